From an optimization exercise on the open Yosys and OpenROAD flow, aimed at small area, a short achievable clock period and few clock cycles; shortcuts taken in it are not production practice.
RTL that was checked went through simulation tests only; none was proved equivalent to the original.
The runs stand in the order in which they began. Some may have run side by side, so a run need not build on the results above it, and the first need not be the original design.
Not every run is shown, and edits may drop behaviour that the tests do not exercise.
For runs 2 to 5, 7 to 11, 13 to 16, 18 and 21, only the layout was checked, not whether the RTL still works.
No activity file was given, so power comes from the tool's default toggle rates.

File: flow/design.v
module inst_decoder(
    input wire [(32-1):0] instruction_code,
    input en,
    output wire [4:0] rd, rs1, rs2,
    output wire [19:0] imm_1231,
    output reg invalid_instruction,
    output [47:0] inst_flags
);
 	reg inst_beq;
    reg inst_bge;
    reg inst_bgeu;
    reg inst_blt;
    reg inst_bltu;
    reg inst_bne;
	reg inst_jalr;
	reg inst_jal;
	reg inst_auipc;
    reg inst_addi;
    reg inst_andi;
	reg inst_ori;
    reg inst_slli;
    reg inst_slti;
    reg inst_sltiu;
    reg inst_srai;
    reg inst_srli;
    reg inst_xori;
	reg inst_add;
    reg inst_and;
	reg inst_or;
    reg inst_sll;
    reg inst_slt;
    reg inst_sltu;
    reg inst_sra;
    reg inst_srl;
    reg inst_sub;
	reg inst_xor;
	reg inst_lui;
	reg inst_lb;
    reg inst_lbu;
    reg inst_lh;
    reg inst_lhu;
    reg inst_lw;
    reg inst_sb;
    reg inst_sh;
    reg inst_sw;
    reg inst_csrrc;
    reg inst_csrrci;
    reg inst_csrrs;
    reg inst_csrrsi;
    reg inst_csrrw;
    reg inst_csrrwi;
    reg inst_ebreak;
    reg inst_ecall;
	reg inst_mret;
	reg inst_sret;
	reg inst_wfi;
    wire [4:0] opcode;
    wire [2:0] funct3;
    assign opcode = instruction_code[6:2];
    assign funct3 = instruction_code[14:12];
    assign imm_1231 = en ? instruction_code[31:12] : 20'b0;
    assign rd = en ? instruction_code[11:7] : 5'b0;
    assign rs1 = en ? instruction_code[19:15] : 5'b0;
    assign rs2 = en ? instruction_code[24:20] : 5'b0;
    assign inst_flags = {inst_wfi,inst_sret,inst_mret,inst_ecall,inst_ebreak,inst_csrrwi,inst_csrrw,inst_csrrsi,inst_csrrs,inst_csrrci,inst_csrrc,inst_sw,inst_sh,inst_sb,inst_lw,inst_lhu,inst_lh,inst_lbu,inst_lb,inst_lui,inst_xor,inst_sub,inst_srl,inst_sra,inst_sltu,inst_slt,inst_sll,inst_or,inst_and,inst_add,inst_xori,inst_srli,inst_srai,inst_sltiu,inst_slti,inst_slli,inst_ori,inst_andi,inst_addi,inst_auipc,inst_jal,inst_jalr,inst_bne,inst_bltu,inst_blt,inst_bgeu,inst_bge,inst_beq};
    task get_jmp_op;
        case (funct3)
            3'b000: inst_beq = 1'b1;  
            3'b001: inst_bne = 1'b1;  
            3'b100: inst_blt = 1'b1;  
            3'b101: inst_bge = 1'b1;  
            3'b110: inst_bltu = 1'b1;  
            3'b111: inst_bgeu = 1'b1;  
            default: begin
                invalid_instruction = 1'd1;
            end
        endcase
    endtask
    task get_alu_op;
        case (funct3)
            3'b000: begin 
                inst_add = instruction_code[30] ? 1'b0 : 1'b1;   
                inst_sub = instruction_code[30] ? 1'b1 : 1'b0;
            end
            3'b001: inst_sll = 1'b1;   
            3'b010: inst_slt = 1'b1;   
            3'b011: inst_sltu = 1'b1;   
            3'b100: inst_xor = 1'b1;   
            3'b101: begin
                inst_srl = instruction_code[30] ? 1'b0 : 1'b1;  
                inst_sra = instruction_code[30] ? 1'b1 : 1'b0;
            end
            3'b110: inst_or = 1'b1;   
            3'b111: inst_and = 1'b1;   
            default: begin
                invalid_instruction = 1'd1;
            end
        endcase
    endtask
    task get_alu1_op;
        case (funct3)
            3'b000: inst_addi = 1'b1;   
            3'b001: inst_slli = 1'b1;   
            3'b010: inst_slti = 1'b1;   
            3'b011: inst_sltiu = 1'b1;   
            3'b100: inst_xori = 1'b1;   
            3'b101: begin 
                inst_srli = instruction_code[30] ? 1'b0 : 1'b1;  
                inst_srai = instruction_code[30] ? 1'b1 : 1'b0;
            end
            3'b110: inst_ori = 1'b1;  
            3'b111: inst_andi = 1'b1;  
            default: begin
                invalid_instruction = 1'd1;
            end
        endcase
    endtask
    task get_mem_load_op;
        case (funct3)
            3'b000: inst_lb = 1'b1;  
            3'b001: inst_lh = 1'b1;  
            3'b010: inst_lw = 1'b1;  
            3'b100: inst_lbu = 1'b1;  
            3'b101: inst_lhu = 1'b1;  
            default: begin
                invalid_instruction = (instruction_code == 32'd0) ? 1'd0 : 1'd1;
            end
        endcase
    endtask
    task get_mem_store_op;
        case (funct3)
            3'b000: inst_sb = 1'b1;  
            3'b001: inst_sh = 1'b1;  
            3'b010: inst_sw = 1'b1;  
            default: begin
                invalid_instruction = 1'd1;
            end
        endcase
    endtask
    task get_csr_op;
        case (funct3)
            3'b001: inst_csrrw = 1'b1;  
            3'b010: inst_csrrs = 1'b1;  
            3'b011: inst_csrrc = 1'b1;  
            3'b101: inst_csrrwi = 1'b1;  
            3'b110: inst_csrrsi = 1'b1;  
            3'b111: inst_csrrci = 1'b1;  
            default: begin
                invalid_instruction = 1'd1;
            end
        endcase
    endtask
    task get_mechine_op;
        case (instruction_code)
            32'h10200073: inst_sret = 1'b1;  
            32'h10500073: inst_wfi = 1'b1;  
            32'h30200073: inst_mret = 1'b1;  
            32'h100073: inst_ebreak = 1'b1;  
            32'h73: inst_ecall = 1'b1;  
            default: begin
                invalid_instruction = 1'd1;
            end
        endcase
    endtask
    always @(*) begin
        if (en) begin
    invalid_instruction = 1'b0; 
    inst_beq = 1'b0; 
    inst_bge = 1'b0; 
    inst_bgeu = 1'b0; 
    inst_blt = 1'b0; 
    inst_bltu = 1'b0; 
    inst_bne = 1'b0; 
    inst_addi = 1'b0; 
    inst_andi = 1'b0; 
    inst_csrrc = 1'b0; 
    inst_csrrci = 1'b0; 
    inst_csrrs = 1'b0; 
    inst_csrrsi = 1'b0; 
    inst_csrrw = 1'b0; 
    inst_csrrwi = 1'b0; 
    inst_ebreak = 1'b0; 
    inst_ecall = 1'b0; 
    inst_jalr = 1'b0; 
    inst_lb = 1'b0; 
    inst_lbu = 1'b0; 
    inst_lh = 1'b0; 
    inst_lhu = 1'b0; 
    inst_lw = 1'b0; 
    inst_ori = 1'b0; 
    inst_slli = 1'b0; 
    inst_slti = 1'b0; 
    inst_sltiu = 1'b0; 
    inst_srai = 1'b0; 
    inst_srli = 1'b0; 
    inst_xori = 1'b0; 
    inst_jal = 1'b0; 
    inst_add = 1'b0; 
    inst_and = 1'b0; 
    inst_mret = 1'b0; 
    inst_or = 1'b0; 
    inst_sll = 1'b0; 
    inst_slt = 1'b0; 
    inst_sltu = 1'b0; 
    inst_sra = 1'b0; 
    inst_sret = 1'b0; 
    inst_srl = 1'b0; 
    inst_sub = 1'b0; 
    inst_wfi = 1'b0; 
    inst_xor = 1'b0; 
    inst_sb = 1'b0; 
    inst_sh = 1'b0; 
    inst_sw = 1'b0; 
    inst_auipc = 1'b0; 
    inst_lui = 1'b0;;
            if(instruction_code[1:0] != 2'b11) begin
                invalid_instruction = (instruction_code == 32'd0) ? 1'd0 : 1'd1;
            end
            else begin
                case (opcode)
                    5'b11000: begin
                        get_jmp_op();
                    end
                    5'b11001: begin
                        if (funct3 == 3'b000) begin  
                            inst_jalr = 1'b1;
                        end
                    end
                    5'b11011: begin  
                        inst_jal = 1'b1;
                    end
                    5'b00101: begin
                        inst_auipc = 1'b1;  
                    end
                    5'b00100: begin
                        get_alu1_op();
                    end
                    5'b01100: begin
                        get_alu_op();
                    end
                    5'b01101: begin
                        inst_lui = 1'b1;  
                    end
                    5'b00000: begin
                        get_mem_load_op();
                    end
                    5'b01000: begin
                        get_mem_store_op();
                    end
                    5'b11100: begin
                        if (funct3 == 3'b000) begin
                            get_mechine_op();
                        end
                        else begin
                            get_csr_op();
                        end
                    end
                    default: begin
                        invalid_instruction = (instruction_code == 32'd0) ? 1'd0 : 1'd1;
                    end
                endcase
            end
        end
        else begin
    invalid_instruction = 1'b0; 
    inst_beq = 1'b0; 
    inst_bge = 1'b0; 
    inst_bgeu = 1'b0; 
    inst_blt = 1'b0; 
    inst_bltu = 1'b0; 
    inst_bne = 1'b0; 
    inst_addi = 1'b0; 
    inst_andi = 1'b0; 
    inst_csrrc = 1'b0; 
    inst_csrrci = 1'b0; 
    inst_csrrs = 1'b0; 
    inst_csrrsi = 1'b0; 
    inst_csrrw = 1'b0; 
    inst_csrrwi = 1'b0; 
    inst_ebreak = 1'b0; 
    inst_ecall = 1'b0; 
    inst_jalr = 1'b0; 
    inst_lb = 1'b0; 
    inst_lbu = 1'b0; 
    inst_lh = 1'b0; 
    inst_lhu = 1'b0; 
    inst_lw = 1'b0; 
    inst_ori = 1'b0; 
    inst_slli = 1'b0; 
    inst_slti = 1'b0; 
    inst_sltiu = 1'b0; 
    inst_srai = 1'b0; 
    inst_srli = 1'b0; 
    inst_xori = 1'b0; 
    inst_jal = 1'b0; 
    inst_add = 1'b0; 
    inst_and = 1'b0; 
    inst_mret = 1'b0; 
    inst_or = 1'b0; 
    inst_sll = 1'b0; 
    inst_slt = 1'b0; 
    inst_sltu = 1'b0; 
    inst_sra = 1'b0; 
    inst_sret = 1'b0; 
    inst_srl = 1'b0; 
    inst_sub = 1'b0; 
    inst_wfi = 1'b0; 
    inst_xor = 1'b0; 
    inst_sb = 1'b0; 
    inst_sh = 1'b0; 
    inst_sw = 1'b0; 
    inst_auipc = 1'b0; 
    inst_lui = 1'b0;;
        end
    end
endmodule
module ex_alu(
    input rst_n,
    input [4:0] rd, 
    input [(32-1):0] rs1_data, rs2_data,
    input [19:0] imm_1231,
    input [47:0] inst_flags,
    output reg [4:0] rd_out,
    output reg out_en,
    output reg [(32-1):0] rd_data
);
wire inst_addi;
wire inst_andi;
wire inst_ori;
wire inst_slli;
wire inst_slti;
wire inst_sltiu;
wire inst_srai;
wire inst_srli;
wire inst_xori;
wire inst_add;
wire inst_and;
wire inst_or;
wire inst_sll;
wire inst_slt;
wire inst_sltu;
wire inst_sra;
wire inst_srl;
wire inst_sub;
wire inst_xor;
wire inst_lui;
wire [11:0] imm_2031;
assign imm_2031 = imm_1231[19:8];
assign inst_addi = inst_flags[9];
assign inst_andi = inst_flags[10];
assign inst_ori = inst_flags[11];
assign inst_slli = inst_flags[12];
assign inst_slti = inst_flags[13];
assign inst_sltiu = inst_flags[14];
assign inst_srai = inst_flags[15];
assign inst_srli = inst_flags[16];
assign inst_xori = inst_flags[17];
assign inst_add = inst_flags[18];
assign inst_and = inst_flags[19];
assign inst_or = inst_flags[20];
assign inst_sll = inst_flags[21];
assign inst_slt = inst_flags[22];
assign inst_sltu = inst_flags[23];
assign inst_sra = inst_flags[24];
assign inst_srl = inst_flags[25];
assign inst_sub = inst_flags[26];
assign inst_xor = inst_flags[27];
assign inst_lui = inst_flags[28];
always @(*) begin
    if (rst_n) begin
        rd_out = rd;
        if (inst_addi) begin
            rd_data = rs1_data + {{20{imm_2031[11]}}, imm_2031};
            out_en = 1'b1;
        end
        else if (inst_add) begin
            rd_data = rs1_data + rs2_data;
            out_en = 1'b1;
        end
        else if (inst_sub) begin
            rd_data = rs1_data - rs2_data;
            out_en = 1'b1;
        end
        else if (inst_andi) begin
            rd_data = rs1_data & {{20{imm_2031[11]}}, imm_2031};
            out_en = 1'b1;
        end
        else if (inst_and) begin
            rd_data = rs1_data & rs2_data;
            out_en = 1'b1;
        end
        else if (inst_ori) begin
            rd_data = rs1_data | {{20{imm_2031[11]}}, imm_2031};
            out_en = 1'b1;
        end
        else if (inst_or) begin
            rd_data = rs1_data | rs2_data;
            out_en = 1'b1;
        end
        else if (inst_xor) begin
            rd_data = rs1_data ^ rs2_data;
            out_en = 1'b1;
        end
        else if (inst_xori) begin
            rd_data = rs1_data ^ {{20{imm_2031[11]}}, imm_2031};
            out_en = 1'b1;
        end
        else if (inst_slli) begin
            rd_data = rs1_data << {imm_2031[4:0]};
            out_en = 1'b1;
        end
        else if (inst_sll) begin
            rd_data = rs1_data << {rs2_data[4:0]};
            out_en = 1'b1;
        end
        else if (inst_slti) begin
            rd_data = ($signed(rs1_data) < $signed({{20{imm_2031[11]}}, imm_2031})) ? 32'd1 : 32'b0;
            out_en = 1'b1;
        end
        else if (inst_sltiu) begin
            rd_data = (rs1_data < {{20{imm_2031[11]}}, imm_2031}) ? 32'd1 : 32'b0;
            out_en = 1'b1;
        end
        else if (inst_srai) begin
            rd_data = $signed(rs1_data) >>> imm_2031[4:0];
            out_en = 1'b1;
        end
        else if (inst_sra)  begin
            rd_data = $signed(rs1_data) >>> rs2_data[4:0];
            out_en = 1'b1;
        end
        else if (inst_srli) begin
            rd_data = rs1_data >> imm_2031[4:0];
            out_en = 1'b1;
        end
        else if (inst_srl) begin
            rd_data = rs1_data >> rs2_data[4:0];
            out_en = 1'b1;
        end
        else if (inst_slt) begin
            rd_data = ($signed(rs1_data) < $signed(rs2_data)) ? 32'd1 : 32'b0;
            out_en = 1'b1;
        end
        else if (inst_sltu) begin
            rd_data = (rs1_data < rs2_data) ? 32'd1 : 32'b0;
            out_en = 1'b1;
        end
        else if (inst_lui) begin
            rd_data = {imm_1231, 12'b0};
            out_en = 1'b1;
        end
        else begin
            out_en = 1'b0;
            rd_out = 0;
            rd_data = 0;
        end
    end
    else begin
        out_en = 0;
        rd_out = 0;
        rd_data = 0;
    end
end
endmodule
module ex_branch(
    input rst_n,
    input [(32-1):0] pc_cur,pc_next,
    input [4:0] rd,
    input [(32-1):0] rs1_data, rs2_data,
    input [19:0] imm_1231,
    input [47:0] inst_flags,
    input branch_hazard,  
    output reg [(32-1):0] pc_next_out,
    output reg jmp_en,
    output reg [4:0] rd_out,
    output reg [(32-1):0] rd_data_out,
    output reg b_n_jmp,  
    output reg rd_out_en
);
    wire [6:0] imm_2531;
    wire inst_beq;
    wire inst_bge;
    wire inst_bgeu;
    wire inst_blt;
    wire inst_bltu;
    wire inst_bne;
	wire inst_jalr;
	wire inst_jal;
	wire inst_auipc;
    assign imm_2531 = imm_1231[19:13];
    assign inst_beq = inst_flags[0];
    assign inst_bge = inst_flags[1];
    assign inst_bgeu = inst_flags[2];
    assign inst_blt = inst_flags[3];
    assign inst_bltu = inst_flags[4];
    assign inst_bne = inst_flags[5];
	assign inst_jalr = inst_flags[6];
	assign inst_jal = inst_flags[7];
	assign inst_auipc = inst_flags[8];
    wire [(32-1):0] b_target;
    assign b_target = pc_cur + {{20{imm_2531[6]}}, rd[0], imm_2531[5:0], rd[4:1], 1'b0};
    always @(*) begin
        pc_next_out = 0;
        jmp_en = 1'b0;
        rd_out_en = 1'b0;
        b_n_jmp = 1'b0;
        rd_out = 5'b0;
        rd_data_out = 0;
        if (rst_n) begin
            if (inst_beq) begin
                pc_next_out = b_target;
                jmp_en = (rs1_data == rs2_data) ? 1'b1 : 1'b0;
                b_n_jmp = branch_hazard ? 1'b0 : (~jmp_en);
            end
            else if (inst_bge) begin
                pc_next_out = b_target;
                jmp_en = ($signed(rs1_data) >= $signed(rs2_data)) ? 1'b1 : 1'b0;
                b_n_jmp = branch_hazard ? 1'b0 : ~jmp_en;
            end
            else if (inst_bgeu) begin
                pc_next_out = b_target;
                jmp_en = (rs1_data >= rs2_data) ? 1'b1 : 1'b0;
                b_n_jmp = branch_hazard ? 1'b0 : ~jmp_en;
            end
            else if (inst_blt) begin
                pc_next_out = b_target;
                jmp_en = ($signed(rs1_data) < $signed(rs2_data)) ? 1'b1 : 1'b0;
                b_n_jmp = branch_hazard ? 1'b0 : ~jmp_en;
            end
            else if (inst_bltu) begin
                pc_next_out = b_target;
                jmp_en = (rs1_data < rs2_data) ? 1'b1 : 1'b0;
                b_n_jmp = branch_hazard ? 1'b0 : ~jmp_en;
            end
            else if (inst_bne) begin
                pc_next_out = b_target;
                jmp_en = (rs1_data != rs2_data) ? 1'b1 : 1'b0;
                b_n_jmp = branch_hazard ? 1'b0 : ~jmp_en;
            end
            else if (inst_jalr) begin
                pc_next_out = (rs1_data + {{20{imm_1231[19]}}, imm_1231[19:8]});
                pc_next_out[0] = 1'b0;
                jmp_en = 1'b1;
                rd_out = rd;
                rd_data_out = pc_next;
                rd_out_en = 1'b1;
            end
            else if (inst_jal) begin
                pc_next_out = (pc_cur + {{12{imm_1231[19]}}, imm_1231[7:0], imm_1231[8], imm_1231[18:9], 1'b0});
                jmp_en = 1'b1;
                rd_out = rd;
                rd_data_out = pc_next;
                rd_out_en = 1'b1;
            end
            else if (inst_auipc) begin
                rd_data_out = pc_cur + ({{12{imm_1231[19]}}, imm_1231[19:0]} << 12);
                rd_out_en = 1'b1;
                rd_out = rd;
            end
        end
    end
endmodule
module ex_mem(
    input clk, rst_n,
    input valid,
    input [4:0] rd,
    input [(32-1):0] rs1_data, rs2_data,
    input [11:0] imm_2031,
    input [(32-1):0] mem_data_in,
    input mem_ready,
    input [47:0] inst_flags,
    output wire [4:0] rd_out,
    output wire rd_en,
    output reg [(32-1):0] rd_data,
    output reg [1:0] byte_size,  
    output reg [(32-1):0] mem_data,
    output reg [(32-1):0] mem_addr,
    output wire busy_flag,
    output wire mem_req,
    output reg mem_write_en
);
    reg state;
    reg load_signed;
    wire inst_lb;
    wire inst_lbu;
    wire inst_lh;
    wire inst_lhu;
    wire inst_lw;
    wire inst_sb;
    wire inst_sh;
    wire inst_sw;
    wire is_load, is_store;
    assign inst_lb = inst_flags[29];
    assign inst_lbu = inst_flags[30];
    assign inst_lh = inst_flags[31];
    assign inst_lhu = inst_flags[32];
    assign inst_lw = inst_flags[33];
    assign inst_sb = inst_flags[34];
    assign inst_sh = inst_flags[35];
    assign inst_sw = inst_flags[36];
    assign is_load = valid & (inst_lb | inst_lbu | inst_lh | inst_lhu | inst_lw);
    assign is_store = valid & (inst_sb | inst_sh | inst_sw);
    assign mem_req = (state == 1'b1);
    assign busy_flag = (is_load | is_store) & ~(mem_req & mem_ready);
    assign rd_en = is_load & mem_req & mem_ready;
    assign rd_out = rd_en ? rd : 5'd0;
    always @(*) begin
        case (byte_size)
            2'd1: rd_data = load_signed ? {{24{mem_data_in[7]}}, mem_data_in[7:0]} : {24'd0, mem_data_in[7:0]};
            2'd2: rd_data = load_signed ? {{16{mem_data_in[15]}}, mem_data_in[15:0]} : {16'd0, mem_data_in[15:0]};
            default: rd_data = mem_data_in;
        endcase
        if (!rd_en) begin
            rd_data = 32'd0;
        end
    end
    always @(posedge clk or negedge rst_n) begin
        if (!rst_n) begin
            state <= 1'b0;
            byte_size <= 2'd0;
            mem_data <= 32'd0;
            mem_addr <= 32'd0;
            mem_write_en <= 1'b0;
            load_signed <= 1'b0;
        end
        else begin
            case (state)
                1'b0: begin
                    if (is_load) begin
                        state <= 1'b1;
                        mem_addr <= rs1_data + {{20{imm_2031[11]}},imm_2031};
                        byte_size <= (inst_lb | inst_lbu) ? 2'd1 : (inst_lh | inst_lhu) ? 2'd2 : 2'd0;
                        load_signed <= inst_lb | inst_lh;
                        mem_write_en <= 1'b0;
                    end
                    else if (is_store) begin
                        state <= 1'b1;
                        mem_addr <= rs1_data + {{20{imm_2031[11]}},imm_2031[11:5],rd};
                        mem_data <= inst_sb ? {24'd0, rs2_data[7:0]} : inst_sh ? {16'd0, rs2_data[15:0]} : rs2_data;
                        byte_size <= inst_sb ? 2'd1 : inst_sh ? 2'd2 : 2'd0;
                        mem_write_en <= 1'b1;
                    end
                end
                1'b1: begin
                    if (mem_ready) begin
                        state <= 1'b0;
                        mem_write_en <= 1'b0;
                    end
                end
            endcase
        end
    end
endmodule
 module registers(
    input wire clk,
    input wire rst_n,
    input wire [4:0] rs1_addr,
    input wire [4:0] rs2_addr,
    input wire [4:0] rd_addr,
    input wire [(32-1):0] rd_data,
    input wire rd_en,
    output wire [(32-1):0] rs1_out,
    output wire [(32-1):0] rs2_out
    );
    reg [(32-1):0] reg_file[(32-1):0];
    integer i;
    wire [(32-1):0] x1_out;
    wire [(32-1):0] x2_out;
    assign rs1_out = (rs1_addr == 5'd0) ? 32'd0 : reg_file[rs1_addr];
    assign rs2_out = (rs2_addr == 5'd0) ? 32'd0 : reg_file[rs2_addr];
    assign x1_out = reg_file[1];
    assign x2_out = reg_file[2];
    always @(posedge clk or negedge rst_n) begin
        if (!rst_n) begin
            for (i = 0; i < 32; i = i + 1) begin
                reg_file[i] <= 32'h00000000;
            end
        end
        else begin 
            if (rd_en & (rd_addr != 5'd0)) begin
                reg_file[rd_addr] <= rd_data;
            end
        end
    end
endmodule
 module inst_fetch(
    input clk,
    input rst_n,
    input [(32-1):0] jmp_pc,
    input jmp_en,
    input next_en,
    input [(32-1):0]inst_data,
    input inst_mem_ready,
    output wire inst_mem_read_en,
    output reg [(32-1):0] cur_inst_addr,
    output wire [(32-1):0] next_inst_addr,
    output wire [(32-1):0] inst_code,
    output wire inst_ready
 );
    assign next_inst_addr = cur_inst_addr + 4;
    assign inst_mem_read_en = next_en;
    assign inst_ready = inst_mem_read_en & inst_mem_ready & ~jmp_en;
    assign inst_code = inst_data;
    always @(posedge clk or negedge rst_n) begin
        if (!rst_n) begin
            cur_inst_addr <= 32'h0000_0000;
        end
        else begin
            if (jmp_en) begin
                cur_inst_addr <= jmp_pc;
            end
            else if (inst_ready) begin
                cur_inst_addr <= next_inst_addr;
            end
        end
    end
 endmodule
module cpu_pipeline(
    input wire clk,
    input wire rst_n,
    output wire ibus_req,
    output wire [(32-1):0] ibus_addr,
    input wire [(32-1):0] ibus_rdata,
    input wire ibus_ready,
    output wire dbus_req,
    output wire dbus_we,
    output wire [(32-1):0] dbus_addr,
    output wire [(32-1):0] dbus_wdata,
    output wire [1:0] dbus_size,
    input wire [(32-1):0] dbus_rdata,
    input wire dbus_ready
);
    wire [(32-1):0] inst_code;
    wire inst_ready;
    wire [(32-1):0] cur_inst_addr;
    wire [(32-1):0] next_inst_addr;
    wire fetch_en;
    reg jmp_en;
    reg [(32-1):0] jmp_pc;
    wire [(32-1):0] branch_pc_next_out;
    wire branch_jmp_en;
    wire [4:0] branch_rd_out;
    wire [(32-1):0] branch_rd_data_out;
    wire branch_rd_out_en;
    wire [47:0] inst_decode_out;
    wire inst_mem_busy;
    reg if_id_valid;
    reg [(32-1):0] if_id_pc_cur;
    reg [(32-1):0] if_id_inst_code;
    reg id_ex_valid;
    reg [47:0] id_ex_inst_flags;
    reg [4:0] id_ex_rd;
    reg [(32-1):0] id_ex_rs1_data;
    reg [(32-1):0] id_ex_rs2_data;
    reg [19:0] id_ex_imm_1231;
    reg [(32-1):0] id_ex_pc_cur;
    inst_fetch inst_fetch(
        .clk(clk),
        .rst_n(rst_n),
        .jmp_pc(jmp_pc),
        .jmp_en(jmp_en),
        .next_en(fetch_en),
        .inst_data(ibus_rdata),
        .inst_mem_ready(ibus_ready),
        .inst_mem_read_en(ibus_req),
        .cur_inst_addr(cur_inst_addr),
        .next_inst_addr(next_inst_addr),
        .inst_code(inst_code),
        .inst_ready(inst_ready)
    );
    assign ibus_addr = cur_inst_addr;
    wire [4:0] rd, rs1, rs2;
    wire [19:0] imm_1231;
    wire invalid_instruction;
    inst_decoder inst_decoder(
        .instruction_code(if_id_valid ? if_id_inst_code : 32'd0),
        .en(1'd1),
        .rd(rd),
        .rs1(rs1),
        .rs2(rs2),
        .imm_1231(imm_1231),
        .invalid_instruction(invalid_instruction),
        .inst_flags(inst_decode_out)
    );
    wire [4:0] alu_rd_out;
    wire alu_rd_out_en;
    wire [(32-1):0] alu_rd_data;
    ex_alu alu(
        .rst_n(rst_n),
        .rd(id_ex_rd),
        .rs1_data(id_ex_rs1_data),
        .rs2_data(id_ex_rs2_data),
        .imm_1231(id_ex_imm_1231),
        .inst_flags(id_ex_inst_flags),
        .rd_out(alu_rd_out),
        .out_en(alu_rd_out_en),
        .rd_data(alu_rd_data)
    );
    ex_branch ex_branch(
        .rst_n(rst_n),
        .pc_cur(id_ex_pc_cur),
        .pc_next(id_ex_pc_cur + 32'd4),
        .rd(id_ex_rd),
        .rs1_data(id_ex_rs1_data),
        .rs2_data(id_ex_rs2_data),
        .imm_1231(id_ex_imm_1231),
        .inst_flags(id_ex_inst_flags),
        .branch_hazard(1'b1),
        .rd_out(branch_rd_out),
        .rd_out_en(branch_rd_out_en),
        .rd_data_out(branch_rd_data_out),
        .b_n_jmp(),
        .pc_next_out(branch_pc_next_out),
        .jmp_en(branch_jmp_en)
    );
    wire [4:0] mem_rd_out;
    wire mem_rd_en;
    wire [(32-1):0] mem_rd_data;
    ex_mem ex_mem(
        .clk(clk),
        .rst_n(rst_n),
        .valid(id_ex_valid),
        .rd(id_ex_rd),
        .rs1_data(id_ex_rs1_data),
        .rs2_data(id_ex_rs2_data),
        .imm_2031(id_ex_imm_1231[19:8]),
        .inst_flags(id_ex_inst_flags),
        .mem_data_in(dbus_rdata),
        .mem_ready(dbus_ready),
        .busy_flag(inst_mem_busy),
        .rd_out(mem_rd_out),
        .rd_en(mem_rd_en),
        .rd_data(mem_rd_data),
        .byte_size(dbus_size),
        .mem_data(dbus_wdata),
        .mem_addr(dbus_addr),
        .mem_req(dbus_req),
        .mem_write_en(dbus_we)
    );
    wire [(32-1):0] rs1_out;
    wire [(32-1):0] rs2_out;
    reg ex_stop;
    reg fowrard_wb_rd_en;
    reg [4:0] fowrard_wb_rd;
    reg [(32-1):0] fowrard_wb_rd_data;
    reg rs1_forward, rs2_forward;
    wire pipe_flush;
    registers registers(
        .clk(clk),
        .rst_n(rst_n),
        .rd_addr(fowrard_wb_rd),
        .rs1_addr(rs1),
        .rs2_addr(rs2),
        .rd_data(fowrard_wb_rd_data),
        .rd_en(fowrard_wb_rd_en),
        .rs1_out(rs1_out),
        .rs2_out(rs2_out)
    );
    always @(*) begin
        ex_stop = inst_mem_busy;
    end
    always @(*) begin
        fowrard_wb_rd_en = 1'b0;
        fowrard_wb_rd = 0;
        fowrard_wb_rd_data = 0;
        if (mem_rd_en) begin
            fowrard_wb_rd_en = 1'b1;
            fowrard_wb_rd = mem_rd_out;
            fowrard_wb_rd_data = mem_rd_data;
        end
        else if (branch_rd_out_en && id_ex_valid) begin
            fowrard_wb_rd = branch_rd_out;
            fowrard_wb_rd_data = branch_rd_data_out;
            fowrard_wb_rd_en = 1'b1;
        end
        else if (alu_rd_out_en && id_ex_valid) begin
            fowrard_wb_rd = alu_rd_out;
            fowrard_wb_rd_data = alu_rd_data;
            fowrard_wb_rd_en = 1'b1;
        end
        rs1_forward = (rs1 != 5'd0 && rs1 == fowrard_wb_rd && fowrard_wb_rd_en);
        rs2_forward = (rs2 != 5'd0 && rs2 == fowrard_wb_rd && fowrard_wb_rd_en);
    end
    always @(*) begin
        jmp_en = branch_jmp_en & id_ex_valid;
        jmp_pc = branch_pc_next_out;
    end
    assign pipe_flush = jmp_en;
    assign fetch_en = ~ex_stop;
    always @(posedge clk or negedge rst_n) begin
        if (!rst_n) begin
            if_id_valid <= 1'b0;
            if_id_pc_cur <= 32'd0;
            if_id_inst_code <= 32'd0;
        end
        else if (!ex_stop) begin
            if_id_valid <= ~pipe_flush & inst_ready;
            if_id_pc_cur <= cur_inst_addr;
            if_id_inst_code <= inst_code;
        end
    end
    always @(posedge clk or negedge rst_n) begin
        if (!rst_n) begin
            id_ex_valid <= 1'b0;
            id_ex_pc_cur <= 32'd0;
            id_ex_inst_flags <= 48'd0;
            id_ex_rd <= 5'd0;
            id_ex_rs1_data <= 32'd0;
            id_ex_rs2_data <= 32'd0;
            id_ex_imm_1231 <= 20'd0;
        end
        else if (!ex_stop) begin
            if (pipe_flush) begin
                id_ex_valid <= 1'b0;
                id_ex_inst_flags <= 48'd0;
            end
            else begin
                id_ex_valid <= if_id_valid;
                id_ex_inst_flags <= inst_decode_out;
            end
            id_ex_pc_cur <= if_id_pc_cur;
            id_ex_rd <= rd;
            id_ex_imm_1231 <= imm_1231;
            id_ex_rs1_data <= rs1_forward ? fowrard_wb_rd_data : rs1_out;
            id_ex_rs2_data <= rs2_forward ? fowrard_wb_rd_data : rs2_out;
        end
    end
endmodule
File: flow/run.sh
#!/bin/bash
# synth_recipe.tcl (not shown) runs the flow's synth.tcl, then flattens the netlist and writes it again
# the make line also repeats each setting of config.mk as NAME=value (left out here)
make -C /OpenROAD-flow-scripts/flow DESIGN_CONFIG=/design/flow/config.mk WORK_HOME=/design/flow/orfs CLKGATE_MAP_FILE= SYNTH_SCRIPT=/design/flow/synth_recipe.tcl finish
File: flow/config.mk
export PLATFORM = sky130hd
export DESIGN_NAME = cpu_pipeline
export DESIGN_NICKNAME = cpu_pipeline
export VERILOG_FILES = /design/flow/design.v
export SDC_FILE = /design/flow/constraint.sdc
export NUM_CORES = 8
export LEC_CHECK = 0
export CAP_MARGIN = 30
export CORE_MARGIN = 2
export CORE_UTILIZATION = 40
export SLEW_MARGIN = 20
File: flow/constraint.sdc
create_clock -name core_clock -period 8.0 [get_ports {clk}]
set_input_delay 1.6000 -clock core_clock [delete_from_list [all_inputs] [get_ports {clk}]]
set_output_delay 1.6000 -clock core_clock [all_outputs]
set_load 0.01 [all_outputs]
==> flow_summary_export.csv, run 1 <==
group,metric,value,unit
critical_path,startpoint,"id_ex_rs2_data[1]",
placement,post-place-ws,2.15,ns
clocking,postCtsSetupRepairBufs,0,
clocking,cts_tree,"built",
critical_path,slowest_delay,1.10,ns
synth,synth.most_common_cell,"nand2_1",
clocking,hold_buffers,0,
critical_path,worstPathCellList,"clkinv_1, buf_4, fa_1, a221oi_1, o21ai_0, a2111oi_1, buf_4, o41ai_4, a21oi_2, buf_4, o221ai_1",
synth,seq_area_frac_synth,0.383,
floorplan,core,214000,sq um
synth,yosys-top-cells-count,"nand2_1, dfrtp_1, o21ai_0, clkbuf_1, a22oi_1",
placement,dp_hpwl,343000,um
critical_path,required,8.50,ns
final_layout,drive_above_1_share,0.109,
floorplan,rows,170,
synth,ys_ff_latch,1317,
grt,antenna_found_initial,49,
clocking,clk_pin_slew_worst_paths,0.06,ns
critical_path,cp_num_buf_inv,4,
synth,synth_cell_types,111,
placement,dp_cells,12600,
power_and_ir_drop,p_leak,39.5,nW
critical_path,end_kind,"register",
power_and_ir_drop,peakVddDrop,0.258,mV
critical_path,critPathKind,"reg2reg",
clocking,cts_buffer_depth,3,
synth,synth.area.top_cells,"dfrtp_1, nand2_1, o21ai_0",
placement,io_buffers,168,
synth,synth_edf_count,0,
timing,worst_pin_slew,1.23,ns
timing,rsz0062_at_grt,"false",
outcome,status,"no timing/DRC/antenna violations",
final_layout,fillerInstances,20800,
synth,synth_cells,10100,
timing,finalCritPeriodShare,0.739,
drt,dr.pass1.iters,13,
timing,max_freq,169,MHz
drt,wirelength,522000,um
drt,vias,93900,
clocking,clk_latency,0.88,ns
timing,slew_violations,0,
critical_path,cp_max_fo,42,
synth,postSynth.asyncResetShare,1.00,
critical_path,crit_path_top_delay_cell,"a2111oi_1",
final_layout,fin_cells,12900,
timing,finalHoldViolCount,0,
power_and_ir_drop,p_switching,6.06,mW
clocking,cts.sinks,1317,
placement,place_congestion,1.11,
power_and_ir_drop,pwr-share-comb,0.200,
placement,placed_area,91100,sq um
drt,initialDrtViolationCount,17500,
synth,synth_ff_type,"dfrtp_1",
critical_path,crit_path_frequent_cell,"buf_4",
drt,wl_per_cell,40.4,um
clocking,ctsHtreeMaxLevel,4,
clocking,post_cts_resized,0,
grt,grt_max_degree,188,
grt,grt.overflow.total,0,
drt,drc,0,
synth,syn_avg_cell_area,8.48,sq um
synth,ys_warn_count,8,
power_and_ir_drop,pwr-share-seq,0.391,
grt,grt_pass1_wl,711000,um
drt,vias_per_cell,7.28,
timing,worst_slack,2.09,ns
worst_hold_path,hp-class,"reg2reg",
floorplan,start_util,0.401,
critical_path,arrival,6.42,ns
critical_path,worst-r2r-cell-count,11,
power_and_ir_drop,powerDensity,192,nW/um^2
final_layout,area_growth,12.6,%
floorplan,die_w,468,um
power_and_ir_drop,pwr-share-clk,0.409,
synth,netlist.top_cell.by_area,"dfrtp_1",
clocking,cts_buffers,150,
timing,fin_setup_tns,0,ns
critical_path,crit_cells,11,
timing,setup_viol,0,
final_layout,final_cell_area,96800,sq um
final_layout,final_util,0.452,
flow_run,maxCapViolCount,0,
grt,gr-usage-all-layers,0.463,
final_layout,largest_reg_flops,992,
power_and_ir_drop,p_sw_frac,0.327,
clocking,clockRootBuffer,"clkbuf_16",
power_and_ir_drop,p_total,18.6,mW
critical_path,crit_end,"id_ex_rs2_data[2]",
critical_path,r2r_start,"id_ex_rs2_data[1]",
synth,synth_area,86000,sq um
timing,fin_crit,5.91,ns
drt,antenna_left,0,
critical_path,r2r_slack,2.09,ns
timing,slew_headroom,0.177,
floorplan,die_y,468,um
synth,synth.top_cell.area_share,0.383,
final_layout,top_regs,"registers.reg_file (992), id_ex_inst_flags (37)",
grt,grt_pass1_vias,86600,
final_layout,regMostFlops,"registers.reg_file",
critical_path,startpoint_type,"register",
timing,hold_slack,0.469,ns
timing,finClkSkew,0.0692,ns
critical_path,reg2reg_to,"id_ex_rs2_data[2]",
critical_path,cp_top_family,"compound AO/OA/AOI/OAI gates",
floorplan,ios,169,
floorplan,die_area,219000,sq um
power_and_ir_drop,p_int,12.5,mW
final_layout,num-nets-final,10200,
[power by group through the flow]
stage / clock, mW / combinational, mW / sequential, mW
floorplan: 0 / 1.90 / 7.28
global placement: 0 / 3.50 / 7.36
detailed placement: 0 / 3.53 / 7.37
CTS: 7.61 / 3.54 / 7.25
global route: 7.89 / 3.86 / 7.27
finish: 7.59 / 3.71 / 7.25
[cell type report]
cell class	instances	area (sq um)	share of cell area
Multi-Input combinational cell	7700	49200	0.508
Antenna cell	35	87.6	0.000905
Timing Repair Buffer	546	4910	0.0508
Sequential cell	1317	33000	0.341
Clock buffer	210	4300	0.0444
Clock inverter	68	1080	0.0112
Tap cell	2838	3550	0.0367
Inverter	183	694	0.00717
[cells by family after synthesis]
| group | count (synthesis) | share of synthesized area |
|---|---|---|
| fa+ha+maj | 264 | 0.0390 |
| simple gates | 3291 | 0.167 |
| mux | 299 | 0.0561 |
| xor+xnor | 194 | 0.0198 |
| flops | 1317 | 0.383 |
| buf+inv | 1120 | 0.0541 |
| compound gates | 3652 | 0.281 |
[worst min path at each step]
stage	start	end	cells past startpoint
floorplan	if_id_pc_cur[10]	if_id_pc_cur[10]	2
global route	if_id_pc_cur[11]	if_id_pc_cur[11]	2
CTS	if_id_pc_cur[9]	if_id_pc_cur[9]	2
global placement	if_id_pc_cur[28]	if_id_pc_cur[28]	2
detailed placement	if_id_pc_cur[26]	if_id_pc_cur[26]	2
finish	if_id_pc_cur[24]	if_id_pc_cur[24]	2
[routing by layer]
metal / track usage / share of wire
met4: 0.370 / 0.10
met1: 0.567 / 0.36
met5: 0.00856 / 0.00096
met2: 0.645 / 0.40
met3: 0.179 / 0.14
[placed cells by master (no fill, tap or decap), types with 95 or more instances in the layout]
| cell | count |
|---|---|
| a21oi_1 | 453 |
| a221oi_1 | 172 |
| a22o_1 | 133 |
| a22oi_1 | 619 |
| a31oi_1 | 95 |
| buf_4 | 344 |
| clkbuf_16 | 151 |
| clkdlybuf4s50_1 | 167 |
| dfrtp_1 | 1295 |
| ha_1 | 257 |
| inv_1 | 168 |
| mux2i_1 | 101 |
| mux4_2 | 132 |
| nand2_1 | 1870 |
| nand3_1 | 200 |
| nand4_1 | 179 |
| nor2_1 | 458 |
| nor3_1 | 111 |
| o21ai_0 | 1133 |
| o21ai_1 | 140 |
| xnor2_1 | 128 |
[tightest hold or removal path, stage by stage (launching register included)]
cell and delay [ns]:
dfrtp_1 0.34, nand2_1 0.05, nand2_1 0.05
Testbench counts, summed over its fixed seeds: cycles 117,740.
==> run 2, diff against run 1 <==
==> flow/design.v (replaced) <==
module ex_alu(
    input wire [(32-1):0] a,
    input wire [(32-1):0] b,
    input wire [2:0] funct3,
    input wire sub,           
    input wire arith,         
    output wire [(32-1):0] result,
    output wire lt_s,         
    output wire lt_u,         
    output wire eq
);
    wire [32:0] sum = {1'b0, a} + {1'b0, b} + {32'd0, sub};
    assign lt_u = ~sum[32];
    assign lt_s = (a[31] ^ b[31]) ? sum[31] : a[31];
    wire [31:0] x = a ^ b;
    assign eq = &x;           
    wire left = (funct3 == 3'b001);
    reg [31:0] a_rev;
    integer i;
    always @(*) begin
        for (i = 0; i < 32; i = i + 1) a_rev[i] = a[31 - i];
    end
    wire [31:0] sh_in = left ? a_rev : a;
    wire [32:0] sh_ext = {arith & ~left & a[31], sh_in};
    wire [32:0] sh_out = $signed(sh_ext) >>> b[4:0];
    reg [31:0] sh_rev;
    always @(*) begin
        for (i = 0; i < 32; i = i + 1) sh_rev[i] = sh_out[31 - i];
    end
    reg [31:0] r;
    always @(*) begin
        case (funct3)
            3'b000: r = sum[31:0];
            3'b001: r = sh_rev;
            3'b010: r = {31'd0, lt_s};
            3'b011: r = {31'd0, lt_u};
            3'b100: r = x;
            3'b101: r = sh_out[31:0];
            3'b110: r = a | b;
            default: r = a & b;
        endcase
    end
    assign result = r;
endmodule
module registers(
    input wire clk,
    input wire [4:0] rs1_addr,
    input wire [4:0] rs2_addr,
    input wire [4:0] rd_addr,
    input wire [(32-1):0] rd_data,
    input wire rd_en,
    output wire [(32-1):0] rs1_out,
    output wire [(32-1):0] rs2_out
);
    reg [(32-1):0] reg_file[1:31];
    assign rs1_out = (rs1_addr == 5'd0) ? 32'd0 : reg_file[rs1_addr];
    assign rs2_out = (rs2_addr == 5'd0) ? 32'd0 : reg_file[rs2_addr];
    always @(posedge clk) begin
        if (rd_en && rd_addr != 5'd0)
            reg_file[rd_addr] <= rd_data;
    end
endmodule
module cpu_pipeline(
    input wire clk,
    input wire rst_n,
    output wire ibus_req,
    output wire [(32-1):0] ibus_addr,
    input wire [(32-1):0] ibus_rdata,
    input wire ibus_ready,
    output wire dbus_req,
    output wire dbus_we,
    output wire [(32-1):0] dbus_addr,
    output wire [(32-1):0] dbus_wdata,
    output wire [1:0] dbus_size,
    input wire [(32-1):0] dbus_rdata,
    input wire dbus_ready
);
    reg ex_valid;
    reg [31:0] ex_rs1, ex_b, ex_imm;
    reg ex_sub;         
    reg [4:0] ex_rd;
    reg [2:0] ex_f3;
    reg ex_f7;           
    reg ex_wr;           
    reg ex_lui, ex_auipc, ex_jal, ex_jalr, ex_br, ex_ld, ex_st, ex_opimm, ex_op;
    reg [31:2] fetch_q;
    reg fetch_inc;
    wire [31:2] seq_pc = fetch_q + {29'd0, fetch_inc};
    wire redirect;
    wire [31:0] agu;
    wire [31:0] wb_data;
    wire ex_mem = ex_ld | ex_st;
    wire stall = ex_valid & ex_mem & ~dbus_ready;
    wire accept = ibus_ready & ~stall;
    wire [31:2] fetch_pc = redirect ? agu[31:2] : seq_pc;
    assign ibus_addr = {fetch_pc, 2'b00};
    assign ibus_req = ~stall;
    always @(posedge clk or negedge rst_n) begin
        if (!rst_n) begin
            fetch_q <= 30'd0;
            fetch_inc <= 1'b0;
        end
        else begin
            fetch_q <= fetch_pc;
            fetch_inc <= accept;
        end
    end
    wire [31:0] inst = ibus_rdata;
    wire [6:0] opc = inst[6:0];
    wire d_lui   = (opc == 7'b0110111);
    wire d_auipc = (opc == 7'b0010111);
    wire d_jal   = (opc == 7'b1101111);
    wire d_jalr  = (opc == 7'b1100111);
    wire d_br    = (opc == 7'b1100011);
    wire d_ld    = (opc == 7'b0000011);
    wire d_st    = (opc == 7'b0100011);
    wire d_opimm = (opc == 7'b0010011);
    wire d_op    = (opc == 7'b0110011);
    wire d_wr = (d_lui | d_auipc | d_jal | d_jalr | d_ld | d_opimm | d_op) & (inst[11:7] != 5'd0);
    wire [31:0] imm_i = {{20{inst[31]}}, inst[31:20]};
    wire [31:0] imm_s = {{20{inst[31]}}, inst[31:25], inst[11:7]};
    wire [31:0] imm_b = {{19{inst[31]}}, inst[31], inst[7], inst[30:25], inst[11:8], 1'b0};
    wire [31:0] imm_j = {{11{inst[31]}}, inst[31], inst[19:12], inst[20], inst[30:21], 1'b0};
    wire [31:0] imm_u = {inst[31:12], 12'd0};
    wire [31:0] imm_raw = d_st ? imm_s :
                          d_br ? imm_b :
                          d_jal ? imm_j :
                          (d_lui | d_auipc) ? imm_u : imm_i;
    wire d_sub = d_br | ((d_op | d_opimm) & (inst[14:13] == 2'b01)) |
                 (d_op & inst[30] & (inst[14:12] == 3'b000));
    wire [4:0] rs1 = inst[19:15];
    wire [4:0] rs2 = inst[24:20];
    wire [31:0] rf_rs1, rf_rs2;
    wire wb_en = ex_valid & ex_wr;
    registers registers(
        .clk(clk),
        .rs1_addr(rs1),
        .rs2_addr(rs2),
        .rd_addr(ex_rd),
        .rd_data(wb_data),
        .rd_en(wb_en & ~stall),
        .rs1_out(rf_rs1),
        .rs2_out(rf_rs2)
    );
    wire fwd1 = wb_en & (ex_rd == rs1);
    wire fwd2 = wb_en & (ex_rd == rs2);
    always @(posedge clk or negedge rst_n) begin
        if (!rst_n)
            ex_valid <= 1'b0;
        else if (!stall)
            ex_valid <= ibus_ready;
    end
    always @(posedge clk) begin
        if (!stall) begin
            ex_rs1 <= fwd1 ? wb_data : rf_rs1;
            ex_b <= {32{d_sub}} ^ (d_opimm ? imm_i : (fwd2 ? wb_data : rf_rs2));
            ex_sub <= d_sub;
            ex_imm <= imm_raw;
            ex_rd <= inst[11:7];
            ex_f3 <= inst[14:12];
            ex_f7 <= inst[30];
            ex_wr <= d_wr;
            ex_lui <= d_lui;
            ex_auipc <= d_auipc;
            ex_jal <= d_jal;
            ex_jalr <= d_jalr;
            ex_br <= d_br;
            ex_ld <= d_ld;
            ex_st <= d_st;
            ex_opimm <= d_opimm;
            ex_op <= d_op;
        end
    end
    wire [31:0] alu_out;
    wire lt_s, lt_u, eq;
    ex_alu alu(
        .a(ex_rs1),
        .b(ex_b),
        .funct3(ex_br ? 3'b000 : ex_f3),
        .sub(ex_sub),
        .arith(ex_f7),
        .result(alu_out),
        .lt_s(lt_s),
        .lt_u(lt_u),
        .eq(eq)
    );
    wire br_cond = (ex_f3[2] ? (ex_f3[1] ? lt_u : lt_s) : eq) ^ ex_f3[0];
    assign redirect = ex_valid & (ex_jal | ex_jalr | (ex_br & br_cond));
    wire base_pc = ex_br | ex_jal | ex_auipc;
    wire base_rs1 = ex_ld | ex_st | ex_jalr;
    wire [31:0] base = ({32{base_pc}} & {fetch_q, 2'b00}) | ({32{base_rs1}} & ex_rs1);
    assign agu = base + ex_imm;
    wire [31:0] ld_data;
    assign ld_data[7:0] = dbus_rdata[7:0];
    assign ld_data[15:8] = (ex_f3 == 3'b000) ? {8{dbus_rdata[7]}} : dbus_rdata[15:8];
    assign ld_data[31:16] = (ex_f3 == 3'b000) ? {16{dbus_rdata[7]}} :
                            (ex_f3 == 3'b001) ? {16{dbus_rdata[15]}} : dbus_rdata[31:16];
    assign wb_data = ex_ld ? ld_data :
                     (ex_jal | ex_jalr) ? {seq_pc, 2'b00} :
                     (ex_lui | ex_auipc) ? agu : alu_out;
    assign dbus_req = ex_valid & ex_mem;
    assign dbus_we = ex_st;
    assign dbus_addr = agu;
    assign dbus_wdata = ex_b;
    assign dbus_size = {~ex_f3[1] & ex_f3[0], ~ex_f3[1] & ~ex_f3[0]};
endmodule
==> flow_summary_export.csv, run 2 <==
group,metric,value,unit
outcome,status,"no timing/DRC/antenna violations",
clocking,clockRootBuffer,"clkbuf_16",
timing,fin_crit,7.61,ns
power_and_ir_drop,peakVddDrop,0.178,mV
critical_path,required,6.40,ns
drt,drc,0,
synth,seq_area_frac_synth,0.543,
clocking,clk_pin_slew_worst_paths,0.07,ns
placement,dp_hpwl,162000,um
floorplan,core,156000,sq um
timing,worst_pin_slew,1.28,ns
drt,vias,44400,
timing,fin_setup_tns,0,ns
critical_path,r2r_slack,1.57,ns
clocking,postCtsSetupRepairBufs,0,
floorplan,die_y,400,um
final_layout,final_cell_mix,"edfxtp_1, mux4_2, nor2_1, a21oi_1, mux2i_1",
critical_path,arrival,6.01,ns
worst_hold_path,holdPathStages,2,
timing,slew_headroom,0.147,
critical_path,critPathKind,"reg2out",
critical_path,worst-r2r-cell-count,12,
clocking,cts.sinks,1138,
flow_run,maxCapViolCount,0,
placement,place_congestion,1.03,
timing,finClkSkew,0.0600,ns
worst_hold_path,hp-class,"reg2reg",
power_and_ir_drop,p_leak,24.3,nW
power_and_ir_drop,powerDensity,239,nW/um^2
final_layout,final_util,0.457,
drt,initialDrtViolationCount,6383,
grt,antenna_found_initial,11,
critical_path,reg2reg_to,"registers.reg_file[18][12]",
clocking,cts_buffer_depth,3,
drt,wl_per_cell,37.3,um
floorplan,die_w,400,um
timing,max_freq,131,MHz
floorplan,die_area,160000,sq um
synth,synth_edf_count,1106,
drt,vias_per_cell,6.66,
synth,synth_cell_types,90,
drt,wirelength,248000,um
timing,rsz0062_at_grt,"false",
clocking,hold_buffers,0,
synth,syn_avg_cell_area,14.3,sq um
floorplan,ios,169,
synth,netlist.top_cell.by_area,"edfxtp_1",
clocking,clk_latency,0.77,ns
critical_path,r2r_start,"ex_br",
floorplan,rows,145,
grt,grt_max_degree,96,
synth,postSynth.asyncResetShare,0.0281,
final_layout,area_growth,13.7,%
synth,ys_warn_count,3,
clocking,cts_buffers,115,
clocking,ctsHtreeMaxLevel,3,
synth,yosys-top-cells-count,"edfxtp_1, mux4_2, nor2_1, a21oi_1, mux2i_1",
timing,setup_viol,0,
grt,gr-usage-all-layers,0.307,
timing,finalCritPeriodShare,0.951,
synth,synth.top_cell.area_share,0.530,
synth,ys_ff_latch,1138,
worst_hold_path,min_to,"fetch_q[27]",
clocking,post_cts_resized,0,
grt,grt_pass1_wl,341000,um
critical_path,startpoint_type,"register",
synth,synth_area,62600,sq um
critical_path,cp_max_fo,17,
worst_hold_path,min-delay-start,"fetch_q[27]",
final_layout,num-nets-final,4663,
timing,slew_violations,0,
synth,synth_cells,4384,
final_layout,largest_reg_flops,992,
synth,synth_ff_type,"edfxtp_1",
final_layout,multiInputGateArea,27200,sq um
final_layout,regMostFlops,"registers.reg_file",
critical_path,end_kind,"output port",
synth,synth.area.top_cells,"edfxtp_1, mux4_2, mux2i_1",
synth,synth.most_common_cell,"edfxtp_1",
floorplan,start_util,0.402,
power_and_ir_drop,p_total,17.0,mW
final_layout,drive_above_1_share,0.210,
placement,io_buffers,166,
grt,grt_pass1_vias,42500,
drt,antenna_left,0,
final_layout,final_common_cell,"edfxtp_1",
final_layout,seqCellArea,34000,sq um
timing,finalHoldViolCount,0,
final_layout,fillerInstances,13600,
clocking,cts_tree,"built",
drt,dr.pass1.iters,6,
grt,grt.overflow.total,0,
## run 2: cell types whose count changed after synthesis, sizes merged, moves of 187 or more
cell,before,now
edfxtp,0,1106
nand2,1905,211
mux4,138,515
nor2,508,321
a22oi,619,56
dfrtp,1317,32
o21ai,1310,179
clkbuf,751,236
## run 2: cell families after synthesis
group / synth area share
AO/OA/AOI/OAI: 0.103
multiplexers: 0.231
other: 0.0000599
buffers and inverters: 0.0285
AND/OR/NAND/NOR: 0.0571
flip-flops: 0.543
adder cells (fa/ha/maj): 0.0203
XOR/XNOR: 0.0161
## run 2: critical path, stage by stage (launching register included)
cell and delay [ns]:
edfxtp_1 0.63, or3_1 0.72, buf_4 0.32, a22o_1 0.27
ha_1 0.37, nand2_1 0.14, o21ai_0 0.25, o21ai_0 0.16
a21oi_1 0.61, a31oi_1 0.22, nor2b_1 0.20, o21a_1 0.20
xnor2_1 0.27, nor2_1 0.08, a21oi_1 0.20, clkdlybuf4s50_1 0.57
## run 2: how the worst max path moves through the flow
stage,slack [ns],depth (start not counted),start,endpoint
CTS,0.45,15,ex_br,ibus_addr[31]
floorplan,1.81,19,ex_b[3],ibus_addr[17]
finish,0.39,15,ex_br,ibus_addr[24]
global route,0.15,15,ex_br,ibus_addr[31]
global placement,1.32,15,ex_br,ibus_addr[31]
detailed placement,1.28,15,ex_br,ibus_addr[31]
## run 2: final cells by class
type | instances | share of cell area
diodes | 4 | 0.000141
clock buffers | 137 | 0.0425
clock inverters | 80 | 0.0110
inverters | 126 | 0.00668
multi-input cells | 2787 | 0.383
flip-flops and latches | 1138 | 0.478
well taps | 2058 | 0.0362
repair buffers | 327 | 0.0432
## run 2: layer usage
layer  routed length (um)  track usage  vias to the layer above
met5                   72            0                        -
met4                14500        0.156                       12
met3                26400       0.0656                      565
met2               112000        0.472                     2894
met1                95700        0.412                    22900
li1                     -            -                    18000
## run 2: per-stage QoR
step / setup slack [ns] / cells / hold WS, ns / instance area (sq um)
5_1_grt: 0.150 / 6653 / 0.803 / 71200
2_1_floorplan: 1.81 / 4385 / 0.647 / 62600
4_1_cts: 0.453 / 6650 / 0.790 / 71200
3_5_place_dp: 1.28 / 6433 / 0.765 / 67300
6_report: 0.389 / 6657 / 0.778 / 71200
3_3_place_gp: 1.32 / 6422 / 0.752 / 67100
## run 2: power breakdown
| group | switching (mW) | internal (mW) | total (mW) | leakage [nW] |
|---|---|---|---|---|
| registers | 0.326 | 7.13 | 7.46 | 10.6 |
| clock network | 2.42 | 3.12 | 5.54 | 1.87 |
| logic | 2.65 | 1.38 | 4.03 | 11.8 |
==> run 3, diff against run 2 <==
==> flow/design.v (replaced) <==
module ex_alu(
    input wire [(32-1):0] a,
    input wire [(32-1):0] b,
    input wire [2:0] funct3,
    input wire sub,           
    input wire arith,         
    output wire [(32-1):0] result,
    output wire lt_s,         
    output wire lt_u          
);
    wire [32:0] sum = {1'b0, a} + {1'b0, b} + {32'd0, sub};
    assign lt_u = ~sum[32];
    assign lt_s = (a[31] ^ b[31]) ? sum[31] : a[31];
    wire [31:0] x = a ^ b;
    wire left = (funct3 == 3'b001);
    reg [31:0] a_rev;
    integer i;
    always @(*) begin
        for (i = 0; i < 32; i = i + 1) a_rev[i] = a[31 - i];
    end
    wire [31:0] sh_in = left ? a_rev : a;
    wire [32:0] sh_ext = {arith & ~left & a[31], sh_in};
    wire [32:0] sh_out = $signed(sh_ext) >>> b[4:0];
    reg [31:0] sh_rev;
    always @(*) begin
        for (i = 0; i < 32; i = i + 1) sh_rev[i] = sh_out[31 - i];
    end
    reg [31:0] r;
    always @(*) begin
        case (funct3)
            3'b000: r = sum[31:0];
            3'b001: r = sh_rev;
            3'b010: r = {31'd0, lt_s};
            3'b011: r = {31'd0, lt_u};
            3'b100: r = x;
            3'b101: r = sh_out[31:0];
            3'b110: r = a | b;
            default: r = a & b;
        endcase
    end
    assign result = r;
endmodule
module ex_branch(
    input wire [(32-1):0] a,
    input wire [(32-1):0] b,
    input wire [2:0] funct3,
    output wire taken
);
    wire eq = (a == b);
    wire lt_u = (a < b);
    wire lt_s = (a[31] ^ b[31]) ? a[31] : lt_u;
    assign taken = (funct3[2] ? (funct3[1] ? lt_u : lt_s) : eq) ^ funct3[0];
endmodule
module rf_aoi222(input wire a1, a2, b1, b2, c1, c2, output wire y);
    assign y = ~((a1 & a2) | (b1 & b2) | (c1 & c2));
endmodule
module rf_nand2(input wire a, b, output wire y);
    assign y = ~(a & b);
endmodule
module rf_or11n(input wire [10:0] a, output wire y);
    assign y = ~&a;
endmodule
module rf_wmux(input wire s, sn, a, b, output wire y);
    assign y = (s & a) | (sn & b);
endmodule
module rf_read(input wire [31:1] sel, input wire [32*31-1:0] q, output wire [31:0] y);
    genvar b, g;
    generate for (b = 0; b < 32; b = b + 1) begin : bit_
        wire [10:0] t;
        for (g = 0; g < 10; g = g + 1) begin : grp
            rf_aoi222 u(.a1(sel[3*g+1]), .a2(q[32*(3*g+0) + b]),
                        .b1(sel[3*g+2]), .b2(q[32*(3*g+1) + b]),
                        .c1(sel[3*g+3]), .c2(q[32*(3*g+2) + b]),
                        .y(t[g]));
        end
        rf_nand2 u31(.a(sel[31]), .b(q[32*30 + b]), .y(t[10]));
        rf_or11n o(.a(t), .y(y[b]));
    end endgenerate
endmodule
module registers(
    input wire clk,
    input wire [4:0] rs1_addr,
    input wire [4:0] rs2_addr,
    input wire [4:0] rd_addr,
    input wire [(32-1):0] rd_data,
    input wire rd_en,
    output wire [(32-1):0] rs1_out,
    output wire [(32-1):0] rs2_out
);
    reg [32*31-1:0] q;      
    wire [32*31-1:0] d;
    wire [31:1] sel1, sel2, we;
    genvar i, b;
    generate for (i = 1; i < 32; i = i + 1) begin : reg_
        assign sel1[i] = (rs1_addr == i);
        assign sel2[i] = (rs2_addr == i);
        assign we[i] = rd_en & (rd_addr == i);
        for (b = 0; b < 32; b = b + 1) begin : bit_
            rf_wmux m(.s(we[i]), .sn(~we[i]), .a(rd_data[b]), .b(q[32*(i-1) + b]), .y(d[32*(i-1) + b]));
        end
    end endgenerate
    always @(posedge clk)
        q <= d;
    rf_read p1(.sel(sel1), .q(q), .y(rs1_out));
    rf_read p2(.sel(sel2), .q(q), .y(rs2_out));
endmodule
module cpu_pipeline(
    input wire clk,
    input wire rst_n,
    output wire ibus_req,
    output wire [(32-1):0] ibus_addr,
    input wire [(32-1):0] ibus_rdata,
    input wire ibus_ready,
    output wire dbus_req,
    output wire dbus_we,
    output wire [(32-1):0] dbus_addr,
    output wire [(32-1):0] dbus_wdata,
    output wire [1:0] dbus_size,
    input wire [(32-1):0] dbus_rdata,
    input wire dbus_ready
);
    reg ex_valid;
    reg ex_redirect;     
    reg [31:0] ex_rs1;
    reg [31:0] ex_b;     
    reg ex_sub;
    reg [31:0] ex_addr;  
    reg [4:0] ex_rd;
    reg [2:0] ex_f3;
    reg ex_f7;           
    reg ex_wr;           
    reg ex_link;         
    reg ex_upper;        
    reg ex_ld, ex_st;
    reg [31:2] fetch_q;
    reg fetch_inc;
    wire [31:2] seq_pc = fetch_q + {29'd0, fetch_inc};
    wire [31:0] wb_data;
    wire ex_mem = ex_ld | ex_st;
    wire replay = ex_valid & ex_mem & ~dbus_ready;
    wire accept = ibus_ready & ~replay;
    wire [31:2] fetch_pc = ex_redirect ? ex_addr[31:2] : seq_pc;
    assign ibus_addr = {fetch_pc, 2'b00};
    assign ibus_req = ~replay;
    always @(posedge clk or negedge rst_n) begin
        if (!rst_n) begin
            fetch_q <= 30'd0;
            fetch_inc <= 1'b0;
        end
        else begin
            if (!replay)
                fetch_q <= fetch_pc;
            fetch_inc <= accept;
        end
    end
    wire [31:0] inst = ibus_rdata;
    wire [6:0] opc = inst[6:0];
    wire d_lui   = (opc == 7'b0110111);
    wire d_auipc = (opc == 7'b0010111);
    wire d_jal   = (opc == 7'b1101111);
    wire d_jalr  = (opc == 7'b1100111);
    wire d_br    = (opc == 7'b1100011);
    wire d_ld    = (opc == 7'b0000011);
    wire d_st    = (opc == 7'b0100011);
    wire d_opimm = (opc == 7'b0010011);
    wire d_op    = (opc == 7'b0110011);
    wire d_wr = (d_lui | d_auipc | d_jal | d_jalr | d_ld | d_opimm | d_op) & (inst[11:7] != 5'd0);
    wire d_sub = ((d_op | d_opimm) & (inst[14:13] == 2'b01)) |
                 (d_op & inst[30] & (inst[14:12] == 3'b000));
    wire [31:0] imm_i = {{20{inst[31]}}, inst[31:20]};
    wire [31:0] imm_s = {{20{inst[31]}}, inst[31:25], inst[11:7]};
    wire [31:0] imm_b = {{19{inst[31]}}, inst[31], inst[7], inst[30:25], inst[11:8], 1'b0};
    wire [31:0] imm_j = {{11{inst[31]}}, inst[31], inst[19:12], inst[20], inst[30:21], 1'b0};
    wire [31:0] imm_u = {inst[31:12], 12'd0};
    wire [31:0] imm = d_st ? imm_s :
                      d_br ? imm_b :
                      d_jal ? imm_j :
                      (d_lui | d_auipc) ? imm_u : imm_i;
    wire [4:0] rs1 = inst[19:15];
    wire [4:0] rs2 = inst[24:20];
    wire [31:0] rf_rs1, rf_rs2;
    wire wb_en = ex_valid & ex_wr;
    registers registers(
        .clk(clk),
        .rs1_addr(rs1),
        .rs2_addr(rs2),
        .rd_addr(ex_rd),
        .rd_data(wb_data),
        .rd_en(wb_en & ~replay),
        .rs1_out(rf_rs1),
        .rs2_out(rf_rs2)
    );
    wire fwd1 = wb_en & (ex_rd == rs1);
    wire fwd2 = wb_en & (ex_rd == rs2);
    wire [31:0] rs1v = fwd1 ? wb_data : rf_rs1;
    wire [31:0] rs2v = fwd2 ? wb_data : rf_rs2;
    wire base_pc = d_br | d_jal | d_auipc;
    wire base_rs1 = d_ld | d_st | d_jalr;
    wire [31:0] base = ({32{base_pc}} & {fetch_pc, 2'b00}) | ({32{base_rs1}} & rs1v);
    wire [31:0] addr = base + imm;
    wire br_taken;
    ex_branch ex_branch(
        .a(rs1v),
        .b(rs2v),
        .funct3(inst[14:12]),
        .taken(br_taken)
    );
    always @(posedge clk or negedge rst_n) begin
        if (!rst_n) begin
            ex_valid <= 1'b0;
            ex_redirect <= 1'b0;
        end
        else begin
            ex_valid <= accept;
            ex_redirect <= accept & (d_jal | d_jalr | (d_br & br_taken));
        end
    end
    always @(posedge clk) begin
        ex_rs1 <= rs1v;
        ex_b <= {32{d_sub}} ^ (d_opimm ? imm_i : rs2v);
        ex_sub <= d_sub;
        ex_addr <= addr;
        ex_rd <= inst[11:7];
        ex_f3 <= inst[14:12];
        ex_f7 <= inst[30];
        ex_wr <= d_wr;
        ex_link <= d_jal | d_jalr;
        ex_upper <= d_lui | d_auipc;
        ex_ld <= d_ld;
        ex_st <= d_st;
    end
    wire [31:0] alu_out;
    ex_alu alu(
        .a(ex_rs1),
        .b(ex_b),
        .funct3(ex_f3),
        .sub(ex_sub),
        .arith(ex_f7),
        .result(alu_out),
        .lt_s(),
        .lt_u()
    );
    wire [31:0] ld_data;
    assign ld_data[7:0] = dbus_rdata[7:0];
    assign ld_data[15:8] = (ex_f3 == 3'b000) ? {8{dbus_rdata[7]}} : dbus_rdata[15:8];
    assign ld_data[31:16] = (ex_f3 == 3'b000) ? {16{dbus_rdata[7]}} :
                            (ex_f3 == 3'b001) ? {16{dbus_rdata[15]}} : dbus_rdata[31:16];
    assign wb_data = ex_ld ? ld_data :
                     ex_link ? {seq_pc, 2'b00} :
                     ex_upper ? ex_addr : alu_out;
    assign dbus_req = ex_valid & ex_mem;
    assign dbus_we = ex_st;
    assign dbus_addr = ex_addr;
    assign dbus_wdata = ex_b;
    assign dbus_size = {~ex_f3[1] & ex_f3[0], ~ex_f3[1] & ~ex_f3[0]};
endmodule
--- a/flow/config.mk
+++ b/flow/config.mk
@@ -5,7 +5,12 @@
 export SDC_FILE = /design/flow/constraint.sdc
 export NUM_CORES = 8
 export LEC_CHECK = 0
+export ABC_CLOCK_PERIOD_IN_PS = 4000
 export CAP_MARGIN = 30
 export CORE_MARGIN = 2
 export CORE_UTILIZATION = 40
+export SETUP_SLACK_MARGIN = 3.5
 export SLEW_MARGIN = 20
+export SYNTH_HIERARCHICAL = 1
+export SYNTH_MINIMUM_KEEP_SIZE = 0
+export TNS_END_PERCENT = 20
==> flow_summary_export.csv, run 3 <==
group,metric,value,unit
drt,drc,0,
critical_path,end_kind,"register",
synth,synth_cells,5270,
final_layout,largest_reg_flops,992,
clocking,clk_latency,0.81,ns
timing,setup_viol,0,
final_layout,final_common_cell,"dfxtp_1",
drt,vias_per_cell,7.42,
critical_path,startpoint_type,"primary input",
timing,fin_setup_tns,0,ns
drt,vias,57500,
clocking,cts.sinks,1135,
timing,worst_pin_slew,1.10,ns
critical_path,startpoint,"ibus_rdata[18]",
floorplan,die_area,139000,sq um
synth,ys_warn_count,9,
floorplan,core,135000,sq um
timing,rsz0062_at_grt,"true",
timing,finalCritPeriodShare,0.805,
clocking,cts_buffers,119,
critical_path,cp_max_fo,24,
clocking,ctsHtreeMaxLevel,3,
final_layout,fillerInstances,12100,
timing,fin_crit,6.44,ns
placement,place_congestion,1.04,
floorplan,die_w,372,um
grt,grt_pass1_vias,52600,
drt,wl_per_cell,37.4,um
timing,finClkSkew,0.106,ns
flow_run,maxCapViolCount,0,
timing,slew_headroom,0.262,
final_layout,final_util,0.510,
grt,grt-busiest-layer,"met2",
clocking,cts_buffer_depth,3,
grt,grt.overflow.total,0,
timing,max_freq,155,MHz
placement,io_buffers,166,
floorplan,die_y,372,um
final_layout,drive_above_1_share,0.203,
worst_hold_path,hp-class,"reg2reg",
outcome,status,"no timing/DRC/antenna violations",
critical_path,arrival,7.11,ns
floorplan,start_util,0.402,
power_and_ir_drop,p_leak,26.1,nW
final_layout,final_cell_mix,"dfxtp_1, a22o_1, a222oi_1, buf_4, nand2_1",
drt,dr.pass1.iters,14,
grt,grtUsageMet3,0.119,
final_layout,area_growth,26.9,%
final_layout,regMostFlops,"registers.q",
clocking,clk_pin_slew_worst_paths,0.06,ns
synth,synth_area,54200,sq um
grt,grt_pass1_wl,401000,um
critical_path,critPathKind,"in2reg",
timing,finalHoldViolCount,0,
clocking,clockRootBuffer,"clkbuf_16",
clocking,cts_tree,"built",
critical_path,required,8.67,ns
grt,antenna_found_initial,23,
timing,slew_violations,0,
critical_path,reg2reg_to,"ex_addr[24]",
critical_path,crit_end,"ex_addr[21]",
grt,gr-usage-all-layers,0.398,
drt,initialDrtViolationCount,14000,
critical_path,r2r_start,"ex_rs1[1]",
critical_path,r2r_slack,1.61,ns
power_and_ir_drop,peakVddDrop,0.179,mV
floorplan,ios,169,
drt,wirelength,290000,um
grt,met1_usage,0.493,
grt,grt_max_degree,42,
grt,use_met2,0.586,
power_and_ir_drop,powerDensity,196,nW/um^2
final_layout,num-nets-final,6068,
critical_path,worst-r2r-cell-count,31,
synth,syn_avg_cell_area,10.3,sq um
drt,antenna_left,0,
placement,dp_hpwl,193000,um
floorplan,rows,135,
[run 3: layout make-up]
| class | count | area [sq um] | share of cell area |
|---|---|---|---|
| inverters | 152 | 591 | 0.00858 |
| clock inverters | 57 | 693 | 0.0101 |
| repair inverters | 1 | 8.76 | 0.000127 |
| multi-input cells | 3846 | 32500 | 0.473 |
| repair buffers | 611 | 6320 | 0.0919 |
| diodes | 8 | 20.0 | 0.000291 |
| flip-flops and latches | 1135 | 23000 | 0.334 |
| clock buffers | 164 | 3410 | 0.0495 |
| well taps | 1781 | 2230 | 0.0324 |
[run 3: report_power, final]
group	total, mW	internal (mW)	switching (mW)
clock network	5.83	3.32	2.51
registers	5.95	5.79	0.160
logic	1.71	0.660	1.05
total	13.5	9.76	3.72
[run 3: worst min path at each step]
stage	from	end	slack, ns	depth (start not counted)
finish	registers.q[37]	registers.q[37]	0.50	1
global route	registers.q[921]	registers.q[921]	0.51	1
CTS	registers.q[972]	registers.q[972]	0.50	1
detailed placement	registers.q[890]	registers.q[890]	0.48	1
global placement	registers.q[414]	registers.q[414]	0.47	1
floorplan	fetch_q[21]	fetch_q[21]	0.45	2
[run 3: critical path, cell delays in order]
cell and delay [ns]:
clkdlybuf4s15_1 0.47, or3b_4 0.31, buf_4 0.15, nor2_4 0.15
buf_4 0.24, a222oi_1 0.41, nand4_1 0.45, or3_1 0.58
mux2_2 0.35, nand2_1 0.09, o21ai_0 0.09, ha_2 0.47
o21ai_1 0.18, nor2_4 0.19, nand3_4 0.11, buf_4 0.17
buf_6 0.11, buf_6 0.10, buf_6 0.10, a21oi_4 0.18
o21ai_2 0.10, a21oi_2 0.22, mux2i_1 0.20, nand2_1 0.06
[run 3: what timing repair did]
action                     in CTS  in global routing
pin swaps                     102                 69
gates resized for setup       344                152
cloned                          8                  5
hold buffers                    0                  0
hold endpoints to repair        0                  0
buffers inserted              116                 48
setup endpoints to repair     945                610
[run 3: per-layer routing]
| metal | part of all wire | routed length (um) |
|---|---|---|
| met2 | 0.42 | 121000 |
| met1 | 0.36 | 105000 |
| met3 | 0.13 | 37400 |
| met5 | 0.00047 | 135 |
| met4 | 0.091 | 26400 |
[run 3: per-stage QoR]
step | hold slack, ns | power (mW) | std cells | setup slack, ns | cell area (sq um)
after floorplan | 0.453 | 6.72 | 5271 | 2.16 | 54700
after CTS | 0.496 | 13.3 | 7683 | 1.64 | 67500
final | 0.496 | 13.5 | 7755 | 1.56 | 68800
after global routing | 0.509 | 13.8 | 7748 | 1.45 | 68800
after global placement | 0.473 | 7.47 | 7311 | 0.578 | 60400
after detailed placement | 0.477 | 7.49 | 7338 | 0.593 | 61000
==> run 4, diff against run 3 <==
--- a/flow/design.v
+++ b/flow/design.v
@@ -1,17 +1,61 @@
+module add_xor32(input wire [31:0] a, input wire [31:0] b, output wire [31:0] y);
+    assign y = a ^ b;
+endmodule
+module add_and32(input wire [31:0] a, input wire [31:0] b, output wire [31:0] y);
+    assign y = a & b;
+endmodule
+module add_carry32(
+    input wire [31:0] g,
+    input wire [31:0] p,
+    input wire cin,
+    output wire [32:0] c
+);
+    wire [32:0] gl [0:6];
+    wire [32:0] pl [0:6];
+    assign gl[0] = {g, cin};
+    assign pl[0] = {p, 1'b0};
+    genvar l, i;
+    generate for (l = 0; l < 6; l = l + 1) begin : lv
+        for (i = 0; i < 33; i = i + 1) begin : pos
+            if (i >= (1 << l)) begin : m
+                assign gl[l+1][i] = gl[l][i] | (pl[l][i] & gl[l][i - (1 << l)]);
+                assign pl[l+1][i] = pl[l][i] & pl[l][i - (1 << l)];
+            end else begin : t
+                assign gl[l+1][i] = gl[l][i];
+                assign pl[l+1][i] = pl[l][i];
+            end
+        end
+    end endgenerate
+    assign c = gl[6];
+endmodule
+module add32(
+    input wire [31:0] a,
+    input wire [31:0] b,
+    input wire cin,
+    output wire [31:0] sum,
+    output wire cout
+);
+    wire [31:0] p, g;
+    wire [32:0] c;
+    add_xor32 px(.a(a), .b(b), .y(p));
+    add_and32 gx(.a(a), .b(b), .y(g));
+    add_carry32 cy(.g(g), .p(p), .cin(cin), .c(c));
+    add_xor32 sx(.a(p), .b(c[31:0]), .y(sum));
+    assign cout = c[32];
+endmodule
 module ex_alu(
     input wire [(32-1):0] a,
     input wire [(32-1):0] b,
     input wire [2:0] funct3,
     input wire sub,           
     input wire arith,         
-    output wire [(32-1):0] result,
-    output wire lt_s,         
-    output wire lt_u          
+    output wire [(32-1):0] result
 );
-    wire [32:0] sum = {1'b0, a} + {1'b0, b} + {32'd0, sub};
-    assign lt_u = ~sum[32];
-    assign lt_s = (a[31] ^ b[31]) ? sum[31] : a[31];
-    wire [31:0] x = a ^ b;
+    wire [31:0] sum;
+    wire cout;
+    add32 add(.a(a), .b(b), .cin(sub), .sum(sum), .cout(cout));
+    wire lt_u = ~cout;
+    wire lt_s = (a[31] ^ b[31]) ? sum[31] : a[31];
     wire left = (funct3 == 3'b001);
     reg [31:0] a_rev;
     integer i;
@@ -28,11 +72,11 @@
     reg [31:0] r;
     always @(*) begin
         case (funct3)
-            3'b000: r = sum[31:0];
+            3'b000: r = sum;
             3'b001: r = sh_rev;
             3'b010: r = {31'd0, lt_s};
             3'b011: r = {31'd0, lt_u};
-            3'b100: r = x;
+            3'b100: r = a ^ b;
             3'b101: r = sh_out[31:0];
             3'b110: r = a | b;
             default: r = a & b;
@@ -40,15 +84,60 @@
     end
     assign result = r;
 endmodule
+module br_eqv(input wire [31:0] a, input wire [31:0] b, output wire [31:0] y);
+    assign y = ~(a ^ b);
+endmodule
+module br_tree(
+    input wire [31:0] a,
+    input wire [31:0] b,
+    input wire [31:0] eq,      
+    output wire eq_all,
+    output wire lt_u,
+    output wire lt_s
+);
+    wire [31:0] lt = ~a & b;   
+    wire [30:0] l0 = lt[30:0], e0 = eq[30:0];
+    wire [15:0] l1, e1;
+    wire [7:0] l2, e2;
+    wire [3:0] l3, e3;
+    wire [1:0] l4, e4;
+    genvar i;
+    generate
+        for (i = 0; i < 15; i = i + 1) begin : s1
+            assign l1[i] = l0[2*i+1] | (e0[2*i+1] & l0[2*i]);
+            assign e1[i] = e0[2*i+1] & e0[2*i];
+        end
+        assign l1[15] = l0[30];
+        assign e1[15] = e0[30];
+        for (i = 0; i < 8; i = i + 1) begin : s2
+            assign l2[i] = l1[2*i+1] | (e1[2*i+1] & l1[2*i]);
+            assign e2[i] = e1[2*i+1] & e1[2*i];
+        end
+        for (i = 0; i < 4; i = i + 1) begin : s3
+            assign l3[i] = l2[2*i+1] | (e2[2*i+1] & l2[2*i]);
+            assign e3[i] = e2[2*i+1] & e2[2*i];
+        end
+        for (i = 0; i < 2; i = i + 1) begin : s4
+            assign l4[i] = l3[2*i+1] | (e3[2*i+1] & l3[2*i]);
+            assign e4[i] = e3[2*i+1] & e3[2*i];
+        end
+    endgenerate
+    wire l5 = l4[1] | (e4[1] & l4[0]);
+    wire e5 = e4[1] & e4[0];
+    assign eq_all = eq[31] & e5;
+    assign lt_u = lt[31] | (eq[31] & l5);
+    assign lt_s = (a[31] & ~b[31]) | (eq[31] & l5);
+endmodule
 module ex_branch(
     input wire [(32-1):0] a,
     input wire [(32-1):0] b,
     input wire [2:0] funct3,
     output wire taken
 );
-    wire eq = (a == b);
-    wire lt_u = (a < b);
-    wire lt_s = (a[31] ^ b[31]) ? a[31] : lt_u;
+    wire [31:0] eqv;
+    wire eq, lt_u, lt_s;
+    br_eqv ev(.a(a), .b(b), .y(eqv));
+    br_tree t(.a(a), .b(b), .eq(eqv), .eq_all(eq), .lt_u(lt_u), .lt_s(lt_s));
     assign taken = (funct3[2] ? (funct3[1] ? lt_u : lt_s) : eq) ^ funct3[0];
 endmodule
 module rf_aoi222(input wire a1, a2, b1, b2, c1, c2, output wire y);
@@ -120,26 +209,25 @@
     input wire dbus_ready
 );
     reg ex_valid;
-    reg ex_redirect;     
     reg [31:0] ex_rs1;
     reg [31:0] ex_b;     
     reg ex_sub;
-    reg [31:0] ex_addr;  
+    reg [31:0] ex_imm;
     reg [4:0] ex_rd;
     reg [2:0] ex_f3;
     reg ex_f7;           
     reg ex_wr;           
-    reg ex_link;         
-    reg ex_upper;        
-    reg ex_ld, ex_st;
+    reg ex_lui, ex_auipc, ex_jal, ex_jalr, ex_br, ex_ld, ex_st;
     reg [31:2] fetch_q;
     reg fetch_inc;
     wire [31:2] seq_pc = fetch_q + {29'd0, fetch_inc};
     wire [31:0] wb_data;
+    wire redirect;
+    wire [31:0] target;
     wire ex_mem = ex_ld | ex_st;
     wire replay = ex_valid & ex_mem & ~dbus_ready;
     wire accept = ibus_ready & ~replay;
-    wire [31:2] fetch_pc = ex_redirect ? ex_addr[31:2] : seq_pc;
+    wire [31:2] fetch_pc = redirect ? target[31:2] : seq_pc;
     assign ibus_addr = {fetch_pc, 2'b00};
     assign ibus_req = ~replay;
     always @(posedge clk or negedge rst_n) begin
@@ -194,38 +282,26 @@
     wire fwd2 = wb_en & (ex_rd == rs2);
     wire [31:0] rs1v = fwd1 ? wb_data : rf_rs1;
     wire [31:0] rs2v = fwd2 ? wb_data : rf_rs2;
-    wire base_pc = d_br | d_jal | d_auipc;
-    wire base_rs1 = d_ld | d_st | d_jalr;
-    wire [31:0] base = ({32{base_pc}} & {fetch_pc, 2'b00}) | ({32{base_rs1}} & rs1v);
-    wire [31:0] addr = base + imm;
-    wire br_taken;
-    ex_branch ex_branch(
-        .a(rs1v),
-        .b(rs2v),
-        .funct3(inst[14:12]),
-        .taken(br_taken)
-    );
     always @(posedge clk or negedge rst_n) begin
-        if (!rst_n) begin
+        if (!rst_n)
             ex_valid <= 1'b0;
-            ex_redirect <= 1'b0;
-        end
-        else begin
+        else
             ex_valid <= accept;
-            ex_redirect <= accept & (d_jal | d_jalr | (d_br & br_taken));
-        end
     end
     always @(posedge clk) begin
         ex_rs1 <= rs1v;
         ex_b <= {32{d_sub}} ^ (d_opimm ? imm_i : rs2v);
         ex_sub <= d_sub;
-        ex_addr <= addr;
+        ex_imm <= imm;
         ex_rd <= inst[11:7];
         ex_f3 <= inst[14:12];
         ex_f7 <= inst[30];
         ex_wr <= d_wr;
-        ex_link <= d_jal | d_jalr;
-        ex_upper <= d_lui | d_auipc;
+        ex_lui <= d_lui;
+        ex_auipc <= d_auipc;
+        ex_jal <= d_jal;
+        ex_jalr <= d_jalr;
+        ex_br <= d_br;
         ex_ld <= d_ld;
         ex_st <= d_st;
     end
@@ -236,21 +312,33 @@
         .funct3(ex_f3),
         .sub(ex_sub),
         .arith(ex_f7),
-        .result(alu_out),
-        .lt_s(),
-        .lt_u()
+        .result(alu_out)
+    );
+    wire [31:0] pc_rel;
+    add32 pc_add(.a({fetch_q, 2'b00}), .b(ex_imm), .cin(1'b0), .sum(pc_rel), .cout());
+    wire [31:0] rs_rel;
+    add32 rs_add(.a(ex_rs1), .b(ex_imm), .cin(1'b0), .sum(rs_rel), .cout());
+    wire br_taken;
+    ex_branch ex_branch(
+        .a(ex_rs1),
+        .b(ex_b),
+        .funct3(ex_f3),
+        .taken(br_taken)
     );
+    assign redirect = ex_valid & (ex_jal | ex_jalr | (ex_br & br_taken));
+    assign target = ex_jalr ? rs_rel : pc_rel;
     wire [31:0] ld_data;
     assign ld_data[7:0] = dbus_rdata[7:0];
     assign ld_data[15:8] = (ex_f3 == 3'b000) ? {8{dbus_rdata[7]}} : dbus_rdata[15:8];
     assign ld_data[31:16] = (ex_f3 == 3'b000) ? {16{dbus_rdata[7]}} :
                             (ex_f3 == 3'b001) ? {16{dbus_rdata[15]}} : dbus_rdata[31:16];
     assign wb_data = ex_ld ? ld_data :
-                     ex_link ? {seq_pc, 2'b00} :
-                     ex_upper ? ex_addr : alu_out;
+                     (ex_jal | ex_jalr) ? {seq_pc, 2'b00} :
+                     ex_lui ? ex_imm :
+                     ex_auipc ? pc_rel : alu_out;
     assign dbus_req = ex_valid & ex_mem;
     assign dbus_we = ex_st;
-    assign dbus_addr = ex_addr;
+    assign dbus_addr = rs_rel;
     assign dbus_wdata = ex_b;
     assign dbus_size = {~ex_f3[1] & ex_f3[0], ~ex_f3[1] & ~ex_f3[0]};
 endmodule
==> flow/config.mk (replaced) <==
export PLATFORM = sky130hd
export DESIGN_NAME = cpu_pipeline
export DESIGN_NICKNAME = cpu_pipeline
export VERILOG_FILES = /design/flow/design.v
export SDC_FILE = /design/flow/constraint.sdc
export NUM_CORES = 8
export LEC_CHECK = 0
export CAP_MARGIN = 30
export CORE_MARGIN = 2
export CORE_UTILIZATION = 40
export SLEW_MARGIN = 20
export SYNTH_HIERARCHICAL = 1
export SYNTH_MINIMUM_KEEP_SIZE = 0
==> flow_summary_export.csv, run 4 <==
group,metric,value,unit
final_layout,regMostFlops,"registers.q",
placement,dp_hpwl,197000,um
grt,antenna_found_initial,15,
clocking,clk_pin_slew_worst_paths,0.06,ns
floorplan,ios,169,
timing,rsz0062_at_grt,"false",
synth,syn_avg_cell_area,10.2,sq um
clocking,post_cts_resized,0,
critical_path,r2r_slack,1.44,ns
timing,slew_headroom,0.229,
timing,fin_setup_tns,0,ns
clocking,cts_buffers,131,
grt,gr-usage-all-layers,0.404,
timing,finalHoldViolCount,0,
floorplan,die_area,145000,sq um
timing,max_freq,146,MHz
critical_path,required,6.40,ns
drt,initialDrtViolationCount,13500,
final_layout,drive_above_1_share,0.123,
drt,antenna_left,0,
timing,fin_crit,6.86,ns
drt,wirelength,307000,um
placement,post-place-ws,1.75,ns
final_layout,fin_cells,7943,
floorplan,core,141000,sq um
critical_path,reg2reg_to,"registers.q[153]",
critical_path,r2r_start,"ex_b[4]",
drt,drc,0,
drt,dr.pass1.iters,14,
critical_path,startpoint_type,"register",
power_and_ir_drop,peakVddDrop,0.163,mV
final_layout,largest_reg_flops,992,
grt,grt_pass1_vias,55000,
grt,grt_max_degree,55,
placement,io_buffers,166,
flow_run,maxCapViolCount,0,
final_layout,final_cell_mix,"dfxtp_1, a22o_1, a222oi_1, nand2_1, buf_4",
final_layout,area_growth,18.5,%
timing,worst_pin_slew,1.16,ns
timing,finClkSkew,0.0451,ns
final_layout,final_common_cell,"dfxtp_1",
clocking,cts_tree,"built",
power_and_ir_drop,powerDensity,224,nW/um^2
clocking,hold_buffers,0,
timing,finalCritPeriodShare,0.858,
synth,synth_cells,5552,
timing,worst_slack,1.14,ns
clocking,clockRootBuffer,"clkbuf_16",
grt,grt.overflow.total,0,
critical_path,critPathKind,"reg2out",
power_and_ir_drop,p_leak,25.7,nW
worst_hold_path,holdPathStages,1,
drt,wl_per_cell,38.6,um
floorplan,die_y,380,um
final_layout,final_util,0.476,
clocking,clk_latency,0.78,ns
final_layout,num-nets-final,6075,
synth,ys_warn_count,10,
clocking,cts_buffer_depth,3,
grt,grt_pass1_wl,427000,um
worst_hold_path,min-delay-start,"registers.q[521]",
clocking,cts.sinks,1137,
critical_path,cp_max_fo,34,
floorplan,die_w,380,um
final_layout,fillerInstances,13200,
clocking,postCtsSetupRepairBufs,0,
synth,synth_area,56600,sq um
placement,dp_cells,7695,
clocking,ctsHtreeMaxLevel,4,
critical_path,worst-r2r-cell-count,14,
drt,vias_per_cell,7.44,
timing,setup_viol,0,
critical_path,arrival,5.26,ns
worst_hold_path,hp-class,"reg2reg",
timing,slew_violations,0,
floorplan,rows,138,
drt,vias,59100,
outcome,status,"no timing/DRC/antenna violations",
floorplan,start_util,0.401,
critical_path,end_kind,"output port",
worst_hold_path,min_to,"registers.q[521]",
placement,place_congestion,1.05,
## run 4: through the flow
| stage | cell area, sq um | power [mW] | hold slack, ns |
|---|---|---|---|
| finish | 67100 | 15.1 | 0.495 |
| global route | 67100 | 15.4 | 0.506 |
| CTS | 67000 | 14.9 | 0.497 |
| detailed placement | 62600 | 8.78 | 0.475 |
| global placement | 62400 | 8.78 | 0.473 |
| floorplan | 56600 | 7.60 | 0.460 |
## run 4: cell type report
class                           count  area, sq um  share of cell area
Timing Repair Buffer              401         3570              0.0532
Tap cell                         1890         2360              0.0352
Clock buffer                      189         3850              0.0574
Antenna cell                        7         17.5            0.000261
Inverter                          111          417             0.00621
Sequential cell                  1137        22900               0.342
Clock inverter                     49          609             0.00908
Multi-Input combinational cell   4159        33300               0.497
## run 4: worst max path at each step
stage               start       endpoint  cells after the start
3_3_place_gp   ex_rs1[21]  ibus_addr[20]                     14
6_report       ex_rs1[21]  ibus_addr[26]                     15
5_1_grt        ex_rs1[25]  ibus_addr[23]                     15
2_1_floorplan     ex_b[1]        ex_b[9]                     15
3_5_place_dp   ex_rs1[21]  ibus_addr[20]                     14
4_1_cts        ex_rs1[21]  ibus_addr[26]                     14
## run 4: critical path, cell delays in order, from the launching register on
cell and delay, ns:
dfxtp_1 1.01, xnor2_1 0.22, and3_2 0.23, nand4_2 0.12
nor2_2 0.19, o211ai_1 0.15, a41oi_1 0.22, mux2i_1 0.10
a21oi_1 0.27, xor2_1 0.11, a211oi_1 0.29, nand2b_2 0.37
buf_12 0.24, a211oi_1 0.08, a31oi_1 0.26, clkdlybuf4s50_1 0.58
## run 4: report_power, final
| part | switching [mW] | total (mW) | internal [mW] |
|---|---|---|---|
| combinational | 1.68 | 2.60 | 0.920 |
| clock | 2.65 | 6.27 | 3.62 |
| sequential | 0.351 | 6.18 | 5.83 |
| total | 4.68 | 15.1 | 10.4 |
## run 4: routing by layer
layer,wire (um),up-vias,track usage
li1,-,24200,-
met1,111000,28800,0.499
met2,131000,5013,0.611
met3,37600,1030,0.103
met4,26400,8,0.286
met5,48,-,0
==> run 5, diff against run 4 <==
--- a/flow/config.mk
+++ b/flow/config.mk
@@ -8,6 +8,7 @@
 export CAP_MARGIN = 30
 export CORE_MARGIN = 2
 export CORE_UTILIZATION = 40
+export SETUP_SLACK_MARGIN = 3.0
 export SLEW_MARGIN = 20
 export SYNTH_HIERARCHICAL = 1
 export SYNTH_MINIMUM_KEEP_SIZE = 0
==> flow_summary_export.csv, run 5 <==
group,metric,value,unit
drt,dr.pass1.iters,14,
drt,initialDrtViolationCount,14100,
power_and_ir_drop,peakVddDrop,0.197,mV
clocking,hold_buffers,0,
grt,grt_pass1_wl,419000,um
worst_hold_path,hp-class,"reg2reg",
critical_path,worst-r2r-cell-count,21,
outcome,status,"no timing/DRC/antenna violations",
timing,setup_viol,0,
clocking,cts_buffers,119,
timing,fin_setup_tns,0,ns
power_and_ir_drop,powerDensity,214,nW/um^2
critical_path,end_kind,"output port",
timing,slew_violations,0,
critical_path,critPathKind,"reg2out",
floorplan,die_w,380,um
placement,io_buffers,166,
power_and_ir_drop,p_leak,26.7,nW
clocking,cts_buffer_depth,3,
timing,worst_pin_slew,1.05,ns
synth,synth_area,56600,sq um
floorplan,ios,169,
final_layout,largest_reg_flops,992,
timing,finalCritPeriodShare,0.729,
clocking,ctsHtreeMaxLevel,3,
grt,gr-usage-all-layers,0.393,
flow_run,maxCapViolCount,0,
synth,ys_warn_count,10,
floorplan,die_area,145000,sq um
drt,vias_per_cell,7.45,
drt,drc,0,
clocking,clk_pin_slew_worst_paths,0.07,ns
critical_path,startpoint_type,"register",
final_layout,final_common_cell,"dfxtp_1",
placement,place_congestion,1.10,
critical_path,startpoint,"ex_rs1[18]",
timing,rsz0062_at_grt,"true",
timing,finalHoldViolCount,0,
final_layout,final_cell_area,69800,sq um
floorplan,core,141000,sq um
placement,dp_hpwl,193000,um
final_layout,regMostFlops,"registers.q",
placement,placed_area,62800,sq um
critical_path,r2r_start,"ex_rs1[2]",
floorplan,start_util,0.401,
worst_hold_path,holdPathStages,1,
timing,slew_headroom,0.291,
grt,grt_max_degree,55,
grt,grt.overflow.total,0,
critical_path,reg2reg_to,"ex_rs1[22]",
final_layout,area_growth,23.4,%
synth,synth_cells,5552,
final_layout,drive_above_1_share,0.186,
grt,grt_pass1_vias,55400,
drt,wirelength,301000,um
critical_path,cp_max_fo,13,
drt,wl_per_cell,37.4,um
timing,fin_crit,5.84,ns
timing,finClkSkew,0.0486,ns
clocking,clk_latency,0.79,ns
power_and_ir_drop,p_total,15.0,mW
critical_path,r2r_slack,2.66,ns
worst_hold_path,min_to,"registers.q[149]",
drt,antenna_left,0,
worst_hold_path,min-delay-start,"registers.q[149]",
timing,max_freq,171,MHz
critical_path,arrival,4.24,ns
clocking,clockRootBuffer,"clkbuf_16",
critical_path,required,6.40,ns
floorplan,die_y,380,um
drt,vias,59900,
final_layout,final_cell_mix,"dfxtp_1, a22o_1, a222oi_1, buf_4, nand2_1",
synth,syn_avg_cell_area,10.2,sq um
clocking,cts_tree,"built",
grt,antenna_found_initial,16,
floorplan,rows,138,
clocking,cts.sinks,1137,
final_layout,num-nets-final,6176,
-- run 5: repair_timing --
item | in CTS | in global routing
gates resized for setup | 447 | 192
endpoints found under the setup margin | 910 | 830
gates cloned | 6 | 0
setup buffers | 82 | 37
pin swaps | 48 | 34
-- run 5: how the worst max path moves through the flow --
stage | slack (ns) | to
6_report | 2.16 | ibus_addr[4]
2_1_floorplan | 3.09 | ex_b[15]
3_5_place_dp | 1.76 | ibus_addr[28]
4_1_cts | 2.29 | ibus_addr[26]
3_3_place_gp | 1.73 | ibus_addr[28]
5_1_grt | 2.08 | ibus_addr[31]
-- run 5: critical path: stages (launching register included) --
cell and delay, ns:
dfxtp_1 0.33, buf_6 0.21, xnor2_1 0.13, and3b_1 0.20, o21ai_1 0.18, a31oi_2 0.12
a31oi_2 0.22, a41oi_1 0.15, mux2i_1 0.28, a21oi_4 0.18, xor2_2 0.25, a211oi_2 0.23
buf_4 0.16, nor2b_4 0.04, buf_4 0.16, buf_16 0.18, a21oi_2 0.18, clkdlybuf4s15_1 0.26
-- run 5: metal layers --
| layer | vias up | part of all wire | track usage |
|---|---|---|---|
| met5 | - | 0.00086 | 0.00926 |
| met4 | 18 | 0.095 | 0.310 |
| met3 | 1190 | 0.13 | 0.121 |
| met2 | 5244 | 0.41 | 0.575 |
| met1 | 29100 | 0.35 | 0.478 |
| li1 | 24400 | - | - |
-- run 5: stage by stage --
stage	setup WS, ns	hold WS [ns]	utilization	instances
2_1_floorplan	3.09	0.460	-	5561
3_3_place_gp	1.73	0.472	0.442	7660
3_5_place_dp	1.76	0.476	0.445	7681
4_1_cts	2.29	0.496	0.488	7992
5_1_grt	2.08	0.510	0.495	8035
6_report	2.16	0.492	0.495	8039
-- run 5: power by group --
group	switching (mW)	total, mW	leakage (nW)	internal (mW)
registers	0.337	6.16	9.34	5.83
logic	1.79	2.79	15.3	0.999
clock network	2.54	6.02	2.09	3.48
total	4.67	15.0	26.7	10.3
-- run 5: cell type report --
| cell class | instances | area (sq um) |
|---|---|---|
| clock buffers | 174 | 3570 |
| diodes | 5 | 12.5 |
| flip-flops and latches | 1137 | 23100 |
| repair buffers | 511 | 4910 |
| multi-input cells | 4162 | 34900 |
| well taps | 1890 | 2360 |
| fillers | 12800 | 71200 |
| inverters | 111 | 428 |
| clock inverters | 49 | 641 |
==> run 6, diff against run 5 <==
--- a/flow/design.v
+++ b/flow/design.v
@@ -33,9 +33,10 @@
     input wire [31:0] b,
     input wire cin,
     output wire [31:0] sum,
-    output wire cout
+    output wire cout,
+    output wire [31:0] p,     
+    output wire [31:0] g      
 );
-    wire [31:0] p, g;
     wire [32:0] c;
     add_xor32 px(.a(a), .b(b), .y(p));
     add_and32 gx(.a(a), .b(b), .y(g));
@@ -51,9 +52,9 @@
     input wire arith,         
     output wire [(32-1):0] result
 );
-    wire [31:0] sum;
+    wire [31:0] sum, x, n;
     wire cout;
-    add32 add(.a(a), .b(b), .cin(sub), .sum(sum), .cout(cout));
+    add32 add(.a(a), .b(b), .cin(sub), .sum(sum), .cout(cout), .p(x), .g(n));
     wire lt_u = ~cout;
     wire lt_s = (a[31] ^ b[31]) ? sum[31] : a[31];
     wire left = (funct3 == 3'b001);
@@ -76,10 +77,10 @@
             3'b001: r = sh_rev;
             3'b010: r = {31'd0, lt_s};
             3'b011: r = {31'd0, lt_u};
-            3'b100: r = a ^ b;
+            3'b100: r = x;
             3'b101: r = sh_out[31:0];
-            3'b110: r = a | b;
-            default: r = a & b;
+            3'b110: r = x | n;
+            default: r = n;
         endcase
     end
     assign result = r;
@@ -219,8 +220,7 @@
     reg ex_wr;           
     reg ex_lui, ex_auipc, ex_jal, ex_jalr, ex_br, ex_ld, ex_st;
     reg [31:2] fetch_q;
-    reg fetch_inc;
-    wire [31:2] seq_pc = fetch_q + {29'd0, fetch_inc};
+    wire [31:2] seq_pc = fetch_q + {29'd0, ex_valid};
     wire [31:0] wb_data;
     wire redirect;
     wire [31:0] target;
@@ -231,15 +231,10 @@
     assign ibus_addr = {fetch_pc, 2'b00};
     assign ibus_req = ~replay;
     always @(posedge clk or negedge rst_n) begin
-        if (!rst_n) begin
+        if (!rst_n)
             fetch_q <= 30'd0;
-            fetch_inc <= 1'b0;
-        end
-        else begin
-            if (!replay)
-                fetch_q <= fetch_pc;
-            fetch_inc <= accept;
-        end
+        else if (!replay)
+            fetch_q <= fetch_pc;
     end
     wire [31:0] inst = ibus_rdata;
     wire [6:0] opc = inst[6:0];
@@ -315,9 +310,9 @@
         .result(alu_out)
     );
     wire [31:0] pc_rel;
-    add32 pc_add(.a({fetch_q, 2'b00}), .b(ex_imm), .cin(1'b0), .sum(pc_rel), .cout());
+    add32 pc_add(.a({fetch_q, 2'b00}), .b(ex_imm), .cin(1'b0), .sum(pc_rel), .cout(), .p(), .g());
     wire [31:0] rs_rel;
-    add32 rs_add(.a(ex_rs1), .b(ex_imm), .cin(1'b0), .sum(rs_rel), .cout());
+    add32 rs_add(.a(ex_rs1), .b(ex_imm), .cin(1'b0), .sum(rs_rel), .cout(), .p(), .g());
     wire br_taken;
     ex_branch ex_branch(
         .a(ex_rs1),
==> flow_summary_export.csv, run 6 <==
group,metric,value,unit
outcome,status,"no timing/DRC/antenna violations",
drt,wl_per_cell,37.6,um
final_layout,area_growth,25.6,%
critical_path,end_kind,"output port",
final_layout,final_cell_area,69900,sq um
timing,slew_headroom,0.185,
timing,setup_viol,0,
final_layout,fin_cells,7908,
drt,vias_per_cell,7.59,
worst_hold_path,hp-class,"reg2reg",
timing,slew_violations,0,
timing,max_freq,180,MHz
clocking,hold_buffers,0,
power_and_ir_drop,p_total,15.0,mW
power_and_ir_drop,peakVddDrop,0.204,mV
power_and_ir_drop,p_leak,26.2,nW
floorplan,die_y,377,um
placement,post-place-ws,1.97,ns
grt,grt_pass1_wl,412000,um
floorplan,start_util,0.404,
floorplan,rows,136,
timing,finClkSkew,0.0847,ns
placement,place_congestion,1.10,
clocking,cts_buffer_depth,3,
floorplan,die_w,377,um
grt,grt_max_degree,55,
floorplan,die_area,142000,sq um
final_layout,final_util,0.507,
timing,fin_crit,5.57,ns
synth,synth_area,55700,sq um
placement,io_buffers,166,
critical_path,arrival,3.97,ns
final_layout,num-nets-final,6070,
clocking,cts_buffers,119,
timing,finalCritPeriodShare,0.696,
clocking,cts_tree,"built",
drt,initialDrtViolationCount,13400,
placement,dp_cells,7488,
final_layout,largest_reg_flops,992,
placement,placed_area,61800,sq um
final_layout,final_common_cell,"dfxtp_1",
timing,hold_slack,0.497,ns
clocking,clk_pin_slew_worst_paths,0.07,ns
critical_path,startpoint_type,"register",
timing,finalHoldViolCount,0,
critical_path,required,6.40,ns
placement,dp_hpwl,189000,um
drt,vias,60000,
critical_path,cp_max_fo,5,
floorplan,core,138000,sq um
synth,syn_avg_cell_area,10.2,sq um
clocking,clockRootBuffer,"clkbuf_16",
clocking,clk_latency,0.82,ns
timing,worst_slack,2.43,ns
final_layout,final_cell_mix,"dfxtp_1, a22o_1, a222oi_1, buf_4, nand2_1",
timing,worst_pin_slew,1.21,ns
clocking,cts.sinks,1137,
floorplan,ios,169,
grt,grt_pass1_vias,55200,
timing,fin_setup_tns,0,ns
drt,drc,0,
final_layout,drive_above_1_share,0.208,
final_layout,regMostFlops,"registers.q",
synth,ys_warn_count,10,
clocking,ctsHtreeMaxLevel,3,
grt,grt.overflow.total,0,
flow_run,maxCapViolCount,0,
power_and_ir_drop,powerDensity,214,nW/um^2
grt,antenna_found_initial,15,
synth,synth_cells,5462,
grt,gr-usage-all-layers,0.395,
timing,rsz0062_at_grt,"true",
drt,wirelength,298000,um
drt,antenna_left,0,
critical_path,critPathKind,"reg2out",
drt,dr.pass1.iters,14,
run 6: where the power goes:
part	switching [mW]	total, mW	internal [mW]
sequential	0.339	6.14	5.80
combinational	1.82	2.99	1.17
clock	2.57	5.87	3.30
run 6: final cells by class:
cell class,count,area (sq um)
Fill cell,12300,67900
Multi-Input combinational cell,4110,34500
Sequential cell,1137,23200
Timing Repair Buffer,565,5680
Clock buffer,176,3480
Tap cell,1794,2240
Clock inverter,48,623
Inverter,67,256
Antenna cell,11,27.5
run 6: what timing repair did:
action / in CTS / in global routing
setup endpoints to repair: 815 / 862
cloned: 5 / 3
resized for setup: 488 / 240
pin swaps: 63 / 35
buffers inserted: 127 / 47
run 6: critical path: stages, from the launching register on:
cell and delay (ns):
dfxtp_4 0.47, xor2_4 0.22, and3_4 0.22, a31o_4 0.18, o211ai_1 0.10, buf_4 0.17, a21oi_4 0.23, o21ai_4 0.10
buf_6 0.14, o41ai_4 0.40, xor2_2 0.19, mux2_2 0.31, mux2_4 0.28, buf_6 0.13
run 6: worst paths after layout:
check / depth (start not counted) / start / slack [ns] / endpoint
min: 1 / registers.q[630] / 0.50 / registers.q[630]
max: 13 / ex_imm[3] / 2.43 / ibus_addr[31]
max in group asynchronous: 2 / rst_n / 6.38 / fetch_q[6]
min reg2reg: 1 / registers.q[630] / 0.50 / registers.q[630]
max reg2reg: 35 / ex_b[27] / 2.52 / fetch_q[11]
min in group asynchronous: 2 / rst_n / 1.25 / fetch_q[10]
run 6: metal layers:
layer / global-route usage / vias up / wire length [um]
li1: - / 24200 / -
met1: 0.469 / 29100 / 102000
met2: 0.581 / 5369 / 123000
met3: 0.119 / 1364 / 39800
met4: 0.343 / 10 / 32500
met5: 0.00480 / - / 92
Testbench counts for the RTL of run 6, summed over its fixed seeds: cycles 77,558.
==> run 7, diff against run 6 <==
--- a/flow/design.v
+++ b/flow/design.v
@@ -47,17 +47,21 @@
 module ex_alu(
     input wire [(32-1):0] a,
     input wire [(32-1):0] b,
-    input wire [2:0] funct3,
     input wire sub,           
     input wire arith,         
-    output wire [(32-1):0] result
+    input wire left,          
+    output wire [(32-1):0] sum,
+    output wire [(32-1):0] x,      
+    output wire [(32-1):0] n,      
+    output wire [(32-1):0] shl,
+    output wire [(32-1):0] shr,
+    output wire lt_s,         
+    output wire lt_u          
 );
-    wire [31:0] sum, x, n;
     wire cout;
     add32 add(.a(a), .b(b), .cin(sub), .sum(sum), .cout(cout), .p(x), .g(n));
-    wire lt_u = ~cout;
-    wire lt_s = (a[31] ^ b[31]) ? sum[31] : a[31];
-    wire left = (funct3 == 3'b001);
+    assign lt_u = ~cout;
+    assign lt_s = (a[31] ^ b[31]) ? sum[31] : a[31];
     reg [31:0] a_rev;
     integer i;
     always @(*) begin
@@ -70,20 +74,8 @@
     always @(*) begin
         for (i = 0; i < 32; i = i + 1) sh_rev[i] = sh_out[31 - i];
     end
-    reg [31:0] r;
-    always @(*) begin
-        case (funct3)
-            3'b000: r = sum;
-            3'b001: r = sh_rev;
-            3'b010: r = {31'd0, lt_s};
-            3'b011: r = {31'd0, lt_u};
-            3'b100: r = x;
-            3'b101: r = sh_out[31:0];
-            3'b110: r = x | n;
-            default: r = n;
-        endcase
-    end
-    assign result = r;
+    assign shl = sh_rev;
+    assign shr = sh_out[31:0];
 endmodule
 module br_eqv(input wire [31:0] a, input wire [31:0] b, output wire [31:0] y);
     assign y = ~(a ^ b);
@@ -132,14 +124,13 @@
 module ex_branch(
     input wire [(32-1):0] a,
     input wire [(32-1):0] b,
-    input wire [2:0] funct3,
-    output wire taken
+    output wire eq,
+    output wire lt_u,
+    output wire lt_s
 );
     wire [31:0] eqv;
-    wire eq, lt_u, lt_s;
     br_eqv ev(.a(a), .b(b), .y(eqv));
     br_tree t(.a(a), .b(b), .eq(eqv), .eq_all(eq), .lt_u(lt_u), .lt_s(lt_s));
-    assign taken = (funct3[2] ? (funct3[1] ? lt_u : lt_s) : eq) ^ funct3[0];
 endmodule
 module rf_aoi222(input wire a1, a2, b1, b2, c1, c2, output wire y);
     assign y = ~((a1 & a2) | (b1 & b2) | (c1 & c2));
@@ -218,7 +209,7 @@
     reg [2:0] ex_f3;
     reg ex_f7;           
     reg ex_wr;           
-    reg ex_lui, ex_auipc, ex_jal, ex_jalr, ex_br, ex_ld, ex_st;
+    reg ex_lui, ex_auipc, ex_jal, ex_jalr, ex_br, ex_ld, ex_st, ex_opimm, ex_op;
     reg [31:2] fetch_q;
     wire [31:2] seq_pc = fetch_q + {29'd0, ex_valid};
     wire [31:0] wb_data;
@@ -299,38 +290,73 @@
         ex_br <= d_br;
         ex_ld <= d_ld;
         ex_st <= d_st;
+        ex_opimm <= d_opimm;
+        ex_op <= d_op;
     end
-    wire [31:0] alu_out;
+    wire [31:0] sum, x, n, shl, shr;
+    wire alu_lts, alu_ltu;
     ex_alu alu(
         .a(ex_rs1),
         .b(ex_b),
-        .funct3(ex_f3),
         .sub(ex_sub),
         .arith(ex_f7),
-        .result(alu_out)
+        .left(ex_f3 == 3'b001),
+        .sum(sum),
+        .x(x),
+        .n(n),
+        .shl(shl),
+        .shr(shr),
+        .lt_s(alu_lts),
+        .lt_u(alu_ltu)
     );
     wire [31:0] pc_rel;
     add32 pc_add(.a({fetch_q, 2'b00}), .b(ex_imm), .cin(1'b0), .sum(pc_rel), .cout(), .p(), .g());
     wire [31:0] rs_rel;
     add32 rs_add(.a(ex_rs1), .b(ex_imm), .cin(1'b0), .sum(rs_rel), .cout(), .p(), .g());
-    wire br_taken;
+    wire eq, lt_u, lt_s;
     ex_branch ex_branch(
         .a(ex_rs1),
         .b(ex_b),
-        .funct3(ex_f3),
-        .taken(br_taken)
+        .eq(eq),
+        .lt_u(lt_u),
+        .lt_s(lt_s)
     );
-    assign redirect = ex_valid & (ex_jal | ex_jalr | (ex_br & br_taken));
+    wire exb = ex_valid & ex_br;
+    wire c_beq  = exb & (ex_f3 == 3'b000);
+    wire c_bne  = exb & (ex_f3 == 3'b001);
+    wire c_blt  = exb & (ex_f3 == 3'b100);
+    wire c_bge  = exb & (ex_f3 == 3'b101);
+    wire c_bltu = exb & (ex_f3 == 3'b110);
+    wire c_bgeu = exb & (ex_f3 == 3'b111);
+    assign redirect = (ex_valid & (ex_jal | ex_jalr)) |
+                      (c_beq & eq) | (c_bne & ~eq) |
+                      (c_blt & lt_s) | (c_bge & ~lt_s) |
+                      (c_bltu & lt_u) | (c_bgeu & ~lt_u);
     assign target = ex_jalr ? rs_rel : pc_rel;
     wire [31:0] ld_data;
     assign ld_data[7:0] = dbus_rdata[7:0];
     assign ld_data[15:8] = (ex_f3 == 3'b000) ? {8{dbus_rdata[7]}} : dbus_rdata[15:8];
     assign ld_data[31:16] = (ex_f3 == 3'b000) ? {16{dbus_rdata[7]}} :
                             (ex_f3 == 3'b001) ? {16{dbus_rdata[15]}} : dbus_rdata[31:16];
-    assign wb_data = ex_ld ? ld_data :
-                     (ex_jal | ex_jalr) ? {seq_pc, 2'b00} :
-                     ex_lui ? ex_imm :
-                     ex_auipc ? pc_rel : alu_out;
+    wire ex_alu_op = ex_opimm | ex_op;
+    wire s_sum  = ex_alu_op & (ex_f3 == 3'b000);
+    wire s_sll  = ex_alu_op & (ex_f3 == 3'b001);
+    wire s_slt  = ex_alu_op & (ex_f3 == 3'b010);
+    wire s_sltu = ex_alu_op & (ex_f3 == 3'b011);
+    wire s_sr   = ex_alu_op & (ex_f3 == 3'b101);
+    wire s_x    = ex_alu_op & ((ex_f3 == 3'b100) | (ex_f3 == 3'b110));   
+    wire s_n    = ex_alu_op & ((ex_f3 == 3'b110) | (ex_f3 == 3'b111));   
+    wire s_link = ex_jal | ex_jalr;
+    assign wb_data = ({32{s_sum}} & sum) |
+                     ({32{s_sll}} & shl) |
+                     ({32{s_sr}} & shr) |
+                     ({32{s_x}} & x) |
+                     ({32{s_n}} & n) |
+                     {31'd0, (s_slt & alu_lts) | (s_sltu & alu_ltu)} |
+                     ({32{ex_ld}} & ld_data) |
+                     ({32{s_link}} & {seq_pc, 2'b00}) |
+                     ({32{ex_lui}} & ex_imm) |
+                     ({32{ex_auipc}} & pc_rel);
     assign dbus_req = ex_valid & ex_mem;
     assign dbus_we = ex_st;
     assign dbus_addr = rs_rel;
==> flow_summary_export.csv, run 7 <==
group,metric,value,unit
grt,grt.overflow.total,0,
critical_path,slowest_delay,0.43,ns
floorplan,ios,169,
drt,drc,0,
flow_run,maxCapViolCount,0,
clocking,hold_buffers,0,
critical_path,worst-r2r-cell-count,15,
critical_path,startpoint_type,"register",
timing,max_freq,181,MHz
timing,finalHoldViolCount,0,
critical_path,worstPathCellList,"buf_8, xnor2_1, and4_1, nand3_1, o221ai_2, o21ai_2, a41oi_1, mux2i_1, xnor2_1, a221oi_4, nor2_4, buf_12, buf_16, mux2_4, buf_6",
timing,slew_violations,0,
drt,wirelength,299000,um
final_layout,multiInputGateArea,33700,sq um
drt,antenna_left,0,
drt,vias_per_cell,7.47,
final_layout,num-nets-final,5880,
floorplan,core,139000,sq um
clocking,clockRootBuffer,"clkbuf_16",
final_layout,area_growth,22.9,%
grt,grt_pass1_wl,411000,um
final_layout,fillerInstances,12700,
worst_hold_path,holdPathStages,1,
final_layout,regMostFlops,"registers.q",
critical_path,crit_path_frequent_cell,"xnor2_1",
floorplan,die_y,378,um
critical_path,r2r_start,"ex_f3[1]",
clocking,clk_pin_slew_worst_paths,0.07,ns
power_and_ir_drop,powerDensity,213,nW/um^2
timing,worst_pin_slew,1.20,ns
timing,fin_setup_tns,0,ns
placement,place_congestion,1.01,
floorplan,die_w,378,um
critical_path,critPathKind,"reg2out",
clocking,cts_buffer_depth,3,
synth,ys_warn_count,10,
grt,grt_pass1_vias,52500,
drt,dr.pass1.iters,13,
final_layout,largest_reg_flops,992,
drt,wl_per_cell,38.3,um
worst_hold_path,hp-class,"reg2reg",
final_layout,drive_above_1_share,0.186,
placement,dp_hpwl,196000,um
grt,gr-usage-all-layers,0.398,
timing,finalCritPeriodShare,0.691,
timing,setup_viol,0,
clocking,cts.sinks,1139,
final_layout,final_cell_mix,"dfxtp_1, a22o_1, a222oi_1, nand2_1, buf_4",
timing,slew_headroom,0.201,
clocking,clk_latency,0.79,ns
floorplan,die_area,143000,sq um
final_layout,final_cell_area,68600,sq um
critical_path,required,6.40,ns
critical_path,crit_path_top_delay_cell,"a221oi_4",
synth,synth_cells,5350,
clocking,cts_buffers,118,
critical_path,cp_max_fo,16,
drt,vias,58400,
critical_path,arrival,3.93,ns
critical_path,end_kind,"output port",
power_and_ir_drop,p_leak,26.0,nW
clocking,ctsHtreeMaxLevel,3,
timing,finClkSkew,0.0680,ns
outcome,status,"no timing/DRC/antenna violations",
power_and_ir_drop,peakVddDrop,0.194,mV
critical_path,reg2reg_to,"ex_rs1[21]",
floorplan,start_util,0.402,
power_and_ir_drop,p_total,14.6,mW
synth,syn_avg_cell_area,10.4,sq um
floorplan,rows,137,
grt,antenna_found_initial,47,
worst_hold_path,min-delay-start,"registers.q[147]",
final_layout,seqCellArea,23100,sq um
synth,synth_area,55800,sq um
clocking,cts_tree,"built",
final_layout,final_common_cell,"dfxtp_1",
grt,grt_max_degree,61,
timing,fin_crit,5.53,ns
drt,initialDrtViolationCount,13800,
worst_hold_path,min_to,"registers.q[147]",
placement,placed_area,61600,sq um
timing,rsz0062_at_grt,"true",
placement,io_buffers,166,
critical_path,r2r_slack,2.91,ns
[run 7: how the worst max path moves through the flow]
stage | cells past startpoint | startpoint | slack, ns | end
2_1_floorplan | 8 | dbus_ready | 3.09 | registers.q[623]
5_1_grt | 14 | ex_rs1[2] | 2.40 | ibus_addr[2]
3_3_place_gp | 13 | ex_rs1[18] | 1.81 | ibus_addr[19]
3_5_place_dp | 13 | ex_rs1[18] | 1.86 | ibus_addr[19]
4_1_cts | 14 | ex_rs1[2] | 2.54 | ibus_addr[2]
6_report | 15 | ex_rs1[12] | 2.47 | ibus_addr[2]
[run 7: stage by stage]
stage	worst slack (ns)	hold WS, ns	util	instances
5_1_grt	2.40	0.506	0.493	7789
3_3_place_gp	1.81	0.472	0.439	7408
6_report	2.47	0.495	0.494	7807
3_5_place_dp	1.86	0.475	0.443	7433
4_1_cts	2.54	0.497	0.488	7754
2_1_floorplan	3.09	0.460	-	5359
[run 7: report_power, final]
part           leakage (nW)  internal (mW)  switching (mW)
Sequential             9.36           5.79           0.283
Clock                  2.04           3.44            2.50
Combinational          14.6          0.999            1.60
[run 7: timing repair]
item	4_1_cts	5_1_grt
cloned	4	1
setup endpoints to repair	665	391
setup buffers	99	19
pin swaps	46	26
gates resized for setup	433	92
[run 7: final cells by class]
type,instances,share of cell area
multi-input combinational,3971,0.491
sequential,1139,0.336
timing repair buffer,500,0.0726
clock buffer,162,0.0492
tap,1876,0.0342
clock inverter,56,0.0112
inverter,80,0.00438
antenna,23,0.000839
[run 7: metal layers]
| metal | GRT usage | vias to the layer above | wire length [um] |
|---|---|---|---|
| met4 | 0.245 | 36 | 22400 |
| met2 | 0.580 | 4947 | 124000 |
| met5 | 0.00961 | - | 378 |
| met3 | 0.139 | 1021 | 42100 |
| li1 | - | 23700 | - |
| met1 | 0.499 | 28600 | 110000 |
[run 7: critical path: cells and delay by family (launching register included)]
| family | cells | cell delay, ns |
|---|---|---|
| AO/OA/AOI/OAI | 4 | 0.89 |
| XOR/XNOR | 2 | 0.33 |
| buffers and inverters | 4 | 0.65 |
| flip-flops | 1 | 0.36 |
| multiplexers | 2 | 0.44 |
| AND/OR/NAND/NOR | 3 | 0.45 |
==> run 8, diff against run 7 <==
--- a/flow/design.v
+++ b/flow/design.v
@@ -44,6 +44,74 @@
     add_xor32 sx(.a(p), .b(c[31:0]), .y(sum));
     assign cout = c[32];
 endmodule
+module add_carry32_bk(
+    input wire [31:0] g,
+    input wire [31:0] p,
+    input wire cin,
+    output wire [32:0] c
+);
+    wire [32:0] g0 = {g, cin};
+    wire [32:0] p0 = {p, 1'b0};
+    reg [32:0] gg, pp;
+    integer span, i;
+    always @(*) begin
+        gg = g0;
+        pp = p0;
+        for (span = 1; span < 33; span = span * 2)
+            for (i = 2 * span - 1; i < 33; i = i + 2 * span) begin
+                gg[i] = gg[i] | (pp[i] & gg[i - span]);
+                pp[i] = pp[i] & pp[i - span];
+            end
+        for (span = 16; span >= 1; span = span / 2)
+            for (i = 3 * span - 1; i < 33; i = i + 2 * span) begin
+                gg[i] = gg[i] | (pp[i] & gg[i - span]);
+                pp[i] = pp[i] & pp[i - span];
+            end
+    end
+    assign c = gg;
+endmodule
+module add32_bk(
+    input wire [31:0] a,
+    input wire [31:0] b,
+    input wire cin,
+    output wire [31:0] sum
+);
+    wire [31:0] p, g;
+    wire [32:0] c;
+    add_xor32 px(.a(a), .b(b), .y(p));
+    add_and32 gx(.a(a), .b(b), .y(g));
+    add_carry32_bk cy(.g(g), .p(p), .cin(cin), .c(c));
+    add_xor32 sx(.a(p), .b(c[31:0]), .y(sum));
+endmodule
+module sh_mux2i(input wire s, input wire a1, input wire a0, output wire y);
+    assign y = ~(s ? a1 : a0);
+endmodule
+module sh_right32(
+    input wire [31:0] a,
+    input wire left,
+    input wire fill,         
+    input wire [4:0] amt,
+    output wire [31:0] y
+);
+    wire [31:0] st [0:5];
+    genvar i, k;
+    generate
+        for (i = 0; i < 32; i = i + 1) begin : in_
+            sh_mux2i m(.s(left), .a1(a[31 - i]), .a0(a[i]), .y(st[0][i]));
+        end
+        for (k = 0; k < 5; k = k + 1) begin : stage
+            wire f = (k % 2 == 0) ? ~fill : fill;
+            for (i = 0; i < 32; i = i + 1) begin : b_
+                if (i + (1 << k) < 32) begin : m
+                    sh_mux2i m(.s(amt[k]), .a1(st[k][i + (1 << k)]), .a0(st[k][i]), .y(st[k+1][i]));
+                end else begin : e
+                    sh_mux2i m(.s(amt[k]), .a1(f), .a0(st[k][i]), .y(st[k+1][i]));
+                end
+            end
+        end
+    endgenerate
+    assign y = st[5];
+endmodule
 module ex_alu(
     input wire [(32-1):0] a,
     input wire [(32-1):0] b,
@@ -62,20 +130,15 @@
     add32 add(.a(a), .b(b), .cin(sub), .sum(sum), .cout(cout), .p(x), .g(n));
     assign lt_u = ~cout;
     assign lt_s = (a[31] ^ b[31]) ? sum[31] : a[31];
-    reg [31:0] a_rev;
-    integer i;
-    always @(*) begin
-        for (i = 0; i < 32; i = i + 1) a_rev[i] = a[31 - i];
-    end
-    wire [31:0] sh_in = left ? a_rev : a;
-    wire [32:0] sh_ext = {arith & ~left & a[31], sh_in};
-    wire [32:0] sh_out = $signed(sh_ext) >>> b[4:0];
+    wire [31:0] sh_out;
+    sh_right32 sh(.a(a), .left(left), .fill(arith & ~left & a[31]), .amt(b[4:0]), .y(sh_out));
     reg [31:0] sh_rev;
+    integer i;
     always @(*) begin
         for (i = 0; i < 32; i = i + 1) sh_rev[i] = sh_out[31 - i];
     end
     assign shl = sh_rev;
-    assign shr = sh_out[31:0];
+    assign shr = sh_out;
 endmodule
 module br_eqv(input wire [31:0] a, input wire [31:0] b, output wire [31:0] y);
     assign y = ~(a ^ b);
@@ -185,6 +248,22 @@
     rf_read p1(.sel(sel1), .q(q), .y(rs1_out));
     rf_read p2(.sel(sel2), .q(q), .y(rs2_out));
 endmodule
+module inst_fetch #(parameter W = 8) (
+    input wire jalr,           
+    input wire jal,            
+    input wire c_beq, c_bne, c_blt, c_bge, c_bltu, c_bgeu,   
+    input wire eq, lt_s, lt_u,
+    input wire [W-1:0] rs_target,
+    input wire [W-1:0] pc_target,
+    input wire [W-1:0] seq,
+    output wire [W-1:0] pc
+);
+    wire taken = jal |
+                 (eq ? c_beq : c_bne) |
+                 (lt_s ? c_blt : c_bge) |
+                 (lt_u ? c_bltu : c_bgeu);
+    assign pc = jalr ? rs_target : (taken ? pc_target : seq);
+endmodule
 module cpu_pipeline(
     input wire clk,
     input wire rst_n,
@@ -213,12 +292,10 @@
     reg [31:2] fetch_q;
     wire [31:2] seq_pc = fetch_q + {29'd0, ex_valid};
     wire [31:0] wb_data;
-    wire redirect;
-    wire [31:0] target;
+    wire [31:2] fetch_pc;
     wire ex_mem = ex_ld | ex_st;
     wire replay = ex_valid & ex_mem & ~dbus_ready;
     wire accept = ibus_ready & ~replay;
-    wire [31:2] fetch_pc = redirect ? target[31:2] : seq_pc;
     assign ibus_addr = {fetch_pc, 2'b00};
     assign ibus_req = ~replay;
     always @(posedge clk or negedge rst_n) begin
@@ -310,7 +387,7 @@
         .lt_u(alu_ltu)
     );
     wire [31:0] pc_rel;
-    add32 pc_add(.a({fetch_q, 2'b00}), .b(ex_imm), .cin(1'b0), .sum(pc_rel), .cout(), .p(), .g());
+    add32_bk pc_add(.a({fetch_q, 2'b00}), .b(ex_imm), .cin(1'b0), .sum(pc_rel));
     wire [31:0] rs_rel;
     add32 rs_add(.a(ex_rs1), .b(ex_imm), .cin(1'b0), .sum(rs_rel), .cout(), .p(), .g());
     wire eq, lt_u, lt_s;
@@ -328,11 +405,23 @@
     wire c_bge  = exb & (ex_f3 == 3'b101);
     wire c_bltu = exb & (ex_f3 == 3'b110);
     wire c_bgeu = exb & (ex_f3 == 3'b111);
-    assign redirect = (ex_valid & (ex_jal | ex_jalr)) |
-                      (c_beq & eq) | (c_bne & ~eq) |
-                      (c_blt & lt_s) | (c_bge & ~lt_s) |
-                      (c_bltu & lt_u) | (c_bgeu & ~lt_u);
-    assign target = ex_jalr ? rs_rel : pc_rel;
+    wire j_jal = ex_valid & ex_jal;
+    wire j_jalr = ex_valid & ex_jalr;
+    genvar gs;
+    generate for (gs = 0; gs < 4; gs = gs + 1) begin : fsel
+        localparam integer LO = 2 + 8 * gs;
+        localparam integer W = (gs == 3) ? 6 : 8;
+        inst_fetch #(.W(W)) f(
+            .jalr(j_jalr), .jal(j_jal),
+            .c_beq(c_beq), .c_bne(c_bne), .c_blt(c_blt), .c_bge(c_bge),
+            .c_bltu(c_bltu), .c_bgeu(c_bgeu),
+            .eq(eq), .lt_s(lt_s), .lt_u(lt_u),
+            .rs_target(rs_rel[LO+W-1:LO]),
+            .pc_target(pc_rel[LO+W-1:LO]),
+            .seq(seq_pc[LO+W-1:LO]),
+            .pc(fetch_pc[LO+W-1:LO])
+        );
+    end endgenerate
     wire [31:0] ld_data;
     assign ld_data[7:0] = dbus_rdata[7:0];
     assign ld_data[15:8] = (ex_f3 == 3'b000) ? {8{dbus_rdata[7]}} : dbus_rdata[15:8];
==> flow_summary_export.csv, run 8 <==
group,metric,value,unit
drt,vias_per_cell,7.62,
clocking,ctsHtreeMaxLevel,3,
worst_hold_path,min_to,"registers.q[133]",
final_layout,drive_above_1_share,0.199,
final_layout,area_growth,25.7,%
clocking,clockRootBuffer,"clkbuf_16",
grt,grt_pass1_wl,409000,um
placement,place_congestion,1.06,
timing,fin_crit,5.42,ns
critical_path,arrival,3.82,ns
drt,vias,59500,
critical_path,worstPathCellList,"buf_12, xor2_4, and3_4, a31o_4, buf_6, o21ai_4, a31oi_4, a221o_1, a221o_1, xor2_2, nor2b_1, a21oi_1, buf_2",
clocking,clk_pin_slew_worst_paths,0.06,ns
critical_path,critPathKind,"reg2out",
grt,grt_pass1_vias,55300,
clocking,cts_buffers,119,
placement,dp_hpwl,186000,um
critical_path,crit_path_frequent_cell,"a221o_1",
synth,syn_avg_cell_area,10.4,sq um
drt,antenna_left,0,
clocking,cts_tree,"built",
power_and_ir_drop,peakVddDrop,0.208,mV
critical_path,end_kind,"output port",
critical_path,r2r_start,"ex_b[2]",
critical_path,crit_path_top_delay_cell,"dfxtp_4",
placement,placed_area,61300,sq um
critical_path,cp_num_buf_inv,3,
synth,synth_area,55400,sq um
final_layout,final_util,0.506,
drt,dr.pass1.iters,17,
clocking,cts.sinks,1139,
timing,slew_violations,0,
grt,antenna_found_initial,31,
clocking,clk_latency,0.85,ns
timing,finalCritPeriodShare,0.677,
grt,gr-usage-all-layers,0.395,
final_layout,fillerInstances,12300,
floorplan,start_util,0.403,
clocking,cts_buffer_depth,3,
critical_path,crit_cells,13,
drt,initialDrtViolationCount,13500,
floorplan,die_w,376,um
timing,rsz0062_at_grt,"true",
floorplan,core,137000,sq um
drt,drc,0,
critical_path,cp_top_family,"compound AO/OA/AOI/OAI gates",
final_layout,num-nets-final,5958,
timing,finalHoldViolCount,0,
floorplan,die_area,141000,sq um
power_and_ir_drop,powerDensity,218,nW/um^2
drt,wl_per_cell,37.9,um
grt,grt_max_degree,61,
synth,synth_cells,5317,
clocking,hold_buffers,0,
timing,max_freq,185,MHz
critical_path,startpoint_type,"register",
final_layout,largest_reg_flops,992,
timing,slew_headroom,0.233,
outcome,status,"no timing/DRC/antenna violations",
final_layout,regMostFlops,"registers.q",
timing,worst_pin_slew,1.15,ns
final_layout,final_common_cell,"dfxtp_1",
worst_hold_path,holdPathStages,1,
power_and_ir_drop,p_leak,26.6,nW
critical_path,r2r_slack,2.68,ns
grt,grt.overflow.total,0,
critical_path,worst-r2r-cell-count,30,
power_and_ir_drop,p_total,15.1,mW
drt,wirelength,296000,um
floorplan,ios,169,
critical_path,slowest_delay,0.41,ns
final_layout,final_cell_mix,"dfxtp_1, a22o_1, a222oi_1, buf_4, nand2_1",
floorplan,die_y,376,um
critical_path,cp_max_fo,3,
synth,ys_warn_count,12,
critical_path,required,6.40,ns
timing,worst_slack,2.58,ns
timing,finClkSkew,0.117,ns
placement,io_buffers,166,
worst_hold_path,min-delay-start,"registers.q[133]",
placement,post-place-ws,2.16,ns
final_layout,final_cell_area,69600,sq um
timing,setup_viol,0,
worst_hold_path,hp-class,"reg2reg",
final_layout,seqCellArea,23200,sq um
floorplan,rows,136,
flow_run,maxCapViolCount,0,
critical_path,reg2reg_to,"fetch_q[6]",
final_layout,multiInputGateArea,34200,sq um
timing,fin_setup_tns,0,ns
## run 8: cell types whose count changed in the layout (fill, tap and decap cells not counted), sizes merged, moves of 19 or more
cell	before	now
mux2	99	79
mux2i	108	226
mux4	45	0
nor2b	29	81
buf	370	437
o21ai	115	72
nand2	269	227
a21oi	72	96
a41oi	2	32
o31ai	33	14
o41ai	3	35
inv	84	59
## run 8: routing by layer
| metal | GRT usage | up-vias | routed length (um) |
|---|---|---|---|
| met5 | 0.00103 | - | 214 |
| met3 | 0.142 | 1515 | 42300 |
| met1 | 0.471 | 28700 | 103000 |
| met4 | 0.310 | 34 | 28000 |
| met2 | 0.574 | 5420 | 122000 |
| li1 | - | 23800 | - |
## run 8: final cells by class
type,instances,area share
Multi-Input combinational cell,4006,0.492
Sequential cell,1139,0.333
Timing Repair Buffer,565,0.0755
Clock buffer,172,0.0503
Tap cell,1794,0.0322
Clock inverter,50,0.0137
Inverter,56,0.00316
Antenna cell,18,0.000647
Timing Repair inverter,1,0.0000719
## run 8: worst max-delay path by stage
| stage | startpoint | end | slack [ns] |
|---|---|---|---|
| 4_1_cts | ex_rs1[1] | ibus_addr[31] | 2.69 |
| 3_3_place_gp | ex_rs1[3] | ibus_addr[31] | 2.20 |
| 2_1_floorplan | ex_f3[2] | ex_rs1[22] | 2.93 |
| 3_5_place_dp | ex_rs1[3] | ibus_addr[31] | 2.16 |
| 6_report | ex_rs1[1] | ibus_addr[19] | 2.58 |
| 5_1_grt | ex_rs1[1] | ibus_addr[19] | 2.54 |
## run 8: repair_timing
item	CTS	global route
cloned	5	1
buffers inserted	121	55
pin swaps	99	61
setup endpoints to repair	311	313
gates resized for setup	456	193
## run 8: where the power goes
group          switching, mW  internal [mW]  total, mW
clock                   2.59           3.73       6.32
combinational           1.57           1.16       2.73
sequential             0.306           5.80       6.10
## run 8: metrics by stage
stage          hold slack [ns]  cells
4_1_cts                  0.496   7723
3_5_place_dp             0.476   7375
6_report                 0.495   7801
5_1_grt                  0.510   7786
2_1_floorplan            0.460   5326
3_3_place_gp             0.472   7353
==> run 9, diff against run 8 <==
--- a/flow/config.mk
+++ b/flow/config.mk
@@ -8,7 +8,7 @@
 export CAP_MARGIN = 30
 export CORE_MARGIN = 2
 export CORE_UTILIZATION = 40
-export SETUP_SLACK_MARGIN = 3.0
+export SETUP_SLACK_MARGIN = 3.6
 export SLEW_MARGIN = 20
 export SYNTH_HIERARCHICAL = 1
 export SYNTH_MINIMUM_KEEP_SIZE = 0
==> flow_summary_export.csv, run 9 <==
group,metric,value,unit
grt,antenna_found_initial,25,
synth,synth_cells,5317,
power_and_ir_drop,p_leak,26.8,nW
critical_path,required,6.40,ns
grt,grt_pass1_wl,413000,um
placement,io_buffers,166,
timing,max_freq,180,MHz
critical_path,startpoint_type,"register",
clocking,cts_buffer_depth,3,
drt,drc,0,
final_layout,final_cell_mix,"dfxtp_1, a22o_1, a222oi_1, buf_4, nand2_1",
synth,syn_avg_cell_area,10.4,sq um
timing,rsz0062_at_grt,"true",
clocking,clockRootBuffer,"clkbuf_16",
drt,wirelength,304000,um
placement,placed_area,61200,sq um
floorplan,rows,136,
clocking,clk_pin_slew_worst_paths,0.06,ns
floorplan,ios,169,
final_layout,drive_above_1_share,0.210,
final_layout,regMostFlops,"registers.q",
floorplan,die_w,376,um
floorplan,start_util,0.403,
drt,dr.pass1.iters,14,
timing,setup_viol,0,
clocking,hold_buffers,0,
clocking,clk_latency,0.83,ns
flow_run,maxCapViolCount,0,
floorplan,core,137000,sq um
grt,grt.overflow.total,0,
timing,finalCritPeriodShare,0.693,
placement,dp_hpwl,186000,um
final_layout,final_common_cell,"dfxtp_1",
drt,vias,59400,
critical_path,cp_max_fo,6,
timing,finClkSkew,0.0957,ns
clocking,ctsHtreeMaxLevel,3,
timing,slew_headroom,0.187,
grt,grt_max_degree,61,
placement,place_congestion,1.03,
timing,worst_pin_slew,1.22,ns
synth,ys_warn_count,12,
drt,vias_per_cell,7.59,
timing,slew_violations,0,
timing,fin_setup_tns,0,ns
drt,antenna_left,0,
final_layout,final_cell_area,70100,sq um
critical_path,end_kind,"output port",
critical_path,critPathKind,"reg2out",
synth,synth_area,55400,sq um
final_layout,area_growth,26.5,%
grt,grt_pass1_vias,54200,
floorplan,die_y,376,um
critical_path,arrival,3.94,ns
clocking,cts_buffers,121,
timing,fin_crit,5.54,ns
timing,finalHoldViolCount,0,
worst_hold_path,hp-class,"reg2reg",
power_and_ir_drop,peakVddDrop,0.214,mV
floorplan,die_area,141000,sq um
clocking,cts.sinks,1139,
power_and_ir_drop,powerDensity,211,nW/um^2
drt,wl_per_cell,38.8,um
drt,initialDrtViolationCount,13600,
clocking,cts_tree,"built",
grt,gr-usage-all-layers,0.401,
final_layout,largest_reg_flops,992,
final_layout,num-nets-final,5991,
outcome,status,"no timing/DRC/antenna violations",
-- run 9: through the flow --
| step | utilization | hold WS, ns | power, mW | std cells | worst slack, ns |
|---|---|---|---|---|---|
| after floorplan | - | 0.460 | 7.36 | 5326 | 3.54 |
| after global placement | 0.442 | 0.472 | 8.24 | 7331 | 1.97 |
| after detailed placement | 0.445 | 0.477 | 8.25 | 7352 | 1.99 |
| after CTS | 0.497 | 0.497 | 14.5 | 7724 | 2.61 |
| after global routing | 0.509 | 0.506 | 15.1 | 7818 | 2.30 |
| final | 0.510 | 0.498 | 14.8 | 7828 | 2.46 |
-- run 9: worst max-delay path, stage by stage (launching register included) --
cell and delay (ns):
dfxtp_4 0.42, xnor2_2 0.13, and4_4 0.27, nand4_4 0.14, nor2_4 0.16, o211ai_1 0.10
buf_4 0.17, a41oi_4 0.33, buf_6 0.15, buf_6 0.10, buf_4 0.11, mux2i_4 0.32
buf_4 0.17, a41oi_1 0.17, a21oi_2 0.22, clkbuf_2 0.15
-- run 9: final timing paths --
check                                  from  depth (start not counted)  slack (ns)               end
max                              ex_rs1[27]                         15        2.46     ibus_addr[25]
min                        registers.q[255]                          1        0.50  registers.q[255]
max reg2reg                      ex_rs1[27]                         31        2.49       fetch_q[13]
min reg2reg                registers.q[255]                          1        0.50  registers.q[255]
max in group asynchronous             rst_n                          1        6.49       fetch_q[16]
min in group asynchronous             rst_n                          1        0.90        fetch_q[6]
-- run 9: what timing repair did --
| item | 4_1_cts | 5_1_grt |
|---|---|---|
| buffers inserted | 142 | 79 |
| gates resized for setup | 555 | 235 |
| setup endpoints to repair | 792 | 425 |
| gates cloned | 4 | 8 |
| pin swaps | 120 | 61 |
-- run 9: cell type report --
cell class | instances | area [sq um]
antenna | 10 | 25.0
clock buffer | 181 | 3590
clock inverter | 45 | 666
fill | 12200 | 67400
inverter | 56 | 221
multi-input combinational | 4010 | 34600
sequential | 1139 | 23100
tap | 1794 | 2240
timing repair buffer | 592 | 5640
timing repair inverter | 1 | 5.00
-- run 9: per-layer routing --
metal / vias up / share of wire / GRT usage
li1: 23900 / - / -
met2: 5396 / 0.42 / 0.596
met3: 1282 / 0.14 / 0.117
met5: - / 0.00046 / 0.00137
met4: 20 / 0.089 / 0.286
met1: 28800 / 0.36 / 0.495
-- run 9: power by group --
part	total (mW)	leakage, nW	switching [mW]	internal, mW
logic	2.64	15.4	1.54	1.09
registers	6.09	9.37	0.288	5.80
clock network	6.07	2.08	2.60	3.46
==> run 10, diff against run 9 <==
--- a/flow/design.v
+++ b/flow/design.v
@@ -1,32 +1,29 @@
-module add_xor32(input wire [31:0] a, input wire [31:0] b, output wire [31:0] y);
+module cg_inv(input wire a, output wire y);
+    assign y = ~a;
+endmodule
+module cg_xor2(input wire a, input wire b, output wire y);
     assign y = a ^ b;
 endmodule
-module add_and32(input wire [31:0] a, input wire [31:0] b, output wire [31:0] y);
+module cg_xnor2(input wire a, input wire b, output wire y);
+    assign y = ~(a ^ b);
+endmodule
+module cg_and2(input wire a, input wire b, output wire y);
     assign y = a & b;
 endmodule
-module add_carry32(
-    input wire [31:0] g,
-    input wire [31:0] p,
-    input wire cin,
-    output wire [32:0] c
-);
-    wire [32:0] gl [0:6];
-    wire [32:0] pl [0:6];
-    assign gl[0] = {g, cin};
-    assign pl[0] = {p, 1'b0};
-    genvar l, i;
-    generate for (l = 0; l < 6; l = l + 1) begin : lv
-        for (i = 0; i < 33; i = i + 1) begin : pos
-            if (i >= (1 << l)) begin : m
-                assign gl[l+1][i] = gl[l][i] | (pl[l][i] & gl[l][i - (1 << l)]);
-                assign pl[l+1][i] = pl[l][i] & pl[l][i - (1 << l)];
-            end else begin : t
-                assign gl[l+1][i] = gl[l][i];
-                assign pl[l+1][i] = pl[l][i];
-            end
-        end
-    end endgenerate
-    assign c = gl[6];
+module cg_nand2(input wire a, input wire b, output wire y);
+    assign y = ~(a & b);
+endmodule
+module cg_nor2(input wire a, input wire b, output wire y);
+    assign y = ~(a | b);
+endmodule
+module cg_nor2b(input wire a, input wire bn, output wire y);   
+    assign y = ~(a | ~bn);
+endmodule
+module cg_a21oi(input wire a1, input wire a2, input wire b1, output wire y);
+    assign y = ~((a1 & a2) | b1);
+endmodule
+module cg_o21ai(input wire a1, input wire a2, input wire b1, output wire y);
+    assign y = ~((a1 | a2) & b1);
 endmodule
 module add32(
     input wire [31:0] a,
@@ -37,51 +34,595 @@
     output wire [31:0] p,     
     output wire [31:0] g      
 );
-    wire [32:0] c;
-    add_xor32 px(.a(a), .b(b), .y(p));
-    add_and32 gx(.a(a), .b(b), .y(g));
-    add_carry32 cy(.g(g), .p(p), .cin(cin), .c(c));
-    add_xor32 sx(.a(p), .b(c[31:0]), .y(sum));
-    assign cout = c[32];
-endmodule
-module add_carry32_bk(
-    input wire [31:0] g,
-    input wire [31:0] p,
-    input wire cin,
-    output wire [32:0] c
-);
-    wire [32:0] g0 = {g, cin};
-    wire [32:0] p0 = {p, 1'b0};
-    reg [32:0] gg, pp;
-    integer span, i;
-    always @(*) begin
-        gg = g0;
-        pp = p0;
-        for (span = 1; span < 33; span = span * 2)
-            for (i = 2 * span - 1; i < 33; i = i + 2 * span) begin
-                gg[i] = gg[i] | (pp[i] & gg[i - span]);
-                pp[i] = pp[i] & pp[i - span];
-            end
-        for (span = 16; span >= 1; span = span / 2)
-            for (i = 3 * span - 1; i < 33; i = i + 2 * span) begin
-                gg[i] = gg[i] | (pp[i] & gg[i - span]);
-                pp[i] = pp[i] & pp[i - span];
-            end
-    end
-    assign c = gg;
-endmodule
-module add32_bk(
-    input wire [31:0] a,
-    input wire [31:0] b,
-    input wire cin,
-    output wire [31:0] sum
-);
-    wire [31:0] p, g;
-    wire [32:0] c;
-    add_xor32 px(.a(a), .b(b), .y(p));
-    add_and32 gx(.a(a), .b(b), .y(g));
-    add_carry32_bk cy(.g(g), .p(p), .cin(cin), .c(c));
-    add_xor32 sx(.a(p), .b(c[31:0]), .y(sum));
+    cg_xor2 px0(.a(a[0]), .b(b[0]), .y(p[0]));
+    cg_and2 gx0(.a(a[0]), .b(b[0]), .y(g[0]));
+    cg_xor2 px1(.a(a[1]), .b(b[1]), .y(p[1]));
+    cg_and2 gx1(.a(a[1]), .b(b[1]), .y(g[1]));
+    cg_xor2 px2(.a(a[2]), .b(b[2]), .y(p[2]));
+    cg_and2 gx2(.a(a[2]), .b(b[2]), .y(g[2]));
+    cg_xor2 px3(.a(a[3]), .b(b[3]), .y(p[3]));
+    cg_and2 gx3(.a(a[3]), .b(b[3]), .y(g[3]));
+    cg_xor2 px4(.a(a[4]), .b(b[4]), .y(p[4]));
+    cg_and2 gx4(.a(a[4]), .b(b[4]), .y(g[4]));
+    cg_xor2 px5(.a(a[5]), .b(b[5]), .y(p[5]));
+    cg_and2 gx5(.a(a[5]), .b(b[5]), .y(g[5]));
+    cg_xor2 px6(.a(a[6]), .b(b[6]), .y(p[6]));
+    cg_and2 gx6(.a(a[6]), .b(b[6]), .y(g[6]));
+    cg_xor2 px7(.a(a[7]), .b(b[7]), .y(p[7]));
+    cg_and2 gx7(.a(a[7]), .b(b[7]), .y(g[7]));
+    cg_xor2 px8(.a(a[8]), .b(b[8]), .y(p[8]));
+    cg_and2 gx8(.a(a[8]), .b(b[8]), .y(g[8]));
+    cg_xor2 px9(.a(a[9]), .b(b[9]), .y(p[9]));
+    cg_and2 gx9(.a(a[9]), .b(b[9]), .y(g[9]));
+    cg_xor2 px10(.a(a[10]), .b(b[10]), .y(p[10]));
+    cg_and2 gx10(.a(a[10]), .b(b[10]), .y(g[10]));
+    cg_xor2 px11(.a(a[11]), .b(b[11]), .y(p[11]));
+    cg_and2 gx11(.a(a[11]), .b(b[11]), .y(g[11]));
+    cg_xor2 px12(.a(a[12]), .b(b[12]), .y(p[12]));
+    cg_and2 gx12(.a(a[12]), .b(b[12]), .y(g[12]));
+    cg_xor2 px13(.a(a[13]), .b(b[13]), .y(p[13]));
+    cg_and2 gx13(.a(a[13]), .b(b[13]), .y(g[13]));
+    cg_xor2 px14(.a(a[14]), .b(b[14]), .y(p[14]));
+    cg_and2 gx14(.a(a[14]), .b(b[14]), .y(g[14]));
+    cg_xor2 px15(.a(a[15]), .b(b[15]), .y(p[15]));
+    cg_and2 gx15(.a(a[15]), .b(b[15]), .y(g[15]));
+    cg_xor2 px16(.a(a[16]), .b(b[16]), .y(p[16]));
+    cg_and2 gx16(.a(a[16]), .b(b[16]), .y(g[16]));
+    cg_xor2 px17(.a(a[17]), .b(b[17]), .y(p[17]));
+    cg_and2 gx17(.a(a[17]), .b(b[17]), .y(g[17]));
+    cg_xor2 px18(.a(a[18]), .b(b[18]), .y(p[18]));
+    cg_and2 gx18(.a(a[18]), .b(b[18]), .y(g[18]));
+    cg_xor2 px19(.a(a[19]), .b(b[19]), .y(p[19]));
+    cg_and2 gx19(.a(a[19]), .b(b[19]), .y(g[19]));
+    cg_xor2 px20(.a(a[20]), .b(b[20]), .y(p[20]));
+    cg_and2 gx20(.a(a[20]), .b(b[20]), .y(g[20]));
+    cg_xor2 px21(.a(a[21]), .b(b[21]), .y(p[21]));
+    cg_and2 gx21(.a(a[21]), .b(b[21]), .y(g[21]));
+    cg_xor2 px22(.a(a[22]), .b(b[22]), .y(p[22]));
+    cg_and2 gx22(.a(a[22]), .b(b[22]), .y(g[22]));
+    cg_xor2 px23(.a(a[23]), .b(b[23]), .y(p[23]));
+    cg_and2 gx23(.a(a[23]), .b(b[23]), .y(g[23]));
+    cg_xor2 px24(.a(a[24]), .b(b[24]), .y(p[24]));
+    cg_and2 gx24(.a(a[24]), .b(b[24]), .y(g[24]));
+    cg_xor2 px25(.a(a[25]), .b(b[25]), .y(p[25]));
+    cg_and2 gx25(.a(a[25]), .b(b[25]), .y(g[25]));
+    cg_xor2 px26(.a(a[26]), .b(b[26]), .y(p[26]));
+    cg_and2 gx26(.a(a[26]), .b(b[26]), .y(g[26]));
+    cg_xor2 px27(.a(a[27]), .b(b[27]), .y(p[27]));
+    cg_and2 gx27(.a(a[27]), .b(b[27]), .y(g[27]));
+    cg_xor2 px28(.a(a[28]), .b(b[28]), .y(p[28]));
+    cg_and2 gx28(.a(a[28]), .b(b[28]), .y(g[28]));
+    cg_xor2 px29(.a(a[29]), .b(b[29]), .y(p[29]));
+    cg_and2 gx29(.a(a[29]), .b(b[29]), .y(g[29]));
+    cg_xor2 px30(.a(a[30]), .b(b[30]), .y(p[30]));
+    cg_and2 gx30(.a(a[30]), .b(b[30]), .y(g[30]));
+    cg_xor2 px31(.a(a[31]), .b(b[31]), .y(p[31]));
+    cg_and2 gx31(.a(a[31]), .b(b[31]), .y(g[31]));
+    wire n1;
+    cg_a21oi u1(.a1(p[0]), .a2(cin), .b1(g[0]), .y(n1));
+    wire n2;
+    cg_a21oi u2(.a1(p[1]), .a2(g[0]), .b1(g[1]), .y(n2));
+    wire n3;
+    cg_nand2 u3(.a(p[1]), .b(p[0]), .y(n3));
+    wire n4;
+    cg_a21oi u4(.a1(p[2]), .a2(g[1]), .b1(g[2]), .y(n4));
+    wire n5;
+    cg_nand2 u5(.a(p[2]), .b(p[1]), .y(n5));
+    wire n6;
+    cg_a21oi u6(.a1(p[3]), .a2(g[2]), .b1(g[3]), .y(n6));
+    wire n7;
+    cg_nand2 u7(.a(p[3]), .b(p[2]), .y(n7));
+    wire n8;
+    cg_a21oi u8(.a1(p[4]), .a2(g[3]), .b1(g[4]), .y(n8));
+    wire n9;
+    cg_nand2 u9(.a(p[4]), .b(p[3]), .y(n9));
+    wire n10;
+    cg_a21oi u10(.a1(p[5]), .a2(g[4]), .b1(g[5]), .y(n10));
+    wire n11;
+    cg_nand2 u11(.a(p[5]), .b(p[4]), .y(n11));
+    wire n12;
+    cg_a21oi u12(.a1(p[6]), .a2(g[5]), .b1(g[6]), .y(n12));
+    wire n13;
+    cg_nand2 u13(.a(p[6]), .b(p[5]), .y(n13));
+    wire n14;
+    cg_a21oi u14(.a1(p[7]), .a2(g[6]), .b1(g[7]), .y(n14));
+    wire n15;
+    cg_nand2 u15(.a(p[7]), .b(p[6]), .y(n15));
+    wire n16;
+    cg_a21oi u16(.a1(p[8]), .a2(g[7]), .b1(g[8]), .y(n16));
+    wire n17;
+    cg_nand2 u17(.a(p[8]), .b(p[7]), .y(n17));
+    wire n18;
+    cg_a21oi u18(.a1(p[9]), .a2(g[8]), .b1(g[9]), .y(n18));
+    wire n19;
+    cg_nand2 u19(.a(p[9]), .b(p[8]), .y(n19));
+    wire n20;
+    cg_a21oi u20(.a1(p[10]), .a2(g[9]), .b1(g[10]), .y(n20));
+    wire n21;
+    cg_nand2 u21(.a(p[10]), .b(p[9]), .y(n21));
+    wire n22;
+    cg_a21oi u22(.a1(p[11]), .a2(g[10]), .b1(g[11]), .y(n22));
+    wire n23;
+    cg_nand2 u23(.a(p[11]), .b(p[10]), .y(n23));
+    wire n24;
+    cg_a21oi u24(.a1(p[12]), .a2(g[11]), .b1(g[12]), .y(n24));
+    wire n25;
+    cg_nand2 u25(.a(p[12]), .b(p[11]), .y(n25));
+    wire n26;
+    cg_a21oi u26(.a1(p[13]), .a2(g[12]), .b1(g[13]), .y(n26));
+    wire n27;
+    cg_nand2 u27(.a(p[13]), .b(p[12]), .y(n27));
+    wire n28;
+    cg_a21oi u28(.a1(p[14]), .a2(g[13]), .b1(g[14]), .y(n28));
+    wire n29;
+    cg_nand2 u29(.a(p[14]), .b(p[13]), .y(n29));
+    wire n30;
+    cg_a21oi u30(.a1(p[15]), .a2(g[14]), .b1(g[15]), .y(n30));
+    wire n31;
+    cg_nand2 u31(.a(p[15]), .b(p[14]), .y(n31));
+    wire n32;
+    cg_a21oi u32(.a1(p[16]), .a2(g[15]), .b1(g[16]), .y(n32));
+    wire n33;
+    cg_nand2 u33(.a(p[16]), .b(p[15]), .y(n33));
+    wire n34;
+    cg_a21oi u34(.a1(p[17]), .a2(g[16]), .b1(g[17]), .y(n34));
+    wire n35;
+    cg_nand2 u35(.a(p[17]), .b(p[16]), .y(n35));
+    wire n36;
+    cg_a21oi u36(.a1(p[18]), .a2(g[17]), .b1(g[18]), .y(n36));
+    wire n37;
+    cg_nand2 u37(.a(p[18]), .b(p[17]), .y(n37));
+    wire n38;
+    cg_a21oi u38(.a1(p[19]), .a2(g[18]), .b1(g[19]), .y(n38));
+    wire n39;
+    cg_nand2 u39(.a(p[19]), .b(p[18]), .y(n39));
+    wire n40;
+    cg_a21oi u40(.a1(p[20]), .a2(g[19]), .b1(g[20]), .y(n40));
+    wire n41;
+    cg_nand2 u41(.a(p[20]), .b(p[19]), .y(n41));
+    wire n42;
+    cg_a21oi u42(.a1(p[21]), .a2(g[20]), .b1(g[21]), .y(n42));
+    wire n43;
+    cg_nand2 u43(.a(p[21]), .b(p[20]), .y(n43));
+    wire n44;
+    cg_a21oi u44(.a1(p[22]), .a2(g[21]), .b1(g[22]), .y(n44));
+    wire n45;
+    cg_nand2 u45(.a(p[22]), .b(p[21]), .y(n45));
+    wire n46;
+    cg_a21oi u46(.a1(p[23]), .a2(g[22]), .b1(g[23]), .y(n46));
+    wire n47;
+    cg_nand2 u47(.a(p[23]), .b(p[22]), .y(n47));
+    wire n48;
+    cg_a21oi u48(.a1(p[24]), .a2(g[23]), .b1(g[24]), .y(n48));
+    wire n49;
+    cg_nand2 u49(.a(p[24]), .b(p[23]), .y(n49));
+    wire n50;
+    cg_a21oi u50(.a1(p[25]), .a2(g[24]), .b1(g[25]), .y(n50));
+    wire n51;
+    cg_nand2 u51(.a(p[25]), .b(p[24]), .y(n51));
+    wire n52;
+    cg_a21oi u52(.a1(p[26]), .a2(g[25]), .b1(g[26]), .y(n52));
+    wire n53;
+    cg_nand2 u53(.a(p[26]), .b(p[25]), .y(n53));
+    wire n54;
+    cg_a21oi u54(.a1(p[27]), .a2(g[26]), .b1(g[27]), .y(n54));
+    wire n55;
+    cg_nand2 u55(.a(p[27]), .b(p[26]), .y(n55));
+    wire n56;
+    cg_a21oi u56(.a1(p[28]), .a2(g[27]), .b1(g[28]), .y(n56));
+    wire n57;
+    cg_nand2 u57(.a(p[28]), .b(p[27]), .y(n57));
+    wire n58;
+    cg_a21oi u58(.a1(p[29]), .a2(g[28]), .b1(g[29]), .y(n58));
+    wire n59;
+    cg_nand2 u59(.a(p[29]), .b(p[28]), .y(n59));
+    wire n60;
+    cg_a21oi u60(.a1(p[30]), .a2(g[29]), .b1(g[30]), .y(n60));
+    wire n61;
+    cg_nand2 u61(.a(p[30]), .b(p[29]), .y(n61));
+    wire n62;
+    cg_a21oi u62(.a1(p[31]), .a2(g[30]), .b1(g[31]), .y(n62));
+    wire n63;
+    cg_nand2 u63(.a(p[31]), .b(p[30]), .y(n63));
+    wire n64;
+    cg_inv u64(.a(cin), .y(n64));
+    wire n65;
+    cg_o21ai u65(.a1(n3), .a2(n64), .b1(n2), .y(n65));
+    wire n66;
+    cg_o21ai u66(.a1(n5), .a2(n1), .b1(n4), .y(n66));
+    wire n67;
+    cg_o21ai u67(.a1(n7), .a2(n2), .b1(n6), .y(n67));
+    wire n68;
+    cg_nor2 u68(.a(n7), .b(n3), .y(n68));
+    wire n69;
+    cg_o21ai u69(.a1(n9), .a2(n4), .b1(n8), .y(n69));
+    wire n70;
+    cg_nor2 u70(.a(n9), .b(n5), .y(n70));
+    wire n71;
+    cg_o21ai u71(.a1(n11), .a2(n6), .b1(n10), .y(n71));
+    wire n72;
+    cg_nor2 u72(.a(n11), .b(n7), .y(n72));
+    wire n73;
+    cg_o21ai u73(.a1(n13), .a2(n8), .b1(n12), .y(n73));
+    wire n74;
+    cg_nor2 u74(.a(n13), .b(n9), .y(n74));
+    wire n75;
+    cg_o21ai u75(.a1(n15), .a2(n10), .b1(n14), .y(n75));
+    wire n76;
+    cg_nor2 u76(.a(n15), .b(n11), .y(n76));
+    wire n77;
+    cg_o21ai u77(.a1(n17), .a2(n12), .b1(n16), .y(n77));
+    wire n78;
+    cg_nor2 u78(.a(n17), .b(n13), .y(n78));
+    wire n79;
+    cg_o21ai u79(.a1(n19), .a2(n14), .b1(n18), .y(n79));
+    wire n80;
+    cg_nor2 u80(.a(n19), .b(n15), .y(n80));
+    wire n81;
+    cg_o21ai u81(.a1(n21), .a2(n16), .b1(n20), .y(n81));
+    wire n82;
+    cg_nor2 u82(.a(n21), .b(n17), .y(n82));
+    wire n83;
+    cg_o21ai u83(.a1(n23), .a2(n18), .b1(n22), .y(n83));
+    wire n84;
+    cg_nor2 u84(.a(n23), .b(n19), .y(n84));
+    wire n85;
+    cg_o21ai u85(.a1(n25), .a2(n20), .b1(n24), .y(n85));
+    wire n86;
+    cg_nor2 u86(.a(n25), .b(n21), .y(n86));
+    wire n87;
+    cg_o21ai u87(.a1(n27), .a2(n22), .b1(n26), .y(n87));
+    wire n88;
+    cg_nor2 u88(.a(n27), .b(n23), .y(n88));
+    wire n89;
+    cg_o21ai u89(.a1(n29), .a2(n24), .b1(n28), .y(n89));
+    wire n90;
+    cg_nor2 u90(.a(n29), .b(n25), .y(n90));
+    wire n91;
+    cg_o21ai u91(.a1(n31), .a2(n26), .b1(n30), .y(n91));
+    wire n92;
+    cg_nor2 u92(.a(n31), .b(n27), .y(n92));
+    wire n93;
+    cg_o21ai u93(.a1(n33), .a2(n28), .b1(n32), .y(n93));
+    wire n94;
+    cg_nor2 u94(.a(n33), .b(n29), .y(n94));
+    wire n95;
+    cg_o21ai u95(.a1(n35), .a2(n30), .b1(n34), .y(n95));
+    wire n96;
+    cg_nor2 u96(.a(n35), .b(n31), .y(n96));
+    wire n97;
+    cg_o21ai u97(.a1(n37), .a2(n32), .b1(n36), .y(n97));
+    wire n98;
+    cg_nor2 u98(.a(n37), .b(n33), .y(n98));
+    wire n99;
+    cg_o21ai u99(.a1(n39), .a2(n34), .b1(n38), .y(n99));
+    wire n100;
+    cg_nor2 u100(.a(n39), .b(n35), .y(n100));
+    wire n101;
+    cg_o21ai u101(.a1(n41), .a2(n36), .b1(n40), .y(n101));
+    wire n102;
+    cg_nor2 u102(.a(n41), .b(n37), .y(n102));
+    wire n103;
+    cg_o21ai u103(.a1(n43), .a2(n38), .b1(n42), .y(n103));
+    wire n104;
+    cg_nor2 u104(.a(n43), .b(n39), .y(n104));
+    wire n105;
+    cg_o21ai u105(.a1(n45), .a2(n40), .b1(n44), .y(n105));
+    wire n106;
+    cg_nor2 u106(.a(n45), .b(n41), .y(n106));
+    wire n107;
+    cg_o21ai u107(.a1(n47), .a2(n42), .b1(n46), .y(n107));
+    wire n108;
+    cg_nor2 u108(.a(n47), .b(n43), .y(n108));
+    wire n109;
+    cg_o21ai u109(.a1(n49), .a2(n44), .b1(n48), .y(n109));
+    wire n110;
+    cg_nor2 u110(.a(n49), .b(n45), .y(n110));
+    wire n111;
+    cg_o21ai u111(.a1(n51), .a2(n46), .b1(n50), .y(n111));
+    wire n112;
+    cg_nor2 u112(.a(n51), .b(n47), .y(n112));
+    wire n113;
+    cg_o21ai u113(.a1(n53), .a2(n48), .b1(n52), .y(n113));
+    wire n114;
+    cg_nor2 u114(.a(n53), .b(n49), .y(n114));
+    wire n115;
+    cg_o21ai u115(.a1(n55), .a2(n50), .b1(n54), .y(n115));
+    wire n116;
+    cg_nor2 u116(.a(n55), .b(n51), .y(n116));
+    wire n117;
+    cg_o21ai u117(.a1(n57), .a2(n52), .b1(n56), .y(n117));
+    wire n118;
+    cg_nor2 u118(.a(n57), .b(n53), .y(n118));
+    wire n119;
+    cg_o21ai u119(.a1(n59), .a2(n54), .b1(n58), .y(n119));
+    wire n120;
+    cg_nor2 u120(.a(n59), .b(n55), .y(n120));
+    wire n121;
+    cg_o21ai u121(.a1(n61), .a2(n56), .b1(n60), .y(n121));
+    wire n122;
+    cg_nor2 u122(.a(n61), .b(n57), .y(n122));
+    wire n123;
+    cg_o21ai u123(.a1(n63), .a2(n58), .b1(n62), .y(n123));
+    wire n124;
+    cg_nor2 u124(.a(n63), .b(n59), .y(n124));
+    wire n125;
+    cg_a21oi u125(.a1(n68), .a2(cin), .b1(n67), .y(n125));
+    wire n126;
+    cg_inv u126(.a(n1), .y(n126));
+    wire n127;
+    cg_a21oi u127(.a1(n70), .a2(n126), .b1(n69), .y(n127));
+    wire n128;
+    cg_a21oi u128(.a1(n72), .a2(n65), .b1(n71), .y(n128));
+    wire n129;
+    cg_a21oi u129(.a1(n74), .a2(n66), .b1(n73), .y(n129));
+    wire n130;
+    cg_a21oi u130(.a1(n76), .a2(n67), .b1(n75), .y(n130));
+    wire n131;
+    cg_nand2 u131(.a(n76), .b(n68), .y(n131));
+    wire n132;
+    cg_a21oi u132(.a1(n78), .a2(n69), .b1(n77), .y(n132));
+    wire n133;
+    cg_nand2 u133(.a(n78), .b(n70), .y(n133));
+    wire n134;
+    cg_a21oi u134(.a1(n80), .a2(n71), .b1(n79), .y(n134));
+    wire n135;
+    cg_nand2 u135(.a(n80), .b(n72), .y(n135));
+    wire n136;
+    cg_a21oi u136(.a1(n82), .a2(n73), .b1(n81), .y(n136));
+    wire n137;
+    cg_nand2 u137(.a(n82), .b(n74), .y(n137));
+    wire n138;
+    cg_a21oi u138(.a1(n84), .a2(n75), .b1(n83), .y(n138));
+    wire n139;
+    cg_nand2 u139(.a(n84), .b(n76), .y(n139));
+    wire n140;
+    cg_a21oi u140(.a1(n86), .a2(n77), .b1(n85), .y(n140));
+    wire n141;
+    cg_nand2 u141(.a(n86), .b(n78), .y(n141));
+    wire n142;
+    cg_a21oi u142(.a1(n88), .a2(n79), .b1(n87), .y(n142));
+    wire n143;
+    cg_nand2 u143(.a(n88), .b(n80), .y(n143));
+    wire n144;
+    cg_a21oi u144(.a1(n90), .a2(n81), .b1(n89), .y(n144));
+    wire n145;
+    cg_nand2 u145(.a(n90), .b(n82), .y(n145));
+    wire n146;
+    cg_a21oi u146(.a1(n92), .a2(n83), .b1(n91), .y(n146));
+    wire n147;
+    cg_nand2 u147(.a(n92), .b(n84), .y(n147));
+    wire n148;
+    cg_a21oi u148(.a1(n94), .a2(n85), .b1(n93), .y(n148));
+    wire n149;
+    cg_nand2 u149(.a(n94), .b(n86), .y(n149));
+    wire n150;
+    cg_a21oi u150(.a1(n96), .a2(n87), .b1(n95), .y(n150));
+    wire n151;
+    cg_nand2 u151(.a(n96), .b(n88), .y(n151));
+    wire n152;
+    cg_a21oi u152(.a1(n98), .a2(n89), .b1(n97), .y(n152));
+    wire n153;
+    cg_nand2 u153(.a(n98), .b(n90), .y(n153));
+    wire n154;
+    cg_a21oi u154(.a1(n100), .a2(n91), .b1(n99), .y(n154));
+    wire n155;
+    cg_nand2 u155(.a(n100), .b(n92), .y(n155));
+    wire n156;
+    cg_a21oi u156(.a1(n102), .a2(n93), .b1(n101), .y(n156));
+    wire n157;
+    cg_nand2 u157(.a(n102), .b(n94), .y(n157));
+    wire n158;
+    cg_a21oi u158(.a1(n104), .a2(n95), .b1(n103), .y(n158));
+    wire n159;
+    cg_nand2 u159(.a(n104), .b(n96), .y(n159));
+    wire n160;
+    cg_a21oi u160(.a1(n106), .a2(n97), .b1(n105), .y(n160));
+    wire n161;
+    cg_nand2 u161(.a(n106), .b(n98), .y(n161));
+    wire n162;
+    cg_a21oi u162(.a1(n108), .a2(n99), .b1(n107), .y(n162));
+    wire n163;
+    cg_nand2 u163(.a(n108), .b(n100), .y(n163));
+    wire n164;
+    cg_a21oi u164(.a1(n110), .a2(n101), .b1(n109), .y(n164));
+    wire n165;
+    cg_nand2 u165(.a(n110), .b(n102), .y(n165));
+    wire n166;
+    cg_a21oi u166(.a1(n112), .a2(n103), .b1(n111), .y(n166));
+    wire n167;
+    cg_nand2 u167(.a(n112), .b(n104), .y(n167));
+    wire n168;
+    cg_a21oi u168(.a1(n114), .a2(n105), .b1(n113), .y(n168));
+    wire n169;
+    cg_nand2 u169(.a(n114), .b(n106), .y(n169));
+    wire n170;
+    cg_a21oi u170(.a1(n116), .a2(n107), .b1(n115), .y(n170));
+    wire n171;
+    cg_nand2 u171(.a(n116), .b(n108), .y(n171));
+    wire n172;
+    cg_a21oi u172(.a1(n118), .a2(n109), .b1(n117), .y(n172));
+    wire n173;
+    cg_nand2 u173(.a(n118), .b(n110), .y(n173));
+    wire n174;
+    cg_a21oi u174(.a1(n120), .a2(n111), .b1(n119), .y(n174));
+    wire n175;
+    cg_nand2 u175(.a(n120), .b(n112), .y(n175));
+    wire n176;
+    cg_a21oi u176(.a1(n122), .a2(n113), .b1(n121), .y(n176));
+    wire n177;
+    cg_nand2 u177(.a(n122), .b(n114), .y(n177));
+    wire n178;
+    cg_a21oi u178(.a1(n124), .a2(n115), .b1(n123), .y(n178));
+    wire n179;
+    cg_nand2 u179(.a(n124), .b(n116), .y(n179));
+    wire n180;
+    cg_o21ai u180(.a1(n131), .a2(n64), .b1(n130), .y(n180));
+    wire n181;
+    cg_o21ai u181(.a1(n133), .a2(n1), .b1(n132), .y(n181));
+    wire n182;
+    cg_inv u182(.a(n65), .y(n182));
+    wire n183;
+    cg_o21ai u183(.a1(n135), .a2(n182), .b1(n134), .y(n183));
+    wire n184;
+    cg_inv u184(.a(n66), .y(n184));
+    wire n185;
+    cg_o21ai u185(.a1(n137), .a2(n184), .b1(n136), .y(n185));
+    wire n186;
+    cg_o21ai u186(.a1(n139), .a2(n125), .b1(n138), .y(n186));
+    wire n187;
+    cg_o21ai u187(.a1(n141), .a2(n127), .b1(n140), .y(n187));
+    wire n188;
+    cg_o21ai u188(.a1(n143), .a2(n128), .b1(n142), .y(n188));
+    wire n189;
+    cg_o21ai u189(.a1(n145), .a2(n129), .b1(n144), .y(n189));
+    wire n190;
+    cg_o21ai u190(.a1(n147), .a2(n130), .b1(n146), .y(n190));
+    wire n191;
+    cg_nor2 u191(.a(n147), .b(n131), .y(n191));
+    wire n192;
+    cg_o21ai u192(.a1(n149), .a2(n132), .b1(n148), .y(n192));
+    wire n193;
+    cg_nor2 u193(.a(n149), .b(n133), .y(n193));
+    wire n194;
+    cg_o21ai u194(.a1(n151), .a2(n134), .b1(n150), .y(n194));
+    wire n195;
+    cg_nor2 u195(.a(n151), .b(n135), .y(n195));
+    wire n196;
+    cg_o21ai u196(.a1(n153), .a2(n136), .b1(n152), .y(n196));
+    wire n197;
+    cg_nor2 u197(.a(n153), .b(n137), .y(n197));
+    wire n198;
+    cg_o21ai u198(.a1(n155), .a2(n138), .b1(n154), .y(n198));
+    wire n199;
+    cg_nor2 u199(.a(n155), .b(n139), .y(n199));
+    wire n200;
+    cg_o21ai u200(.a1(n157), .a2(n140), .b1(n156), .y(n200));
+    wire n201;
+    cg_nor2 u201(.a(n157), .b(n141), .y(n201));
+    wire n202;
+    cg_o21ai u202(.a1(n159), .a2(n142), .b1(n158), .y(n202));
+    wire n203;
+    cg_nor2 u203(.a(n159), .b(n143), .y(n203));
+    wire n204;
+    cg_o21ai u204(.a1(n161), .a2(n144), .b1(n160), .y(n204));
+    wire n205;
+    cg_nor2 u205(.a(n161), .b(n145), .y(n205));
+    wire n206;
+    cg_o21ai u206(.a1(n163), .a2(n146), .b1(n162), .y(n206));
+    wire n207;
+    cg_nor2 u207(.a(n163), .b(n147), .y(n207));
+    wire n208;
+    cg_o21ai u208(.a1(n165), .a2(n148), .b1(n164), .y(n208));
+    wire n209;
+    cg_nor2 u209(.a(n165), .b(n149), .y(n209));
+    wire n210;
+    cg_o21ai u210(.a1(n167), .a2(n150), .b1(n166), .y(n210));
+    wire n211;
+    cg_nor2 u211(.a(n167), .b(n151), .y(n211));
+    wire n212;
+    cg_o21ai u212(.a1(n169), .a2(n152), .b1(n168), .y(n212));
+    wire n213;
+    cg_nor2 u213(.a(n169), .b(n153), .y(n213));
+    wire n214;
+    cg_o21ai u214(.a1(n171), .a2(n154), .b1(n170), .y(n214));
+    wire n215;
+    cg_nor2 u215(.a(n171), .b(n155), .y(n215));
+    wire n216;
+    cg_o21ai u216(.a1(n173), .a2(n156), .b1(n172), .y(n216));
+    wire n217;
+    cg_nor2 u217(.a(n173), .b(n157), .y(n217));
+    wire n218;
+    cg_o21ai u218(.a1(n175), .a2(n158), .b1(n174), .y(n218));
+    wire n219;
+    cg_nor2 u219(.a(n175), .b(n159), .y(n219));
+    wire n220;
+    cg_o21ai u220(.a1(n177), .a2(n160), .b1(n176), .y(n220));
+    wire n221;
+    cg_nor2 u221(.a(n177), .b(n161), .y(n221));
+    wire n222;
+    cg_o21ai u222(.a1(n179), .a2(n162), .b1(n178), .y(n222));
+    wire n223;
+    cg_nor2 u223(.a(n179), .b(n163), .y(n223));
+    wire n224;
+    cg_a21oi u224(.a1(n191), .a2(cin), .b1(n190), .y(n224));
+    wire n225;
+    cg_a21oi u225(.a1(n193), .a2(n126), .b1(n192), .y(n225));
+    wire n226;
+    cg_a21oi u226(.a1(n195), .a2(n65), .b1(n194), .y(n226));
+    wire n227;
+    cg_a21oi u227(.a1(n197), .a2(n66), .b1(n196), .y(n227));
+    wire n228;
+    cg_inv u228(.a(n125), .y(n228));
+    wire n229;
+    cg_a21oi u229(.a1(n199), .a2(n228), .b1(n198), .y(n229));
+    wire n230;
+    cg_inv u230(.a(n127), .y(n230));
+    wire n231;
+    cg_a21oi u231(.a1(n201), .a2(n230), .b1(n200), .y(n231));
+    wire n232;
+    cg_inv u232(.a(n128), .y(n232));
+    wire n233;
+    cg_a21oi u233(.a1(n203), .a2(n232), .b1(n202), .y(n233));
+    wire n234;
+    cg_inv u234(.a(n129), .y(n234));
+    wire n235;
+    cg_a21oi u235(.a1(n205), .a2(n234), .b1(n204), .y(n235));
+    wire n236;
+    cg_a21oi u236(.a1(n207), .a2(n180), .b1(n206), .y(n236));
+    wire n237;
+    cg_a21oi u237(.a1(n209), .a2(n181), .b1(n208), .y(n237));
+    wire n238;
+    cg_a21oi u238(.a1(n211), .a2(n183), .b1(n210), .y(n238));
+    wire n239;
+    cg_a21oi u239(.a1(n213), .a2(n185), .b1(n212), .y(n239));
+    wire n240;
+    cg_a21oi u240(.a1(n215), .a2(n186), .b1(n214), .y(n240));
+    wire n241;
+    cg_a21oi u241(.a1(n217), .a2(n187), .b1(n216), .y(n241));
+    wire n242;
+    cg_a21oi u242(.a1(n219), .a2(n188), .b1(n218), .y(n242));
+    wire n243;
+    cg_a21oi u243(.a1(n221), .a2(n189), .b1(n220), .y(n243));
+    wire n244;
+    cg_a21oi u244(.a1(n223), .a2(n190), .b1(n222), .y(n244));
+    wire n245;
+    cg_nand2 u245(.a(n223), .b(n191), .y(n245));
+    wire n246;
+    cg_o21ai u246(.a1(n245), .a2(n64), .b1(n244), .y(n246));
+    cg_xor2 sx0(.a(p[0]), .b(cin), .y(sum[0]));
+    cg_xnor2 sx1(.a(p[1]), .b(n1), .y(sum[1]));
+    cg_xor2 sx2(.a(p[2]), .b(n65), .y(sum[2]));
+    cg_xor2 sx3(.a(p[3]), .b(n66), .y(sum[3]));
+    cg_xnor2 sx4(.a(p[4]), .b(n125), .y(sum[4]));
+    cg_xnor2 sx5(.a(p[5]), .b(n127), .y(sum[5]));
+    cg_xnor2 sx6(.a(p[6]), .b(n128), .y(sum[6]));
+    cg_xnor2 sx7(.a(p[7]), .b(n129), .y(sum[7]));
+    cg_xor2 sx8(.a(p[8]), .b(n180), .y(sum[8]));
+    cg_xor2 sx9(.a(p[9]), .b(n181), .y(sum[9]));
+    cg_xor2 sx10(.a(p[10]), .b(n183), .y(sum[10]));
+    cg_xor2 sx11(.a(p[11]), .b(n185), .y(sum[11]));
+    cg_xor2 sx12(.a(p[12]), .b(n186), .y(sum[12]));
+    cg_xor2 sx13(.a(p[13]), .b(n187), .y(sum[13]));
+    cg_xor2 sx14(.a(p[14]), .b(n188), .y(sum[14]));
+    cg_xor2 sx15(.a(p[15]), .b(n189), .y(sum[15]));
+    cg_xnor2 sx16(.a(p[16]), .b(n224), .y(sum[16]));
+    cg_xnor2 sx17(.a(p[17]), .b(n225), .y(sum[17]));
+    cg_xnor2 sx18(.a(p[18]), .b(n226), .y(sum[18]));
+    cg_xnor2 sx19(.a(p[19]), .b(n227), .y(sum[19]));
+    cg_xnor2 sx20(.a(p[20]), .b(n229), .y(sum[20]));
+    cg_xnor2 sx21(.a(p[21]), .b(n231), .y(sum[21]));
+    cg_xnor2 sx22(.a(p[22]), .b(n233), .y(sum[22]));
+    cg_xnor2 sx23(.a(p[23]), .b(n235), .y(sum[23]));
+    cg_xnor2 sx24(.a(p[24]), .b(n236), .y(sum[24]));
+    cg_xnor2 sx25(.a(p[25]), .b(n237), .y(sum[25]));
+    cg_xnor2 sx26(.a(p[26]), .b(n238), .y(sum[26]));
+    cg_xnor2 sx27(.a(p[27]), .b(n239), .y(sum[27]));
+    cg_xnor2 sx28(.a(p[28]), .b(n240), .y(sum[28]));
+    cg_xnor2 sx29(.a(p[29]), .b(n241), .y(sum[29]));
+    cg_xnor2 sx30(.a(p[30]), .b(n242), .y(sum[30]));
+    cg_xnor2 sx31(.a(p[31]), .b(n243), .y(sum[31]));
+    assign cout = n246;
 endmodule
 module sh_mux2i(input wire s, input wire a1, input wire a0, output wire y);
     assign y = ~(s ? a1 : a0);
@@ -140,49 +681,271 @@
     assign shl = sh_rev;
     assign shr = sh_out;
 endmodule
-module br_eqv(input wire [31:0] a, input wire [31:0] b, output wire [31:0] y);
-    assign y = ~(a ^ b);
-endmodule
 module br_tree(
     input wire [31:0] a,
     input wire [31:0] b,
-    input wire [31:0] eq,      
     output wire eq_all,
     output wire lt_u,
     output wire lt_s
 );
-    wire [31:0] lt = ~a & b;   
-    wire [30:0] l0 = lt[30:0], e0 = eq[30:0];
-    wire [15:0] l1, e1;
-    wire [7:0] l2, e2;
-    wire [3:0] l3, e3;
-    wire [1:0] l4, e4;
-    genvar i;
-    generate
-        for (i = 0; i < 15; i = i + 1) begin : s1
-            assign l1[i] = l0[2*i+1] | (e0[2*i+1] & l0[2*i]);
-            assign e1[i] = e0[2*i+1] & e0[2*i];
-        end
-        assign l1[15] = l0[30];
-        assign e1[15] = e0[30];
-        for (i = 0; i < 8; i = i + 1) begin : s2
-            assign l2[i] = l1[2*i+1] | (e1[2*i+1] & l1[2*i]);
-            assign e2[i] = e1[2*i+1] & e1[2*i];
-        end
-        for (i = 0; i < 4; i = i + 1) begin : s3
-            assign l3[i] = l2[2*i+1] | (e2[2*i+1] & l2[2*i]);
-            assign e3[i] = e2[2*i+1] & e2[2*i];
-        end
-        for (i = 0; i < 2; i = i + 1) begin : s4
-            assign l4[i] = l3[2*i+1] | (e3[2*i+1] & l3[2*i]);
-            assign e4[i] = e3[2*i+1] & e3[2*i];
-        end
-    endgenerate
-    wire l5 = l4[1] | (e4[1] & l4[0]);
-    wire e5 = e4[1] & e4[0];
-    assign eq_all = eq[31] & e5;
-    assign lt_u = lt[31] | (eq[31] & l5);
-    assign lt_s = (a[31] & ~b[31]) | (eq[31] & l5);
+    wire n1;
+    cg_xnor2 u1(.a(a[0]), .b(b[0]), .y(n1));
+    wire n2;
+    cg_nor2b u2(.a(a[0]), .bn(b[0]), .y(n2));
+    wire n3;
+    cg_xnor2 u3(.a(a[1]), .b(b[1]), .y(n3));
+    wire n4;
+    cg_nor2b u4(.a(a[1]), .bn(b[1]), .y(n4));
+    wire n5;
+    cg_xnor2 u5(.a(a[2]), .b(b[2]), .y(n5));
+    wire n6;
+    cg_nor2b u6(.a(a[2]), .bn(b[2]), .y(n6));
+    wire n7;
+    cg_xnor2 u7(.a(a[3]), .b(b[3]), .y(n7));
+    wire n8;
+    cg_nor2b u8(.a(a[3]), .bn(b[3]), .y(n8));
+    wire n9;
+    cg_xnor2 u9(.a(a[4]), .b(b[4]), .y(n9));
+    wire n10;
+    cg_nor2b u10(.a(a[4]), .bn(b[4]), .y(n10));
+    wire n11;
+    cg_xnor2 u11(.a(a[5]), .b(b[5]), .y(n11));
+    wire n12;
+    cg_nor2b u12(.a(a[5]), .bn(b[5]), .y(n12));
+    wire n13;
+    cg_xnor2 u13(.a(a[6]), .b(b[6]), .y(n13));
+    wire n14;
+    cg_nor2b u14(.a(a[6]), .bn(b[6]), .y(n14));
+    wire n15;
+    cg_xnor2 u15(.a(a[7]), .b(b[7]), .y(n15));
+    wire n16;
+    cg_nor2b u16(.a(a[7]), .bn(b[7]), .y(n16));
+    wire n17;
+    cg_xnor2 u17(.a(a[8]), .b(b[8]), .y(n17));
+    wire n18;
+    cg_nor2b u18(.a(a[8]), .bn(b[8]), .y(n18));
+    wire n19;
+    cg_xnor2 u19(.a(a[9]), .b(b[9]), .y(n19));
+    wire n20;
+    cg_nor2b u20(.a(a[9]), .bn(b[9]), .y(n20));
+    wire n21;
+    cg_xnor2 u21(.a(a[10]), .b(b[10]), .y(n21));
+    wire n22;
+    cg_nor2b u22(.a(a[10]), .bn(b[10]), .y(n22));
+    wire n23;
+    cg_xnor2 u23(.a(a[11]), .b(b[11]), .y(n23));
+    wire n24;
+    cg_nor2b u24(.a(a[11]), .bn(b[11]), .y(n24));
+    wire n25;
+    cg_xnor2 u25(.a(a[12]), .b(b[12]), .y(n25));
+    wire n26;
+    cg_nor2b u26(.a(a[12]), .bn(b[12]), .y(n26));
+    wire n27;
+    cg_xnor2 u27(.a(a[13]), .b(b[13]), .y(n27));
+    wire n28;
+    cg_nor2b u28(.a(a[13]), .bn(b[13]), .y(n28));
+    wire n29;
+    cg_xnor2 u29(.a(a[14]), .b(b[14]), .y(n29));
+    wire n30;
+    cg_nor2b u30(.a(a[14]), .bn(b[14]), .y(n30));
+    wire n31;
+    cg_xnor2 u31(.a(a[15]), .b(b[15]), .y(n31));
+    wire n32;
+    cg_nor2b u32(.a(a[15]), .bn(b[15]), .y(n32));
+    wire n33;
+    cg_xnor2 u33(.a(a[16]), .b(b[16]), .y(n33));
+    wire n34;
+    cg_nor2b u34(.a(a[16]), .bn(b[16]), .y(n34));
+    wire n35;
+    cg_xnor2 u35(.a(a[17]), .b(b[17]), .y(n35));
+    wire n36;
+    cg_nor2b u36(.a(a[17]), .bn(b[17]), .y(n36));
+    wire n37;
+    cg_xnor2 u37(.a(a[18]), .b(b[18]), .y(n37));
+    wire n38;
+    cg_nor2b u38(.a(a[18]), .bn(b[18]), .y(n38));
+    wire n39;
+    cg_xnor2 u39(.a(a[19]), .b(b[19]), .y(n39));
+    wire n40;
+    cg_nor2b u40(.a(a[19]), .bn(b[19]), .y(n40));
+    wire n41;
+    cg_xnor2 u41(.a(a[20]), .b(b[20]), .y(n41));
+    wire n42;
+    cg_nor2b u42(.a(a[20]), .bn(b[20]), .y(n42));
+    wire n43;
+    cg_xnor2 u43(.a(a[21]), .b(b[21]), .y(n43));
+    wire n44;
+    cg_nor2b u44(.a(a[21]), .bn(b[21]), .y(n44));
+    wire n45;
+    cg_xnor2 u45(.a(a[22]), .b(b[22]), .y(n45));
+    wire n46;
+    cg_nor2b u46(.a(a[22]), .bn(b[22]), .y(n46));
+    wire n47;
+    cg_xnor2 u47(.a(a[23]), .b(b[23]), .y(n47));
+    wire n48;
+    cg_nor2b u48(.a(a[23]), .bn(b[23]), .y(n48));
+    wire n49;
+    cg_xnor2 u49(.a(a[24]), .b(b[24]), .y(n49));
+    wire n50;
+    cg_nor2b u50(.a(a[24]), .bn(b[24]), .y(n50));
+    wire n51;
+    cg_xnor2 u51(.a(a[25]), .b(b[25]), .y(n51));
+    wire n52;
+    cg_nor2b u52(.a(a[25]), .bn(b[25]), .y(n52));
+    wire n53;
+    cg_xnor2 u53(.a(a[26]), .b(b[26]), .y(n53));
+    wire n54;
+    cg_nor2b u54(.a(a[26]), .bn(b[26]), .y(n54));
+    wire n55;
+    cg_xnor2 u55(.a(a[27]), .b(b[27]), .y(n55));
+    wire n56;
+    cg_nor2b u56(.a(a[27]), .bn(b[27]), .y(n56));
+    wire n57;
+    cg_xnor2 u57(.a(a[28]), .b(b[28]), .y(n57));
+    wire n58;
+    cg_nor2b u58(.a(a[28]), .bn(b[28]), .y(n58));
+    wire n59;
+    cg_xnor2 u59(.a(a[29]), .b(b[29]), .y(n59));
+    wire n60;
+    cg_nor2b u60(.a(a[29]), .bn(b[29]), .y(n60));
+    wire n61;
+    cg_xnor2 u61(.a(a[30]), .b(b[30]), .y(n61));
+    wire n62;
+    cg_nor2b u62(.a(a[30]), .bn(b[30]), .y(n62));
+    wire n63;
+    cg_a21oi u63(.a1(n3), .a2(n2), .b1(n4), .y(n63));
+    wire n64;
+    cg_nand2 u64(.a(n3), .b(n1), .y(n64));
+    wire n65;
+    cg_a21oi u65(.a1(n7), .a2(n6), .b1(n8), .y(n65));
+    wire n66;
+    cg_nand2 u66(.a(n7), .b(n5), .y(n66));
+    wire n67;
+    cg_a21oi u67(.a1(n11), .a2(n10), .b1(n12), .y(n67));
+    wire n68;
+    cg_nand2 u68(.a(n11), .b(n9), .y(n68));
+    wire n69;
+    cg_a21oi u69(.a1(n15), .a2(n14), .b1(n16), .y(n69));
+    wire n70;
+    cg_nand2 u70(.a(n15), .b(n13), .y(n70));
+    wire n71;
+    cg_a21oi u71(.a1(n19), .a2(n18), .b1(n20), .y(n71));
+    wire n72;
+    cg_nand2 u72(.a(n19), .b(n17), .y(n72));
+    wire n73;
+    cg_a21oi u73(.a1(n23), .a2(n22), .b1(n24), .y(n73));
+    wire n74;
+    cg_nand2 u74(.a(n23), .b(n21), .y(n74));
+    wire n75;
+    cg_a21oi u75(.a1(n27), .a2(n26), .b1(n28), .y(n75));
+    wire n76;
+    cg_nand2 u76(.a(n27), .b(n25), .y(n76));
+    wire n77;
+    cg_a21oi u77(.a1(n31), .a2(n30), .b1(n32), .y(n77));
+    wire n78;
+    cg_nand2 u78(.a(n31), .b(n29), .y(n78));
+    wire n79;
+    cg_a21oi u79(.a1(n35), .a2(n34), .b1(n36), .y(n79));
+    wire n80;
+    cg_nand2 u80(.a(n35), .b(n33), .y(n80));
+    wire n81;
+    cg_a21oi u81(.a1(n39), .a2(n38), .b1(n40), .y(n81));
+    wire n82;
+    cg_nand2 u82(.a(n39), .b(n37), .y(n82));
+    wire n83;
+    cg_a21oi u83(.a1(n43), .a2(n42), .b1(n44), .y(n83));
+    wire n84;
+    cg_nand2 u84(.a(n43), .b(n41), .y(n84));
+    wire n85;
+    cg_a21oi u85(.a1(n47), .a2(n46), .b1(n48), .y(n85));
+    wire n86;
+    cg_nand2 u86(.a(n47), .b(n45), .y(n86));
+    wire n87;
+    cg_a21oi u87(.a1(n51), .a2(n50), .b1(n52), .y(n87));
+    wire n88;
+    cg_nand2 u88(.a(n51), .b(n49), .y(n88));
+    wire n89;
+    cg_a21oi u89(.a1(n55), .a2(n54), .b1(n56), .y(n89));
+    wire n90;
+    cg_nand2 u90(.a(n55), .b(n53), .y(n90));
+    wire n91;
+    cg_a21oi u91(.a1(n59), .a2(n58), .b1(n60), .y(n91));
+    wire n92;
+    cg_nand2 u92(.a(n59), .b(n57), .y(n92));
+    wire n93;
+    cg_inv u93(.a(n62), .y(n93));
+    wire n94;
+    cg_inv u94(.a(n61), .y(n94));
+    wire n95;
+    cg_o21ai u95(.a1(n66), .a2(n63), .b1(n65), .y(n95));
+    wire n96;
+    cg_nor2 u96(.a(n66), .b(n64), .y(n96));
+    wire n97;
+    cg_o21ai u97(.a1(n70), .a2(n67), .b1(n69), .y(n97));
+    wire n98;
+    cg_nor2 u98(.a(n70), .b(n68), .y(n98));
+    wire n99;
+    cg_o21ai u99(.a1(n74), .a2(n71), .b1(n73), .y(n99));
+    wire n100;
+    cg_nor2 u100(.a(n74), .b(n72), .y(n100));
+    wire n101;
+    cg_o21ai u101(.a1(n78), .a2(n75), .b1(n77), .y(n101));
+    wire n102;
+    cg_nor2 u102(.a(n78), .b(n76), .y(n102));
+    wire n103;
+    cg_o21ai u103(.a1(n82), .a2(n79), .b1(n81), .y(n103));
+    wire n104;
+    cg_nor2 u104(.a(n82), .b(n80), .y(n104));
+    wire n105;
+    cg_o21ai u105(.a1(n86), .a2(n83), .b1(n85), .y(n105));
+    wire n106;
+    cg_nor2 u106(.a(n86), .b(n84), .y(n106));
+    wire n107;
+    cg_o21ai u107(.a1(n90), .a2(n87), .b1(n89), .y(n107));
+    wire n108;
+    cg_nor2 u108(.a(n90), .b(n88), .y(n108));
+    wire n109;
+    cg_o21ai u109(.a1(n94), .a2(n91), .b1(n93), .y(n109));
+    wire n110;
+    cg_nor2 u110(.a(n94), .b(n92), .y(n110));
+    wire n111;
+    cg_a21oi u111(.a1(n98), .a2(n95), .b1(n97), .y(n111));
+    wire n112;
+    cg_nand2 u112(.a(n98), .b(n96), .y(n112));
+    wire n113;
+    cg_a21oi u113(.a1(n102), .a2(n99), .b1(n101), .y(n113));
+    wire n114;
+    cg_nand2 u114(.a(n102), .b(n100), .y(n114));
+    wire n115;
+    cg_a21oi u115(.a1(n106), .a2(n103), .b1(n105), .y(n115));
+    wire n116;
+    cg_nand2 u116(.a(n106), .b(n104), .y(n116));
+    wire n117;
+    cg_a21oi u117(.a1(n110), .a2(n107), .b1(n109), .y(n117));
+    wire n118;
+    cg_nand2 u118(.a(n110), .b(n108), .y(n118));
+    wire n119;
+    cg_o21ai u119(.a1(n114), .a2(n111), .b1(n113), .y(n119));
+    wire n120;
+    cg_nor2 u120(.a(n114), .b(n112), .y(n120));
+    wire n121;
+    cg_o21ai u121(.a1(n118), .a2(n115), .b1(n117), .y(n121));
+    wire n122;
+    cg_nor2 u122(.a(n118), .b(n116), .y(n122));
+    wire n123;
+    cg_a21oi u123(.a1(n122), .a2(n119), .b1(n121), .y(n123));
+    wire n124;
+    cg_nand2 u124(.a(n122), .b(n120), .y(n124));
+    wire n125;
+    cg_inv u125(.a(n123), .y(n125));
+    wire n126;
+    cg_inv u126(.a(n124), .y(n126));
+    wire l_low = n125;    
+    wire e_low = n126;    
+    wire e31 = ~(a[31] ^ b[31]);
+    assign eq_all = e31 & e_low;
+    assign lt_u = (~a[31] & b[31]) | (e31 & l_low);
+    assign lt_s = (a[31] & ~b[31]) | (e31 & l_low);
 endmodule
 module ex_branch(
     input wire [(32-1):0] a,
@@ -191,9 +954,7 @@
     output wire lt_u,
     output wire lt_s
 );
-    wire [31:0] eqv;
-    br_eqv ev(.a(a), .b(b), .y(eqv));
-    br_tree t(.a(a), .b(b), .eq(eqv), .eq_all(eq), .lt_u(lt_u), .lt_s(lt_s));
+    br_tree t(.a(a), .b(b), .eq_all(eq), .lt_u(lt_u), .lt_s(lt_s));
 endmodule
 module rf_aoi222(input wire a1, a2, b1, b2, c1, c2, output wire y);
     assign y = ~((a1 & a2) | (b1 & b2) | (c1 & c2));
@@ -249,20 +1010,18 @@
     rf_read p2(.sel(sel2), .q(q), .y(rs2_out));
 endmodule
 module inst_fetch #(parameter W = 8) (
-    input wire jalr,           
-    input wire jal,            
+    input wire jump,           
     input wire c_beq, c_bne, c_blt, c_bge, c_bltu, c_bgeu,   
     input wire eq, lt_s, lt_u,
-    input wire [W-1:0] rs_target,
-    input wire [W-1:0] pc_target,
+    input wire [W-1:0] target,
     input wire [W-1:0] seq,
     output wire [W-1:0] pc
 );
-    wire taken = jal |
+    wire taken = jump |
                  (eq ? c_beq : c_bne) |
                  (lt_s ? c_blt : c_bge) |
                  (lt_u ? c_bltu : c_bgeu);
-    assign pc = jalr ? rs_target : (taken ? pc_target : seq);
+    assign pc = taken ? target : seq;
 endmodule
 module cpu_pipeline(
     input wire clk,
@@ -386,10 +1145,11 @@
         .lt_s(alu_lts),
         .lt_u(alu_ltu)
     );
-    wire [31:0] pc_rel;
-    add32_bk pc_add(.a({fetch_q, 2'b00}), .b(ex_imm), .cin(1'b0), .sum(pc_rel));
-    wire [31:0] rs_rel;
-    add32 rs_add(.a(ex_rs1), .b(ex_imm), .cin(1'b0), .sum(rs_rel), .cout(), .p(), .g());
+    wire base_pc = ex_br | ex_jal | ex_auipc;
+    wire base_rs = ex_ld | ex_st | ex_jalr;
+    wire [31:0] base = ({32{base_pc}} & {fetch_q, 2'b00}) | ({32{base_rs}} & ex_rs1);
+    wire [31:0] agu;
+    add32 agu_add(.a(base), .b(ex_imm), .cin(1'b0), .sum(agu), .cout(), .p(), .g());
     wire eq, lt_u, lt_s;
     ex_branch ex_branch(
         .a(ex_rs1),
@@ -405,19 +1165,17 @@
     wire c_bge  = exb & (ex_f3 == 3'b101);
     wire c_bltu = exb & (ex_f3 == 3'b110);
     wire c_bgeu = exb & (ex_f3 == 3'b111);
-    wire j_jal = ex_valid & ex_jal;
-    wire j_jalr = ex_valid & ex_jalr;
+    wire jump = ex_valid & (ex_jal | ex_jalr);
     genvar gs;
     generate for (gs = 0; gs < 4; gs = gs + 1) begin : fsel
         localparam integer LO = 2 + 8 * gs;
         localparam integer W = (gs == 3) ? 6 : 8;
         inst_fetch #(.W(W)) f(
-            .jalr(j_jalr), .jal(j_jal),
+            .jump(jump),
             .c_beq(c_beq), .c_bne(c_bne), .c_blt(c_blt), .c_bge(c_bge),
             .c_bltu(c_bltu), .c_bgeu(c_bgeu),
             .eq(eq), .lt_s(lt_s), .lt_u(lt_u),
-            .rs_target(rs_rel[LO+W-1:LO]),
-            .pc_target(pc_rel[LO+W-1:LO]),
+            .target(agu[LO+W-1:LO]),
             .seq(seq_pc[LO+W-1:LO]),
             .pc(fetch_pc[LO+W-1:LO])
         );
@@ -445,10 +1203,10 @@
                      ({32{ex_ld}} & ld_data) |
                      ({32{s_link}} & {seq_pc, 2'b00}) |
                      ({32{ex_lui}} & ex_imm) |
-                     ({32{ex_auipc}} & pc_rel);
+                     ({32{ex_auipc}} & agu);
     assign dbus_req = ex_valid & ex_mem;
     assign dbus_we = ex_st;
-    assign dbus_addr = rs_rel;
+    assign dbus_addr = agu;
     assign dbus_wdata = ex_b;
     assign dbus_size = {~ex_f3[1] & ex_f3[0], ~ex_f3[1] & ~ex_f3[0]};
 endmodule
--- a/flow/config.mk
+++ b/flow/config.mk
@@ -8,7 +8,7 @@
 export CAP_MARGIN = 30
 export CORE_MARGIN = 2
 export CORE_UTILIZATION = 40
-export SETUP_SLACK_MARGIN = 3.6
+export SETUP_SLACK_MARGIN = 3.0
 export SLEW_MARGIN = 20
 export SYNTH_HIERARCHICAL = 1
 export SYNTH_MINIMUM_KEEP_SIZE = 0
==> flow_summary_export.csv, run 10 <==
group,metric,value,unit
critical_path,critPathKind,"reg2out",
clocking,cts_tree,"built",
clocking,cts_buffer_depth,3,
floorplan,rows,135,
timing,rsz0062_at_grt,"true",
placement,io_buffers,166,
critical_path,r2r_slack,2.82,ns
clocking,clockRootBuffer,"clkbuf_16",
worst_hold_path,min_to,"registers.q[977]",
worst_hold_path,min-delay-start,"registers.q[977]",
grt,grt_pass1_wl,414000,um
timing,fin_crit,5.54,ns
grt,grt.overflow.total,0,
synth,synth_cells,5212,
timing,finalHoldViolCount,0,
final_layout,largest_reg_flops,992,
final_layout,regMostFlops,"registers.q",
placement,dp_hpwl,195000,um
final_layout,final_common_cell,"dfxtp_1",
grt,antenna_found_initial,31,
final_layout,final_cell_area,69400,sq um
drt,drc,0,
timing,hold_slack,0.496,ns
drt,dr.pass1.iters,13,
critical_path,worst-r2r-cell-count,21,
clocking,clk_latency,0.82,ns
outcome,status,"no timing/DRC/antenna violations",
worst_hold_path,holdPathStages,1,
critical_path,slowest_delay,0.50,ns
timing,max_freq,180,MHz
final_layout,fillerInstances,12000,
timing,finClkSkew,0.0627,ns
grt,grt_max_degree,47,
critical_path,arrival,3.94,ns
clocking,cts.sinks,1139,
floorplan,ios,169,
grt,gr-usage-all-layers,0.406,
synth,synth_area,54600,sq um
synth,ys_warn_count,10,
grt,grt_pass1_vias,52800,
final_layout,final_cell_mix,"dfxtp_1, a22o_1, a222oi_1, buf_4, nand2_1",
drt,vias_per_cell,7.56,
placement,placed_area,60600,sq um
clocking,hold_buffers,0,
critical_path,end_kind,"output port",
synth,syn_avg_cell_area,10.5,sq um
critical_path,cp_max_fo,5,
timing,fin_setup_tns,0,ns
critical_path,cp_top_family,"compound AO/OA/AOI/OAI gates",
floorplan,start_util,0.403,
drt,initialDrtViolationCount,13800,
placement,place_congestion,1.08,
final_layout,drive_above_1_share,0.242,
timing,slew_violations,0,
critical_path,crit_path_frequent_cell,"buf_6",
critical_path,crit_path_top_delay_cell,"or3_4",
worst_hold_path,hp-class,"reg2reg",
floorplan,die_area,140000,sq um
timing,finalCritPeriodShare,0.693,
clocking,cts_buffers,118,
critical_path,required,6.40,ns
critical_path,startpoint_type,"register",
drt,wirelength,301000,um
floorplan,die_y,374,um
timing,slew_headroom,0.165,
flow_run,maxCapViolCount,0,
drt,vias,58000,
final_layout,num-nets-final,5851,
critical_path,reg2reg_to,"ex_rs1[22]",
drt,wl_per_cell,39.2,um
drt,antenna_left,0,
timing,setup_viol,0,
power_and_ir_drop,powerDensity,195,nW/um^2
clocking,clk_pin_slew_worst_paths,0.07,ns
critical_path,worstPathCellList,"or3_4, buf_6, a22o_4, xor2_4, buf_6, a21oi_4, o21ai_4, a21oi_2, o21ai_2, buf_4, xor2_2, buf_4, mux2_4, buf_6",
floorplan,die_w,374,um
floorplan,core,135000,sq um
timing,worst_pin_slew,1.24,ns
clocking,ctsHtreeMaxLevel,3,
critical_path,r2r_start,"ex_st",
power_and_ir_drop,p_leak,25.7,nW
final_layout,area_growth,27.1,%
power_and_ir_drop,peakVddDrop,0.204,mV
critical_path,cp_num_buf_inv,5,
==> run 10: final cells by class <==
type                       instances  area [sq um]  area share
multi-input combinational       3895         34000       0.489
sequential                      1139         23100       0.333
timing repair buffer             571          5580      0.0804
clock buffer                     167          3310      0.0477
tap                             1781          2230      0.0321
clock inverter                    56           947      0.0136
inverter                          54           205     0.00296
antenna                           14          35.0    0.000505
==> run 10: worst max-delay path by stage <==
stage / start / end / slack, ns / cells past startpoint
final: ex_st / ibus_addr[8] / 2.46 / 14
after global routing: ex_st / ibus_addr[8] / 2.40 / 14
after CTS: ex_st / ibus_addr[27] / 2.43 / 14
after detailed placement: ex_ld / ibus_addr[21] / 1.98 / 12
after global placement: ex_ld / ibus_addr[31] / 1.54 / 11
after floorplan: ex_b[2] / ibus_addr[23] / 3.02 / 13
==> run 10: through the flow <==
step,std cells,utilization,setup WS (ns),power [mW]
floorplan,5218,-,3.02,6.66
global placement,7210,0.443,1.54,7.30
finish,7677,0.512,2.46,13.5
global route,7664,0.512,2.40,13.8
detailed placement,7234,0.447,1.98,7.30
CTS,7579,0.499,2.43,13.3
==> run 10: repair_timing <==
item                                    4_1_cts  5_1_grt
resized for setup                           570      299
buffers inserted                            113       75
gates cloned                                  9        5
pin swaps                                    64       99
endpoints found under the setup margin      684      282
==> run 10: layer usage <==
metal	vias up	track usage	share of wire
li1	23300	-	-
met1	28400	0.504	0.36
met2	5172	0.597	0.41
met3	1175	0.129	0.14
met4	28	0.277	0.089
met5	-	0	0.00059
==> run 10: power by group <==
group          internal (mW)  switching, mW  leakage (nW)  total [mW]
clock                   3.50           2.56          2.05        6.06
sequential              5.77          0.227          9.40        6.00
combinational          0.604          0.882          14.3        1.49
total                   9.87           3.67          25.7        13.5
==> run 11, diff against run 10 <==
--- a/flow/design.v
+++ b/flow/design.v
@@ -624,337 +624,354 @@
     cg_xnor2 sx31(.a(p[31]), .b(n243), .y(sum[31]));
     assign cout = n246;
 endmodule
-module sh_mux2i(input wire s, input wire a1, input wire a0, output wire y);
-    assign y = ~(s ? a1 : a0);
-endmodule
-module sh_right32(
-    input wire [31:0] a,
-    input wire left,
-    input wire fill,         
-    input wire [4:0] amt,
-    output wire [31:0] y
-);
-    wire [31:0] st [0:5];
-    genvar i, k;
-    generate
-        for (i = 0; i < 32; i = i + 1) begin : in_
-            sh_mux2i m(.s(left), .a1(a[31 - i]), .a0(a[i]), .y(st[0][i]));
-        end
-        for (k = 0; k < 5; k = k + 1) begin : stage
-            wire f = (k % 2 == 0) ? ~fill : fill;
-            for (i = 0; i < 32; i = i + 1) begin : b_
-                if (i + (1 << k) < 32) begin : m
-                    sh_mux2i m(.s(amt[k]), .a1(st[k][i + (1 << k)]), .a0(st[k][i]), .y(st[k+1][i]));
-                end else begin : e
-                    sh_mux2i m(.s(amt[k]), .a1(f), .a0(st[k][i]), .y(st[k+1][i]));
-                end
-            end
-        end
-    endgenerate
-    assign y = st[5];
-endmodule
-module ex_alu(
-    input wire [(32-1):0] a,
-    input wire [(32-1):0] b,
-    input wire sub,           
-    input wire arith,         
-    input wire left,          
-    output wire [(32-1):0] sum,
-    output wire [(32-1):0] x,      
-    output wire [(32-1):0] n,      
-    output wire [(32-1):0] shl,
-    output wire [(32-1):0] shr,
-    output wire lt_s,         
-    output wire lt_u          
-);
-    wire cout;
-    add32 add(.a(a), .b(b), .cin(sub), .sum(sum), .cout(cout), .p(x), .g(n));
-    assign lt_u = ~cout;
-    assign lt_s = (a[31] ^ b[31]) ? sum[31] : a[31];
-    wire [31:0] sh_out;
-    sh_right32 sh(.a(a), .left(left), .fill(arith & ~left & a[31]), .amt(b[4:0]), .y(sh_out));
-    reg [31:0] sh_rev;
-    integer i;
-    always @(*) begin
-        for (i = 0; i < 32; i = i + 1) sh_rev[i] = sh_out[31 - i];
-    end
-    assign shl = sh_rev;
-    assign shr = sh_out;
-endmodule
-module br_tree(
-    input wire [31:0] a,
-    input wire [31:0] b,
-    output wire eq_all,
-    output wire lt_u,
-    output wire lt_s
+module add16(
+    input wire [15:0] a,
+    input wire [15:0] b,
+    input wire cin,
+    output wire [15:0] sum,
+    output wire cout,
+    output wire [15:0] p,     
+    output wire [15:0] g      
 );
+    cg_xor2 px0(.a(a[0]), .b(b[0]), .y(p[0]));
+    cg_and2 gx0(.a(a[0]), .b(b[0]), .y(g[0]));
+    cg_xor2 px1(.a(a[1]), .b(b[1]), .y(p[1]));
+    cg_and2 gx1(.a(a[1]), .b(b[1]), .y(g[1]));
+    cg_xor2 px2(.a(a[2]), .b(b[2]), .y(p[2]));
+    cg_and2 gx2(.a(a[2]), .b(b[2]), .y(g[2]));
+    cg_xor2 px3(.a(a[3]), .b(b[3]), .y(p[3]));
+    cg_and2 gx3(.a(a[3]), .b(b[3]), .y(g[3]));
+    cg_xor2 px4(.a(a[4]), .b(b[4]), .y(p[4]));
+    cg_and2 gx4(.a(a[4]), .b(b[4]), .y(g[4]));
+    cg_xor2 px5(.a(a[5]), .b(b[5]), .y(p[5]));
+    cg_and2 gx5(.a(a[5]), .b(b[5]), .y(g[5]));
+    cg_xor2 px6(.a(a[6]), .b(b[6]), .y(p[6]));
+    cg_and2 gx6(.a(a[6]), .b(b[6]), .y(g[6]));
+    cg_xor2 px7(.a(a[7]), .b(b[7]), .y(p[7]));
+    cg_and2 gx7(.a(a[7]), .b(b[7]), .y(g[7]));
+    cg_xor2 px8(.a(a[8]), .b(b[8]), .y(p[8]));
+    cg_and2 gx8(.a(a[8]), .b(b[8]), .y(g[8]));
+    cg_xor2 px9(.a(a[9]), .b(b[9]), .y(p[9]));
+    cg_and2 gx9(.a(a[9]), .b(b[9]), .y(g[9]));
+    cg_xor2 px10(.a(a[10]), .b(b[10]), .y(p[10]));
+    cg_and2 gx10(.a(a[10]), .b(b[10]), .y(g[10]));
+    cg_xor2 px11(.a(a[11]), .b(b[11]), .y(p[11]));
+    cg_and2 gx11(.a(a[11]), .b(b[11]), .y(g[11]));
+    cg_xor2 px12(.a(a[12]), .b(b[12]), .y(p[12]));
+    cg_and2 gx12(.a(a[12]), .b(b[12]), .y(g[12]));
+    cg_xor2 px13(.a(a[13]), .b(b[13]), .y(p[13]));
+    cg_and2 gx13(.a(a[13]), .b(b[13]), .y(g[13]));
+    cg_xor2 px14(.a(a[14]), .b(b[14]), .y(p[14]));
+    cg_and2 gx14(.a(a[14]), .b(b[14]), .y(g[14]));
+    cg_xor2 px15(.a(a[15]), .b(b[15]), .y(p[15]));
+    cg_and2 gx15(.a(a[15]), .b(b[15]), .y(g[15]));
     wire n1;
-    cg_xnor2 u1(.a(a[0]), .b(b[0]), .y(n1));
+    cg_a21oi u1(.a1(p[0]), .a2(cin), .b1(g[0]), .y(n1));
     wire n2;
-    cg_nor2b u2(.a(a[0]), .bn(b[0]), .y(n2));
+    cg_a21oi u2(.a1(p[1]), .a2(g[0]), .b1(g[1]), .y(n2));
     wire n3;
-    cg_xnor2 u3(.a(a[1]), .b(b[1]), .y(n3));
+    cg_nand2 u3(.a(p[1]), .b(p[0]), .y(n3));
     wire n4;
-    cg_nor2b u4(.a(a[1]), .bn(b[1]), .y(n4));
+    cg_a21oi u4(.a1(p[2]), .a2(g[1]), .b1(g[2]), .y(n4));
     wire n5;
-    cg_xnor2 u5(.a(a[2]), .b(b[2]), .y(n5));
+    cg_nand2 u5(.a(p[2]), .b(p[1]), .y(n5));
     wire n6;
-    cg_nor2b u6(.a(a[2]), .bn(b[2]), .y(n6));
+    cg_a21oi u6(.a1(p[3]), .a2(g[2]), .b1(g[3]), .y(n6));
     wire n7;
-    cg_xnor2 u7(.a(a[3]), .b(b[3]), .y(n7));
+    cg_nand2 u7(.a(p[3]), .b(p[2]), .y(n7));
     wire n8;
-    cg_nor2b u8(.a(a[3]), .bn(b[3]), .y(n8));
+    cg_a21oi u8(.a1(p[4]), .a2(g[3]), .b1(g[4]), .y(n8));
     wire n9;
-    cg_xnor2 u9(.a(a[4]), .b(b[4]), .y(n9));
+    cg_nand2 u9(.a(p[4]), .b(p[3]), .y(n9));
     wire n10;
-    cg_nor2b u10(.a(a[4]), .bn(b[4]), .y(n10));
+    cg_a21oi u10(.a1(p[5]), .a2(g[4]), .b1(g[5]), .y(n10));
     wire n11;
-    cg_xnor2 u11(.a(a[5]), .b(b[5]), .y(n11));
+    cg_nand2 u11(.a(p[5]), .b(p[4]), .y(n11));
     wire n12;
-    cg_nor2b u12(.a(a[5]), .bn(b[5]), .y(n12));
+    cg_a21oi u12(.a1(p[6]), .a2(g[5]), .b1(g[6]), .y(n12));
     wire n13;
-    cg_xnor2 u13(.a(a[6]), .b(b[6]), .y(n13));
+    cg_nand2 u13(.a(p[6]), .b(p[5]), .y(n13));
     wire n14;
-    cg_nor2b u14(.a(a[6]), .bn(b[6]), .y(n14));
+    cg_a21oi u14(.a1(p[7]), .a2(g[6]), .b1(g[7]), .y(n14));
     wire n15;
-    cg_xnor2 u15(.a(a[7]), .b(b[7]), .y(n15));
+    cg_nand2 u15(.a(p[7]), .b(p[6]), .y(n15));
     wire n16;
-    cg_nor2b u16(.a(a[7]), .bn(b[7]), .y(n16));
+    cg_a21oi u16(.a1(p[8]), .a2(g[7]), .b1(g[8]), .y(n16));
     wire n17;
-    cg_xnor2 u17(.a(a[8]), .b(b[8]), .y(n17));
+    cg_nand2 u17(.a(p[8]), .b(p[7]), .y(n17));
     wire n18;
-    cg_nor2b u18(.a(a[8]), .bn(b[8]), .y(n18));
+    cg_a21oi u18(.a1(p[9]), .a2(g[8]), .b1(g[9]), .y(n18));
     wire n19;
-    cg_xnor2 u19(.a(a[9]), .b(b[9]), .y(n19));
+    cg_nand2 u19(.a(p[9]), .b(p[8]), .y(n19));
     wire n20;
-    cg_nor2b u20(.a(a[9]), .bn(b[9]), .y(n20));
+    cg_a21oi u20(.a1(p[10]), .a2(g[9]), .b1(g[10]), .y(n20));
     wire n21;
-    cg_xnor2 u21(.a(a[10]), .b(b[10]), .y(n21));
+    cg_nand2 u21(.a(p[10]), .b(p[9]), .y(n21));
     wire n22;
-    cg_nor2b u22(.a(a[10]), .bn(b[10]), .y(n22));
+    cg_a21oi u22(.a1(p[11]), .a2(g[10]), .b1(g[11]), .y(n22));
     wire n23;
-    cg_xnor2 u23(.a(a[11]), .b(b[11]), .y(n23));
+    cg_nand2 u23(.a(p[11]), .b(p[10]), .y(n23));
     wire n24;
-    cg_nor2b u24(.a(a[11]), .bn(b[11]), .y(n24));
+    cg_a21oi u24(.a1(p[12]), .a2(g[11]), .b1(g[12]), .y(n24));
     wire n25;
-    cg_xnor2 u25(.a(a[12]), .b(b[12]), .y(n25));
+    cg_nand2 u25(.a(p[12]), .b(p[11]), .y(n25));
     wire n26;
-    cg_nor2b u26(.a(a[12]), .bn(b[12]), .y(n26));
+    cg_a21oi u26(.a1(p[13]), .a2(g[12]), .b1(g[13]), .y(n26));
     wire n27;
-    cg_xnor2 u27(.a(a[13]), .b(b[13]), .y(n27));
+    cg_nand2 u27(.a(p[13]), .b(p[12]), .y(n27));
     wire n28;
-    cg_nor2b u28(.a(a[13]), .bn(b[13]), .y(n28));
+    cg_a21oi u28(.a1(p[14]), .a2(g[13]), .b1(g[14]), .y(n28));
     wire n29;
-    cg_xnor2 u29(.a(a[14]), .b(b[14]), .y(n29));
+    cg_nand2 u29(.a(p[14]), .b(p[13]), .y(n29));
     wire n30;
-    cg_nor2b u30(.a(a[14]), .bn(b[14]), .y(n30));
+    cg_a21oi u30(.a1(p[15]), .a2(g[14]), .b1(g[15]), .y(n30));
     wire n31;
-    cg_xnor2 u31(.a(a[15]), .b(b[15]), .y(n31));
+    cg_nand2 u31(.a(p[15]), .b(p[14]), .y(n31));
     wire n32;
-    cg_nor2b u32(.a(a[15]), .bn(b[15]), .y(n32));
+    cg_inv u32(.a(cin), .y(n32));
     wire n33;
-    cg_xnor2 u33(.a(a[16]), .b(b[16]), .y(n33));
+    cg_o21ai u33(.a1(n3), .a2(n32), .b1(n2), .y(n33));
     wire n34;
-    cg_nor2b u34(.a(a[16]), .bn(b[16]), .y(n34));
+    cg_o21ai u34(.a1(n5), .a2(n1), .b1(n4), .y(n34));
     wire n35;
-    cg_xnor2 u35(.a(a[17]), .b(b[17]), .y(n35));
+    cg_o21ai u35(.a1(n7), .a2(n2), .b1(n6), .y(n35));
     wire n36;
-    cg_nor2b u36(.a(a[17]), .bn(b[17]), .y(n36));
+    cg_nor2 u36(.a(n7), .b(n3), .y(n36));
     wire n37;
-    cg_xnor2 u37(.a(a[18]), .b(b[18]), .y(n37));
+    cg_o21ai u37(.a1(n9), .a2(n4), .b1(n8), .y(n37));
     wire n38;
-    cg_nor2b u38(.a(a[18]), .bn(b[18]), .y(n38));
+    cg_nor2 u38(.a(n9), .b(n5), .y(n38));
     wire n39;
-    cg_xnor2 u39(.a(a[19]), .b(b[19]), .y(n39));
+    cg_o21ai u39(.a1(n11), .a2(n6), .b1(n10), .y(n39));
     wire n40;
-    cg_nor2b u40(.a(a[19]), .bn(b[19]), .y(n40));
+    cg_nor2 u40(.a(n11), .b(n7), .y(n40));
     wire n41;
-    cg_xnor2 u41(.a(a[20]), .b(b[20]), .y(n41));
+    cg_o21ai u41(.a1(n13), .a2(n8), .b1(n12), .y(n41));
     wire n42;
-    cg_nor2b u42(.a(a[20]), .bn(b[20]), .y(n42));
+    cg_nor2 u42(.a(n13), .b(n9), .y(n42));
     wire n43;
-    cg_xnor2 u43(.a(a[21]), .b(b[21]), .y(n43));
+    cg_o21ai u43(.a1(n15), .a2(n10), .b1(n14), .y(n43));
     wire n44;
-    cg_nor2b u44(.a(a[21]), .bn(b[21]), .y(n44));
+    cg_nor2 u44(.a(n15), .b(n11), .y(n44));
     wire n45;
-    cg_xnor2 u45(.a(a[22]), .b(b[22]), .y(n45));
+    cg_o21ai u45(.a1(n17), .a2(n12), .b1(n16), .y(n45));
     wire n46;
-    cg_nor2b u46(.a(a[22]), .bn(b[22]), .y(n46));
+    cg_nor2 u46(.a(n17), .b(n13), .y(n46));
     wire n47;
-    cg_xnor2 u47(.a(a[23]), .b(b[23]), .y(n47));
+    cg_o21ai u47(.a1(n19), .a2(n14), .b1(n18), .y(n47));
     wire n48;
-    cg_nor2b u48(.a(a[23]), .bn(b[23]), .y(n48));
+    cg_nor2 u48(.a(n19), .b(n15), .y(n48));
     wire n49;
-    cg_xnor2 u49(.a(a[24]), .b(b[24]), .y(n49));
+    cg_o21ai u49(.a1(n21), .a2(n16), .b1(n20), .y(n49));
     wire n50;
-    cg_nor2b u50(.a(a[24]), .bn(b[24]), .y(n50));
+    cg_nor2 u50(.a(n21), .b(n17), .y(n50));
     wire n51;
-    cg_xnor2 u51(.a(a[25]), .b(b[25]), .y(n51));
+    cg_o21ai u51(.a1(n23), .a2(n18), .b1(n22), .y(n51));
     wire n52;
-    cg_nor2b u52(.a(a[25]), .bn(b[25]), .y(n52));
+    cg_nor2 u52(.a(n23), .b(n19), .y(n52));
     wire n53;
-    cg_xnor2 u53(.a(a[26]), .b(b[26]), .y(n53));
+    cg_o21ai u53(.a1(n25), .a2(n20), .b1(n24), .y(n53));
     wire n54;
-    cg_nor2b u54(.a(a[26]), .bn(b[26]), .y(n54));
+    cg_nor2 u54(.a(n25), .b(n21), .y(n54));
     wire n55;
-    cg_xnor2 u55(.a(a[27]), .b(b[27]), .y(n55));
+    cg_o21ai u55(.a1(n27), .a2(n22), .b1(n26), .y(n55));
     wire n56;
-    cg_nor2b u56(.a(a[27]), .bn(b[27]), .y(n56));
+    cg_nor2 u56(.a(n27), .b(n23), .y(n56));
     wire n57;
-    cg_xnor2 u57(.a(a[28]), .b(b[28]), .y(n57));
+    cg_o21ai u57(.a1(n29), .a2(n24), .b1(n28), .y(n57));
     wire n58;
-    cg_nor2b u58(.a(a[28]), .bn(b[28]), .y(n58));
+    cg_nor2 u58(.a(n29), .b(n25), .y(n58));
     wire n59;
-    cg_xnor2 u59(.a(a[29]), .b(b[29]), .y(n59));
+    cg_o21ai u59(.a1(n31), .a2(n26), .b1(n30), .y(n59));
     wire n60;
-    cg_nor2b u60(.a(a[29]), .bn(b[29]), .y(n60));
+    cg_nor2 u60(.a(n31), .b(n27), .y(n60));
     wire n61;
-    cg_xnor2 u61(.a(a[30]), .b(b[30]), .y(n61));
+    cg_a21oi u61(.a1(n36), .a2(cin), .b1(n35), .y(n61));
     wire n62;
-    cg_nor2b u62(.a(a[30]), .bn(b[30]), .y(n62));
+    cg_inv u62(.a(n1), .y(n62));
     wire n63;
-    cg_a21oi u63(.a1(n3), .a2(n2), .b1(n4), .y(n63));
+    cg_a21oi u63(.a1(n38), .a2(n62), .b1(n37), .y(n63));
     wire n64;
-    cg_nand2 u64(.a(n3), .b(n1), .y(n64));
+    cg_a21oi u64(.a1(n40), .a2(n33), .b1(n39), .y(n64));
     wire n65;
-    cg_a21oi u65(.a1(n7), .a2(n6), .b1(n8), .y(n65));
+    cg_a21oi u65(.a1(n42), .a2(n34), .b1(n41), .y(n65));
     wire n66;
-    cg_nand2 u66(.a(n7), .b(n5), .y(n66));
+    cg_a21oi u66(.a1(n44), .a2(n35), .b1(n43), .y(n66));
     wire n67;
-    cg_a21oi u67(.a1(n11), .a2(n10), .b1(n12), .y(n67));
+    cg_nand2 u67(.a(n44), .b(n36), .y(n67));
     wire n68;
-    cg_nand2 u68(.a(n11), .b(n9), .y(n68));
+    cg_a21oi u68(.a1(n46), .a2(n37), .b1(n45), .y(n68));
     wire n69;
-    cg_a21oi u69(.a1(n15), .a2(n14), .b1(n16), .y(n69));
+    cg_nand2 u69(.a(n46), .b(n38), .y(n69));
     wire n70;
-    cg_nand2 u70(.a(n15), .b(n13), .y(n70));
+    cg_a21oi u70(.a1(n48), .a2(n39), .b1(n47), .y(n70));
     wire n71;
-    cg_a21oi u71(.a1(n19), .a2(n18), .b1(n20), .y(n71));
+    cg_nand2 u71(.a(n48), .b(n40), .y(n71));
     wire n72;
-    cg_nand2 u72(.a(n19), .b(n17), .y(n72));
+    cg_a21oi u72(.a1(n50), .a2(n41), .b1(n49), .y(n72));
     wire n73;
-    cg_a21oi u73(.a1(n23), .a2(n22), .b1(n24), .y(n73));
+    cg_nand2 u73(.a(n50), .b(n42), .y(n73));
     wire n74;
-    cg_nand2 u74(.a(n23), .b(n21), .y(n74));
+    cg_a21oi u74(.a1(n52), .a2(n43), .b1(n51), .y(n74));
     wire n75;
-    cg_a21oi u75(.a1(n27), .a2(n26), .b1(n28), .y(n75));
+    cg_nand2 u75(.a(n52), .b(n44), .y(n75));
     wire n76;
-    cg_nand2 u76(.a(n27), .b(n25), .y(n76));
+    cg_a21oi u76(.a1(n54), .a2(n45), .b1(n53), .y(n76));
     wire n77;
-    cg_a21oi u77(.a1(n31), .a2(n30), .b1(n32), .y(n77));
+    cg_nand2 u77(.a(n54), .b(n46), .y(n77));
     wire n78;
-    cg_nand2 u78(.a(n31), .b(n29), .y(n78));
+    cg_a21oi u78(.a1(n56), .a2(n47), .b1(n55), .y(n78));
     wire n79;
-    cg_a21oi u79(.a1(n35), .a2(n34), .b1(n36), .y(n79));
+    cg_nand2 u79(.a(n56), .b(n48), .y(n79));
     wire n80;
-    cg_nand2 u80(.a(n35), .b(n33), .y(n80));
+    cg_a21oi u80(.a1(n58), .a2(n49), .b1(n57), .y(n80));
     wire n81;
-    cg_a21oi u81(.a1(n39), .a2(n38), .b1(n40), .y(n81));
+    cg_nand2 u81(.a(n58), .b(n50), .y(n81));
     wire n82;
-    cg_nand2 u82(.a(n39), .b(n37), .y(n82));
+    cg_a21oi u82(.a1(n60), .a2(n51), .b1(n59), .y(n82));
     wire n83;
-    cg_a21oi u83(.a1(n43), .a2(n42), .b1(n44), .y(n83));
+    cg_nand2 u83(.a(n60), .b(n52), .y(n83));
     wire n84;
-    cg_nand2 u84(.a(n43), .b(n41), .y(n84));
+    cg_o21ai u84(.a1(n67), .a2(n32), .b1(n66), .y(n84));
     wire n85;
-    cg_a21oi u85(.a1(n47), .a2(n46), .b1(n48), .y(n85));
+    cg_o21ai u85(.a1(n69), .a2(n1), .b1(n68), .y(n85));
     wire n86;
-    cg_nand2 u86(.a(n47), .b(n45), .y(n86));
+    cg_inv u86(.a(n33), .y(n86));
     wire n87;
-    cg_a21oi u87(.a1(n51), .a2(n50), .b1(n52), .y(n87));
+    cg_o21ai u87(.a1(n71), .a2(n86), .b1(n70), .y(n87));
     wire n88;
-    cg_nand2 u88(.a(n51), .b(n49), .y(n88));
+    cg_inv u88(.a(n34), .y(n88));
     wire n89;
-    cg_a21oi u89(.a1(n55), .a2(n54), .b1(n56), .y(n89));
+    cg_o21ai u89(.a1(n73), .a2(n88), .b1(n72), .y(n89));
     wire n90;
-    cg_nand2 u90(.a(n55), .b(n53), .y(n90));
+    cg_o21ai u90(.a1(n75), .a2(n61), .b1(n74), .y(n90));
     wire n91;
-    cg_a21oi u91(.a1(n59), .a2(n58), .b1(n60), .y(n91));
+    cg_o21ai u91(.a1(n77), .a2(n63), .b1(n76), .y(n91));
     wire n92;
-    cg_nand2 u92(.a(n59), .b(n57), .y(n92));
+    cg_o21ai u92(.a1(n79), .a2(n64), .b1(n78), .y(n92));
     wire n93;
-    cg_inv u93(.a(n62), .y(n93));
+    cg_o21ai u93(.a1(n81), .a2(n65), .b1(n80), .y(n93));
     wire n94;
-    cg_inv u94(.a(n61), .y(n94));
+    cg_o21ai u94(.a1(n83), .a2(n66), .b1(n82), .y(n94));
     wire n95;
-    cg_o21ai u95(.a1(n66), .a2(n63), .b1(n65), .y(n95));
+    cg_nor2 u95(.a(n83), .b(n67), .y(n95));
     wire n96;
-    cg_nor2 u96(.a(n66), .b(n64), .y(n96));
-    wire n97;
-    cg_o21ai u97(.a1(n70), .a2(n67), .b1(n69), .y(n97));
-    wire n98;
-    cg_nor2 u98(.a(n70), .b(n68), .y(n98));
-    wire n99;
-    cg_o21ai u99(.a1(n74), .a2(n71), .b1(n73), .y(n99));
-    wire n100;
-    cg_nor2 u100(.a(n74), .b(n72), .y(n100));
-    wire n101;
-    cg_o21ai u101(.a1(n78), .a2(n75), .b1(n77), .y(n101));
-    wire n102;
-    cg_nor2 u102(.a(n78), .b(n76), .y(n102));
-    wire n103;
-    cg_o21ai u103(.a1(n82), .a2(n79), .b1(n81), .y(n103));
-    wire n104;
-    cg_nor2 u104(.a(n82), .b(n80), .y(n104));
-    wire n105;
-    cg_o21ai u105(.a1(n86), .a2(n83), .b1(n85), .y(n105));
-    wire n106;
-    cg_nor2 u106(.a(n86), .b(n84), .y(n106));
-    wire n107;
-    cg_o21ai u107(.a1(n90), .a2(n87), .b1(n89), .y(n107));
-    wire n108;
-    cg_nor2 u108(.a(n90), .b(n88), .y(n108));
-    wire n109;
-    cg_o21ai u109(.a1(n94), .a2(n91), .b1(n93), .y(n109));
-    wire n110;
-    cg_nor2 u110(.a(n94), .b(n92), .y(n110));
-    wire n111;
-    cg_a21oi u111(.a1(n98), .a2(n95), .b1(n97), .y(n111));
-    wire n112;
-    cg_nand2 u112(.a(n98), .b(n96), .y(n112));
-    wire n113;
-    cg_a21oi u113(.a1(n102), .a2(n99), .b1(n101), .y(n113));
-    wire n114;
-    cg_nand2 u114(.a(n102), .b(n100), .y(n114));
-    wire n115;
-    cg_a21oi u115(.a1(n106), .a2(n103), .b1(n105), .y(n115));
-    wire n116;
-    cg_nand2 u116(.a(n106), .b(n104), .y(n116));
-    wire n117;
-    cg_a21oi u117(.a1(n110), .a2(n107), .b1(n109), .y(n117));
-    wire n118;
-    cg_nand2 u118(.a(n110), .b(n108), .y(n118));
-    wire n119;
-    cg_o21ai u119(.a1(n114), .a2(n111), .b1(n113), .y(n119));
-    wire n120;
-    cg_nor2 u120(.a(n114), .b(n112), .y(n120));
-    wire n121;
-    cg_o21ai u121(.a1(n118), .a2(n115), .b1(n117), .y(n121));
-    wire n122;
-    cg_nor2 u122(.a(n118), .b(n116), .y(n122));
-    wire n123;
-    cg_a21oi u123(.a1(n122), .a2(n119), .b1(n121), .y(n123));
-    wire n124;
-    cg_nand2 u124(.a(n122), .b(n120), .y(n124));
-    wire n125;
-    cg_inv u125(.a(n123), .y(n125));
-    wire n126;
-    cg_inv u126(.a(n124), .y(n126));
-    wire l_low = n125;    
-    wire e_low = n126;    
-    wire e31 = ~(a[31] ^ b[31]);
-    assign eq_all = e31 & e_low;
-    assign lt_u = (~a[31] & b[31]) | (e31 & l_low);
-    assign lt_s = (a[31] & ~b[31]) | (e31 & l_low);
+    cg_a21oi u96(.a1(n95), .a2(cin), .b1(n94), .y(n96));
+    cg_xor2 sx0(.a(p[0]), .b(cin), .y(sum[0]));
+    cg_xnor2 sx1(.a(p[1]), .b(n1), .y(sum[1]));
+    cg_xor2 sx2(.a(p[2]), .b(n33), .y(sum[2]));
+    cg_xor2 sx3(.a(p[3]), .b(n34), .y(sum[3]));
+    cg_xnor2 sx4(.a(p[4]), .b(n61), .y(sum[4]));
+    cg_xnor2 sx5(.a(p[5]), .b(n63), .y(sum[5]));
+    cg_xnor2 sx6(.a(p[6]), .b(n64), .y(sum[6]));
+    cg_xnor2 sx7(.a(p[7]), .b(n65), .y(sum[7]));
+    cg_xor2 sx8(.a(p[8]), .b(n84), .y(sum[8]));
+    cg_xor2 sx9(.a(p[9]), .b(n85), .y(sum[9]));
+    cg_xor2 sx10(.a(p[10]), .b(n87), .y(sum[10]));
+    cg_xor2 sx11(.a(p[11]), .b(n89), .y(sum[11]));
+    cg_xor2 sx12(.a(p[12]), .b(n90), .y(sum[12]));
+    cg_xor2 sx13(.a(p[13]), .b(n91), .y(sum[13]));
+    cg_xor2 sx14(.a(p[14]), .b(n92), .y(sum[14]));
+    cg_xor2 sx15(.a(p[15]), .b(n93), .y(sum[15]));
+    cg_inv co(.a(n96), .y(cout));
 endmodule
-module ex_branch(
+module sh_mux2i(input wire s, input wire a1, input wire a0, output wire y);
+    assign y = ~(s ? a1 : a0);
+endmodule
+module sh_right32(
+    input wire [31:0] a,
+    input wire left,
+    input wire fill,         
+    input wire [4:0] amt,
+    output wire [31:0] y
+);
+    wire [31:0] st [0:5];
+    genvar i, k;
+    generate
+        for (i = 0; i < 32; i = i + 1) begin : in_
+            sh_mux2i m(.s(left), .a1(a[31 - i]), .a0(a[i]), .y(st[0][i]));
+        end
+        for (k = 0; k < 5; k = k + 1) begin : stage
+            wire f = (k % 2 == 0) ? ~fill : fill;
+            for (i = 0; i < 32; i = i + 1) begin : b_
+                if (i + (1 << k) < 32) begin : m
+                    sh_mux2i m(.s(amt[k]), .a1(st[k][i + (1 << k)]), .a0(st[k][i]), .y(st[k+1][i]));
+                end else begin : e
+                    sh_mux2i m(.s(amt[k]), .a1(f), .a0(st[k][i]), .y(st[k+1][i]));
+                end
+            end
+        end
+    endgenerate
+    assign y = st[5];
+endmodule
+module ex_alu(
+    input wire [(32-1):0] a,
+    input wire [(32-1):0] b,
+    input wire sub,           
+    input wire arith,         
+    input wire left,          
+    output wire [(32-1):0] sum,
+    output wire [(32-1):0] x,      
+    output wire [(32-1):0] n,      
+    output wire [(32-1):0] shl,
+    output wire [(32-1):0] shr,
+    output wire lt_s,         
+    output wire lt_u          
+);
+    wire cout;
+    add32 add(.a(a), .b(b), .cin(sub), .sum(sum), .cout(cout), .p(x), .g(n));
+    assign lt_u = ~cout;
+    assign lt_s = (a[31] ^ b[31]) ? sum[31] : a[31];
+    wire [31:0] sh_out;
+    sh_right32 sh(.a(a), .left(left), .fill(arith & ~left & a[31]), .amt(b[4:0]), .y(sh_out));
+    reg [31:0] sh_rev;
+    integer i;
+    always @(*) begin
+        for (i = 0; i < 32; i = i + 1) sh_rev[i] = sh_out[31 - i];
+    end
+    assign shl = sh_rev;
+    assign shr = sh_out;
+endmodule
+module br_group(input wire [3:0] a, input wire [3:0] b, output wire lt, output wire eq);
+    assign eq = (a == b);
+    assign lt = (a < b);
+endmodule
+module br_pre(
     input wire [(32-1):0] a,
     input wire [(32-1):0] b,
-    output wire eq,
+    output wire [7:0] lt,      
+    output wire [7:0] eq,      
+    output wire lt7s           
+);
+    genvar k;
+    generate for (k = 0; k < 8; k = k + 1) begin : g
+        br_group u(.a(a[4*k+3:4*k]), .b(b[4*k+3:4*k]), .lt(lt[k]), .eq(eq[k]));
+    end endgenerate
+    br_group us(.a({~a[31], a[30:28]}), .b({~b[31], b[30:28]}), .lt(lt7s), .eq());
+endmodule
+module br_merge(
+    input wire [7:0] lt,
+    input wire [7:0] eq,
+    input wire lt7s,
+    output wire eq_all,
     output wire lt_u,
     output wire lt_s
 );
-    br_tree t(.a(a), .b(b), .eq_all(eq), .lt_u(lt_u), .lt_s(lt_s));
+    wire l10 = lt[1] | (eq[1] & lt[0]);
+    wire e10 = eq[1] & eq[0];
+    wire l32 = lt[3] | (eq[3] & lt[2]);
+    wire e32 = eq[3] & eq[2];
+    wire l54 = lt[5] | (eq[5] & lt[4]);
+    wire e54 = eq[5] & eq[4];
+    wire l30 = l32 | (e32 & l10);
+    wire e30 = e32 & e10;
+    wire l64 = lt[6] | (eq[6] & l54);
+    wire e64 = eq[6] & e54;
+    wire l60 = l64 | (e64 & l30);
+    wire e60 = e64 & e30;
+    assign eq_all = eq[7] & e60;
+    assign lt_u = lt[7] | (eq[7] & l60);
+    assign lt_s = lt7s | (eq[7] & l60);
 endmodule
 module rf_aoi222(input wire a1, a2, b1, b2, c1, c2, output wire y);
     assign y = ~((a1 & a2) | (b1 & b2) | (c1 & c2));
@@ -1042,12 +1059,18 @@
     reg [31:0] ex_rs1;
     reg [31:0] ex_b;     
     reg ex_sub;
-    reg [31:0] ex_imm;
+    reg [31:16] ex_imm;   
     reg [4:0] ex_rd;
     reg [2:0] ex_f3;
     reg ex_f7;           
     reg ex_wr;           
     reg ex_lui, ex_auipc, ex_jal, ex_jalr, ex_br, ex_ld, ex_st, ex_opimm, ex_op;
+    reg [7:0] ex_clt, ex_ceq;   
+    reg ex_clt7s;
+    reg [15:0] ex_agu_lo;   
+    reg ex_agu_c16;
+    reg ex_base_pc;      
+    reg ex_base_rs;      
     reg [31:2] fetch_q;
     wire [31:2] seq_pc = fetch_q + {29'd0, ex_valid};
     wire [31:0] wb_data;
@@ -1104,6 +1127,15 @@
     wire fwd2 = wb_en & (ex_rd == rs2);
     wire [31:0] rs1v = fwd1 ? wb_data : rf_rs1;
     wire [31:0] rs2v = fwd2 ? wb_data : rf_rs2;
+    wire d_base_pc = d_br | d_jal | d_auipc;
+    wire d_base_rs = d_ld | d_st | d_jalr;
+    wire [15:0] base_lo = ({16{d_base_pc}} & {fetch_pc[15:2], 2'b00}) | ({16{d_base_rs}} & rs1v[15:0]);
+    wire [15:0] agu_lo;
+    wire agu_c16;
+    add16 agu_lo_add(.a(base_lo), .b(imm[15:0]), .cin(1'b0), .sum(agu_lo), .cout(agu_c16), .p(), .g());
+    wire [7:0] d_clt, d_ceq;
+    wire d_clt7s;
+    br_pre br_pre(.a(rs1v), .b(rs2v), .lt(d_clt), .eq(d_ceq), .lt7s(d_clt7s));
     always @(posedge clk or negedge rst_n) begin
         if (!rst_n)
             ex_valid <= 1'b0;
@@ -1114,7 +1146,7 @@
         ex_rs1 <= rs1v;
         ex_b <= {32{d_sub}} ^ (d_opimm ? imm_i : rs2v);
         ex_sub <= d_sub;
-        ex_imm <= imm;
+        ex_imm <= imm[31:16];
         ex_rd <= inst[11:7];
         ex_f3 <= inst[14:12];
         ex_f7 <= inst[30];
@@ -1128,6 +1160,13 @@
         ex_st <= d_st;
         ex_opimm <= d_opimm;
         ex_op <= d_op;
+        ex_clt <= d_clt;
+        ex_ceq <= d_ceq;
+        ex_clt7s <= d_clt7s;
+        ex_base_pc <= d_base_pc;
+        ex_base_rs <= d_base_rs;
+        ex_agu_lo <= agu_lo;
+        ex_agu_c16 <= agu_c16;
     end
     wire [31:0] sum, x, n, shl, shr;
     wire alu_lts, alu_ltu;
@@ -1145,16 +1184,16 @@
         .lt_s(alu_lts),
         .lt_u(alu_ltu)
     );
-    wire base_pc = ex_br | ex_jal | ex_auipc;
-    wire base_rs = ex_ld | ex_st | ex_jalr;
-    wire [31:0] base = ({32{base_pc}} & {fetch_q, 2'b00}) | ({32{base_rs}} & ex_rs1);
-    wire [31:0] agu;
-    add32 agu_add(.a(base), .b(ex_imm), .cin(1'b0), .sum(agu), .cout(), .p(), .g());
+    wire [31:16] base_hi = ({16{ex_base_pc}} & fetch_q[31:16]) | ({16{ex_base_rs}} & ex_rs1[31:16]);
+    wire [31:16] agu_hi;
+    add16 agu_add(.a(base_hi), .b(ex_imm[31:16]), .cin(ex_agu_c16), .sum(agu_hi), .cout(), .p(), .g());
+    wire [31:0] agu = {agu_hi, ex_agu_lo};
     wire eq, lt_u, lt_s;
-    ex_branch ex_branch(
-        .a(ex_rs1),
-        .b(ex_b),
-        .eq(eq),
+    br_merge br_merge(
+        .lt(ex_clt),
+        .eq(ex_ceq),
+        .lt7s(ex_clt7s),
+        .eq_all(eq),
         .lt_u(lt_u),
         .lt_s(lt_s)
     );
@@ -1202,8 +1241,7 @@
                      {31'd0, (s_slt & alu_lts) | (s_sltu & alu_ltu)} |
                      ({32{ex_ld}} & ld_data) |
                      ({32{s_link}} & {seq_pc, 2'b00}) |
-                     ({32{ex_lui}} & ex_imm) |
-                     ({32{ex_auipc}} & agu);
+                     ({32{ex_lui | ex_auipc}} & agu);
     assign dbus_req = ex_valid & ex_mem;
     assign dbus_we = ex_st;
     assign dbus_addr = agu;
==> flow/flow/run.sh (new file) <==
#!/bin/bash
# Layout flow: the standard flow (standard.sh), with every input and
# output port buffered by buf_4 cells instead of the buffer cell that
# buffer_ports picks by default. Its full output goes to standard.log.
set -e
export BUFFER_PORTS_ARGS="-buffer_cell sky130_fd_sc_hd__buf_4"
bash standard.sh > standard.log 2>&1
==> flow/standard.sh (new file) <==
#!/bin/bash
# synth_recipe.tcl (not shown) runs the flow's synth.tcl, then flattens the netlist and writes it again
# the make line also repeats each setting of config.mk as NAME=value (left out here)
make -C /OpenROAD-flow-scripts/flow DESIGN_CONFIG=/design/flow/config.mk WORK_HOME=/design/flow/orfs CLKGATE_MAP_FILE= SYNTH_SCRIPT=/design/flow/synth_recipe.tcl "${@:-finish}"
removed: flow/run.sh
==> flow_summary_export.csv, run 11 <==
group,metric,value,unit
timing,max_freq,185,MHz
clocking,ctsHtreeMaxLevel,3,
power_and_ir_drop,p_int,9.95,mW
timing,finClkSkew,0.0536,ns
power_and_ir_drop,p_switching,3.56,mW
clocking,hold_buffers,0,
timing,fin_crit,5.41,ns
floorplan,die_y,373,um
clocking,cts_tree,"built",
clocking,clk_pin_slew_worst_paths,0.07,ns
synth,synth_area,54400,sq um
timing,worst_slack,2.59,ns
drt,dr.pass1.iters,17,
timing,worst_pin_slew,1.79,ns
drt,initialDrtViolationCount,12800,
drt,wirelength,289000,um
floorplan,die_w,373,um
drt,vias_per_cell,7.39,
critical_path,startpoint_type,"primary input",
clocking,cts.sinks,1159,
floorplan,rows,135,
synth,synth_cells,5165,
grt,grt_max_degree,51,
final_layout,largest_reg_flops,992,
synth,ys_warn_count,10,
clocking,clk_latency,0.80,ns
critical_path,end_kind,"register",
critical_path,arrival,6.13,ns
final_layout,regMostFlops,"registers.q",
worst_hold_path,min_to,"registers.q[987]",
flow_run,maxCapViolCount,1,
timing,finalHoldViolCount,0,
grt,grt_pass1_wl,399000,um
power_and_ir_drop,p_sw_frac,0.264,
clocking,clockRootBuffer,"clkbuf_16",
critical_path,required,8.72,ns
drt,wl_per_cell,38.4,um
placement,post-place-ws,1.67,ns
power_and_ir_drop,powerDensity,203,nW/um^2
final_layout,top_regs,"registers.q (992), ex_b (32), ex_rs1 (32)",
worst_hold_path,holdPathStages,1,
critical_path,reg2reg_to,"ex_agu_lo[12]",
timing,fin_setup_tns,0,ns
power_and_ir_drop,p_leak,24.8,nW
grt,grt_pass1_vias,51100,
floorplan,ios,169,
power_and_ir_drop,pwr-share-clk,0.457,
timing,rsz0062_at_grt,"true",
timing,slew_headroom,-0.227,
drt,antenna_left,0,
final_layout,final_cell_mix,"dfxtp_1, a22o_1, a222oi_1, buf_4, nand2_1",
placement,place_congestion,1.06,
final_layout,num-nets-final,5701,
floorplan,die_area,139000,sq um
grt,grt.overflow.total,0,
timing,finalCritPeriodShare,0.676,
final_layout,drive_above_1_share,0.217,
grt,antenna_found_initial,40,
power_and_ir_drop,pwr-share-comb,0.094,
power_and_ir_drop,pwr-share-seq,0.449,
drt,vias,55500,
critical_path,critPathKind,"in2reg",
worst_hold_path,min-delay-start,"registers.q[987]",
floorplan,core,135000,sq um
outcome,so_faults,"max-capacitance violations, max-slew violations",
outcome,status,"failed layout checks",
clocking,cts_buffer_depth,3,
critical_path,r2r_slack,2.67,ns
worst_hold_path,hp-class,"reg2reg",
timing,slew_violations,4,
critical_path,worst-r2r-cell-count,23,
placement,dp_hpwl,195000,um
final_layout,final_common_cell,"dfxtp_1",
timing,setup_viol,0,
synth,syn_avg_cell_area,10.5,sq um
critical_path,r2r_start,"ex_f3[1]",
final_layout,area_growth,22.3,%
placement,io_buffers,166,
floorplan,start_util,0.402,
clocking,cts_buffers,120,
grt,gr-usage-all-layers,0.392,
drt,drc,0,
power_and_ir_drop,peakVddDrop,0.189,mV
critical_path,cp_max_fo,32,
placement,placed_area,60000,sq um
final_layout,final_cell_area,66500,sq um
[run 11: stage by stage]
stage / cells / hold WS (ns) / total power [mW] / util
3_5_place_dp: 7176 / 0.476 / 7.28 / 0.443
4_1_cts: 7428 / 0.497 / 13.4 / 0.483
2_1_floorplan: 5171 / 0.460 / 6.70 / -
3_3_place_gp: 7147 / 0.473 / 7.28 / 0.438
5_1_grt: 7492 / 0.507 / 13.8 / 0.491
6_report: 7510 / 0.496 / 13.5 / 0.492
[run 11: cell type report]
cell class / instances / area, sq um
antenna: 31 / 77.6
clock buffer: 166 / 3530
clock inverter: 59 / 827
fill: 12400 / 68800
inverter: 97 / 368
multi-input combinational: 3787 / 32100
sequential: 1159 / 23400
tap: 1781 / 2230
timing repair buffer: 429 / 3960
timing repair inverter: 1 / 5.00
[run 11: timing repair]
| item | 4_1_cts | 5_1_grt |
|---|---|---|
| gates resized for setup | 164 | 135 |
| setup endpoints to repair | 332 | 56 |
| gates cloned | 3 | 4 |
| endpoints found under the hold margin | 0 | 0 |
| setup buffers | 24 | 43 |
| pin swaps | 22 | 40 |
[run 11: layer usage]
| metal | global-route usage | routed length (um) | vias up |
|---|---|---|---|
| met1 | 0.472 | 102000 | 27200 |
| met5 | 0 | 101 | - |
| met4 | 0.298 | 27200 | 16 |
| met2 | 0.603 | 124000 | 4507 |
| met3 | 0.0984 | 34700 | 1021 |
| li1 | - | - | 22700 |
[run 11: power by group through the flow]
stage / Clock, mW / Sequential [mW] / Combinational (mW)
after floorplan: 0 / 6.12 / 0.582
after global placement: 0 / 6.18 / 1.10
after global routing: 6.43 / 6.07 / 1.30
after detailed placement: 0 / 6.18 / 1.10
final: 6.18 / 6.07 / 1.27
after CTS: 6.19 / 6.06 / 1.17
[run 11: worst max path at each step]
stage,start,end,slack [ns],cells past startpoint
4_1_cts,ex_f3[1],ex_agu_lo[8],2.87,21
6_report,ibus_rdata[17],ex_agu_lo[14],2.59,15
3_3_place_gp,ibus_rdata[16],ex_agu_lo[11],1.64,15
2_1_floorplan,ex_f3[2],ex_agu_lo[14],2.44,21
5_1_grt,ex_f3[1],ex_agu_lo[14],2.65,22
3_5_place_dp,ibus_rdata[16],ex_agu_lo[14],1.67,15
[run 11: critical path, cell delays in order]
cell,delay [ns]
buf_4,0.17
or3b_4,0.34
nor2_4,0.04
buf_4,0.29
a222oi_1,0.51
nand4_1,0.76
or3_4,0.66
mux2_2,0.39
a22o_1,0.31
xor2_2,0.28
nand2_1,0.14
nor2_1,0.19
nand2_1,0.08
o21ai_1,0.15
xor2_1,0.16
==> run 12, diff against run 11 <==
--- a/flow/design.v
+++ b/flow/design.v
@@ -624,354 +624,337 @@
     cg_xnor2 sx31(.a(p[31]), .b(n243), .y(sum[31]));
     assign cout = n246;
 endmodule
-module add16(
-    input wire [15:0] a,
-    input wire [15:0] b,
-    input wire cin,
-    output wire [15:0] sum,
-    output wire cout,
-    output wire [15:0] p,     
-    output wire [15:0] g      
+module sh_mux2i(input wire s, input wire a1, input wire a0, output wire y);
+    assign y = ~(s ? a1 : a0);
+endmodule
+module sh_right32(
+    input wire [31:0] a,
+    input wire left,
+    input wire fill,         
+    input wire [4:0] amt,
+    output wire [31:0] y
+);
+    wire [31:0] st [0:5];
+    genvar i, k;
+    generate
+        for (i = 0; i < 32; i = i + 1) begin : in_
+            sh_mux2i m(.s(left), .a1(a[31 - i]), .a0(a[i]), .y(st[0][i]));
+        end
+        for (k = 0; k < 5; k = k + 1) begin : stage
+            wire f = (k % 2 == 0) ? ~fill : fill;
+            for (i = 0; i < 32; i = i + 1) begin : b_
+                if (i + (1 << k) < 32) begin : m
+                    sh_mux2i m(.s(amt[k]), .a1(st[k][i + (1 << k)]), .a0(st[k][i]), .y(st[k+1][i]));
+                end else begin : e
+                    sh_mux2i m(.s(amt[k]), .a1(f), .a0(st[k][i]), .y(st[k+1][i]));
+                end
+            end
+        end
+    endgenerate
+    assign y = st[5];
+endmodule
+module ex_alu(
+    input wire [(32-1):0] a,
+    input wire [(32-1):0] b,
+    input wire sub,           
+    input wire arith,         
+    input wire left,          
+    output wire [(32-1):0] sum,
+    output wire [(32-1):0] x,      
+    output wire [(32-1):0] n,      
+    output wire [(32-1):0] shl,
+    output wire [(32-1):0] shr,
+    output wire lt_s,         
+    output wire lt_u          
+);
+    wire cout;
+    add32 add(.a(a), .b(b), .cin(sub), .sum(sum), .cout(cout), .p(x), .g(n));
+    assign lt_u = ~cout;
+    assign lt_s = (a[31] ^ b[31]) ? sum[31] : a[31];
+    wire [31:0] sh_out;
+    sh_right32 sh(.a(a), .left(left), .fill(arith & ~left & a[31]), .amt(b[4:0]), .y(sh_out));
+    reg [31:0] sh_rev;
+    integer i;
+    always @(*) begin
+        for (i = 0; i < 32; i = i + 1) sh_rev[i] = sh_out[31 - i];
+    end
+    assign shl = sh_rev;
+    assign shr = sh_out;
+endmodule
+module br_tree(
+    input wire [31:0] a,
+    input wire [31:0] b,
+    output wire eq_all,
+    output wire lt_u,
+    output wire lt_s
 );
-    cg_xor2 px0(.a(a[0]), .b(b[0]), .y(p[0]));
-    cg_and2 gx0(.a(a[0]), .b(b[0]), .y(g[0]));
-    cg_xor2 px1(.a(a[1]), .b(b[1]), .y(p[1]));
-    cg_and2 gx1(.a(a[1]), .b(b[1]), .y(g[1]));
-    cg_xor2 px2(.a(a[2]), .b(b[2]), .y(p[2]));
-    cg_and2 gx2(.a(a[2]), .b(b[2]), .y(g[2]));
-    cg_xor2 px3(.a(a[3]), .b(b[3]), .y(p[3]));
-    cg_and2 gx3(.a(a[3]), .b(b[3]), .y(g[3]));
-    cg_xor2 px4(.a(a[4]), .b(b[4]), .y(p[4]));
-    cg_and2 gx4(.a(a[4]), .b(b[4]), .y(g[4]));
-    cg_xor2 px5(.a(a[5]), .b(b[5]), .y(p[5]));
-    cg_and2 gx5(.a(a[5]), .b(b[5]), .y(g[5]));
-    cg_xor2 px6(.a(a[6]), .b(b[6]), .y(p[6]));
-    cg_and2 gx6(.a(a[6]), .b(b[6]), .y(g[6]));
-    cg_xor2 px7(.a(a[7]), .b(b[7]), .y(p[7]));
-    cg_and2 gx7(.a(a[7]), .b(b[7]), .y(g[7]));
-    cg_xor2 px8(.a(a[8]), .b(b[8]), .y(p[8]));
-    cg_and2 gx8(.a(a[8]), .b(b[8]), .y(g[8]));
-    cg_xor2 px9(.a(a[9]), .b(b[9]), .y(p[9]));
-    cg_and2 gx9(.a(a[9]), .b(b[9]), .y(g[9]));
-    cg_xor2 px10(.a(a[10]), .b(b[10]), .y(p[10]));
-    cg_and2 gx10(.a(a[10]), .b(b[10]), .y(g[10]));
-    cg_xor2 px11(.a(a[11]), .b(b[11]), .y(p[11]));
-    cg_and2 gx11(.a(a[11]), .b(b[11]), .y(g[11]));
-    cg_xor2 px12(.a(a[12]), .b(b[12]), .y(p[12]));
-    cg_and2 gx12(.a(a[12]), .b(b[12]), .y(g[12]));
-    cg_xor2 px13(.a(a[13]), .b(b[13]), .y(p[13]));
-    cg_and2 gx13(.a(a[13]), .b(b[13]), .y(g[13]));
-    cg_xor2 px14(.a(a[14]), .b(b[14]), .y(p[14]));
-    cg_and2 gx14(.a(a[14]), .b(b[14]), .y(g[14]));
-    cg_xor2 px15(.a(a[15]), .b(b[15]), .y(p[15]));
-    cg_and2 gx15(.a(a[15]), .b(b[15]), .y(g[15]));
     wire n1;
-    cg_a21oi u1(.a1(p[0]), .a2(cin), .b1(g[0]), .y(n1));
+    cg_xnor2 u1(.a(a[0]), .b(b[0]), .y(n1));
     wire n2;
-    cg_a21oi u2(.a1(p[1]), .a2(g[0]), .b1(g[1]), .y(n2));
+    cg_nor2b u2(.a(a[0]), .bn(b[0]), .y(n2));
     wire n3;
-    cg_nand2 u3(.a(p[1]), .b(p[0]), .y(n3));
+    cg_xnor2 u3(.a(a[1]), .b(b[1]), .y(n3));
     wire n4;
-    cg_a21oi u4(.a1(p[2]), .a2(g[1]), .b1(g[2]), .y(n4));
+    cg_nor2b u4(.a(a[1]), .bn(b[1]), .y(n4));
     wire n5;
-    cg_nand2 u5(.a(p[2]), .b(p[1]), .y(n5));
+    cg_xnor2 u5(.a(a[2]), .b(b[2]), .y(n5));
     wire n6;
-    cg_a21oi u6(.a1(p[3]), .a2(g[2]), .b1(g[3]), .y(n6));
+    cg_nor2b u6(.a(a[2]), .bn(b[2]), .y(n6));
     wire n7;
-    cg_nand2 u7(.a(p[3]), .b(p[2]), .y(n7));
+    cg_xnor2 u7(.a(a[3]), .b(b[3]), .y(n7));
     wire n8;
-    cg_a21oi u8(.a1(p[4]), .a2(g[3]), .b1(g[4]), .y(n8));
+    cg_nor2b u8(.a(a[3]), .bn(b[3]), .y(n8));
     wire n9;
-    cg_nand2 u9(.a(p[4]), .b(p[3]), .y(n9));
+    cg_xnor2 u9(.a(a[4]), .b(b[4]), .y(n9));
     wire n10;
-    cg_a21oi u10(.a1(p[5]), .a2(g[4]), .b1(g[5]), .y(n10));
+    cg_nor2b u10(.a(a[4]), .bn(b[4]), .y(n10));
     wire n11;
-    cg_nand2 u11(.a(p[5]), .b(p[4]), .y(n11));
+    cg_xnor2 u11(.a(a[5]), .b(b[5]), .y(n11));
     wire n12;
-    cg_a21oi u12(.a1(p[6]), .a2(g[5]), .b1(g[6]), .y(n12));
+    cg_nor2b u12(.a(a[5]), .bn(b[5]), .y(n12));
     wire n13;
-    cg_nand2 u13(.a(p[6]), .b(p[5]), .y(n13));
+    cg_xnor2 u13(.a(a[6]), .b(b[6]), .y(n13));
     wire n14;
-    cg_a21oi u14(.a1(p[7]), .a2(g[6]), .b1(g[7]), .y(n14));
+    cg_nor2b u14(.a(a[6]), .bn(b[6]), .y(n14));
     wire n15;
-    cg_nand2 u15(.a(p[7]), .b(p[6]), .y(n15));
+    cg_xnor2 u15(.a(a[7]), .b(b[7]), .y(n15));
     wire n16;
-    cg_a21oi u16(.a1(p[8]), .a2(g[7]), .b1(g[8]), .y(n16));
+    cg_nor2b u16(.a(a[7]), .bn(b[7]), .y(n16));
     wire n17;
-    cg_nand2 u17(.a(p[8]), .b(p[7]), .y(n17));
+    cg_xnor2 u17(.a(a[8]), .b(b[8]), .y(n17));
     wire n18;
-    cg_a21oi u18(.a1(p[9]), .a2(g[8]), .b1(g[9]), .y(n18));
+    cg_nor2b u18(.a(a[8]), .bn(b[8]), .y(n18));
     wire n19;
-    cg_nand2 u19(.a(p[9]), .b(p[8]), .y(n19));
+    cg_xnor2 u19(.a(a[9]), .b(b[9]), .y(n19));
     wire n20;
-    cg_a21oi u20(.a1(p[10]), .a2(g[9]), .b1(g[10]), .y(n20));
+    cg_nor2b u20(.a(a[9]), .bn(b[9]), .y(n20));
     wire n21;
-    cg_nand2 u21(.a(p[10]), .b(p[9]), .y(n21));
+    cg_xnor2 u21(.a(a[10]), .b(b[10]), .y(n21));
     wire n22;
-    cg_a21oi u22(.a1(p[11]), .a2(g[10]), .b1(g[11]), .y(n22));
+    cg_nor2b u22(.a(a[10]), .bn(b[10]), .y(n22));
     wire n23;
-    cg_nand2 u23(.a(p[11]), .b(p[10]), .y(n23));
+    cg_xnor2 u23(.a(a[11]), .b(b[11]), .y(n23));
     wire n24;
-    cg_a21oi u24(.a1(p[12]), .a2(g[11]), .b1(g[12]), .y(n24));
+    cg_nor2b u24(.a(a[11]), .bn(b[11]), .y(n24));
     wire n25;
-    cg_nand2 u25(.a(p[12]), .b(p[11]), .y(n25));
+    cg_xnor2 u25(.a(a[12]), .b(b[12]), .y(n25));
     wire n26;
-    cg_a21oi u26(.a1(p[13]), .a2(g[12]), .b1(g[13]), .y(n26));
+    cg_nor2b u26(.a(a[12]), .bn(b[12]), .y(n26));
     wire n27;
-    cg_nand2 u27(.a(p[13]), .b(p[12]), .y(n27));
+    cg_xnor2 u27(.a(a[13]), .b(b[13]), .y(n27));
     wire n28;
-    cg_a21oi u28(.a1(p[14]), .a2(g[13]), .b1(g[14]), .y(n28));
+    cg_nor2b u28(.a(a[13]), .bn(b[13]), .y(n28));
     wire n29;
-    cg_nand2 u29(.a(p[14]), .b(p[13]), .y(n29));
+    cg_xnor2 u29(.a(a[14]), .b(b[14]), .y(n29));
     wire n30;
-    cg_a21oi u30(.a1(p[15]), .a2(g[14]), .b1(g[15]), .y(n30));
+    cg_nor2b u30(.a(a[14]), .bn(b[14]), .y(n30));
     wire n31;
-    cg_nand2 u31(.a(p[15]), .b(p[14]), .y(n31));
+    cg_xnor2 u31(.a(a[15]), .b(b[15]), .y(n31));
     wire n32;
-    cg_inv u32(.a(cin), .y(n32));
+    cg_nor2b u32(.a(a[15]), .bn(b[15]), .y(n32));
     wire n33;
-    cg_o21ai u33(.a1(n3), .a2(n32), .b1(n2), .y(n33));
+    cg_xnor2 u33(.a(a[16]), .b(b[16]), .y(n33));
     wire n34;
-    cg_o21ai u34(.a1(n5), .a2(n1), .b1(n4), .y(n34));
+    cg_nor2b u34(.a(a[16]), .bn(b[16]), .y(n34));
     wire n35;
-    cg_o21ai u35(.a1(n7), .a2(n2), .b1(n6), .y(n35));
+    cg_xnor2 u35(.a(a[17]), .b(b[17]), .y(n35));
     wire n36;
-    cg_nor2 u36(.a(n7), .b(n3), .y(n36));
+    cg_nor2b u36(.a(a[17]), .bn(b[17]), .y(n36));
     wire n37;
-    cg_o21ai u37(.a1(n9), .a2(n4), .b1(n8), .y(n37));
+    cg_xnor2 u37(.a(a[18]), .b(b[18]), .y(n37));
     wire n38;
-    cg_nor2 u38(.a(n9), .b(n5), .y(n38));
+    cg_nor2b u38(.a(a[18]), .bn(b[18]), .y(n38));
     wire n39;
-    cg_o21ai u39(.a1(n11), .a2(n6), .b1(n10), .y(n39));
+    cg_xnor2 u39(.a(a[19]), .b(b[19]), .y(n39));
     wire n40;
-    cg_nor2 u40(.a(n11), .b(n7), .y(n40));
+    cg_nor2b u40(.a(a[19]), .bn(b[19]), .y(n40));
     wire n41;
-    cg_o21ai u41(.a1(n13), .a2(n8), .b1(n12), .y(n41));
+    cg_xnor2 u41(.a(a[20]), .b(b[20]), .y(n41));
     wire n42;
-    cg_nor2 u42(.a(n13), .b(n9), .y(n42));
+    cg_nor2b u42(.a(a[20]), .bn(b[20]), .y(n42));
     wire n43;
-    cg_o21ai u43(.a1(n15), .a2(n10), .b1(n14), .y(n43));
+    cg_xnor2 u43(.a(a[21]), .b(b[21]), .y(n43));
     wire n44;
-    cg_nor2 u44(.a(n15), .b(n11), .y(n44));
+    cg_nor2b u44(.a(a[21]), .bn(b[21]), .y(n44));
     wire n45;
-    cg_o21ai u45(.a1(n17), .a2(n12), .b1(n16), .y(n45));
+    cg_xnor2 u45(.a(a[22]), .b(b[22]), .y(n45));
     wire n46;
-    cg_nor2 u46(.a(n17), .b(n13), .y(n46));
+    cg_nor2b u46(.a(a[22]), .bn(b[22]), .y(n46));
     wire n47;
-    cg_o21ai u47(.a1(n19), .a2(n14), .b1(n18), .y(n47));
+    cg_xnor2 u47(.a(a[23]), .b(b[23]), .y(n47));
     wire n48;
-    cg_nor2 u48(.a(n19), .b(n15), .y(n48));
+    cg_nor2b u48(.a(a[23]), .bn(b[23]), .y(n48));
     wire n49;
-    cg_o21ai u49(.a1(n21), .a2(n16), .b1(n20), .y(n49));
+    cg_xnor2 u49(.a(a[24]), .b(b[24]), .y(n49));
     wire n50;
-    cg_nor2 u50(.a(n21), .b(n17), .y(n50));
+    cg_nor2b u50(.a(a[24]), .bn(b[24]), .y(n50));
     wire n51;
-    cg_o21ai u51(.a1(n23), .a2(n18), .b1(n22), .y(n51));
+    cg_xnor2 u51(.a(a[25]), .b(b[25]), .y(n51));
     wire n52;
-    cg_nor2 u52(.a(n23), .b(n19), .y(n52));
+    cg_nor2b u52(.a(a[25]), .bn(b[25]), .y(n52));
     wire n53;
-    cg_o21ai u53(.a1(n25), .a2(n20), .b1(n24), .y(n53));
+    cg_xnor2 u53(.a(a[26]), .b(b[26]), .y(n53));
     wire n54;
-    cg_nor2 u54(.a(n25), .b(n21), .y(n54));
+    cg_nor2b u54(.a(a[26]), .bn(b[26]), .y(n54));
     wire n55;
-    cg_o21ai u55(.a1(n27), .a2(n22), .b1(n26), .y(n55));
+    cg_xnor2 u55(.a(a[27]), .b(b[27]), .y(n55));
     wire n56;
-    cg_nor2 u56(.a(n27), .b(n23), .y(n56));
+    cg_nor2b u56(.a(a[27]), .bn(b[27]), .y(n56));
     wire n57;
-    cg_o21ai u57(.a1(n29), .a2(n24), .b1(n28), .y(n57));
+    cg_xnor2 u57(.a(a[28]), .b(b[28]), .y(n57));
     wire n58;
-    cg_nor2 u58(.a(n29), .b(n25), .y(n58));
+    cg_nor2b u58(.a(a[28]), .bn(b[28]), .y(n58));
     wire n59;
-    cg_o21ai u59(.a1(n31), .a2(n26), .b1(n30), .y(n59));
+    cg_xnor2 u59(.a(a[29]), .b(b[29]), .y(n59));
     wire n60;
-    cg_nor2 u60(.a(n31), .b(n27), .y(n60));
+    cg_nor2b u60(.a(a[29]), .bn(b[29]), .y(n60));
     wire n61;
-    cg_a21oi u61(.a1(n36), .a2(cin), .b1(n35), .y(n61));
+    cg_xnor2 u61(.a(a[30]), .b(b[30]), .y(n61));
     wire n62;
-    cg_inv u62(.a(n1), .y(n62));
+    cg_nor2b u62(.a(a[30]), .bn(b[30]), .y(n62));
     wire n63;
-    cg_a21oi u63(.a1(n38), .a2(n62), .b1(n37), .y(n63));
+    cg_a21oi u63(.a1(n3), .a2(n2), .b1(n4), .y(n63));
     wire n64;
-    cg_a21oi u64(.a1(n40), .a2(n33), .b1(n39), .y(n64));
+    cg_nand2 u64(.a(n3), .b(n1), .y(n64));
     wire n65;
-    cg_a21oi u65(.a1(n42), .a2(n34), .b1(n41), .y(n65));
+    cg_a21oi u65(.a1(n7), .a2(n6), .b1(n8), .y(n65));
     wire n66;
-    cg_a21oi u66(.a1(n44), .a2(n35), .b1(n43), .y(n66));
+    cg_nand2 u66(.a(n7), .b(n5), .y(n66));
     wire n67;
-    cg_nand2 u67(.a(n44), .b(n36), .y(n67));
+    cg_a21oi u67(.a1(n11), .a2(n10), .b1(n12), .y(n67));
     wire n68;
-    cg_a21oi u68(.a1(n46), .a2(n37), .b1(n45), .y(n68));
+    cg_nand2 u68(.a(n11), .b(n9), .y(n68));
     wire n69;
-    cg_nand2 u69(.a(n46), .b(n38), .y(n69));
+    cg_a21oi u69(.a1(n15), .a2(n14), .b1(n16), .y(n69));
     wire n70;
-    cg_a21oi u70(.a1(n48), .a2(n39), .b1(n47), .y(n70));
+    cg_nand2 u70(.a(n15), .b(n13), .y(n70));
     wire n71;
-    cg_nand2 u71(.a(n48), .b(n40), .y(n71));
+    cg_a21oi u71(.a1(n19), .a2(n18), .b1(n20), .y(n71));
     wire n72;
-    cg_a21oi u72(.a1(n50), .a2(n41), .b1(n49), .y(n72));
+    cg_nand2 u72(.a(n19), .b(n17), .y(n72));
     wire n73;
-    cg_nand2 u73(.a(n50), .b(n42), .y(n73));
+    cg_a21oi u73(.a1(n23), .a2(n22), .b1(n24), .y(n73));
     wire n74;
-    cg_a21oi u74(.a1(n52), .a2(n43), .b1(n51), .y(n74));
+    cg_nand2 u74(.a(n23), .b(n21), .y(n74));
     wire n75;
-    cg_nand2 u75(.a(n52), .b(n44), .y(n75));
+    cg_a21oi u75(.a1(n27), .a2(n26), .b1(n28), .y(n75));
     wire n76;
-    cg_a21oi u76(.a1(n54), .a2(n45), .b1(n53), .y(n76));
+    cg_nand2 u76(.a(n27), .b(n25), .y(n76));
     wire n77;
-    cg_nand2 u77(.a(n54), .b(n46), .y(n77));
+    cg_a21oi u77(.a1(n31), .a2(n30), .b1(n32), .y(n77));
     wire n78;
-    cg_a21oi u78(.a1(n56), .a2(n47), .b1(n55), .y(n78));
+    cg_nand2 u78(.a(n31), .b(n29), .y(n78));
     wire n79;
-    cg_nand2 u79(.a(n56), .b(n48), .y(n79));
+    cg_a21oi u79(.a1(n35), .a2(n34), .b1(n36), .y(n79));
     wire n80;
-    cg_a21oi u80(.a1(n58), .a2(n49), .b1(n57), .y(n80));
+    cg_nand2 u80(.a(n35), .b(n33), .y(n80));
     wire n81;
-    cg_nand2 u81(.a(n58), .b(n50), .y(n81));
+    cg_a21oi u81(.a1(n39), .a2(n38), .b1(n40), .y(n81));
     wire n82;
-    cg_a21oi u82(.a1(n60), .a2(n51), .b1(n59), .y(n82));
+    cg_nand2 u82(.a(n39), .b(n37), .y(n82));
     wire n83;
-    cg_nand2 u83(.a(n60), .b(n52), .y(n83));
+    cg_a21oi u83(.a1(n43), .a2(n42), .b1(n44), .y(n83));
     wire n84;
-    cg_o21ai u84(.a1(n67), .a2(n32), .b1(n66), .y(n84));
+    cg_nand2 u84(.a(n43), .b(n41), .y(n84));
     wire n85;
-    cg_o21ai u85(.a1(n69), .a2(n1), .b1(n68), .y(n85));
+    cg_a21oi u85(.a1(n47), .a2(n46), .b1(n48), .y(n85));
     wire n86;
-    cg_inv u86(.a(n33), .y(n86));
+    cg_nand2 u86(.a(n47), .b(n45), .y(n86));
     wire n87;
-    cg_o21ai u87(.a1(n71), .a2(n86), .b1(n70), .y(n87));
+    cg_a21oi u87(.a1(n51), .a2(n50), .b1(n52), .y(n87));
     wire n88;
-    cg_inv u88(.a(n34), .y(n88));
+    cg_nand2 u88(.a(n51), .b(n49), .y(n88));
     wire n89;
-    cg_o21ai u89(.a1(n73), .a2(n88), .b1(n72), .y(n89));
+    cg_a21oi u89(.a1(n55), .a2(n54), .b1(n56), .y(n89));
     wire n90;
-    cg_o21ai u90(.a1(n75), .a2(n61), .b1(n74), .y(n90));
+    cg_nand2 u90(.a(n55), .b(n53), .y(n90));
     wire n91;
-    cg_o21ai u91(.a1(n77), .a2(n63), .b1(n76), .y(n91));
+    cg_a21oi u91(.a1(n59), .a2(n58), .b1(n60), .y(n91));
     wire n92;
-    cg_o21ai u92(.a1(n79), .a2(n64), .b1(n78), .y(n92));
+    cg_nand2 u92(.a(n59), .b(n57), .y(n92));
     wire n93;
-    cg_o21ai u93(.a1(n81), .a2(n65), .b1(n80), .y(n93));
+    cg_inv u93(.a(n62), .y(n93));
     wire n94;
-    cg_o21ai u94(.a1(n83), .a2(n66), .b1(n82), .y(n94));
+    cg_inv u94(.a(n61), .y(n94));
     wire n95;
-    cg_nor2 u95(.a(n83), .b(n67), .y(n95));
+    cg_o21ai u95(.a1(n66), .a2(n63), .b1(n65), .y(n95));
     wire n96;
-    cg_a21oi u96(.a1(n95), .a2(cin), .b1(n94), .y(n96));
-    cg_xor2 sx0(.a(p[0]), .b(cin), .y(sum[0]));
-    cg_xnor2 sx1(.a(p[1]), .b(n1), .y(sum[1]));
-    cg_xor2 sx2(.a(p[2]), .b(n33), .y(sum[2]));
-    cg_xor2 sx3(.a(p[3]), .b(n34), .y(sum[3]));
-    cg_xnor2 sx4(.a(p[4]), .b(n61), .y(sum[4]));
-    cg_xnor2 sx5(.a(p[5]), .b(n63), .y(sum[5]));
-    cg_xnor2 sx6(.a(p[6]), .b(n64), .y(sum[6]));
-    cg_xnor2 sx7(.a(p[7]), .b(n65), .y(sum[7]));
-    cg_xor2 sx8(.a(p[8]), .b(n84), .y(sum[8]));
-    cg_xor2 sx9(.a(p[9]), .b(n85), .y(sum[9]));
-    cg_xor2 sx10(.a(p[10]), .b(n87), .y(sum[10]));
-    cg_xor2 sx11(.a(p[11]), .b(n89), .y(sum[11]));
-    cg_xor2 sx12(.a(p[12]), .b(n90), .y(sum[12]));
-    cg_xor2 sx13(.a(p[13]), .b(n91), .y(sum[13]));
-    cg_xor2 sx14(.a(p[14]), .b(n92), .y(sum[14]));
-    cg_xor2 sx15(.a(p[15]), .b(n93), .y(sum[15]));
-    cg_inv co(.a(n96), .y(cout));
+    cg_nor2 u96(.a(n66), .b(n64), .y(n96));
+    wire n97;
+    cg_o21ai u97(.a1(n70), .a2(n67), .b1(n69), .y(n97));
+    wire n98;
+    cg_nor2 u98(.a(n70), .b(n68), .y(n98));
+    wire n99;
+    cg_o21ai u99(.a1(n74), .a2(n71), .b1(n73), .y(n99));
+    wire n100;
+    cg_nor2 u100(.a(n74), .b(n72), .y(n100));
+    wire n101;
+    cg_o21ai u101(.a1(n78), .a2(n75), .b1(n77), .y(n101));
+    wire n102;
+    cg_nor2 u102(.a(n78), .b(n76), .y(n102));
+    wire n103;
+    cg_o21ai u103(.a1(n82), .a2(n79), .b1(n81), .y(n103));
+    wire n104;
+    cg_nor2 u104(.a(n82), .b(n80), .y(n104));
+    wire n105;
+    cg_o21ai u105(.a1(n86), .a2(n83), .b1(n85), .y(n105));
+    wire n106;
+    cg_nor2 u106(.a(n86), .b(n84), .y(n106));
+    wire n107;
+    cg_o21ai u107(.a1(n90), .a2(n87), .b1(n89), .y(n107));
+    wire n108;
+    cg_nor2 u108(.a(n90), .b(n88), .y(n108));
+    wire n109;
+    cg_o21ai u109(.a1(n94), .a2(n91), .b1(n93), .y(n109));
+    wire n110;
+    cg_nor2 u110(.a(n94), .b(n92), .y(n110));
+    wire n111;
+    cg_a21oi u111(.a1(n98), .a2(n95), .b1(n97), .y(n111));
+    wire n112;
+    cg_nand2 u112(.a(n98), .b(n96), .y(n112));
+    wire n113;
+    cg_a21oi u113(.a1(n102), .a2(n99), .b1(n101), .y(n113));
+    wire n114;
+    cg_nand2 u114(.a(n102), .b(n100), .y(n114));
+    wire n115;
+    cg_a21oi u115(.a1(n106), .a2(n103), .b1(n105), .y(n115));
+    wire n116;
+    cg_nand2 u116(.a(n106), .b(n104), .y(n116));
+    wire n117;
+    cg_a21oi u117(.a1(n110), .a2(n107), .b1(n109), .y(n117));
+    wire n118;
+    cg_nand2 u118(.a(n110), .b(n108), .y(n118));
+    wire n119;
+    cg_o21ai u119(.a1(n114), .a2(n111), .b1(n113), .y(n119));
+    wire n120;
+    cg_nor2 u120(.a(n114), .b(n112), .y(n120));
+    wire n121;
+    cg_o21ai u121(.a1(n118), .a2(n115), .b1(n117), .y(n121));
+    wire n122;
+    cg_nor2 u122(.a(n118), .b(n116), .y(n122));
+    wire n123;
+    cg_a21oi u123(.a1(n122), .a2(n119), .b1(n121), .y(n123));
+    wire n124;
+    cg_nand2 u124(.a(n122), .b(n120), .y(n124));
+    wire n125;
+    cg_inv u125(.a(n123), .y(n125));
+    wire n126;
+    cg_inv u126(.a(n124), .y(n126));
+    wire l_low = n125;    
+    wire e_low = n126;    
+    wire e31 = ~(a[31] ^ b[31]);
+    assign eq_all = e31 & e_low;
+    assign lt_u = (~a[31] & b[31]) | (e31 & l_low);
+    assign lt_s = (a[31] & ~b[31]) | (e31 & l_low);
 endmodule
-module sh_mux2i(input wire s, input wire a1, input wire a0, output wire y);
-    assign y = ~(s ? a1 : a0);
-endmodule
-module sh_right32(
-    input wire [31:0] a,
-    input wire left,
-    input wire fill,         
-    input wire [4:0] amt,
-    output wire [31:0] y
-);
-    wire [31:0] st [0:5];
-    genvar i, k;
-    generate
-        for (i = 0; i < 32; i = i + 1) begin : in_
-            sh_mux2i m(.s(left), .a1(a[31 - i]), .a0(a[i]), .y(st[0][i]));
-        end
-        for (k = 0; k < 5; k = k + 1) begin : stage
-            wire f = (k % 2 == 0) ? ~fill : fill;
-            for (i = 0; i < 32; i = i + 1) begin : b_
-                if (i + (1 << k) < 32) begin : m
-                    sh_mux2i m(.s(amt[k]), .a1(st[k][i + (1 << k)]), .a0(st[k][i]), .y(st[k+1][i]));
-                end else begin : e
-                    sh_mux2i m(.s(amt[k]), .a1(f), .a0(st[k][i]), .y(st[k+1][i]));
-                end
-            end
-        end
-    endgenerate
-    assign y = st[5];
-endmodule
-module ex_alu(
-    input wire [(32-1):0] a,
-    input wire [(32-1):0] b,
-    input wire sub,           
-    input wire arith,         
-    input wire left,          
-    output wire [(32-1):0] sum,
-    output wire [(32-1):0] x,      
-    output wire [(32-1):0] n,      
-    output wire [(32-1):0] shl,
-    output wire [(32-1):0] shr,
-    output wire lt_s,         
-    output wire lt_u          
-);
-    wire cout;
-    add32 add(.a(a), .b(b), .cin(sub), .sum(sum), .cout(cout), .p(x), .g(n));
-    assign lt_u = ~cout;
-    assign lt_s = (a[31] ^ b[31]) ? sum[31] : a[31];
-    wire [31:0] sh_out;
-    sh_right32 sh(.a(a), .left(left), .fill(arith & ~left & a[31]), .amt(b[4:0]), .y(sh_out));
-    reg [31:0] sh_rev;
-    integer i;
-    always @(*) begin
-        for (i = 0; i < 32; i = i + 1) sh_rev[i] = sh_out[31 - i];
-    end
-    assign shl = sh_rev;
-    assign shr = sh_out;
-endmodule
-module br_group(input wire [3:0] a, input wire [3:0] b, output wire lt, output wire eq);
-    assign eq = (a == b);
-    assign lt = (a < b);
-endmodule
-module br_pre(
+module ex_branch(
     input wire [(32-1):0] a,
     input wire [(32-1):0] b,
-    output wire [7:0] lt,      
-    output wire [7:0] eq,      
-    output wire lt7s           
-);
-    genvar k;
-    generate for (k = 0; k < 8; k = k + 1) begin : g
-        br_group u(.a(a[4*k+3:4*k]), .b(b[4*k+3:4*k]), .lt(lt[k]), .eq(eq[k]));
-    end endgenerate
-    br_group us(.a({~a[31], a[30:28]}), .b({~b[31], b[30:28]}), .lt(lt7s), .eq());
-endmodule
-module br_merge(
-    input wire [7:0] lt,
-    input wire [7:0] eq,
-    input wire lt7s,
-    output wire eq_all,
+    output wire eq,
     output wire lt_u,
     output wire lt_s
 );
-    wire l10 = lt[1] | (eq[1] & lt[0]);
-    wire e10 = eq[1] & eq[0];
-    wire l32 = lt[3] | (eq[3] & lt[2]);
-    wire e32 = eq[3] & eq[2];
-    wire l54 = lt[5] | (eq[5] & lt[4]);
-    wire e54 = eq[5] & eq[4];
-    wire l30 = l32 | (e32 & l10);
-    wire e30 = e32 & e10;
-    wire l64 = lt[6] | (eq[6] & l54);
-    wire e64 = eq[6] & e54;
-    wire l60 = l64 | (e64 & l30);
-    wire e60 = e64 & e30;
-    assign eq_all = eq[7] & e60;
-    assign lt_u = lt[7] | (eq[7] & l60);
-    assign lt_s = lt7s | (eq[7] & l60);
+    br_tree t(.a(a), .b(b), .eq_all(eq), .lt_u(lt_u), .lt_s(lt_s));
 endmodule
 module rf_aoi222(input wire a1, a2, b1, b2, c1, c2, output wire y);
     assign y = ~((a1 & a2) | (b1 & b2) | (c1 & c2));
@@ -1059,16 +1042,12 @@
     reg [31:0] ex_rs1;
     reg [31:0] ex_b;     
     reg ex_sub;
-    reg [31:16] ex_imm;   
+    reg [31:0] ex_imm;
     reg [4:0] ex_rd;
     reg [2:0] ex_f3;
     reg ex_f7;           
     reg ex_wr;           
     reg ex_lui, ex_auipc, ex_jal, ex_jalr, ex_br, ex_ld, ex_st, ex_opimm, ex_op;
-    reg [7:0] ex_clt, ex_ceq;   
-    reg ex_clt7s;
-    reg [15:0] ex_agu_lo;   
-    reg ex_agu_c16;
     reg ex_base_pc;      
     reg ex_base_rs;      
     reg [31:2] fetch_q;
@@ -1127,15 +1106,6 @@
     wire fwd2 = wb_en & (ex_rd == rs2);
     wire [31:0] rs1v = fwd1 ? wb_data : rf_rs1;
     wire [31:0] rs2v = fwd2 ? wb_data : rf_rs2;
-    wire d_base_pc = d_br | d_jal | d_auipc;
-    wire d_base_rs = d_ld | d_st | d_jalr;
-    wire [15:0] base_lo = ({16{d_base_pc}} & {fetch_pc[15:2], 2'b00}) | ({16{d_base_rs}} & rs1v[15:0]);
-    wire [15:0] agu_lo;
-    wire agu_c16;
-    add16 agu_lo_add(.a(base_lo), .b(imm[15:0]), .cin(1'b0), .sum(agu_lo), .cout(agu_c16), .p(), .g());
-    wire [7:0] d_clt, d_ceq;
-    wire d_clt7s;
-    br_pre br_pre(.a(rs1v), .b(rs2v), .lt(d_clt), .eq(d_ceq), .lt7s(d_clt7s));
     always @(posedge clk or negedge rst_n) begin
         if (!rst_n)
             ex_valid <= 1'b0;
@@ -1146,7 +1116,7 @@
         ex_rs1 <= rs1v;
         ex_b <= {32{d_sub}} ^ (d_opimm ? imm_i : rs2v);
         ex_sub <= d_sub;
-        ex_imm <= imm[31:16];
+        ex_imm <= imm;
         ex_rd <= inst[11:7];
         ex_f3 <= inst[14:12];
         ex_f7 <= inst[30];
@@ -1160,13 +1130,8 @@
         ex_st <= d_st;
         ex_opimm <= d_opimm;
         ex_op <= d_op;
-        ex_clt <= d_clt;
-        ex_ceq <= d_ceq;
-        ex_clt7s <= d_clt7s;
-        ex_base_pc <= d_base_pc;
-        ex_base_rs <= d_base_rs;
-        ex_agu_lo <= agu_lo;
-        ex_agu_c16 <= agu_c16;
+        ex_base_pc <= d_br | d_jal | d_auipc;
+        ex_base_rs <= d_ld | d_st | d_jalr;
     end
     wire [31:0] sum, x, n, shl, shr;
     wire alu_lts, alu_ltu;
@@ -1184,16 +1149,14 @@
         .lt_s(alu_lts),
         .lt_u(alu_ltu)
     );
-    wire [31:16] base_hi = ({16{ex_base_pc}} & fetch_q[31:16]) | ({16{ex_base_rs}} & ex_rs1[31:16]);
-    wire [31:16] agu_hi;
-    add16 agu_add(.a(base_hi), .b(ex_imm[31:16]), .cin(ex_agu_c16), .sum(agu_hi), .cout(), .p(), .g());
-    wire [31:0] agu = {agu_hi, ex_agu_lo};
+    wire [31:0] base = ({32{ex_base_pc}} & {fetch_q, 2'b00}) | ({32{ex_base_rs}} & ex_rs1);
+    wire [31:0] agu;
+    add32 agu_add(.a(base), .b(ex_imm), .cin(1'b0), .sum(agu), .cout(), .p(), .g());
     wire eq, lt_u, lt_s;
-    br_merge br_merge(
-        .lt(ex_clt),
-        .eq(ex_ceq),
-        .lt7s(ex_clt7s),
-        .eq_all(eq),
+    ex_branch ex_branch(
+        .a(ex_rs1),
+        .b(ex_b),
+        .eq(eq),
         .lt_u(lt_u),
         .lt_s(lt_s)
     );
@@ -1241,7 +1204,8 @@
                      {31'd0, (s_slt & alu_lts) | (s_sltu & alu_ltu)} |
                      ({32{ex_ld}} & ld_data) |
                      ({32{s_link}} & {seq_pc, 2'b00}) |
-                     ({32{ex_lui | ex_auipc}} & agu);
+                     ({32{ex_lui}} & ex_imm) |
+                     ({32{ex_auipc}} & agu);
     assign dbus_req = ex_valid & ex_mem;
     assign dbus_we = ex_st;
     assign dbus_addr = agu;
==> flow_summary_export.csv, run 12 <==
group,metric,value,unit
critical_path,slowest_delay,0.59,ns
critical_path,end_kind,"output port",
grt,grt.overflow.total,0,
clocking,cts_buffers,121,
critical_path,critPathKind,"reg2out",
clocking,ctsHtreeMaxLevel,3,
drt,wl_met1,105000,um
drt,top_layer,"met5",
critical_path,worstPathCellList,"xnor2_2, a21oi_2, o21ai_1, a21oi_2, o21ai_1, a21oi_2, inv_2, a21o_4, a222oi_1, and3_4, mux2_4, buf_6",
timing,fin_setup_tns,0,ns
final_layout,largest_reg_flops,992,
placement,dp_hpwl,190000,um
floorplan,rows,135,
final_layout,area_growth,22.0,%
final_layout,fillerInstances,12400,
drt,vias_per_cell,7.47,
flow_run,maxCapViolCount,0,
synth,synth_area,54800,sq um
drt,wl_met2,126000,um
grt,antenna_found_initial,26,
floorplan,die_y,374,um
floorplan,core,136000,sq um
placement,place_congestion,1.07,
final_layout,fin_cells,7582,
drt,routed-wl-met3,39200,um
critical_path,arrival,3.69,ns
final_layout,final_util,0.493,
drt,vias,56700,
floorplan,die_area,140000,sq um
timing,finalCritPeriodShare,0.662,
clocking,cts.sinks,1141,
critical_path,r2r_slack,2.93,ns
drt,drc,0,
power_and_ir_drop,powerDensity,200,nW/um^2
clocking,hold_buffers,0,
timing,setup_viol,0,
critical_path,cp_max_fo,8,
critical_path,worst-r2r-cell-count,16,
outcome,status,"no timing/DRC/antenna violations",
floorplan,die_w,374,um
worst_hold_path,holdPathStages,1,
placement,io_buffers,166,
drt,wirelength,298000,um
placement,dp_cells,7263,
power_and_ir_drop,peakVddDrop,0.199,mV
grt,gr-usage-all-layers,0.403,
floorplan,start_util,0.404,
critical_path,crit_cells,12,
critical_path,crit_path_frequent_cell,"a21oi_2",
critical_path,required,6.40,ns
timing,slew_violations,0,
clocking,cts_buffer_depth,3,
timing,max_freq,189,MHz
critical_path,cp_top_family,"compound AO/OA/AOI/OAI gates",
grt,grt_pass1_vias,52400,
drt,wl_per_cell,39.3,um
synth,ys_warn_count,10,
final_layout,num-nets-final,5754,
timing,finalHoldViolCount,0,
timing,slew_headroom,0.248,
clocking,clockRootBuffer,"clkbuf_16",
final_layout,final_common_cell,"dfxtp_1",
timing,finClkSkew,0.0835,ns
grt,grt_pass1_wl,409000,um
clocking,clk_latency,0.81,ns
power_and_ir_drop,p_leak,24.8,nW
final_layout,final_cell_mix,"dfxtp_1, a22o_1, a222oi_1, buf_4, nand2_1",
synth,synth_cells,5238,
clocking,cts_tree,"built",
worst_hold_path,hp-class,"reg2reg",
final_layout,drive_above_1_share,0.216,
floorplan,ios,169,
drt,antenna_left,0,
timing,fin_crit,5.29,ns
critical_path,cp_num_buf_inv,2,
final_layout,regMostFlops,"registers.q",
clocking,clk_pin_slew_worst_paths,0.06,ns
drt,dr.pass1.iters,12,
timing,worst_slack,2.71,ns
placement,post-place-ws,2.21,ns
grt,grt_max_degree,52,
synth,syn_avg_cell_area,10.5,sq um
critical_path,crit_path_top_delay_cell,"dfxtp_1",
critical_path,startpoint_type,"register",
drt,initialDrtViolationCount,12500,
timing,worst_pin_slew,1.13,ns
timing,rsz0062_at_grt,"true",
run 12: report_power, final:
group	switching (mW)	internal [mW]
registers	0.207	5.78
clock network	2.54	3.45
logic	0.835	0.555
total	3.59	9.78
run 12: stage by stage:
| step | instance area, sq um | hold WS [ns] | power [mW] |
|---|---|---|---|
| 2_1_floorplan | 54800 | 0.460 | 6.65 |
| 3_3_place_gp | 59600 | 0.472 | 7.25 |
| 3_5_place_dp | 60200 | 0.477 | 7.26 |
| 4_1_cts | 66200 | 0.496 | 13.3 |
| 5_1_grt | 66800 | 0.507 | 13.7 |
| 6_report | 66800 | 0.498 | 13.4 |
run 12: final timing paths:
path                             startpoint          endpoint
setup / recovery                   ex_b[19]     ibus_addr[16]
hold / removal             registers.q[540]  registers.q[540]
setup reg to reg                  ex_rs1[7]           ex_b[0]
hold reg to reg            registers.q[540]  registers.q[540]
max in group asynchronous             rst_n          ex_valid
min in group asynchronous             rst_n       fetch_q[11]
run 12: what timing repair did:
action / 4_1_cts / 5_1_grt
cloned: 5 / 1
pin swaps: 23 / 17
setup endpoints to repair: 817 / 280
resized for setup: 272 / 64
buffers inserted: 37 / 29
run 12: layer usage:
metal / vias to the layer above / global-route usage
met2: 4802 / 0.596
met1: 27800 / 0.491
met4: 20 / 0.305
li1: 23100 / -
met5: - / 0
met3: 1009 / 0.122
run 12: cell type report:
cell class / count / area (sq um) / area share
multi-input combinational: 3912 / 32800 / 0.490
sequential: 1141 / 23100 / 0.346
timing repair buffer: 448 / 4230 / 0.0633
clock buffer: 186 / 3580 / 0.0536
tap: 1781 / 2230 / 0.0333
clock inverter: 40 / 631 / 0.00944
inverter: 57 / 218 / 0.00326
antenna: 16 / 40.0 / 0.000599
timing repair inverter: 1 / 5.00 / 0.0000749
Testbench counts for the RTL of run 12, summed over its fixed seeds: cycles 77,558.
==> run 13, diff against run 12 <==
==> flow/design.v: back to that of run 11 <==
--- a/flow/config.mk
+++ b/flow/config.mk
@@ -8,7 +8,7 @@
 export CAP_MARGIN = 30
 export CORE_MARGIN = 2
 export CORE_UTILIZATION = 40
-export SETUP_SLACK_MARGIN = 3.0
+export SETUP_SLACK_MARGIN = 3.6
 export SLEW_MARGIN = 20
 export SYNTH_HIERARCHICAL = 1
 export SYNTH_MINIMUM_KEEP_SIZE = 0
==> flow_summary_export.csv, run 13 <==
group,metric,value,unit
placement,io_buffers,166,
drt,vias_per_cell,7.49,
critical_path,end_kind,"register",
floorplan,die_w,373,um
timing,rsz0062_at_grt,"true",
power_and_ir_drop,peakVddDrop,0.154,mV
final_layout,top_regs,"registers.q (992), ex_b (32), ex_rs1 (32)",
clocking,cts_tree,"built",
worst_hold_path,hp-class,"reg2reg",
outcome,status,"no timing/DRC/antenna violations",
clocking,cts.sinks,1159,
critical_path,reg2reg_to,"ex_agu_lo[9]",
timing,worst_pin_slew,1.32,ns
floorplan,ios,169,
grt,grt_pass1_wl,419000,um
power_and_ir_drop,powerDensity,192,nW/um^2
drt,antenna_left,0,
worst_hold_path,min-delay-start,"registers.q[319]",
flow_run,maxCapViolCount,0,
floorplan,die_area,139000,sq um
worst_hold_path,min_to,"registers.q[319]",
synth,synth_cells,5165,
drt,drc,0,
critical_path,worst-r2r-cell-count,24,
drt,wirelength,313000,um
timing,fin_crit,5.06,ns
synth,synth_area,54400,sq um
timing,max_freq,198,MHz
clocking,clk_latency,0.81,ns
power_and_ir_drop,p_leak,27.3,nW
final_layout,final_common_cell,"dfxtp_1",
timing,slew_violations,0,
clocking,cts_buffer_depth,3,
synth,syn_avg_cell_area,10.5,sq um
placement,post-place-ws,1.77,ns
critical_path,cp_max_fo,6,
clocking,cts_buffers,131,
drt,initialDrtViolationCount,14200,
final_layout,regMostFlops,"registers.q",
final_layout,drive_above_1_share,0.285,
placement,place_congestion,1.03,
drt,wl_per_cell,40.1,um
drt,vias,58400,
final_layout,fin_cells,7796,
grt,grt_pass1_vias,53800,
clocking,hold_buffers,0,
floorplan,rows,135,
drt,dr.pass1.iters,17,
final_layout,largest_reg_flops,992,
floorplan,start_util,0.402,
critical_path,arrival,5.74,ns
worst_hold_path,holdPathStages,1,
synth,ys_warn_count,10,
grt,grt.overflow.total,0,
grt,antenna_found_initial,37,
critical_path,r2r_start,"ex_f3[1]",
timing,fin_setup_tns,0,ns
final_layout,num-nets-final,5998,
timing,finalCritPeriodShare,0.632,
timing,worst_slack,2.94,ns
critical_path,critPathKind,"in2reg",
timing,hold_slack,0.494,ns
clocking,ctsHtreeMaxLevel,4,
final_layout,final_cell_mix,"dfxtp_1, a22o_1, a222oi_1, buf_4, nand2_1",
floorplan,die_y,373,um
critical_path,startpoint_type,"primary input",
floorplan,core,135000,sq um
grt,gr-usage-all-layers,0.415,
final_layout,area_growth,32.2,%
placement,dp_hpwl,194000,um
timing,slew_headroom,0.102,
critical_path,r2r_slack,3.10,ns
grt,grt_max_degree,51,
critical_path,required,8.68,ns
clocking,clockRootBuffer,"clkbuf_16",
timing,setup_viol,0,
timing,finClkSkew,0.0315,ns
timing,finalHoldViolCount,0,
clocking,clk_pin_slew_worst_paths,0.06,ns
final_layout,final_util,0.532,
placement,dp_cells,7175,
==> run 13: cell count changes in the layout (fill, tap and decap cells not counted), sizes merged, moves of 13 or more <==
cell,previous run,this run
buf,442,686
inv,58,107
xnor2,115,67
nor2b,47,10
ha,4,38
o21ai,170,138
xor2,100,129
mux2i,238,213
dfxtp,1110,1128
nor2,252,235
mux2,93,109
a22oi,4,18
clkbuf,188,201
==> run 13: worst max path at each step <==
stage	startpoint	end	slack, ns	depth (start not counted)
after detailed placement	ibus_rdata[16]	ex_agu_c16	1.77	17
after floorplan	ex_f3[2]	ex_agu_lo[14]	2.44	21
after global routing	ex_f3[1]	ex_agu_lo[10]	3.00	24
after CTS	ex_ceq[5]	ibus_addr[8]	3.15	8
after global placement	ibus_rdata[16]	ex_agu_lo[14]	1.80	16
final	ibus_rdata[15]	ex_agu_lo[10]	2.94	20
==> run 13: repair_timing <==
item,in CTS,in global routing
endpoints found under the setup margin,748,117
gates resized for setup,579,205
setup buffers,221,104
gates cloned,22,13
pin swaps,182,112
==> run 13: worst max-delay path, stage by stage <==
cell and delay [ns]:
buf_12 0.13, or3b_4 0.29, buf_12 0.11, nor2_4 0.06, buf_12 0.13, buf_12 0.13, buf_12 0.13, buf_12 0.13
a222oi_1 0.39, nand4_1 0.48, or3_1 0.48, mux2_4 0.31, a22o_1 0.28, and2_2 0.26, a21oi_4 0.19, o21ai_4 0.09
buf_4 0.14, a21oi_2 0.15, o21ai_2 0.08, xor2_1 0.15
==> run 13: layout make-up <==
type	instances	area, sq um
multi-input cells	3798	34100
well taps	1781	2230
clock buffers	193	3790
diodes	24	60.1
repair inverters	1	5.00
repair buffers	704	7330
inverters	97	373
fillers	11700	63400
clock inverters	39	524
flip-flops and latches	1159	23500
==> run 13: metal layers <==
layer  GRT usage  vias to the layer above  routed length [um]
met4       0.329                       28               32700
met2       0.597                     5188              125000
met5           0                        -                 178
met3       0.167                     1358               46000
met1       0.489                    28500              108000
li1            -                    23300                   -
==> run 13: where the power goes <==
part | internal [mW] | switching [mW]
logic | 0.670 | 0.912
clock network | 3.51 | 2.65
registers | 5.89 | 0.183
total | 10.1 | 3.75
==> run 13: stage by stage <==
| stage | cell area [sq um] | total power [mW] |
|---|---|---|
| 3_3_place_gp | 59600 | 7.27 |
| 6_report | 71900 | 13.8 |
| 2_1_floorplan | 55000 | 6.71 |
| 5_1_grt | 71900 | 14.1 |
| 4_1_cts | 69700 | 13.6 |
| 3_5_place_dp | 60300 | 7.28 |
==> run 14, diff against run 13 <==
--- a/flow/design.v
+++ b/flow/design.v
@@ -979,16 +979,17 @@
 module rf_nand2(input wire a, b, output wire y);
     assign y = ~(a & b);
 endmodule
-module rf_or11n(input wire [10:0] a, output wire y);
+module rf_or12n(input wire [11:0] a, output wire y);
     assign y = ~&a;
 endmodule
 module rf_wmux(input wire s, sn, a, b, output wire y);
     assign y = (s & a) | (sn & b);
 endmodule
-module rf_read(input wire [31:1] sel, input wire [32*31-1:0] q, output wire [31:0] y);
+module rf_read(input wire [31:1] sel, input wire [32*31-1:0] q,
+               input wire byp, input wire [31:0] wd, output wire [31:0] y);
     genvar b, g;
     generate for (b = 0; b < 32; b = b + 1) begin : bit_
-        wire [10:0] t;
+        wire [11:0] t;
         for (g = 0; g < 10; g = g + 1) begin : grp
             rf_aoi222 u(.a1(sel[3*g+1]), .a2(q[32*(3*g+0) + b]),
                         .b1(sel[3*g+2]), .b2(q[32*(3*g+1) + b]),
@@ -996,7 +997,8 @@
                         .y(t[g]));
         end
         rf_nand2 u31(.a(sel[31]), .b(q[32*30 + b]), .y(t[10]));
-        rf_or11n o(.a(t), .y(y[b]));
+        rf_nand2 ub(.a(byp), .b(wd[b]), .y(t[11]));
+        rf_or12n o(.a(t), .y(y[b]));
     end endgenerate
 endmodule
 module registers(
@@ -1006,16 +1008,19 @@
     input wire [4:0] rd_addr,
     input wire [(32-1):0] rd_data,
     input wire rd_en,
+    input wire byp_en,       
     output wire [(32-1):0] rs1_out,
     output wire [(32-1):0] rs2_out
 );
     reg [32*31-1:0] q;      
     wire [32*31-1:0] d;
     wire [31:1] sel1, sel2, we;
+    wire byp1 = byp_en & (rd_addr == rs1_addr);
+    wire byp2 = byp_en & (rd_addr == rs2_addr);
     genvar i, b;
     generate for (i = 1; i < 32; i = i + 1) begin : reg_
-        assign sel1[i] = (rs1_addr == i);
-        assign sel2[i] = (rs2_addr == i);
+        assign sel1[i] = (rs1_addr == i) & ~byp1;
+        assign sel2[i] = (rs2_addr == i) & ~byp2;
         assign we[i] = rd_en & (rd_addr == i);
         for (b = 0; b < 32; b = b + 1) begin : bit_
             rf_wmux m(.s(we[i]), .sn(~we[i]), .a(rd_data[b]), .b(q[32*(i-1) + b]), .y(d[32*(i-1) + b]));
@@ -1023,8 +1028,8 @@
     end endgenerate
     always @(posedge clk)
         q <= d;
-    rf_read p1(.sel(sel1), .q(q), .y(rs1_out));
-    rf_read p2(.sel(sel2), .q(q), .y(rs2_out));
+    rf_read p1(.sel(sel1), .q(q), .byp(byp1), .wd(rd_data), .y(rs1_out));
+    rf_read p2(.sel(sel2), .q(q), .byp(byp2), .wd(rd_data), .y(rs2_out));
 endmodule
 module inst_fetch #(parameter W = 8) (
     input wire jump,           
@@ -1120,13 +1125,12 @@
         .rd_addr(ex_rd),
         .rd_data(wb_data),
         .rd_en(wb_en & ~replay),
+        .byp_en(wb_en),
         .rs1_out(rf_rs1),
         .rs2_out(rf_rs2)
     );
-    wire fwd1 = wb_en & (ex_rd == rs1);
-    wire fwd2 = wb_en & (ex_rd == rs2);
-    wire [31:0] rs1v = fwd1 ? wb_data : rf_rs1;
-    wire [31:0] rs2v = fwd2 ? wb_data : rf_rs2;
+    wire [31:0] rs1v = rf_rs1;
+    wire [31:0] rs2v = rf_rs2;
     wire d_base_pc = d_br | d_jal | d_auipc;
     wire d_base_rs = d_ld | d_st | d_jalr;
     wire [15:0] base_lo = ({16{d_base_pc}} & {fetch_pc[15:2], 2'b00}) | ({16{d_base_rs}} & rs1v[15:0]);
--- a/flow/config.mk
+++ b/flow/config.mk
@@ -8,7 +8,7 @@
 export CAP_MARGIN = 30
 export CORE_MARGIN = 2
 export CORE_UTILIZATION = 40
-export SETUP_SLACK_MARGIN = 3.6
+export SETUP_SLACK_MARGIN = 3.0
 export SLEW_MARGIN = 20
 export SYNTH_HIERARCHICAL = 1
 export SYNTH_MINIMUM_KEEP_SIZE = 0
==> flow_summary_export.csv, run 14 <==
group,metric,value,unit
power_and_ir_drop,p_int,9.88,mW
timing,max_freq,183,MHz
critical_path,required,8.65,ns
grt,gr-usage-all-layers,0.409,
synth,synth_area,53800,sq um
floorplan,ios,169,
synth,synth_cells,5069,
timing,finalCritPeriodShare,0.683,
power_and_ir_drop,pwr-share-comb,0.085,
critical_path,r2r_slack,2.54,ns
drt,antenna_left,0,
floorplan,start_util,0.403,
final_layout,drive_above_1_share,0.243,
synth,ys_warn_count,10,
grt,grtUsageMet3,0.155,
final_layout,largest_reg_flops,992,
placement,dp_hpwl,191000,um
power_and_ir_drop,pwr-share-seq,0.449,
drt,wirelength,298000,um
floorplan,core,133000,sq um
power_and_ir_drop,pwr-share-clk,0.466,
power_and_ir_drop,p_total,13.3,mW
final_layout,final_cell_mix,"dfxtp_1, a22o_1, a222oi_1, buf_4, nand2_1",
drt,vias,56000,
power_and_ir_drop,powerDensity,196,nW/um^2
drt,drc,0,
floorplan,die_w,371,um
power_and_ir_drop,p_leak,24.5,nW
floorplan,die_y,371,um
grt,grt.overflow.total,0,
critical_path,end_kind,"register",
grt,grt_pass1_wl,404000,um
clocking,clk_latency,0.79,ns
flow_run,maxCapViolCount,0,
timing,setup_viol,0,
grt,grt_max_degree,36,
critical_path,startpoint_type,"register",
grt,grt-busiest-layer,"met2",
timing,fin_setup_tns,0,ns
grt,use_met2,0.605,
final_layout,num-nets-final,5699,
placement,place_congestion,1.09,
drt,vias_per_cell,7.50,
timing,worst_pin_slew,1.22,ns
critical_path,critPathKind,"reg2reg",
critical_path,arrival,6.11,ns
critical_path,cp_max_fo,8,
critical_path,r2r_start,"ex_f3[1]",
grt,met1_usage,0.479,
clocking,clockRootBuffer,"clkbuf_16",
final_layout,top_regs,"registers.q (992), ex_b (32), ex_rs1 (32)",
clocking,cts_tree,"built",
timing,rsz0062_at_grt,"true",
worst_hold_path,holdPathStages,1,
timing,fin_crit,5.46,ns
final_layout,area_growth,26.6,%
worst_hold_path,min_to,"registers.q[290]",
final_layout,regMostFlops,"registers.q",
clocking,ctsHtreeMaxLevel,4,
drt,wl_per_cell,39.9,um
placement,io_buffers,166,
timing,finalHoldViolCount,0,
timing,slew_violations,0,
floorplan,rows,134,
critical_path,worst-r2r-cell-count,24,
timing,slew_headroom,0.185,
timing,finClkSkew,0.0311,ns
worst_hold_path,min-delay-start,"registers.q[290]",
grt,grt_pass1_vias,51500,
worst_hold_path,hp-class,"reg2reg",
synth,syn_avg_cell_area,10.6,sq um
final_layout,final_common_cell,"dfxtp_1",
clocking,clk_pin_slew_worst_paths,0.06,ns
power_and_ir_drop,peakVddDrop,0.192,mV
floorplan,die_area,138000,sq um
clocking,cts_buffer_depth,3,
critical_path,reg2reg_to,"ex_agu_lo[8]",
drt,dr.pass1.iters,15,
power_and_ir_drop,p_switching,3.44,mW
clocking,cts.sinks,1159,
clocking,hold_buffers,0,
outcome,status,"no timing/DRC/antenna violations",
grt,antenna_found_initial,19,
drt,initialDrtViolationCount,13800,
clocking,cts_buffers,130,
power_and_ir_drop,p_sw_frac,0.258,
[run 14: what timing repair did]
item	CTS	global route
setup endpoints to repair	365	83
buffers inserted	79	57
resized for setup	273	220
pin swaps	71	75
cloned	8	5
[run 14: layer usage]
metal | vias up | share of wire
met5 | - | 0.00056
met3 | 1187 | 0.14
met4 | 20 | 0.097
met1 | 27300 | 0.34
met2 | 4924 | 0.42
li1 | 22600 | -
[run 14: final cells by class]
| cell class | count | area, sq um |
|---|---|---|
| repair buffers | 518 | 4880 |
| well taps | 1768 | 2210 |
| inverters | 98 | 374 |
| multi-input cells | 3685 | 32800 |
| clock buffers | 195 | 3880 |
| repair inverters | 1 | 5.00 |
| fillers | 11900 | 65300 |
| flip-flops and latches | 1159 | 23500 |
| diodes | 10 | 25.0 |
| clock inverters | 35 | 464 |
[run 14: critical path, cell delays in order (launching register included)]
cell and delay, ns:
dfxtp_4 0.34, nand2b_4 0.13, buf_6 0.13, nor2_4 0.19, buf_12 0.14, buf_12 0.14
mux2i_4 0.26, mux2i_2 0.13, mux2i_1 0.20, mux2i_1 0.12, mux2i_1 0.33, mux2i_1 0.17
a222oi_1 0.68, nand3_4 0.17, buf_12 0.20, nand2_2 0.05, nand4_1 0.24, or3_4 0.45
a22o_4 0.30, and2_4 0.18, a21oi_4 0.22, o21ai_4 0.11, a21oi_4 0.17, o21ai_2 0.08
xor2_1 0.15
[run 14: worst max path at each step]
stage | start | end | slack, ns | cells after the start
2_1_floorplan | ex_f3[0] | ex_agu_lo[10] | 2.49 | 24
3_3_place_gp | ibus_rdata[18] | ex_agu_lo[14] | 1.55 | 15
3_5_place_dp | ibus_rdata[18] | ex_agu_lo[15] | 1.55 | 16
4_1_cts | ex_f3[1] | ex_agu_lo[15] | 2.76 | 25
5_1_grt | ex_f3[1] | ex_agu_lo[8] | 2.42 | 25
6_report | ex_f3[1] | ex_agu_lo[8] | 2.54 | 24
[run 14: power groups by stage]
stage / Combinational [mW] / Sequential (mW) / Clock [mW]
floorplan: 0.456 / 6.04 / 0
global placement: 0.882 / 6.10 / 0
detailed placement: 0.888 / 6.10 / 0
CTS: 0.977 / 5.98 / 6.19
global route: 1.15 / 5.99 / 6.43
finish: 1.13 / 5.99 / 6.20
[run 14: per-stage QoR]
step                      utilization  instances  area, sq um  hold slack, ns  setup WS [ns]
after detailed placement        0.448       7072        59700           0.475           1.55
after global placement          0.445       7055        59300           0.473           1.55
after floorplan                     -       5075        54400           0.460           2.49
final                           0.510       7469        68100           0.496           2.54
after global routing            0.510       7460        68100           0.507           2.42
after CTS                       0.498       7389        66400           0.495           2.76
==> run 15, diff against run 14 <==
--- a/flow/design.v
+++ b/flow/design.v
@@ -624,257 +624,6 @@
     cg_xnor2 sx31(.a(p[31]), .b(n243), .y(sum[31]));
     assign cout = n246;
 endmodule
-module add16(
-    input wire [15:0] a,
-    input wire [15:0] b,
-    input wire cin,
-    output wire [15:0] sum,
-    output wire cout,
-    output wire [15:0] p,     
-    output wire [15:0] g      
-);
-    cg_xor2 px0(.a(a[0]), .b(b[0]), .y(p[0]));
-    cg_and2 gx0(.a(a[0]), .b(b[0]), .y(g[0]));
-    cg_xor2 px1(.a(a[1]), .b(b[1]), .y(p[1]));
-    cg_and2 gx1(.a(a[1]), .b(b[1]), .y(g[1]));
-    cg_xor2 px2(.a(a[2]), .b(b[2]), .y(p[2]));
-    cg_and2 gx2(.a(a[2]), .b(b[2]), .y(g[2]));
-    cg_xor2 px3(.a(a[3]), .b(b[3]), .y(p[3]));
-    cg_and2 gx3(.a(a[3]), .b(b[3]), .y(g[3]));
-    cg_xor2 px4(.a(a[4]), .b(b[4]), .y(p[4]));
-    cg_and2 gx4(.a(a[4]), .b(b[4]), .y(g[4]));
-    cg_xor2 px5(.a(a[5]), .b(b[5]), .y(p[5]));
-    cg_and2 gx5(.a(a[5]), .b(b[5]), .y(g[5]));
-    cg_xor2 px6(.a(a[6]), .b(b[6]), .y(p[6]));
-    cg_and2 gx6(.a(a[6]), .b(b[6]), .y(g[6]));
-    cg_xor2 px7(.a(a[7]), .b(b[7]), .y(p[7]));
-    cg_and2 gx7(.a(a[7]), .b(b[7]), .y(g[7]));
-    cg_xor2 px8(.a(a[8]), .b(b[8]), .y(p[8]));
-    cg_and2 gx8(.a(a[8]), .b(b[8]), .y(g[8]));
-    cg_xor2 px9(.a(a[9]), .b(b[9]), .y(p[9]));
-    cg_and2 gx9(.a(a[9]), .b(b[9]), .y(g[9]));
-    cg_xor2 px10(.a(a[10]), .b(b[10]), .y(p[10]));
-    cg_and2 gx10(.a(a[10]), .b(b[10]), .y(g[10]));
-    cg_xor2 px11(.a(a[11]), .b(b[11]), .y(p[11]));
-    cg_and2 gx11(.a(a[11]), .b(b[11]), .y(g[11]));
-    cg_xor2 px12(.a(a[12]), .b(b[12]), .y(p[12]));
-    cg_and2 gx12(.a(a[12]), .b(b[12]), .y(g[12]));
-    cg_xor2 px13(.a(a[13]), .b(b[13]), .y(p[13]));
-    cg_and2 gx13(.a(a[13]), .b(b[13]), .y(g[13]));
-    cg_xor2 px14(.a(a[14]), .b(b[14]), .y(p[14]));
-    cg_and2 gx14(.a(a[14]), .b(b[14]), .y(g[14]));
-    cg_xor2 px15(.a(a[15]), .b(b[15]), .y(p[15]));
-    cg_and2 gx15(.a(a[15]), .b(b[15]), .y(g[15]));
-    wire n1;
-    cg_a21oi u1(.a1(p[0]), .a2(cin), .b1(g[0]), .y(n1));
-    wire n2;
-    cg_a21oi u2(.a1(p[1]), .a2(g[0]), .b1(g[1]), .y(n2));
-    wire n3;
-    cg_nand2 u3(.a(p[1]), .b(p[0]), .y(n3));
-    wire n4;
-    cg_a21oi u4(.a1(p[2]), .a2(g[1]), .b1(g[2]), .y(n4));
-    wire n5;
-    cg_nand2 u5(.a(p[2]), .b(p[1]), .y(n5));
-    wire n6;
-    cg_a21oi u6(.a1(p[3]), .a2(g[2]), .b1(g[3]), .y(n6));
-    wire n7;
-    cg_nand2 u7(.a(p[3]), .b(p[2]), .y(n7));
-    wire n8;
-    cg_a21oi u8(.a1(p[4]), .a2(g[3]), .b1(g[4]), .y(n8));
-    wire n9;
-    cg_nand2 u9(.a(p[4]), .b(p[3]), .y(n9));
-    wire n10;
-    cg_a21oi u10(.a1(p[5]), .a2(g[4]), .b1(g[5]), .y(n10));
-    wire n11;
-    cg_nand2 u11(.a(p[5]), .b(p[4]), .y(n11));
-    wire n12;
-    cg_a21oi u12(.a1(p[6]), .a2(g[5]), .b1(g[6]), .y(n12));
-    wire n13;
-    cg_nand2 u13(.a(p[6]), .b(p[5]), .y(n13));
-    wire n14;
-    cg_a21oi u14(.a1(p[7]), .a2(g[6]), .b1(g[7]), .y(n14));
-    wire n15;
-    cg_nand2 u15(.a(p[7]), .b(p[6]), .y(n15));
-    wire n16;
-    cg_a21oi u16(.a1(p[8]), .a2(g[7]), .b1(g[8]), .y(n16));
-    wire n17;
-    cg_nand2 u17(.a(p[8]), .b(p[7]), .y(n17));
-    wire n18;
-    cg_a21oi u18(.a1(p[9]), .a2(g[8]), .b1(g[9]), .y(n18));
-    wire n19;
-    cg_nand2 u19(.a(p[9]), .b(p[8]), .y(n19));
-    wire n20;
-    cg_a21oi u20(.a1(p[10]), .a2(g[9]), .b1(g[10]), .y(n20));
-    wire n21;
-    cg_nand2 u21(.a(p[10]), .b(p[9]), .y(n21));
-    wire n22;
-    cg_a21oi u22(.a1(p[11]), .a2(g[10]), .b1(g[11]), .y(n22));
-    wire n23;
-    cg_nand2 u23(.a(p[11]), .b(p[10]), .y(n23));
-    wire n24;
-    cg_a21oi u24(.a1(p[12]), .a2(g[11]), .b1(g[12]), .y(n24));
-    wire n25;
-    cg_nand2 u25(.a(p[12]), .b(p[11]), .y(n25));
-    wire n26;
-    cg_a21oi u26(.a1(p[13]), .a2(g[12]), .b1(g[13]), .y(n26));
-    wire n27;
-    cg_nand2 u27(.a(p[13]), .b(p[12]), .y(n27));
-    wire n28;
-    cg_a21oi u28(.a1(p[14]), .a2(g[13]), .b1(g[14]), .y(n28));
-    wire n29;
-    cg_nand2 u29(.a(p[14]), .b(p[13]), .y(n29));
-    wire n30;
-    cg_a21oi u30(.a1(p[15]), .a2(g[14]), .b1(g[15]), .y(n30));
-    wire n31;
-    cg_nand2 u31(.a(p[15]), .b(p[14]), .y(n31));
-    wire n32;
-    cg_inv u32(.a(cin), .y(n32));
-    wire n33;
-    cg_o21ai u33(.a1(n3), .a2(n32), .b1(n2), .y(n33));
-    wire n34;
-    cg_o21ai u34(.a1(n5), .a2(n1), .b1(n4), .y(n34));
-    wire n35;
-    cg_o21ai u35(.a1(n7), .a2(n2), .b1(n6), .y(n35));
-    wire n36;
-    cg_nor2 u36(.a(n7), .b(n3), .y(n36));
-    wire n37;
-    cg_o21ai u37(.a1(n9), .a2(n4), .b1(n8), .y(n37));
-    wire n38;
-    cg_nor2 u38(.a(n9), .b(n5), .y(n38));
-    wire n39;
-    cg_o21ai u39(.a1(n11), .a2(n6), .b1(n10), .y(n39));
-    wire n40;
-    cg_nor2 u40(.a(n11), .b(n7), .y(n40));
-    wire n41;
-    cg_o21ai u41(.a1(n13), .a2(n8), .b1(n12), .y(n41));
-    wire n42;
-    cg_nor2 u42(.a(n13), .b(n9), .y(n42));
-    wire n43;
-    cg_o21ai u43(.a1(n15), .a2(n10), .b1(n14), .y(n43));
-    wire n44;
-    cg_nor2 u44(.a(n15), .b(n11), .y(n44));
-    wire n45;
-    cg_o21ai u45(.a1(n17), .a2(n12), .b1(n16), .y(n45));
-    wire n46;
-    cg_nor2 u46(.a(n17), .b(n13), .y(n46));
-    wire n47;
-    cg_o21ai u47(.a1(n19), .a2(n14), .b1(n18), .y(n47));
-    wire n48;
-    cg_nor2 u48(.a(n19), .b(n15), .y(n48));
-    wire n49;
-    cg_o21ai u49(.a1(n21), .a2(n16), .b1(n20), .y(n49));
-    wire n50;
-    cg_nor2 u50(.a(n21), .b(n17), .y(n50));
-    wire n51;
-    cg_o21ai u51(.a1(n23), .a2(n18), .b1(n22), .y(n51));
-    wire n52;
-    cg_nor2 u52(.a(n23), .b(n19), .y(n52));
-    wire n53;
-    cg_o21ai u53(.a1(n25), .a2(n20), .b1(n24), .y(n53));
-    wire n54;
-    cg_nor2 u54(.a(n25), .b(n21), .y(n54));
-    wire n55;
-    cg_o21ai u55(.a1(n27), .a2(n22), .b1(n26), .y(n55));
-    wire n56;
-    cg_nor2 u56(.a(n27), .b(n23), .y(n56));
-    wire n57;
-    cg_o21ai u57(.a1(n29), .a2(n24), .b1(n28), .y(n57));
-    wire n58;
-    cg_nor2 u58(.a(n29), .b(n25), .y(n58));
-    wire n59;
-    cg_o21ai u59(.a1(n31), .a2(n26), .b1(n30), .y(n59));
-    wire n60;
-    cg_nor2 u60(.a(n31), .b(n27), .y(n60));
-    wire n61;
-    cg_a21oi u61(.a1(n36), .a2(cin), .b1(n35), .y(n61));
-    wire n62;
-    cg_inv u62(.a(n1), .y(n62));
-    wire n63;
-    cg_a21oi u63(.a1(n38), .a2(n62), .b1(n37), .y(n63));
-    wire n64;
-    cg_a21oi u64(.a1(n40), .a2(n33), .b1(n39), .y(n64));
-    wire n65;
-    cg_a21oi u65(.a1(n42), .a2(n34), .b1(n41), .y(n65));
-    wire n66;
-    cg_a21oi u66(.a1(n44), .a2(n35), .b1(n43), .y(n66));
-    wire n67;
-    cg_nand2 u67(.a(n44), .b(n36), .y(n67));
-    wire n68;
-    cg_a21oi u68(.a1(n46), .a2(n37), .b1(n45), .y(n68));
-    wire n69;
-    cg_nand2 u69(.a(n46), .b(n38), .y(n69));
-    wire n70;
-    cg_a21oi u70(.a1(n48), .a2(n39), .b1(n47), .y(n70));
-    wire n71;
-    cg_nand2 u71(.a(n48), .b(n40), .y(n71));
-    wire n72;
-    cg_a21oi u72(.a1(n50), .a2(n41), .b1(n49), .y(n72));
-    wire n73;
-    cg_nand2 u73(.a(n50), .b(n42), .y(n73));
-    wire n74;
-    cg_a21oi u74(.a1(n52), .a2(n43), .b1(n51), .y(n74));
-    wire n75;
-    cg_nand2 u75(.a(n52), .b(n44), .y(n75));
-    wire n76;
-    cg_a21oi u76(.a1(n54), .a2(n45), .b1(n53), .y(n76));
-    wire n77;
-    cg_nand2 u77(.a(n54), .b(n46), .y(n77));
-    wire n78;
-    cg_a21oi u78(.a1(n56), .a2(n47), .b1(n55), .y(n78));
-    wire n79;
-    cg_nand2 u79(.a(n56), .b(n48), .y(n79));
-    wire n80;
-    cg_a21oi u80(.a1(n58), .a2(n49), .b1(n57), .y(n80));
-    wire n81;
-    cg_nand2 u81(.a(n58), .b(n50), .y(n81));
-    wire n82;
-    cg_a21oi u82(.a1(n60), .a2(n51), .b1(n59), .y(n82));
-    wire n83;
-    cg_nand2 u83(.a(n60), .b(n52), .y(n83));
-    wire n84;
-    cg_o21ai u84(.a1(n67), .a2(n32), .b1(n66), .y(n84));
-    wire n85;
-    cg_o21ai u85(.a1(n69), .a2(n1), .b1(n68), .y(n85));
-    wire n86;
-    cg_inv u86(.a(n33), .y(n86));
-    wire n87;
-    cg_o21ai u87(.a1(n71), .a2(n86), .b1(n70), .y(n87));
-    wire n88;
-    cg_inv u88(.a(n34), .y(n88));
-    wire n89;
-    cg_o21ai u89(.a1(n73), .a2(n88), .b1(n72), .y(n89));
-    wire n90;
-    cg_o21ai u90(.a1(n75), .a2(n61), .b1(n74), .y(n90));
-    wire n91;
-    cg_o21ai u91(.a1(n77), .a2(n63), .b1(n76), .y(n91));
-    wire n92;
-    cg_o21ai u92(.a1(n79), .a2(n64), .b1(n78), .y(n92));
-    wire n93;
-    cg_o21ai u93(.a1(n81), .a2(n65), .b1(n80), .y(n93));
-    wire n94;
-    cg_o21ai u94(.a1(n83), .a2(n66), .b1(n82), .y(n94));
-    wire n95;
-    cg_nor2 u95(.a(n83), .b(n67), .y(n95));
-    wire n96;
-    cg_a21oi u96(.a1(n95), .a2(cin), .b1(n94), .y(n96));
-    cg_xor2 sx0(.a(p[0]), .b(cin), .y(sum[0]));
-    cg_xnor2 sx1(.a(p[1]), .b(n1), .y(sum[1]));
-    cg_xor2 sx2(.a(p[2]), .b(n33), .y(sum[2]));
-    cg_xor2 sx3(.a(p[3]), .b(n34), .y(sum[3]));
-    cg_xnor2 sx4(.a(p[4]), .b(n61), .y(sum[4]));
-    cg_xnor2 sx5(.a(p[5]), .b(n63), .y(sum[5]));
-    cg_xnor2 sx6(.a(p[6]), .b(n64), .y(sum[6]));
-    cg_xnor2 sx7(.a(p[7]), .b(n65), .y(sum[7]));
-    cg_xor2 sx8(.a(p[8]), .b(n84), .y(sum[8]));
-    cg_xor2 sx9(.a(p[9]), .b(n85), .y(sum[9]));
-    cg_xor2 sx10(.a(p[10]), .b(n87), .y(sum[10]));
-    cg_xor2 sx11(.a(p[11]), .b(n89), .y(sum[11]));
-    cg_xor2 sx12(.a(p[12]), .b(n90), .y(sum[12]));
-    cg_xor2 sx13(.a(p[13]), .b(n91), .y(sum[13]));
-    cg_xor2 sx14(.a(p[14]), .b(n92), .y(sum[14]));
-    cg_xor2 sx15(.a(p[15]), .b(n93), .y(sum[15]));
-    cg_inv co(.a(n96), .y(cout));
-endmodule
 module sh_mux2i(input wire s, input wire a1, input wire a0, output wire y);
     assign y = ~(s ? a1 : a0);
 endmodule
@@ -1064,7 +813,7 @@
     reg [31:0] ex_rs1;
     reg [31:0] ex_b;     
     reg ex_sub;
-    reg [31:16] ex_imm;   
+    reg [31:0] ex_imm;
     reg [4:0] ex_rd;
     reg [2:0] ex_f3;
     reg ex_f7;           
@@ -1072,8 +821,6 @@
     reg ex_lui, ex_auipc, ex_jal, ex_jalr, ex_br, ex_ld, ex_st, ex_opimm, ex_op;
     reg [7:0] ex_clt, ex_ceq;   
     reg ex_clt7s;
-    reg [15:0] ex_agu_lo;   
-    reg ex_agu_c16;
     reg ex_base_pc;      
     reg ex_base_rs;      
     reg [31:2] fetch_q;
@@ -1131,12 +878,6 @@
     );
     wire [31:0] rs1v = rf_rs1;
     wire [31:0] rs2v = rf_rs2;
-    wire d_base_pc = d_br | d_jal | d_auipc;
-    wire d_base_rs = d_ld | d_st | d_jalr;
-    wire [15:0] base_lo = ({16{d_base_pc}} & {fetch_pc[15:2], 2'b00}) | ({16{d_base_rs}} & rs1v[15:0]);
-    wire [15:0] agu_lo;
-    wire agu_c16;
-    add16 agu_lo_add(.a(base_lo), .b(imm[15:0]), .cin(1'b0), .sum(agu_lo), .cout(agu_c16), .p(), .g());
     wire [7:0] d_clt, d_ceq;
     wire d_clt7s;
     br_pre br_pre(.a(rs1v), .b(rs2v), .lt(d_clt), .eq(d_ceq), .lt7s(d_clt7s));
@@ -1150,7 +891,7 @@
         ex_rs1 <= rs1v;
         ex_b <= {32{d_sub}} ^ (d_opimm ? imm_i : rs2v);
         ex_sub <= d_sub;
-        ex_imm <= imm[31:16];
+        ex_imm <= imm;
         ex_rd <= inst[11:7];
         ex_f3 <= inst[14:12];
         ex_f7 <= inst[30];
@@ -1167,10 +908,8 @@
         ex_clt <= d_clt;
         ex_ceq <= d_ceq;
         ex_clt7s <= d_clt7s;
-        ex_base_pc <= d_base_pc;
-        ex_base_rs <= d_base_rs;
-        ex_agu_lo <= agu_lo;
-        ex_agu_c16 <= agu_c16;
+        ex_base_pc <= d_br | d_jal | d_auipc;
+        ex_base_rs <= d_ld | d_st | d_jalr;
     end
     wire [31:0] sum, x, n, shl, shr;
     wire alu_lts, alu_ltu;
@@ -1188,10 +927,9 @@
         .lt_s(alu_lts),
         .lt_u(alu_ltu)
     );
-    wire [31:16] base_hi = ({16{ex_base_pc}} & fetch_q[31:16]) | ({16{ex_base_rs}} & ex_rs1[31:16]);
-    wire [31:16] agu_hi;
-    add16 agu_add(.a(base_hi), .b(ex_imm[31:16]), .cin(ex_agu_c16), .sum(agu_hi), .cout(), .p(), .g());
-    wire [31:0] agu = {agu_hi, ex_agu_lo};
+    wire [31:0] base = ({32{ex_base_pc}} & {fetch_q, 2'b00}) | ({32{ex_base_rs}} & ex_rs1);
+    wire [31:0] agu;
+    add32 agu_add(.a(base), .b(ex_imm), .cin(1'b0), .sum(agu), .cout(), .p(), .g());
     wire eq, lt_u, lt_s;
     br_merge br_merge(
         .lt(ex_clt),
@@ -1245,7 +983,8 @@
                      {31'd0, (s_slt & alu_lts) | (s_sltu & alu_ltu)} |
                      ({32{ex_ld}} & ld_data) |
                      ({32{s_link}} & {seq_pc, 2'b00}) |
-                     ({32{ex_lui | ex_auipc}} & agu);
+                     ({32{ex_lui}} & ex_imm) |
+                     ({32{ex_auipc}} & agu);
     assign dbus_req = ex_valid & ex_mem;
     assign dbus_we = ex_st;
     assign dbus_addr = agu;
==> flow_summary_export.csv, run 15 <==
group,metric,value,unit
outcome,status,"no timing/DRC/antenna violations",
timing,slew_violations,0,
clocking,clk_pin_slew_worst_paths,0.06,ns
critical_path,worst-r2r-cell-count,19,
floorplan,ios,169,
grt,gr-usage-all-layers,0.414,
critical_path,critPathKind,"reg2reg",
clocking,cts.sinks,1158,
critical_path,r2r_slack,2.81,ns
critical_path,end_kind,"register",
drt,drc,0,
critical_path,required,8.70,ns
timing,finalCritPeriodShare,0.649,
final_layout,area_growth,24.5,%
critical_path,arrival,5.89,ns
critical_path,cp_max_fo,33,
drt,wl_per_cell,40.7,um
critical_path,startpoint_type,"register",
critical_path,cp_num_buf_inv,2,
grt,grt.overflow.total,0,
drt,wirelength,307000,um
drt,dr.pass1.iters,14,
power_and_ir_drop,p_int,9.79,mW
placement,io_buffers,166,
floorplan,die_area,139000,sq um
critical_path,crit_end,"ex_clt[7]",
power_and_ir_drop,pwr-share-comb,0.077,
grt,antenna_found_initial,42,
critical_path,r2r_start,"ex_rs1[1]",
timing,slew_headroom,0.187,
final_layout,regMostFlops,"registers.q",
floorplan,start_util,0.402,
critical_path,cp_top_family,"simple AND/OR/NAND/NOR gates",
critical_path,worstPathCellList,"xor2_2, buf_4, nand2_1, o21ai_4, a21oi_2, o21ai_2, a21oi_2, xnor2_1, and3_1, a221oi_1, and4_1, o311ai_4, buf_4, nand2_1, nand4_1, or3_4, ha_1, nand2_1, o21a_1",
clocking,ctsHtreeMaxLevel,3,
grt,grt_max_degree,36,
drt,vias_per_cell,7.60,
grt,grt-busiest-layer,"met2",
worst_hold_path,hp-class,"reg2reg",
critical_path,crit_cells,19,
timing,rsz0062_at_grt,"true",
final_layout,final_cell_mix,"dfxtp_1, a22o_1, a222oi_1, buf_4, nand2_1",
timing,fin_setup_tns,0,ns
synth,ys_warn_count,10,
synth,synth_cells,5169,
final_layout,drive_above_1_share,0.233,
critical_path,reg2reg_to,"ex_clt[7]",
flow_run,maxCapViolCount,0,
drt,initialDrtViolationCount,13800,
clocking,hold_buffers,0,
grt,grtUsageMet3,0.157,
drt,vias,57200,
placement,placed_area,60000,sq um
clocking,clk_latency,0.83,ns
synth,synth_area,54300,sq um
final_layout,fillerInstances,12000,
critical_path,slowest_delay,0.49,ns
timing,setup_viol,0,
floorplan,die_w,372,um
timing,finClkSkew,0.102,ns
power_and_ir_drop,p_sw_frac,0.259,
floorplan,core,135000,sq um
placement,place_congestion,1.09,
critical_path,crit_path_frequent_cell,"nand2_1",
final_layout,largest_reg_flops,992,
final_layout,num-nets-final,5736,
clocking,cts_buffers,121,
final_layout,final_common_cell,"dfxtp_1",
power_and_ir_drop,powerDensity,195,nW/um^2
power_and_ir_drop,p_leak,24.5,nW
critical_path,crit_path_top_delay_cell,"dfxtp_4",
floorplan,rows,135,
critical_path,startpoint,"ex_rs1[1]",
grt,grt_pass1_vias,51600,
drt,antenna_left,0,
timing,max_freq,193,MHz
power_and_ir_drop,pwr-share-seq,0.453,
clocking,cts_tree,"built",
clocking,cts_buffer_depth,3,
grt,met1_usage,0.513,
timing,worst_pin_slew,1.22,ns
timing,finalHoldViolCount,0,
clocking,clockRootBuffer,"clkbuf_16",
floorplan,die_y,372,um
power_and_ir_drop,pwr-share-clk,0.470,
final_layout,final_cell_area,67600,sq um
power_and_ir_drop,p_switching,3.42,mW
grt,grt_pass1_wl,411000,um
grt,use_met2,0.595,
power_and_ir_drop,peakVddDrop,0.202,mV
timing,fin_crit,5.19,ns
synth,syn_avg_cell_area,10.5,sq um
placement,dp_hpwl,197000,um
[run 15: cell count changes in the layout (fill, tap and decap cells not counted), moves of 17 or more]
cell / previous run / this run
nand2_1: 317 / 362
clkbuf_1: 35 / 17
clkbuf_16: 142 / 125
or3_4: 47 / 21
dfxtp_1: 1077 / 1096
a22o_1: 1029 / 1008
or3_1: 21 / 49
buf_6: 43 / 15
[run 15: through the flow]
stage	setup slack [ns]	hold WS, ns	std cells	utilization	power [mW]
after CTS	2.95	0.497	7448	0.486	13.1
after global routing	2.81	0.506	7517	0.501	13.4
after floorplan	3.00	0.460	5175	-	6.48
after global placement	1.72	0.472	7166	0.440	6.95
final	2.81	0.497	7527	0.501	13.2
after detailed placement	1.89	0.475	7191	0.444	6.95
[run 15: area by class of cell]
type	instances	area [sq um]	share of cell area
repair buffers	468	4210	0.0623
flip-flops and latches	1158	23400	0.346
multi-input cells	3787	33000	0.488
inverters	93	353	0.00522
clock buffers	173	3580	0.0530
diodes	11	27.5	0.000407
clock inverters	55	788	0.0117
well taps	1781	2230	0.0330
repair inverters	1	5.00	0.0000741
[run 15: how the worst min path moves through the flow]
stage	from	end	slack [ns]	cells after the start
detailed placement	registers.q[14]	registers.q[14]	0.47	1
finish	registers.q[324]	registers.q[324]	0.50	1
global route	registers.q[237]	registers.q[237]	0.51	1
floorplan	registers.q[0]	registers.q[0]	0.46	1
global placement	registers.q[596]	registers.q[596]	0.47	1
CTS	registers.q[324]	registers.q[324]	0.50	1
[run 15: repair_timing]
action,4_1_cts,5_1_grt
gates resized for setup,206,265
gates cloned,3,4
setup endpoints to repair,143,77
pin swaps,27,73
setup buffers,26,64
[run 15: per-layer routing]
layer	wire, um	part of all wire
met1	109000	0.36
met2	124000	0.40
met3	46300	0.15
met4	27000	0.088
met5	249	0.00081
[run 15: power by group through the flow]
stage	sequential, mW	combinational, mW	clock [mW]
2_1_floorplan	6.03	0.445	0
3_3_place_gp	6.10	0.857	0
3_5_place_dp	6.09	0.861	0
4_1_cts	5.97	0.903	6.20
5_1_grt	5.98	1.02	6.43
6_report	5.98	1.01	6.21
==> run 16, diff against run 15 <==
--- a/flow/design.v
+++ b/flow/design.v
@@ -722,6 +722,26 @@
     assign lt_u = lt[7] | (eq[7] & l60);
     assign lt_s = lt7s | (eq[7] & l60);
 endmodule
+module wb_ao22n(input wire a1, input wire a2, input wire b1, input wire b2, output wire y);
+    assign y = ~((a1 & a2) | (b1 & b2));
+endmodule
+module wb_nand5(input wire [4:0] a, output wire y);
+    assign y = ~&a;
+endmodule
+module ex_mem(
+    input wire [9:0] s,
+    input wire [32*10-1:0] d,    
+    output wire [31:0] y
+);
+    genvar b, k;
+    generate for (b = 0; b < 32; b = b + 1) begin : bit_
+        wire [4:0] t;
+        for (k = 0; k < 5; k = k + 1) begin : pair
+            wb_ao22n u(.a1(s[2*k]), .a2(d[32*(2*k) + b]), .b1(s[2*k+1]), .b2(d[32*(2*k+1) + b]), .y(t[k]));
+        end
+        wb_nand5 o(.a(t), .y(y[b]));
+    end endgenerate
+endmodule
 module rf_aoi222(input wire a1, a2, b1, b2, c1, c2, output wire y);
     assign y = ~((a1 & a2) | (b1 & b2) | (c1 & c2));
 endmodule
@@ -975,16 +995,12 @@
     wire s_x    = ex_alu_op & ((ex_f3 == 3'b100) | (ex_f3 == 3'b110));   
     wire s_n    = ex_alu_op & ((ex_f3 == 3'b110) | (ex_f3 == 3'b111));   
     wire s_link = ex_jal | ex_jalr;
-    assign wb_data = ({32{s_sum}} & sum) |
-                     ({32{s_sll}} & shl) |
-                     ({32{s_sr}} & shr) |
-                     ({32{s_x}} & x) |
-                     ({32{s_n}} & n) |
-                     {31'd0, (s_slt & alu_lts) | (s_sltu & alu_ltu)} |
-                     ({32{ex_ld}} & ld_data) |
-                     ({32{s_link}} & {seq_pc, 2'b00}) |
-                     ({32{ex_lui}} & ex_imm) |
-                     ({32{ex_auipc}} & agu);
+    ex_mem result(
+        .s({ex_lui, s_link, ex_auipc, s_slt | s_sltu, ex_ld, s_n, s_sr, s_sll, s_x, s_sum}),
+        .d({ex_imm, {seq_pc, 2'b00}, agu, {31'd0, (s_slt & alu_lts) | (s_sltu & alu_ltu)},
+            ld_data, n, shr, shl, x, sum}),
+        .y(wb_data)
+    );
     assign dbus_req = ex_valid & ex_mem;
     assign dbus_we = ex_st;
     assign dbus_addr = agu;
==> flow_summary_export.csv, run 16 <==
group,metric,value,unit
critical_path,cp_top_family,"XOR/XNOR gates",
drt,wirelength,313000,um
critical_path,crit_path_top_delay_cell,"dfxtp_4",
critical_path,arrival,3.50,ns
grt,grt_pass1_wl,416000,um
floorplan,die_y,375,um
synth,ys_warn_count,10,
grt,antenna_found_initial,23,
final_layout,largest_reg_flops,992,
timing,max_freq,196,MHz
timing,finalHoldViolCount,0,
clocking,cts.sinks,1158,
drt,vias,58100,
floorplan,core,137000,sq um
critical_path,cp_num_buf_inv,2,
timing,rsz0062_at_grt,"true",
clocking,cts_buffer_depth,3,
synth,synth_cells,5157,
placement,place_congestion,1.07,
drt,antenna_left,0,
synth,synth_area,55200,sq um
critical_path,slowest_delay,0.41,ns
grt,grt.overflow.total,0,
critical_path,startpoint_type,"register",
timing,slew_headroom,0.222,
clocking,cts_buffers,120,
final_layout,drive_above_1_share,0.256,
power_and_ir_drop,powerDensity,190,nW/um^2
timing,worst_pin_slew,1.17,ns
critical_path,required,6.40,ns
clocking,ctsHtreeMaxLevel,3,
timing,setup_viol,0,
timing,finClkSkew,0.0515,ns
floorplan,die_w,375,um
grt,grt_max_degree,36,
drt,vias_per_cell,7.63,
clocking,cts_tree,"built",
power_and_ir_drop,p_leak,24.6,nW
power_and_ir_drop,p_total,13.0,mW
critical_path,end_kind,"output port",
worst_hold_path,hp-class,"reg2reg",
power_and_ir_drop,peakVddDrop,0.173,mV
floorplan,start_util,0.402,
critical_path,critPathKind,"reg2out",
final_layout,final_cell_mix,"dfxtp_1, a22o_1, a222oi_1, buf_4, nand2_1",
timing,fin_crit,5.10,ns
clocking,clk_pin_slew_worst_paths,0.06,ns
synth,syn_avg_cell_area,10.7,sq um
floorplan,ios,169,
placement,io_buffers,166,
grt,gr-usage-all-layers,0.407,
final_layout,num-nets-final,5813,
critical_path,cp_max_fo,12,
drt,wl_per_cell,41.0,um
timing,fin_setup_tns,0,ns
floorplan,die_area,141000,sq um
grt,grt_pass1_vias,53000,
clocking,clk_latency,0.78,ns
critical_path,crit_path_frequent_cell,"nand2_1",
flow_run,maxCapViolCount,0,
clocking,clockRootBuffer,"clkbuf_16",
drt,initialDrtViolationCount,13900,
timing,slew_violations,0,
final_layout,regMostFlops,"registers.q",
placement,dp_hpwl,184000,um
critical_path,worstPathCellList,"buf_12, a22o_4, xor2_4, nand2_1, nor2_2, nand2_1, o21ai_4, xor2_2, mux2_2, buf_4",
final_layout,final_common_cell,"dfxtp_1",
timing,finalCritPeriodShare,0.637,
drt,drc,0,
outcome,status,"no timing/DRC/antenna violations",
final_layout,area_growth,24.2,%
drt,dr.pass1.iters,17,
floorplan,rows,136,
[run 16: layout make-up]
cell class	instances	area (sq um)
Fill cell	12300	68600
Multi-Input combinational cell	3855	34500
Sequential cell	1158	23400
Timing Repair Buffer	478	3860
Clock buffer	182	3680
Tap cell	1794	2240
Clock inverter	39	490
Inverter	93	357
Antenna cell	21	52.6
Timing Repair inverter	1	5.00
[run 16: timing repair]
action / in CTS / in global routing
hold buffers: 0 / 0
endpoints found under the setup margin: 137 / 82
gates cloned: 10 / 15
hold endpoints to repair: 0 / 0
pin swaps: 32 / 33
buffers inserted: 51 / 76
gates resized for setup: 271 / 141
[run 16: metal layers]
metal | track usage | wire, um | vias up
met5 | 0.000343 | 268 | -
met4 | 0.338 | 34500 | 16
met3 | 0.149 | 48400 | 1529
met2 | 0.589 | 126000 | 5494
met1 | 0.480 | 104000 | 28000
li1 | - | - | 23000
[run 16: power by group]
group          switching [mW]  internal, mW  total [mW]  leakage [nW]
Clock                    2.54          3.43        5.96          2.06
Sequential              0.146          5.84        5.98          9.49
Combinational           0.674         0.388        1.06          13.1
[run 16: worst paths after layout]
check                            startpoint          endpoint  slack, ns  cells after the start
hold / removal             registers.q[322]  registers.q[322]       0.50                      1
hold reg to reg            registers.q[322]  registers.q[322]       0.50                      1
max in group asynchronous             rst_n          ex_valid       6.79                      1
setup reg to reg                    ex_b[7]         ex_clt[0]       3.06                     20
setup / recovery                 ex_base_pc     ibus_addr[14]       2.90                     10
min in group asynchronous             rst_n       fetch_q[26]       0.79                      1
[run 16: through the flow]
| step | instances | util | setup slack [ns] | hold slack (ns) | area, sq um |
|---|---|---|---|---|---|
| floorplan | 5196 | - | 3.00 | 0.460 | 55900 |
| global placement | 7223 | 0.443 | 2.18 | 0.472 | 60800 |
| detailed placement | 7226 | 0.443 | 2.22 | 0.477 | 60800 |
| CTS | 7508 | 0.488 | 2.92 | 0.497 | 67000 |
| global route | 7606 | 0.499 | 2.83 | 0.508 | 68500 |
| finish | 7621 | 0.500 | 2.90 | 0.497 | 68500 |
==> run 17, diff against run 16 <==
--- a/flow/design.v
+++ b/flow/design.v
@@ -722,43 +722,22 @@
     assign lt_u = lt[7] | (eq[7] & l60);
     assign lt_s = lt7s | (eq[7] & l60);
 endmodule
-module wb_ao22n(input wire a1, input wire a2, input wire b1, input wire b2, output wire y);
-    assign y = ~((a1 & a2) | (b1 & b2));
-endmodule
-module wb_nand5(input wire [4:0] a, output wire y);
-    assign y = ~&a;
-endmodule
-module ex_mem(
-    input wire [9:0] s,
-    input wire [32*10-1:0] d,    
-    output wire [31:0] y
-);
-    genvar b, k;
-    generate for (b = 0; b < 32; b = b + 1) begin : bit_
-        wire [4:0] t;
-        for (k = 0; k < 5; k = k + 1) begin : pair
-            wb_ao22n u(.a1(s[2*k]), .a2(d[32*(2*k) + b]), .b1(s[2*k+1]), .b2(d[32*(2*k+1) + b]), .y(t[k]));
-        end
-        wb_nand5 o(.a(t), .y(y[b]));
-    end endgenerate
-endmodule
 module rf_aoi222(input wire a1, a2, b1, b2, c1, c2, output wire y);
     assign y = ~((a1 & a2) | (b1 & b2) | (c1 & c2));
 endmodule
 module rf_nand2(input wire a, b, output wire y);
     assign y = ~(a & b);
 endmodule
-module rf_or12n(input wire [11:0] a, output wire y);
+module rf_or11n(input wire [10:0] a, output wire y);
     assign y = ~&a;
 endmodule
 module rf_wmux(input wire s, sn, a, b, output wire y);
     assign y = (s & a) | (sn & b);
 endmodule
-module rf_read(input wire [31:1] sel, input wire [32*31-1:0] q,
-               input wire byp, input wire [31:0] wd, output wire [31:0] y);
+module rf_read(input wire [31:1] sel, input wire [32*31-1:0] q, output wire [31:0] y);
     genvar b, g;
     generate for (b = 0; b < 32; b = b + 1) begin : bit_
-        wire [11:0] t;
+        wire [10:0] t;
         for (g = 0; g < 10; g = g + 1) begin : grp
             rf_aoi222 u(.a1(sel[3*g+1]), .a2(q[32*(3*g+0) + b]),
                         .b1(sel[3*g+2]), .b2(q[32*(3*g+1) + b]),
@@ -766,8 +745,7 @@
                         .y(t[g]));
         end
         rf_nand2 u31(.a(sel[31]), .b(q[32*30 + b]), .y(t[10]));
-        rf_nand2 ub(.a(byp), .b(wd[b]), .y(t[11]));
-        rf_or12n o(.a(t), .y(y[b]));
+        rf_or11n o(.a(t), .y(y[b]));
     end endgenerate
 endmodule
 module registers(
@@ -777,19 +755,16 @@
     input wire [4:0] rd_addr,
     input wire [(32-1):0] rd_data,
     input wire rd_en,
-    input wire byp_en,       
     output wire [(32-1):0] rs1_out,
     output wire [(32-1):0] rs2_out
 );
     reg [32*31-1:0] q;      
     wire [32*31-1:0] d;
     wire [31:1] sel1, sel2, we;
-    wire byp1 = byp_en & (rd_addr == rs1_addr);
-    wire byp2 = byp_en & (rd_addr == rs2_addr);
     genvar i, b;
     generate for (i = 1; i < 32; i = i + 1) begin : reg_
-        assign sel1[i] = (rs1_addr == i) & ~byp1;
-        assign sel2[i] = (rs2_addr == i) & ~byp2;
+        assign sel1[i] = (rs1_addr == i);
+        assign sel2[i] = (rs2_addr == i);
         assign we[i] = rd_en & (rd_addr == i);
         for (b = 0; b < 32; b = b + 1) begin : bit_
             rf_wmux m(.s(we[i]), .sn(~we[i]), .a(rd_data[b]), .b(q[32*(i-1) + b]), .y(d[32*(i-1) + b]));
@@ -797,8 +772,8 @@
     end endgenerate
     always @(posedge clk)
         q <= d;
-    rf_read p1(.sel(sel1), .q(q), .byp(byp1), .wd(rd_data), .y(rs1_out));
-    rf_read p2(.sel(sel2), .q(q), .byp(byp2), .wd(rd_data), .y(rs2_out));
+    rf_read p1(.sel(sel1), .q(q), .y(rs1_out));
+    rf_read p2(.sel(sel2), .q(q), .y(rs2_out));
 endmodule
 module inst_fetch #(parameter W = 8) (
     input wire jump,           
@@ -892,12 +867,13 @@
         .rd_addr(ex_rd),
         .rd_data(wb_data),
         .rd_en(wb_en & ~replay),
-        .byp_en(wb_en),
         .rs1_out(rf_rs1),
         .rs2_out(rf_rs2)
     );
-    wire [31:0] rs1v = rf_rs1;
-    wire [31:0] rs2v = rf_rs2;
+    wire fwd1 = wb_en & (ex_rd == rs1);
+    wire fwd2 = wb_en & (ex_rd == rs2);
+    wire [31:0] rs1v = fwd1 ? wb_data : rf_rs1;
+    wire [31:0] rs2v = fwd2 ? wb_data : rf_rs2;
     wire [7:0] d_clt, d_ceq;
     wire d_clt7s;
     br_pre br_pre(.a(rs1v), .b(rs2v), .lt(d_clt), .eq(d_ceq), .lt7s(d_clt7s));
@@ -995,12 +971,16 @@
     wire s_x    = ex_alu_op & ((ex_f3 == 3'b100) | (ex_f3 == 3'b110));   
     wire s_n    = ex_alu_op & ((ex_f3 == 3'b110) | (ex_f3 == 3'b111));   
     wire s_link = ex_jal | ex_jalr;
-    ex_mem result(
-        .s({ex_lui, s_link, ex_auipc, s_slt | s_sltu, ex_ld, s_n, s_sr, s_sll, s_x, s_sum}),
-        .d({ex_imm, {seq_pc, 2'b00}, agu, {31'd0, (s_slt & alu_lts) | (s_sltu & alu_ltu)},
-            ld_data, n, shr, shl, x, sum}),
-        .y(wb_data)
-    );
+    assign wb_data = ({32{s_sum}} & sum) |
+                     ({32{s_sll}} & shl) |
+                     ({32{s_sr}} & shr) |
+                     ({32{s_x}} & x) |
+                     ({32{s_n}} & n) |
+                     {31'd0, (s_slt & alu_lts) | (s_sltu & alu_ltu)} |
+                     ({32{ex_ld}} & ld_data) |
+                     ({32{s_link}} & {seq_pc, 2'b00}) |
+                     ({32{ex_lui}} & ex_imm) |
+                     ({32{ex_auipc}} & agu);
     assign dbus_req = ex_valid & ex_mem;
     assign dbus_we = ex_st;
     assign dbus_addr = agu;
==> flow_summary_export.csv, run 17 <==
group,metric,value,unit
timing,slew_violations,0,
clocking,clockRootBuffer,"clkbuf_16",
final_layout,drive_above_1_share,0.223,
critical_path,critPathKind,"in2reg",
clocking,clk_latency,0.81,ns
final_layout,final_common_cell,"dfxtp_1",
placement,place_congestion,1.07,
critical_path,r2r_start,"ex_f3[1]",
worst_hold_path,hp-class,"reg2reg",
floorplan,die_y,375,um
final_layout,final_cell_mix,"dfxtp_1, a22o_1, a222oi_1, buf_4, nand2_1",
critical_path,required,8.73,ns
clocking,clk_pin_slew_worst_paths,0.06,ns
timing,fin_setup_tns,0,ns
timing,rsz0062_at_grt,"true",
critical_path,crit_end,"ex_clt[0]",
drt,antenna_left,0,
floorplan,die_area,141000,sq um
final_layout,num-nets-final,5775,
floorplan,rows,136,
synth,ys_warn_count,10,
timing,slew_headroom,0.155,
timing,fin_crit,5.07,ns
clocking,cts_buffers,131,
critical_path,crit_path_top_delay_cell,"nand4_1",
worst_hold_path,min-delay-start,"registers.q[990]",
power_and_ir_drop,p_total,13.6,mW
floorplan,core,137000,sq um
grt,antenna_found_initial,39,
timing,finalHoldViolCount,0,
drt,wl_per_cell,39.6,um
grt,grt_pass1_vias,52100,
floorplan,ios,169,
placement,post-place-ws,2.32,ns
final_layout,final_util,0.490,
critical_path,arrival,5.80,ns
placement,io_buffers,166,
timing,hold_slack,0.496,ns
drt,wirelength,300000,um
critical_path,worst-r2r-cell-count,17,
clocking,cts.sinks,1158,
floorplan,start_util,0.402,
floorplan,die_w,375,um
clocking,ctsHtreeMaxLevel,4,
timing,finalCritPeriodShare,0.634,
power_and_ir_drop,powerDensity,203,nW/um^2
timing,worst_slack,2.93,ns
clocking,cts_buffer_depth,3,
critical_path,startpoint_type,"primary input",
timing,finClkSkew,0.0420,ns
critical_path,worstPathCellList,"buf_4, nand2b_1, nor2_4, buf_4, a222oi_1, nand4_1, or3_1, mux2_2, inv_1, ha_1, a21oi_1, o21a_1",
timing,max_freq,197,MHz
critical_path,slowest_delay,0.73,ns
power_and_ir_drop,peakVddDrop,0.228,mV
critical_path,startpoint,"ibus_rdata[24]",
critical_path,cp_max_fo,32,
clocking,cts_tree,"built",
critical_path,crit_path_frequent_cell,"buf_4",
timing,setup_viol,0,
flow_run,maxCapViolCount,0,
final_layout,area_growth,21.9,%
power_and_ir_drop,p_leak,24.9,nW
placement,dp_hpwl,197000,um
synth,synth_area,55000,sq um
grt,gr-usage-all-layers,0.405,
drt,initialDrtViolationCount,13700,
clocking,hold_buffers,0,
critical_path,r2r_slack,2.98,ns
final_layout,regMostFlops,"registers.q",
drt,vias,57000,
grt,grt_pass1_wl,411000,um
outcome,status,"no timing/DRC/antenna violations",
grt,grt.overflow.total,0,
grt,grt_max_degree,46,
timing,worst_pin_slew,1.27,ns
critical_path,end_kind,"register",
drt,drc,0,
drt,dr.pass1.iters,14,
synth,synth_cells,5243,
final_layout,largest_reg_flops,992,
synth,syn_avg_cell_area,10.5,sq um
drt,vias_per_cell,7.53,
critical_path,reg2reg_to,"ex_clt[1]",
run 17: worst min-delay path by stage:
stage                            end  slack, ns  depth (start not counted)
detailed placement  registers.q[685]       0.47                          1
floorplan             registers.q[0]       0.46                          1
global route        registers.q[538]       0.51                          1
global placement    registers.q[505]       0.47                          1
CTS                 registers.q[527]       0.50                          1
finish              registers.q[990]       0.50                          1
run 17: final cells by class:
| type | instances | area [sq um] |
|---|---|---|
| fill | 12500 | 69900 |
| multi-input combinational | 3856 | 32800 |
| sequential | 1158 | 23400 |
| clock buffer | 185 | 3840 |
| timing repair buffer | 421 | 3740 |
| tap | 1794 | 2240 |
| clock inverter | 43 | 617 |
| inverter | 100 | 379 |
| antenna | 17 | 42.5 |
| timing repair inverter | 1 | 5.00 |
run 17: stage by stage:
step / std cells / instance area [sq um]
floorplan: 5249 / 55100
global placement: 7243 / 59900
detailed placement: 7271 / 60500
CTS: 7527 / 65900
global route: 7558 / 67100
finish: 7575 / 67100
run 17: power breakdown:
part	internal (mW)	switching, mW
registers	5.89	0.222
clock network	3.63	2.62
logic	0.473	0.808
total	10.0	3.65
run 17: critical path, delay by kind of cell:
family	cells	cell delay, ns
fa+ha+maj	1	0.24
simple gates	4	2.11
compound gates	3	0.87
mux	1	0.31
buf+inv	3	0.63
run 17: per-layer routing:
metal	part of all wire	global-route usage	up-vias
met1	0.37	0.504	28000
met5	0.00061	0	-
met2	0.41	0.588	4907
li1	-	-	23000
met4	0.077	0.257	26
met3	0.14	0.149	1021
run 17: timing repair:
action / CTS / global route
endpoints found under the setup margin: 257 / 126
pin swaps: 15 / 23
gates cloned: 4 / 1
resized for setup: 149 / 165
buffers inserted: 24 / 29
Testbench counts for the RTL of run 17, summed over its fixed seeds: cycles 77,558.
==> run 18, diff against run 17 <==
--- a/flow/design.v
+++ b/flow/design.v
@@ -722,6 +722,26 @@
     assign lt_u = lt[7] | (eq[7] & l60);
     assign lt_s = lt7s | (eq[7] & l60);
 endmodule
+module wb_ao22n(input wire a1, input wire a2, input wire b1, input wire b2, output wire y);
+    assign y = ~((a1 & a2) | (b1 & b2));
+endmodule
+module wb_nand5(input wire [4:0] a, output wire y);
+    assign y = ~&a;
+endmodule
+module ex_mem(
+    input wire [9:0] s,
+    input wire [32*10-1:0] d,    
+    output wire [31:0] y
+);
+    genvar b, k;
+    generate for (b = 0; b < 32; b = b + 1) begin : bit_
+        wire [4:0] t;
+        for (k = 0; k < 5; k = k + 1) begin : pair
+            wb_ao22n u(.a1(s[2*k]), .a2(d[32*(2*k) + b]), .b1(s[2*k+1]), .b2(d[32*(2*k+1) + b]), .y(t[k]));
+        end
+        wb_nand5 o(.a(t), .y(y[b]));
+    end endgenerate
+endmodule
 module rf_aoi222(input wire a1, a2, b1, b2, c1, c2, output wire y);
     assign y = ~((a1 & a2) | (b1 & b2) | (c1 & c2));
 endmodule
@@ -971,16 +991,12 @@
     wire s_x    = ex_alu_op & ((ex_f3 == 3'b100) | (ex_f3 == 3'b110));   
     wire s_n    = ex_alu_op & ((ex_f3 == 3'b110) | (ex_f3 == 3'b111));   
     wire s_link = ex_jal | ex_jalr;
-    assign wb_data = ({32{s_sum}} & sum) |
-                     ({32{s_sll}} & shl) |
-                     ({32{s_sr}} & shr) |
-                     ({32{s_x}} & x) |
-                     ({32{s_n}} & n) |
-                     {31'd0, (s_slt & alu_lts) | (s_sltu & alu_ltu)} |
-                     ({32{ex_ld}} & ld_data) |
-                     ({32{s_link}} & {seq_pc, 2'b00}) |
-                     ({32{ex_lui}} & ex_imm) |
-                     ({32{ex_auipc}} & agu);
+    ex_mem result(
+        .s({ex_lui, s_link, ex_auipc, s_slt | s_sltu, ex_ld, s_n, s_sr, s_sll, s_x, s_sum}),
+        .d({ex_imm, {seq_pc, 2'b00}, agu, {31'd0, (s_slt & alu_lts) | (s_sltu & alu_ltu)},
+            ld_data, n, shr, shl, x, sum}),
+        .y(wb_data)
+    );
     assign dbus_req = ex_valid & ex_mem;
     assign dbus_we = ex_st;
     assign dbus_addr = agu;
==> flow_summary_export.csv, run 18 <==
group,metric,value,unit
outcome,status,"no timing/DRC/antenna violations",
critical_path,r2r_slack,3.16,ns
final_layout,fin_cells,7618,
final_layout,largest_reg_flops,992,
grt,antenna_found_initial,56,
clocking,clk_latency,0.80,ns
critical_path,worstPathCellList,"clkbuf_16, a22o_4, xor2_4, a21oi_2, o21ai_2, a21oi_2, o21ai_1, a21oi_2, xnor2_4, mux2_2, buf_4",
timing,worst_pin_slew,1.13,ns
floorplan,core,137000,sq um
critical_path,reg2reg_to,"ex_clt[7]",
final_layout,seqCellArea,23400,sq um
timing,max_freq,195,MHz
critical_path,worst-r2r-cell-count,18,
clocking,cts_buffers,119,
drt,wl_per_cell,40.1,um
placement,dp_cells,7323,
worst_hold_path,hp-class,"reg2reg",
timing,fin_crit,5.12,ns
synth,synth_cells,5244,
drt,vias_per_cell,7.56,
final_layout,final_util,0.489,
synth,syn_avg_cell_area,10.6,sq um
grt,gr-usage-all-layers,0.409,
critical_path,startpoint,"ex_base_rs",
placement,dp_hpwl,192000,um
drt,dr.pass1.iters,17,
floorplan,die_w,376,um
floorplan,start_util,0.403,
drt,vias,57600,
clocking,cts_buffer_depth,3,
drt,initialDrtViolationCount,14300,
clocking,cts_tree,"built",
floorplan,ios,169,
grt,grt_pass1_wl,417000,um
critical_path,slowest_delay,0.40,ns
final_layout,final_common_cell,"dfxtp_1",
final_layout,num-nets-final,5812,
power_and_ir_drop,p_leak,24.9,nW
final_layout,final_cell_mix,"dfxtp_1, a22o_1, a222oi_1, buf_4, nand2_1",
placement,io_buffers,166,
clocking,cts.sinks,1158,
timing,slew_headroom,0.246,
grt,grt_max_degree,36,
grt,grt_pass1_vias,52500,
critical_path,arrival,3.52,ns
critical_path,crit_path_frequent_cell,"a21oi_2",
critical_path,cp_num_buf_inv,2,
critical_path,cp_max_fo,16,
drt,antenna_left,0,
final_layout,area_growth,21.2,%
power_and_ir_drop,peakVddDrop,0.204,mV
final_layout,drive_above_1_share,0.228,
final_layout,fillerInstances,12600,
flow_run,maxCapViolCount,0,
worst_hold_path,min_to,"registers.q[288]",
clocking,clk_pin_slew_worst_paths,0.07,ns
placement,place_congestion,1.07,
clocking,clockRootBuffer,"clkbuf_16",
critical_path,crit_cells,11,
critical_path,crit_path_top_delay_cell,"dfxtp_4",
clocking,ctsHtreeMaxLevel,3,
worst_hold_path,holdPathStages,1,
critical_path,cp_top_family,"compound AO/OA/AOI/OAI gates",
worst_hold_path,min-delay-start,"registers.q[288]",
timing,rsz0062_at_grt,"true",
floorplan,rows,136,
floorplan,die_area,141000,sq um
critical_path,required,6.40,ns
power_and_ir_drop,powerDensity,196,nW/um^2
timing,finClkSkew,0.0736,ns
synth,ys_warn_count,10,
synth,synth_area,55400,sq um
drt,wirelength,305000,um
timing,setup_viol,0,
final_layout,multiInputGateArea,33800,sq um
timing,slew_violations,0,
timing,finalHoldViolCount,0,
floorplan,die_y,376,um
critical_path,critPathKind,"reg2out",
critical_path,end_kind,"output port",
critical_path,startpoint_type,"register",
timing,finalCritPeriodShare,0.640,
final_layout,regMostFlops,"registers.q",
timing,fin_setup_tns,0,ns
critical_path,r2r_start,"ex_b[0]",
drt,drc,0,
power_and_ir_drop,p_total,13.2,mW
grt,grt.overflow.total,0,
run 18: repair_timing:
action / in CTS / in global routing
endpoints found under the setup margin: 662 / 59
hold buffers: 0 / 0
pin swaps: 12 / 19
buffers inserted: 20 / 28
gates resized for setup: 193 / 104
cloned: 5 / 2
hold endpoints to repair: 0 / 0
run 18: worst max path at each step:
stage / end
after global routing: ibus_addr[30]
after floorplan: ex_clt[4]
after global placement: ex_clt7s
after CTS: ibus_addr[30]
final: ibus_addr[17]
after detailed placement: ex_clt[7]
run 18: layout make-up:
| type | instances | area share |
|---|---|---|
| diodes | 21 | 0.000782 |
| clock buffers | 170 | 0.0515 |
| clock inverters | 48 | 0.00833 |
| inverters | 87 | 0.00516 |
| multi-input cells | 3934 | 0.503 |
| flip-flops and latches | 1158 | 0.348 |
| well taps | 1794 | 0.0334 |
| repair buffers | 405 | 0.0496 |
| repair inverters | 1 | 0.0000745 |
run 18: power breakdown:
part / internal (mW) / leakage, nW / total (mW) / switching [mW]
Sequential: 5.89 / 9.54 / 6.09 / 0.202
Combinational: 0.462 / 13.4 / 1.26 / 0.803
Clock: 3.30 / 1.96 / 5.83 / 2.54
Total: 9.65 / 24.9 / 13.2 / 3.54
run 18: per-layer routing:
metal | global-route usage | part of all wire
met1 | 0.502 | 0.36
met2 | 0.596 | 0.41
met3 | 0.150 | 0.15
met4 | 0.272 | 0.084
met5 | 0.00755 | 0.0024
run 18: through the flow:
| stage | setup slack (ns) | hold slack (ns) | area (sq um) |
|---|---|---|---|
| floorplan | 3.00 | 0.460 | 55700 |
| global placement | 1.92 | 0.473 | 60700 |
| detailed placement | 1.97 | 0.477 | 61000 |
| CTS | 2.90 | 0.497 | 66300 |
| global route | 2.84 | 0.509 | 67100 |
| finish | 2.88 | 0.496 | 67200 |
run 18: worst reg2reg max path, delay by kind of cell (launching register included):
family | cells | cell delay (ns)
xor gates and xnor gates | 2 | 0.67
adders and majority gates | 1 | 0.28
AOI/OAI and AO/OA | 6 | 1.45
and+or+nand+nor | 6 | 1.05
DFF | 1 | 0.40
buffers and inverters | 3 | 0.82
==> run 19, diff against run 18 <==
--- a/flow/design.v
+++ b/flow/design.v
@@ -722,26 +722,6 @@
     assign lt_u = lt[7] | (eq[7] & l60);
     assign lt_s = lt7s | (eq[7] & l60);
 endmodule
-module wb_ao22n(input wire a1, input wire a2, input wire b1, input wire b2, output wire y);
-    assign y = ~((a1 & a2) | (b1 & b2));
-endmodule
-module wb_nand5(input wire [4:0] a, output wire y);
-    assign y = ~&a;
-endmodule
-module ex_mem(
-    input wire [9:0] s,
-    input wire [32*10-1:0] d,    
-    output wire [31:0] y
-);
-    genvar b, k;
-    generate for (b = 0; b < 32; b = b + 1) begin : bit_
-        wire [4:0] t;
-        for (k = 0; k < 5; k = k + 1) begin : pair
-            wb_ao22n u(.a1(s[2*k]), .a2(d[32*(2*k) + b]), .b1(s[2*k+1]), .b2(d[32*(2*k+1) + b]), .y(t[k]));
-        end
-        wb_nand5 o(.a(t), .y(y[b]));
-    end endgenerate
-endmodule
 module rf_aoi222(input wire a1, a2, b1, b2, c1, c2, output wire y);
     assign y = ~((a1 & a2) | (b1 & b2) | (c1 & c2));
 endmodule
@@ -991,12 +971,16 @@
     wire s_x    = ex_alu_op & ((ex_f3 == 3'b100) | (ex_f3 == 3'b110));   
     wire s_n    = ex_alu_op & ((ex_f3 == 3'b110) | (ex_f3 == 3'b111));   
     wire s_link = ex_jal | ex_jalr;
-    ex_mem result(
-        .s({ex_lui, s_link, ex_auipc, s_slt | s_sltu, ex_ld, s_n, s_sr, s_sll, s_x, s_sum}),
-        .d({ex_imm, {seq_pc, 2'b00}, agu, {31'd0, (s_slt & alu_lts) | (s_sltu & alu_ltu)},
-            ld_data, n, shr, shl, x, sum}),
-        .y(wb_data)
-    );
+    assign wb_data = ({32{s_sum}} & sum) |
+                     ({32{s_sll}} & shl) |
+                     ({32{s_sr}} & shr) |
+                     ({32{s_x}} & x) |
+                     ({32{s_n}} & n) |
+                     {31'd0, (s_slt & alu_lts) | (s_sltu & alu_ltu)} |
+                     ({32{ex_ld}} & ld_data) |
+                     ({32{s_link}} & {seq_pc, 2'b00}) |
+                     ({32{ex_lui}} & ex_imm) |
+                     ({32{ex_auipc}} & agu);
     assign dbus_req = ex_valid & ex_mem;
     assign dbus_we = ex_st;
     assign dbus_addr = agu;
==> flow/flow/run.sh (replaced) <==
#!/bin/bash
# Layout flow: the standard flow (standard.sh), with every input and
# output port buffered by buf_2 cells instead of the buffer cell that
# buffer_ports picks by default. Its full output goes to standard.log.
set -e
export BUFFER_PORTS_ARGS="-buffer_cell sky130_fd_sc_hd__buf_2"
bash standard.sh > standard.log 2>&1
--- a/flow/config.mk
+++ b/flow/config.mk
@@ -8,6 +8,7 @@
 export CAP_MARGIN = 30
 export CORE_MARGIN = 2
 export CORE_UTILIZATION = 40
+export CTS_CLUSTER_SIZE = 30
 export SETUP_SLACK_MARGIN = 3.0
 export SLEW_MARGIN = 20
 export SYNTH_HIERARCHICAL = 1
==> flow_summary_export.csv, run 19 <==
group,metric,value,unit
critical_path,startpoint_type,"register",
drt,initialDrtViolationCount,13400,
timing,finalHoldViolCount,0,
synth,ys_warn_count,10,
synth,syn_avg_cell_area,10.5,sq um
grt,grtUsageMet3,0.156,
drt,vias,57000,
grt,antenna_found_initial,63,
drt,antenna_left,0,
final_layout,final_common_cell,"dfxtp_1",
clocking,clockRootBuffer,"clkbuf_16",
drt,drc,0,
final_layout,area_growth,20.7,%
floorplan,die_w,375,um
critical_path,r2r_slack,3.04,ns
critical_path,reg2reg_to,"ex_clt[4]",
final_layout,num-nets-final,5768,
critical_path,startpoint,"ex_rs1[6]",
timing,worst_pin_slew,1.10,ns
clocking,clk_latency,0.80,ns
grt,grt.overflow.total,0,
placement,place_congestion,1.05,
grt,grt_max_degree,45,
timing,finalCritPeriodShare,0.630,
timing,fin_crit,5.04,ns
grt,met1_usage,0.492,
critical_path,slowest_delay,0.60,ns
grt,grt-busiest-layer,"met2",
critical_path,required,6.40,ns
floorplan,start_util,0.402,
power_and_ir_drop,powerDensity,201,nW/um^2
grt,gr-usage-all-layers,0.401,
timing,fin_setup_tns,0,ns
critical_path,r2r_start,"ex_rs1[16]",
placement,dp_hpwl,197000,um
clocking,cts.sinks,1158,
synth,synth_cells,5243,
grt,grt_pass1_wl,410000,um
timing,slew_violations,0,
power_and_ir_drop,pwr-share-comb,0.091,
critical_path,crit_path_top_delay_cell,"dfxtp_2",
critical_path,crit_end,"ibus_addr[14]",
critical_path,worst-r2r-cell-count,15,
floorplan,core,137000,sq um
drt,vias_per_cell,7.51,
clocking,ctsHtreeMaxLevel,3,
critical_path,worstPathCellList,"a22o_2, xor2_4, nand2_2, nor2_4, nand2_1, o21ai_4, buf_12, xor2_2, mux2_2, buf_2",
critical_path,arrival,3.44,ns
final_layout,largest_reg_flops,992,
critical_path,crit_cells,10,
final_layout,fillerInstances,12500,
floorplan,ios,169,
timing,finClkSkew,0.0770,ns
grt,use_met2,0.579,
power_and_ir_drop,p_switching,3.61,mW
drt,wl_per_cell,39.2,um
timing,rsz0062_at_grt,"true",
final_layout,final_util,0.485,
drt,wirelength,298000,um
critical_path,cp_num_buf_inv,2,
critical_path,cp_top_family,"flip-flops",
power_and_ir_drop,p_int,9.76,mW
timing,setup_viol,0,
final_layout,final_cell_mix,"dfxtp_1, a22o_1, a222oi_1, nand2_1, buf_4",
clocking,clk_pin_slew_worst_paths,0.06,ns
power_and_ir_drop,pwr-share-seq,0.457,
critical_path,critPathKind,"reg2out",
synth,synth_area,55000,sq um
final_layout,regMostFlops,"registers.q",
grt,grt_pass1_vias,52500,
flow_run,maxCapViolCount,0,
clocking,cts_buffers,121,
power_and_ir_drop,p_sw_frac,0.270,
final_layout,drive_above_1_share,0.223,
power_and_ir_drop,pwr-share-clk,0.452,
power_and_ir_drop,p_leak,24.7,nW
power_and_ir_drop,peakVddDrop,0.222,mV
critical_path,cp_max_fo,5,
drt,dr.pass1.iters,14,
outcome,status,"no timing/DRC/antenna violations",
timing,slew_headroom,0.268,
clocking,cts_tree,"built",
placement,io_buffers,166,
floorplan,die_y,375,um
timing,max_freq,198,MHz
worst_hold_path,hp-class,"reg2reg",
critical_path,end_kind,"output port",
clocking,hold_buffers,0,
floorplan,rows,136,
clocking,cts_buffer_depth,3,
floorplan,die_area,141000,sq um
-- run 19: cell types whose count changed in the layout (fill, tap and decap cells not counted), moves of 22 or more --
cell	delta
a222oi_1	+24
a22oi_2	-160
a31oi_1	-22
buf_2	+170
buf_4	-168
conb_1	-33
mux2_1	-54
mux2_2	+61
nand2_1	-33
xor2_1	-23
-- run 19: repair_timing --
item                                    CTS  global route
gates cloned                              2             1
pin swaps                                16            33
buffers inserted                         35            22
gates resized for setup                 177           134
endpoints found under the setup margin  283            78
-- run 19: final cells by class --
class,count,area (sq um),share of cell area
Timing Repair inverter,1,5.00,0.0000754
Tap cell,1794,2240,0.0338
Clock inverter,61,721,0.0109
Multi-Input combinational cell,3856,32800,0.494
Timing Repair Buffer,424,3270,0.0493
Antenna cell,27,67.6,0.00102
Sequential cell,1158,23400,0.353
Inverter,100,379,0.00571
Clock buffer,170,3510,0.0529
-- run 19: power groups by stage --
stage	registers [mW]	clock network, mW	logic, mW
after floorplan	6.11	0	0.634
after global placement	6.21	0	1.05
after detailed placement	6.21	0	1.06
after CTS	6.09	6.04	1.12
after global routing	6.12	6.27	1.24
final	6.12	6.04	1.21
-- run 19: routing by layer --
metal | vias to the layer above | routed length (um)
li1 | 23000 | -
met1 | 28100 | 108000
met2 | 4877 | 123000
met3 | 1025 | 43200
met4 | 38 | 23300
met5 | - | 322
-- run 19: worst min-delay path by stage --
stage | slack (ns) | start | endpoint | depth (start not counted)
2_1_floorplan | 0.46 | registers.q[0] | registers.q[0] | 1
3_5_place_dp | 0.48 | registers.q[816] | registers.q[816] | 1
4_1_cts | 0.50 | registers.q[827] | registers.q[827] | 1
5_1_grt | 0.51 | registers.q[920] | registers.q[920] | 1
6_report | 0.50 | registers.q[827] | registers.q[827] | 1
3_3_place_gp | 0.47 | registers.q[690] | registers.q[690] | 1
-- run 19: metrics by stage --
step	worst slack, ns	area [sq um]	total power [mW]	hold slack, ns	std cells
after global routing	2.92	66400	13.6	0.509	7570
after global placement	2.06	59500	7.26	0.472	7245
after detailed placement	2.19	59900	7.27	0.477	7266
after CTS	2.97	65300	13.2	0.497	7534
after floorplan	2.93	55100	6.75	0.460	5249
final	2.96	66400	13.4	0.498	7591
Testbench counts for the RTL of run 19, summed over its fixed seeds: cycles 77,558.
==> run 20, diff against run 19 <==
==> flow/flow/run.sh (replaced) <==
#!/bin/bash
# Layout flow: the standard flow (standard.sh), with every input and
# output port buffered by buf_4 cells instead of the buffer cell that
# buffer_ports picks by default. Its full output goes to standard.log.
set -e
export BUFFER_PORTS_ARGS="-buffer_cell sky130_fd_sc_hd__buf_4"
bash standard.sh > standard.log 2>&1
--- a/flow/config.mk
+++ b/flow/config.mk
@@ -7,8 +7,7 @@
 export LEC_CHECK = 0
 export CAP_MARGIN = 30
 export CORE_MARGIN = 2
-export CORE_UTILIZATION = 40
-export CTS_CLUSTER_SIZE = 30
+export CORE_UTILIZATION = 50
 export SETUP_SLACK_MARGIN = 3.0
 export SLEW_MARGIN = 20
 export SYNTH_HIERARCHICAL = 1
==> flow_summary_export.csv, run 20 <==
group,metric,value,unit
floorplan,die_w,336,um
timing,slew_headroom,0.328,
critical_path,startpoint_type,"register",
power_and_ir_drop,p_leak,24.9,nW
grt,grt_pass1_wl,401000,um
power_and_ir_drop,p_sw_frac,0.264,
clocking,clockRootBuffer,"clkbuf_16",
critical_path,required,6.40,ns
timing,fin_setup_tns,0,ns
final_layout,drive_above_1_share,0.218,
placement,dp_hpwl,192000,um
timing,max_freq,197,MHz
grt,antenna_found_initial,40,
critical_path,slowest_delay,0.42,ns
critical_path,cp_num_buf_inv,2,
clocking,cts_buffers,119,
timing,slew_violations,0,
timing,finalCritPeriodShare,0.633,
drt,dr.pass1.iters,15,
final_layout,largest_reg_flops,992,
timing,worst_pin_slew,1.01,ns
drt,wl_per_cell,40.6,um
critical_path,cp_max_fo,16,
timing,finalHoldViolCount,0,
clocking,clk_pin_slew_worst_paths,0.06,ns
placement,place_congestion,1.06,
placement,io_buffers,166,
placement,post-place-ws,2.28,ns
grt,grt.overflow.total,0,
power_and_ir_drop,pwr-share-seq,0.456,
final_layout,final_common_cell,"dfxtp_1",
timing,rsz0062_at_grt,"true",
floorplan,start_util,0.505,
synth,ys_warn_count,10,
final_layout,final_cell_mix,"dfxtp_1, a22o_1, a222oi_1, buf_4, nand2_1",
synth,syn_avg_cell_area,10.5,sq um
critical_path,critPathKind,"reg2out",
timing,setup_viol,0,
final_layout,area_growth,21.4,%
floorplan,rows,121,
power_and_ir_drop,p_switching,3.55,mW
flow_run,maxCapViolCount,0,
critical_path,crit_path_top_delay_cell,"dfxtp_4",
floorplan,die_area,113000,sq um
power_and_ir_drop,p_int,9.86,mW
grt,gr-usage-all-layers,0.491,
grt,grt_pass1_vias,52200,
power_and_ir_drop,peakVddDrop,0.266,mV
power_and_ir_drop,pwr-share-comb,0.096,
floorplan,die_y,336,um
clocking,cts_tree,"built",
drt,drc,0,
drt,vias,57500,
power_and_ir_drop,powerDensity,201,nW/um^2
drt,initialDrtViolationCount,14200,
final_layout,num-nets-final,5743,
critical_path,arrival,3.46,ns
final_layout,regMostFlops,"registers.q",
clocking,cts.sinks,1158,
clocking,ctsHtreeMaxLevel,3,
grt,grt_max_degree,45,
placement,placed_area,60300,sq um
timing,worst_slack,2.94,ns
floorplan,ios,169,
critical_path,worstPathCellList,"buf_12, a22o_1, xor2_2, nand2_2, o21ai_2, a21oi_2, o21ai_4, a21oi_4, xnor2_2, mux2_4, buf_4",
power_and_ir_drop,pwr-share-clk,0.449,
drt,antenna_left,0,
final_layout,fin_cells,7176,
critical_path,end_kind,"output port",
synth,synth_cells,5243,
timing,fin_crit,5.06,ns
critical_path,cp_top_family,"compound AO/OA/AOI/OAI gates",
clocking,clk_latency,0.76,ns
outcome,status,"no timing/DRC/antenna violations",
placement,dp_cells,6883,
floorplan,core,109000,sq um
worst_hold_path,hp-class,"reg2reg",
synth,synth_area,55000,sq um
final_layout,final_cell_area,66800,sq um
drt,vias_per_cell,8.01,
timing,finClkSkew,0.0683,ns
clocking,cts_buffer_depth,3,
drt,wirelength,291000,um
[run 20: what timing repair did]
item,CTS,global route
hold endpoints to repair,0,0
setup buffers,13,26
endpoints found under the setup margin,155,57
gates resized for setup,145,188
cloned,3,5
hold buffers,0,0
pin swaps,10,40
[run 20: path summary, 6_finish.rpt]
path / startpoint / endpoint / slack (ns) / cells past startpoint
min reg2reg: registers.q[225] / registers.q[225] / 0.50 / 1
max: ex_base_rs / ibus_addr[30] / 2.94 / 11
max in group asynchronous: rst_n / fetch_q[22] / 6.72 / 1
min: registers.q[225] / registers.q[225] / 0.50 / 1
min in group asynchronous: rst_n / fetch_q[9] / 0.82 / 1
max reg2reg: ex_f3[1] / ex_clt[1] / 2.99 / 18
[run 20: layer usage]
metal  GRT usage  part of all wire
met5           0           0.00069
met4       0.337             0.084
met1       0.609              0.36
met2       0.693              0.40
met3       0.199              0.16
[run 20: through the flow]
stage | hold WS (ns) | utilization | power (mW)
2_1_floorplan | 0.460 | - | 6.75
3_3_place_gp | 0.473 | 0.543 | 7.31
3_5_place_dp | 0.478 | 0.554 | 7.33
4_1_cts | 0.497 | 0.601 | 13.3
5_1_grt | 0.507 | 0.612 | 13.7
6_report | 0.496 | 0.613 | 13.4
[run 20: power groups by stage]
stage	clock network (mW)	logic (mW)	registers, mW
after CTS	6.00	1.17	6.08
after floorplan	0	0.634	6.11
after detailed placement	0	1.13	6.20
after global routing	6.23	1.30	6.11
final	6.02	1.28	6.11
after global placement	0	1.11	6.20
[run 20: cell type report]
type                       instances  area (sq um)
antenna                           21          52.6
clock buffer                     181          3560
clock inverter                    44           657
fill                            9098         42200
inverter                         100           379
multi-input combinational       3857         33000
sequential                      1158         23400
tap                             1414          1770
timing repair buffer             400          4020
timing repair inverter             1          5.00
[run 20: worst reg2reg max path, cell delays in order (launching register included)]
cell,delay [ns]
dfxtp_1,0.30
buf_4,0.21
nand2b_2,0.29
nor2_4,0.24
buf_12,0.21
and3b_2,0.34
clkinvlp_4,0.17
mux2i_1,0.10
mux2i_1,0.21
mux2i_1,0.14
mux2i_1,0.26
mux2i_1,0.20
a222oi_1,0.72
nand3_4,0.43
mux2_2,0.54
inv_1,0.08
ha_1,0.25
a21oi_2,0.15
o21a_1,0.14
==> run 21, diff against run 20 <==
--- a/flow/design.v
+++ b/flow/design.v
@@ -722,6 +722,26 @@
     assign lt_u = lt[7] | (eq[7] & l60);
     assign lt_s = lt7s | (eq[7] & l60);
 endmodule
+module wb_ao22n(input wire a1, input wire a2, input wire b1, input wire b2, output wire y);
+    assign y = ~((a1 & a2) | (b1 & b2));
+endmodule
+module wb_nand5(input wire [4:0] a, output wire y);
+    assign y = ~&a;
+endmodule
+module ex_mem(
+    input wire [9:0] s,
+    input wire [32*10-1:0] d,    
+    output wire [31:0] y
+);
+    genvar b, k;
+    generate for (b = 0; b < 32; b = b + 1) begin : bit_
+        wire [4:0] t;
+        for (k = 0; k < 5; k = k + 1) begin : pair
+            wb_ao22n u(.a1(s[2*k]), .a2(d[32*(2*k) + b]), .b1(s[2*k+1]), .b2(d[32*(2*k+1) + b]), .y(t[k]));
+        end
+        wb_nand5 o(.a(t), .y(y[b]));
+    end endgenerate
+endmodule
 module rf_aoi222(input wire a1, a2, b1, b2, c1, c2, output wire y);
     assign y = ~((a1 & a2) | (b1 & b2) | (c1 & c2));
 endmodule
@@ -971,16 +991,12 @@
     wire s_x    = ex_alu_op & ((ex_f3 == 3'b100) | (ex_f3 == 3'b110));   
     wire s_n    = ex_alu_op & ((ex_f3 == 3'b110) | (ex_f3 == 3'b111));   
     wire s_link = ex_jal | ex_jalr;
-    assign wb_data = ({32{s_sum}} & sum) |
-                     ({32{s_sll}} & shl) |
-                     ({32{s_sr}} & shr) |
-                     ({32{s_x}} & x) |
-                     ({32{s_n}} & n) |
-                     {31'd0, (s_slt & alu_lts) | (s_sltu & alu_ltu)} |
-                     ({32{ex_ld}} & ld_data) |
-                     ({32{s_link}} & {seq_pc, 2'b00}) |
-                     ({32{ex_lui}} & ex_imm) |
-                     ({32{ex_auipc}} & agu);
+    ex_mem result(
+        .s({ex_lui, s_link, ex_auipc, s_slt | s_sltu, ex_ld, s_n, s_sr, s_sll, s_x, s_sum}),
+        .d({ex_imm, {seq_pc, 2'b00}, agu, {31'd0, (s_slt & alu_lts) | (s_sltu & alu_ltu)},
+            ld_data, n, shr, shl, x, sum}),
+        .y(wb_data)
+    );
     assign dbus_req = ex_valid & ex_mem;
     assign dbus_we = ex_st;
     assign dbus_addr = agu;
==> flow/flow/run.sh (replaced) <==
#!/bin/bash
# Layout flow: the standard flow (standard.sh), with every input and
# output port buffered by buf_2 cells instead of the buffer cell that
# buffer_ports picks by default. Its full output goes to standard.log.
set -e
export BUFFER_PORTS_ARGS="-buffer_cell sky130_fd_sc_hd__buf_2"
bash standard.sh > standard.log 2>&1
--- a/flow/config.mk
+++ b/flow/config.mk
@@ -7,7 +7,9 @@
 export LEC_CHECK = 0
 export CAP_MARGIN = 30
 export CORE_MARGIN = 2
-export CORE_UTILIZATION = 50
+export CORE_UTILIZATION = 40
+export CTS_CLUSTER_DIAMETER = 120
+export CTS_CLUSTER_SIZE = 22
 export SETUP_SLACK_MARGIN = 3.0
 export SLEW_MARGIN = 20
 export SYNTH_HIERARCHICAL = 1
==> flow_summary_export.csv, run 21 <==
group,metric,value,unit
critical_path,arrival,3.54,ns
clocking,clk_pin_slew_worst_paths,0.10,ns
placement,io_buffers,166,
grt,grt.overflow.total,0,
synth,ys_warn_count,10,
timing,finalHoldViolCount,0,
drt,wl_per_cell,40.9,um
drt,initialDrtViolationCount,14300,
synth,syn_avg_cell_area,10.6,sq um
clocking,clk_latency,0.77,ns
clocking,cts_buffer_depth,3,
grt,grt_max_degree,35,
clocking,ctsHtreeMaxLevel,2,
clocking,cts_tree,"built",
floorplan,die_y,376,um
power_and_ir_drop,peakVddDrop,0.262,mV
drt,vias_per_cell,7.71,
power_and_ir_drop,p_leak,23.9,nW
critical_path,startpoint_type,"register",
timing,worst_pin_slew,1.10,ns
floorplan,die_w,376,um
clocking,hold_buffers,0,
floorplan,core,137000,sq um
final_layout,final_cell_mix,"dfxtp_1, a22o_1, a222oi_1, nand2_1, buf_4",
drt,dr.pass1.iters,17,
timing,finClkSkew,0.0516,ns
timing,max_freq,195,MHz
clocking,cts_buffers,59,
drt,drc,0,
worst_hold_path,hp-class,"reg2reg",
floorplan,die_area,141000,sq um
timing,fin_setup_tns,0,ns
grt,grt_pass1_wl,417000,um
floorplan,start_util,0.403,
drt,vias,57900,
floorplan,rows,136,
final_layout,drive_above_1_share,0.219,
critical_path,end_kind,"output port",
flow_run,maxCapViolCount,0,
critical_path,r2r_slack,3.09,ns
clocking,cts.sinks,1158,
timing,finalCritPeriodShare,0.643,
critical_path,critPathKind,"reg2out",
timing,slew_headroom,0.267,
critical_path,cp_max_fo,15,
timing,setup_viol,0,
power_and_ir_drop,powerDensity,165,nW/um^2
final_layout,final_common_cell,"dfxtp_1",
drt,antenna_left,0,
final_layout,largest_reg_flops,992,
final_layout,num-nets-final,5776,
grt,gr-usage-all-layers,0.408,
placement,dp_hpwl,193000,um
synth,synth_area,55400,sq um
grt,antenna_found_initial,71,
timing,fin_crit,5.14,ns
placement,place_congestion,1.06,
timing,hold_slack,0.503,ns
timing,slew_violations,0,
critical_path,required,6.40,ns
synth,synth_cells,5244,
grt,grt_pass1_vias,52000,
drt,wirelength,307000,um
final_layout,regMostFlops,"registers.q",
final_layout,area_growth,17.0,%
floorplan,ios,169,
clocking,clockRootBuffer,"clkbuf_16",
outcome,status,"no timing/DRC/antenna violations",
timing,rsz0062_at_grt,"true",
==> run 21: what timing repair did <==
action	4_1_cts	5_1_grt
gates resized for setup	186	144
pin swaps	16	28
cloned	6	3
endpoints found under the setup margin	924	62
buffers inserted	29	40
==> run 21: through the flow <==
step | cell area [sq um] | setup WS, ns | cells | power (mW) | util
after floorplan | 55700 | 3.00 | 5283 | 6.75 | -
after CTS | 63600 | 2.91 | 7428 | 10.5 | 0.462
after global placement | 60200 | 1.90 | 7304 | 7.26 | 0.438
after global routing | 64800 | 2.85 | 7479 | 10.9 | 0.471
final | 64800 | 2.86 | 7509 | 10.7 | 0.472
after detailed placement | 60700 | 1.81 | 7324 | 7.27 | 0.442
==> run 21: final timing paths <==
kind | endpoint | start | cells after the start
min reg2reg | registers.q[416] | registers.q[416] | 1
max reg2reg | ex_clt[1] | ex_f3[0] | 17
max in group asynchronous | fetch_q[29] | rst_n | 2
min | registers.q[416] | registers.q[416] | 1
max | ibus_addr[15] | ex_base_pc | 12
min in group asynchronous | fetch_q[11] | rst_n | 1
==> run 21: critical path, cell delays in order (launching register included) <==
cell	delay (ns)
dfxtp_4	0.41
buf_12	0.17
a22o_4	0.27
xor2_2	0.18
buf_4	0.17
a21oi_4	0.21
o21ai_4	0.13
a21oi_4	0.26
o21ai_4	0.11
buf_12	0.14
xor2_4	0.20
mux2_2	0.34
buf_2	0.16
==> run 21: power by group <==
part | leakage, nW | internal [mW] | total [mW] | switching [mW]
clock | 0.773 | 1.34 | 3.38 | 2.04
combinational | 13.5 | 0.427 | 1.24 | 0.808
sequential | 9.54 | 5.88 | 6.09 | 0.202
total | 23.9 | 7.65 | 10.7 | 3.05
==> run 21: final cells by class <==
type / count / area (sq um)
clock inverter: 6 / 88.8
timing repair inverter: 1 / 5.00
sequential: 1158 / 23400
tap: 1794 / 2240
timing repair buffer: 428 / 3270
clock buffer: 63 / 1490
inverter: 87 / 347
fill: 12700 / 72600
multi-input combinational: 3935 / 33900
antenna: 37 / 92.6
==> run 21: per-layer routing <==
metal,vias up,share of wire,track usage
met5,-,0.0014,0.00206
met2,5299,0.41,0.590
met4,56,0.086,0.272
li1,23000,-,-
met3,1338,0.15,0.158
met1,28200,0.35,0.501
==> run 22, diff against run 21 <==
--- a/flow/design.v
+++ b/flow/design.v
@@ -722,26 +722,6 @@
     assign lt_u = lt[7] | (eq[7] & l60);
     assign lt_s = lt7s | (eq[7] & l60);
 endmodule
-module wb_ao22n(input wire a1, input wire a2, input wire b1, input wire b2, output wire y);
-    assign y = ~((a1 & a2) | (b1 & b2));
-endmodule
-module wb_nand5(input wire [4:0] a, output wire y);
-    assign y = ~&a;
-endmodule
-module ex_mem(
-    input wire [9:0] s,
-    input wire [32*10-1:0] d,    
-    output wire [31:0] y
-);
-    genvar b, k;
-    generate for (b = 0; b < 32; b = b + 1) begin : bit_
-        wire [4:0] t;
-        for (k = 0; k < 5; k = k + 1) begin : pair
-            wb_ao22n u(.a1(s[2*k]), .a2(d[32*(2*k) + b]), .b1(s[2*k+1]), .b2(d[32*(2*k+1) + b]), .y(t[k]));
-        end
-        wb_nand5 o(.a(t), .y(y[b]));
-    end endgenerate
-endmodule
 module rf_aoi222(input wire a1, a2, b1, b2, c1, c2, output wire y);
     assign y = ~((a1 & a2) | (b1 & b2) | (c1 & c2));
 endmodule
@@ -991,12 +971,16 @@
     wire s_x    = ex_alu_op & ((ex_f3 == 3'b100) | (ex_f3 == 3'b110));   
     wire s_n    = ex_alu_op & ((ex_f3 == 3'b110) | (ex_f3 == 3'b111));   
     wire s_link = ex_jal | ex_jalr;
-    ex_mem result(
-        .s({ex_lui, s_link, ex_auipc, s_slt | s_sltu, ex_ld, s_n, s_sr, s_sll, s_x, s_sum}),
-        .d({ex_imm, {seq_pc, 2'b00}, agu, {31'd0, (s_slt & alu_lts) | (s_sltu & alu_ltu)},
-            ld_data, n, shr, shl, x, sum}),
-        .y(wb_data)
-    );
+    assign wb_data = ({32{s_sum}} & sum) |
+                     ({32{s_sll}} & shl) |
+                     ({32{s_sr}} & shr) |
+                     ({32{s_x}} & x) |
+                     ({32{s_n}} & n) |
+                     {31'd0, (s_slt & alu_lts) | (s_sltu & alu_ltu)} |
+                     ({32{ex_ld}} & ld_data) |
+                     ({32{s_link}} & {seq_pc, 2'b00}) |
+                     ({32{ex_lui}} & ex_imm) |
+                     ({32{ex_auipc}} & agu);
     assign dbus_req = ex_valid & ex_mem;
     assign dbus_we = ex_st;
     assign dbus_addr = agu;
==> flow_summary_export.csv, run 22 <==
group,metric,value,unit
grt,grt.overflow.total,0,
drt,vias,56200,
final_layout,final_cell_mix,"dfxtp_1, a22o_1, a222oi_1, nand2_1, buf_4",
timing,finalHoldViolCount,0,
floorplan,die_y,375,um
timing,finalCritPeriodShare,0.630,
floorplan,start_util,0.402,
timing,max_freq,198,MHz
timing,fin_crit,5.04,ns
synth,syn_avg_cell_area,10.5,sq um
power_and_ir_drop,pwr-share-clk,0.317,
timing,slew_violations,0,
synth,ys_warn_count,10,
drt,antenna_left,0,
final_layout,final_util,0.464,
floorplan,die_w,375,um
clocking,cts.sinks,1158,
final_layout,largest_reg_flops,992,
floorplan,die_area,141000,sq um
timing,slew_headroom,0.255,
final_layout,num-nets-final,5701,
timing,setup_viol,0,
drt,vias_per_cell,7.57,
timing,rsz0062_at_grt,"true",
power_and_ir_drop,pwr-share-comb,0.113,
placement,dp_cells,7266,
critical_path,startpoint_type,"primary input",
final_layout,final_common_cell,"dfxtp_1",
clocking,cts_buffers,59,
final_layout,fin_cells,7422,
final_layout,drive_above_1_share,0.203,
placement,placed_area,59900,sq um
timing,worst_slack,2.96,ns
flow_run,maxCapViolCount,0,
floorplan,rows,136,
critical_path,required,8.63,ns
final_layout,final_cell_area,63600,sq um
placement,io_buffers,166,
synth,synth_cells,5243,
synth,synth_area,55000,sq um
critical_path,critPathKind,"in2reg",
drt,drc,0,
grt,gr-usage-all-layers,0.398,
timing,hold_slack,0.505,ns
power_and_ir_drop,p_total,10.7,mW
clocking,cts_buffer_depth,3,
clocking,clk_pin_slew_worst_paths,0.09,ns
worst_hold_path,hp-class,"reg2reg",
critical_path,cp_max_fo,17,
grt,grt_pass1_wl,407000,um
floorplan,ios,169,
clocking,cts_tree,"built",
grt,grt_max_degree,45,
drt,wl_per_cell,39.9,um
grt,antenna_found_initial,60,
timing,fin_setup_tns,0,ns
power_and_ir_drop,pwr-share-seq,0.569,
critical_path,arrival,5.67,ns
power_and_ir_drop,p_int,7.70,mW
clocking,clockRootBuffer,"clkbuf_16",
power_and_ir_drop,peakVddDrop,0.188,mV
power_and_ir_drop,p_leak,23.3,nW
drt,wirelength,296000,um
clocking,ctsHtreeMaxLevel,2,
critical_path,end_kind,"register",
timing,worst_pin_slew,1.11,ns
drt,initialDrtViolationCount,13600,
power_and_ir_drop,powerDensity,169,nW/um^2
placement,dp_hpwl,197000,um
floorplan,core,137000,sq um
power_and_ir_drop,p_switching,3.03,mW
grt,grt_pass1_vias,51600,
final_layout,area_growth,15.6,%
timing,finClkSkew,0.0517,ns
clocking,clk_latency,0.75,ns
final_layout,regMostFlops,"registers.q",
placement,place_congestion,1.05,
outcome,status,"no timing/DRC/antenna violations",
clocking,hold_buffers,0,
power_and_ir_drop,p_sw_frac,0.283,
placement,post-place-ws,2.19,ns
drt,dr.pass1.iters,13,
## run 22: layer usage
layer  wire length (um)  GRT usage  part of all wire
met4              22500      0.247             0.076
met5                232    0.00755           0.00078
met3              42400      0.143              0.14
met2             122000      0.583              0.41
met1             108000      0.497              0.37
## run 22: power groups by stage
stage / logic (mW) / clock network (mW) / registers (mW)
floorplan: 0.634 / 0 / 6.11
global placement: 1.05 / 0 / 6.21
detailed placement: 1.06 / 0 / 6.21
CTS: 1.11 / 3.41 / 6.09
global route: 1.24 / 3.60 / 6.12
finish: 1.22 / 3.40 / 6.11
## run 22: final cells by class
class | count | area [sq um]
fillers | 12800 | 73400
multi-input cells | 3856 | 32700
flip-flops and latches | 1158 | 23400
repair buffers | 419 | 3210
well taps | 1794 | 2240
clock buffers | 62 | 1500
inverters | 100 | 379
clock inverters | 6 | 106
diodes | 26 | 65.1
repair inverters | 1 | 5.00
## run 22: timing repair
action                     4_1_cts  5_1_grt
resized for setup              174      126
setup endpoints to repair      296       82
cloned                           2        1
pin swaps                       15       23
buffers inserted                31       21
## run 22: final timing paths
kind,startpoint,to,slack [ns],cells after the start
worst max-delay path,ibus_rdata[19],ex_clt[0],2.96,11
worst min-delay path,registers.q[983],registers.q[983],0.50,1
worst max register to register,ex_f3[1],ex_clt[4],3.02,19
worst min register to register,registers.q[983],registers.q[983],0.50,1
max in group asynchronous,rst_n,fetch_q[21],6.41,1
min in group asynchronous,rst_n,fetch_q[8],0.97,1
## run 22: worst max-delay path, cell delays in order
cell	delay, ns
buf_2	0.18
nand2_1	0.74
nor2_4	0.32
buf_4	0.35
a222oi_1	0.35
nand4_1	0.49
or3_1	0.69
mux2_2	0.38
ha_1	0.31
nand2_1	0.06
o21a_1	0.16
Testbench counts for the RTL of run 22, summed over its fixed seeds: cycles 77,558.
==> run 23, diff against run 22 <==
--- a/flow/config.mk
+++ b/flow/config.mk
@@ -10,6 +10,7 @@
 export CORE_UTILIZATION = 40
 export CTS_CLUSTER_DIAMETER = 120
 export CTS_CLUSTER_SIZE = 22
+export GPL_TIMING_DRIVEN = 0
 export SETUP_SLACK_MARGIN = 3.0
 export SLEW_MARGIN = 20
 export SYNTH_HIERARCHICAL = 1
==> flow_summary_export.csv, run 23 <==
group,metric,value,unit
outcome,status,"no timing/DRC/antenna violations",
clocking,cts_buffers,60,
synth,synth_area,55000,sq um
placement,placed_area,63200,sq um
timing,finalCritPeriodShare,0.637,
clocking,clk_pin_slew_worst_paths,0.09,ns
grt,grt.overflow.total,0,
clocking,cts_tree,"built",
clocking,cts.sinks,1158,
final_layout,drive_above_1_share,0.228,
flow_run,maxCapViolCount,0,
grt,grtUsageMet3,0.119,
power_and_ir_drop,powerDensity,162,nW/um^2
timing,setup_viol,0,
timing,finClkSkew,0.0857,ns
final_layout,fillerInstances,12400,
placement,io_buffers,166,
synth,syn_avg_cell_area,10.5,sq um
timing,hold_slack,0.502,ns
drt,vias,56700,
critical_path,arrival,5.73,ns
timing,worst_slack,2.90,ns
drt,wirelength,298000,um
final_layout,final_cell_area,67200,sq um
floorplan,die_area,141000,sq um
drt,initialDrtViolationCount,12000,
final_layout,regMostFlops,"registers.q",
timing,fin_setup_tns,0,ns
drt,antenna_left,0,
grt,grt_pass1_vias,52800,
timing,finalHoldViolCount,0,
grt,grt_pass1_wl,411000,um
grt,grt_max_degree,33,
placement,dp_cells,7421,
floorplan,die_w,375,um
timing,rsz0062_at_grt,"true",
power_and_ir_drop,p_total,10.9,mW
final_layout,area_growth,22.1,%
placement,post-place-ws,1.97,ns
placement,dp_hpwl,214000,um
critical_path,startpoint_type,"primary input",
final_layout,final_util,0.491,
placement,place_congestion,1.06,
floorplan,die_y,375,um
critical_path,worstPathCellList,"buf_2, nand3b_1, nor2_4, buf_16, buf_8, a222oi_1, nand4_1, or3_4, mux2_2, ha_1, a21oi_2, o21a_1",
clocking,ctsHtreeMaxLevel,2,
timing,worst_pin_slew,1.14,ns
clocking,hold_buffers,0,
drt,vias_per_cell,7.49,
critical_path,end_kind,"register",
final_layout,final_cell_mix,"dfxtp_1, a22o_1, a222oi_1, nand2_1, mux2i_1",
drt,wl_per_cell,39.3,um
critical_path,crit_path_top_delay_cell,"nand4_1",
timing,slew_headroom,0.238,
critical_path,required,8.63,ns
grt,grt-busiest-layer,"met2",
drt,drc,0,
floorplan,core,137000,sq um
timing,fin_crit,5.10,ns
floorplan,ios,169,
clocking,cts_buffer_depth,3,
grt,met1_usage,0.475,
clocking,clk_latency,0.80,ns
floorplan,rows,136,
grt,use_met2,0.617,
final_layout,final_common_cell,"dfxtp_1",
timing,slew_violations,0,
power_and_ir_drop,peakVddDrop,0.204,mV
grt,antenna_found_initial,32,
grt,gr-usage-all-layers,0.403,
timing,max_freq,196,MHz
synth,ys_warn_count,10,
drt,dr.pass1.iters,13,
clocking,clockRootBuffer,"clkbuf_16",
worst_hold_path,hp-class,"reg2reg",
critical_path,cp_max_fo,14,
synth,synth_cells,5243,
floorplan,start_util,0.402,
final_layout,num-nets-final,5861,
final_layout,largest_reg_flops,992,
critical_path,critPathKind,"in2reg",
power_and_ir_drop,p_leak,24.8,nW
critical_path,slowest_delay,0.84,ns
final_layout,fin_cells,7575,
run 23: path summary, 6_finish.rpt:
| kind | start | endpoint | slack, ns | depth (start not counted) |
|---|---|---|---|---|
| min reg2reg | registers.q[226] | registers.q[226] | 0.50 | 1 |
| max reg2reg | ex_f3[2] | ex_clt[7] | 3.09 | 20 |
| max | ibus_rdata[17] | ex_clt[5] | 2.90 | 12 |
| min | registers.q[226] | registers.q[226] | 0.50 | 1 |
| max in group asynchronous | rst_n | fetch_q[2] | 6.76 | 2 |
| min in group asynchronous | rst_n | fetch_q[21] | 0.79 | 1 |
run 23: what timing repair did:
| action | 4_1_cts | 5_1_grt |
|---|---|---|
| pin swaps | 32 | 33 |
| resized for setup | 233 | 157 |
| gates cloned | 3 | 2 |
| endpoints found under the setup margin | 718 | 118 |
| setup buffers | 33 | 23 |
run 23: report_power, final:
group          internal, mW  leakage (nW)  switching [mW]  total [mW]
clock network          1.38         0.807            2.08        3.46
logic                 0.490          14.5           0.847        1.34
registers              5.88          9.53           0.187        6.07
total                  7.75          24.8            3.11        10.9
run 23: final cells by class:
class | instances | area [sq um] | area share
antenna | 17 | 42.5 | 0.000633
buffer | 136 | 896 | 0.0133
clock buffer | 64 | 1520 | 0.0226
clock inverter | 7 | 155 | 0.00231
inverter | 100 | 379 | 0.00564
multi-input combinational | 3857 | 33100 | 0.493
sequential | 1158 | 23400 | 0.348
tap | 1794 | 2240 | 0.0334
timing repair buffer | 441 | 5430 | 0.0808
timing repair inverter | 1 | 5.00 | 0.0000745
run 23: critical path: cells and delay by family:
kind	cells	cell delay [ns]
fa+ha+maj	1	0.32
buf+inv	3	0.66
simple gates	4	2.17
mux	1	0.32
compound gates	3	0.62
run 23: metal layers:
| layer | share of wire | vias up |
|---|---|---|
| li1 | - | 23200 |
| met1 | 0.35 | 27800 |
| met2 | 0.43 | 4611 |
| met3 | 0.12 | 1178 |
| met4 | 0.096 | 12 |
| met5 | 0.00026 | - |
==> run 24, diff against run 23 <==
--- a/flow/config.mk
+++ b/flow/config.mk
@@ -10,8 +10,7 @@
 export CORE_UTILIZATION = 40
 export CTS_CLUSTER_DIAMETER = 120
 export CTS_CLUSTER_SIZE = 22
-export GPL_TIMING_DRIVEN = 0
-export SETUP_SLACK_MARGIN = 3.0
+export SETUP_SLACK_MARGIN = 3.25
 export SLEW_MARGIN = 20
 export SYNTH_HIERARCHICAL = 1
 export SYNTH_MINIMUM_KEEP_SIZE = 0
==> flow_summary_export.csv, run 24 <==
group,metric,value,unit
clocking,cts_buffers,60,
final_layout,area_growth,19.8,%
critical_path,r2r_start,"ex_base_pc",
clocking,clk_latency,0.77,ns
drt,dr.pass1.iters,17,
timing,worst_slack,2.99,ns
drt,antenna_left,0,
worst_hold_path,min_to,"registers.q[974]",
timing,slew_violations,0,
clocking,clk_pin_slew_worst_paths,0.10,ns
critical_path,startpoint_type,"register",
final_layout,final_cell_area,65900,sq um
synth,synth_cells,5243,
timing,rsz0062_at_grt,"true",
final_layout,fillerInstances,12400,
placement,dp_cells,7281,
grt,antenna_found_initial,58,
grt,grt_max_degree,45,
floorplan,die_area,141000,sq um
outcome,status,"no timing/DRC/antenna violations",
drt,wl_per_cell,40.8,um
placement,place_congestion,1.07,
synth,synth_area,55000,sq um
timing,slew_headroom,0.237,
final_layout,seqCellArea,23400,sq um
synth,ys_warn_count,10,
timing,finClkSkew,0.0609,ns
floorplan,rows,136,
clocking,cts_tree,"built",
critical_path,worst-r2r-cell-count,19,
timing,finalHoldViolCount,0,
drt,wirelength,307000,um
grt,grt_pass1_vias,51900,
timing,setup_viol,0,
timing,finalCritPeriodShare,0.627,
final_layout,num-nets-final,5800,
critical_path,r2r_slack,3.15,ns
final_layout,final_cell_mix,"dfxtp_1, a22o_1, a222oi_1, buf_4, nand2_1",
floorplan,core,137000,sq um
clocking,cts.sinks,1158,
grt,gr-usage-all-layers,0.410,
timing,fin_crit,5.01,ns
power_and_ir_drop,p_leak,24.3,nW
timing,max_freq,199,MHz
grt,grt.overflow.total,0,
critical_path,cp_max_fo,10,
power_and_ir_drop,peakVddDrop,0.206,mV
clocking,hold_buffers,0,
critical_path,arrival,3.41,ns
critical_path,crit_path_top_delay_cell,"dfxtp_4",
synth,syn_avg_cell_area,10.5,sq um
power_and_ir_drop,powerDensity,167,nW/um^2
drt,vias_per_cell,7.68,
critical_path,critPathKind,"reg2out",
final_layout,largest_reg_flops,992,
floorplan,die_w,375,um
final_layout,final_util,0.481,
placement,dp_hpwl,203000,um
grt,grt_pass1_wl,417000,um
timing,worst_pin_slew,1.13,ns
floorplan,ios,169,
critical_path,worstPathCellList,"buf_4, a22o_2, xor2_4, nand2_2, nor2_2, nand2_1, nor2_1, a21oi_2, xnor2_2, mux2_4, buf_6",
critical_path,required,6.40,ns
flow_run,maxCapViolCount,0,
critical_path,end_kind,"output port",
clocking,cts_buffer_depth,3,
clocking,ctsHtreeMaxLevel,2,
drt,vias,57700,
critical_path,reg2reg_to,"ex_clt[4]",
timing,hold_slack,0.504,ns
final_layout,multiInputGateArea,33900,sq um
placement,io_buffers,166,
drt,initialDrtViolationCount,14200,
final_layout,regMostFlops,"registers.q",
worst_hold_path,holdPathStages,1,
floorplan,start_util,0.402,
final_layout,fin_cells,7517,
final_layout,final_common_cell,"dfxtp_1",
drt,drc,0,
timing,fin_setup_tns,0,ns
floorplan,die_y,375,um
placement,post-place-ws,1.87,ns
worst_hold_path,hp-class,"reg2reg",
final_layout,drive_above_1_share,0.237,
worst_hold_path,min-delay-start,"registers.q[974]",
power_and_ir_drop,p_total,11.0,mW
placement,placed_area,60200,sq um
clocking,clockRootBuffer,"clkbuf_16",
critical_path,slowest_delay,0.40,ns
## run 24: where the power goes
group          leakage (nW)  internal [mW]  switching, mW
logic                  14.0          0.566          0.875
clock network         0.811           1.39           2.06
registers              9.52           5.88          0.236
total                  24.3           7.84           3.17
## run 24: worst max-delay path by stage
stage / cells after the start / slack [ns] / startpoint / endpoint
2_1_floorplan: 20 / 3.04 / ex_f3[2] / ex_clt[6]
3_3_place_gp: 18 / 1.83 / ex_f3[1] / ex_clt[7]
3_5_place_dp: 18 / 1.87 / ex_f3[1] / ex_clt[7]
4_1_cts: 11 / 3.05 / ex_base_pc / ibus_addr[26]
5_1_grt: 11 / 2.92 / ex_base_pc / ibus_addr[21]
6_report: 11 / 2.99 / ex_base_pc / ibus_addr[21]
## run 24: final cells by class
class	instances	area share
Antenna cell	20	0.000759
Clock buffer	64	0.0233
Tap cell	1794	0.0340
Multi-Input combinational cell	3860	0.514
Sequential cell	1158	0.355
Timing Repair Buffer	513	0.0648
Timing Repair inverter	1	0.0000759
Clock inverter	7	0.00180
Inverter	100	0.00575
## run 24: repair_timing
action                     in CTS  in global routing
setup endpoints to repair     788                140
buffers inserted               78                 54
gates cloned                    6                  3
pin swaps                      76                 77
gates resized for setup       331                229
## run 24: layer usage
metal | track usage | vias to the layer above | wire length [um]
li1 | - | 23000 | -
met5 | 0 | - | 271
met1 | 0.518 | 28200 | 111000
met2 | 0.592 | 5278 | 126000
met4 | 0.269 | 38 | 25900
met3 | 0.138 | 1205 | 44500
## run 24: critical path: cells and delay by family, from the launching register on
family          cells  cell delay [ns]
mux                 1             0.32
compound gates      2             0.44
flops               1             0.40
buf+inv             2             0.33
xor+xnor            2             0.46
simple gates        4             0.71
==> run 25, diff against run 24 <==
--- a/flow/design.v
+++ b/flow/design.v
@@ -734,17 +734,21 @@
 module rf_wmux(input wire s, sn, a, b, output wire y);
     assign y = (s & a) | (sn & b);
 endmodule
-module rf_read(input wire [31:1] sel, input wire [32*31-1:0] q, output wire [31:0] y);
-    genvar b, g;
-    generate for (b = 0; b < 32; b = b + 1) begin : bit_
+module rf_read #(parameter W = 16) (input wire [4:0] addr, input wire [W*31-1:0] q, output wire [W-1:0] y);
+    wire [31:1] sel;
+    genvar b, g, i;
+    generate for (i = 1; i < 32; i = i + 1) begin : dec
+        assign sel[i] = (addr == i);
+    end endgenerate
+    generate for (b = 0; b < W; b = b + 1) begin : bit_
         wire [10:0] t;
         for (g = 0; g < 10; g = g + 1) begin : grp
-            rf_aoi222 u(.a1(sel[3*g+1]), .a2(q[32*(3*g+0) + b]),
-                        .b1(sel[3*g+2]), .b2(q[32*(3*g+1) + b]),
-                        .c1(sel[3*g+3]), .c2(q[32*(3*g+2) + b]),
+            rf_aoi222 u(.a1(sel[3*g+1]), .a2(q[W*(3*g+0) + b]),
+                        .b1(sel[3*g+2]), .b2(q[W*(3*g+1) + b]),
+                        .c1(sel[3*g+3]), .c2(q[W*(3*g+2) + b]),
                         .y(t[g]));
         end
-        rf_nand2 u31(.a(sel[31]), .b(q[32*30 + b]), .y(t[10]));
+        rf_nand2 u31(.a(sel[31]), .b(q[W*30 + b]), .y(t[10]));
         rf_or11n o(.a(t), .y(y[b]));
     end endgenerate
 endmodule
@@ -760,11 +764,12 @@
 );
     reg [32*31-1:0] q;      
     wire [32*31-1:0] d;
-    wire [31:1] sel1, sel2, we;
+    wire [31:1] we;
+    wire [16*31-1:0] q_lo, q_hi;
     genvar i, b;
     generate for (i = 1; i < 32; i = i + 1) begin : reg_
-        assign sel1[i] = (rs1_addr == i);
-        assign sel2[i] = (rs2_addr == i);
+        assign q_lo[16*(i-1) +: 16] = q[32*(i-1) +: 16];
+        assign q_hi[16*(i-1) +: 16] = q[32*(i-1) + 16 +: 16];
         assign we[i] = rd_en & (rd_addr == i);
         for (b = 0; b < 32; b = b + 1) begin : bit_
             rf_wmux m(.s(we[i]), .sn(~we[i]), .a(rd_data[b]), .b(q[32*(i-1) + b]), .y(d[32*(i-1) + b]));
@@ -772,8 +777,10 @@
     end endgenerate
     always @(posedge clk)
         q <= d;
-    rf_read p1(.sel(sel1), .q(q), .y(rs1_out));
-    rf_read p2(.sel(sel2), .q(q), .y(rs2_out));
+    rf_read p1l(.addr(rs1_addr), .q(q_lo), .y(rs1_out[15:0]));
+    rf_read p1h(.addr(rs1_addr), .q(q_hi), .y(rs1_out[31:16]));
+    rf_read p2l(.addr(rs2_addr), .q(q_lo), .y(rs2_out[15:0]));
+    rf_read p2h(.addr(rs2_addr), .q(q_hi), .y(rs2_out[31:16]));
 endmodule
 module inst_fetch #(parameter W = 8) (
     input wire jump,           
--- a/flow/config.mk
+++ b/flow/config.mk
@@ -10,7 +10,7 @@
 export CORE_UTILIZATION = 40
 export CTS_CLUSTER_DIAMETER = 120
 export CTS_CLUSTER_SIZE = 22
-export SETUP_SLACK_MARGIN = 3.25
+export SETUP_SLACK_MARGIN = 3.0
 export SLEW_MARGIN = 20
 export SYNTH_HIERARCHICAL = 1
 export SYNTH_MINIMUM_KEEP_SIZE = 0
==> flow_summary_export.csv, run 25 <==
group,metric,value,unit
synth,synth_cells,5335,
critical_path,cp_max_fo,7,
timing,max_freq,199,MHz
clocking,clk_pin_slew_worst_paths,0.09,ns
drt,top_layer,"met5",
clocking,cts_tree,"built",
final_layout,fin_cells,7522,
timing,fin_setup_tns,0,ns
worst_hold_path,min_to,"registers.q[899]",
power_and_ir_drop,powerDensity,168,nW/um^2
placement,post-place-ws,2.07,ns
clocking,clockRootBuffer,"clkbuf_16",
final_layout,final_util,0.464,
clocking,hold_buffers,0,
timing,finClkSkew,0.0800,ns
drt,antenna_left,0,
synth,synth_area,55500,sq um
floorplan,rows,136,
final_layout,final_cell_mix,"dfxtp_1, a22o_1, a222oi_1, nand2_1, buf_4",
power_and_ir_drop,p_leak,23.5,nW
timing,setup_viol,0,
critical_path,reg2reg_to,"ex_clt[6]",
power_and_ir_drop,peakVddDrop,0.211,mV
outcome,status,"no timing/DRC/antenna violations",
synth,ys_warn_count,10,
final_layout,drive_above_1_share,0.201,
drt,wl_met2,116000,um
grt,grt_max_degree,46,
floorplan,ios,169,
clocking,cts.sinks,1158,
drt,wl_per_cell,36.6,um
final_layout,largest_reg_flops,992,
final_layout,final_cell_area,63700,sq um
grt,grt_pass1_wl,385000,um
drt,vias_per_cell,7.49,
clocking,ctsHtreeMaxLevel,2,
placement,placed_area,60100,sq um
drt,routed-wl-met3,36700,um
power_and_ir_drop,p_total,10.7,mW
drt,vias,56400,
grt,gr-usage-all-layers,0.367,
placement,io_buffers,166,
critical_path,r2r_start,"ex_f3[1]",
timing,hold_slack,0.501,ns
placement,dp_hpwl,188000,um
final_layout,num-nets-final,5813,
grt,grt.overflow.total,0,
critical_path,required,6.40,ns
worst_hold_path,holdPathStages,1,
grt,grt_pass1_vias,51000,
placement,dp_cells,7383,
timing,worst_pin_slew,1.23,ns
critical_path,critPathKind,"reg2out",
grt,antenna_found_initial,35,
flow_run,maxCapViolCount,0,
clocking,clk_latency,0.78,ns
worst_hold_path,hp-class,"reg2reg",
critical_path,r2r_slack,3.00,ns
floorplan,start_util,0.403,
clocking,cts_buffers,60,
final_layout,area_growth,14.9,%
critical_path,arrival,3.43,ns
drt,dr.pass1.iters,12,
timing,finalCritPeriodShare,0.629,
timing,finalHoldViolCount,0,
timing,slew_violations,0,
drt,wirelength,275000,um
final_layout,final_common_cell,"dfxtp_1",
timing,slew_headroom,0.182,
floorplan,core,137000,sq um
timing,fin_crit,5.03,ns
critical_path,startpoint_type,"register",
timing,rsz0062_at_grt,"true",
final_layout,regMostFlops,"registers.q",
drt,wl_met1,104000,um
drt,drc,0,
clocking,cts_buffer_depth,3,
worst_hold_path,min-delay-start,"registers.q[899]",
final_layout,fillerInstances,12800,
timing,worst_slack,2.97,ns
drt,initialDrtViolationCount,13200,
synth,syn_avg_cell_area,10.4,sq um
critical_path,startpoint,"ex_valid",
critical_path,end_kind,"output port",
floorplan,die_w,376,um
placement,place_congestion,1.10,
floorplan,die_area,142000,sq um
critical_path,worst-r2r-cell-count,19,
floorplan,die_y,376,um
## run 25: routing by layer
layer / vias to the layer above / track usage
li1: 23100 / -
met1: 27700 / 0.479
met2: 4720 / 0.551
met3: 794 / 0.0995
met4: 32 / 0.197
met5: - / 0.00892
## run 25: how the worst max path moves through the flow
stage                    endpoint  cells past startpoint
global placement         ex_clt7s                     18
CTS                 ibus_addr[30]                     11
detailed placement      ex_ceq[1]                     16
floorplan               ex_clt[6]                     20
finish              ibus_addr[27]                      7
global route        ibus_addr[31]                     11
## run 25: layout make-up
class / count / area [sq um] / area share
flip-flops and latches: 1158 / 23400 / 0.367
multi-input cells: 3945 / 32800 / 0.515
repair inverters: 1 / 5.00 / 0.0000785
repair buffers: 441 / 3210 / 0.0504
inverters: 100 / 383 / 0.00601
diodes: 13 / 32.5 / 0.000510
clock buffers: 64 / 1540 / 0.0241
well taps: 1794 / 2240 / 0.0352
clock inverters: 6 / 100 / 0.00157
## run 25: worst max-delay path, stage by stage, from the launching register on
cell and delay [ns]:
dfrtp_2 0.49, ha_1 0.27, nand4_1 0.25, nor2_2 0.39, nand4b_1 0.26, xnor2_2 0.59
mux2_4 0.28, buf_2 0.13
## run 25: repair_timing
item | in CTS | in global routing
setup buffers | 15 | 27
gates cloned | 3 | 2
pin swaps | 13 | 29
gates resized for setup | 127 | 165
setup endpoints to repair | 277 | 112
## run 25: power by group
part / internal (mW) / total [mW] / switching [mW]
combinational: 0.422 / 1.18 / 0.761
clock: 1.39 / 3.42 / 2.03
sequential: 5.88 / 6.10 / 0.221
total: 7.69 / 10.7 / 3.01
Testbench counts for the RTL of run 25, summed over its fixed seeds: cycles 77,558.
==> run 26, diff against run 25 <==
==> flow/design.v: back to that of run 17 <==
--- a/flow/config.mk
+++ b/flow/config.mk
@@ -8,8 +8,8 @@
 export CAP_MARGIN = 30
 export CORE_MARGIN = 2
 export CORE_UTILIZATION = 40
-export CTS_CLUSTER_DIAMETER = 120
-export CTS_CLUSTER_SIZE = 22
+export CTS_CLUSTER_DIAMETER = 130
+export CTS_CLUSTER_SIZE = 24
 export SETUP_SLACK_MARGIN = 3.0
 export SLEW_MARGIN = 20
 export SYNTH_HIERARCHICAL = 1
==> flow_summary_export.csv, run 26 <==
group,metric,value,unit
outcome,status,"no timing/DRC/antenna violations",
clocking,clk_pin_slew_worst_paths,0.10,ns
clocking,cts.sinks,1158,
drt,dr.pass1.iters,15,
drt,wirelength,296000,um
drt,initialDrtViolationCount,13800,
final_layout,final_cell_mix,"dfxtp_1, a22o_1, a222oi_1, nand2_1, buf_4",
clocking,clk_latency,0.73,ns
critical_path,cp_max_fo,32,
floorplan,ios,169,
power_and_ir_drop,p_switching,3.00,mW
critical_path,startpoint_type,"primary input",
power_and_ir_drop,peakVddDrop,0.186,mV
final_layout,drive_above_1_share,0.201,
final_layout,fillerInstances,12800,
drt,vias,56400,
synth,ys_warn_count,10,
clocking,cts_buffer_depth,3,
placement,io_buffers,166,
clocking,ctsHtreeMaxLevel,2,
grt,antenna_found_initial,58,
drt,drc,0,
floorplan,die_w,375,um
timing,hold_slack,0.504,ns
critical_path,r2r_start,"ex_b[13]",
power_and_ir_drop,pwr-share-comb,0.115,
synth,synth_area,55000,sq um
clocking,hold_buffers,0,
drt,antenna_left,0,
timing,setup_viol,0,
final_layout,area_growth,15.5,%
placement,dp_hpwl,197000,um
critical_path,end_kind,"register",
critical_path,crit_path_top_delay_cell,"nand4_1",
final_layout,num-nets-final,5702,
floorplan,die_area,141000,sq um
final_layout,largest_reg_flops,992,
power_and_ir_drop,pwr-share-clk,0.309,
final_layout,fin_cells,7425,
grt,grt_pass1_vias,51600,
timing,finClkSkew,0.0348,ns
drt,wl_per_cell,39.8,um
power_and_ir_drop,powerDensity,167,nW/um^2
timing,fin_setup_tns,0,ns
floorplan,rows,136,
grt,grt.overflow.total,0,
grt,gr-usage-all-layers,0.397,
worst_hold_path,min-delay-start,"registers.q[983]",
power_and_ir_drop,p_leak,23.3,nW
synth,synth_cells,5243,
drt,vias_per_cell,7.59,
timing,finalCritPeriodShare,0.625,
power_and_ir_drop,p_sw_frac,0.283,
timing,slew_violations,0,
final_layout,final_common_cell,"dfxtp_1",
timing,worst_pin_slew,1.13,ns
timing,slew_headroom,0.242,
floorplan,die_y,375,um
clocking,cts_buffers,54,
timing,max_freq,200,MHz
synth,syn_avg_cell_area,10.5,sq um
timing,finalHoldViolCount,0,
clocking,clockRootBuffer,"clkbuf_16",
critical_path,critPathKind,"in2reg",
critical_path,slowest_delay,0.73,ns
grt,grt_max_degree,45,
worst_hold_path,hp-class,"reg2reg",
placement,place_congestion,1.05,
critical_path,arrival,5.63,ns
critical_path,startpoint,"ibus_rdata[16]",
floorplan,core,137000,sq um
final_layout,final_cell_area,63500,sq um
flow_run,maxCapViolCount,0,
placement,placed_area,59900,sq um
final_layout,final_util,0.464,
grt,grt_pass1_wl,407000,um
critical_path,worstPathCellList,"buf_2, nand2b_1, buf_8, nor2_4, buf_4, a222oi_1, nand4_1, or3_1, mux2_2, ha_1, nand2_1, o21a_1",
clocking,cts_tree,"built",
timing,rsz0062_at_grt,"true",
floorplan,start_util,0.402,
critical_path,required,8.63,ns
power_and_ir_drop,pwr-share-seq,0.577,
timing,fin_crit,5.00,ns
power_and_ir_drop,p_int,7.60,mW
placement,dp_cells,7266,
final_layout,regMostFlops,"registers.q",
## run 26: worst paths after layout
kind                                          to  slack, ns  cells past startpoint
worst min-delay path            registers.q[983]       0.50                      1
min in group asynchronous             fetch_q[9]       0.98                      1
worst max register to register         ex_clt[4]       3.05                     15
worst min register to register  registers.q[983]       0.50                      1
worst max-delay path                   ex_clt[2]       3.00                     12
max in group asynchronous            fetch_q[25]       6.42                      1
## run 26: power groups by stage
stage	clock, mW	combinational [mW]	sequential, mW
2_1_floorplan	0	0.634	6.11
3_3_place_gp	0	1.05	6.21
3_5_place_dp	0	1.06	6.21
4_1_cts	3.28	1.11	6.09
5_1_grt	3.46	1.24	6.12
6_report	3.27	1.22	6.11
## run 26: what timing repair did
action	CTS	global route
gates cloned	2	2
buffers inserted	40	17
resized for setup	158	137
pin swaps	17	25
setup endpoints to repair	300	87
## run 26: final cells by class
cell class / count / area [sq um] / share of cell area
diodes: 30 / 75.1 / 0.00118
clock buffers: 59 / 1430 / 0.0226
clock inverters: 2 / 46.3 / 0.000729
inverters: 100 / 379 / 0.00597
multi-input cells: 3856 / 32700 / 0.514
flip-flops and latches: 1158 / 23400 / 0.369
well taps: 1794 / 2240 / 0.0353
repair buffers: 425 / 3260 / 0.0514
repair inverters: 1 / 5.00 / 0.0000788
## run 26: layer usage
metal	track usage	up-vias	wire, um
met5	0.00720	-	267
met4	0.251	28	21900
met3	0.138	935	41600
met2	0.581	4774	123000
met1	0.497	27900	109000
li1	-	22800	-
## run 26: worst max-delay path, delay by kind of cell
kind            cells  cell delay, ns
simple gates        5            1.96
mux                 1            0.31
fa+ha+maj           1            0.31
buf+inv             3            0.80
compound gates      2            0.61
## run 26: through the flow
| stage | power (mW) | worst slack (ns) |
|---|---|---|
| 6_report | 10.6 | 3.00 |
| 5_1_grt | 10.8 | 2.93 |
| 4_1_cts | 10.5 | 3.00 |
| 3_5_place_dp | 7.27 | 2.19 |
| 3_3_place_gp | 7.26 | 2.06 |
| 2_1_floorplan | 6.75 | 2.93 |
Testbench counts for the RTL of run 26, summed over its fixed seeds: cycles 77,558.
==> run 27, diff against run 26 <==
--- a/flow/config.mk
+++ b/flow/config.mk
@@ -5,12 +5,12 @@
 export SDC_FILE = /design/flow/constraint.sdc
 export NUM_CORES = 8
 export LEC_CHECK = 0
-export CAP_MARGIN = 30
+export CAP_MARGIN = 15
 export CORE_MARGIN = 2
 export CORE_UTILIZATION = 40
 export CTS_CLUSTER_DIAMETER = 130
 export CTS_CLUSTER_SIZE = 24
 export SETUP_SLACK_MARGIN = 3.0
-export SLEW_MARGIN = 20
+export SLEW_MARGIN = 10
 export SYNTH_HIERARCHICAL = 1
 export SYNTH_MINIMUM_KEEP_SIZE = 0
==> flow_summary_export.csv, run 27 <==
group,metric,value,unit
worst_hold_path,hp-class,"reg2reg",
grt,grt_pass1_vias,51300,
critical_path,startpoint_type,"primary input",
timing,fin_setup_tns,0,ns
drt,wl_per_cell,39.9,um
worst_hold_path,min-delay-start,"registers.q[133]",
critical_path,cp_num_buf_inv,2,
floorplan,start_util,0.402,
critical_path,worstPathCellList,"buf_2, nand2_1, nor2_4, a222oi_1, nand4_1, or3_1, mux2_2, inv_1, ha_1, a21oi_1, o21a_1",
critical_path,startpoint,"ibus_rdata[21]",
timing,slew_headroom,0.142,
synth,synth_cells,5243,
power_and_ir_drop,peakVddDrop,0.165,mV
final_layout,num-nets-final,5673,
floorplan,rows,136,
final_layout,area_growth,14.4,%
critical_path,critPathKind,"in2reg",
synth,syn_avg_cell_area,10.5,sq um
drt,drc,0,
placement,io_buffers,166,
critical_path,slowest_delay,0.73,ns
placement,post-place-ws,2.08,ns
floorplan,die_y,375,um
final_layout,regMostFlops,"registers.q",
clocking,hold_buffers,0,
grt,grt_max_degree,45,
clocking,cts_tree,"built",
timing,setup_viol,0,
drt,initialDrtViolationCount,13300,
floorplan,ios,169,
placement,placed_area,59500,sq um
timing,finClkSkew,0.0307,ns
clocking,cts_buffers,54,
timing,worst_pin_slew,1.28,ns
drt,vias_per_cell,7.60,
power_and_ir_drop,p_switching,2.98,mW
final_layout,largest_reg_flops,992,
timing,finalCritPeriodShare,0.637,
floorplan,core,137000,sq um
grt,grt_pass1_wl,406000,um
final_layout,final_cell_area,62900,sq um
timing,rsz0062_at_grt,"true",
timing,fin_crit,5.09,ns
critical_path,required,8.67,ns
timing,max_freq,196,MHz
placement,place_congestion,1.05,
grt,grt.overflow.total,0,
timing,finalHoldViolCount,0,
grt,antenna_found_initial,58,
power_and_ir_drop,pwr-share-clk,0.309,
drt,wirelength,295000,um
power_and_ir_drop,pwr-share-seq,0.578,
drt,vias,56100,
critical_path,cp_max_fo,23,
synth,synth_area,55000,sq um
flow_run,maxCapViolCount,0,
final_layout,drive_above_1_share,0.197,
critical_path,cp_top_family,"simple AND/OR/NAND/NOR gates",
clocking,ctsHtreeMaxLevel,2,
clocking,clk_latency,0.72,ns
power_and_ir_drop,pwr-share-comb,0.113,
power_and_ir_drop,p_sw_frac,0.281,
floorplan,die_w,375,um
clocking,clk_pin_slew_worst_paths,0.10,ns
clocking,cts_buffer_depth,3,
critical_path,r2r_start,"ex_b[4]",
outcome,status,"no timing/DRC/antenna violations",
critical_path,r2r_slack,3.05,ns
power_and_ir_drop,powerDensity,168,nW/um^2
critical_path,crit_path_top_delay_cell,"nand4_1",
synth,ys_warn_count,10,
final_layout,final_cell_mix,"dfxtp_1, a22o_1, a222oi_1, nand2_1, buf_4",
final_layout,seqCellArea,23400,sq um
final_layout,multiInputGateArea,32700,sq um
critical_path,end_kind,"register",
placement,dp_hpwl,194000,um
grt,gr-usage-all-layers,0.397,
power_and_ir_drop,p_leak,23.0,nW
floorplan,die_area,141000,sq um
power_and_ir_drop,p_int,7.60,mW
clocking,cts.sinks,1158,
final_layout,fillerInstances,12800,
final_layout,final_common_cell,"dfxtp_1",
timing,worst_slack,2.91,ns
drt,dr.pass1.iters,14,
timing,slew_violations,0,
critical_path,arrival,5.76,ns
clocking,clockRootBuffer,"clkbuf_16",
drt,antenna_left,0,
[run 27: area by class of cell]
cell class,count,share of cell area
Multi-Input combinational cell,3857,0.520
Sequential cell,1158,0.372
Timing Repair Buffer,395,0.0423
Tap cell,1794,0.0357
Clock buffer,59,0.0231
Inverter,100,0.00603
Antenna cell,19,0.000756
Clock inverter,2,0.000338
Timing Repair inverter,1,0.0000795
[run 27: what timing repair did]
action	in CTS	in global routing
buffers inserted	30	25
gates cloned	3	1
pin swaps	18	25
gates resized for setup	166	125
setup endpoints to repair	276	113
[run 27: path summary, 6_finish.rpt]
path,end,cells past startpoint
min reg2reg,registers.q[133],1
max in group asynchronous,fetch_q[25],1
min in group asynchronous,fetch_q[8],1
min,registers.q[133],1
max reg2reg,ex_clt[3],14
max,ex_clt[0],11
[run 27: routing by layer]
metal	share of wire	global-route usage	routed length [um]
met4	0.080	0.250	23700
met5	0.00091	0	267
met2	0.41	0.577	120000
met3	0.14	0.136	41900
met1	0.37	0.502	109000
[run 27: power by group through the flow]
stage / logic [mW] / clock network [mW] / registers (mW)
after floorplan: 0.634 / 0 / 6.11
after global placement: 1.05 / 0 / 6.21
final: 1.20 / 3.27 / 6.11
after detailed placement: 1.06 / 0 / 6.21
after CTS: 1.11 / 3.26 / 6.09
after global routing: 1.23 / 3.46 / 6.12
[run 27: per-stage QoR]
step	power [mW]	cells	hold slack, ns	utilization
floorplan	6.75	5249	0.460	-
global placement	7.26	7245	0.472	0.434
detailed placement	7.27	7246	0.477	0.434
CTS	10.5	7340	0.505	0.453
global route	10.8	7369	0.517	0.459
finish	10.6	7385	0.504	0.459
==> run 28, diff against run 27 <==
--- a/flow/config.mk
+++ b/flow/config.mk
@@ -5,12 +5,13 @@
 export SDC_FILE = /design/flow/constraint.sdc
 export NUM_CORES = 8
 export LEC_CHECK = 0
-export CAP_MARGIN = 15
+export CAP_MARGIN = 30
 export CORE_MARGIN = 2
 export CORE_UTILIZATION = 40
 export CTS_CLUSTER_DIAMETER = 130
 export CTS_CLUSTER_SIZE = 24
+export PLACE_DENSITY = 0.75
 export SETUP_SLACK_MARGIN = 3.0
-export SLEW_MARGIN = 10
+export SLEW_MARGIN = 20
 export SYNTH_HIERARCHICAL = 1
 export SYNTH_MINIMUM_KEEP_SIZE = 0
==> flow_summary_export.csv, run 28 <==
group,metric,value,unit
outcome,status,"no timing/DRC/antenna violations",
placement,place_congestion,1.10,
final_layout,num-nets-final,5662,
critical_path,cp_num_buf_inv,2,
final_layout,fin_cells,7388,
drt,vias_per_cell,7.67,
clocking,clk_latency,0.72,ns
flow_run,maxCapViolCount,0,
critical_path,crit_path_frequent_cell,"mux2i_1",
worst_hold_path,holdPathStages,1,
worst_hold_path,hp-class,"reg2reg",
final_layout,regMostFlops,"registers.q",
critical_path,arrival,5.69,ns
final_layout,final_util,0.460,
timing,finClkSkew,0.0311,ns
floorplan,die_y,375,um
placement,placed_area,59700,sq um
grt,antenna_found_initial,44,
timing,finalCritPeriodShare,0.628,
critical_path,startpoint_type,"register",
timing,fin_setup_tns,0,ns
placement,dp_hpwl,180000,um
clocking,clockRootBuffer,"clkbuf_16",
critical_path,cp_max_fo,25,
critical_path,worst-r2r-cell-count,16,
final_layout,final_cell_area,63000,sq um
power_and_ir_drop,powerDensity,168,nW/um^2
power_and_ir_drop,p_total,10.6,mW
critical_path,worstPathCellList,"buf_8, nand2b_2, nor2_4, buf_12, mux2i_1, mux2i_1, mux2i_1, mux2i_1, mux2i_1, mux2i_1, a222oi_1, o2111ai_4, mux2_2, ha_1, a21oi_1, o21a_1",
drt,dr.pass1.iters,15,
floorplan,die_area,141000,sq um
timing,max_freq,199,MHz
drt,routed-wl-met3,41400,um
final_layout,final_common_cell,"dfxtp_1",
final_layout,seqCellArea,23400,sq um
final_layout,final_cell_mix,"dfxtp_1, a22o_1, a222oi_1, nand2_1, mux2i_1",
grt,grt.overflow.total,0,
final_layout,multiInputGateArea,32400,sq um
worst_hold_path,min-delay-start,"registers.q[540]",
clocking,clk_pin_slew_worst_paths,0.10,ns
critical_path,critPathKind,"reg2reg",
grt,grt_pass1_vias,52600,
timing,setup_viol,0,
timing,rsz0062_at_grt,"true",
critical_path,end_kind,"register",
critical_path,slowest_delay,0.70,ns
clocking,cts_tree,"built",
grt,grt_max_degree,45,
critical_path,r2r_slack,2.97,ns
grt,gr-usage-all-layers,0.378,
synth,synth_cells,5243,
drt,initialDrtViolationCount,14400,
drt,wl_met2,116000,um
final_layout,fillerInstances,12700,
clocking,cts_buffer_depth,3,
drt,antenna_left,0,
synth,ys_warn_count,10,
placement,dp_cells,7250,
drt,top_layer,"met5",
drt,wirelength,281000,um
timing,worst_slack,2.97,ns
final_layout,area_growth,14.5,%
placement,io_buffers,166,
clocking,cts_buffers,55,
placement,post-place-ws,2.16,ns
floorplan,die_w,375,um
floorplan,core,137000,sq um
floorplan,start_util,0.402,
drt,wl_per_cell,38.0,um
critical_path,r2r_start,"ex_f3[0]",
worst_hold_path,min_to,"registers.q[540]",
drt,drc,0,
timing,hold_slack,0.504,ns
timing,finalHoldViolCount,0,
clocking,cts.sinks,1158,
clocking,ctsHtreeMaxLevel,2,
synth,syn_avg_cell_area,10.5,sq um
timing,slew_violations,0,
drt,vias,56700,
critical_path,cp_top_family,"multiplexers",
critical_path,reg2reg_to,"ex_clt[1]",
timing,fin_crit,5.03,ns
timing,worst_pin_slew,1.24,ns
final_layout,drive_above_1_share,0.192,
power_and_ir_drop,p_leak,23.1,nW
grt,grt_pass1_wl,392000,um
critical_path,required,8.67,ns
critical_path,crit_path_top_delay_cell,"a222oi_1",
drt,wl_met1,95300,um
floorplan,rows,136,
timing,slew_headroom,0.172,
floorplan,ios,169,
synth,synth_area,55000,sq um
power_and_ir_drop,peakVddDrop,0.189,mV
final_layout,largest_reg_flops,992,
[run 28: worst max path at each step]
stage,startpoint,to,cells after the start
finish,ex_f3[0],ex_clt[1],16
global route,ex_base_rs,ibus_addr[29],11
CTS,ex_base_pc,ibus_addr[17],12
detailed placement,ex_f3[1],ex_clt[5],18
global placement,ex_f3[1],ex_clt[5],19
floorplan,ex_f3[2],ex_clt[6],20
[run 28: what timing repair did]
item	CTS	global route
setup buffers	9	26
pin swaps	12	29
hold buffers	0	0
gates cloned	4	1
endpoints found under the setup margin	333	56
gates resized for setup	144	117
[run 28: final cells by class]
class | instances | area share
Antenna cell | 31 | 0.00123
Clock buffer | 61 | 0.0236
Clock inverter | 3 | 0.000894
Inverter | 100 | 0.00602
Multi-Input combinational cell | 3858 | 0.515
Sequential cell | 1158 | 0.371
Tap cell | 1794 | 0.0356
Timing Repair Buffer | 382 | 0.0465
Timing Repair inverter | 1 | 0.0000794
[run 28: power by group]
group / leakage [nW] / switching (mW) / internal, mW
clock: 0.756 / 1.96 / 1.33
combinational: 12.8 / 0.766 / 0.406
sequential: 9.53 / 0.218 / 5.88
[run 28: metal layers]
| layer | up-vias | track usage |
|---|---|---|
| met3 | 1361 | 0.142 |
| met4 | 34 | 0.290 |
| met2 | 5270 | 0.554 |
| li1 | 22700 | - |
| met1 | 27300 | 0.445 |
| met5 | - | 0.00343 |
==> run 29, diff against run 28 <==
==> flow/design.v: back to that of run 25 <==
--- a/flow/config.mk
+++ b/flow/config.mk
@@ -10,7 +10,6 @@
 export CORE_UTILIZATION = 40
 export CTS_CLUSTER_DIAMETER = 130
 export CTS_CLUSTER_SIZE = 24
-export PLACE_DENSITY = 0.75
 export SETUP_SLACK_MARGIN = 3.0
 export SLEW_MARGIN = 20
 export SYNTH_HIERARCHICAL = 1
==> flow_summary_export.csv, run 29 <==
group,metric,value,unit
clocking,cts_buffers,55,
placement,dp_hpwl,188000,um
grt,grt_pass1_wl,385000,um
timing,setup_viol,0,
worst_hold_path,hp-class,"reg2reg",
final_layout,area_growth,13.9,%
timing,finalHoldViolCount,0,
clocking,cts_buffer_depth,3,
grt,grt-busiest-layer,"met2",
timing,slew_headroom,0.217,
power_and_ir_drop,peakVddDrop,0.149,mV
drt,drc,0,
floorplan,core,137000,sq um
final_layout,final_cell_mix,"dfxtp_1, a22o_1, a222oi_1, nand2_1, buf_4",
clocking,cts_tree,"built",
final_layout,drive_above_1_share,0.193,
floorplan,ios,169,
grt,grt.overflow.total,0,
critical_path,cp_max_fo,9,
clocking,hold_buffers,0,
outcome,status,"no timing/DRC/antenna violations",
power_and_ir_drop,p_total,10.6,mW
clocking,ctsHtreeMaxLevel,2,
critical_path,startpoint,"ex_base_pc",
critical_path,required,6.40,ns
drt,wirelength,276000,um
flow_run,maxCapViolCount,0,
critical_path,r2r_start,"ex_f3[1]",
grt,grt_max_degree,46,
floorplan,rows,136,
synth,synth_area,55500,sq um
drt,antenna_left,0,
synth,syn_avg_cell_area,10.4,sq um
timing,fin_crit,5.01,ns
power_and_ir_drop,powerDensity,167,nW/um^2
final_layout,num-nets-final,5807,
grt,grtUsageMet3,0.104,
final_layout,regMostFlops,"registers.q",
drt,initialDrtViolationCount,13300,
final_layout,final_util,0.460,
timing,worst_pin_slew,1.17,ns
timing,slew_violations,0,
drt,dr.pass1.iters,13,
final_layout,final_common_cell,"dfxtp_1",
grt,met1_usage,0.483,
placement,place_congestion,1.10,
clocking,cts.sinks,1158,
timing,fin_setup_tns,0,ns
critical_path,critPathKind,"reg2out",
timing,rsz0062_at_grt,"true",
clocking,clk_pin_slew_worst_paths,0.10,ns
floorplan,die_area,142000,sq um
floorplan,die_y,376,um
drt,wl_per_cell,36.8,um
synth,ys_warn_count,10,
floorplan,start_util,0.403,
critical_path,startpoint_type,"register",
floorplan,die_w,376,um
grt,grt_pass1_vias,50900,
placement,io_buffers,166,
timing,max_freq,200,MHz
timing,finalCritPeriodShare,0.627,
final_layout,largest_reg_flops,992,
drt,vias,56100,
synth,synth_cells,5335,
clocking,clk_latency,0.72,ns
drt,vias_per_cell,7.47,
timing,finClkSkew,0.0383,ns
grt,antenna_found_initial,32,
grt,use_met2,0.555,
worst_hold_path,min-delay-start,"registers.q[530]",
clocking,clockRootBuffer,"clkbuf_16",
power_and_ir_drop,p_leak,23.4,nW
critical_path,end_kind,"output port",
grt,gr-usage-all-layers,0.369,
critical_path,arrival,3.41,ns
==> run 29: layout make-up <==
| cell class | count | area (sq um) |
|---|---|---|
| Fill cell | 12900 | 74300 |
| Sequential cell | 1158 | 23400 |
| Tap cell | 1794 | 2240 |
| Timing Repair inverter | 1 | 5.00 |
| Timing Repair Buffer | 440 | 3190 |
| Clock inverter | 3 | 43.8 |
| Antenna cell | 10 | 25.0 |
| Multi-Input combinational cell | 3945 | 32400 |
| Inverter | 100 | 379 |
| Clock buffer | 60 | 1460 |
==> run 29: per-stage QoR <==
| step | cells | setup slack [ns] | hold slack (ns) | instance area, sq um |
|---|---|---|---|---|
| final | 7511 | 2.99 | 0.503 | 63200 |
| after global routing | 7501 | 2.95 | 0.515 | 63200 |
| after CTS | 7463 | 3.00 | 0.505 | 62300 |
| after detailed placement | 7383 | 2.07 | 0.477 | 60100 |
| after global placement | 7359 | 1.75 | 0.472 | 59700 |
| after floorplan | 5341 | 2.93 | 0.460 | 55600 |
==> run 29: routing by layer <==
layer / up-vias / routed length (um) / share of wire
li1: 23100 / - / -
met1: 27700 / 105000 / 0.38
met2: 4503 / 117000 / 0.42
met3: 785 / 37400 / 0.14
met4: 26 / 17300 / 0.063
met5: - / 172 / 0.00062
==> run 29: where the power goes <==
group	internal (mW)	switching [mW]	total, mW
Combinational	0.412	0.754	1.17
Clock	1.31	1.99	3.30
Sequential	5.88	0.219	6.10
Total	7.60	2.96	10.6
==> run 29: worst paths after layout <==
kind,depth (start not counted),end,slack (ns)
max,12,ibus_addr[30],2.99
min in group asynchronous,1,fetch_q[4],0.98
max reg2reg,17,ex_b[8],3.05
min reg2reg,1,registers.q[530],0.50
min,1,registers.q[530],0.50
max in group asynchronous,1,ex_valid,6.41
==> run 29: worst max-delay path, cell delays in order (launching register included) <==
cell     delay, ns
dfxtp_4       0.37
buf_4         0.17
a22o_1        0.28
xor2_2        0.20
buf_4         0.18
a21oi_4       0.17
o21ai_1       0.14
a21oi_2       0.22
o21ai_4       0.13
a21oi_2       0.25
xnor2_2       0.15
mux2_4        0.30
buf_2         0.14
==> run 29: repair_timing <==
item,in CTS,in global routing
pin swaps,15,21
cloned,4,1
resized for setup,124,104
endpoints found under the setup margin,263,107
setup buffers,13,25
Testbench counts for the RTL of run 29, summed over its fixed seeds: cycles 77,558.

-- re-timing with driven ports --
No port has a modelled driver above. Below, the same layouts with a new extraction and two added sets of constraints. Step 1: set_driving_cell puts a clkbuf_16 on clk and a buf_2 on each other input, an assumption about the parent block. Step 2 times the ports against the registers' clock, not the clock port: input delays grow and output delays shrink by t, the midpoint of the rising clock arrivals with the driver on. Three values: ideal ports, drivers, drivers and shift; two values: the first two.
run	shift t [ns]	setup slack, ns	worst setup path at the end	clock arrival spread, ns	pins driven straight from the clock port
run 1	0.948	2.086 / 2.086 / 2.045	input to register	0.069 / 0.069	1
run 2	0.826	0.389 / 0.307 / 1.132	register to output	0.060 / 0.061	1
run 3	0.834	1.557 / 1.530 / 0.696	input to register	0.105 / 0.106	1
run 4	0.845	1.140 / 1.052 / 1.436	register to register	0.045 / 0.045	1
run 5	0.851	2.165 / 2.076 / 2.021	input to register	0.049 / 0.049	1
run 6	0.861	2.430 / 2.347 / 1.949	input to register	0.085 / 0.085	1
run 7	0.847	2.471 / 2.385 / 2.096	input to register	0.069 / 0.068	1
run 8	0.875	2.582 / 2.501 / 2.082	input to register	0.116 / 0.117	1
run 9	0.863	2.460 / 2.379 / 2.490	register to register	0.096 / 0.096	1
run 10	0.862	2.458 / 2.381 / 2.052	input to register	0.064 / 0.064	1
run 11	0.853	2.588 / 2.650 / 1.797	input to register	0.055 / 0.056	1
run 12	0.844	2.707 / 2.631 / 2.296	input to register	0.084 / 0.084	1
run 13	0.886	2.945 / 2.900 / 2.014	input to register	0.035 / 0.036	1
run 14	0.851	2.537 / 2.537 / 1.768	input to register	0.031 / 0.031	1
run 15	0.850	2.809 / 2.748 / 1.971	input to register	0.103 / 0.103	1
run 16	0.841	2.901 / 2.815 / 2.110	input to register	0.052 / 0.051	1
run 17	0.862	2.928 / 2.873 / 2.011	input to register	0.042 / 0.042	1
run 18	0.848	2.884 / 2.797 / 2.170	input to register	0.074 / 0.074	1
run 19	0.853	2.959 / 2.866 / 2.179	input to register	0.077 / 0.077	1
run 20	0.806	2.936 / 2.857 / 2.277	input to register	0.069 / 0.069	1
run 21	0.832	2.859 / 2.771 / 2.183	input to register	0.051 / 0.052	1
run 22	0.806	2.959 / 2.944 / 2.153	input to register	0.052 / 0.052	1
run 23	0.834	2.903 / 2.836 / 2.002	input to register	0.091 / 0.091	1
run 24	0.822	2.986 / 2.902 / 2.201	input to register	0.061 / 0.061	1
run 25	0.817	2.970 / 2.892 / 2.226	input to register	0.080 / 0.080	1
run 26	0.786	3.003 / 2.952 / 2.191	input to register	0.034 / 0.035	1
run 27	0.784	2.905 / 2.893 / 2.120	input to register	0.031 / 0.030	1
run 28	0.792	2.974 / 2.917 / 2.179	input to register	0.031 / 0.031	1
run 29	0.780	2.988 / 2.916 / 2.300	input to register	0.045 / 0.045	1
For run 13, which loses most, drivers alone change the setup slack by -0.045 ns; drivers and shift together by -0.931 ns.
